What follows belongs to an exercise in optimizing a design on an open flow for small area, a short achievable clock period and few clock cycles per item; a production flow would make more cautious choices. RTL that was checked went through simulation tests only; none was proved equivalent to the original. Runs are listed by start time; runs that overlapped did not see each other's results, and the first one shown may already differ from the original design. Some runs may be left out. An edit can pass the tests and still lose a function that they never use. Only the layout flow was run in runs 2 to 4, 6, 10, 17 to 20, 22 to 24, 26 to 28, 30 to 32, 37 and 43; the RTL was not checked for function there.

**run.sh**
```bash
#!/bin/bash
# synth_recipe.tcl (not shown) runs the flow's synth.tcl, then flattens the netlist and writes it again
# the make line also repeats each setting of config.mk as NAME=value (left out here)
make -C /OpenROAD-flow-scripts/flow DESIGN_CONFIG=/design/flow/config.mk WORK_HOME=/design/flow/orfs CLKGATE_MAP_FILE= SYNTH_SCRIPT=/design/flow/synth_recipe.tcl finish
```
**constraint.sdc**
```tcl
create_clock -name core_clock -period 14.0 [get_ports {Clock}]
set_input_delay 2.8000 -clock core_clock [delete_from_list [all_inputs] [get_ports {Clock}]]
set_output_delay 2.8000 -clock core_clock [all_outputs]
set_load 0.01 [all_outputs]
```
**design.v**
```verilog
typedef enum logic [3:0] {
	S_TOP_IDLE,
	S_TOP_ENABLE_UART_RX,
	S_TOP_WAIT_UART_RX,
	S_burst_read,
	S_M3_TOP_converting,
	S_M2_TOP_converting,
	S_M1_TOP_converting,
	S_VGA
} TOP_state_type;
typedef enum logic [1:0] {
	S_RXC_IDLE,
	S_RXC_SYNC,
	S_RXC_ASSEMBLE_DATA,
	S_RXC_STOP_BIT
} RX_Controller_state_type;
typedef enum logic [2:0] {
	S_US_IDLE,
	S_US_STRIP_FILE_HEADER_1,
	S_US_STRIP_FILE_HEADER_2,
	S_US_START_FIRST_BYTE_RECEIVE,
	S_US_WRITE_FIRST_BYTE,
	S_US_START_SECOND_BYTE_RECEIVE,
	S_US_WRITE_SECOND_BYTE
} UART_SRAM_state_type;
typedef enum logic [3:0] {
	S_VS_WAIT_NEW_PIXEL_ROW,
	S_VS_NEW_PIXEL_ROW_DELAY_1,
	S_VS_NEW_PIXEL_ROW_DELAY_2,
	S_VS_NEW_PIXEL_ROW_DELAY_3,
	S_VS_NEW_PIXEL_ROW_DELAY_4,
	S_VS_NEW_PIXEL_ROW_DELAY_5,
	S_VS_FETCH_PIXEL_DATA_0,
	S_VS_FETCH_PIXEL_DATA_1,
	S_VS_FETCH_PIXEL_DATA_2,
	S_VS_FETCH_PIXEL_DATA_3
} VGA_SRAM_state_type;
typedef enum logic [5:0] {
	S_M1_convert_IDLE,
	S_M1_convert_Leadin_0,
	S_M1_convert_Leadin_1,
	S_M1_convert_Leadin_2,
	S_M1_convert_Leadin_3,
	S_M1_convert_Leadin_4,
	S_M1_convert_Leadin_5,
	S_M1_convert_Leadin_6,
	S_M1_convert_Leadin_7,
	S_M1_convert_Leadin_8,
	S_M1_convert_Leadin_9,
	S_M1_convert_Leadin_10,
	S_M1_convert_CommonCase_0,
	S_M1_convert_CommonCase_1,
	S_M1_convert_CommonCase_2,
	S_M1_convert_CommonCase_3,
	S_M1_convert_CommonCase_4,
	S_M1_convert_CommonCase_5,
	S_M1_convert_CommonCase_6,
	S_M1_convert_CommonCase_7,
	S_M1_convert_CommonCase_8,
	S_M1_convert_CommonCase_9,
	S_M1_convert_CommonCase_10
} S_M1_convert_state_type;
typedef enum logic [3:0] {
	S_M2_Leadin_CQ,
	S_M2_Leadin_CT,
	S_M2_load_T1,
	S_M2_CommonCase_1,
	S_M2_load_S_prime1,
	S_M2_CommonCase_2,
	S_M2_Leadout_CS,
	S_M2_Leadout_WS,
	S_M2_convert_IDLE
} S_M2_state_type;
typedef enum logic [3:0] {
	S_M3_Leadin,
	S_M3_read_2_leadin,
	S_M3_00_R3W1,
	S_M3_00_R3W1_delay,
	S_M3_10_10_ZeroRun,
	S_M3_wait_Qb_update,
	S_M3_11_fillZero,
	S_M3_wait,
	S_M3_read,
	S_M3_convert_IDLE
} S_M3_state_type;
`timescale 1ns/100ps
`default_nettype none
module Milestone1_convert (
	input  logic          Clock,
    input  logic           Resetn,  
	input logic           Enable,
	input logic   [15:0]  SRAM_read_data,
	input logic           redo,
	output logic          SRAM_we_n,
	output logic  [17:0]  SRAM_address,
	output logic  [15:0]  SRAM_write_data,
	output logic          Finish
);
S_M1_convert_state_type S_M1_convert_state;
enum logic [2:0] {
	mode_normal_R,
	mode_normal_GB,
	mode_R_R_extra,
	mode_R_Y_extra,
	mode_extra_GB
} RGB_mode;
logic [17:0] SRAM_address_Y;
logic [17:0] SRAM_address_U;
logic [17:0] SRAM_address_V;
logic [17:0] SRAM_address_RGB;
logic[15:0] VGA_sram_data_Y;
logic[7:0] red_buffer,red_buffer_extra;
logic[7:0] blue_buffer;
logic signed [31:0] U_upsampled[3:0];
logic signed [31:0] V_upsampled[3:0];
logic signed [31:0] Y_upsampled[3:0];
logic [31:0] Y_temp,Y_temp_extra;
logic [7:0] Y_shift_reg[3:0];
logic [7:0] U_shift_reg[7:0];
logic [7:0] V_shift_reg[7:0];
logic multiplier_mode;
logic UV_mode;
logic quick_v_mode;
logic [17:0]end_of_row;
logic [8:0] row_nbr;
logic [17:0] pixel_nbr;
logic [7:0] R,R_extra;
logic [7:0] G;
logic [7:0] B;
logic [31:0] result;
logic [31:0] result_intermediate;
logic signed [63:0] M1_long,M2_long,M3_long;
logic signed [31:0] M1,M2,M3;
logic signed [31:0] oprand1,oprand2,oprand3,oprand4,oprand5,oprand6;
logic signed [31:0] Y_to_use,Y_extra_to_use;
logic signed [31:0] R_intermediate,R_extra_intermediate,G_intermediate,B_intermediate;
logic signed [31:0] R_signed,R_extra_signed,B_signed,G_signed;
assign
	M1_long = oprand1*oprand2,
	M2_long = oprand3*oprand4,
	M3_long = oprand5*oprand6,
	M1 = M1_long[31:0],
	M2 = M2_long[31:0],
	M3 = M3_long[31:0];
always_comb begin
	oprand1 = 32'd0;
	oprand2 = 32'd0;
	oprand3 = 32'd0;
	oprand4 = 32'd0;
	oprand5 = 32'd0;
	oprand6 = 32'd0;
	if (multiplier_mode == 1'b0) begin 
		case (RGB_mode)
		mode_normal_R: begin
			oprand1 = 32'd76284;
			oprand2 = Y_upsampled[0]-32'd16; 
			oprand3 = 32'd104595;
			oprand4 = V_upsampled[0]-32'd128;
			oprand5 = 32'd1; 
			oprand6 = 32'd1; 
		end
		mode_normal_GB: begin
			oprand1 = -32'd25624;
			oprand2 = U_upsampled[0]-32'd128;
			oprand3 = -32'd53281;
			oprand4 = V_upsampled[0]-32'd128;
			oprand5 = 32'd132251;
			oprand6 = U_upsampled[0]-32'd128;
		end
		mode_R_R_extra: begin
			oprand1 = 32'd76284;
			oprand2 = Y_upsampled[0]-32'd16; 
			oprand3 = 32'd104595;
			oprand4 = V_upsampled[0]-32'd128;
			oprand5 = 32'd104595; 
			oprand6 = V_upsampled[1]-32'd128; 
		end
		mode_R_Y_extra: begin
			oprand1 = 32'd76284;
			oprand2 = Y_upsampled[0]-32'd16; 
			oprand3 = 32'd104595;
			oprand4 = V_upsampled[0]-32'd128;
			oprand5 = 32'd76284; 
			oprand6 = Y_upsampled[2]-32'd16; 
		end
		mode_extra_GB: begin
			oprand1 = -32'd25624;
			oprand2 = U_upsampled[0]-32'd128;
			oprand3 = -32'd53281;
			oprand4 = V_upsampled[0]-32'd128;
			oprand5 = 32'd132251;
			oprand6 = U_upsampled[0]-32'd128;
		end
		endcase
	end else begin
		if (UV_mode == 1'b0) begin
			oprand1 = 32'd21;
			oprand2 = {24'd0,{U_shift_reg[0]}}+{24'd0,{U_shift_reg[5]}};
			oprand3 = -32'd52;
			oprand4 = {24'd0,{U_shift_reg[1]}}+{24'd0,{U_shift_reg[4]}};
			oprand5 = 32'd159;
			oprand6 = {24'd0,{U_shift_reg[2]}}+{24'd0,{U_shift_reg[3]}};
		end else begin
			oprand1 = 32'd21;
			oprand2 = {24'd0,{V_shift_reg[0]}}+{24'd0,{V_shift_reg[5]}};
			oprand3 = -32'd52;
			oprand4 = {24'd0,{V_shift_reg[1]}}+{24'd0,{V_shift_reg[4]}};
			oprand5 = 32'd159;
			oprand6 = {24'd0,{V_shift_reg[2]}}+{24'd0,{V_shift_reg[3]}};
		end
	end
	R_intermediate = 32'd0;
	R_extra_intermediate = 32'd0;
	G_intermediate = 32'd0;
	B_intermediate = 32'd0;
	result = 32'd0;
	result_intermediate = 32'd0;
	R = 8'd0;
	R_extra = 8'd0;
	G =  8'd0;
	B =  8'd0;
	R_signed = 32'd0;
	R_extra_signed = 32'd0;
	G_signed = 32'd0;
	B_signed = 32'd0;
	Y_to_use = 32'd0;
	Y_extra_to_use = 32'd0;
	if (multiplier_mode == 1'b0) begin
		case (RGB_mode)
		mode_normal_R: begin
			R_signed = M1 + M2;
			R_intermediate = {{16{R_signed[31]}},{R_signed[31:16]}};
			Y_to_use = M1; 
			R = ($signed(R_intermediate) < $signed('d0)) ? 8'd0 : (($signed(R_intermediate) > $signed('d255)) ? 8'd255 : R_intermediate[7:0]);
		end
		mode_normal_GB: begin
			G_signed = (Y_temp + M1 + M2);
			G_intermediate = {{16{G_signed[31]}},{G_signed[31:16]}};
			G = ($signed(G_intermediate) < $signed('d0)) ? 8'd0 : (($signed(G_intermediate) > $signed('d255)) ? 8'd255 : G_intermediate[7:0]);
			B_signed = (Y_temp + M3);
			B_intermediate = {{16{B_signed[31]}},{B_signed[31:16]}};
			B = ($signed(B_intermediate) < $signed('d0)) ? 8'd0 : (($signed(B_intermediate) > $signed('d255)) ? 8'd255 : B_intermediate[7:0]);
		end
		mode_R_R_extra: begin
			R_signed = M1 + M2;
			R_intermediate = {{16{R_signed[31]}},{R_signed[31:16]}};
			Y_to_use = M1; 
			R = ($signed(R_intermediate) < $signed('d0)) ? 8'd0 : (($signed(R_intermediate) > $signed('d255)) ? 8'd255 : R_intermediate[7:0]);
			R_extra_signed = Y_temp_extra + M3; 
			R_extra_intermediate = {{16{R_extra_signed[31]}},{R_extra_signed[31:16]}};
			R_extra = ($signed(R_extra_intermediate) < $signed('d0)) ? 8'd0 : (($signed(R_extra_intermediate) > $signed('d255)) ? 8'd255 : R_extra_intermediate[7:0]);
		end
		mode_R_Y_extra: begin
			R_signed = M1 + M2;
			R_intermediate = {{16{R_signed[31]}},{R_signed[31:16]}};
			Y_to_use = M1; 
			Y_extra_to_use = M3; 
			R = ($signed(R_intermediate) < $signed('d0)) ? 8'd0 : (($signed(R_intermediate) > $signed('d255)) ? 8'd255 : R_intermediate[7:0]);
		end
		mode_extra_GB: begin
			G_signed = (Y_temp_extra + M1 + M2);
			G_intermediate = {{16{G_signed[31]}},{G_signed[31:16]}};
			G = ($signed(G_intermediate) < $signed('d0)) ? 8'd0 : (($signed(G_intermediate) > $signed('d255)) ? 8'd255 : G_intermediate[7:0]);
			B_signed = (Y_temp_extra + M3);
			B_intermediate = {{16{B_signed[31]}},{B_signed[31:16]}};
			B = ($signed(B_intermediate) < $signed('d0)) ? 8'd0 : (($signed(B_intermediate) > $signed('d255)) ? 8'd255 : B_intermediate[7:0]);
		end
		endcase
	end else begin
		result_intermediate = M1+M2+M3+32'd128;
		result = {{8{result_intermediate[31]}},{result_intermediate[31:8]}};
	end
end	
always_ff @ (posedge Clock or negedge Resetn) begin
	if (Resetn == 1'b0) begin
		S_M1_convert_state <= S_M1_convert_IDLE;
		SRAM_we_n <= 1'b1;
		SRAM_address <= 18'd0;
		SRAM_address_Y <= 18'd0;
		SRAM_address_U <= 18'd38400;
		SRAM_address_V <= 18'd57600;
		SRAM_address_RGB <= 18'd146944;
		Y_upsampled[0] <= 32'd0;
		Y_upsampled[1] <= 32'd0;
		Y_upsampled[2] <= 32'd0;
		Y_upsampled[3] <= 32'd0;
		U_upsampled[0] <= 32'd0;
		U_upsampled[1] <= 32'd0;
		U_upsampled[2] <= 32'd0;
		U_upsampled[3] <= 32'd0;
		V_upsampled[0] <= 32'd0;
		V_upsampled[1] <= 32'd0;
		V_upsampled[2] <= 32'd0;
		V_upsampled[3] <= 32'd0;
		Y_shift_reg[0] <= 8'd0;
		Y_shift_reg[1] <= 8'd0;
		Y_shift_reg[2] <= 8'd0;
		Y_shift_reg[3] <= 8'd0;
		U_shift_reg[0] <= 8'd0;
		U_shift_reg[1] <= 8'd0;
		U_shift_reg[2] <= 8'd0;
		U_shift_reg[3] <= 8'd0;
		U_shift_reg[4] <= 8'd0;
		U_shift_reg[5] <= 8'd0;
		U_shift_reg[6] <= 8'd0;
		U_shift_reg[7] <= 8'd0;
		V_shift_reg[0] <= 8'd0;
		V_shift_reg[1] <= 8'd0;
		V_shift_reg[2] <= 8'd0;
		V_shift_reg[3] <= 8'd0;
		V_shift_reg[4] <= 8'd0;
		V_shift_reg[5] <= 8'd0;
		V_shift_reg[6] <= 8'd0;
		V_shift_reg[7] <= 8'd0;
		multiplier_mode <= 1'b0;
		RGB_mode <= mode_normal_R;
		UV_mode <= 1'b0;
		Finish <= 1'b0;
		red_buffer <= 8'd0;
		red_buffer_extra <= 8'd0;
		blue_buffer <= 8'd0;
		end_of_row <= 18'd318; 
		SRAM_write_data <= 16'd0;
		row_nbr <= 9'd0;
		pixel_nbr <= 18'd0;
	end else begin
		case (S_M1_convert_state)
		S_M1_convert_IDLE: begin
			SRAM_we_n <= 1'b1;
			if (Finish == 1'b1) begin
				SRAM_we_n <= 1'b1; 
				if (redo == 1'b1) begin
					Finish <= 1'b0;
					SRAM_we_n <= 1'b1;
					SRAM_address <= 18'd0;
					SRAM_address_Y <= 18'd0;
					SRAM_address_U <= 18'd38400;
					SRAM_address_V <= 18'd57600;
					SRAM_address_RGB <= 18'd146944;
					multiplier_mode <= 1'b0;
					RGB_mode <= mode_normal_R;
					UV_mode <= 1'b0;
					red_buffer <= 8'd0;
					red_buffer_extra <= 8'd0;
					blue_buffer <= 8'd0;
					end_of_row <= 18'd318; 
					SRAM_write_data <= 16'd0;
					row_nbr <= 9'd0;
					pixel_nbr <= 18'd0;
				end
			end else begin
				if (Enable == 1'b1) begin
					S_M1_convert_state <= S_M1_convert_Leadin_0;
				end
			end
		end
		S_M1_convert_Leadin_0: begin
			SRAM_address <= SRAM_address_Y;
			SRAM_address_Y <= 18'd1 + SRAM_address_Y;
			SRAM_we_n <= 1'b1; 
			S_M1_convert_state <= S_M1_convert_Leadin_1;
		end
		S_M1_convert_Leadin_1: begin
			SRAM_address <= SRAM_address_U;
			SRAM_address_U <= 18'd1 + SRAM_address_U;
			SRAM_we_n <= 1'b1; 
			S_M1_convert_state <= S_M1_convert_Leadin_2;
		end
		S_M1_convert_Leadin_2: begin
			SRAM_address <= SRAM_address_V;
			SRAM_address_V <= 18'd1 + SRAM_address_V;
			SRAM_we_n <= 1'b1; 
			S_M1_convert_state <= S_M1_convert_Leadin_3;
		end
		S_M1_convert_Leadin_3: begin
			SRAM_address <= SRAM_address_U;
			SRAM_address_U <= 18'd1 + SRAM_address_U;
			SRAM_we_n <= 1'b1; 
			Y_shift_reg[0] <= SRAM_read_data[15:8];
			Y_shift_reg[1] <= SRAM_read_data[7:0];
			S_M1_convert_state <= S_M1_convert_Leadin_4;
		end
		S_M1_convert_Leadin_4: begin
			SRAM_address <= SRAM_address_V;
			SRAM_address_V <= 18'd1 + SRAM_address_V;
			SRAM_we_n <= 1'b1; 
			U_shift_reg[3] <= SRAM_read_data[7:0]; 
			U_shift_reg[2] <= SRAM_read_data[15:8];
			U_shift_reg[1] <= SRAM_read_data[15:8];
			U_shift_reg[0] <= SRAM_read_data[15:8];
			S_M1_convert_state <= S_M1_convert_Leadin_5;
		end
		S_M1_convert_Leadin_5: begin
			SRAM_address <= SRAM_address_Y;
			SRAM_address_Y <= 18'd1 + SRAM_address_Y;
			SRAM_we_n <= 1'b1; 
			V_shift_reg[3] <= SRAM_read_data[7:0]; 
			V_shift_reg[2] <= SRAM_read_data[15:8];
			V_shift_reg[1] <= SRAM_read_data[15:8];
			V_shift_reg[0] <= SRAM_read_data[15:8];
			S_M1_convert_state <= S_M1_convert_Leadin_6;
		end
		S_M1_convert_Leadin_6: begin
			SRAM_address <= SRAM_address_U;
			SRAM_address_U <= 18'd1 + SRAM_address_U;
			SRAM_we_n <= 1'b1; 
			U_shift_reg[4] <= SRAM_read_data[15:8]; 
			U_shift_reg[5] <= SRAM_read_data[7:0];
			S_M1_convert_state <= S_M1_convert_Leadin_7;
		end
		S_M1_convert_Leadin_7: begin
			SRAM_address <= SRAM_address_V;
			SRAM_address_V <= 18'd1 + SRAM_address_V;
			SRAM_we_n <= 1'b1; 
			V_shift_reg[5] <= SRAM_read_data[7:0];
			V_shift_reg[4] <= SRAM_read_data[15:8]; 
			S_M1_convert_state <= S_M1_convert_Leadin_8;
		end
		S_M1_convert_Leadin_8: begin
			Y_shift_reg[2] <= SRAM_read_data[15:8];
			Y_shift_reg[3] <= SRAM_read_data[7:0];
			S_M1_convert_state <= S_M1_convert_Leadin_9;
		end
		S_M1_convert_Leadin_9: begin
			U_shift_reg[6] <= SRAM_read_data[15:8];
			U_shift_reg[7] <= SRAM_read_data[7:0];
			S_M1_convert_state <= S_M1_convert_Leadin_10;
		end
		S_M1_convert_Leadin_10: begin
			Y_upsampled[0] <= {24'd0,Y_shift_reg[0]};
			Y_upsampled[1] <= {24'd0,Y_shift_reg[1]};
			Y_upsampled[2] <= {24'd0,Y_shift_reg[2]};
			Y_upsampled[3] <= {24'd0,Y_shift_reg[3]};
			V_shift_reg[6] <= SRAM_read_data[15:8];
			V_shift_reg[7] <= SRAM_read_data[7:0];
			S_M1_convert_state <= S_M1_convert_CommonCase_0;
			multiplier_mode <= 1'b1;
			UV_mode <= 1'b0;
		end
		S_M1_convert_CommonCase_0: begin
			SRAM_address <= SRAM_address_U;
			SRAM_address_U <= 18'd1 + SRAM_address_U;
			SRAM_we_n <= 1'b1; 
			U_shift_reg[0] <= U_shift_reg[1];
			U_shift_reg[1] <= U_shift_reg[2];
			U_shift_reg[2] <= U_shift_reg[3];
			U_shift_reg[3] <= U_shift_reg[4];
			U_shift_reg[4] <= U_shift_reg[5];
			U_shift_reg[5] <= U_shift_reg[6];
			U_shift_reg[6] <= U_shift_reg[7];
			U_upsampled[1] <= result;
			U_upsampled[0] <= U_shift_reg[2];
			S_M1_convert_state <= S_M1_convert_CommonCase_1;
			UV_mode <= 1'b1;
		end
		S_M1_convert_CommonCase_1: begin
			SRAM_address <= SRAM_address_V;
			SRAM_address_V <= 18'd1 + SRAM_address_V;
			SRAM_we_n <= 1'b1; 
			V_shift_reg[0] <= V_shift_reg[1];
			V_shift_reg[1] <= V_shift_reg[2];
			V_shift_reg[2] <= V_shift_reg[3];
			V_shift_reg[3] <= V_shift_reg[4];
			V_shift_reg[4] <= V_shift_reg[5];
			V_shift_reg[5] <= V_shift_reg[6];
			V_shift_reg[6] <= V_shift_reg[7];
			V_upsampled[1] <= result;
			V_upsampled[0] <= V_shift_reg[2];
			S_M1_convert_state <= S_M1_convert_CommonCase_2;
			UV_mode <= 1'b0;
		end
		S_M1_convert_CommonCase_2: begin
			SRAM_address <= SRAM_address_Y;
			SRAM_address_Y <= 18'd1 + SRAM_address_Y;
			SRAM_we_n <= 1'b1; 
			U_shift_reg[0] <= U_shift_reg[1];
			U_shift_reg[1] <= U_shift_reg[2];
			U_shift_reg[2] <= U_shift_reg[3];
			U_shift_reg[3] <= U_shift_reg[4];
			U_shift_reg[4] <= U_shift_reg[5];
			U_shift_reg[5] <= U_shift_reg[6];
			U_upsampled[3] <= result;
			U_upsampled[2] <= U_shift_reg[2];
			S_M1_convert_state <= S_M1_convert_CommonCase_3;
			UV_mode <= 1'b1;
		end
		S_M1_convert_CommonCase_3: begin
			SRAM_address <= SRAM_address_Y;
			SRAM_address_Y <= 18'd1 + SRAM_address_Y;
			SRAM_we_n <= 1'b1; 
			U_shift_reg[6] <= SRAM_read_data[15:8];
			U_shift_reg[7] <= SRAM_read_data[7:0];
			V_shift_reg[0] <= V_shift_reg[1];
			V_shift_reg[1] <= V_shift_reg[2];
			V_shift_reg[2] <= V_shift_reg[3];
			V_shift_reg[3] <= V_shift_reg[4];
			V_shift_reg[4] <= V_shift_reg[5];
			V_shift_reg[5] <= V_shift_reg[6];
			V_upsampled[3] <= result;
			V_upsampled[2] <= V_shift_reg[2];
			S_M1_convert_state <= S_M1_convert_CommonCase_4;
			multiplier_mode <= 1'b0;
			RGB_mode <= mode_R_Y_extra;
		end
		S_M1_convert_CommonCase_4: begin	
			V_shift_reg[6] <= SRAM_read_data[15:8];
			V_shift_reg[7] <= SRAM_read_data[7:0];
			red_buffer <= R;
			Y_temp <= Y_to_use;
			Y_temp_extra <= Y_extra_to_use;
			S_M1_convert_state <= S_M1_convert_CommonCase_5;
			RGB_mode <= mode_normal_GB;
		end
		S_M1_convert_CommonCase_5: begin
			SRAM_address <= SRAM_address_RGB;
			SRAM_address_RGB <= 18'd1 + SRAM_address_RGB;
			SRAM_we_n <= 1'b0; 
			SRAM_write_data <= {red_buffer,G};
			blue_buffer <= B;
			Y_shift_reg[0] <= SRAM_read_data[15:8];
			Y_shift_reg[1] <= SRAM_read_data[7:0];
			Y_upsampled[0] <= Y_upsampled[1];
			Y_upsampled[1] <= Y_upsampled[2];
			Y_upsampled[2] <= Y_upsampled[3];
			U_upsampled[0] <= U_upsampled[1];
			U_upsampled[1] <= U_upsampled[2];
			U_upsampled[2] <= U_upsampled[3];
			V_upsampled[0] <= V_upsampled[1];
			V_upsampled[1] <= V_upsampled[2];
			V_upsampled[2] <= V_upsampled[3];
			S_M1_convert_state <= S_M1_convert_CommonCase_6;
			RGB_mode <= mode_R_R_extra;
		end
		S_M1_convert_CommonCase_6: begin
			SRAM_address <= SRAM_address_RGB;
			SRAM_address_RGB <= 18'd1 + SRAM_address_RGB;
			SRAM_we_n <= 1'b0; 
			SRAM_write_data <= {blue_buffer,R};
			Y_shift_reg[2] <= SRAM_read_data[15:8];
			Y_shift_reg[3] <= SRAM_read_data[7:0];
			pixel_nbr <= pixel_nbr + 18'd1;
			Y_temp <= Y_to_use;
			red_buffer_extra <= R_extra;
			S_M1_convert_state <= S_M1_convert_CommonCase_7;
			RGB_mode <= mode_normal_GB;
		end
		S_M1_convert_CommonCase_7: begin
			SRAM_address <= SRAM_address_RGB;
			SRAM_address_RGB <= 18'd1 + SRAM_address_RGB;
			SRAM_we_n <= 1'b0; 
			SRAM_write_data <= {G,B};
			pixel_nbr <= pixel_nbr + 18'd1;
			Y_upsampled[0] <= Y_upsampled[1];
			Y_upsampled[1] <= Y_upsampled[2];
			U_upsampled[0] <= U_upsampled[1];
			U_upsampled[1] <= U_upsampled[2];
			V_upsampled[0] <= V_upsampled[1];
			V_upsampled[1] <= V_upsampled[2];
			S_M1_convert_state <= S_M1_convert_CommonCase_8;
			RGB_mode <= mode_extra_GB;
		end
		S_M1_convert_CommonCase_8: begin
			SRAM_address <= SRAM_address_RGB;
			SRAM_address_RGB <= 18'd1 + SRAM_address_RGB;
			SRAM_we_n <= 1'b0; 
			SRAM_write_data <= {red_buffer_extra,G};
			blue_buffer <= B;
			Y_upsampled[0] <= Y_upsampled[1];
			U_upsampled[0] <= U_upsampled[1];
			V_upsampled[0] <= V_upsampled[1];
			S_M1_convert_state <= S_M1_convert_CommonCase_9;
			RGB_mode <= mode_normal_R;
		end
		S_M1_convert_CommonCase_9: begin
			SRAM_address <= SRAM_address_RGB;
			SRAM_address_RGB <= 18'd1 + SRAM_address_RGB;
			SRAM_we_n <= 1'b0; 
			SRAM_write_data <= {blue_buffer,R};
			Y_temp <= Y_to_use;
			pixel_nbr <= pixel_nbr + 18'd1;
			S_M1_convert_state <= S_M1_convert_CommonCase_10;
			RGB_mode <= mode_normal_GB;
		end
		S_M1_convert_CommonCase_10: begin
			if (pixel_nbr < end_of_row) begin
				if (pixel_nbr < end_of_row - 18'd8) begin
					SRAM_address <= SRAM_address_RGB;
					SRAM_address_RGB <= 18'd1 + SRAM_address_RGB;
					SRAM_we_n <= 1'b0; 
					SRAM_write_data <= {G,B};
					pixel_nbr <= pixel_nbr + 18'd1;
					Y_upsampled[0] <= {24'd0,Y_shift_reg[0]};
					Y_upsampled[1] <= {24'd0,Y_shift_reg[1]};
					Y_upsampled[2] <= {24'd0,Y_shift_reg[2]};
					Y_upsampled[3] <= {24'd0,Y_shift_reg[3]};
					S_M1_convert_state <= S_M1_convert_CommonCase_0;
					multiplier_mode <= 1'b1;
					UV_mode <= 1'b0;	
				end else begin
					SRAM_address <= SRAM_address_RGB;
					SRAM_address_RGB <= 18'd1 + SRAM_address_RGB;
					SRAM_we_n <= 1'b0; 
					SRAM_write_data <= {G,B};
					pixel_nbr <= pixel_nbr + 18'd1;
					Y_upsampled[0] <= {24'd0,Y_shift_reg[0]};
					Y_upsampled[1] <= {24'd0,Y_shift_reg[1]};
					Y_upsampled[2] <= {24'd0,Y_shift_reg[2]};
					Y_upsampled[3] <= {24'd0,Y_shift_reg[3]};
					U_shift_reg[6] <= U_shift_reg[5];
					U_shift_reg[7] <= U_shift_reg[5];
					V_shift_reg[6] <= V_shift_reg[5];
					V_shift_reg[7] <= V_shift_reg[5];
					S_M1_convert_state <= S_M1_convert_CommonCase_0;
					multiplier_mode <= 1'b1;
					UV_mode <= 1'b0;
				end
			end else begin
				SRAM_address_Y <= SRAM_address_Y - 18'd2;
				SRAM_address_U <= SRAM_address_U - 18'd3;
				SRAM_address_V <= SRAM_address_V - 18'd3;
				row_nbr <= row_nbr + 9'd1;
				SRAM_address <= SRAM_address_RGB;
				SRAM_address_RGB <= 18'd1 + SRAM_address_RGB;
				SRAM_we_n <= 1'b0; 
				SRAM_write_data <= {G,B};
				pixel_nbr <= pixel_nbr + 18'd1;
				if (SRAM_address_Y < 17'd38399) begin
					S_M1_convert_state <= S_M1_convert_Leadin_0;
					end_of_row <= end_of_row + 18'd320;
				end else begin
					SRAM_address <= SRAM_address_RGB;
					SRAM_we_n <= 1'b0; 
					SRAM_write_data <= {G,B};
					Finish <= 1'b1;
					S_M1_convert_state <= S_M1_convert_IDLE;
				end
			end
		end
		default: S_M1_convert_state <= S_M1_convert_IDLE;
		endcase
	end
end
endmodule
```
**config.mk**
```make
export PLATFORM = sky130hd
export DESIGN_NAME = Milestone1_convert
export DESIGN_NICKNAME = Milestone1_convert
export VERILOG_FILES = /design/flow/design.v
export SDC_FILE = /design/flow/constraint.sdc
export NUM_CORES = 4
export LEC_CHECK = 0
export CAP_MARGIN = 20
export CORE_MARGIN = 2
export CORE_UTILIZATION = 40
export SLEW_MARGIN = 20
```
==> results of run 1 <==
-- what timing repair did --
action | in CTS | in global routing
resized for setup | 0 | 2
buffers inserted | 0 | 0
endpoints found under the setup margin | 0 | 16
-- synth_stat cells, drive strengths merged, types with 26 or more instances --
library cell,number
inv,1598
fa,1023
nand2,833
ha,798
nor2,580
dfrtp,540
a21oi,402
o21ai,346
xnor2,255
clkbuf,220
nand3,137
nor3,112
xor2,103
a21o,102
a31oi,95
a22oi,88
mux2i,82
and2,67
edfxtp,64
mux2,59
o21a,56
nand2b,54
o22ai,50
or3,46
nor2b,45
and3,41
a22o,40
nand4,35
o21bai,35
buf,33
a211oi,32
nor4,30
a21boi,26
-- path summary, 6_finish.rpt --
path | start | end | slack, ns | depth (start not counted)
min in group asynchronous | Resetn | V_shift_reg[6][1] | 1.97 | 1
worst max register to register | U_shift_reg[1][1] | SRAM_write_data[3] | 0.56 | 50
worst min-delay path | U_upsampled[1][18] | U_upsampled[0][18] | 0.45 | 2
max in group asynchronous | Resetn | SRAM_address[11] | 9.70 | 4
worst max-delay path | U_shift_reg[1][1] | SRAM_write_data[3] | 0.56 | 50
worst min register to register | U_upsampled[1][18] | U_upsampled[0][18] | 0.45 | 2
-- logic make-up (layout without fill, tap and decap cells) --
| group | count (synthesis) | after routing |
|---|---|---|
| AOI/OAI and AO/OA | 1478 | 1478 |
| xor gates and xnor gates | 365 | 365 |
| adders and majority gates | 1822 | 1822 |
| buffers and inverters | 1853 | 1995 |
| DFF | 621 | 621 |
| muxes | 141 | 141 |
| other | 2 | 39 |
| and+or+nand+nor | 2069 | 2069 |
-- tightest hold or removal path: stages, from the launching register on --
cell and delay [ns]:
dfrtp_1 0.35, nand2_1 0.06, nand2_1 0.05
-- metal layers --
metal	part of all wire, %	global-route usage, %
met1	43	37.5
met2	45	42.3
met3	7.5	4.58
met4	4.5	10.7
met5	0.035	0
-- per-stage QoR --
stage / instances / hold WS, ns / utilization, %
after floorplan: 8382 / 0.439 / -
after global placement: 10900 / 0.457 / 42.7
after detailed placement: 10900 / 0.459 / 42.7
after CTS: 11000 / 0.438 / 44.0
after global routing: 11000 / 0.478 / 44.1
final: 11000 / 0.446 / 44.1
-- cell type report --
| type | count | area [µm²] |
|---|---|---|
| inverters | 1600 | 6010 |
| flip-flops and latches | 621 | 15900 |
| well taps | 2511 | 3140 |
| diodes | 6 | 15.0 |
| clock buffers | 113 | 2170 |
| multi-input cells | 5908 | 54200 |
| fillers | 18500 | 106000 |
| clock inverters | 27 | 427 |
| repair buffers | 255 | 2080 |
==> flow_summary_export.csv, run 1 <==
group,metric,value,unit
run_status,status,"finished clean",
synth,ys_seq_area_share,20.7,%
synth,syn_area_per_cell,9.19,µm²
floorplan,dieArea,0.195,mm²
critical_path,cp_max_fo,7,
drt,antenna_violating_nets_post_route,0,
clock_network,cts_root_buffer,"clkbuf_16",
finish,drive_above_1_share,5.65,%
finish,final_cell_mix,"inv_1 (1596), fa_1 (1023), nand2_1 (830), ha_1 (798), nor2_1 (572)",
synth,synth_simple_gate_area_share,12.0,%
clock_network,clockBufferDepth,3,
clock_network,clkLatencyLatePin,0.73,ns
finish,areaGrowthSynthToFinish,9.32,%
synth,synth_flop_cell,"dfrtp_1",
synth,ys_ff_latch,621,
place,gp_congestion,1.02,
sta,tns,0,ns
drt,wl_per_cell,24.2,µm
sta,max_freq,0.0744,GHz
critical_path,crit_required,14.60,ns
sta,slew_violations,0,
place,io_buffers,55,
clock_network,ctsHtreeMaxLevel,3,
floorplan,die_h,442,µm
worst_hold_path,hp-class,"reg -> reg",
sta,hold_viol_final,0,
critical_path,cp_slowest_cell,"o21ai_0",
critical_path,slowest_delay,0.66,ns
critical_path,critPathBufInv,7,
critical_path,path_class,"reg -> reg",
grt,grt_pass1_wl,398000,µm
floorplan,initial_core_util,40.3,%
place,dp_hpwl,219000,µm
finish,final_nets,10300,
synth,yosysTopAreaCellShare,26.7,%
finish,final_common_cell,"inv_1",
clock_network,clock-sinks,621,
synth,synth_top_area_cell,"fa_1",
critical_path,cp-end-kind,"register",
clock_network,ctsHoldBuffers,0,
floorplan,die_x,442,µm
floorplan,core,0.190,mm²
synth,synth_cell_types,93,
grt,grt_max_degree,133,
floorplan,io_pins,56,
sta,tightest_slew,1.24,ns
drt,drc,0,
grt,grtUsageTotal,27.1,%
synth,synth_edf_count,64,
floorplan,placementRows,160,
synth,synth-compound-area-share,12.3,%
drt,vias,60600,
place,dp_slack,0.575,ns
grt,grt_pass1_vias,61800,
synth,synthAdderAreaFrac,39.7,%
synth,synthXorXnorAreaFrac,4.31,%
sta,setup_ws,0.564,ns
grt,grt_antenna_before_repair,16,
sta,setup_viol,0,
synth,synth_area_leaders,"fa_1 (27%), dfrtp_1 (18%), ha_1 (13%)",
place,post_dp_cell_area,0.0813,mm²
sta,finalCritPeriodShare,96.0,%
finish,reg_top3,"U_upsampled: 96 flops, V_upsampled: 96 flops",
clock_network,path_clk_slew,0.06,ns
critical_path,cp_top_family,"adder cells",
synth,synth_warnings,7,
drt,totalWireLength,267000,µm
clock_network,cts-buffers-inserted,76,
synth,synth_top_family_by_area,"adder cells",
drt,first_pass_iters,9,
sta,finalClockSkew,0.0791,ns
sta,min_period,13.44,ns
drt,vias_per_cell,5.49,
synth,synthCells,8351,
finish,fin_area,0.0839,mm²
synth,muxShareOfSynthArea,1.93,%
sta,rsz0062_at_grt,"no",
synth,netlist_area,0.0768,mm²
grt,grt_overflow,0,
sta,relSlewSlack,16.9,%
synth,async_flop_share,89.7,%
run,drv_cap,0,
drt,drtIter0Drc,5706,
critical_path,startpoint_type,"register",
critical_path,cp.arrival,14.04,ns
clock_network,cts_tree,"done",
Testbench counts, summed over its fixed seeds: cycles 1,710,736, frames 8.
Power of run 1 is left out: the tool's default activity adds up to more than one toggle a clock period on the data nets, which glitch-free logic cannot reach.
--- run 2: outline of the changes from run 1 ---
design.v: 643 -> 1105 lines; modules unchanged: 0
  Milestone1_convert: edited, 556 -> 206 lines, not shown
  firu: new, 276 lines, not shown
  pixu: new, 536 lines, shown in part
==> module pixu as of run 2, first 40 of 536 lines <==
module pixu(input wire [7:0] y, input wire [8:0] wu, input wire [8:0] wv, output wire [7:0] r8, output wire [7:0] g8, output wire [7:0] b8);
wire cr_1 = y[5] ^ y[3];
wire cr_2 = y[5] & y[3];
wire cr_3 = y[6] ^ y[4] ^ y[2];
wire cr_4 = (y[6] & y[4]) | (y[6] & y[2]) | (y[4] & y[2]);
wire cr_5 = y[7] ^ y[5] ^ y[3];
wire cr_6 = (y[7] & y[5]) | (y[7] & y[3]) | (y[5] & y[3]);
wire cr_7 = y[0] ^ ~wv[5];
wire cr_8 = y[0] & ~wv[5];
wire cr_9 = y[6] ^ y[4] ^ y[1];
wire cr_10 = (y[6] & y[4]) | (y[6] & y[1]) | (y[4] & y[1]);
wire cr_11 = ~wv[6] ^ wv[4];
wire cr_12 = ~wv[6] & wv[4];
wire cr_13 = y[7] ^ y[5] ^ y[2];
wire cr_14 = (y[7] & y[5]) | (y[7] & y[2]) | (y[5] & y[2]);
wire cr_15 = ~wv[7] ^ wv[5] ^ ~wv[3];
wire cr_16 = (~wv[7] & wv[5]) | (~wv[7] & ~wv[3]) | (wv[5] & ~wv[3]);
wire cr_17 = y[6] ^ y[3] ^ ~wv[8];
wire cr_18 = (y[6] & y[3]) | (y[6] & ~wv[8]) | (y[3] & ~wv[8]);
wire cr_19 = ~y[4] ^ ~wv[6];
wire cr_20 = ~y[4] & ~wv[6];
wire cr_21 = ~y[5] ^ ~wv[7] ^ wv[5];
wire cr_22 = (~y[5] & ~wv[7]) | (~y[5] & wv[5]) | (~wv[7] & wv[5]);
wire cr_23 = ~y[6] ^ ~wv[8] ^ wv[6];
wire cr_24 = (~y[6] & ~wv[8]) | (~y[6] & wv[6]) | (~wv[8] & wv[6]);
wire cr_25 = wv[4] ^ wv[1];
wire cr_26 = wv[4] & wv[1];
wire cr_27 = ~y[7] ^ y[0] ^ wv[7];
wire cr_28 = (~y[7] & y[0]) | (~y[7] & wv[7]) | (y[0] & wv[7]);
wire cr_29 = wv[5] ^ wv[2] ^ 1'b1;
wire cr_30 = (wv[5] & wv[2]) | (wv[5] & 1'b1) | (wv[2] & 1'b1);
wire cr_31 = y[1] ^ wv[8] ^ wv[6];
wire cr_32 = (y[1] & wv[8]) | (y[1] & wv[6]) | (wv[8] & wv[6]);
wire cr_33 = wv[3] ^ 1'b1;
wire cr_34 = wv[3] & 1'b1;
wire cr_35 = y[2] ^ y[0] ^ wv[7];
wire cr_36 = (y[2] & y[0]) | (y[2] & wv[7]) | (y[0] & wv[7]);
wire cr_37 = wv[4] ^ ~wv[0] ^ 1'b1;
wire cr_38 = (wv[4] & ~wv[0]) | (wv[4] & 1'b1) | (~wv[0] & 1'b1);
wire cr_39 = y[3] ^ y[1] ^ wv[8];
==> run 2 against run 1 <==
- clock skew fell by 0.040 ns
- synthesized area fell by 69%
- critical endpoint is now SRAM_write_data[0]
- utilization rose by 0.73 points
- via count fell by 73%
==> flow_summary_export.csv, run 2 <==
group,metric,value,unit
grt,grt_max_degree,58,
grt,met2_usage,34.8,%
synth,ys_ff_latch,274,
finish,final_cell_mix,"inv_1 (479), fa_1 (278), ha_1 (211), edfxtp_1 (186), nor2_1 (118)",
place,io_buffers,55,
finish,ff_latch_area,0.00736,mm²
finish,drive_above_1_share,6.34,%
grt,grt_pass1_vias,17200,
drt,vias,16600,
drt,drtIter0Drc,1134,
grt,grtUsageTotal,20.9,%
synth,synthCells,2262,
drt,antenna_violating_nets_post_route,0,
drt,wl_met1,27000,µm
clock_network,cts_root_buffer,"clkbuf_16",
synth,synth_edf_count,186,
sta,relSlewSlack,30.1,%
clock_network,cts-buffers-inserted,29,
synth,yosysMostFrequentCell,"inv_1",
sta,rsz0062_at_grt,"no",
grt,grt_antenna_before_repair,2,
sta,setup_viol,0,
synth,synth_cell_types,87,
clock_network,ctsHtreeMaxLevel,1,
drt,routed.top_layer,"met5",
clock_network,path_clk_slew,0.08,ns
finish,multiInputGateArea,0.0145,mm²
drt,drc,0,
sta,max_freq,0.116,GHz
sta,slew_violations,0,
synth,synth_flop_cell,"edfxtp_1",
drt,wl_met2,30000,µm
critical_path,cp_max_fo,40,
floorplan,initial_core_util,40.4,%
finish,stdcell_count,3124,
grt,grt_pass1_wl,98400,µm
floorplan,placementRows,89,
finish,fill_cells,5481,
critical_path,crit_required,14.42,ns
clock_network,ctsHoldBuffers,0,
worst_hold_path,whs_path_depth,0,
sta,finalClockSkew,0.0391,ns
place,numPlacedInstances,3070,
clock_network,cts_tree,"done",
synth,synth_top_area_cell,"edfxtp_1",
critical_path,ff2ff_path_depth,23,
floorplan,die_h,248,µm
synth,synth_area_leaders,"edfxtp_1 (23%), fa_1 (23%), ha_1 (11%)",
critical_path,startpoint_type,"register",
place,gp_congestion,0.932,
drt,totalWireLength,63100,µm
floorplan,die_x,248,µm
floorplan,io_pins,56,
worst_hold_path,hp-class,"reg -> reg",
grt,use_met3,4.52,%
critical_path,path_class,"reg -> reg",
grt,grt.busiest_layer,"met2",
clock_network,clkLatencyLatePin,0.60,ns
synth,yosysTopAreaCellShare,23.4,%
synth,ys_top_cells_by_count,"inv_1 (479), fa_1 (278), ha_1 (212)",
sta,tns,0,ns
drt,vias_per_cell,5.30,
finish,reg_top3,"su: 48 flops, sv: 48 flops",
floorplan,dieArea,0.0616,mm²
sta,tightest_slew,1.02,ns
synth,syn_area_per_cell,10.6,µm²
synth,netlist_area,0.0239,mm²
clock_network,cts.repair.resized,0,
drt,wl_per_cell,20.2,µm
grt,met1_usage,27.7,%
clock_network,clock-sinks,274,
critical_path,cp.arrival,9.01,ns
synth,async_flop_share,1.09,%
clock_network,post_cts_buffers,0,
finish,final_common_cell,"inv_1",
clock_network,clockBufferDepth,3,
floorplan,core,0.0590,mm²
place,dp_hpwl,50600,µm
sta,hold_viol_final,0,
finish,areaGrowthSynthToFinish,10.8,%
drt,dr_wl_met3,4380,µm
run,drv_cap,0,
critical_path,cp-end-kind,"register",
synth,synth_warnings,3,
synth,ys_seq_area_share,30.8,%
drt,first_pass_iters,5,
sta,min_period,8.58,ns
run_status,status,"finished clean",
sta,finalCritPeriodShare,61.3,%
grt,grt_overflow,0,
finish,final_nets,2838,
run 2: cell types whose count changed after synthesis, moves of 85 or more:
| cell | before | now |
|---|---|---|
| nand3_1 | 137 | 48 |
| a31oi_1 | 95 | 7 |
| clkbuf_1 | 219 | 31 |
| nor2_1 | 580 | 118 |
| a21oi_1 | 399 | 82 |
| xnor2_1 | 253 | 55 |
| edfxtp_1 | 64 | 186 |
| dfrtp_1 | 540 | 2 |
| ha_1 | 798 | 212 |
| nand2_1 | 832 | 116 |
| inv_1 | 1597 | 479 |
| dfxtp_1 | 0 | 85 |
| fa_1 | 1023 | 278 |
| o21ai_0 | 334 | 77 |
run 2: cells by family (layout without fill, tap and decap cells):
family / after synthesis / in the layout / share of synthesized area (%)
AOI/OAI and AO/OA: 329 / 329 / 9.17
DFF: 274 / 274 / 30.8
muxes: 97 / 97 / 4.29
buffers and inverters: 532 / 620 / 8.54
xor gates and xnor gates: 95 / 95 / 3.49
adders and majority gates: 490 / 490 / 34.4
other: 0 / 1 / 0
and+or+nand+nor: 445 / 445 / 9.24
run 2: metrics by stage:
step / hold WS (ns) / utilization (%) / area, µm² / worst slack [ns]
floorplan: 0.310 / - / 23900 / 5.54
global placement: 0.310 / 43.0 / 25400 / 5.83
detailed placement: 0.313 / 43.0 / 25400 / 5.53
CTS: 0.328 / 44.8 / 26400 / 5.59
global route: 0.346 / 44.8 / 26400 / 4.96
finish: 0.326 / 44.8 / 26400 / 5.42
run 2: critical path: stages, from the launching register on:
cell and delay, ns:
dfxtp_1 0.35, inv_1 0.10, ha_1 0.31, nand2_1 0.29, inv_2 0.30, buf_4 0.54
mux2i_1 0.92, inv_1 0.52, fa_1 0.56, fa_1 0.51, fa_1 0.53, inv_1 0.06
fa_1 0.51, inv_1 0.04, ha_1 0.41, nand3_1 0.11, nor3_1 0.28, nand3_1 0.15
nor3_1 0.36, nor3_1 0.18, or2_2 0.36, o31ai_1 0.48, inv_1 0.24, o221ai_1 0.25
run 2: worst paths after layout:
path                            slack [ns]                  to     start
worst min-delay path                  0.33            tag_c[0]  tag_b[0]
min in group asynchronous             2.41              Finish    Resetn
worst min register to register        0.33            tag_c[0]  tag_b[0]
worst max-delay path                  5.42  SRAM_write_data[0]     ph[0]
worst max register to register        5.42  SRAM_write_data[0]     ph[0]
max in group asynchronous            11.37           SRAM_we_n    Resetn
run 2: area by class of cell:
cell class | count | share of cell area (%)
clock buffer | 32 | 2.79
inverter | 481 | 6.83
sequential | 274 | 27.8
multi-input combinational | 1456 | 54.8
timing repair buffer | 86 | 2.96
tap | 773 | 3.66
antenna | 1 | 0.00946
clock inverter | 21 | 1.14
Power of run 2 is not shown: the default activity estimate is doubtful for this run.
## Run 3: large edit since run 2, in outline
design.v: 1105 -> 907 lines; modules unchanged: 0
  Milestone1_convert: edited, 206 -> 267 lines, not shown
  fir_sum: new, 144 lines, not shown
  pix_sum: new, 409 lines, shown in part
  removed: firu, pixu
==> module pix_sum as of run 3, first 37 of 409 lines <==
module pix_sum(input wire [22:0] yt, input wire [8:0] pu, input wire [8:0] npu, input wire [8:0] pv, input wire [8:0] npv,
  output wire [10:0] ra, output wire [10:0] rb, output wire rc,
  output wire [10:0] ga, output wire [10:0] gb, output wire gc,
  output wire [10:0] ba, output wire [10:0] bb, output wire bc);
wire sr_1 = yt[5] ^ npv[7] ^ pv[5];
wire sr_2 = (yt[5] & npv[7]) | (yt[5] & pv[5]) | (npv[7] & pv[5]);
wire sr_3 = yt[6] ^ pv[8] ^ pv[6];
wire sr_4 = (yt[6] & pv[8]) | (yt[6] & pv[6]) | (pv[8] & pv[6]);
wire sr_5 = yt[7] ^ npv[7] ^ pv[5];
wire sr_6 = (yt[7] & npv[7]) | (yt[7] & pv[5]) | (npv[7] & pv[5]);
wire sr_7 = yt[8] ^ pv[8] ^ pv[6];
wire sr_8 = (yt[8] & pv[8]) | (yt[8] & pv[6]) | (pv[8] & pv[6]);
wire sr_9 = yt[9] ^ pv[7];
wire sr_10 = yt[9] & pv[7];
wire sr_11 = yt[10] ^ npv[8];
wire sr_12 = yt[10] & npv[8];
wire sr_13 = yt[11] ^ pv[6] ^ npv[2];
wire sr_14 = (yt[11] & pv[6]) | (yt[11] & npv[2]) | (pv[6] & npv[2]);
wire sr_15 = yt[12] ^ npv[7];
wire sr_16 = yt[12] & npv[7];
wire sr_17 = yt[13] ^ pv[8] ^ npv[4];
wire sr_18 = (yt[13] & pv[8]) | (yt[13] & npv[4]) | (pv[8] & npv[4]);
wire sr_19 = pv[2] ^ npv[0];
wire sr_20 = pv[2] & npv[0];
wire sr_21 = yt[14] ^ pv[5] ^ pv[3];
wire sr_22 = (yt[14] & pv[5]) | (yt[14] & pv[3]) | (pv[5] & pv[3]);
wire sr_23 = yt[15] ^ npv[6] ^ pv[4];
wire sr_24 = (yt[15] & npv[6]) | (yt[15] & pv[4]) | (npv[6] & pv[4]);
wire sr_25 = npv[2] ^ pv[0];
wire sr_26 = npv[2] & pv[0];
wire sr_27 = yt[16] ^ pv[7] ^ pv[5];
wire sr_28 = (yt[16] & pv[7]) | (yt[16] & pv[5]) | (pv[7] & pv[5]);
wire sr_29 = npv[3] ^ pv[1];
wire sr_30 = npv[3] & pv[1];
wire sr_31 = yt[17] ^ npv[8] ^ pv[6];
wire sr_32 = (yt[17] & npv[8]) | (yt[17] & pv[6]) | (npv[8] & pv[6]);
wire sr_33 = npv[4] ^ pv[2] ^ npv[7];
==> run 3 against run 2 <==
- design area grew 14%
- synthesized area increased by 13%
- sequential cell count is 166 higher
- utilization rose by 0.20 points
- global-route usage down 3.2 points
- cell count rose by 9.7%
- largest cell class unchanged
- clock skew shrank 0.015 ns
- count of clock-buffer cells in the layout is 32 higher
==> flow_summary_export.csv, run 3 <==
group,metric,value,unit
run_status,status,"finished clean",
floorplan,io_pins,56,
critical_path,cp-end-kind,"register",
clock_network,cts.repair.resized,0,
grt,grt_overflow,0,
grt,grt_pass1_wl,97400,µm
clock_network,cts-buffers-inserted,49,
finish,drive_above_1_share,6.97,%
place,dp_hpwl,47700,µm
drt,vias_per_cell,5.01,
synth,yosysTopAreaCellShare,20.6,%
place,post_dp_cell_area,0.0286,mm²
synth,synth_flop_cell,"dfxtp_1",
drt,wl_met2,30100,µm
drt,totalWireLength,61200,µm
floorplan,core,0.0672,mm²
critical_path,cp.arrival,8.32,ns
clock_network,clockBufferDepth,3,
critical_path,worstReg2RegStart,"ph[0]",
critical_path,cp_top_family,"simple AND/OR/NAND/NOR gates",
place,io_buffers,55,
synth,netlist_area,0.0271,mm²
finish,fin_area,0.0302,mm²
synth,synth_edf_count,186,
sta,tightest_slew,1.05,ns
floorplan,initial_core_util,40.3,%
sta,finalCritPeriodShare,56.3,%
finish,reg_top3,"su: 48 flops, sv: 48 flops, p_yt: 23 flops",
drt,routed.top_layer,"met4",
critical_path,cp_max_fo,25,
grt,grt_pass1_vias,17900,
clock_network,ctsHoldBuffers,0,
place,gp_congestion,0.923,
synth,synth-compound-area-share,9.51,%
clock_network,clock-sinks,440,
synth,synthAdderAreaFrac,29.1,%
floorplan,die_x,264,µm
synth,syn_area_per_cell,11.0,µm²
clock_network,path_clk_slew,0.06,ns
synth,synth_top_area_cell,"edfxtp_1",
clock_network,ctsHtreeMaxLevel,2,
synth,synth_simple_gate_area_share,8.20,%
sta,relSlewSlack,29.7,%
synth,synth_top_family_by_area,"adder cells",
clock_network,clkLatencyLatePin,0.58,ns
drt,drtIter0Drc,1020,
worst_hold_path,whs_path_depth,0,
finish,multiInputGateArea,0.0144,mm²
floorplan,dieArea,0.0698,mm²
critical_path,critPathBufInv,3,
synth,muxShareOfSynthArea,2.91,%
grt,grtUsageTotal,17.8,%
worst_hold_path,hp-class,"reg -> reg",
synth,ys_ff_latch,440,
synth,async_flop_share,0.682,%
sta,setup_viol,0,
critical_path,crit_required,14.44,ns
synth,synthXorXnorAreaFrac,3.49,%
drt,drc,0,
drt,vias,17200,
finish,final_cell_mix,"inv_1 (464), fa_1 (255), dfxtp_1 (251), ha_1 (221), edfxtp_1 (186)",
sta,min_period,7.88,ns
finish,areaGrowthSynthToFinish,11.6,%
synth,synth_cell_types,88,
synth,synth_warnings,3,
sta,hold_viol_final,0,
critical_path,ff2ff_path_depth,25,
finish,fill_cells,6134,
critical_path,slowest_delay,0.82,ns
synth,synthCells,2452,
drt,dr_wl_met3,2850,µm
synth,synth_area_leaders,"edfxtp_1 (21%), fa_1 (19%), dfxtp_1 (19%)",
sta,finalClockSkew,0.0245,ns
run,drv_cap,0,
critical_path,startpoint_type,"register",
finish,diodes,0,
drt,antenna_violating_nets_post_route,0,
clock_network,cts_tree,"done",
finish,ff_latch_area,0.0107,mm²
drt,wl_per_cell,17.9,µm
sta,slew_violations,0,
clock_network,post_cts_buffers,0,
floorplan,placementRows,95,
finish,final_nets,3013,
critical_path,reg2reg_slack,6.12,ns
sta,tns,0,ns
floorplan,die_h,264,µm
sta,max_freq,0.127,GHz
critical_path,path_class,"reg -> reg",
worst_hold_path,hold_path_end,"tag_b[1]",
finish,final_common_cell,"inv_1",
synth,ys_seq_area_share,39.4,%
worst_hold_path,hold_path_startpoint,"tag_a[1]",
sta,rsz0062_at_grt,"no",
grt,grt_max_degree,60,
drt,first_pass_iters,5,
clock_network,cts_root_buffer,"clkbuf_16",
grt,grt_antenna_before_repair,0,
critical_path,cp_slowest_cell,"or3_1",
drt,wl_met1,26600,µm
synth,yosysMostFrequentCell,"inv_1",
critical_path,r2r_end,"p_yt[22]",
synth,ys_top_cells_by_count,"inv_1 (465), fa_1 (255), dfxtp_1 (251)",
run 3: cells by family (layout without fill, tap and decap cells):
logic type,Yosys count,count (layout)
AND/OR/NAND/NOR,450,450
buffers and inverters,520,622
flip-flops,440,440
adder cells (fa/ha/maj),476,476
AO/OA/AOI/OAI,385,385
XOR/XNOR,108,108
multiplexers,73,73
run 3: metrics by stage:
stage	std cells	worst slack, ns	hold WS (ns)	util, %
finish	3427	6.12	0.329	45.0
detailed placement	3339	6.13	0.312	42.6
global route	3427	5.52	0.331	45.0
CTS	3427	6.06	0.327	45.0
floorplan	2452	7.25	0.310	-
global placement	3339	6.41	0.313	42.6
run 3: per-layer routing:
layer | track usage [%] | vias up
met2 | 30.6 | 346
met4 | 5.02 | 0
met3 | 2.86 | 104
met1 | 23.1 | 8459
met5 | 0 | -
li1 | - | 8274
run 3: layout make-up:
type                       count  area share, %
inverter                     467           5.80
multi-input combinational   1492           47.7
clock inverter                24          0.886
tap                          873           3.61
clock buffer                  64           4.54
sequential                   440           35.4
timing repair buffer          67           2.12
run 3: worst max-delay path by stage:
stage	from	to	slack, ns	cells past startpoint
floorplan	ph[0]	p_yt[22]	7.25	25
detailed placement	ph[0]	p_yt[22]	6.13	25
finish	ph[0]	p_yt[22]	6.12	25
CTS	ph[0]	p_yt[22]	6.06	25
global route	ph[0]	p_yt[22]	5.52	25
global placement	ph[0]	p_yt[22]	6.41	25
run 3: worst reg2reg max path: cells and delay by family, from the launching register on:
kind | cells | cell delay [ns]
xor+xnor | 2 | 0.57
flops | 1 | 0.71
simple gates | 7 | 2.03
compound gates | 8 | 1.89
buf+inv | 3 | 0.65
fa+ha+maj | 5 | 1.86
Power of run 3 is not shown: default switching activity piles up to over one toggle a cycle in this logic, so the estimate is an artifact.
==> run 4: changes to the inputs <==
==> flow/run.sh (new file) <==
#!/bin/bash
# Standard ORFS layout (standard.sh), with timing repair aimed at a setup
# margin below the design's clock period.  The SDC and clock are unchanged.
set -euo pipefail
bash standard.sh SETUP_SLACK_MARGIN=9.5 finish > orfs_make.log 2>&1
==> standard.sh (new file) <==
#!/bin/bash
# synth_recipe.tcl (not shown) runs the flow's synth.tcl, then flattens the netlist and writes it again
# the make line also repeats each setting of config.mk as NAME=value (left out here)
make -C /OpenROAD-flow-scripts/flow DESIGN_CONFIG=/design/flow/config.mk WORK_HOME=/design/flow/orfs CLKGATE_MAP_FILE= SYNTH_SCRIPT=/design/flow/synth_recipe.tcl "${@:-finish}"
removed: run.sh
==> run 4 against run 3 <==
- via count grew 2.0%
- worst setup slack better by 2.0 ns
- utilization increased by 1.3 points
- register-to-register slack improved by 2.0 ns
- sequential cell count did not move
- highest routed layer unchanged
==> flow_summary_export.csv, run 4 <==
group,metric,value,unit
place,dp_hpwl,47600,µm
synth,ys_top_cells_by_count,"inv_1 (465), fa_1 (255), dfxtp_1 (251)",
synth,synth_top_area_cell,"edfxtp_1",
floorplan,placementRows,95,
finish,ff_latch_area,0.0107,mm²
sta,finalClockSkew,0.0336,ns
synth,ys_ff_latch,440,
sta,setup_viol,0,
synth,synthCells,2452,
grt,grt_overflow,0,
worst_hold_path,hold_path_startpoint,"tag_a[1]",
finish,areaGrowthSynthToFinish,14.9,%
synth,async_flop_share,0.682,%
place,io_buffers,55,
sta,tns,0,ns
synth,netlist_area,0.0271,mm²
critical_path,cp.arrival,6.32,ns
critical_path,startpoint_type,"register",
finish,multiInputGateArea,0.0149,mm²
drt,drtIter0Drc,945,
grt,grtUsageTotal,18.1,%
sta,min_period,5.87,ns
drt,vias,17500,
synth,synth_cell_types,88,
drt,wl_per_cell,18.0,µm
clock_network,ctsHtreeMaxLevel,2,
clock_network,cts_tree,"done",
clock_network,clockBufferDepth,3,
grt,grt_pass1_wl,99600,µm
floorplan,dieArea,0.0698,mm²
sta,finalCritPeriodShare,41.9,%
finish,drive_above_1_share,12.1,%
critical_path,crit_path_start,"ph[1]",
run,drv_cap,0,
sta,rsz0062_at_grt,"yes",
sta,tightest_slew,1.04,ns
clock_network,cts_root_buffer,"clkbuf_16",
synth,yosysMostFrequentCell,"inv_1",
sta,hold_viol_final,0,
floorplan,io_pins,56,
floorplan,initial_core_util,40.3,%
critical_path,cp-end-kind,"register",
worst_hold_path,hp-class,"reg -> reg",
floorplan,die_x,264,µm
finish,final_cell_mix,"inv_1 (453), fa_1 (254), dfxtp_1 (241), ha_1 (215), edfxtp_1 (186)",
drt,drc,0,
critical_path,crit_required,14.45,ns
finish,diodes,0,
floorplan,core,0.0672,mm²
sta,relSlewSlack,30.5,%
synth,synth_warnings,3,
clock_network,clock-sinks,440,
synth,synth_edf_count,186,
clock_network,cts-buffers-inserted,48,
sta,max_freq,0.170,GHz
clock_network,clkLatencyLatePin,0.60,ns
synth,ys_seq_area_share,39.4,%
grt,grt_pass1_vias,18100,
critical_path,cp_max_fo,6,
drt,totalWireLength,62900,µm
clock_network,path_clk_slew,0.06,ns
grt,grt_antenna_before_repair,0,
drt,vias_per_cell,5.03,
critical_path,worstReg2RegStart,"ph[1]",
floorplan,die_h,264,µm
synth,syn_area_per_cell,11.0,µm²
finish,final_common_cell,"inv_1",
place,gp_congestion,0.933,
finish,final_nets,3068,
finish,fill_cells,6004,
finish,reg_top3,"su: 48 flops, sv: 48 flops, p_yt: 23 flops",
sta,slew_violations,0,
synth,synth_flop_cell,"dfxtp_1",
synth,yosysTopAreaCellShare,20.6,%
grt,grt_max_degree,61,
synth,synth_area_leaders,"edfxtp_1 (21%), fa_1 (19%), dfxtp_1 (19%)",
run_status,status,"finished clean",
critical_path,path_class,"reg -> reg",
drt,first_pass_iters,6,
drt,antenna_violating_nets_post_route,0,
run 4: through the flow:
stage          hold WS (ns)  std cells  utilization (%)  cell area (µm²)  worst slack [ns]
4_1_cts               0.328       3463             46.0            30900              8.17
2_1_floorplan         0.310       2452                -            27300              7.97
3_3_place_gp          0.314       3338             42.8            28800              6.63
5_1_grt               0.339       3484             46.4            31100              7.93
3_5_place_dp          0.315       3338             42.8            28800              6.36
6_report              0.326       3484             46.4            31100              8.13
run 4: logic make-up after synthesis:
| logic type | count (synthesis) | share of synthesized area [%] |
|---|---|---|
| buffers and inverters | 520 | 7.38 |
| xor gates and xnor gates | 108 | 3.49 |
| DFF | 440 | 39.4 |
| and+or+nand+nor | 450 | 8.20 |
| AOI/OAI and AO/OA | 385 | 9.51 |
| muxes | 73 | 2.91 |
| adders and majority gates | 476 | 29.1 |
run 4: timing repair:
action | CTS | global route
hold buffers | 0 | 0
cloned | 2 | 1
gates resized for setup | 61 | 24
endpoints found under the setup margin | 54 | 47
buffers inserted | 34 | 20
pin swaps | 33 | 14
run 4: worst paths after layout:
path / endpoint / slack (ns) / cells after the start
worst max-delay path: p_yt[22] / 8.13 / 22
worst min-delay path: tag_b[1] / 0.33 / 0
worst max register to register: p_yt[22] / 8.13 / 22
worst min register to register: tag_b[1] / 0.33 / 0
max in group asynchronous: SRAM_we_n / 11.25 / 1
min in group asynchronous: Finish / 2.47 / 1
run 4: final cells by class:
| class | count | area share, % |
|---|---|---|
| Timing Repair inverter | 1 | 0.0281 |
| Multi-Input combinational cell | 1494 | 47.8 |
| Timing Repair Buffer | 120 | 3.45 |
| Tap cell | 873 | 3.51 |
| Clock buffer | 71 | 4.59 |
| Clock inverter | 18 | 0.527 |
| Inverter | 467 | 5.70 |
| Sequential cell | 440 | 34.4 |
run 4: worst max-delay path: stages (launching register included):
cell and delay, ns:
dfxtp_4 0.34, or2b_4 0.26, or3_4 0.47, mux2i_4 0.24, ha_4 0.29, inv_4 0.04
ha_4 0.27, inv_4 0.04, fa_1 0.56, fa_1 0.45, fa_1 0.54, inv_2 0.05
ha_4 0.21, o21ai_2 0.13, nand2_1 0.06, a21o_1 0.17, and3_4 0.15, o31a_1 0.30
o311a_1 0.32, o21a_1 0.21, o21a_1 0.21, o41ai_4 0.27, o21ai_1 0.13
run 4: layer usage:
metal | global-route usage (%) | wire length, µm | vias up
met1 | 24.3 | 27800 | 8655
met2 | 30.8 | 30900 | 383
met3 | 2.76 | 2780 | 87
li1 | - | - | 8397
met4 | 4.56 | 1390 | 0
met5 | 0 | 0 | -
Power of run 4 is left out for the same reason.
--- run 5: outline of the changes from run 4 ---
design.v: 907 -> 1065 lines; modules unchanged: 0
  Milestone1_convert: edited, 267 -> 294 lines, not shown
  yt_part: new, 56 lines, not shown
  pix_sum: edited, 409 -> 481 lines, not shown
  fir_sum: edited, 144 -> 147 lines
==> module fir_sum, changes in run 5 <==
@@ -1,2 +1,3 @@
-module fir_sum(input wire [8:0] p1, input wire [8:0] np2, input wire [8:0] p3, input wire [8:0] np3, output wire [8:0] w);
+module fir_sum(input wire [8:0] p1, input wire [8:0] np2, input wire [8:0] p3, input wire [8:0] np3,
+  output wire [8:0] ha, output wire [8:0] hb, output wire c);
 wire fi_1 = p1[8] ^ p1[6];
@@ -141,4 +142,6 @@
 wire fi_140 = p3[8] & fi_110;
-wire [16:0] fs = {fi_140, fi_139, fi_137, fi_135, fi_133, fi_131, fi_129, fi_127, fi_125, fi_123, fi_121, fi_119, fi_117, fi_115, fi_113, np3[0], p1[0]} + {1'b0, fi_138, fi_136, fi_134, fi_132, fi_130, fi_128, fi_126, fi_124, fi_122, fi_120, fi_118, fi_116, fi_114, fi_112, fi_111, p3[0]};
-assign w = fs[16:8];
+wire [8:0] fi_lo = {1'b0, {fi_123, fi_121, fi_119, fi_117, fi_115, fi_113, np3[0], p1[0]}} + {1'b0, {fi_122, fi_120, fi_118, fi_116, fi_114, fi_112, fi_111, p3[0]}};
+assign ha = {fi_140, fi_139, fi_137, fi_135, fi_133, fi_131, fi_129, fi_127, fi_125};
+assign hb = {1'b0, fi_138, fi_136, fi_134, fi_132, fi_130, fi_128, fi_126, fi_124};
+assign c = fi_lo[8];
 endmodule
==> run 5 against run 4 <==
- clock skew rose by 0.027 ns
- non-clock buffer count fell by 58
- utilization fell by 1.2 points
- count of clock-buffer cells in the layout rose by 1
- design area rose by 0.99%
- worst setup slack improved by 1.5 ns
- via count fell by 0.90%
- synthesized cell count fell by 0.16%
- register-to-register slack improved by 2.1 ns
- critical path depth fell by 21
- routed wire length rose by 1.5%
- highest routed layer unchanged
==> flow_summary_export.csv, run 5 <==
group,metric,value,unit
grt,grt_pass1_wl,101000,µm
floorplan,die_h,269,µm
place,gp_congestion,0.911,
sta,relSlewSlack,25.9,%
synth,synth_edf_count,170,
clock_network,cts-buffers-inserted,52,
worst_hold_path,hold_path_end,"tag_b[0]",
drt,vias,17400,
synth,ys_top_cells_by_count,"inv_1 (464), dfxtp_1 (312), fa_1 (280)",
critical_path,r2r_end,"q_gc",
synth,async_flop_share,0.619,%
floorplan,core,0.0697,mm²
drt,antenna_violating_nets_post_route,0,
clock_network,cts_tree,"done",
finish,drive_above_1_share,7.32,%
floorplan,initial_core_util,40.2,%
sta,slew_violations,0,
synth,synthCells,2448,
drt,totalWireLength,63800,µm
finish,fill_cells,6464,
sta,tns,0,ns
sta,rsz0062_at_grt,"no",
finish,reg_top3,"su: 48 flops, sv: 48 flops",
critical_path,ff2ff_path_depth,10,
critical_path,cp_max_fo,2,
worst_hold_path,hp-class,"reg -> reg",
finish,final_cell_mix,"inv_1 (464), dfxtp_1 (311), fa_1 (280), ha_1 (210), edfxtp_1 (170)",
worst_hold_path,hold_path_startpoint,"tag_a[0]",
clock_network,clock-sinks,485,
drt,drtIter0Drc,1056,
place,dp_hpwl,49900,µm
synth,ys_ff_latch,485,
run,drv_cap,0,
synth,synth_top_area_cell,"dfxtp_1",
synth,yosysTopAreaCellShare,22.3,%
synth,yosysMostFrequentCell,"inv_1",
sta,setup_viol,0,
grt,grt_antenna_before_repair,0,
critical_path,crit_required,11.20,ns
synth,synth_area_leaders,"dfxtp_1 (22%), fa_1 (20%), edfxtp_1 (18%)",
critical_path,cp_slowest_cell,"clkdlybuf4s50_1",
critical_path,cp.arrival,1.53,ns
floorplan,placementRows,97,
floorplan,dieArea,0.0722,mm²
clock_network,path_clk_slew,0.06,ns
synth,synth_cell_types,84,
critical_path,cp-end-kind,"primary output",
worst_hold_path,whs_path_depth,0,
sta,min_period,4.33,ns
clock_network,ctsHtreeMaxLevel,2,
drt,vias_per_cell,4.97,
drt,first_pass_iters,5,
sta,tightest_slew,1.10,ns
finish,areaGrowthSynthToFinish,12.2,%
floorplan,die_x,269,µm
grt,grt_max_degree,60,
critical_path,worstPathCellList,"clkdlybuf4s50_1",
synth,synth_flop_cell,"dfxtp_1",
critical_path,worstReg2RegStart,"p_nu[4]",
clock_network,clockBufferDepth,3,
critical_path,cp_top_family,"buffers and inverters",
finish,final_common_cell,"inv_1",
grt,grtUsageTotal,18.1,%
synth,synth_warnings,3,
grt,grt_pass1_vias,18100,
clock_network,post_cts_buffers,0,
sta,finalCritPeriodShare,30.9,%
critical_path,startpoint_type,"register",
synth,netlist_area,0.0280,mm²
critical_path,path_class,"reg -> out",
synth,syn_area_per_cell,11.4,µm²
drt,drc,0,
floorplan,io_pins,56,
clock_network,clkLatencyLatePin,0.64,ns
sta,max_freq,0.231,GHz
finish,final_nets,3023,
sta,finalClockSkew,0.0609,ns
finish,diodes,0,
run_status,status,"finished clean",
synth,ys_seq_area_share,40.8,%
sta,hold_viol_final,0,
drt,wl_per_cell,18.2,µm
grt,grt_overflow,0,
critical_path,critPathBufInv,1,
clock_network,cts_root_buffer,"clkbuf_16",
critical_path,slowest_delay,0.56,ns
critical_path,reg2reg_slack,10.26,ns
place,io_buffers,55,
==> run 5: cell count changes after synthesis, sizes merged, moves of 17 or more <==
cell	before	now
a211oi	25	8
a21o	51	27
dfxtp	251	312
fa	255	280
nand2	117	96
nand3	47	27
==> run 5: worst max path at each step <==
stage | startpoint | endpoint | slack [ns] | cells after the start
after detailed placement | SRAM_read_data[8] | sv[5][0] | 10.12 | 3
after global routing | SRAM_address[17] | SRAM_address[17] | 9.62 | 1
final | SRAM_address[17] | SRAM_address[17] | 9.67 | 1
after global placement | SRAM_read_data[12] | sv[5][4] | 10.16 | 3
after floorplan | p_u[8] | q_bc | 10.63 | 11
after CTS | SRAM_address[17] | SRAM_address[17] | 9.63 | 1
==> run 5: final cells by class <==
type                            count  area (µm²)  area share [%]
Clock buffer                       72        1560            4.95
Clock inverter                     25         309           0.983
Inverter                          466        1750            5.56
Multi-Input combinational cell   1446       14600            46.5
Sequential cell                   485       11400            36.4
Tap cell                          940        1180            3.74
Timing Repair Buffer               62         602            1.91
==> run 5: routing by layer <==
| layer | vias up | share of wire, % | global-route usage, % |
|---|---|---|---|
| li1 | 8263 | - | - |
| met1 | 8634 | 46 | 24.7 |
| met2 | 367 | 47 | 29.8 |
| met3 | 100 | 4.5 | 2.62 |
| met4 | 0 | 2.8 | 5.93 |
| met5 | - | 0 | 0 |
==> run 5: cell families (layout without fill, tap and decap cells) <==
| kind of cell | after synthesis | in the layout | synth area share, % |
|---|---|---|---|
| AND/OR/NAND/NOR | 392 | 392 | 6.97 |
| multiplexers | 93 | 93 | 3.59 |
| flip-flops | 485 | 485 | 40.8 |
| AO/OA/AOI/OAI | 367 | 367 | 8.86 |
| adder cells (fa/ha/maj) | 490 | 490 | 29.4 |
| buffers and inverters | 517 | 625 | 7.05 |
| XOR/XNOR | 104 | 104 | 3.35 |
==> run 5: repair_timing <==
item                       CTS  global route
setup endpoints to repair    1             0
hold buffers                 0             0
gates resized for setup      1             0
==> run 5: metrics by stage <==
stage | setup WS, ns | instances | hold WS [ns] | cell area, µm² | util (%)
floorplan | 10.63 | 2448 | 0.310 | 28000 | -
global placement | 10.16 | 3399 | 0.315 | 29600 | 42.5
detailed placement | 10.12 | 3399 | 0.321 | 29600 | 42.5
CTS | 9.63 | 3496 | 0.330 | 31400 | 45.1
global route | 9.62 | 3496 | 0.336 | 31400 | 45.1
finish | 9.67 | 3496 | 0.328 | 31400 | 45.1
Testbench counts for the RTL of run 5, summed over its fixed seeds: cycles 1,545,808, frames 8.
Power of run 5 is left out for the same reason.
## Run 6: large edit since run 5, in outline
design.v: 1065 -> 987 lines; modules unchanged: 0
  Milestone1_convert: edited, 294 -> 286 lines, not shown
  yt_part: edited, 56 -> 55 lines
  pix_sum: edited, 481 -> 413 lines, not shown
  fir_sum: edited, 147 -> 146 lines, not shown
==> module yt_part, changes in run 6 <==
@@ -1,2 +1,2 @@
-module yt_part(input wire [7:0] y, output wire [13:0] lo, output wire c, output wire [10:0] ha, output wire [10:0] hb);
+module yt_part(input wire [7:0] y, output wire [13:0] lo, output wire c, output wire [10:0] hi);
 wire [7:0] ny = ~y;
@@ -53,4 +53,3 @@
 assign c = yp_lo[14];
-assign ha = {ny[7], ny[7], ny[7], yp_47, yp_45, yp_43, yp_41, yp_39, yp_37, yp_35, yp_33};
-assign hb = {1'b0, 1'b0, yp_48, yp_46, yp_44, yp_42, yp_40, yp_38, yp_36, yp_34, yp_32};
+assign hi = {ny[7], ny[7], ny[7], yp_47, yp_45, yp_43, yp_41, yp_39, yp_37, yp_35, yp_33} + {1'b0, 1'b0, yp_48, yp_46, yp_44, yp_42, yp_40, yp_38, yp_36, yp_34, yp_32};
 endmodule
removed: flow/run.sh
removed: standard.sh
==> run.sh (new file) <==
#!/bin/bash
# synth_recipe.tcl (not shown) runs the flow's synth.tcl, then flattens the netlist and writes it again
# the make line also repeats each setting of config.mk as NAME=value (left out here)
make -C /OpenROAD-flow-scripts/flow DESIGN_CONFIG=/design/flow/config.mk WORK_HOME=/design/flow/orfs CLKGATE_MAP_FILE= SYNTH_SCRIPT=/design/flow/synth_recipe.tcl finish
==> run 6 against run 5 <==
- still clean
- via count is 4.2% lower
- register-to-register slack lost 2.0 ns
- clock skew is 0.026 ns lower
==> flow_summary_export.csv, run 6 <==
group,metric,value,unit
run_status,status,"finished clean",
clock_network,post_cts_buffers,0,
synth,yosysMostFrequentCell,"inv_1",
drt,wl_per_cell,17.1,µm
critical_path,cp_max_fo,9,
sta,finalClockSkew,0.0344,ns
drt,first_pass_iters,5,
drt,vias,16600,
floorplan,die_h,261,µm
critical_path,r2r_end,"q_g[10]",
clock_network,clockBufferDepth,3,
sta,min_period,5.70,ns
clock_network,cts_root_buffer,"clkbuf_16",
sta,slew_violations,0,
drt,vias_per_cell,5.02,
place,dp_hpwl,44200,µm
synth,synthCells,2363,
synth,synth_cell_types,90,
sta,tightest_slew,0.963,ns
critical_path,reg2reg_slack,8.30,ns
synth,ys_seq_area_share,37.7,%
finish,reg_top3,"su: 48 flops, sv: 48 flops",
critical_path,ff2ff_path_depth,16,
clock_network,cts-buffers-inserted,45,
clock_network,cts.repair.resized,0,
floorplan,die_x,261,µm
sta,max_freq,0.175,GHz
place,gp_congestion,0.884,
synth,ys_top_cells_by_count,"inv_1 (390), fa_1 (253), dfxtp_1 (237)",
finish,stdcell_count,3315,
run,drv_cap,0,
finish,multiInputGateArea,0.0147,mm²
place,io_buffers,55,
synth,ys_ff_latch,410,
critical_path,worstReg2RegStart,"p_u[6]",
synth,yosysTopAreaCellShare,19.4,%
finish,areaGrowthSynthToFinish,10.8,%
synth,netlist_area,0.0263,mm²
finish,final_common_cell,"inv_1",
finish,drive_above_1_share,7.55,%
sta,relSlewSlack,35.8,%
clock_network,clkLatencyLatePin,0.59,ns
floorplan,initial_core_util,40.2,%
sta,setup_viol,0,
drt,totalWireLength,56600,µm
clock_network,path_clk_slew,0.06,ns
critical_path,crit_required,14.48,ns
worst_hold_path,hp-class,"reg -> reg",
finish,diodes,0,
drt,antenna_violating_nets_post_route,0,
sta,tns,0,ns
finish,ff_latch_area,0.00993,mm²
sta,hold_viol_final,0,
finish,fill_cells,5969,
floorplan,io_pins,56,
place,numPlacedInstances,3234,
synth,synth_flop_cell,"dfxtp_1",
grt,grtUsageTotal,17.3,%
critical_path,cp-end-kind,"register",
sta,finalCritPeriodShare,40.7,%
clock_network,cts_tree,"done",
synth,syn_area_per_cell,11.1,µm²
synth,synth_top_area_cell,"edfxtp_1",
critical_path,crit_path_start,"p_u[6]",
critical_path,path_class,"reg -> reg",
drt,drtIter0Drc,867,
clock_network,ctsHtreeMaxLevel,2,
finish,final_nets,2893,
sta,rsz0062_at_grt,"no",
grt,grt_overflow,0,
clock_network,clock-sinks,410,
synth,synth_edf_count,170,
synth,synth_warnings,3,
grt,grt_pass1_vias,17600,
critical_path,crit_path_end,"q_g[10]",
grt,grt_antenna_before_repair,0,
floorplan,placementRows,94,
critical_path,startpoint_type,"register",
floorplan,core,0.0655,mm²
synth,synth_area_leaders,"edfxtp_1 (19%), fa_1 (19%), dfxtp_1 (18%)",
drt,drc,0,
clock_network,ctsHoldBuffers,0,
synth,async_flop_share,0.732,%
grt,grt_pass1_wl,93200,µm
finish,final_cell_mix,"inv_1 (390), fa_1 (253), dfxtp_1 (236), ha_1 (203), edfxtp_1 (170)",
floorplan,dieArea,0.0679,mm²
critical_path,cp.arrival,6.18,ns
grt,grt_max_degree,99,
[run 6: changes by cell type in the layout (fill, tap and decap cells not counted), sizes merged, moves of 9 or more]
cell,delta
and2,+35
xnor2,+31
and3,+13
mux2,+9
nand2,+11
fa,-27
nor2,-23
a21oi,+10
mux2i,-14
a21boi,+9
inv,-76
nand3,+15
dfxtp,-75
[run 6: worst min-delay path by stage]
| stage | from | to | slack [ns] | cells past startpoint |
|---|---|---|---|---|
| floorplan | tag_a[0] | tag_b[0] | 0.31 | 0 |
| global placement | tag_a[0] | tag_b[0] | 0.32 | 0 |
| detailed placement | tag_b[0] | tag_c[0] | 0.32 | 0 |
| CTS | tag_b[1] | tag_c[1] | 0.33 | 0 |
| global route | tag_b[0] | tag_c[0] | 0.34 | 0 |
| finish | tag_b[0] | tag_c[0] | 0.33 | 0 |
[run 6: worst max-delay path, cell delays in order (launching register included)]
cell	delay, ns
dfxtp_1	0.69
inv_1	0.43
fa_1	0.60
inv_1	0.08
fa_1	0.55
fa_1	0.45
fa_1	0.51
inv_1	0.04
ha_1	0.21
fa_1	0.40
a21o_1	0.17
a21oi_1	0.22
o21bai_1	0.11
a2111oi_0	0.64
o31ai_1	0.15
a21oi_1	0.19
xnor2_1	0.15
[run 6: layout make-up]
class / instances / share of cell area [%]
Clock buffer: 67 / 4.42
Timing Repair Buffer: 62 / 2.07
Inverter: 391 / 5.03
Tap cell: 864 / 3.70
Multi-Input combinational cell: 1507 / 50.2
Clock inverter: 14 / 0.570
Sequential cell: 410 / 34.0
[run 6: stage by stage]
stage	hold slack [ns]	utilization (%)	worst slack (ns)	cell area [µm²]
2_1_floorplan	0.310	-	8.97	26300
3_3_place_gp	0.315	42.3	8.44	27700
3_5_place_dp	0.315	42.3	8.29	27700
4_1_cts	0.327	44.6	8.27	29200
5_1_grt	0.335	44.6	7.85	29200
6_report	0.326	44.6	8.30	29200
[run 6: logic make-up after synthesis]
kind of cell	Yosys count	share of synthesized area, %
adders and majority gates	456	28.9
DFF	410	37.7
and+or+nand+nor	453	9.00
buffers and inverters	446	6.68
AOI/OAI and AO/OA	372	9.51
muxes	88	3.67
xor gates and xnor gates	138	4.59
[run 6: layer usage]
layer | routed length (µm) | global-route usage [%]
met4 | 1380 | 4.84
met5 | 0 | 0
met1 | 25400 | 22.7
met2 | 27800 | 30.0
met3 | 1980 | 2.40
Power of run 6 is left out for the same reason.
==> run 7: changes to the inputs <==
==> design.v: back to that of run 5 <==
==> run 7 against run 6 <==
- critical path depth decreased by 15
- first-iteration DRC count up 22%
- clock skew rose by 0.026 ns
- critical path type is now reg -> out
- die area up 6.3%
- critical endpoint is now SRAM_we_n
==> flow_summary_export.csv, run 7 <==
group,metric,value,unit
clock_network,cts-buffers-inserted,52,
finish,areaGrowthSynthToFinish,12.2,%
floorplan,die_h,269,µm
synth,yosysMostFrequentCell,"inv_1",
critical_path,r2r_end,"q_gc",
clock_network,clock-sinks,485,
drt,vias_per_cell,4.97,
synth,synth_warnings,3,
critical_path,slowest_delay,0.54,ns
finish,final_common_cell,"inv_1",
place,io_buffers,55,
worst_hold_path,hold_path_end,"tag_b[0]",
critical_path,path_class,"reg -> out",
sta,finalCritPeriodShare,32.0,%
critical_path,crit_required,11.20,ns
critical_path,worstPathCellList,"clkdlybuf4s50_1",
grt,grt_max_degree,60,
critical_path,startpoint_type,"register",
floorplan,core,0.0697,mm²
critical_path,critPathBufInv,1,
drt,vias,17400,
floorplan,io_pins,56,
drt,first_pass_iters,5,
place,dp_hpwl,49900,µm
worst_hold_path,hp-class,"reg -> reg",
run_status,status,"finished clean",
place,gp_congestion,0.911,
drt,antenna_violating_nets_post_route,0,
grt,grt_pass1_vias,18100,
clock_network,clkLatencyLatePin,0.64,ns
finish,final_cell_mix,"inv_1 (464), dfxtp_1 (311), fa_1 (280), ha_1 (210), edfxtp_1 (170)",
worst_hold_path,hold_path_startpoint,"tag_a[0]",
place,dp_slack,10.12,ns
clock_network,post_cts_buffers,0,
sta,hold_viol_final,0,
clock_network,cts_tree,"done",
grt,grt_antenna_before_repair,0,
synth,yosysTopAreaCellShare,22.3,%
clock_network,clockBufferDepth,3,
floorplan,initial_core_util,40.2,%
sta,setup_ws,9.52,ns
run,drv_cap,0,
critical_path,cp_max_fo,1,
sta,tns,0,ns
synth,synth_top_area_cell,"dfxtp_1",
synth,synth_area_leaders,"dfxtp_1 (22%), fa_1 (20%), edfxtp_1 (18%)",
sta,rsz0062_at_grt,"no",
finish,reg_top3,"su: 48 flops, sv: 48 flops",
critical_path,cp.arrival,1.68,ns
synth,synthCells,2448,
critical_path,ff2ff_path_depth,10,
clock_network,path_clk_slew,0.06,ns
synth,ys_seq_area_share,40.8,%
floorplan,dieArea,0.0722,mm²
critical_path,cp-end-kind,"primary output",
sta,relSlewSlack,25.9,%
grt,grt_pass1_wl,101000,µm
clock_network,cts.repair.resized,0,
synth,ys_ff_latch,485,
drt,wl_per_cell,18.2,µm
sta,setup_viol,0,
worst_hold_path,whs_path_depth,0,
critical_path,cp_slowest_cell,"clkdlybuf4s50_1",
finish,fill_cells,6463,
sta,max_freq,0.223,GHz
synth,synth_cell_types,84,
clock_network,ctsHtreeMaxLevel,2,
drt,drtIter0Drc,1056,
finish,final_nets,3023,
grt,grtUsageTotal,18.1,%
synth,synth_flop_cell,"dfxtp_1",
synth,syn_area_per_cell,11.4,µm²
clock_network,ctsHoldBuffers,0,
sta,min_period,4.48,ns
finish,diodes,0,
synth,netlist_area,0.0280,mm²
critical_path,worstReg2RegStart,"p_nu[4]",
critical_path,cp_top_family,"buffers and inverters",
synth,synth_edf_count,170,
sta,tightest_slew,1.10,ns
floorplan,die_x,269,µm
drt,drc,0,
clock_network,cts_root_buffer,"clkbuf_16",
sta,finalClockSkew,0.0608,ns
synth,ys_top_cells_by_count,"inv_1 (464), dfxtp_1 (312), fa_1 (280)",
critical_path,reg2reg_slack,10.26,ns
floorplan,placementRows,97,
finish,drive_above_1_share,7.32,%
synth,async_flop_share,0.619,%
grt,grt_overflow,0,
drt,totalWireLength,63800,µm
sta,slew_violations,0,
## run 7: cell types whose count changed in the layout (fill, tap and decap cells not counted), moves of 11 or more
cell and change:
and2_1 -33, fa_1 +27, inv_1 +74, nand3_1 -14, nand2_1 -11, nor2_1 +22, xnor2_1 -31, mux2i_1 +14
clkbuf_16 +11, dfxtp_1 +75
## run 7: worst max path at each step
| stage | start | to | slack (ns) | cells after the start |
|---|---|---|---|---|
| 3_5_place_dp | SRAM_read_data[8] | sv[5][0] | 10.12 | 3 |
| 6_report | SRAM_we_n | SRAM_we_n | 9.52 | 1 |
| 5_1_grt | SRAM_we_n | SRAM_we_n | 9.46 | 1 |
| 2_1_floorplan | p_u[8] | q_bc | 10.63 | 11 |
| 4_1_cts | SRAM_we_n | SRAM_we_n | 9.49 | 1 |
| 3_3_place_gp | SRAM_read_data[12] | sv[5][4] | 10.16 | 3 |
## run 7: routing by layer
| layer | GRT usage, % | vias to the layer above | wire (µm) |
|---|---|---|---|
| met5 | 0 | - | 0 |
| li1 | - | 8263 | - |
| met4 | 5.93 | 0 | 1760 |
| met3 | 2.62 | 100 | 2890 |
| met1 | 24.7 | 8632 | 29200 |
| met2 | 29.8 | 369 | 30000 |
## run 7: kinds of logic (layout without fill, tap and decap cells)
group | after synthesis | count (layout) | synth area share, %
fa+ha+maj | 490 | 490 | 29.4
compound gates | 367 | 367 | 8.86
simple gates | 392 | 392 | 6.97
xor+xnor | 104 | 104 | 3.35
buf+inv | 517 | 625 | 7.05
mux | 93 | 93 | 3.59
flops | 485 | 485 | 40.8
## run 7: layout make-up
type,instances,area [µm²],share of cell area (%)
multi-input cells,1446,14600,46.5
clock buffers,72,1560,4.95
repair buffers,62,603,1.92
well taps,940,1180,3.74
inverters,466,1750,5.56
clock inverters,25,309,0.983
flip-flops and latches,485,11400,36.3
## run 7: per-stage QoR
step / instances / area [µm²] / hold slack [ns] / util, %
2_1_floorplan: 2448 / 28000 / 0.310 / -
3_3_place_gp: 3399 / 29600 / 0.315 / 42.5
3_5_place_dp: 3399 / 29600 / 0.321 / 42.5
4_1_cts: 3496 / 31400 / 0.330 / 45.1
5_1_grt: 3496 / 31400 / 0.336 / 45.1
6_report: 3496 / 31400 / 0.328 / 45.1
Testbench counts for the RTL of run 7, summed over its fixed seeds: cycles 1,545,808, frames 8.
Power of run 7 is left out for the same reason.
==> run 8: too many edits to list; what changed since run 7 <==
design.v: 1065 -> 1004 lines; modules unchanged: 0
  Milestone1_convert: edited, 294 -> 291 lines, not shown
  yt_part: edited, 56 -> 55 lines, not shown
  pix_sum: edited, 481 -> 417 lines, shown in part
  fir_sum: edited, 147 -> 146 lines, not shown
  csa_fa: new, 4 lines
  csa_ha: new, 4 lines
==> module pix_sum as of run 8, first 38 of 417 lines <==
module pix_sum(input wire [13:0] ytl, input wire ytc, input wire [10:0] yth,
  input wire [8:0] pu, input wire [8:0] npu, input wire [8:0] pv, input wire [8:0] npv,
  output wire [10:0] ra, output wire [10:0] rb, output wire rc,
  output wire [10:0] ga, output wire [10:0] gb, output wire gc,
  output wire [10:0] ba, output wire [10:0] bb, output wire bc);
wire [0:0] ytc_v = ytc;
wire sr_1, sr_2;
csa_fa sr_1_f (.a(ytl[5]), .b(npv[7]), .c(pv[5]), .s(sr_1), .co(sr_2));
wire sr_3, sr_4;
csa_fa sr_3_f (.a(ytl[6]), .b(pv[8]), .c(pv[6]), .s(sr_3), .co(sr_4));
wire sr_5, sr_6;
csa_fa sr_5_f (.a(ytl[7]), .b(npv[7]), .c(pv[5]), .s(sr_5), .co(sr_6));
wire sr_7, sr_8;
csa_fa sr_7_f (.a(ytl[8]), .b(pv[8]), .c(pv[6]), .s(sr_7), .co(sr_8));
wire sr_9, sr_10;
csa_ha sr_9_h (.a(ytl[9]), .b(pv[7]), .s(sr_9), .co(sr_10));
wire sr_11, sr_12;
csa_ha sr_11_h (.a(ytl[10]), .b(npv[8]), .s(sr_11), .co(sr_12));
wire sr_13, sr_14;
csa_fa sr_13_f (.a(ytl[11]), .b(pv[6]), .c(npv[2]), .s(sr_13), .co(sr_14));
wire sr_15, sr_16;
csa_ha sr_15_h (.a(ytl[12]), .b(npv[7]), .s(sr_15), .co(sr_16));
wire sr_17, sr_18;
csa_fa sr_17_f (.a(ytl[13]), .b(pv[8]), .c(npv[4]), .s(sr_17), .co(sr_18));
wire sr_19, sr_20;
csa_ha sr_19_h (.a(pv[2]), .b(npv[0]), .s(sr_19), .co(sr_20));
wire sr_21, sr_22;
csa_fa sr_21_f (.a(yth[0]), .b(ytc_v[0]), .c(pv[5]), .s(sr_21), .co(sr_22));
wire sr_23, sr_24;
csa_ha sr_23_h (.a(pv[3]), .b(npv[1]), .s(sr_23), .co(sr_24));
wire sr_25, sr_26;
csa_fa sr_25_f (.a(yth[1]), .b(npv[6]), .c(pv[4]), .s(sr_25), .co(sr_26));
wire sr_27, sr_28;
csa_fa sr_27_f (.a(npv[2]), .b(pv[0]), .c(npv[5]), .s(sr_27), .co(sr_28));
wire sr_29, sr_30;
csa_fa sr_29_f (.a(yth[2]), .b(pv[7]), .c(pv[5]), .s(sr_29), .co(sr_30));
wire sr_31, sr_32;
csa_ha sr_31_h (.a(npv[3]), .b(pv[1]), .s(sr_31), .co(sr_32));
==> module csa_fa as of run 8 <==
module csa_fa(input wire a, input wire b, input wire c, output wire s, output wire co);
assign s = a ^ b ^ c;
assign co = (a & b) | (a & c) | (b & c);
endmodule
==> module csa_ha as of run 8 <==
module csa_ha(input wire a, input wire b, output wire s, output wire co);
assign s = a ^ b;
assign co = a & b;
endmodule
--- a/config.mk
+++ b/config.mk
@@ -11 +11,2 @@
 export SLEW_MARGIN = 20
+export SYNTH_HIERARCHICAL = 1
==> run 8 against run 7 <==
- count of clock-buffer cells in the layout increased by 1
- fmax rose by 1.3%
- die area down 4.5%
- via count is 5.3% lower
- non-clock buffer count unchanged
- critical path depth unchanged
- sequential share of layout area up 1.0 points
- utilization fell by 0.76 points
- hold slack gained 0.0022 ns
==> flow_summary_export.csv, run 8 <==
group,metric,value,unit
grt,grtUsageTotal,17.3,%
finish,multiInputGateArea,0.0146,mm²
drt,vias_per_cell,5.29,
floorplan,core,0.0660,mm²
grt,grt_antenna_before_repair,0,
clock_network,clkLatencyLatePin,0.59,ns
floorplan,die_x,263,µm
drt,first_pass_iters,5,
finish,final_cell_mix,"dfxtp_1 (287), fa_1 (256), ha_1 (221), edfxtp_1 (170), inv_1 (111)",
clock_network,cts-buffers-inserted,49,
floorplan,placementRows,94,
finish,finalCoreUtilization,44.4,%
drt,drc,0,
drt,wl_per_cell,19.1,µm
clock_network,clock-sinks,461,
clock_network,ctsHtreeMaxLevel,2,
clock_network,cts_root_buffer,"clkbuf_16",
sta,tns,0,ns
finish,fill_cells,5921,
floorplan,dieArea,0.0689,mm²
finish,ff_latch_area,0.0109,mm²
synth,synth_cell_types,88,
finish,reg_top3,"su: 48 flops, sv: 48 flops",
finish,final_nets,2702,
critical_path,path_class,"reg -> out",
clock_network,post_cts_buffers,0,
clock_network,cts.repair.resized,0,
grt,grt_max_degree,49,
synth,yosysTopAreaCellShare,21.6,%
critical_path,cp-end-kind,"primary output",
clock_network,ctsHoldBuffers,0,
finish,areaGrowthSynthToFinish,9.46,%
synth,async_flop_share,0.651,%
place,dp_hpwl,45300,µm
sta,relSlewSlack,29.0,%
clock_network,cts_tree,"done",
synth,synth_flop_cell,"dfxtp_1",
synth,synth_edf_count,170,
grt,grt_overflow,0,
synth,netlist_area,0.0267,mm²
synth,synth_warnings,9,
drt,drtIter0Drc,1034,
synth,ys_ff_latch,461,
critical_path,worstPathCellList,"clkdlybuf4s50_1",
run,drv_cap,0,
grt,grt_pass1_vias,17000,
synth,synthCells,2214,
place,numPlacedInstances,3018,
critical_path,startpoint_type,"register",
sta,hold_viol_final,0,
synth,syn_area_per_cell,12.1,µm²
sta,slew_violations,0,
synth,synth_area_leaders,"dfxtp_1 (22%), fa_1 (19%), edfxtp_1 (19%)",
floorplan,initial_core_util,40.5,%
sta,tightest_slew,1.06,ns
sta,setup_viol,0,
critical_path,slowest_delay,0.53,ns
sta,finalCritPeriodShare,31.6,%
critical_path,cp_slowest_cell,"clkdlybuf4s50_1",
drt,antenna_violating_nets_post_route,0,
critical_path,cp.arrival,1.62,ns
sta,min_period,4.42,ns
sta,rsz0062_at_grt,"no",
finish,stdcell_count,3106,
synth,yosysMostFrequentCell,"dfxtp_1",
run_status,status,"finished clean",
critical_path,cp_top_family,"buffers and inverters",
critical_path,crit_required,11.20,ns
clock_network,clockBufferDepth,3,
floorplan,die_h,263,µm
critical_path,critPathBufInv,1,
synth,ys_top_cells_by_count,"dfxtp_1 (288), fa_1 (256), ha_1 (221)",
place,gp_congestion,0.876,
synth,ys_seq_area_share,40.9,%
worst_hold_path,hp-class,"reg -> reg",
grt,grt_pass1_wl,94200,µm
clock_network,path_clk_slew,0.06,ns
sta,max_freq,0.226,GHz
floorplan,io_pins,56,
finish,drive_above_1_share,7.81,%
synth,synth_top_area_cell,"dfxtp_1",
drt,totalWireLength,59300,µm
finish,diodes,0,
sta,finalClockSkew,0.0229,ns
finish,final_common_cell,"dfxtp_1",
critical_path,cp_max_fo,1,
place,io_buffers,55,
drt,vias,16400,
## run 8: changes by cell type after synthesis, moves of 12 or more
cell / previous run / this run
nand4_1: 12 / 25
dfxtp_1: 312 / 288
a22oi_1: 24 / 11
xnor2_1: 58 / 79
a31oi_1: 9 / 21
a21oi_1: 83 / 99
nand3_1: 27 / 50
inv_1: 464 / 111
buf_4: 0 / 69
and2_1: 9 / 22
o21ai_1: 4 / 36
fa_1: 280 / 256
## run 8: metal layers
metal | share of wire (%) | routed length (µm) | track usage [%] | vias up
met3 | 4.7 | 2800 | 2.78 | 109
met2 | 47 | 27800 | 28.0 | 393
met1 | 44 | 26300 | 23.2 | 8202
met5 | 0 | 0 | 0 | -
li1 | - | - | - | 7741
met4 | 3.9 | 2310 | 7.25 | 0
## run 8: through the flow
| stage | hold WS, ns | instance area (µm²) | setup WS, ns |
|---|---|---|---|
| floorplan | 0.310 | 26700 | 10.08 |
| global placement | 0.320 | 27700 | 9.86 |
| detailed placement | 0.319 | 27700 | 9.83 |
| CTS | 0.337 | 29300 | 9.53 |
| global route | 0.345 | 29300 | 9.51 |
| finish | 0.330 | 29300 | 9.58 |
## run 8: kinds of logic after synthesis
group	after synthesis	share of synthesized area, %
AO/OA/AOI/OAI	393	9.49
XOR/XNOR	119	4.00
adder cells (fa/ha/maj)	477	29.5
buffers and inverters	237	4.37
flip-flops	461	40.9
multiplexers	82	3.32
AND/OR/NAND/NOR	445	8.38
## run 8: worst paths after layout
check	from	to	slack (ns)	depth (start not counted)
worst max-delay path	SRAM_we_n	SRAM_we_n	9.58	1
worst min-delay path	tag_b[1]	tag_c[1]	0.33	0
worst max register to register	f_p1[6]	g_h[8]	9.82	11
worst min register to register	tag_b[1]	tag_c[1]	0.33	0
max in group asynchronous	Resetn	SRAM_we_n	11.39	1
min in group asynchronous	Resetn	Finish	2.39	1
## run 8: area by class of cell
type                            instances  area share [%]
Tap cell                              864            3.69
Timing Repair Buffer                   62            2.06
Inverter                              115            1.47
Multi-Input combinational cell       1516            50.0
Clock inverter                         15           0.363
Clock buffer                           73            5.04
Sequential cell                       461            37.4
## run 8: Yosys stat by module (local to each module, per instance)
module	flops+latches	cells inside	times used
pix_sum	0	174	1
fir_sum	0	53	1
Milestone1_convert	461	1591	1
csa_fa	0	1	245
csa_ha	0	1	48
yt_part	0	103	1
Testbench counts for the RTL of run 8, summed over its fixed seeds: cycles 1,545,808, frames 8.
Power of run 8 is left out for the same reason.
==> run 9: changes to the inputs <==
==> flow/run.sh (new file) <==
#!/bin/bash
# Standard ORFS layout (standard.sh) with two changes in how it is made:
#  - the port buffers are buf_4 cells instead of the buffer ORFS picks
#  - timing repair aims at a setup margin below the design's clock period
# The SDC, clock period and I/O constraints are the standard flow's, unchanged.
set -euo pipefail
bash standard.sh SETUP_SLACK_MARGIN=10.0 "BUFFER_PORTS_ARGS=-buffer_cell sky130_fd_sc_hd__buf_4" finish > orfs_make.log 2>&1
==> standard.sh (new file) <==
#!/bin/bash
# synth_recipe.tcl (not shown) runs the flow's synth.tcl, then flattens the netlist and writes it again
# the make line also repeats each setting of config.mk as NAME=value (left out here)
make -C /OpenROAD-flow-scripts/flow DESIGN_CONFIG=/design/flow/config.mk WORK_HOME=/design/flow/orfs CLKGATE_MAP_FILE= SYNTH_SCRIPT=/design/flow/synth_recipe.tcl "${@:-finish}"
removed: run.sh
==> run 9 against run 8 <==
- register-to-register slack better by 0.27 ns
- die area stayed put
- critical path type unchanged
- still clean
- first-iteration DRC count is 5.6% lower
- count of clock-buffer cells in the layout is 12 lower
- hold slack worse by 0.0034 ns
- worst setup slack better by 0.43 ns
- highest routed layer unchanged
- global-route usage is 0.26 points lower
- critical endpoint unchanged
==> flow_summary_export.csv, run 9 <==
group,metric,value,unit
run_status,status,"finished clean",
critical_path,slowest_delay,0.52,ns
clock_network,ctsHtreeMaxLevel,2,
drt,drtIter0Drc,976,
critical_path,worstPathCellList,"buf_6",
critical_path,r2r_end,"g_h[8]",
grt,grt_pass1_wl,93000,µm
grt,grt_antenna_before_repair,1,
synth,ys_seq_area_share,40.9,%
grt,grtUsageTotal,17.1,%
synth,synthCells,2214,
worst_hold_path,whs_path_depth,0,
synth,yosysTopAreaCellShare,21.6,%
critical_path,path_class,"reg -> out",
sta,finalClockSkew,0.0289,ns
worst_hold_path,hold_path_end,"tag_c[1]",
floorplan,io_pins,56,
sta,hold_ws,0.327,ns
synth,synth_area_leaders,"dfxtp_1 (22%), fa_1 (19%), edfxtp_1 (19%)",
critical_path,crit_required,11.20,ns
synth,netlist_area,0.0267,mm²
sta,min_period,3.99,ns
drt,wl_per_cell,19.0,µm
worst_hold_path,hp-class,"reg -> reg",
grt,grt_max_degree,49,
clock_network,cts-buffers-inserted,48,
synth,yosysMostFrequentCell,"dfxtp_1",
synth,ys_top_cells_by_count,"dfxtp_1 (288), fa_1 (256), ha_1 (221)",
grt,grt_overflow,0,
finish,final_common_cell,"dfxtp_1",
synth,synth_top_area_cell,"dfxtp_1",
synth,async_flop_share,0.651,%
synth,ys_ff_latch,461,
clock_network,clkLatencyLatePin,0.59,ns
critical_path,cp-end-kind,"primary output",
grt,grt_pass1_vias,16900,
floorplan,dieArea,0.0689,mm²
sta,rsz0062_at_grt,"yes",
critical_path,cp_max_fo,1,
critical_path,cp_slowest_cell,"dfstp_2",
critical_path,startpoint_type,"register",
place,gp_congestion,0.843,
drt,first_pass_iters,7,
sta,relSlewSlack,31.8,%
critical_path,cp_top_family,"flip-flops",
place,io_buffers,55,
synth,synth_flop_cell,"dfxtp_1",
run,drv_cap,0,
finish,fill_cells,5972,
drt,vias_per_cell,5.27,
finish,final_nets,2701,
synth,syn_area_per_cell,12.1,µm²
sta,tightest_slew,1.02,ns
synth,synth_cell_types,88,
sta,max_freq,0.250,GHz
sta,finalCritPeriodShare,28.5,%
critical_path,cp.arrival,1.19,ns
clock_network,path_clk_slew,0.06,ns
place,dp_hpwl,45300,µm
drt,drc,0,
worst_hold_path,hold_path_startpoint,"tag_b[1]",
finish,areaGrowthSynthToFinish,9.10,%
sta,slew_violations,0,
synth,synth_edf_count,170,
floorplan,core,0.0660,mm²
finish,drive_above_1_share,10.5,%
critical_path,ff2ff_path_depth,11,
floorplan,die_h,263,µm
critical_path,worst-path-stages,1,
clock_network,cts_root_buffer,"clkbuf_16",
drt,antenna_violating_nets_post_route,0,
critical_path,reg2reg_slack,10.09,ns
finish,reg_top3,"su: 48 flops, sv: 48 flops",
drt,totalWireLength,58900,µm
clock_network,cts_tree,"done",
floorplan,die_x,263,µm
clock_network,ctsHoldBuffers,0,
drt,vias,16400,
finish,diodes,0,
finish,final_cell_mix,"dfxtp_1 (284), fa_1 (255), ha_1 (220), edfxtp_1 (170), inv_1 (110)",
synth,synth_warnings,9,
clock_network,clock-sinks,461,
sta,tns,0,ns
critical_path,worstReg2RegStart,"f_p1[8]",
floorplan,initial_core_util,40.5,%
floorplan,placementRows,94,
clock_network,clockBufferDepth,3,
sta,setup_viol,0,
sta,hold_viol_final,0,
critical_path,critPathBufInv,1,
run 9: Yosys stat by module (local to each module, per instance):
module,cells,copies in the design
Milestone1_convert,1591,1
pix_sum,174,1
yt_part,103,1
fir_sum,53,1
csa_fa,1,245
csa_ha,1,48
run 9: layout make-up:
| class | count | area [µm²] | share of cell area, % |
|---|---|---|---|
| inverter | 115 | 432 | 1.48 |
| tap | 864 | 1080 | 3.70 |
| timing repair buffer | 62 | 469 | 1.61 |
| sequential | 461 | 11000 | 37.5 |
| multi-input combinational | 1516 | 14600 | 50.2 |
| clock buffer | 61 | 1330 | 4.56 |
| clock inverter | 29 | 269 | 0.922 |
run 9: layer usage:
| metal | wire length [µm] | part of all wire, % | GRT usage [%] |
|---|---|---|---|
| met4 | 1650 | 2.8 | 5.56 |
| met1 | 26300 | 45 | 22.8 |
| met2 | 28100 | 48 | 28.3 |
| met5 | 0 | 0 | 0 |
| met3 | 2830 | 4.8 | 2.84 |
run 9: kinds of logic (layout without fill, tap and decap cells):
kind of cell / after synthesis / after routing / synth area share [%]
adder cells (fa/ha/maj): 477 / 477 / 29.5
AND/OR/NAND/NOR: 445 / 445 / 8.38
flip-flops: 461 / 461 / 40.9
AO/OA/AOI/OAI: 393 / 393 / 9.49
XOR/XNOR: 119 / 119 / 4.00
multiplexers: 82 / 82 / 3.32
buffers and inverters: 237 / 267 / 4.37
run 9: what timing repair did:
item,in CTS,in global routing
pin swaps,0,5
resized for setup,5,2
setup endpoints to repair,3,3
buffers inserted,0,1
run 9: stage by stage:
stage | worst slack (ns) | instances | util (%) | area, µm²
after global routing | 9.96 | 3108 | 44.2 | 29200
after global placement | 9.85 | 3017 | 41.8 | 27600
after detailed placement | 9.84 | 3017 | 41.8 | 27600
after CTS | 9.97 | 3107 | 44.2 | 29200
final | 10.01 | 3108 | 44.2 | 29200
after floorplan | 10.08 | 2214 | - | 26700
run 9: worst max-delay path by stage:
stage	endpoint	slack, ns	startpoint
3_5_place_dp	g_h[8]	9.84	f_p1[6]
4_1_cts	SRAM_we_n	9.97	SRAM_we_n
2_1_floorplan	g_h[8]	10.08	f_p1[6]
6_report	SRAM_we_n	10.01	SRAM_we_n
3_3_place_gp	g_h[8]	9.85	f_p1[6]
5_1_grt	SRAM_we_n	9.96	SRAM_we_n
Power of run 9 is left out for the same reason.
==> run 10: changes to the inputs <==
--- a/design.v
+++ b/design.v
@@ -188,2 +188,5 @@
 assign wr = (kind_b != K_NONE);
+always_ff @(posedge Clock) begin
+	SRAM_we_n <= ~(run && wr);
+end
 always_ff @(posedge Clock or negedge Resetn) begin
@@ -192,7 +195,4 @@
 		Finish    <= 1'b0;
-		SRAM_we_n <= 1'b1;
 	end else begin
-		SRAM_we_n <= 1'b1;
 		if (run) begin
-			SRAM_we_n <= ~wr;
 			if (nph == 4'd7 && y_addr == 16'd38400) begin
@@ -306,3 +306,3 @@
 assign t_cd = {1'b0, tc} + {1'b0, td};
-logic [8:0]  f_p1, f_np2, f_p3;
+logic [8:0]  f_p1, f_np2, f_p3, f_np3;
 always_ff @(posedge Clock) begin
@@ -311,2 +311,3 @@
 	f_p3  <= t_cd;
+	f_np3 <= ~t_cd;
 end
@@ -314,3 +315,3 @@
 logic       fm_c, g_c;
-fir_sum u_fir (.p1(f_p1), .np2(f_np2), .p3(f_p3), .np3(~f_p3), .hi(fm_h), .c(fm_c));
+fir_sum u_fir (.p1(f_p1), .np2(f_np2), .p3(f_p3), .np3(f_np3), .hi(fm_h), .c(fm_c));
 always_ff @(posedge Clock) begin
==> run 10 against run 9 <==
- still clean on timing, DRC and antenna
- clock skew decreased by 0.0062 ns
- hold slack got worse by 0.0077 ns
- first-iteration DRC count decreased by 7.8%
- synthesized area about the same
- critical path depth unchanged
- cell count decreased by 0.64%
- synthesized cell count decreased by 1.2%
- routed wire length decreased by 1.7%
- register-to-register slack improved by 0.02 ns
- via count decreased by 1.5%
- global-route usage decreased by 0.070 points
- non-clock buffer count increased by 1
- highest routed layer is now met5
==> flow_summary_export.csv, run 10 <==
group,metric,value,unit
sta,rsz0062_at_grt,"no",
critical_path,reg2reg_slack,10.11,ns
critical_path,cp.arrival,1.11,ns
critical_path,cp_slowest_cell,"dfrtp_1",
place,io_buffers,55,
grt,grt_pass1_vias,16800,
floorplan,core,0.0660,mm²
sta,finalCritPeriodShare,27.9,%
clock_network,path_clk_slew,0.06,ns
sta,min_period,3.91,ns
place,dp_hpwl,44100,µm
synth,async_flop_share,0.426,%
drt,first_pass_iters,5,
sta,hold_viol_final,0,
critical_path,crit_required,11.20,ns
critical_path,slowest_delay,0.38,ns
sta,relSlewSlack,30.4,%
critical_path,cp-end-kind,"primary output",
finish,final_nets,2683,
critical_path,cp_top_family,"flip-flops",
grt,grtUsageTotal,17.0,%
clock_network,clkLatencyLatePin,0.59,ns
worst_hold_path,whs_path_depth,0,
grt,grt_overflow,0,
place,dp_slack,9.75,ns
synth,synth_top_area_cell,"dfxtp_1",
finish,areaGrowthSynthToFinish,9.49,%
clock_network,ctsHoldBuffers,0,
synth,synth_area_leaders,"dfxtp_1 (22%), fa_1 (19%), edfxtp_1 (19%)",
grt,grt_max_degree,55,
synth,synth_cell_types,90,
finish,reg_top3,"su: 48 flops, sv: 48 flops",
drt,drtIter0Drc,900,
drt,drc,0,
clock_network,clockBufferDepth,3,
synth,ys_seq_area_share,41.6,%
drt,antenna_violating_nets_post_route,0,
floorplan,die_h,262,µm
grt,grt_pass1_wl,92700,µm
synth,synthCells,2188,
synth,netlist_area,0.0267,mm²
synth,yosysTopAreaCellShare,22.3,%
finish,final_cell_mix,"dfxtp_1 (295), fa_1 (255), ha_1 (219), edfxtp_1 (170), nor2_1 (120)",
run,drv_cap,0,
clock_network,clock-sinks,470,
clock_network,cts_root_buffer,"clkbuf_16",
sta,tightest_slew,1.04,ns
run_status,status,"finished clean",
synth,ys_ff_latch,470,
synth,synth_edf_count,170,
synth,synth_flop_cell,"dfxtp_1",
sta,setup_viol,0,
critical_path,worstPathCellList,"buf_4",
finish,multiInputGateArea,0.0145,mm²
grt,grt_antenna_before_repair,3,
synth,yosysMostFrequentCell,"dfxtp_1",
critical_path,critPathBufInv,1,
floorplan,io_pins,56,
finish,stdcell_count,3088,
clock_network,cts-buffers-inserted,50,
critical_path,worstReg2RegStart,"f_p1[6]",
critical_path,startpoint_type,"register",
sta,setup_ws,10.09,ns
floorplan,initial_core_util,40.5,%
finish,drive_above_1_share,10.9,%
clock_network,cts_tree,"done",
floorplan,die_x,262,µm
drt,wl_per_cell,18.8,µm
critical_path,r2r_end,"g_h[6]",
place,gp_congestion,0.867,
drt,vias,16100,
clock_network,ctsHtreeMaxLevel,2,
critical_path,ff2ff_path_depth,11,
sta,slew_violations,0,
sta,max_freq,0.256,GHz
floorplan,placementRows,94,
critical_path,cp_max_fo,2,
worst_hold_path,hp-class,"reg -> reg",
synth,synth_warnings,9,
floorplan,dieArea,0.0689,mm²
synth,syn_area_per_cell,12.2,µm²
worst_hold_path,hold_path_end,"tag_c[1]",
drt,totalWireLength,57900,µm
sta,finalClockSkew,0.0227,ns
finish,diodes,0,
finish,final_common_cell,"dfxtp_1",
place,numPlacedInstances,2997,
finish,ff_latch_area,0.0111,mm²
sta,tns,0,ns
synth,ys_top_cells_by_count,"dfxtp_1 (298), fa_1 (256), ha_1 (221)",
drt,vias_per_cell,5.22,
critical_path,path_class,"reg -> out",
finish,fill_cells,5978,
worst_hold_path,hold_path_startpoint,"tag_b[1]",
==> run 10: changes by cell type after synthesis, sizes merged, moves of 9 or more <==
cell / change
o21ai: -21
nor3: -14
nor2: +16
dfxtp: +10
xor2: +9
inv: -9
a21oi: +9
==> run 10: area by class of cell <==
cell class                      instances  share of cell area (%)
Sequential cell                       470                    38.0
Clock buffer                           69                    4.80
Tap cell                              864                    3.69
Clock inverter                         21                   0.812
Timing Repair Buffer                   63                    1.62
Inverter                              106                    1.36
Multi-Input combinational cell       1495                    49.7
==> run 10: timing repair <==
| item | 4_1_cts | 5_1_grt |
|---|---|---|
| buffers inserted | 1 | 0 |
| resized for setup | 3 | 6 |
| setup endpoints to repair | 3 | 3 |
| gates cloned | 0 | 0 |
| pin swaps | 4 | 5 |
==> run 10: cell families (layout without fill, tap and decap cells) <==
| group | Yosys count | after routing | share of synthesized area [%] |
|---|---|---|---|
| flip-flops | 470 | 470 | 41.6 |
| buffers and inverters | 223 | 259 | 4.17 |
| AND/OR/NAND/NOR | 424 | 424 | 7.92 |
| adder cells (fa/ha/maj) | 477 | 477 | 29.5 |
| AO/OA/AOI/OAI | 383 | 383 | 9.16 |
| XOR/XNOR | 125 | 125 | 4.10 |
| multiplexers | 86 | 86 | 3.52 |
==> run 10: worst max-delay path by stage <==
| stage | from | slack (ns) | endpoint | cells past startpoint |
|---|---|---|---|---|
| 2_1_floorplan | f_p1[6] | 10.08 | g_h[8] | 11 |
| 3_3_place_gp | f_p1[6] | 9.85 | g_h[8] | 11 |
| 3_5_place_dp | f_p1[6] | 9.75 | g_h[6] | 11 |
| 4_1_cts | f_p1[8] | 10.04 | g_h[6] | 11 |
| 5_1_grt | f_p1[6] | 10.01 | g_h[8] | 11 |
| 6_report | Finish | 10.09 | Finish | 1 |
==> run 10: through the flow <==
stage	cell area, µm²	hold slack, ns	utilization [%]
floorplan	26700	0.310	-
global placement	27600	0.318	41.8
detailed placement	27600	0.313	41.8
CTS	29200	0.322	44.3
global route	29300	0.315	44.3
finish	29300	0.319	44.3
==> run 10: layer usage <==
metal	GRT usage [%]	up-vias	share of wire, %
met1	23.3	8088	46
met2	27.6	320	47
li1	-	7610	-
met4	4.88	6	2.6
met3	3.18	101	4.8
met5	0	-	0.074
==> run 10: Yosys stat by module (local to each module, per instance) <==
module	cells inside	flip-flops and latches	cell area, µm²
Milestone1_convert	1565	470	18600
csa_fa	1	0	20.0
csa_ha	1	0	12.5
fir_sum	53	0	469
pix_sum	174	0	1360
yt_part	103	0	811
Power of run 10 is left out for the same reason.
--- run 11: outline of the changes from run 10 ---
design.v: 1005 -> 930 lines; modules unchanged: 4
  Milestone1_convert: edited, 292 -> 293 lines
  pix_sum: edited, 417 -> 341 lines, not shown
==> module Milestone1_convert, changes in run 11 <==
@@ -249,3 +249,4 @@
 logic [10:0] p_yth;
-logic [8:0]  p_u, p_nu, p_v, p_nv;
+logic [8:0]  p_u, p_v;
+logic [10:0] p_u3, p_v3;
 always_ff @(posedge Clock) begin
@@ -255,5 +256,5 @@
 	p_u   <= su9;
-	p_nu  <= ~su9;
+	p_u3  <= {2'd0, su9} + {1'b0, su9, 1'b0};
 	p_v   <= sv9;
-	p_nv  <= ~sv9;
+	p_v3  <= {2'd0, sv9} + {1'b0, sv9, 1'b0};
 end
@@ -264,3 +265,3 @@
 pix_sum u_pix (.ytl(p_ytl), .ytc(p_ytc), .yth(p_yth),
-	.pu(p_u), .npu(p_nu), .pv(p_v), .npv(p_nv),
+	.pu(p_u), .pu3(p_u3), .pv(p_v), .pv3(p_v3),
 	.ra(m_ra), .rb(m_rb), .rc(m_rc), .ga(m_ga), .gb(m_gb), .gc(m_gc),
@@ -276,5 +277,5 @@
 logic [10:0] s_r, s_g, s_b;
-assign s_r = q_ra + q_rb + {10'd0, q_rc} + 11'd1024;
-assign s_g = q_ga + q_gb + {10'd0, q_gc} + 11'd1024;
-assign s_b = q_ba + q_bb + {10'd0, q_bc} + 11'd1024;
+assign s_r = q_ra + q_rb + {10'd0, q_rc};
+assign s_g = q_ga + q_gb + {10'd0, q_gc};
+assign s_b = q_ba + q_bb + {10'd0, q_bc};
 logic [7:0] r8, g8, b8;
==> run 11 against run 10 <==
- die area shrank 0.97%
- synthesized area decreased by 0.98%
- sequential share of layout area rose by 0.32 points
- clock skew down 0.0054 ns
- global-route usage rose by 0.37 points
- register-to-register slack improved by 0.06 ns
- routed wire length up 0.71%
- design area down 0.49%
- first-iteration DRC count increased by 3.6%
- critical path depth is the same
==> flow_summary_export.csv, run 11 <==
group,metric,value,unit
run_status,status,"finished clean",
critical_path,cp_slowest_cell,"dfrtp_1",
place,numPlacedInstances,3028,
clock_network,path_clk_slew,0.06,ns
finish,multiInputGateArea,0.0140,mm²
synth,netlist_area,0.0265,mm²
synth,muxShareOfSynthArea,3.45,%
synth,synth_warnings,9,
synth,synthAdderAreaFrac,26.3,%
finish,fill_cells,6124,
synth,async_flop_share,0.424,%
critical_path,cp.arrival,1.13,ns
drt,drtIter0Drc,932,
sta,hold_viol_final,0,
synth,synthXorXnorAreaFrac,4.63,%
sta,slew_violations,0,
finish,final_common_cell,"dfxtp_1",
sta,finalCritPeriodShare,28.1,%
finish,final_cell_mix,"dfxtp_1 (297), ha_1 (219), fa_1 (208), edfxtp_1 (170), inv_1 (145)",
drt,vias,16200,
clock_network,clockBufferDepth,3,
sta,finalClockSkew,0.0174,ns
clock_network,clock-sinks,472,
place,io_buffers,55,
floorplan,die_h,261,µm
critical_path,slowest_delay,0.39,ns
worst_hold_path,hold_path_startpoint,"tag_a[1]",
synth,synth_flop_cell,"dfxtp_1",
floorplan,dieArea,0.0682,mm²
grt,grt_pass1_vias,16900,
synth,synth_top_family_by_area,"adder cells",
drt,drc,0,
synth,synth-compound-area-share,10.1,%
worst_hold_path,hp-class,"reg -> reg",
sta,relSlewSlack,32.8,%
drt,wl_per_cell,18.6,µm
grt,grt_max_degree,107,
finish,ff_latch_area,0.0112,mm²
finish,drive_above_1_share,11.7,%
synth,synth_area_leaders,"dfxtp_1 (23%), edfxtp_1 (19%), fa_1 (16%)",
clock_network,clkLatencyLatePin,0.60,ns
place,dp_hpwl,45000,µm
drt,vias_per_cell,5.16,
critical_path,crit_path_start,"Finish",
critical_path,cp_max_fo,3,
sta,max_freq,0.254,GHz
critical_path,critPathBufInv,1,
finish,diodes,0,
floorplan,io_pins,56,
sta,tns,0,ns
synth,ys_top_cells_by_count,"dfxtp_1 (300), ha_1 (221), fa_1 (209)",
clock_network,cts_root_buffer,"clkbuf_16",
critical_path,crit_required,11.20,ns
clock_network,cts_tree,"done",
sta,tightest_slew,1.01,ns
floorplan,placementRows,94,
synth,synth_simple_gate_area_share,8.47,%
place,gp_congestion,0.871,
drt,antenna_violating_nets_post_route,0,
synth,synthCells,2218,
synth,ys_seq_area_share,42.2,%
sta,setup_viol,0,
grt,grt_antenna_before_repair,1,
sta,rsz0062_at_grt,"no",
finish,reg_top3,"su: 48 flops, sv: 48 flops",
finish,final_nets,2670,
synth,ys_ff_latch,472,
critical_path,path_class,"reg -> out",
critical_path,worstPathCellList,"buf_4",
synth,synth_edf_count,170,
finish,stdcell_count,3128,
critical_path,startpoint_type,"register",
clock_network,ctsHoldBuffers,0,
floorplan,core,0.0656,mm²
place,post_dp_cell_area,0.0273,mm²
grt,grt_overflow,0,
synth,yosysTopAreaCellShare,22.7,%
run,drv_cap,0,
synth,syn_area_per_cell,11.9,µm²
grt,grt_pass1_wl,92800,µm
drt,first_pass_iters,5,
critical_path,worstReg2RegStart,"f_p1[8]",
floorplan,initial_core_util,40.3,%
drt,totalWireLength,58300,µm
finish,areaGrowthSynthToFinish,10.0,%
sta,hold_ws,0.327,ns
synth,yosysMostFrequentCell,"dfxtp_1",
synth,synth_top_area_cell,"dfxtp_1",
synth,synth_cell_types,86,
critical_path,cp_top_family,"flip-flops",
clock_network,cts-buffers-inserted,52,
finish,fin_area,0.0291,mm²
clock_network,ctsHtreeMaxLevel,2,
floorplan,die_x,261,µm
sta,min_period,3.93,ns
critical_path,cp-end-kind,"primary output",
grt,grtUsageTotal,17.4,%
## run 11: worst paths after layout
check	endpoint	slack, ns	depth (start not counted)
max in group asynchronous	run	11.93	1
max	Finish	10.07	1
min in group asynchronous	run	1.98	1
min	tag_b[1]	0.33	0
min reg2reg	tag_b[1]	0.33	0
max reg2reg	g_h[8]	10.17	11
## run 11: cells by family after synthesis
group                    count (synthesis)
adder cells (fa/ha/maj)                430
AO/OA/AOI/OAI                          406
flip-flops                             472
AND/OR/NAND/NOR                        422
multiplexers                            83
buffers and inverters                  265
XOR/XNOR                               140
## run 11: final cells by class
type	instances	share of cell area, %
clock buffers	74	5.14
clock inverters	24	0.954
inverters	145	1.87
repair buffers	68	1.75
well taps	864	3.71
flip-flops and latches	472	38.4
multi-input cells	1481	48.2
## run 11: metrics by stage
step	util (%)	worst slack (ns)
6_report	44.4	10.07
5_1_grt	44.4	10.01
4_1_cts	44.3	10.03
3_5_place_dp	41.6	9.84
3_3_place_gp	41.6	9.84
2_1_floorplan	-	10.08
## run 11: metal layers
metal  vias to the layer above  share of wire (%)  global-route usage (%)
met1                      8072                 47                    24.1
met4                         0                2.0                    4.17
met2                       264                 47                    28.6
met5                         -                  0                       0
met3                        81                3.7                    2.66
li1                       7739                  -                       -
## run 11: per-module statistics from Yosys, one instance, submodules excluded
module | cells inside | copies in the design | flops+latches
fir_sum | 53 | 1 | 0
yt_part | 103 | 1 | 0
pix_sum | 202 | 1 | 0
Milestone1_convert | 1607 | 1 | 472
csa_ha | 1 | 57 | 0
csa_fa | 1 | 196 | 0
## run 11: what timing repair did
item / in CTS / in global routing
pin swaps: 1 / 7
gates cloned: 0 / 0
resized for setup: 4 / 3
setup endpoints to repair: 2 / 2
setup buffers: 0 / 2
Testbench counts for the RTL of run 11, summed over its fixed seeds: cycles 1,545,808, frames 8.
Power of run 11 is left out for the same reason.
==> run 12: changes to the inputs <==
--- a/config.mk
+++ b/config.mk
@@ -10,2 +10,3 @@
 export CORE_UTILIZATION = 40
+export CTS_BUF_LIST = sky130_fd_sc_hd__clkbuf_8
 export SLEW_MARGIN = 20
==> run 12 against run 11 <==
- count of clock-buffer cells in the layout increased by 24
- register-to-register slack got worse by 0.07 ns
- cell count increased by 1.8%
- highest routed layer unchanged
- sequential cell count did not move
- clock skew grew 0.0073 ns
- design area barely moved
- synthesized cell count is the same
- synthesized area did not move
==> flow_summary_export.csv, run 12 <==
group,metric,value,unit
run_status,status,"finished clean",
synth,synthAdderAreaFrac,26.3,%
synth,synth-compound-area-share,10.1,%
grt,met1_usage,24.1,%
sta,setup_ws,10.03,ns
clock_network,clock-sinks,472,
critical_path,startpoint_type,"register",
finish,areaGrowthSynthToFinish,10.1,%
synth,netlist_area,0.0265,mm²
grt,grt_antenna_before_repair,1,
synth,synthCells,2218,
drt,vias,16300,
grt,grt.busiest_layer,"met2",
floorplan,dieArea,0.0682,mm²
clock_network,clockBufferDepth,3,
grt,grt_pass1_vias,17200,
critical_path,cp_max_fo,2,
grt,grt_pass1_wl,93400,µm
drt,antenna_violating_nets_post_route,0,
grt,grtUsageTotal,17.6,%
clock_network,ctsHtreeMaxLevel,3,
critical_path,reg2reg_slack,10.10,ns
run,drv_cap,0,
synth,synth_edf_count,170,
drt,wl_per_cell,18.4,µm
clock_network,clkLatencyLatePin,0.67,ns
critical_path,critPathBufInv,1,
floorplan,die_x,261,µm
sta,relSlewSlack,32.6,%
sta,hold_ws,0.323,ns
critical_path,cp_top_family,"flip-flops",
sta,tightest_slew,1.01,ns
finish,drive_above_1_share,13.4,%
synth,yosysMostFrequentCell,"dfxtp_1",
place,dp_slack,9.84,ns
synth,syn_area_per_cell,11.9,µm²
clock_network,ctsHoldBuffers,0,
synth,synth_top_area_cell,"dfxtp_1",
critical_path,slowest_delay,0.39,ns
place,gp_congestion,0.871,
floorplan,die_h,261,µm
place,dp_hpwl,45000,µm
drt,vias_per_cell,5.11,
finish,fill_cells,6148,
sta,setup_viol,0,
sta,tns,0,ns
synth,synth_simple_gate_area_share,8.47,%
grt,use_met3,3.01,%
grt,grt_max_degree,107,
synth,ys_top_cells_by_count,"dfxtp_1 (300), ha_1 (221), fa_1 (209)",
synth,ys_seq_area_share,42.2,%
sta,max_freq,0.252,GHz
synth,synth_area_leaders,"dfxtp_1 (23%), edfxtp_1 (19%), fa_1 (16%)",
synth,synth_warnings,9,
critical_path,cp-end-kind,"primary output",
finish,final_common_cell,"dfxtp_1",
critical_path,path_class,"reg -> out",
finish,finalCoreUtilization,44.4,%
place,io_buffers,55,
critical_path,cp_slowest_cell,"dfrtp_1",
synth,async_flop_share,0.424,%
synth,ys_ff_latch,472,
finish,reg_top3,"su: 48 flops, sv: 48 flops",
drt,drtIter0Drc,801,
sta,hold_viol_final,0,
synth,synth_flop_cell,"dfxtp_1",
drt,totalWireLength,58700,µm
synth,muxShareOfSynthArea,3.45,%
sta,slew_violations,0,
clock_network,path_clk_slew,0.06,ns
floorplan,core,0.0656,mm²
floorplan,initial_core_util,40.3,%
floorplan,io_pins,56,
sta,min_period,3.97,ns
synth,synth_cell_types,86,
clock_network,cts_root_buffer,"clkbuf_8",
finish,diodes,0,
synth,synth_top_family_by_area,"adder cells",
sta,rsz0062_at_grt,"yes",
sta,finalCritPeriodShare,28.4,%
finish,final_nets,2701,
synth,synthXorXnorAreaFrac,4.63,%
drt,first_pass_iters,5,
drt,drc,0,
grt,grt_overflow,0,
synth,yosysTopAreaCellShare,22.7,%
finish,final_cell_mix,"dfxtp_1 (293), ha_1 (219), fa_1 (208), edfxtp_1 (170), inv_1 (162)",
critical_path,cp.arrival,1.17,ns
sta,finalClockSkew,0.0247,ns
clock_network,cts-buffers-inserted,82,
critical_path,worstPathCellList,"buf_6",
grt,met2_usage,28.5,%
worst_hold_path,hp-class,"reg -> reg",
floorplan,placementRows,94,
clock_network,cts_tree,"done",
critical_path,crit_required,11.20,ns
## run 12: logic make-up after synthesis
family,Yosys count
DFF,472
xor gates and xnor gates,140
AOI/OAI and AO/OA,406
and+or+nand+nor,422
muxes,83
buffers and inverters,265
adders and majority gates,430
## run 12: per-stage QoR
stage	cell area, µm²	std cells
after CTS	29100	3181
after floorplan	26500	2218
after global placement	27300	3028
after global routing	29100	3183
final	29100	3183
after detailed placement	27300	3028
## run 12: worst paths after layout
kind	startpoint	to	cells after the start
min in group asynchronous	Resetn	run	1
worst min register to register	tag_b[1]	tag_c[1]	0
worst max register to register	f_p1[6]	g_h[8]	11
max in group asynchronous	Resetn	run	1
worst max-delay path	Finish	Finish	1
worst min-delay path	tag_b[1]	tag_c[1]	0
## run 12: repair_timing
| action | 4_1_cts | 5_1_grt |
|---|---|---|
| gates resized for setup | 8 | 6 |
| setup endpoints to repair | 7 | 3 |
| pin swaps | 1 | 14 |
| buffers inserted | 1 | 2 |
## run 12: cell type report
cell class | instances | area [µm²] | area share [%]
Multi-Input combinational cell | 1481 | 14000 | 48.2
Tap cell | 864 | 1080 | 3.71
Timing Repair Buffer | 69 | 522 | 1.79
Sequential cell | 472 | 11200 | 38.3
Clock buffer | 98 | 1350 | 4.63
Clock inverter | 54 | 427 | 1.46
Inverter | 145 | 544 | 1.87
## run 12: per-module statistics from Yosys (local to each module, per instance)
module	cells inside	flops+latches	copies in the design
Milestone1_convert	1607	472	1
yt_part	103	0	1
csa_ha	1	0	57
fir_sum	53	0	1
pix_sum	202	0	1
csa_fa	1	0	196
## run 12: per-layer routing
layer	up-vias	routed length, µm	part of all wire, %
met1	8054	27400	47
met3	82	2530	4.3
met5	-	0	0
met4	0	1240	2.1
met2	329	27600	47
li1	7814	-	-
Power of run 12 is left out for the same reason.
==> run 13: changes to the inputs <==
--- a/config.mk
+++ b/config.mk
@@ -10,3 +10,3 @@
 export CORE_UTILIZATION = 40
-export CTS_BUF_LIST = sky130_fd_sc_hd__clkbuf_8
+export CTS_BUF_LIST = sky130_fd_sc_hd__clkbuf_4 sky130_fd_sc_hd__clkbuf_8
 export SLEW_MARGIN = 20
==> run 13 against run 12 <==
- synthesized cell count unchanged
- via count up 0.14%
- design area up 0.22%
- cell count unchanged
- critical path type unchanged
- worst setup slack worse by 0.00080 ns
- clock skew down 0.0025 ns
- fmax about the same
- largest cell class unchanged
- sequential share of layout area down 0.084 points
- critical path depth unchanged
- hold slack about the same
- register-to-register slack about the same
- critical endpoint unchanged
- count of clock-buffer cells in the layout up 17
==> flow_summary_export.csv, run 13 <==
group,metric,value,unit
sta,tns,0,ns
finish,stdcell_count,3183,
place,gp_congestion,0.871,
synth,synth_cell_types,86,
clock_network,cts_tree,"done",
grt,grt_pass1_wl,93400,µm
finish,finalCoreUtilization,44.5,%
finish,final_nets,2701,
floorplan,io_pins,56,
clock_network,clkLatencyLatePin,0.66,ns
clock_network,clock-sinks,472,
clock_network,path_clk_slew,0.06,ns
clock_network,cts-buffers-inserted,82,
sta,hold_viol_final,0,
synth,ys_seq_area_share,42.2,%
finish,areaGrowthSynthToFinish,10.4,%
sta,max_freq,0.252,GHz
sta,slew_violations,0,
drt,drtIter0Drc,801,
place,numPlacedInstances,3028,
sta,setup_viol,0,
clock_network,ctsHoldBuffers,0,
synth,synth_area_leaders,"dfxtp_1 (23%), edfxtp_1 (19%), fa_1 (16%)",
grt,grt_antenna_before_repair,1,
place,io_buffers,55,
critical_path,critPathBufInv,1,
finish,drive_above_1_share,14.1,%
synth,synth_top_area_cell,"dfxtp_1",
synth,synth_warnings,9,
critical_path,startpoint_type,"register",
drt,antenna_violating_nets_post_route,0,
critical_path,cp_top_family,"flip-flops",
critical_path,worstPathCellList,"buf_6",
drt,vias_per_cell,5.12,
synth,netlist_area,0.0265,mm²
sta,rsz0062_at_grt,"yes",
run,drv_cap,0,
critical_path,cp_max_fo,2,
finish,ff_latch_area,0.0112,mm²
clock_network,ctsHtreeMaxLevel,3,
sta,finalCritPeriodShare,28.4,%
sta,min_period,3.97,ns
synth,syn_area_per_cell,11.9,µm²
critical_path,cp_slowest_cell,"dfrtp_1",
floorplan,placementRows,94,
finish,diodes,0,
critical_path,path_class,"reg -> out",
grt,grt_max_degree,107,
sta,hold_ws,0.324,ns
floorplan,initial_core_util,40.3,%
synth,yosysTopAreaCellShare,22.7,%
finish,final_cell_mix,"dfxtp_1 (293), ha_1 (219), fa_1 (208), edfxtp_1 (170), inv_1 (145)",
finish,reg_top3,"su: 48 flops, sv: 48 flops",
floorplan,die_x,261,µm
drt,drc,0,
floorplan,core,0.0656,mm²
critical_path,crit_required,11.20,ns
run_status,status,"finished clean",
grt,grt_pass1_vias,17200,
sta,relSlewSlack,32.3,%
clock_network,cts_root_buffer,"clkbuf_8",
drt,vias,16300,
worst_hold_path,hp-class,"reg -> reg",
synth,yosysMostFrequentCell,"dfxtp_1",
synth,ys_top_cells_by_count,"dfxtp_1 (300), ha_1 (221), fa_1 (209)",
drt,wl_per_cell,18.5,µm
grt,grt_overflow,0,
critical_path,cp-end-kind,"primary output",
finish,final_common_cell,"dfxtp_1",
synth,synth_flop_cell,"dfxtp_1",
critical_path,slowest_delay,0.39,ns
finish,multiInputGateArea,0.0140,mm²
synth,ys_ff_latch,472,
finish,fill_cells,6136,
sta,tightest_slew,1.02,ns
place,dp_hpwl,45000,µm
synth,async_flop_share,0.424,%
critical_path,cp.arrival,1.17,ns
floorplan,die_h,261,µm
synth,synthCells,2218,
drt,totalWireLength,58800,µm
grt,grtUsageTotal,17.6,%
clock_network,clockBufferDepth,3,
sta,finalClockSkew,0.0222,ns
synth,synth_edf_count,170,
drt,first_pass_iters,5,
floorplan,dieArea,0.0682,mm²
## run 13: stage by stage
step | instance area, µm² | worst slack [ns]
6_report | 29200 | 10.03
5_1_grt | 29200 | 9.96
4_1_cts | 29200 | 9.96
3_5_place_dp | 27300 | 9.84
3_3_place_gp | 27300 | 9.84
2_1_floorplan | 26500 | 10.08
## run 13: kinds of logic after synthesis
family	Yosys count	share of synthesized area, %
DFF	472	42.2
adders and majority gates	430	26.3
and+or+nand+nor	422	8.47
AOI/OAI and AO/OA	406	10.1
buffers and inverters	265	4.89
xor gates and xnor gates	140	4.63
muxes	83	3.45
## run 13: modules after synthesis, one instance, submodules excluded
| module | cells | copies in the design |
|---|---|---|
| csa_ha | 1 | 57 |
| Milestone1_convert | 1607 | 1 |
| csa_fa | 1 | 196 |
| pix_sum | 202 | 1 |
| fir_sum | 53 | 1 |
| yt_part | 103 | 1 |
## run 13: layout make-up
| cell class | count | share of cell area (%) |
|---|---|---|
| multi-input combinational | 1481 | 48.1 |
| sequential | 472 | 38.3 |
| clock buffer | 115 | 5.06 |
| tap | 864 | 3.70 |
| inverter | 145 | 1.86 |
| timing repair buffer | 69 | 1.79 |
| clock inverter | 37 | 1.24 |
## run 13: path summary, 6_finish.rpt
path,startpoint,endpoint,cells after the start,slack [ns]
max,Finish,Finish,1,10.03
min,tag_b[1],tag_c[1],0,0.32
max reg2reg,f_p1[6],g_h[8],11,10.10
min reg2reg,tag_b[1],tag_c[1],0,0.32
max in group asynchronous,Resetn,run,1,11.99
min in group asynchronous,Resetn,run,1,1.91
## run 13: per-layer routing
| layer | routed length, µm | GRT usage (%) |
|---|---|---|
| met5 | 0 | 0 |
| met4 | 1230 | 5.52 |
| met3 | 2430 | 3.01 |
| met2 | 27500 | 28.5 |
| met1 | 27600 | 24.1 |
## run 13: what timing repair did
action	in CTS	in global routing
pin swaps	1	14
gates cloned	0	0
endpoints found under the setup margin	7	3
setup buffers	1	2
gates resized for setup	8	6
endpoints found under the hold margin	0	0
Power of run 13 is left out for the same reason.
==> run 14: changes to the inputs <==
--- a/config.mk
+++ b/config.mk
@@ -10,3 +10,4 @@
 export CORE_UTILIZATION = 40
-export CTS_BUF_LIST = sky130_fd_sc_hd__clkbuf_4 sky130_fd_sc_hd__clkbuf_8
+export CTS_CLUSTER_DIAMETER = 60
+export CTS_CLUSTER_SIZE = 24
 export SLEW_MARGIN = 20
==> run 14 against run 13 <==
- critical path type unchanged
- still clean
- synthesized cell count is the same
- critical path depth stayed put
- sequential cell count unchanged
- worst setup slack better by 0.064 ns
- design area shrank 1.4%
==> flow_summary_export.csv, run 14 <==
group,metric,value,unit
synth,synth_edf_count,170,
floorplan,die_h,261,µm
sta,finalClockSkew,0.0326,ns
synth,synth_cell_types,86,
synth,ys_top_cells_by_count,"dfxtp_1 (300), ha_1 (221), fa_1 (209)",
synth,synthCells,2218,
sta,hold_ws,0.321,ns
critical_path,slowest_delay,0.40,ns
finish,drive_above_1_share,11.3,%
finish,diodes,0,
finish,areaGrowthSynthToFinish,8.81,%
sta,max_freq,0.256,GHz
finish,final_common_cell,"dfxtp_1",
sta,relSlewSlack,33.3,%
critical_path,path_class,"reg -> out",
floorplan,core,0.0656,mm²
floorplan,initial_core_util,40.3,%
finish,final_nets,2658,
place,gp_congestion,0.871,
drt,first_pass_iters,5,
synth,netlist_area,0.0265,mm²
clock_network,ctsHtreeMaxLevel,2,
grt,grt_overflow,0,
synth,ys_seq_area_share,42.2,%
sta,rsz0062_at_grt,"no",
worst_hold_path,hp-class,"reg -> reg",
critical_path,crit_required,11.20,ns
critical_path,cp_max_fo,3,
sta,min_period,3.91,ns
drt,drc,0,
drt,totalWireLength,58000,µm
synth,synth_top_area_cell,"dfxtp_1",
clock_network,cts_tree,"done",
finish,reg_top3,"su: 48 flops, sv: 48 flops",
critical_path,cp_top_family,"flip-flops",
sta,finalCritPeriodShare,27.9,%
floorplan,dieArea,0.0682,mm²
drt,vias,16100,
sta,setup_viol,0,
place,io_buffers,55,
synth,synth_flop_cell,"dfxtp_1",
clock_network,cts_root_buffer,"clkbuf_16",
synth,yosysTopAreaCellShare,22.7,%
drt,wl_per_cell,18.7,µm
drt,vias_per_cell,5.18,
synth,async_flop_share,0.424,%
clock_network,clock-sinks,472,
clock_network,cts-buffers-inserted,41,
place,dp_hpwl,45000,µm
finish,fill_cells,6159,
sta,hold_viol_final,0,
grt,grt_pass1_wl,92300,µm
drt,antenna_violating_nets_post_route,0,
floorplan,placementRows,94,
critical_path,cp-end-kind,"primary output",
critical_path,cp.arrival,1.11,ns
clock_network,path_clk_slew,0.08,ns
synth,ys_ff_latch,472,
critical_path,reg2reg_slack,10.16,ns
grt,grt_antenna_before_repair,1,
synth,synth_warnings,9,
clock_network,ctsHoldBuffers,0,
drt,drtIter0Drc,878,
synth,syn_area_per_cell,11.9,µm²
finish,fin_area,0.0288,mm²
critical_path,critPathBufInv,1,
run_status,status,"finished clean",
finish,final_cell_mix,"dfxtp_1 (297), ha_1 (219), fa_1 (208), edfxtp_1 (170), inv_1 (145)",
critical_path,worstPathCellList,"buf_4",
floorplan,die_x,261,µm
sta,tightest_slew,1.00,ns
critical_path,startpoint_type,"register",
critical_path,cp_slowest_cell,"dfrtp_1",
synth,yosysMostFrequentCell,"dfxtp_1",
run,drv_cap,0,
floorplan,io_pins,56,
grt,grt_pass1_vias,16800,
grt,grt_max_degree,107,
place,post_dp_cell_area,0.0273,mm²
synth,synth_area_leaders,"dfxtp_1 (23%), edfxtp_1 (19%), fa_1 (16%)",
sta,tns,0,ns
grt,grtUsageTotal,17.3,%
clock_network,clkLatencyLatePin,0.59,ns
sta,slew_violations,0,
clock_network,clockBufferDepth,3,
finish,finalCoreUtilization,43.9,%
## run 14: routing by layer
| metal | part of all wire, % | global-route usage [%] |
|---|---|---|
| met2 | 47 | 28.8 |
| met1 | 47 | 24.1 |
| met3 | 4.1 | 2.54 |
| met5 | 0 | 0 |
| met4 | 1.8 | 3.80 |
## run 14: repair_timing
item,CTS,global route
endpoints found under the setup margin,2,2
pin swaps,1,7
gates resized for setup,4,2
buffers inserted,0,1
## run 14: modules after synthesis (local to each module, per instance)
module,cells inside,cell area (µm²),copies in the design
Milestone1_convert,1607,19000,1
csa_fa,1,20.0,196
csa_ha,1,12.5,57
fir_sum,53,469,1
pix_sum,202,1500,1
yt_part,103,811,1
## run 14: stage by stage
step / setup slack (ns) / cells
detailed placement: 9.84 / 3028
global route: 10.02 / 3105
CTS: 10.04 / 3104
finish: 10.09 / 3105
global placement: 9.84 / 3028
floorplan: 10.08 / 2218
## run 14: kinds of logic (layout without fill, tap and decap cells)
group	Yosys count	after routing	synth area share, %
flip-flops	472	472	42.2
AO/OA/AOI/OAI	406	406	10.1
adder cells (fa/ha/maj)	430	430	26.3
multiplexers	83	83	3.45
buffers and inverters	265	288	4.89
XOR/XNOR	140	140	4.63
AND/OR/NAND/NOR	422	422	8.47
## run 14: worst paths after layout
check,startpoint,cells past startpoint,end
worst max register to register,f_p1[6],11,g_h[8]
worst max-delay path,Finish,1,Finish
worst min register to register,tag_b[0],0,tag_c[0]
max in group asynchronous,Resetn,1,run
min in group asynchronous,Resetn,1,run
worst min-delay path,tag_b[0],0,tag_c[0]
## run 14: layout make-up
type | instances | area, µm² | area share (%)
inverter | 145 | 544 | 1.89
timing repair buffer | 67 | 503 | 1.75
tap | 864 | 1080 | 3.75
clock buffer | 47 | 1110 | 3.86
clock inverter | 29 | 349 | 1.21
multi-input combinational | 1481 | 14000 | 48.8
sequential | 472 | 11200 | 38.8
Power of run 14 is left out for the same reason.
==> run 15: changes to the inputs <==
--- a/config.mk
+++ b/config.mk
@@ -9,5 +9,3 @@
 export CORE_MARGIN = 2
-export CORE_UTILIZATION = 40
-export CTS_CLUSTER_DIAMETER = 60
-export CTS_CLUSTER_SIZE = 24
+export CORE_UTILIZATION = 60
 export SLEW_MARGIN = 20
==> run 15 against run 14 <==
- die area shrank 33%
- largest cell class unchanged
- synthesized cell count unchanged
- cell count is 8.3% lower
- clock skew down 0.016 ns
- sequential cell count did not move
- synthesized area did not move
- global-route usage up 8.1 points
==> flow_summary_export.csv, run 15 <==
group,metric,value,unit
grt,grt_overflow,0,
finish,diodes,0,
synth,synth-compound-area-share,10.1,%
critical_path,cp.arrival,1.14,ns
drt,first_pass_iters,5,
synth,synthCells,2218,
synth,synth_top_area_cell,"dfxtp_1",
drt,vias_per_cell,5.67,
synth,ys_seq_area_share,42.2,%
drt,antenna_violating_nets_post_route,0,
finish,final_nets,2670,
finish,areaGrowthSynthToFinish,8.50,%
finish,final_cell_mix,"dfxtp_1 (297), ha_1 (219), fa_1 (208), edfxtp_1 (170), inv_1 (145)",
critical_path,cp_top_family,"flip-flops",
floorplan,initial_core_util,61.2,%
synth,ys_ff_latch,472,
floorplan,die_h,214,µm
clock_network,clock-sinks,472,
sta,setup_viol,0,
worst_hold_path,whs_path_depth,0,
synth,synth_flop_cell,"dfxtp_1",
finish,reg_top3,"su: 48 flops, sv: 48 flops",
synth,netlist_area,0.0265,mm²
floorplan,core,0.0433,mm²
critical_path,worstReg2RegStart,"f_p1[6]",
sta,hold_viol_final,0,
synth,muxShareOfSynthArea,3.45,%
drt,drtIter0Drc,1127,
sta,finalClockSkew,0.0170,ns
critical_path,crit_required,11.20,ns
finish,drive_above_1_share,11.8,%
drt,vias,16100,
synth,ys_top_cells_by_count,"dfxtp_1 (300), ha_1 (221), fa_1 (209)",
floorplan,placementRows,76,
sta,max_freq,0.254,GHz
sta,rsz0062_at_grt,"yes",
synth,synth_edf_count,170,
critical_path,startpoint_type,"register",
finish,final_common_cell,"dfxtp_1",
floorplan,dieArea,0.0458,mm²
critical_path,slowest_delay,0.39,ns
run_status,status,"finished clean",
place,gp_congestion,0.871,
synth,async_flop_share,0.424,%
grt,grt_pass1_wl,90700,µm
grt,grt_antenna_before_repair,0,
drt,wl_per_cell,20.0,µm
synth,yosysTopAreaCellShare,22.7,%
drt,totalWireLength,57000,µm
critical_path,cp-end-kind,"primary output",
clock_network,cts-buffers-inserted,51,
synth,synth_simple_gate_area_share,8.47,%
sta,tns,0,ns
worst_hold_path,hold_path_startpoint,"tag_b[1]",
synth,yosysMostFrequentCell,"dfxtp_1",
critical_path,critPathBufInv,1,
synth,syn_area_per_cell,11.9,µm²
synth,synthAdderAreaFrac,26.3,%
place,io_buffers,55,
synth,synth_top_family_by_area,"adder cells",
clock_network,clockBufferDepth,3,
synth,synthXorXnorAreaFrac,4.63,%
critical_path,r2r_end,"g_h[6]",
clock_network,clkLatencyLatePin,0.60,ns
grt,grtUsageTotal,25.4,%
drt,drc,0,
critical_path,reg2reg_slack,10.13,ns
critical_path,ff2ff_path_depth,11,
place,dp_hpwl,43600,µm
clock_network,ctsHtreeMaxLevel,2,
sta,relSlewSlack,34.7,%
synth,synth_warnings,9,
worst_hold_path,hold_path_end,"tag_c[1]",
clock_network,ctsHoldBuffers,0,
grt,grt_pass1_vias,16500,
run,drv_cap,0,
clock_network,cts_root_buffer,"clkbuf_16",
grt,grt_max_degree,64,
synth,synth_cell_types,86,
worst_hold_path,hp-class,"reg -> reg",
synth,synth_area_leaders,"dfxtp_1 (23%), edfxtp_1 (19%), fa_1 (16%)",
floorplan,die_x,214,µm
critical_path,cp_slowest_cell,"dfrtp_1",
sta,slew_violations,0,
critical_path,cp_max_fo,3,
critical_path,path_class,"reg -> out",
floorplan,io_pins,56,
finish,fill_cells,3276,
critical_path,worstPathCellList,"buf_4",
sta,min_period,3.94,ns
clock_network,cts_tree,"done",
sta,tightest_slew,0.979,ns
clock_network,path_clk_slew,0.06,ns
sta,finalCritPeriodShare,28.2,%
==> run 15: cells by family after synthesis <==
family | count (synthesis)
simple gates | 422
flops | 472
fa+ha+maj | 430
xor+xnor | 140
mux | 83
compound gates | 406
buf+inv | 265
==> run 15: layout make-up <==
cell class,instances,area (µm²),area share (%)
clock inverters,23,218,0.758
well taps,585,732,2.55
multi-input cells,1481,14000,48.9
repair buffers,69,518,1.80
inverters,145,544,1.90
clock buffers,72,1490,5.19
flip-flops and latches,472,11200,38.9
==> run 15: timing repair <==
item | CTS | global route
pin swaps | 0 | 11
setup endpoints to repair | 2 | 2
buffers inserted | 0 | 3
resized for setup | 4 | 4
==> run 15: worst max path at each step <==
stage,from,to,cells past startpoint
finish,Finish,Finish,1
global route,f_p1[6],g_h[8],11
CTS,Finish,Finish,1
detailed placement,f_p1[6],g_h[8],11
global placement,f_p1[6],g_h[8],11
floorplan,f_p1[6],g_h[8],11
==> run 15: layer usage <==
layer | up-vias | track usage (%) | wire, µm
met1 | 7942 | 37.0 | 27200
li1 | 7726 | - | -
met3 | 92 | 3.69 | 2680
met5 | - | 0 | 0
met2 | 385 | 39.9 | 25700
met4 | 0 | 7.44 | 1380
==> run 15: metrics by stage <==
step / instance area, µm² / instances / hold WS (ns) / util, % / setup slack [ns]
after floorplan: 26500 / 2218 / 0.310 / - / 10.08
after global placement: 26900 / 2749 / 0.314 / 62.3 / 9.89
after detailed placement: 26900 / 2749 / 0.326 / 62.3 / 9.87
after CTS: 28700 / 2844 / 0.342 / 66.2 / 10.01
after global routing: 28700 / 2847 / 0.347 / 66.4 / 9.99
final: 28700 / 2847 / 0.333 / 66.4 / 10.06
==> run 15: per-module statistics from Yosys, one instance, submodules excluded <==
module,times used,flip-flops and latches,cells
fir_sum,1,0,53
yt_part,1,0,103
csa_fa,196,0,1
pix_sum,1,0,202
csa_ha,57,0,1
Milestone1_convert,1,472,1607
Power of run 15 is left out for the same reason.
==> run 16: changes to the inputs <==
--- a/flow/run.sh
+++ b/flow/run.sh
@@ -6,2 +6,2 @@
 set -euo pipefail
-bash standard.sh SETUP_SLACK_MARGIN=10.0 "BUFFER_PORTS_ARGS=-buffer_cell sky130_fd_sc_hd__buf_4" finish > orfs_make.log 2>&1
+bash standard.sh SETUP_SLACK_MARGIN=9.6 "BUFFER_PORTS_ARGS=-buffer_cell sky130_fd_sc_hd__buf_4" finish > orfs_make.log 2>&1
--- a/config.mk
+++ b/config.mk
@@ -9,3 +9,5 @@
 export CORE_MARGIN = 2
-export CORE_UTILIZATION = 60
+export CORE_UTILIZATION = 40
+export CTS_CLUSTER_DIAMETER = 60
+export CTS_CLUSTER_SIZE = 24
 export SLEW_MARGIN = 20
==> run 16 against run 15 <==
- still clean
- fmax down 5.3%
- worst setup slack worse by 0.22 ns
- synthesized area unchanged
- sequential cell count unchanged
- global-route usage down 8.1 points
- hold slack worse by 0.0092 ns
- sequential share of layout area down 0.087 points
- critical path depth up 10
- cell count up 9.0%
- die area up 49%
- critical endpoint is now g_h[8]
- largest cell class unchanged
==> flow_summary_export.csv, run 16 <==
group,metric,value,unit
run_status,status,"finished clean",
sta,hold_viol_final,0,
synth,async_flop_share,0.424,%
clock_network,cts.repair.resized,0,
clock_network,post_cts_buffers,0,
floorplan,io_pins,56,
finish,reg_top3,"su: 48 flops, sv: 48 flops",
critical_path,critPathBufInv,0,
sta,tns,0,ns
synth,synth_top_area_cell,"dfxtp_1",
drt,totalWireLength,58200,µm
synth,ys_top_cells_by_count,"dfxtp_1 (300), ha_1 (221), fa_1 (209)",
critical_path,cp_common_cell,"fa_1",
run,drv_cap,0,
drt,vias,16100,
critical_path,cp_max_fo,3,
finish,final_cell_mix,"dfxtp_1 (299), ha_1 (221), fa_1 (209), edfxtp_1 (170), inv_1 (145)",
finish,multiInputGateArea,0.0140,mm²
sta,finalCritPeriodShare,29.8,%
clock_network,cts-buffers-inserted,41,
critical_path,cp_slowest_cell,"fa_1",
grt,grt_overflow,0,
grt,grt_antenna_before_repair,1,
drt,drtIter0Drc,870,
floorplan,dieArea,0.0682,mm²
finish,drive_above_1_share,11.0,%
critical_path,startpoint_type,"register",
clock_network,cts_tree,"done",
worst_hold_path,whs_path_depth,0,
place,io_buffers,55,
floorplan,die_h,261,µm
drt,drc,0,
synth,synth_area_leaders,"dfxtp_1 (23%), edfxtp_1 (19%), fa_1 (16%)",
drt,vias_per_cell,5.19,
critical_path,cp.arrival,4.66,ns
place,post_dp_cell_area,0.0273,mm²
drt,wl_per_cell,18.7,µm
synth,ys_seq_area_share,42.2,%
clock_network,clockBufferDepth,3,
floorplan,initial_core_util,40.3,%
critical_path,worstPathCellList,"ha_1 > fa_1 > fa_1 > fa_1 > fa_1 > ha_1 > fa_1 > a211oi_2 > o21ai_1 > a31oi_1 > xnor2_1",
sta,slew_violations,0,
critical_path,path_class,"reg -> reg",
synth,synth_cell_types,86,
finish,fill_cells,6163,
place,dp_hpwl,45000,µm
critical_path,reg2reg_slack,9.83,ns
sta,min_period,4.17,ns
synth,ys_ff_latch,472,
floorplan,placementRows,94,
finish,final_common_cell,"dfxtp_1",
critical_path,ff2ff_path_depth,11,
worst_hold_path,hp-class,"reg -> reg",
floorplan,core,0.0656,mm²
drt,first_pass_iters,5,
sta,relSlewSlack,33.4,%
synth,synth_edf_count,170,
synth,synth_warnings,9,
clock_network,cts_root_buffer,"clkbuf_16",
critical_path,worst-path-stages,11,
finish,areaGrowthSynthToFinish,8.67,%
critical_path,cp_top_family,"adder cells",
clock_network,clkLatencyLatePin,0.59,ns
synth,netlist_area,0.0265,mm²
synth,yosysTopAreaCellShare,22.7,%
clock_network,ctsHtreeMaxLevel,2,
critical_path,slowest_delay,0.58,ns
sta,finalClockSkew,0.0341,ns
grt,grt_max_degree,107,
sta,rsz0062_at_grt,"no",
drt,antenna_violating_nets_post_route,0,
finish,final_nets,2657,
sta,max_freq,0.240,GHz
synth,yosysMostFrequentCell,"dfxtp_1",
synth,synth_flop_cell,"dfxtp_1",
sta,tightest_slew,0.999,ns
grt,grtUsageTotal,17.3,%
critical_path,cp-end-kind,"register",
finish,diodes,0,
finish,fin_area,0.0288,mm²
place,gp_congestion,0.871,
sta,setup_viol,0,
critical_path,crit_required,14.49,ns
clock_network,ctsHoldBuffers,0,
clock_network,clock-sinks,472,
sta,hold_ws,0.324,ns
synth,syn_area_per_cell,11.9,µm²
finish,ff_latch_area,0.0112,mm²
grt,grt_pass1_wl,92300,µm
synth,synthCells,2218,
floorplan,die_x,261,µm
clock_network,path_clk_slew,0.08,ns
grt,grt_pass1_vias,16800,
-- run 16: cell counts after synthesis --
Identical to the previous run, type by type.
-- run 16: final cells by class --
| class | count | area share, % |
|---|---|---|
| clock buffers | 47 | 3.86 |
| clock inverters | 29 | 1.21 |
| inverters | 145 | 1.89 |
| multi-input cells | 1481 | 48.7 |
| flip-flops and latches | 472 | 38.8 |
| well taps | 864 | 3.76 |
| repair buffers | 66 | 1.72 |
-- run 16: through the flow --
stage / std cells / worst slack [ns] / utilization, %
global placement: 3028 / 9.84 / 41.6
floorplan: 2218 / 10.08 / -
CTS: 3104 / 9.82 / 43.8
global route: 3104 / 9.67 / 43.8
finish: 3104 / 9.83 / 43.8
detailed placement: 3028 / 9.84 / 41.6
-- run 16: layer usage --
metal	routed length (µm)	track usage, %	vias up
met2	27500	28.8	292
met5	0	0	-
met3	2360	2.54	79
met1	27200	24.0	8047
li1	-	-	7702
met4	1060	3.80	0
-- run 16: modules after synthesis, one instance, submodules excluded --
module,area [µm²],times used,cells,flip-flops and latches
csa_ha,12.5,57,1,0
fir_sum,469,1,53,0
yt_part,811,1,103,0
csa_fa,20.0,196,1,0
pix_sum,1500,1,202,0
Milestone1_convert,19000,1,1607,472
-- run 16: final timing paths --
path                            end     start
min                        tag_c[0]  tag_b[0]
max in group asynchronous       run    Resetn
min reg2reg                tag_c[0]  tag_b[0]
max reg2reg                  g_h[8]   f_p1[6]
min in group asynchronous       run    Resetn
max                          g_h[8]   f_p1[6]
-- run 16: worst reg2reg max path, delay by kind of cell (launching register included) --
family          cells  cell delay (ns)
compound gates      3             0.59
flops               1             0.44
xor+xnor            1             0.14
fa+ha+maj           7             2.92
-- run 16: cells by family after synthesis --
group / after synthesis / share of synthesized area (%)
AOI/OAI and AO/OA: 406 / 10.1
and+or+nand+nor: 422 / 8.47
muxes: 83 / 3.45
buffers and inverters: 265 / 4.89
adders and majority gates: 430 / 26.3
DFF: 472 / 42.2
xor gates and xnor gates: 140 / 4.63
Power of run 16 is left out for the same reason.
==> run 17: changes to the inputs <==
--- a/design.v
+++ b/design.v
@@ -106,3 +106,3 @@
 logic [15:0] y_addr;        
-logic [17:0] u_addr;        
+logic [15:0] u_addr;        
 logic [17:0] rgb_addr;      
@@ -208,4 +208,11 @@
 end
-logic [17:0] v_addr;
-assign v_addr = {u_addr[17:8] + 10'd75, u_addr[7:0]};    
+logic [17:0] v_addr, a_sel, a_inc;
+assign v_addr = {1'b0, u_addr[15:8] + 9'd75, u_addr[7:0]};    
+always_comb begin
+	a_sel = rgb_addr;
+	if (rd_y) a_sel = {2'd0, y_addr};
+	if (rd_u) a_sel = {2'd0, u_addr};
+	if (rd_v) a_sel = v_addr;
+end
+assign a_inc = a_sel + 18'd1;
 always_ff @(posedge Clock) begin
@@ -219,3 +226,3 @@
 		y_addr   <= 16'd0;
-		u_addr   <= 18'd38400;
+		u_addr   <= 16'd38400;
 		rgb_addr <= 18'd146944;
@@ -247,20 +254,9 @@
 		tag_a <= T_NONE;
-		if (rd_y) begin
-			SRAM_address <= {2'd0, y_addr};
-			y_addr <= y_addr + 16'd1;
-			tag_a  <= T_Y;
-		end
-		if (rd_u) begin
-			SRAM_address <= u_addr;
-			u_addr <= u_addr + 18'd1;
-			tag_a  <= T_U;
-		end
-		if (rd_v) begin
-			SRAM_address <= v_addr;
-			tag_a  <= T_V;
-		end
-		if (wr) begin
-			SRAM_address <= rgb_addr;
-			rgb_addr <= rgb_addr + 18'd1;
-		end
+		if (rd_y) tag_a <= T_Y;
+		if (rd_u) tag_a <= T_U;
+		if (rd_v) tag_a <= T_V;
+		SRAM_address <= a_sel;
+		if (rd_y) y_addr   <= a_inc[15:0];
+		if (rd_u) u_addr   <= a_inc[15:0];
+		if (wr)   rgb_addr <= a_inc;
 	end
--- a/flow/run.sh
+++ b/flow/run.sh
@@ -6,2 +6,2 @@
 set -euo pipefail
-bash standard.sh SETUP_SLACK_MARGIN=9.6 "BUFFER_PORTS_ARGS=-buffer_cell sky130_fd_sc_hd__buf_4" finish > orfs_make.log 2>&1
+bash standard.sh SETUP_SLACK_MARGIN=10.0 "BUFFER_PORTS_ARGS=-buffer_cell sky130_fd_sc_hd__buf_4" finish > orfs_make.log 2>&1
==> run 17 against run 16 <==
- worst setup slack gained 0.26 ns
- critical path depth shrank 10
- fmax grew 6.7%
- first-iteration DRC count grew 19%
==> flow_summary_export.csv, run 17 <==
group,metric,value,unit
drt,wl_met1,26600,µm
synth,synth_top_area_cell,"dfxtp_1",
grt,grt_max_degree,52,
critical_path,cp_max_fo,2,
floorplan,die_h,261,µm
sta,finalCritPeriodShare,27.9,%
drt,drc,0,
synth,synthAdderAreaFrac,26.2,%
sta,slew_violations,0,
drt,antenna_violating_nets_post_route,0,
floorplan,initial_core_util,40.2,%
sta,max_freq,0.256,GHz
floorplan,dieArea,0.0680,mm²
sta,rsz0062_at_grt,"yes",
synth,muxShareOfSynthArea,3.54,%
finish,diodes,0,
clock_network,cts_root_buffer,"clkbuf_16",
clock_network,clock-sinks,470,
critical_path,crit_required,11.20,ns
synth,synthXorXnorAreaFrac,3.52,%
drt,routed.top_layer,"met4",
critical_path,cp_slowest_cell,"dfrtp_1",
synth,synth-compound-area-share,11.2,%
sta,tns,0,ns
clock_network,clockBufferDepth,3,
place,io_buffers,55,
drt,wl_met2,28400,µm
finish,drive_above_1_share,12.1,%
clock_network,ctsHtreeMaxLevel,2,
floorplan,die_x,261,µm
sta,setup_viol,0,
run,drv_cap,0,
synth,synth_simple_gate_area_share,8.50,%
drt,vias_per_cell,5.23,
synth,synth_warnings,9,
critical_path,critPathBufInv,1,
drt,first_pass_iters,5,
synth,yosysMostFrequentCell,"dfxtp_1",
synth,netlist_area,0.0264,mm²
finish,final_nets,2673,
grt,grt_antenna_before_repair,0,
clock_network,cts-buffers-inserted,38,
critical_path,slowest_delay,0.39,ns
synth,ys_ff_latch,470,
worst_hold_path,hp-class,"reg -> reg",
finish,final_cell_mix,"dfxtp_1 (294), ha_1 (211), fa_1 (208), edfxtp_1 (170), inv_1 (146)",
grt,grtUsageTotal,17.8,%
clock_network,clkLatencyLatePin,0.59,ns
run_status,status,"finished clean",
synth,ys_seq_area_share,42.2,%
critical_path,cp_top_family,"flip-flops",
synth,async_flop_share,0.426,%
drt,wl_per_cell,19.1,µm
synth,ys_top_cells_by_count,"dfxtp_1 (298), ha_1 (217), fa_1 (209)",
grt,grt_overflow,0,
synth,synth_top_family_by_area,"adder cells",
floorplan,placementRows,94,
finish,reg_top3,"su: 48 flops, sv: 48 flops",
place,post_dp_cell_area,0.0272,mm²
critical_path,worstPathCellList,"buf_4",
sta,tightest_slew,1.01,ns
critical_path,cp-end-kind,"primary output",
synth,yosysTopAreaCellShare,22.6,%
drt,vias,16300,
sta,hold_viol_final,0,
synth,synth_area_leaders,"dfxtp_1 (23%), edfxtp_1 (19%), fa_1 (16%)",
drt,dr_wl_met3,2910,µm
grt,grt_pass1_vias,17200,
synth,synth_cell_types,101,
synth,synth_edf_count,170,
synth,syn_area_per_cell,11.8,µm²
critical_path,startpoint_type,"register",
finish,fin_area,0.0288,mm²
critical_path,path_class,"reg -> out",
synth,synthCells,2239,
sta,finalClockSkew,0.0380,ns
drt,drtIter0Drc,1033,
drt,totalWireLength,59600,µm
clock_network,ctsHoldBuffers,0,
finish,final_common_cell,"dfxtp_1",
floorplan,core,0.0655,mm²
place,dp_hpwl,46000,µm
synth,synth_flop_cell,"dfxtp_1",
sta,min_period,3.90,ns
place,gp_congestion,0.876,
sta,relSlewSlack,32.7,%
clock_network,cts_tree,"done",
clock_network,path_clk_slew,0.08,ns
floorplan,io_pins,56,
critical_path,cp.arrival,1.10,ns
finish,areaGrowthSynthToFinish,9.21,%
grt,grt_pass1_wl,94700,µm
run 17: cell count changes after synthesis, sizes merged, moves of 7 or more:
cell	delta
and3	-12
xnor2	-18
xor2	-16
buf	+8
and2	-34
a21oi	+12
nor2	+69
o21a	-8
o21bai	+7
a211oi	+15
nand2	+14
a31o	-7
a2bb2oi	-7
a31oi	+8
run 17: timing repair:
action	4_1_cts	5_1_grt
resized for setup	11	19
cloned	0	0
endpoints found under the setup margin	24	14
pin swaps	2	13
setup buffers	3	4
run 17: kinds of logic (layout without fill, tap and decap cells):
family / Yosys count / after routing
flops: 470 / 470
simple gates: 448 / 448
compound gates: 434 / 434
fa+ha+maj: 426 / 426
buf+inv: 270 / 288
xor+xnor: 106 / 106
mux: 85 / 85
run 17: worst paths after layout:
| kind | start | endpoint | slack (ns) | cells past startpoint |
|---|---|---|---|---|
| setup / recovery | Finish | Finish | 10.10 | 1 |
| hold / removal | tag_b[0] | tag_c[0] | 0.33 | 0 |
| setup reg to reg | f_p1[6] | g_h[8] | 10.14 | 11 |
| hold reg to reg | tag_b[0] | tag_c[0] | 0.33 | 0 |
| max in group asynchronous | Resetn | Finish | 11.92 | 1 |
| min in group asynchronous | Resetn | Finish | 1.99 | 1 |
run 17: routing by layer:
layer / track usage (%) / vias up
met5: 0 / -
met4: 5.52 / 0
met3: 3.49 / 104
met2: 30.0 / 365
met1: 23.0 / 8047
li1: - / 7799
run 17: Yosys stat by module, one instance, submodules excluded:
| module | flip-flops and latches | copies in the design |
|---|---|---|
| Milestone1_convert | 470 | 1 |
| pix_sum | 0 | 1 |
| yt_part | 0 | 1 |
| fir_sum | 0 | 1 |
| csa_fa | 0 | 196 |
| csa_ha | 0 | 57 |
run 17: area by class of cell:
class	instances	area (µm²)
clock inverter	30	417
multi-input combinational	1499	14100
clock buffer	40	980
fill	5945	36700
tap	864	1080
inverter	146	548
timing repair buffer	72	557
sequential	470	11100
run 17: per-stage QoR:
stage	util, %	setup WS (ns)	cells	hold WS, ns
after floorplan	-	10.08	2239	0.310
after global placement	41.5	9.62	3044	0.313
after detailed placement	41.5	9.57	3044	0.314
after CTS	43.7	10.02	3117	0.335
after global routing	43.9	9.98	3121	0.340
final	43.9	10.10	3121	0.331
Power of run 17 is left out for the same reason.
==> run 18: changes to the inputs <==
--- a/flow/run.sh
+++ b/flow/run.sh
@@ -6,2 +6,2 @@
 set -euo pipefail
-bash standard.sh SETUP_SLACK_MARGIN=10.0 "BUFFER_PORTS_ARGS=-buffer_cell sky130_fd_sc_hd__buf_4" finish > orfs_make.log 2>&1
+bash standard.sh SETUP_SLACK_MARGIN=10.3 "BUFFER_PORTS_ARGS=-buffer_cell sky130_fd_sc_hd__buf_4" finish > orfs_make.log 2>&1
--- a/config.mk
+++ b/config.mk
@@ -10,4 +10,4 @@
 export CORE_UTILIZATION = 40
-export CTS_CLUSTER_DIAMETER = 60
-export CTS_CLUSTER_SIZE = 24
+export CTS_CLUSTER_DIAMETER = 70
+export CTS_CLUSTER_SIZE = 36
 export SLEW_MARGIN = 20
==> run 18 against run 17 <==
- die area is the same
- register-to-register slack better by 0.04 ns
- count of clock-buffer cells in the layout decreased by 7
- non-clock buffer count increased by 27
- hold slack better by 0.0075 ns
- critical endpoint unchanged
==> flow_summary_export.csv, run 18 <==
group,metric,value,unit
clock_network,clkLatencyLatePin,0.63,ns
critical_path,crit_required,11.20,ns
sta,relSlewSlack,32.7,%
critical_path,startpoint_type,"register",
place,dp_hpwl,46100,µm
clock_network,ctsHtreeMaxLevel,1,
finish,diodes,0,
worst_hold_path,hp-class,"reg -> reg",
run,drv_cap,0,
drt,wl_per_cell,19.2,µm
sta,finalClockSkew,0.0406,ns
drt,drtIter0Drc,1012,
finish,fill_cells,5959,
clock_network,clockBufferDepth,3,
place,io_buffers,55,
synth,syn_area_per_cell,11.8,µm²
place,gp_congestion,0.883,
sta,rsz0062_at_grt,"yes",
finish,areaGrowthSynthToFinish,10.4,%
grt,grt_max_degree,50,
floorplan,dieArea,0.0680,mm²
synth,ys_seq_area_share,42.2,%
critical_path,slowest_delay,0.40,ns
synth,ys_ff_latch,470,
synth,ys_top_cells_by_count,"dfxtp_1 (298), ha_1 (217), fa_1 (209)",
drt,drc,0,
drt,totalWireLength,60100,µm
synth,synthCells,2239,
critical_path,critPathBufInv,1,
synth,synth_edf_count,170,
sta,setup_viol,0,
floorplan,die_h,261,µm
critical_path,cp.arrival,1.12,ns
drt,first_pass_iters,5,
critical_path,path_class,"reg -> out",
clock_network,cts_root_buffer,"clkbuf_16",
clock_network,cts_tree,"done",
floorplan,placementRows,94,
floorplan,core,0.0655,mm²
synth,async_flop_share,0.426,%
synth,yosysMostFrequentCell,"dfxtp_1",
sta,tightest_slew,1.01,ns
synth,synth_top_area_cell,"dfxtp_1",
synth,yosysTopAreaCellShare,22.6,%
critical_path,cp-end-kind,"primary output",
sta,max_freq,0.255,GHz
critical_path,cp_max_fo,2,
drt,antenna_violating_nets_post_route,0,
synth,synth_area_leaders,"dfxtp_1 (23%), edfxtp_1 (19%), fa_1 (16%)",
finish,final_cell_mix,"dfxtp_1 (255), ha_1 (210), fa_1 (208), edfxtp_1 (170), inv_1 (145)",
synth,synth_flop_cell,"dfxtp_1",
floorplan,io_pins,56,
sta,tns,0,ns
sta,finalCritPeriodShare,28.0,%
grt,grtUsageTotal,17.8,%
synth,synth_cell_types,101,
synth,netlist_area,0.0264,mm²
critical_path,worstPathCellList,"buf_6",
finish,final_common_cell,"dfxtp_1",
finish,final_nets,2693,
grt,grt_overflow,0,
critical_path,cp_top_family,"flip-flops",
grt,grt_antenna_before_repair,0,
drt,vias_per_cell,5.26,
clock_network,cts-buffers-inserted,30,
floorplan,initial_core_util,40.2,%
floorplan,die_x,261,µm
run_status,status,"finished clean",
sta,hold_viol_final,0,
grt,grt_pass1_wl,95100,µm
finish,drive_above_1_share,14.5,%
clock_network,path_clk_slew,0.11,ns
sta,min_period,3.92,ns
critical_path,cp_slowest_cell,"dfrtp_1",
drt,vias,16500,
synth,synth_warnings,9,
clock_network,clock-sinks,470,
grt,grt_pass1_vias,17200,
sta,slew_violations,0,
finish,reg_top3,"su: 48 flops, sv: 48 flops",
## run 18: cell count changes in the layout (fill, tap and decap cells not counted), sizes merged
| cell | previous run | this run |
|---|---|---|
| inv | 165 | 155 |
| a211oi | 28 | 29 |
| buf | 72 | 99 |
| clkinv | 8 | 13 |
| clkinvlp | 2 | 1 |
| clkbuf | 40 | 33 |
| bufinv | 1 | 0 |
## run 18: cells by family after synthesis
kind of cell             share of synthesized area [%]
flip-flops                                        42.2
AND/OR/NAND/NOR                                   8.50
AO/OA/AOI/OAI                                     11.2
multiplexers                                      3.54
adder cells (fa/ha/maj)                           26.2
buffers and inverters                             4.91
XOR/XNOR                                          3.52
## run 18: area by class of cell
type / count / area [µm²] / share of cell area, %
Timing Repair Buffer: 99 / 905 / 3.11
Multi-Input combinational cell: 1500 / 14100 / 48.6
Tap cell: 864 / 1080 / 3.71
Sequential cell: 470 / 11200 / 38.4
Inverter: 146 / 552 / 1.90
Clock buffer: 33 / 805 / 2.76
Clock inverter: 23 / 447 / 1.53
## run 18: timing repair
item | 4_1_cts | 5_1_grt
setup buffers | 14 | 17
endpoints found under the setup margin | 84 | 85
pin swaps | 5 | 11
gates cloned | 0 | 1
gates resized for setup | 82 | 33
hold buffers | 0 | 0
## run 18: final timing paths
path                       depth (start not counted)  slack (ns)        to  startpoint
setup / recovery                                   1       10.08    Finish      Finish
hold / removal                                     0        0.34  tag_c[0]    tag_b[0]
setup reg to reg                                  11       10.18    g_h[8]     f_p1[6]
hold reg to reg                                    0        0.34  tag_c[0]    tag_b[0]
max in group asynchronous                          1       11.95    Finish      Resetn
min in group asynchronous                          1        1.97       run      Resetn
## run 18: metal layers
| layer | vias up | part of all wire (%) | global-route usage [%] |
|---|---|---|---|
| met2 | 324 | 50 | 31.2 |
| met4 | 0 | 1.7 | 3.38 |
| met5 | - | 0 | 0 |
| met3 | 64 | 3.9 | 2.27 |
| met1 | 8255 | 45 | 23.6 |
| li1 | 7834 | - | - |
## run 18: Yosys stat by module (local to each module, per instance)
module              cells  flops+latches  cell area [µm²]
yt_part               104              0              816
csa_ha                  1              0             12.5
Milestone1_convert   1627            470            18900
pix_sum               202              0             1500
csa_fa                  1              0             20.0
fir_sum                53              0              469
## run 18: metrics by stage
step                      setup WS, ns  instances  utilization (%)  cell area (µm²)  hold slack [ns]
final                            10.08       3135             44.4            29100            0.338
after global routing             10.02       3135             44.4            29100            0.346
after CTS                        10.04       3117             44.0            28800            0.342
after detailed placement          9.65       3047             41.6            27200            0.314
after global placement            9.79       3047             41.6            27200            0.312
after floorplan                  10.29       2239                -            26400            0.310
Power of run 18 is left out for the same reason.
==> run 19: changes to the inputs <==
--- a/flow/run.sh
+++ b/flow/run.sh
@@ -6,2 +6,2 @@
 set -euo pipefail
-bash standard.sh SETUP_SLACK_MARGIN=10.3 "BUFFER_PORTS_ARGS=-buffer_cell sky130_fd_sc_hd__buf_4" finish > orfs_make.log 2>&1
+bash standard.sh SETUP_SLACK_MARGIN=10.0 "BUFFER_PORTS_ARGS=-buffer_cell sky130_fd_sc_hd__buf_4" finish > orfs_make.log 2>&1
--- a/config.mk
+++ b/config.mk
@@ -11,3 +11,3 @@
 export CTS_CLUSTER_DIAMETER = 70
-export CTS_CLUSTER_SIZE = 36
+export CTS_CLUSTER_SIZE = 44
 export SLEW_MARGIN = 20
==> run 19 against run 18 <==
- still clean
- sequential share of layout area grew 0.69 points
- count of clock-buffer cells in the layout shrank 4
- via count shrank 1.6%
- utilization shrank 0.98 points
- cell count shrank 1.0%
- die area is the same
- hold slack lost 0.0041 ns
- routed wire length shrank 1.4%
- synthesized cell count is the same
- critical path depth is the same
- clock skew shrank 0.021 ns
- highest routed layer unchanged
==> flow_summary_export.csv, run 19 <==
group,metric,value,unit
finish,reg_top3,"su: 48 flops, sv: 48 flops",
drt,vias_per_cell,5.23,
clock_network,cts_tree,"done",
drt,totalWireLength,59300,µm
synth,synth_cell_types,101,
synth,muxShareOfSynthArea,3.54,%
grt,grt_pass1_wl,94100,µm
drt,routed.top_layer,"met4",
drt,wl_per_cell,19.1,µm
drt,wl_met1,26700,µm
critical_path,reg2reg_slack,10.11,ns
sta,finalClockSkew,0.0198,ns
critical_path,cp_max_fo,2,
synth,synth_simple_gate_area_share,8.50,%
place,dp_hpwl,46000,µm
synth,ys_seq_area_share,42.2,%
floorplan,initial_core_util,40.2,%
critical_path,cp_top_family,"flip-flops",
synth,ys_ff_latch,470,
worst_hold_path,hp-class,"reg -> reg",
grt,grt_max_degree,52,
critical_path,worstPathCellList,"buf_4",
synth,synth_top_area_cell,"dfxtp_1",
drt,antenna_violating_nets_post_route,0,
synth,synth_top_family_by_area,"adder cells",
finish,final_nets,2663,
synth,synthXorXnorAreaFrac,3.52,%
sta,tightest_slew,0.994,ns
floorplan,dieArea,0.0680,mm²
floorplan,die_h,261,µm
finish,drive_above_1_share,11.4,%
sta,hold_ws,0.334,ns
critical_path,crit_required,11.20,ns
synth,yosysMostFrequentCell,"dfxtp_1",
sta,relSlewSlack,33.7,%
run_status,status,"finished clean",
critical_path,path_class,"reg -> out",
synth,synthAdderAreaFrac,26.2,%
synth,synth_warnings,9,
synth,yosysTopAreaCellShare,22.6,%
sta,setup_ws,10.07,ns
drt,wl_met2,28400,µm
worst_hold_path,whs_path_depth,0,
critical_path,ff2ff_path_depth,11,
floorplan,die_x,261,µm
synth,synth_edf_count,170,
clock_network,cts_root_buffer,"clkbuf_16",
sta,tns,0,ns
finish,ff_latch_area,0.0111,mm²
floorplan,placementRows,94,
critical_path,critPathBufInv,1,
sta,hold_viol_final,0,
finish,fill_cells,5990,
floorplan,core,0.0655,mm²
critical_path,cp.arrival,1.13,ns
sta,rsz0062_at_grt,"yes",
synth,syn_area_per_cell,11.8,µm²
clock_network,path_clk_slew,0.10,ns
place,dp_slack,9.57,ns
grt,grt_pass1_vias,17000,
run,drv_cap,0,
critical_path,startpoint_type,"register",
synth,synth_flop_cell,"dfxtp_1",
sta,min_period,3.93,ns
synth,synthCells,2239,
critical_path,cp-end-kind,"primary output",
worst_hold_path,hold_path_startpoint,"tag_b[0]",
clock_network,clock-sinks,470,
synth,netlist_area,0.0264,mm²
grt,grt_antenna_before_repair,0,
finish,diodes,0,
critical_path,worstReg2RegStart,"f_p1[6]",
drt,drtIter0Drc,1129,
sta,setup_viol,0,
place,io_buffers,55,
finish,final_cell_mix,"dfxtp_1 (294), ha_1 (211), fa_1 (208), edfxtp_1 (170), inv_1 (146)",
sta,finalCritPeriodShare,28.1,%
synth,async_flop_share,0.426,%
clock_network,cts-buffers-inserted,28,
sta,slew_violations,0,
critical_path,r2r_end,"g_h[6]",
floorplan,io_pins,56,
finish,areaGrowthSynthToFinish,8.01,%
critical_path,cp_slowest_cell,"dfrtp_1",
synth,synth_area_leaders,"dfxtp_1 (23%), edfxtp_1 (19%), fa_1 (16%)",
worst_hold_path,hold_path_end,"tag_c[0]",
drt,vias,16200,
grt,grt_overflow,0,
clock_network,ctsHtreeMaxLevel,1,
grt,grtUsageTotal,17.6,%
finish,final_common_cell,"dfxtp_1",
finish,multiInputGateArea,0.0141,mm²
drt,first_pass_iters,5,
place,gp_congestion,0.876,
critical_path,slowest_delay,0.39,ns
synth,ys_top_cells_by_count,"dfxtp_1 (298), ha_1 (217), fa_1 (209)",
drt,dr_wl_met3,2700,µm
drt,drc,0,
clock_network,clkLatencyLatePin,0.61,ns
synth,synth-compound-area-share,11.2,%
sta,max_freq,0.254,GHz
clock_network,clockBufferDepth,3,
-- run 19: cell counts after synthesis --
Identical to the previous run, type by type.
-- run 19: logic make-up (layout without fill, tap and decap cells) --
logic type	count (synthesis)	count (layout)
AO/OA/AOI/OAI	434	434
XOR/XNOR	106	106
adder cells (fa/ha/maj)	426	426
buffers and inverters	270	270
flip-flops	470	470
multiplexers	85	85
AND/OR/NAND/NOR	448	448
-- run 19: final cells by class --
cell class | instances | share of cell area (%)
Tap cell | 864 | 3.80
Inverter | 146 | 1.92
Multi-Input combinational cell | 1499 | 49.4
Clock buffer | 29 | 2.55
Timing Repair Buffer | 72 | 1.96
Sequential cell | 470 | 39.1
Clock inverter | 23 | 1.24
-- run 19: timing repair --
| item | CTS | global route |
|---|---|---|
| buffers inserted | 3 | 4 |
| setup endpoints to repair | 21 | 16 |
| cloned | 0 | 0 |
| hold buffers | 0 | 0 |
| pin swaps | 2 | 12 |
| gates resized for setup | 10 | 20 |
-- run 19: worst register-to-register path, stage by stage, from the launching register on --
cell and delay [ns]:
dfxtp_4 0.36, ha_4 0.23, fa_1 0.56, fa_1 0.44
fa_1 0.51, fa_1 0.46, ha_4 0.19, fa_2 0.39
a211oi_2 0.27, o21bai_1 0.12, a21oi_2 0.16, xnor2_1 0.13
-- run 19: metal layers --
layer  global-route usage, %  vias to the layer above
met3                    2.95                       83
met1                    23.1                     8054
met5                       0                        -
met2                    29.9                      310
met4                    4.78                        0
li1                        -                     7768
-- run 19: worst max-delay path by stage --
stage | from | cells after the start | slack, ns | to
finish | Finish | 1 | 10.07 | Finish
floorplan | f_p1[6] | 11 | 10.08 | g_h[8]
global placement | nk[0] | 11 | 9.62 | rgb_addr[14]
global route | f_p1[6] | 11 | 9.95 | g_h[8]
detailed placement | nk[0] | 11 | 9.57 | rgb_addr[14]
CTS | nph[1] | 14 | 10.0 | u_addr[14]
-- run 19: per-module statistics from Yosys (local to each module, per instance) --
module,cell area (µm²),copies in the design
Milestone1_convert,18900,1
pix_sum,1500,1
yt_part,816,1
fir_sum,469,1
csa_fa,20.0,196
csa_ha,12.5,57
-- run 19: through the flow --
stage          instance area, µm²  std cells  util, %
3_5_place_dp                27200       3044     41.5
6_report                    28500       3103     43.5
4_1_cts                     28300       3099     43.3
5_1_grt                     28500       3103     43.5
2_1_floorplan               26400       2239        -
3_3_place_gp                27200       3044     41.5
Power of run 19 is left out for the same reason.
==> run 20: changes to the inputs <==
==> flow/run.sh (replaced) <==
#!/bin/bash
# Standard ORFS layout (standard.sh) with these changes in how it is made:
#  - the port buffers are buf_4 cells instead of the buffer ORFS picks
#  - clock tree: larger sink clusters, no dummy loads
#  - timing repair aims at a setup margin below the design's clock period
# The SDC, clock period and I/O constraints are the standard flow's, unchanged.
set -euo pipefail
bash standard.sh SETUP_SLACK_MARGIN=10.0 \
  "BUFFER_PORTS_ARGS=-buffer_cell sky130_fd_sc_hd__buf_4" \
  "CTS_ARGS=-sink_clustering_enable -repair_clock_nets -sink_clustering_size 36 -sink_clustering_max_diameter 70 -dont_use_dummy_load" \
  finish > orfs_make.log 2>&1
--- a/config.mk
+++ b/config.mk
@@ -10,4 +10,2 @@
 export CORE_UTILIZATION = 40
-export CTS_CLUSTER_DIAMETER = 70
-export CTS_CLUSTER_SIZE = 44
 export SLEW_MARGIN = 20
==> run 20 against run 19 <==
- die area unchanged
- routed wire length is 0.15% lower
- cell count down 0.77%
- sequential share of layout area grew 0.53 points
- still clean on timing, DRC and antenna
- largest cell class unchanged
- design area down 1.3%
- sequential cell count unchanged
==> flow_summary_export.csv, run 20 <==
group,metric,value,unit
sta,slew_violations,0,
finish,fill_cells,6026,
grt,grt_max_degree,52,
worst_hold_path,hold_path_startpoint,"tag_b[0]",
sta,rsz0062_at_grt,"yes",
critical_path,r2r_end,"g_h[6]",
critical_path,startpoint_type,"register",
grt,grt_pass1_wl,93900,µm
drt,wl_per_cell,19.2,µm
drt,vias,16200,
floorplan,dieArea,0.0680,mm²
synth,synth_area_leaders,"dfxtp_1 (23%), edfxtp_1 (19%), fa_1 (16%)",
synth,yosysTopAreaCellShare,22.6,%
critical_path,ff2ff_path_depth,11,
run_status,status,"finished clean",
sta,finalCritPeriodShare,28.0,%
clock_network,cts_root_buffer,"clkbuf_16",
synth,netlist_area,0.0264,mm²
worst_hold_path,whs_path_depth,0,
synth,ys_top_cells_by_count,"dfxtp_1 (298), ha_1 (217), fa_1 (209)",
critical_path,path_class,"reg -> out",
drt,drc,0,
sta,setup_viol,0,
synth,synth_edf_count,170,
critical_path,cp-end-kind,"primary output",
clock_network,cts-buffers-inserted,28,
sta,finalClockSkew,0.0466,ns
finish,reg_top3,"su: 48 flops, sv: 48 flops",
critical_path,cp_top_family,"flip-flops",
finish,diodes,0,
synth,ys_ff_latch,470,
grt,grtUsageTotal,17.5,%
critical_path,worstReg2RegStart,"f_p1[6]",
finish,final_cell_mix,"dfxtp_1 (294), ha_1 (211), fa_1 (208), edfxtp_1 (170), inv_1 (146)",
critical_path,cp.arrival,1.12,ns
critical_path,crit_required,11.20,ns
critical_path,reg2reg_slack,10.10,ns
finish,fin_area,0.0281,mm²
synth,muxShareOfSynthArea,3.54,%
sta,min_period,3.92,ns
synth,synth_cell_types,101,
synth,syn_area_per_cell,11.8,µm²
floorplan,die_x,261,µm
drt,first_pass_iters,5,
clock_network,clockBufferDepth,3,
grt,grt_antenna_before_repair,0,
worst_hold_path,hp-class,"reg -> reg",
synth,synthAdderAreaFrac,26.2,%
finish,areaGrowthSynthToFinish,6.57,%
synth,synth-compound-area-share,11.2,%
synth,synth_top_area_cell,"dfxtp_1",
synth,synth_top_family_by_area,"adder cells",
place,gp_congestion,0.876,
grt,grt_overflow,0,
drt,totalWireLength,59200,µm
drt,antenna_violating_nets_post_route,0,
sta,max_freq,0.255,GHz
grt,grt_pass1_vias,17000,
finish,final_nets,2663,
floorplan,die_h,261,µm
place,dp_slack,9.57,ns
clock_network,clock-sinks,470,
clock_network,ctsHtreeMaxLevel,1,
sta,relSlewSlack,33.8,%
synth,yosysMostFrequentCell,"dfxtp_1",
critical_path,cp_max_fo,2,
synth,synth_warnings,9,
place,post_dp_cell_area,0.0272,mm²
clock_network,cts_tree,"done",
floorplan,core,0.0655,mm²
finish,drive_above_1_share,10.5,%
synth,ys_seq_area_share,42.2,%
place,dp_hpwl,46000,µm
synth,synthCells,2239,
critical_path,slowest_delay,0.39,ns
finish,finalCoreUtilization,42.9,%
place,io_buffers,55,
worst_hold_path,hold_path_end,"tag_c[0]",
synth,synthXorXnorAreaFrac,3.52,%
sta,hold_viol_final,0,
clock_network,ctsHoldBuffers,0,
sta,setup_ws,10.08,ns
clock_network,path_clk_slew,0.08,ns
drt,vias_per_cell,5.27,
floorplan,placementRows,94,
critical_path,cp_slowest_cell,"dfrtp_1",
floorplan,initial_core_util,40.2,%
clock_network,clkLatencyLatePin,0.60,ns
run,drv_cap,0,
synth,synth_simple_gate_area_share,8.50,%
synth,async_flop_share,0.426,%
critical_path,worstPathCellList,"buf_4",
sta,tns,0,ns
finish,final_common_cell,"dfxtp_1",
critical_path,critPathBufInv,1,
drt,drtIter0Drc,998,
synth,synth_flop_cell,"dfxtp_1",
sta,tightest_slew,0.992,ns
floorplan,io_pins,56,
run 20: cell counts after synthesis:
No cell type changed its count.
run 20: per-module statistics from Yosys (local to each module, per instance):
module	cells	area, µm²	flip-flops and latches
Milestone1_convert	1627	18900	470
pix_sum	202	1500	0
yt_part	104	816	0
fir_sum	53	469	0
csa_fa	1	20.0	0
csa_ha	1	12.5	0
run 20: worst reg2reg max path, stage by stage (launching register included):
cell,delay [ns]
dfxtp_4,0.36
ha_4,0.23
fa_1,0.56
fa_1,0.44
fa_1,0.51
fa_1,0.46
ha_4,0.20
fa_2,0.39
a211oi_2,0.27
o21bai_1,0.12
a21oi_2,0.16
xnor2_1,0.13
run 20: layout make-up:
cell class | instances | area, µm² | share of cell area (%)
multi-input combinational | 1499 | 14100 | 50.1
timing repair buffer | 72 | 557 | 1.98
tap | 864 | 1080 | 3.85
inverter | 146 | 548 | 1.95
sequential | 470 | 11100 | 39.6
clock buffer | 28 | 701 | 2.49
run 20: stage by stage:
stage | std cells | hold slack, ns
3_5_place_dp | 3044 | 0.314
2_1_floorplan | 2239 | 0.310
6_report | 3079 | 0.331
3_3_place_gp | 3044 | 0.313
5_1_grt | 3079 | 0.340
4_1_cts | 3075 | 0.335
run 20: per-layer routing:
metal / track usage, % / wire (µm)
met5: 0 / 0
met4: 5.14 / 1670
met3: 2.91 / 2900
met2: 29.8 / 28200
met1: 23.0 / 26500
run 20: worst max-delay path by stage:
stage | start | endpoint | slack, ns | cells past startpoint
floorplan | f_p1[6] | g_h[8] | 10.08 | 11
global placement | nk[0] | rgb_addr[14] | 9.62 | 11
detailed placement | nk[0] | rgb_addr[14] | 9.57 | 11
CTS | nph[2] | u_addr[14] | 10.03 | 12
global route | f_p1[6] | g_h[8] | 9.94 | 11
finish | Finish | Finish | 10.08 | 1
run 20: repair_timing:
action / in CTS / in global routing
pin swaps: 3 / 11
endpoints found under the hold margin: 0 / 0
setup buffers: 3 / 4
resized for setup: 12 / 18
gates cloned: 0 / 0
setup endpoints to repair: 22 / 14
run 20: cell families after synthesis:
family          count (synthesis)
xor+xnor                      106
flops                         470
mux                            85
simple gates                  448
fa+ha+maj                     426
buf+inv                       270
compound gates                434
Power of run 20 is left out for the same reason.
==> run 21: changes to the inputs <==
--- a/design.v
+++ b/design.v
@@ -106,3 +106,3 @@
 logic [15:0] y_addr;        
-logic [15:0] u_addr;        
+logic [17:0] u_addr;        
 logic [17:0] rgb_addr;      
@@ -208,11 +208,4 @@
 end
-logic [17:0] v_addr, a_sel, a_inc;
-assign v_addr = {1'b0, u_addr[15:8] + 9'd75, u_addr[7:0]};    
-always_comb begin
-	a_sel = rgb_addr;
-	if (rd_y) a_sel = {2'd0, y_addr};
-	if (rd_u) a_sel = {2'd0, u_addr};
-	if (rd_v) a_sel = v_addr;
-end
-assign a_inc = a_sel + 18'd1;
+logic [17:0] v_addr;
+assign v_addr = {u_addr[17:8] + 10'd75, u_addr[7:0]};    
 always_ff @(posedge Clock) begin
@@ -226,3 +219,3 @@
 		y_addr   <= 16'd0;
-		u_addr   <= 16'd38400;
+		u_addr   <= 18'd38400;
 		rgb_addr <= 18'd146944;
@@ -254,9 +247,20 @@
 		tag_a <= T_NONE;
-		if (rd_y) tag_a <= T_Y;
-		if (rd_u) tag_a <= T_U;
-		if (rd_v) tag_a <= T_V;
-		SRAM_address <= a_sel;
-		if (rd_y) y_addr   <= a_inc[15:0];
-		if (rd_u) u_addr   <= a_inc[15:0];
-		if (wr)   rgb_addr <= a_inc;
+		if (rd_y) begin
+			SRAM_address <= {2'd0, y_addr};
+			y_addr <= y_addr + 16'd1;
+			tag_a  <= T_Y;
+		end
+		if (rd_u) begin
+			SRAM_address <= u_addr;
+			u_addr <= u_addr + 18'd1;
+			tag_a  <= T_U;
+		end
+		if (rd_v) begin
+			SRAM_address <= v_addr;
+			tag_a  <= T_V;
+		end
+		if (wr) begin
+			SRAM_address <= rgb_addr;
+			rgb_addr <= rgb_addr + 18'd1;
+		end
 	end
==> flow/run.sh (replaced) <==
#!/bin/bash
# Standard ORFS layout (standard.sh) with two changes in how it is made:
#  - the port buffers are buf_4 cells instead of the buffer ORFS picks
#  - timing repair aims at a setup margin below the design's clock period
# The SDC, clock period and I/O constraints are the standard flow's, unchanged.
set -euo pipefail
bash standard.sh SETUP_SLACK_MARGIN=10.0 "BUFFER_PORTS_ARGS=-buffer_cell sky130_fd_sc_hd__buf_4" finish > orfs_make.log 2>&1
--- a/config.mk
+++ b/config.mk
@@ -10,2 +10,4 @@
 export CORE_UTILIZATION = 40
+export CTS_CLUSTER_DIAMETER = 70
+export CTS_CLUSTER_SIZE = 36
 export SLEW_MARGIN = 20
==> run 21 against run 20 <==
- still clean
- utilization is 0.74 points higher
- count of clock-buffer cells in the layout is 12 higher
- clock skew is 0.016 ns lower
- cell count is 0.39% higher
- routed wire length is 2.5% lower
- register-to-register slack better by 0.07 ns
- critical path depth stayed put
- design area is 1.9% higher
- fmax hardly changed
- non-clock buffer count is 5 lower
- die area is 0.38% higher
==> flow_summary_export.csv, run 21 <==
group,metric,value,unit
clock_network,clock-sinks,472,
clock_network,ctsHoldBuffers,0,
finish,finalCoreUtilization,43.6,%
run_status,status,"finished clean",
sta,hold_viol_final,0,
floorplan,initial_core_util,40.3,%
sta,hold_ws,0.334,ns
synth,ys_seq_area_share,42.2,%
critical_path,reg2reg_slack,10.17,ns
sta,relSlewSlack,32.4,%
synth,ys_ff_latch,472,
synth,ys_top_cells_by_count,"dfxtp_1 (300), ha_1 (221), fa_1 (209)",
finish,reg_top3,"su: 48 flops, sv: 48 flops",
synth,yosysMostFrequentCell,"dfxtp_1",
worst_hold_path,hold_path_end,"tag_c[1]",
drt,totalWireLength,57800,µm
critical_path,r2r_end,"g_h[8]",
grt,grt_antenna_before_repair,1,
run,drv_cap,0,
finish,final_nets,2651,
floorplan,dieArea,0.0682,mm²
clock_network,path_clk_slew,0.09,ns
place,dp_hpwl,45000,µm
drt,first_pass_iters,5,
critical_path,cp_max_fo,3,
finish,drive_above_1_share,10.7,%
sta,max_freq,0.255,GHz
synth,synth_top_area_cell,"dfxtp_1",
floorplan,core,0.0656,mm²
clock_network,clkLatencyLatePin,0.57,ns
critical_path,worstReg2RegStart,"f_p1[6]",
critical_path,cp.arrival,1.12,ns
clock_network,ctsHtreeMaxLevel,2,
synth,synthCells,2218,
floorplan,die_x,261,µm
synth,synth_cell_types,86,
sta,setup_viol,0,
floorplan,io_pins,56,
critical_path,slowest_delay,0.41,ns
finish,final_common_cell,"dfxtp_1",
grt,grtUsageTotal,17.2,%
critical_path,cp_slowest_cell,"dfrtp_1",
floorplan,die_h,261,µm
clock_network,cts_root_buffer,"clkbuf_16",
grt,grt_max_degree,107,
worst_hold_path,whs_path_depth,0,
sta,min_period,3.92,ns
sta,tns,0,ns
drt,wl_per_cell,18.7,µm
sta,rsz0062_at_grt,"no",
critical_path,worstPathCellList,"buf_4",
critical_path,ff2ff_path_depth,11,
synth,async_flop_share,0.424,%
synth,syn_area_per_cell,11.9,µm²
synth,synth_area_leaders,"dfxtp_1 (23%), edfxtp_1 (19%), fa_1 (16%)",
synth,synth_warnings,9,
finish,areaGrowthSynthToFinish,8.19,%
critical_path,startpoint_type,"register",
place,gp_congestion,0.871,
critical_path,critPathBufInv,1,
drt,vias_per_cell,5.18,
synth,synth_flop_cell,"dfxtp_1",
place,io_buffers,55,
drt,vias,16000,
worst_hold_path,hp-class,"reg -> reg",
synth,yosysTopAreaCellShare,22.7,%
worst_hold_path,hold_path_startpoint,"tag_b[1]",
clock_network,clockBufferDepth,3,
drt,drtIter0Drc,830,
grt,grt_pass1_wl,91900,µm
floorplan,placementRows,94,
critical_path,path_class,"reg -> out",
drt,drc,0,
critical_path,cp-end-kind,"primary output",
grt,grt_pass1_vias,16700,
synth,netlist_area,0.0265,mm²
finish,diodes,0,
sta,slew_violations,0,
synth,synth_edf_count,170,
critical_path,cp_top_family,"flip-flops",
grt,grt_overflow,0,
clock_network,cts_tree,"done",
sta,finalCritPeriodShare,28.0,%
critical_path,crit_required,11.20,ns
sta,tightest_slew,1.01,ns
clock_network,cts-buffers-inserted,34,
sta,finalClockSkew,0.0303,ns
finish,final_cell_mix,"dfxtp_1 (297), ha_1 (219), fa_1 (208), edfxtp_1 (170), inv_1 (145)",
drt,antenna_violating_nets_post_route,0,
[run 21: stage by stage]
stage / worst slack, ns / instance area, µm² / cells
floorplan: 10.08 / 26500 / 2218
global placement: 9.84 / 27300 / 3028
detailed placement: 9.84 / 27300 / 3028
CTS: 10.04 / 28600 / 3090
global route: 10.02 / 28600 / 3091
finish: 10.08 / 28600 / 3091
[run 21: logic make-up after synthesis]
kind of cell               Yosys count  share of synthesized area [%]
muxes                               83                           3.45
DFF                                472                           42.2
adders and majority gates          430                           26.3
and+or+nand+nor                    422                           8.47
xor gates and xnor gates           140                           4.63
AOI/OAI and AO/OA                  406                           10.1
buffers and inverters              265                           4.89
[run 21: final cells by class]
| class | instances | area, µm² |
|---|---|---|
| multi-input cells | 1481 | 14000 |
| repair buffers | 67 | 503 |
| fillers | 6169 | 37000 |
| clock buffers | 40 | 958 |
| clock inverters | 22 | 335 |
| well taps | 864 | 1080 |
| inverters | 145 | 544 |
| flip-flops and latches | 472 | 11200 |
[run 21: metal layers]
layer | wire length (µm) | track usage [%]
met5 | 0 | 0
met4 | 1080 | 3.65
met3 | 1940 | 2.47
met2 | 27200 | 28.6
met1 | 27500 | 24.0
[run 21: worst register-to-register path, stage by stage, from the launching register on]
cell,delay (ns)
dfxtp_2,0.41
ha_4,0.22
fa_1,0.49
fa_1,0.43
fa_1,0.51
fa_1,0.45
ha_4,0.19
fa_2,0.39
a211oi_2,0.27
o21ai_1,0.10
a31oi_1,0.17
xnor2_1,0.14
[run 21: worst max path at each step]
| stage | slack, ns | start | cells past startpoint | end |
|---|---|---|---|---|
| CTS | 10.04 | f_p1[8] | 11 | g_h[8] |
| finish | 10.08 | Finish | 1 | Finish |
| floorplan | 10.08 | f_p1[6] | 11 | g_h[8] |
| global placement | 9.84 | f_p1[6] | 11 | g_h[8] |
| global route | 10.02 | Finish | 1 | Finish |
| detailed placement | 9.84 | f_p1[6] | 11 | g_h[8] |
[run 21: per-module statistics from Yosys, one instance, submodules excluded]
| module | area, µm² | copies in the design |
|---|---|---|
| Milestone1_convert | 19000 | 1 |
| csa_fa | 20.0 | 196 |
| csa_ha | 12.5 | 57 |
| fir_sum | 469 | 1 |
| pix_sum | 1500 | 1 |
| yt_part | 811 | 1 |
[run 21: what timing repair did]
action                     4_1_cts  5_1_grt
pin swaps                        1        7
setup buffers                    0        1
resized for setup                4        3
setup endpoints to repair        2        2
Testbench counts for the RTL of run 21, summed over its fixed seeds: cycles 1,545,808, frames 8.
Power of run 21 is left out for the same reason.
==> run 22: changes to the inputs <==
--- a/design.v
+++ b/design.v
@@ -106,3 +106,3 @@
 logic [15:0] y_addr;        
-logic [17:0] u_addr;        
+logic [15:0] u_addr;        
 logic [17:0] rgb_addr;      
@@ -208,4 +208,11 @@
 end
-logic [17:0] v_addr;
-assign v_addr = {u_addr[17:8] + 10'd75, u_addr[7:0]};    
+logic [17:0] v_addr, a_sel, a_inc;
+assign v_addr = {1'b0, u_addr[15:8] + 9'd75, u_addr[7:0]};    
+always_comb begin
+	a_sel = rgb_addr;
+	if (rd_y) a_sel = {2'd0, y_addr};
+	if (rd_u) a_sel = {2'd0, u_addr};
+	if (rd_v) a_sel = v_addr;
+end
+assign a_inc = a_sel + 18'd1;
 always_ff @(posedge Clock) begin
@@ -219,3 +226,3 @@
 		y_addr   <= 16'd0;
-		u_addr   <= 18'd38400;
+		u_addr   <= 16'd38400;
 		rgb_addr <= 18'd146944;
@@ -247,20 +254,9 @@
 		tag_a <= T_NONE;
-		if (rd_y) begin
-			SRAM_address <= {2'd0, y_addr};
-			y_addr <= y_addr + 16'd1;
-			tag_a  <= T_Y;
-		end
-		if (rd_u) begin
-			SRAM_address <= u_addr;
-			u_addr <= u_addr + 18'd1;
-			tag_a  <= T_U;
-		end
-		if (rd_v) begin
-			SRAM_address <= v_addr;
-			tag_a  <= T_V;
-		end
-		if (wr) begin
-			SRAM_address <= rgb_addr;
-			rgb_addr <= rgb_addr + 18'd1;
-		end
+		if (rd_y) tag_a <= T_Y;
+		if (rd_u) tag_a <= T_U;
+		if (rd_v) tag_a <= T_V;
+		SRAM_address <= a_sel;
+		if (rd_y) y_addr   <= a_inc[15:0];
+		if (rd_u) u_addr   <= a_inc[15:0];
+		if (wr)   rgb_addr <= a_inc;
 	end
==> flow/run.sh (replaced) <==
#!/bin/bash
# Standard ORFS layout (standard.sh) with these changes in how it is made:
#  - the port buffers are buf_4 cells instead of the buffer ORFS picks
#  - clock tree: larger sink clusters, no dummy loads
#  - timing repair aims at a setup margin below the design's clock period
# The SDC, clock period and I/O constraints are the standard flow's, unchanged.
set -euo pipefail
bash standard.sh SETUP_SLACK_MARGIN=10.0 \
  "BUFFER_PORTS_ARGS=-buffer_cell sky130_fd_sc_hd__buf_4" \
  "CTS_ARGS=-sink_clustering_enable -repair_clock_nets -sink_clustering_size 36 -sink_clustering_max_diameter 70 -dont_use_dummy_load -wire_unit 40" \
  finish > orfs_make.log 2>&1
--- a/config.mk
+++ b/config.mk
@@ -10,4 +10,2 @@
 export CORE_UTILIZATION = 40
-export CTS_CLUSTER_DIAMETER = 70
-export CTS_CLUSTER_SIZE = 36
 export SLEW_MARGIN = 20
==> run 22 against run 21 <==
- still clean on timing, DRC and antenna
- synthesized cell count is 0.95% higher
- register-to-register slack worse by 0.07 ns
- die area is 0.37% lower
- highest routed layer unchanged
==> flow_summary_export.csv, run 22 <==
group,metric,value,unit
drt,routed.top_layer,"met4",
synth,ys_seq_area_share,42.2,%
drt,wl_per_cell,19.2,µm
grt,grt_antenna_before_repair,0,
finish,areaGrowthSynthToFinish,6.57,%
drt,wl_met1,26500,µm
synth,synth_top_area_cell,"dfxtp_1",
sta,setup_ws,10.08,ns
synth,synth_cell_types,101,
finish,diodes,0,
drt,drtIter0Drc,998,
floorplan,die_x,261,µm
drt,first_pass_iters,5,
sta,finalClockSkew,0.0466,ns
synth,netlist_area,0.0264,mm²
critical_path,startpoint_type,"register",
clock_network,cts_root_buffer,"clkbuf_16",
finish,final_nets,2663,
finish,final_common_cell,"dfxtp_1",
drt,antenna_violating_nets_post_route,0,
clock_network,clkLatencyLatePin,0.60,ns
critical_path,cp.arrival,1.12,ns
synth,ys_top_cells_by_count,"dfxtp_1 (298), ha_1 (217), fa_1 (209)",
synth,async_flop_share,0.426,%
grt,grt_pass1_vias,17000,
sta,hold_viol_final,0,
sta,finalCritPeriodShare,28.0,%
run_status,status,"finished clean",
synth,ys_ff_latch,470,
finish,fin_area,0.0281,mm²
place,dp_slack,9.57,ns
critical_path,crit_required,11.20,ns
critical_path,worstPathCellList,"buf_4",
sta,max_freq,0.255,GHz
place,dp_hpwl,46000,µm
clock_network,path_clk_slew,0.08,ns
critical_path,path_class,"reg -> out",
grt,grt_max_degree,52,
synth,synth_flop_cell,"dfxtp_1",
floorplan,initial_core_util,40.2,%
floorplan,placementRows,94,
place,gp_congestion,0.876,
drt,drc,0,
sta,tightest_slew,0.992,ns
grt,grt_overflow,0,
sta,min_period,3.92,ns
clock_network,clock-sinks,470,
sta,relSlewSlack,33.8,%
grt,grtUsageTotal,17.5,%
sta,setup_viol,0,
clock_network,cts-buffers-inserted,28,
synth,synthCells,2239,
drt,dr_wl_met3,2900,µm
sta,slew_violations,0,
sta,tns,0,ns
drt,vias_per_cell,5.27,
synth,synth_warnings,9,
critical_path,cp-end-kind,"primary output",
clock_network,clockBufferDepth,3,
clock_network,ctsHtreeMaxLevel,1,
floorplan,core,0.0655,mm²
critical_path,cp_max_fo,2,
run,drv_cap,0,
floorplan,io_pins,56,
finish,final_cell_mix,"dfxtp_1 (294), ha_1 (211), fa_1 (208), edfxtp_1 (170), inv_1 (146)",
grt,grt_pass1_wl,93900,µm
synth,yosysMostFrequentCell,"dfxtp_1",
finish,reg_top3,"su: 48 flops, sv: 48 flops",
sta,rsz0062_at_grt,"yes",
finish,drive_above_1_share,10.5,%
floorplan,die_h,261,µm
clock_network,ctsHoldBuffers,0,
synth,syn_area_per_cell,11.8,µm²
critical_path,cp_top_family,"flip-flops",
clock_network,cts_tree,"done",
drt,wl_met2,28200,µm
place,io_buffers,55,
place,post_dp_cell_area,0.0272,mm²
critical_path,reg2reg_slack,10.10,ns
critical_path,critPathBufInv,1,
critical_path,slowest_delay,0.39,ns
synth,synth_edf_count,170,
floorplan,dieArea,0.0680,mm²
worst_hold_path,hp-class,"reg -> reg",
synth,yosysTopAreaCellShare,22.6,%
drt,totalWireLength,59200,µm
synth,synth_area_leaders,"dfxtp_1 (23%), edfxtp_1 (19%), fa_1 (16%)",
critical_path,cp_slowest_cell,"dfrtp_1",
drt,vias,16200,
[run 22: cell count changes in the layout (fill, tap and decap cells not counted), sizes merged, moves of 8 or more]
cell | before | now
o21a | 12 | 4
a21oi | 102 | 114
clkbuf | 40 | 28
a211oi | 13 | 28
inv | 159 | 146
and2 | 56 | 22
nand2 | 108 | 122
a31oi | 14 | 22
xnor2 | 96 | 78
and3 | 27 | 15
nor2 | 56 | 125
xor2 | 44 | 28
[run 22: Yosys stat by module, one instance, submodules excluded]
module / cells inside / times used / area, µm²
Milestone1_convert: 1627 / 1 / 18900
yt_part: 104 / 1 / 816
fir_sum: 53 / 1 / 469
csa_ha: 1 / 57 / 12.5
csa_fa: 1 / 196 / 20.0
pix_sum: 202 / 1 / 1500
[run 22: per-layer routing]
| layer | vias to the layer above | track usage (%) |
|---|---|---|
| met2 | 358 | 29.8 |
| met5 | - | 0 |
| met4 | 0 | 5.14 |
| met1 | 8020 | 23.0 |
| met3 | 98 | 2.91 |
| li1 | 7738 | - |
[run 22: worst paths after layout]
kind / startpoint / to / cells past startpoint
worst min-delay path: tag_b[0] / tag_c[0] / 0
min in group asynchronous: Resetn / Finish / 1
worst max-delay path: Finish / Finish / 1
worst min register to register: tag_b[0] / tag_c[0] / 0
max in group asynchronous: Resetn / Finish / 1
worst max register to register: f_p1[6] / g_h[6] / 11
[run 22: timing repair]
| item | CTS | global route |
|---|---|---|
| setup endpoints to repair | 22 | 14 |
| gates resized for setup | 12 | 18 |
| buffers inserted | 3 | 4 |
| hold endpoints to repair | 0 | 0 |
| pin swaps | 3 | 11 |
[run 22: kinds of logic after synthesis]
family | after synthesis | synth area share (%)
AND/OR/NAND/NOR | 448 | 8.50
adder cells (fa/ha/maj) | 426 | 26.2
multiplexers | 85 | 3.54
buffers and inverters | 270 | 4.91
flip-flops | 470 | 42.2
AO/OA/AOI/OAI | 434 | 11.2
XOR/XNOR | 106 | 3.52
[run 22: through the flow]
step	cells	utilization [%]	hold WS [ns]
floorplan	2239	-	0.310
global placement	3044	41.5	0.313
detailed placement	3044	41.5	0.314
CTS	3075	42.7	0.335
global route	3079	42.9	0.340
finish	3079	42.9	0.331
[run 22: cell type report]
| cell class | instances | area (µm²) |
|---|---|---|
| Timing Repair Buffer | 72 | 557 |
| Tap cell | 864 | 1080 |
| Inverter | 146 | 548 |
| Multi-Input combinational cell | 1499 | 14100 |
| Clock buffer | 28 | 701 |
| Fill cell | 6026 | 37400 |
| Sequential cell | 470 | 11100 |
Power of run 22 is left out for the same reason.
==> run 23: changes to the inputs <==
--- a/flow/run.sh
+++ b/flow/run.sh
@@ -9,3 +9,3 @@
   "BUFFER_PORTS_ARGS=-buffer_cell sky130_fd_sc_hd__buf_4" \
-  "CTS_ARGS=-sink_clustering_enable -repair_clock_nets -sink_clustering_size 36 -sink_clustering_max_diameter 70 -dont_use_dummy_load -wire_unit 40" \
+  "CTS_ARGS=-sink_clustering_enable -repair_clock_nets -sink_clustering_size 36 -sink_clustering_max_diameter 70 -dont_use_dummy_load" \
   finish > orfs_make.log 2>&1
--- a/config.mk
+++ b/config.mk
@@ -10,2 +10,3 @@
 export CORE_UTILIZATION = 40
+export GPL_TIMING_DRIVEN = 1
 export SLEW_MARGIN = 20
==> run 23 against run 22 <==
- still clean on timing, DRC and antenna
- first-iteration DRC count unchanged
- hold slack unchanged
- routed wire length unchanged
- non-clock buffer count unchanged
- cell count unchanged
- via count unchanged
- clock skew unchanged
- synthesized area unchanged
- sequential cell count unchanged
- synthesized cell count unchanged
- worst setup slack unchanged
- highest routed layer unchanged
==> flow_summary_export.csv, run 23 <==
group,metric,value,unit
synth,synth_top_area_cell,"dfxtp_1",
run_status,status,"finished clean",
floorplan,die_h,261,µm
drt,antenna_violating_nets_post_route,0,
critical_path,startpoint_type,"register",
synth,ys_ff_latch,470,
synth,synth_cell_types,101,
sta,slew_violations,0,
critical_path,cp.arrival,1.12,ns
drt,drtIter0Drc,998,
clock_network,cts_tree,"done",
floorplan,initial_core_util,40.2,%
finish,diodes,0,
critical_path,worstReg2RegStart,"f_p1[6]",
worst_hold_path,hold_path_startpoint,"tag_b[0]",
finish,ff_latch_area,0.0111,mm²
synth,ys_top_cells_by_count,"dfxtp_1 (298), ha_1 (217), fa_1 (209)",
grt,grt_pass1_wl,93900,µm
drt,wl_per_cell,19.2,µm
sta,relSlewSlack,33.8,%
run,drv_cap,0,
critical_path,reg2reg_slack,10.10,ns
floorplan,dieArea,0.0680,mm²
synth,yosysMostFrequentCell,"dfxtp_1",
critical_path,worstPathCellList,"buf_4",
worst_hold_path,hp-class,"reg -> reg",
grt,grt_antenna_before_repair,0,
synth,netlist_area,0.0264,mm²
floorplan,io_pins,56,
grt,grt_max_degree,52,
grt,grt_overflow,0,
critical_path,r2r_end,"g_h[6]",
finish,multiInputGateArea,0.0141,mm²
sta,tightest_slew,0.992,ns
synth,async_flop_share,0.426,%
clock_network,clkLatencyLatePin,0.60,ns
synth,synth_warnings,9,
critical_path,cp-end-kind,"primary output",
clock_network,clock-sinks,470,
finish,areaGrowthSynthToFinish,6.57,%
critical_path,slowest_delay,0.39,ns
worst_hold_path,whs_path_depth,0,
worst_hold_path,hold_path_end,"tag_c[0]",
sta,tns,0,ns
synth,syn_area_per_cell,11.8,µm²
synth,synth_edf_count,170,
critical_path,critPathBufInv,1,
finish,final_cell_mix,"dfxtp_1 (294), ha_1 (211), fa_1 (208), edfxtp_1 (170), inv_1 (146)",
synth,synth_area_leaders,"dfxtp_1 (23%), edfxtp_1 (19%), fa_1 (16%)",
synth,synthCells,2239,
clock_network,cts-buffers-inserted,28,
drt,drc,0,
finish,fill_cells,6026,
sta,setup_ws,10.08,ns
finish,final_common_cell,"dfxtp_1",
drt,vias_per_cell,5.27,
drt,vias,16200,
finish,reg_top3,"su: 48 flops, sv: 48 flops",
floorplan,die_x,261,µm
grt,grtUsageTotal,17.5,%
drt,totalWireLength,59200,µm
critical_path,cp_top_family,"flip-flops",
finish,drive_above_1_share,10.5,%
floorplan,core,0.0655,mm²
sta,hold_viol_final,0,
synth,yosysTopAreaCellShare,22.6,%
clock_network,ctsHtreeMaxLevel,1,
critical_path,ff2ff_path_depth,11,
floorplan,placementRows,94,
drt,first_pass_iters,5,
synth,synth_flop_cell,"dfxtp_1",
place,io_buffers,55,
sta,finalClockSkew,0.0466,ns
critical_path,cp_max_fo,2,
place,dp_hpwl,46000,µm
place,dp_slack,9.57,ns
critical_path,path_class,"reg -> out",
sta,setup_viol,0,
sta,max_freq,0.255,GHz
sta,rsz0062_at_grt,"yes",
clock_network,cts_root_buffer,"clkbuf_16",
clock_network,clockBufferDepth,3,
place,gp_congestion,0.876,
critical_path,cp_slowest_cell,"dfrtp_1",
finish,final_nets,2663,
sta,finalCritPeriodShare,28.0,%
synth,ys_seq_area_share,42.2,%
critical_path,crit_required,11.20,ns
grt,grt_pass1_vias,17000,
clock_network,path_clk_slew,0.08,ns
sta,min_period,3.92,ns
run 23: worst max path at each step:
| stage | startpoint | end | cells past startpoint |
|---|---|---|---|
| after CTS | nph[2] | u_addr[14] | 12 |
| after global routing | f_p1[6] | g_h[8] | 11 |
| after detailed placement | nk[0] | rgb_addr[14] | 11 |
| after global placement | nk[0] | rgb_addr[14] | 11 |
| final | Finish | Finish | 1 |
| after floorplan | f_p1[6] | g_h[8] | 11 |
run 23: per-module statistics from Yosys, one instance, submodules excluded:
| module | copies in the design | cells inside | area [µm²] |
|---|---|---|---|
| Milestone1_convert | 1 | 1627 | 18900 |
| csa_ha | 57 | 1 | 12.5 |
| pix_sum | 1 | 202 | 1500 |
| yt_part | 1 | 104 | 816 |
| fir_sum | 1 | 53 | 469 |
| csa_fa | 196 | 1 | 20.0 |
run 23: area by class of cell:
class	count	share of cell area, %
repair buffers	72	1.98
multi-input cells	1499	50.1
well taps	864	3.85
flip-flops and latches	470	39.6
inverters	146	1.95
clock buffers	28	2.49
run 23: stage by stage:
stage,cells,hold WS (ns),util (%),area [µm²]
after global routing,3079,0.340,42.9,28100
final,3079,0.331,42.9,28100
after CTS,3075,0.335,42.7,28000
after floorplan,2239,0.310,-,26400
after detailed placement,3044,0.314,41.5,27200
after global placement,3044,0.313,41.5,27200
run 23: timing repair:
action	CTS	global route
buffers inserted	3	4
pin swaps	3	11
hold buffers	0	0
endpoints found under the setup margin	22	14
resized for setup	12	18
run 23: per-layer routing:
| metal | wire length (µm) | vias up | GRT usage (%) |
|---|---|---|---|
| li1 | - | 7738 | - |
| met1 | 26500 | 8020 | 23.0 |
| met2 | 28200 | 358 | 29.8 |
| met3 | 2900 | 98 | 2.91 |
| met4 | 1670 | 0 | 5.14 |
| met5 | 0 | - | 0 |
run 23: cells by family (layout without fill, tap and decap cells):
group,count (synthesis),count (layout),share of synthesized area (%)
muxes,85,85,3.54
AOI/OAI and AO/OA,434,434,11.2
adders and majority gates,426,426,26.2
DFF,470,470,42.2
and+or+nand+nor,448,448,8.50
buffers and inverters,270,246,4.91
xor gates and xnor gates,106,106,3.52
Power of run 23 is left out for the same reason.
==> run 24: changes to the inputs <==
==> run.sh (new file) <==
#!/bin/bash
# synth_recipe.tcl (not shown) runs the flow's synth.tcl, then flattens the netlist and writes it again
# the make line also repeats each setting of config.mk as NAME=value (left out here)
make -C /OpenROAD-flow-scripts/flow DESIGN_CONFIG=/design/flow/config.mk WORK_HOME=/design/flow/orfs CLKGATE_MAP_FILE= SYNTH_SCRIPT=/design/flow/synth_recipe.tcl finish
--- a/config.mk
+++ b/config.mk
@@ -10,3 +10,5 @@
 export CORE_UTILIZATION = 40
-export GPL_TIMING_DRIVEN = 1
+export CTS_CLUSTER_DIAMETER = 70
+export CTS_CLUSTER_SIZE = 36
+export SETUP_SLACK_MARGIN = 5
 export SLEW_MARGIN = 20
removed: flow/run.sh
removed: standard.sh
==> run 24 against run 23 <==
- cell count rose by 0.52%
- count of clock-buffer cells in the layout unchanged
- routed wire length shrank 0.64%
- first-iteration DRC count increased by 14%
- worst setup slack got worse by 0.71 ns
- synthesized area is the same
- largest cell class unchanged
- highest routed layer unchanged
==> flow_summary_export.csv, run 24 <==
group,metric,value,unit
floorplan,initial_core_util,40.2,%
sta,tightest_slew,1.12,ns
floorplan,io_pins,56,
critical_path,path_class,"reg -> reg",
sta,tns,0,ns
grt,grt_pass1_vias,16900,
synth,async_flop_share,0.426,%
sta,setup_viol,0,
synth,synth_top_area_cell,"dfxtp_1",
drt,totalWireLength,58800,µm
grt,grt_overflow,0,
sta,min_period,4.63,ns
worst_hold_path,whs_path_depth,0,
floorplan,die_x,261,µm
finish,reg_top3,"su: 48 flops, sv: 48 flops",
place,gp_congestion,0.899,
clock_network,clock-sinks,470,
floorplan,core,0.0655,mm²
grt,grtUsageTotal,17.5,%
floorplan,dieArea,0.0680,mm²
synth,netlist_area,0.0264,mm²
synth,ys_seq_area_share,42.2,%
clock_network,clkLatencyLatePin,0.60,ns
clock_network,cts-buffers-inserted,27,
place,io_buffers,55,
place,dp_hpwl,46100,µm
synth,synth_edf_count,170,
synth,ys_top_cells_by_count,"dfxtp_1 (298), ha_1 (217), fa_1 (209)",
sta,slew_violations,0,
synth,yosysTopAreaCellShare,22.6,%
critical_path,cp-end-kind,"register",
synth,synth_area_leaders,"dfxtp_1 (23%), edfxtp_1 (19%), fa_1 (16%)",
run,drv_cap,0,
critical_path,worstReg2RegStart,"nk[0]",
clock_network,post_cts_buffers,0,
clock_network,ctsHoldBuffers,0,
critical_path,r2r_end,"rgb_addr[14]",
finish,diodes,0,
finish,drive_above_1_share,7.89,%
sta,hold_viol_final,0,
drt,vias,16300,
drt,wl_per_cell,19.0,µm
drt,drtIter0Drc,1139,
floorplan,placementRows,94,
sta,finalCritPeriodShare,33.1,%
critical_path,cp_max_fo,13,
critical_path,crit_required,14.50,ns
sta,max_freq,0.216,GHz
critical_path,startpoint_type,"register",
clock_network,cts.repair.resized,0,
grt,grt_pass1_wl,93900,µm
grt,grt_antenna_before_repair,0,
finish,final_common_cell,"dfxtp_1",
finish,areaGrowthSynthToFinish,7.76,%
clock_network,path_clk_slew,0.11,ns
synth,synth_cell_types,101,
drt,vias_per_cell,5.27,
sta,hold_ws,0.339,ns
synth,ys_ff_latch,470,
synth,yosysMostFrequentCell,"dfxtp_1",
drt,drc,0,
synth,syn_area_per_cell,11.8,µm²
critical_path,reg2reg_slack,9.37,ns
drt,first_pass_iters,7,
critical_path,cp.arrival,5.13,ns
worst_hold_path,hold_path_startpoint,"tag_a[0]",
finish,final_cell_mix,"dfxtp_1 (297), ha_1 (217), fa_1 (209), edfxtp_1 (170), inv_1 (146)",
worst_hold_path,hp-class,"reg -> reg",
sta,rsz0062_at_grt,"no",
critical_path,ff2ff_path_depth,11,
clock_network,cts_root_buffer,"clkbuf_16",
sta,finalClockSkew,0.0256,ns
finish,final_nets,2656,
worst_hold_path,hold_path_end,"tag_b[0]",
clock_network,cts_tree,"done",
clock_network,ctsHtreeMaxLevel,1,
floorplan,die_h,261,µm
sta,relSlewSlack,25.4,%
clock_network,clockBufferDepth,3,
drt,antenna_violating_nets_post_route,0,
grt,grt_max_degree,50,
synth,synthCells,2239,
run_status,status,"finished clean",
synth,synth_warnings,9,
synth,synth_flop_cell,"dfxtp_1",
## run 24: cell counts after synthesis
Identical to the previous run, type by type.
## run 24: how the worst max path moves through the flow
stage	from	endpoint	slack, ns	depth (start not counted)
6_report	nk[0]	rgb_addr[14]	9.37	11
2_1_floorplan	f_p1[6]	g_h[8]	10.08	11
5_1_grt	nk[0]	rgb_addr[14]	9.21	11
4_1_cts	nk[0]	rgb_addr[14]	9.49	11
3_5_place_dp	nk[0]	rgb_addr[14]	9.50	11
3_3_place_gp	nk[0]	rgb_addr[14]	9.62	11
## run 24: per-layer routing
metal  vias to the layer above  global-route usage [%]  part of all wire [%]
met4                         0                    4.30                   2.5
li1                       7759                       -                     -
met2                       350                    30.0                    48
met3                        86                    1.81                   3.7
met5                         -                       0                     0
met1                      8103                    23.6                    46
## run 24: per-stage QoR
step | instances | util [%] | worst slack (ns) | instance area (µm²)
after global routing | 3095 | 43.4 | 9.21 | 28400
after global placement | 3045 | 41.7 | 9.62 | 27300
after detailed placement | 3045 | 41.7 | 9.50 | 27300
final | 3095 | 43.4 | 9.37 | 28400
after floorplan | 2239 | - | 10.08 | 26400
after CTS | 3095 | 43.4 | 9.49 | 28400
## run 24: final cells by class
type | count | area [µm²]
Fill cell | 5956 | 37100
Multi-Input combinational cell | 1499 | 14000
Sequential cell | 470 | 11100
Tap cell | 864 | 1080
Clock buffer | 28 | 701
Timing Repair Buffer | 66 | 633
Inverter | 146 | 548
Clock inverter | 22 | 364
## run 24: kinds of logic after synthesis
family                     after synthesis  share of synthesized area (%)
AOI/OAI and AO/OA                      434                           11.2
xor gates and xnor gates               106                           3.52
adders and majority gates              426                           26.2
buffers and inverters                  270                           4.91
DFF                                    470                           42.2
muxes                                   85                           3.54
and+or+nand+nor                        448                           8.50
## run 24: Yosys stat by module, one instance, submodules excluded
module | cell area (µm²) | copies in the design
Milestone1_convert | 18900 | 1
csa_fa | 20.0 | 196
csa_ha | 12.5 | 57
fir_sum | 469 | 1
pix_sum | 1500 | 1
yt_part | 816 | 1
## run 24: critical path: stages (launching register included)
cell and delay (ns):
dfxtp_1 0.48, inv_1 0.13, ha_1 0.22, or2_2 0.28, a21o_1 0.18, a21oi_1 0.85
nand3_1 0.69, o32a_4 0.43, a211oi_4 0.56, nand4b_4 0.19, nor3b_1 0.18, a311o_1 0.32
Power of run 24 is left out for the same reason.
==> run 25: changes to the inputs <==
--- a/design.v
+++ b/design.v
@@ -106,3 +106,3 @@
 logic [15:0] y_addr;        
-logic [15:0] u_addr;        
+logic [17:0] u_addr;        
 logic [17:0] rgb_addr;      
@@ -208,11 +208,4 @@
 end
-logic [17:0] v_addr, a_sel, a_inc;
-assign v_addr = {1'b0, u_addr[15:8] + 9'd75, u_addr[7:0]};    
-always_comb begin
-	a_sel = rgb_addr;
-	if (rd_y) a_sel = {2'd0, y_addr};
-	if (rd_u) a_sel = {2'd0, u_addr};
-	if (rd_v) a_sel = v_addr;
-end
-assign a_inc = a_sel + 18'd1;
+logic [17:0] v_addr;
+assign v_addr = {u_addr[17:8] + 10'd75, u_addr[7:0]};    
 always_ff @(posedge Clock) begin
@@ -226,3 +219,3 @@
 		y_addr   <= 16'd0;
-		u_addr   <= 16'd38400;
+		u_addr   <= 18'd38400;
 		rgb_addr <= 18'd146944;
@@ -254,9 +247,20 @@
 		tag_a <= T_NONE;
-		if (rd_y) tag_a <= T_Y;
-		if (rd_u) tag_a <= T_U;
-		if (rd_v) tag_a <= T_V;
-		SRAM_address <= a_sel;
-		if (rd_y) y_addr   <= a_inc[15:0];
-		if (rd_u) u_addr   <= a_inc[15:0];
-		if (wr)   rgb_addr <= a_inc;
+		if (rd_y) begin
+			SRAM_address <= {2'd0, y_addr};
+			y_addr <= y_addr + 16'd1;
+			tag_a  <= T_Y;
+		end
+		if (rd_u) begin
+			SRAM_address <= u_addr;
+			u_addr <= u_addr + 18'd1;
+			tag_a  <= T_U;
+		end
+		if (rd_v) begin
+			SRAM_address <= v_addr;
+			tag_a  <= T_V;
+		end
+		if (wr) begin
+			SRAM_address <= rgb_addr;
+			rgb_addr <= rgb_addr + 18'd1;
+		end
 	end
==> flow/run.sh (new file) <==
#!/bin/bash
# Standard ORFS layout (standard.sh) with these changes in how it is made:
#  - the port buffers are buf_4 cells instead of the buffer ORFS picks
#  - clock tree: larger sink clusters, no dummy loads
#  - timing repair aims at a setup margin below the design's clock period
# The SDC, clock period and I/O constraints are the standard flow's, unchanged.
set -euo pipefail
bash standard.sh SETUP_SLACK_MARGIN=10.0 \
  "BUFFER_PORTS_ARGS=-buffer_cell sky130_fd_sc_hd__buf_4" \
  "CTS_ARGS=-sink_clustering_enable -repair_clock_nets -sink_clustering_size 36 -sink_clustering_max_diameter 70 -dont_use_dummy_load" \
  finish > orfs_make.log 2>&1
==> standard.sh (new file) <==
#!/bin/bash
# synth_recipe.tcl (not shown) runs the flow's synth.tcl, then flattens the netlist and writes it again
# the make line also repeats each setting of config.mk as NAME=value (left out here)
make -C /OpenROAD-flow-scripts/flow DESIGN_CONFIG=/design/flow/config.mk WORK_HOME=/design/flow/orfs CLKGATE_MAP_FILE= SYNTH_SCRIPT=/design/flow/synth_recipe.tcl "${@:-finish}"
--- a/config.mk
+++ b/config.mk
@@ -10,5 +10,2 @@
 export CORE_UTILIZATION = 40
-export CTS_CLUSTER_DIAMETER = 70
-export CTS_CLUSTER_SIZE = 36
-export SETUP_SLACK_MARGIN = 5
 export SLEW_MARGIN = 20
removed: run.sh
==> run 25 against run 24 <==
- sequential share of layout area rose by 0.46 points
- utilization fell by 0.39 points
- via count fell by 2.1%
- cell count fell by 1.0%
- design area fell by 0.73%
- largest cell class unchanged
- clock skew rose by 0.030 ns
- critical path depth fell by 10
- die area rose by 0.38%
- hold slack got worse by 0.0048 ns
- fmax rose by 18%
- first-iteration DRC count fell by 26%
==> flow_summary_export.csv, run 25 <==
group,metric,value,unit
clock_network,clkLatencyLatePin,0.56,ns
drt,totalWireLength,57600,µm
critical_path,crit_required,11.20,ns
synth,synth_edf_count,170,
synth,synth_area_leaders,"dfxtp_1 (23%), edfxtp_1 (19%), fa_1 (16%)",
floorplan,core,0.0656,mm²
floorplan,dieArea,0.0682,mm²
sta,slew_violations,0,
critical_path,worstReg2RegStart,"f_p1[6]",
place,gp_congestion,0.871,
critical_path,ff2ff_path_depth,11,
sta,finalClockSkew,0.0560,ns
critical_path,crit_path_start,"Finish",
sta,tightest_slew,1.01,ns
grt,met1_usage,23.9,%
floorplan,placementRows,94,
sta,tns,0,ns
worst_hold_path,hp-class,"reg -> reg",
clock_network,ctsHtreeMaxLevel,2,
clock_network,path_clk_slew,0.09,ns
synth,ys_ff_latch,472,
floorplan,initial_core_util,40.3,%
synth,netlist_area,0.0265,mm²
finish,drive_above_1_share,9.77,%
grt,grt_overflow,0,
sta,rsz0062_at_grt,"yes",
sta,max_freq,0.255,GHz
place,dp_hpwl,45000,µm
synth,synth_cell_types,86,
synth,synth_flop_cell,"dfxtp_1",
drt,first_pass_iters,5,
sta,min_period,3.92,ns
run,drv_cap,0,
clock_network,clock-sinks,472,
finish,diodes,0,
drt,vias,15900,
critical_path,slowest_delay,0.41,ns
critical_path,cp_slowest_cell,"dfrtp_1",
critical_path,reg2reg_slack,10.12,ns
sta,finalCritPeriodShare,28.0,%
finish,final_cell_mix,"dfxtp_1 (297), ha_1 (219), fa_1 (208), edfxtp_1 (170), inv_1 (145)",
clock_network,clockBufferDepth,3,
critical_path,cp_top_family,"flip-flops",
place,io_buffers,55,
sta,setup_viol,0,
critical_path,r2r_end,"g_h[8]",
drt,vias_per_cell,5.21,
run_status,status,"finished clean",
sta,hold_viol_final,0,
clock_network,cts-buffers-inserted,34,
finish,final_common_cell,"dfxtp_1",
critical_path,critPathBufInv,1,
critical_path,cp-end-kind,"primary output",
grt,grt_max_degree,107,
clock_network,cts_root_buffer,"clkbuf_16",
finish,reg_top3,"su: 48 flops, sv: 48 flops",
synth,yosysMostFrequentCell,"dfxtp_1",
synth,async_flop_share,0.424,%
synth,ys_top_cells_by_count,"dfxtp_1 (300), ha_1 (221), fa_1 (209)",
drt,drc,0,
grt,grt.busiest_layer,"met2",
critical_path,crit_path_end,"Finish",
clock_network,cts_tree,"done",
finish,areaGrowthSynthToFinish,6.57,%
drt,drtIter0Drc,842,
grt,grt_antenna_before_repair,1,
critical_path,startpoint_type,"register",
synth,synth_top_area_cell,"dfxtp_1",
grt,grt_pass1_vias,16600,
drt,wl_per_cell,18.8,µm
finish,fill_cells,6200,
critical_path,cp.arrival,1.12,ns
floorplan,io_pins,56,
floorplan,die_x,261,µm
sta,relSlewSlack,32.7,%
grt,grt_pass1_wl,91600,µm
critical_path,worstPathCellList,"buf_4",
synth,ys_seq_area_share,42.2,%
synth,syn_area_per_cell,11.9,µm²
critical_path,cp_max_fo,3,
synth,yosysTopAreaCellShare,22.7,%
grt,use_met3,2.56,%
finish,final_nets,2652,
critical_path,path_class,"reg -> out",
critical_path,worst-path-stages,1,
synth,synth_warnings,9,
grt,grtUsageTotal,17.2,%
synth,synthCells,2218,
grt,met2_usage,28.5,%
floorplan,die_h,261,µm
drt,antenna_violating_nets_post_route,0,
==> run 25: changes by cell type after synthesis, sizes merged, moves of 7 or more <==
cell / before / now
nor2: 125 / 56
and2: 22 / 56
xnor2: 78 / 96
xor2: 28 / 44
a211oi: 28 / 13
nand2: 122 / 108
a21oi: 114 / 102
and3: 15 / 27
a31oi: 22 / 14
buf: 92 / 84
o21a: 4 / 12
a2bb2oi: 0 / 7
a31o: 3 / 10
o21bai: 32 / 25
==> run 25: per-module statistics from Yosys, one instance, submodules excluded <==
| module | area [µm²] | flip-flops and latches |
|---|---|---|
| yt_part | 811 | 0 |
| csa_ha | 12.5 | 0 |
| csa_fa | 20.0 | 0 |
| Milestone1_convert | 19000 | 472 |
| fir_sum | 469 | 0 |
| pix_sum | 1500 | 0 |
==> run 25: logic make-up after synthesis <==
logic type | Yosys count | share of synthesized area (%)
buffers and inverters | 265 | 4.89
xor gates and xnor gates | 140 | 4.63
and+or+nand+nor | 422 | 8.47
DFF | 472 | 42.2
AOI/OAI and AO/OA | 406 | 10.1
adders and majority gates | 430 | 26.3
muxes | 83 | 3.45
==> run 25: cell type report <==
cell class	instances	area [µm²]	share of cell area [%]
timing repair buffer	68	510	1.81
multi-input combinational	1481	14000	49.8
sequential	472	11200	39.6
tap	864	1080	3.83
inverter	145	544	1.93
clock buffer	34	851	3.02
==> run 25: layer usage <==
layer	part of all wire, %	wire (µm)
met1	47	27100
met2	47	27200
met3	4.0	2290
met4	1.6	950
met5	0	0
==> run 25: how the worst min path moves through the flow <==
stage | slack [ns] | depth (start not counted) | to | startpoint
detailed placement | 0.32 | 0 | tag_b[0] | tag_a[0]
finish | 0.33 | 0 | tag_c[1] | tag_b[1]
CTS | 0.34 | 0 | tag_c[1] | tag_b[1]
global route | 0.35 | 0 | tag_c[1] | tag_b[1]
global placement | 0.32 | 0 | tag_c[0] | tag_b[0]
floorplan | 0.31 | 0 | tag_b[0] | tag_a[0]
==> run 25: repair_timing <==
| action | in CTS | in global routing |
|---|---|---|
| buffers inserted | 0 | 2 |
| gates resized for setup | 4 | 5 |
| hold buffers | 0 | 0 |
| endpoints found under the setup margin | 2 | 2 |
| pin swaps | 1 | 14 |
==> run 25: through the flow <==
step,cells,hold WS (ns),area [µm²],util (%),setup slack (ns)
final,3064,0.334,28200,43.0,10.08
after floorplan,2218,0.310,26500,-,10.08
after global routing,3064,0.347,28200,43.0,9.98
after CTS,3062,0.337,28200,42.9,10.04
after global placement,3028,0.319,27300,41.6,9.84
after detailed placement,3028,0.319,27300,41.6,9.84
Testbench counts for the RTL of run 25, summed over its fixed seeds: cycles 1,545,808, frames 8.
Power of run 25 is left out for the same reason.
==> run 26: changes to the inputs <==
--- a/design.v
+++ b/design.v
@@ -106,3 +106,3 @@
 logic [15:0] y_addr;        
-logic [17:0] u_addr;        
+logic [15:0] u_addr;        
 logic [17:0] rgb_addr;      
@@ -208,4 +208,11 @@
 end
-logic [17:0] v_addr;
-assign v_addr = {u_addr[17:8] + 10'd75, u_addr[7:0]};    
+logic [17:0] v_addr, a_sel, a_inc;
+assign v_addr = {1'b0, u_addr[15:8] + 9'd75, u_addr[7:0]};    
+always_comb begin
+	a_sel = rgb_addr;
+	if (rd_y) a_sel = {2'd0, y_addr};
+	if (rd_u) a_sel = {2'd0, u_addr};
+	if (rd_v) a_sel = v_addr;
+end
+assign a_inc = a_sel + 18'd1;
 always_ff @(posedge Clock) begin
@@ -219,3 +226,3 @@
 		y_addr   <= 16'd0;
-		u_addr   <= 18'd38400;
+		u_addr   <= 16'd38400;
 		rgb_addr <= 18'd146944;
@@ -247,20 +254,9 @@
 		tag_a <= T_NONE;
-		if (rd_y) begin
-			SRAM_address <= {2'd0, y_addr};
-			y_addr <= y_addr + 16'd1;
-			tag_a  <= T_Y;
-		end
-		if (rd_u) begin
-			SRAM_address <= u_addr;
-			u_addr <= u_addr + 18'd1;
-			tag_a  <= T_U;
-		end
-		if (rd_v) begin
-			SRAM_address <= v_addr;
-			tag_a  <= T_V;
-		end
-		if (wr) begin
-			SRAM_address <= rgb_addr;
-			rgb_addr <= rgb_addr + 18'd1;
-		end
+		if (rd_y) tag_a <= T_Y;
+		if (rd_u) tag_a <= T_U;
+		if (rd_v) tag_a <= T_V;
+		SRAM_address <= a_sel;
+		if (rd_y) y_addr   <= a_inc[15:0];
+		if (rd_u) u_addr   <= a_inc[15:0];
+		if (wr)   rgb_addr <= a_inc;
 	end
@@ -347,14 +343,11 @@
 end
-logic [10:0] q_ra, q_rb, q_ga, q_gb, q_ba, q_bb;
-logic        q_rc, q_gc, q_bc;
-logic [10:0] m_ra, m_rb, m_ga, m_gb, m_ba, m_bb;
-logic        m_rc, m_gc, m_bc;
+logic [10:0] q_r, q_g, q_b, m_r, m_g, m_b;
+logic        q_rc, q_gc, q_bc, m_rc, m_gc, m_bc;
 pix_sum u_pix (.ytl(p_ytl), .ytc(p_ytc), .yth(p_yth),
 	.pu(p_u), .pu3(p_u3), .pv(p_v), .pv3(p_v3),
-	.ra(m_ra), .rb(m_rb), .rc(m_rc), .ga(m_ga), .gb(m_gb), .gc(m_gc),
-	.ba(m_ba), .bb(m_bb), .bc(m_bc));
+	.rh(m_r), .rc(m_rc), .gh(m_g), .gc(m_gc), .bh(m_b), .bc(m_bc));
 always_ff @(posedge Clock) begin
-	q_ra <= m_ra; q_rb <= m_rb; q_rc <= m_rc;
-	q_ga <= m_ga; q_gb <= m_gb; q_gc <= m_gc;
-	q_ba <= m_ba; q_bb <= m_bb; q_bc <= m_bc;
+	q_r <= m_r; q_rc <= m_rc;
+	q_g <= m_g; q_gc <= m_gc;
+	q_b <= m_b; q_bc <= m_bc;
 end
@@ -364,5 +357,5 @@
 logic [10:0] s_r, s_g, s_b;
-assign s_r = q_ra + q_rb + {10'd0, q_rc};
-assign s_g = q_ga + q_gb + {10'd0, q_gc};
-assign s_b = q_ba + q_bb + {10'd0, q_bc};
+assign s_r = q_r + {10'd0, q_rc};
+assign s_g = q_g + {10'd0, q_gc};
+assign s_b = q_b + {10'd0, q_bc};
 logic [7:0] r8, g8, b8;
@@ -437,5 +430,4 @@
   input wire [8:0] pu, input wire [10:0] pu3, input wire [8:0] pv, input wire [10:0] pv3,
-  output wire [10:0] ra, output wire [10:0] rb, output wire rc,
-  output wire [10:0] ga, output wire [10:0] gb, output wire gc,
-  output wire [10:0] ba, output wire [10:0] bb, output wire bc);
+  output wire [10:0] rh, output wire rc, output wire [10:0] gh, output wire gc,
+  output wire [10:0] bh, output wire bc);
 wire [0:0] ytc_v = ytc;
@@ -538,4 +530,3 @@
 wire [16:0] r_lo = {1'b0, {sr_69, sr_67, sr_65, sr_63, sr_61, sr_59, sr_57, sr_55, sr_53, sr_51, sr_49, pv[0], ytl[1], ytl[0], pv3[1], pv3[0]}} + {1'b0, {sr_68, sr_66, sr_64, sr_62, sr_60, sr_58, sr_56, sr_54, sr_52, sr_50, sr_48, sr_47, pv3[3], pv3[2], 1'b0, 1'b0}};
-assign ra = {sr_91, sr_89, sr_87, sr_85, sr_83, sr_81, sr_79, sr_77, sr_75, sr_73, sr_71};
-assign rb = {sr_90, sr_88, sr_86, sr_84, sr_82, sr_80, sr_78, sr_76, sr_74, sr_72, sr_70};
+assign rh = {sr_91, sr_89, sr_87, sr_85, sr_83, sr_81, sr_79, sr_77, sr_75, sr_73, sr_71} + {sr_90, sr_88, sr_86, sr_84, sr_82, sr_80, sr_78, sr_76, sr_74, sr_72, sr_70};
 assign rc = r_lo[16];
@@ -684,4 +675,3 @@
 wire [16:0] g_lo = {1'b0, {sg_121, sg_119, sg_117, sg_115, sg_113, sg_111, sg_109, sg_107, sg_105, sg_103, sg_101, sg_99, npv[3], ytl[0], npv[1], pv[0]}} + {1'b0, {sg_120, sg_118, sg_116, sg_114, sg_112, sg_110, sg_108, sg_106, sg_104, sg_102, sg_100, sg_98, sg_97, npv[2], npv[0], 1'b0}};
-assign ga = {~yth[10], sg_141, sg_139, sg_137, sg_135, sg_133, sg_131, sg_129, sg_127, sg_125, sg_123};
-assign gb = {sg_142, sg_140, sg_138, sg_136, sg_134, sg_132, sg_130, sg_128, sg_126, sg_124, sg_122};
+assign gh = {~yth[10], sg_141, sg_139, sg_137, sg_135, sg_133, sg_131, sg_129, sg_127, sg_125, sg_123} + {sg_142, sg_140, sg_138, sg_136, sg_134, sg_132, sg_130, sg_128, sg_126, sg_124, sg_122};
 assign gc = g_lo[16];
@@ -772,4 +762,3 @@
 wire [16:0] b_lo = {1'b0, {sb_63, sb_61, sb_59, sb_57, sb_55, sb_53, sb_51, sb_49, sb_47, sb_45, sb_43, sb_41, pu3[0], ytl[0], pu3[1], pu3[0]}} + {1'b0, {sb_62, sb_60, sb_58, sb_56, sb_54, sb_52, sb_50, sb_48, sb_46, sb_44, sb_42, sb_40, sb_39, pu3[2], 1'b0, 1'b0}};
-assign ba = {~yth[10], sb_83, sb_81, sb_79, sb_77, sb_75, sb_73, sb_71, sb_69, sb_67, sb_65};
-assign bb = {sb_84, sb_82, sb_80, sb_78, sb_76, sb_74, sb_72, sb_70, sb_68, sb_66, sb_64};
+assign bh = {~yth[10], sb_83, sb_81, sb_79, sb_77, sb_75, sb_73, sb_71, sb_69, sb_67, sb_65} + {sb_84, sb_82, sb_80, sb_78, sb_76, sb_74, sb_72, sb_70, sb_68, sb_66, sb_64};
 assign bc = b_lo[16];
==> run 26 against run 25 <==
- cell count up 0.42%
- count of clock-buffer cells in the layout down 5
- worst setup slack worse by 0.027 ns
- via count up 1.9%
- utilization up 1.2 points
- critical path depth unchanged
- sequential cell count down 35
- fmax down 0.69%
==> flow_summary_export.csv, run 26 <==
group,metric,value,unit
run_status,status,"finished clean",
drt,vias,16200,
drt,first_pass_iters,5,
grt,grt_pass1_vias,17000,
floorplan,die_h,257,µm
clock_network,clkLatencyLatePin,0.62,ns
finish,reg_top3,"su: 48 flops, sv: 48 flops",
drt,wl_per_cell,19.9,µm
synth,ys_ff_latch,437,
synth,synth_area_leaders,"dfxtp_1 (21%), edfxtp_1 (20%), fa_1 (16%)",
sta,rsz0062_at_grt,"yes",
drt,vias_per_cell,5.28,
grt,grt_pass1_wl,96600,µm
floorplan,initial_core_util,40.5,%
finish,areaGrowthSynthToFinish,9.21,%
finish,final_cell_mix,"dfxtp_1 (257), ha_1 (220), fa_1 (205), edfxtp_1 (170), inv_1 (146)",
clock_network,clock-sinks,437,
synth,ys_seq_area_share,40.9,%
synth,ys_top_cells_by_count,"dfxtp_1 (265), ha_1 (226), fa_1 (206)",
sta,tightest_slew,1.18,ns
finish,drive_above_1_share,11.3,%
drt,totalWireLength,61300,µm
critical_path,cp_max_fo,2,
place,io_buffers,55,
finish,fill_cells,5873,
grt,grt_max_degree,53,
synth,async_flop_share,0.458,%
clock_network,path_clk_slew,0.09,ns
clock_network,clockBufferDepth,3,
finish,final_common_cell,"dfxtp_1",
sta,tns,0,ns
worst_hold_path,hp-class,"reg -> reg",
sta,setup_viol,0,
sta,finalClockSkew,0.113,ns
synth,synth_cell_types,94,
clock_network,cts_tree,"done",
drt,drc,0,
place,dp_hpwl,48200,µm
sta,slew_violations,0,
critical_path,critPathBufInv,1,
finish,fin_area,0.0279,mm²
drt,antenna_violating_nets_post_route,0,
critical_path,cp_top_family,"flip-flops",
floorplan,core,0.0632,mm²
critical_path,startpoint_type,"register",
critical_path,worstReg2RegStart,"f_p1[6]",
synth,yosysTopAreaCellShare,20.7,%
critical_path,cp.arrival,1.15,ns
run,drv_cap,0,
critical_path,crit_required,11.20,ns
critical_path,crit_path_start,"Finish",
sta,max_freq,0.253,GHz
synth,synth_flop_cell,"dfxtp_1",
sta,hold_ws,0.333,ns
synth,syn_area_per_cell,11.7,µm²
critical_path,slowest_delay,0.40,ns
floorplan,placementRows,92,
sta,finalCritPeriodShare,28.2,%
drt,drtIter0Drc,967,
critical_path,worstPathCellList,"buf_6",
critical_path,cp-end-kind,"primary output",
grt,grt_overflow,0,
clock_network,cts_root_buffer,"clkbuf_16",
sta,min_period,3.95,ns
critical_path,cp_slowest_cell,"dfrtp_1",
synth,synth_top_area_cell,"dfxtp_1",
grt,grtUsageTotal,18.6,%
clock_network,cts-buffers-inserted,29,
floorplan,io_pins,56,
synth,synth_warnings,9,
clock_network,ctsHoldBuffers,0,
synth,synthCells,2183,
finish,finalCoreUtilization,44.2,%
floorplan,dieArea,0.0660,mm²
worst_hold_path,hold_path_startpoint,"tag_b[0]",
synth,netlist_area,0.0256,mm²
sta,relSlewSlack,21.5,%
place,post_dp_cell_area,0.0269,mm²
finish,diodes,0,
sta,hold_viol_final,0,
floorplan,die_x,257,µm
critical_path,path_class,"reg -> out",
clock_network,ctsHtreeMaxLevel,1,
synth,synth_edf_count,170,
finish,final_nets,2685,
grt,grt_antenna_before_repair,0,
place,gp_congestion,0.916,
synth,yosysMostFrequentCell,"dfxtp_1",
==> run 26: layout make-up <==
type	count	area [µm²]	area share [%]
multi-input combinational	1537	14500	51.8
timing repair buffer	80	642	2.30
sequential	437	10500	37.5
inverter	148	556	1.99
tap	846	1060	3.79
clock buffer	29	726	2.60
==> run 26: cell families after synthesis <==
kind of cell	after synthesis	share of synthesized area (%)
flip-flops	437	40.9
AND/OR/NAND/NOR	456	9.20
adder cells (fa/ha/maj)	432	27.2
XOR/XNOR	144	4.93
multiplexers	88	3.81
AO/OA/AOI/OAI	417	10.8
buffers and inverters	209	3.17
==> run 26: routing by layer <==
metal / track usage, % / part of all wire [%] / vias up
li1: - / - / 7770
met1: 23.3 / 42 / 8098
met5: 0 / 0 / -
met3: 2.24 / 3.3 / 87
met4: 5.91 / 3.5 / 0
met2: 33.5 / 51 / 290
==> run 26: repair_timing <==
action,CTS,global route
gates cloned,0,1
pin swaps,4,16
setup endpoints to repair,17,32
buffers inserted,0,12
gates resized for setup,21,24
==> run 26: worst paths after layout <==
path / end / slack (ns) / cells past startpoint
setup / recovery: Finish / 10.05 / 1
hold / removal: tag_c[0] / 0.33 / 0
setup reg to reg: g_h[8] / 10.07 / 11
hold reg to reg: tag_c[0] / 0.33 / 0
max in group asynchronous: Finish / 11.97 / 1
min in group asynchronous: run / 1.95 / 1
==> run 26: per-stage QoR <==
stage          setup slack [ns]  instances
2_1_floorplan             10.05       2183
3_5_place_dp               9.44       3035
3_3_place_gp               9.60       3035
5_1_grt                    9.90       3077
4_1_cts                    9.99       3064
6_report                  10.05       3077
==> run 26: modules after synthesis, one instance, submodules excluded <==
| module | copies in the design | cells | flip-flops and latches |
|---|---|---|---|
| Milestone1_convert | 1 | 1468 | 437 |
| csa_fa | 196 | 1 | 0 |
| csa_ha | 57 | 1 | 0 |
| fir_sum | 1 | 53 | 0 |
| pix_sum | 1 | 304 | 0 |
| yt_part | 1 | 105 | 0 |
Power of run 26 is left out for the same reason.
==> run 27: changes to the inputs <==
--- a/flow/run.sh
+++ b/flow/run.sh
@@ -7,3 +7,3 @@
 set -euo pipefail
-bash standard.sh SETUP_SLACK_MARGIN=10.0 \
+bash standard.sh SETUP_SLACK_MARGIN=10.15 \
   "BUFFER_PORTS_ARGS=-buffer_cell sky130_fd_sc_hd__buf_4" \
==> run 27 against run 26 <==
- hold slack worse by 0.0077 ns
- via count is 0.81% higher
- routed wire length decreased by 1.1%
- cell count increased by 0.29%
- first-iteration DRC count is 12% higher
- worst setup slack improved by 0.039 ns
- synthesized area stayed put
- utilization rose by 0.45 points
- die area unchanged
- clock skew fell by 0.040 ns
==> flow_summary_export.csv, run 27 <==
group,metric,value,unit
floorplan,die_x,257,µm
sta,setup_viol,0,
critical_path,slowest_delay,0.40,ns
drt,vias,16400,
worst_hold_path,hp-class,"reg -> reg",
grt,grt_pass1_vias,17100,
clock_network,ctsHtreeMaxLevel,1,
finish,reg_top3,"su: 48 flops, sv: 48 flops",
floorplan,io_pins,56,
grt,grt_pass1_wl,95600,µm
floorplan,core,0.0632,mm²
finish,final_common_cell,"ha_1",
place,gp_congestion,0.910,
place,io_buffers,55,
drt,wl_per_cell,19.6,µm
synth,yosysTopAreaCellShare,20.7,%
critical_path,path_class,"reg -> out",
critical_path,cp_top_family,"flip-flops",
critical_path,cp-end-kind,"primary output",
grt,grt.busiest_layer,"met2",
floorplan,placementRows,92,
grt,grt_max_degree,53,
sta,slew_violations,0,
synth,synth_warnings,9,
finish,finalCoreUtilization,44.6,%
sta,tns,0,ns
drt,drc,0,
finish,areaGrowthSynthToFinish,10.3,%
synth,synth_area_leaders,"dfxtp_1 (21%), edfxtp_1 (20%), fa_1 (16%)",
synth,ys_ff_latch,437,
grt,grt_overflow,0,
clock_network,clockBufferDepth,3,
drt,antenna_violating_nets_post_route,0,
critical_path,worstPathCellList,"buf_6",
sta,rsz0062_at_grt,"yes",
run_status,status,"finished clean",
grt,grtUsageTotal,18.3,%
synth,syn_area_per_cell,11.7,µm²
run,drv_cap,0,
critical_path,cp_max_fo,2,
floorplan,dieArea,0.0660,mm²
sta,relSlewSlack,33.2,%
synth,synthCells,2183,
finish,drive_above_1_share,13.9,%
clock_network,cts_tree,"done",
floorplan,initial_core_util,40.5,%
drt,drtIter0Drc,1082,
synth,yosysMostFrequentCell,"dfxtp_1",
drt,first_pass_iters,5,
sta,max_freq,0.256,GHz
sta,hold_viol_final,0,
sta,finalCritPeriodShare,27.9,%
drt,totalWireLength,60600,µm
place,dp_hpwl,47000,µm
sta,min_period,3.91,ns
synth,synth_flop_cell,"dfxtp_1",
sta,finalClockSkew,0.0728,ns
grt,met2_usage,32.9,%
critical_path,startpoint_type,"register",
finish,final_cell_mix,"ha_1 (218), dfxtp_1 (214), fa_1 (205), edfxtp_1 (170), inv_1 (148)",
synth,netlist_area,0.0256,mm²
synth,synth_top_area_cell,"dfxtp_1",
critical_path,critPathBufInv,1,
clock_network,cts-buffers-inserted,29,
drt,vias_per_cell,5.31,
grt,met1_usage,23.1,%
synth,ys_top_cells_by_count,"dfxtp_1 (265), ha_1 (226), fa_1 (206)",
clock_network,path_clk_slew,0.08,ns
clock_network,ctsHoldBuffers,0,
synth,synth_edf_count,170,
clock_network,cts_root_buffer,"clkbuf_16",
synth,async_flop_share,0.458,%
synth,synth_cell_types,94,
grt,use_met3,2.15,%
critical_path,cp_slowest_cell,"dfrtp_1",
synth,ys_seq_area_share,40.9,%
critical_path,cp.arrival,1.11,ns
grt,grt_antenna_before_repair,1,
clock_network,clkLatencyLatePin,0.62,ns
floorplan,die_h,257,µm
finish,final_nets,2693,
clock_network,clock-sinks,437,
sta,tightest_slew,1.00,ns
critical_path,crit_required,11.20,ns
[run 27: cell count changes in the layout (fill, tap and decap cells not counted), sizes merged]
| cell | previous run | this run |
|---|---|---|
| buf | 79 | 86 |
| nor2 | 105 | 106 |
| diode | 0 | 1 |
[run 27: kinds of logic (layout without fill, tap and decap cells)]
family	Yosys count	count (layout)	share of synthesized area (%)
AND/OR/NAND/NOR	456	457	9.20
AO/OA/AOI/OAI	417	417	10.8
buffers and inverters	209	264	3.17
adder cells (fa/ha/maj)	432	432	27.2
other	0	1	0
XOR/XNOR	144	144	4.93
flip-flops	437	437	40.9
multiplexers	88	88	3.81
[run 27: what timing repair did]
item	CTS	global route
endpoints found under the setup margin	55	58
resized for setup	71	58
setup buffers	4	14
gates cloned	1	2
pin swaps	16	25
[run 27: worst paths after layout]
check | slack (ns) | cells past startpoint | to | start
setup / recovery | 10.09 | 1 | Finish | Finish
hold / removal | 0.33 | 0 | tag_b[0] | tag_a[0]
setup reg to reg | 10.11 | 11 | g_h[8] | f_p1[8]
hold reg to reg | 0.33 | 0 | tag_b[0] | tag_a[0]
max in group asynchronous | 11.93 | 1 | run | Resetn
min in group asynchronous | 1.98 | 1 | Finish | Resetn
[run 27: layout make-up]
cell class,count,area (µm²)
Timing Repair Buffer,87,816
Clock buffer,29,726
Antenna cell,1,2.50
Fill cell,5714,35000
Inverter,148,556
Multi-Input combinational cell,1538,14500
Tap cell,846,1060
Sequential cell,437,10500
[run 27: routing by layer]
layer	part of all wire (%)	wire, µm
met3	3.8	2320
met2	51	30800
met1	43	25700
met5	0	0
met4	2.8	1690
[run 27: per-module statistics from Yosys (local to each module, per instance)]
module	copies in the design	cells inside	flip-flops and latches	cell area [µm²]
Milestone1_convert	1	1468	437	17400
csa_fa	196	1	0	20.0
csa_ha	57	1	0	12.5
fir_sum	1	53	0	469
pix_sum	1	304	0	2300
yt_part	1	105	0	810
[run 27: stage by stage]
step	hold WS, ns	instances	area [µm²]	setup slack, ns
final	0.325	3086	28200	10.09
after global routing	0.351	3085	28200	9.97
after CTS	0.325	3069	27900	10.05
after detailed placement	0.312	3035	26900	9.34
after global placement	0.316	3035	26900	9.44
after floorplan	0.310	2183	25600	10.16
Power of run 27 is left out for the same reason.
==> run 28: changes to the inputs <==
--- a/flow/run.sh
+++ b/flow/run.sh
@@ -7,3 +7,3 @@
 set -euo pipefail
-bash standard.sh SETUP_SLACK_MARGIN=10.15 \
+bash standard.sh SETUP_SLACK_MARGIN=10.0 \
   "BUFFER_PORTS_ARGS=-buffer_cell sky130_fd_sc_hd__buf_4" \
--- a/config.mk
+++ b/config.mk
@@ -9,3 +9,3 @@
 export CORE_MARGIN = 2
-export CORE_UTILIZATION = 40
+export CORE_UTILIZATION = 60
 export SLEW_MARGIN = 20
==> run 28 against run 27 <==
- still clean
- register-to-register slack got worse by 0.04 ns
- first-iteration DRC count fell by 8.6%
- via count shrank 0.74%
- worst setup slack lost 0.045 ns
- sequential cell count unchanged
- critical path depth did not move
- design area down 2.9%
- utilization rose by 21 points
- non-clock buffer count decreased by 14
- largest cell class unchanged
==> flow_summary_export.csv, run 28 <==
group,metric,value,unit
drt,vias,16300,
sta,min_period,3.95,ns
floorplan,core,0.0420,mm²
floorplan,die_x,210,µm
floorplan,io_pins,56,
critical_path,cp_top_family,"flip-flops",
critical_path,crit_required,11.20,ns
sta,rsz0062_at_grt,"yes",
grt,grtUsageTotal,26.1,%
place,numPlacedInstances,2726,
run,drv_cap,0,
finish,finalCoreUtilization,65.1,%
clock_network,ctsHtreeMaxLevel,1,
drt,first_pass_iters,5,
finish,diodes,0,
run_status,status,"finished clean",
worst_hold_path,hp-class,"reg -> reg",
grt,grt_pass1_vias,16800,
critical_path,reg2reg_slack,10.07,ns
synth,synth_flop_cell,"dfxtp_1",
synth,netlist_area,0.0256,mm²
critical_path,worstReg2RegStart,"f_p1[6]",
clock_network,clockBufferDepth,3,
synth,synth_cell_types,94,
critical_path,cp_slowest_cell,"dfrtp_1",
drt,drtIter0Drc,989,
drt,vias_per_cell,5.89,
critical_path,cp-end-kind,"primary output",
grt,met1_usage,38.6,%
drt,totalWireLength,56000,µm
sta,finalClockSkew,0.0910,ns
finish,final_nets,2676,
sta,tns,0,ns
finish,final_cell_mix,"dfxtp_1 (256), ha_1 (220), fa_1 (205), edfxtp_1 (170), inv_1 (148)",
critical_path,r2r_end,"g_h[8]",
grt,grt_overflow,0,
drt,antenna_violating_nets_post_route,0,
synth,synth_area_leaders,"dfxtp_1 (21%), edfxtp_1 (20%), fa_1 (16%)",
sta,hold_viol_final,0,
grt,use_met3,3.35,%
finish,areaGrowthSynthToFinish,7.08,%
critical_path,cp_max_fo,2,
critical_path,startpoint_type,"register",
sta,relSlewSlack,34.6,%
finish,final_common_cell,"dfxtp_1",
critical_path,cp.arrival,1.15,ns
synth,synth_edf_count,170,
clock_network,cts-buffers-inserted,27,
sta,finalCritPeriodShare,28.2,%
synth,ys_ff_latch,437,
sta,slew_violations,0,
finish,drive_above_1_share,11.0,%
clock_network,cts_root_buffer,"clkbuf_16",
critical_path,ff2ff_path_depth,11,
place,gp_congestion,0.924,
synth,ys_top_cells_by_count,"dfxtp_1 (265), ha_1 (226), fa_1 (206)",
worst_hold_path,hold_path_startpoint,"tag_b[1]",
critical_path,path_class,"reg -> out",
grt,grt_max_degree,53,
finish,fill_cells,3267,
synth,syn_area_per_cell,11.7,µm²
place,dp_hpwl,43700,µm
synth,ys_seq_area_share,40.9,%
clock_network,cts_tree,"done",
grt,grt_antenna_before_repair,0,
worst_hold_path,whs_path_depth,0,
place,io_buffers,55,
sta,tightest_slew,0.981,ns
synth,yosysTopAreaCellShare,20.7,%
floorplan,placementRows,75,
synth,synth_top_area_cell,"dfxtp_1",
synth,synth_warnings,9,
clock_network,clock-sinks,437,
clock_network,clkLatencyLatePin,0.61,ns
drt,drc,0,
synth,synthCells,2183,
grt,grt_pass1_wl,90300,µm
synth,yosysMostFrequentCell,"dfxtp_1",
floorplan,die_h,210,µm
grt,met2_usage,41.3,%
floorplan,dieArea,0.0443,mm²
sta,setup_viol,0,
drt,wl_per_cell,20.3,µm
worst_hold_path,hold_path_end,"tag_c[1]",
finish,stdcell_count,2761,
grt,grt.busiest_layer,"met2",
clock_network,path_clk_slew,0.11,ns
critical_path,slowest_delay,0.45,ns
finish,reg_top3,"su: 48 flops, sv: 48 flops",
floorplan,initial_core_util,60.8,%
critical_path,critPathBufInv,1,
critical_path,worstPathCellList,"buf_4",
sta,max_freq,0.253,GHz
synth,async_flop_share,0.458,%
-- run 28: cell counts after synthesis --
Identical to the previous run, type by type.
-- run 28: how the worst max path moves through the flow --
stage	slack, ns	cells after the start	endpoint	start
2_1_floorplan	10.05	20	rgb_addr[12]	nk[0]
3_3_place_gp	9.83	16	rgb_addr[12]	nph[2]
3_5_place_dp	9.62	16	rgb_addr[12]	nph[2]
4_1_cts	9.99	17	rgb_addr[12]	nph[0]
5_1_grt	9.89	11	g_h[8]	f_p1[6]
6_report	10.05	1	Finish	Finish
-- run 28: Yosys stat by module, one instance, submodules excluded --
module              times used  flip-flops and latches
fir_sum                      1                       0
csa_ha                      57                       0
csa_fa                     196                       0
pix_sum                      1                       0
Milestone1_convert           1                     437
yt_part                      1                       0
-- run 28: logic make-up after synthesis --
group | Yosys count | synth area share (%)
adders and majority gates | 432 | 27.2
AOI/OAI and AO/OA | 417 | 10.8
muxes | 88 | 3.81
and+or+nand+nor | 456 | 9.20
buffers and inverters | 209 | 3.17
DFF | 437 | 40.9
xor gates and xnor gates | 144 | 4.93
-- run 28: area by class of cell --
class	instances	area [µm²]	share of cell area, %
Clock buffer	27	676	2.47
Timing Repair Buffer	73	559	2.04
Multi-Input combinational cell	1537	14400	52.8
Inverter	148	556	2.03
Tap cell	539	674	2.46
Sequential cell	437	10500	38.3
-- run 28: repair_timing --
item | in CTS | in global routing
endpoints found under the hold margin | 0 | 0
setup endpoints to repair | 18 | 28
pin swaps | 2 | 15
hold buffers | 0 | 0
resized for setup | 15 | 23
cloned | 0 | 0
setup buffers | 2 | 6
-- run 28: layer usage --
| layer | part of all wire [%] | up-vias | wire length, µm |
|---|---|---|---|
| met5 | 0 | - | 0 |
| met4 | 2.2 | 0 | 1240 |
| li1 | - | 7782 | - |
| met3 | 4.8 | 85 | 2680 |
| met2 | 45 | 376 | 25300 |
| met1 | 48 | 8012 | 26800 |
-- run 28: metrics by stage --
stage | hold slack, ns | area [µm²] | setup WS, ns
3_5_place_dp | 0.318 | 26500 | 9.62
5_1_grt | 0.353 | 27400 | 9.89
4_1_cts | 0.351 | 27200 | 9.99
3_3_place_gp | 0.314 | 26500 | 9.83
2_1_floorplan | 0.310 | 25600 | 10.05
6_report | 0.345 | 27400 | 10.05
Power of run 28 is left out for the same reason.
## Run 29: large edit since run 28, in outline
design.v: 919 -> 959 lines; modules unchanged: 4
  Milestone1_convert: edited, 286 -> 289 lines, not shown
  pix_sum: edited, 337 -> 374 lines, shown in part
==> module pix_sum as of run 29, first 40 of 374 lines <==
module pix_sum(input wire [13:0] ytl, input wire ytc, input wire [10:0] yth,
  input wire [8:0] pu, input wire [10:0] pu3, input wire [8:0] pv, input wire [10:0] pv3, input wire isb,
  output wire [10:0] xa, output wire [10:0] xb, output wire xc,
  output wire [10:0] ga, output wire [10:0] gb, output wire gc);
wire [0:0] ytc_v = ytc;
wire [8:0] npu = ~pu;
wire [10:0] npu3 = ~pu3;
wire [8:0] npv = ~pv;
wire [10:0] npv3 = ~pv3;
wire [0:0] isb_v = isb;
wire [0:0] nisb_v = ~isb;
wire sg_1, sg_2;
csa_ha sg_1_h (.a(yth[0]), .b(ytc_v[0]), .s(sg_1), .co(sg_2));
wire sg_3, sg_4;
csa_ha sg_3_h (.a(yth[1]), .b(npu[7]), .s(sg_3), .co(sg_4));
wire sg_5, sg_6;
csa_ha sg_5_h (.a(ytl[4]), .b(pu3[3]), .s(sg_5), .co(sg_6));
wire sg_7, sg_8;
csa_fa sg_7_f (.a(ytl[5]), .b(npu3[4]), .c(npv[7]), .s(sg_7), .co(sg_8));
wire sg_9, sg_10;
csa_ha sg_9_h (.a(ytl[6]), .b(pu3[5]), .s(sg_9), .co(sg_10));
wire sg_11, sg_12;
csa_ha sg_11_h (.a(ytl[7]), .b(pu3[6]), .s(sg_11), .co(sg_12));
wire sg_13, sg_14;
csa_fa sg_13_f (.a(ytl[8]), .b(npu3[7]), .c(npu[0]), .s(sg_13), .co(sg_14));
wire sg_15, sg_16;
csa_ha sg_15_h (.a(ytl[9]), .b(pu3[8]), .s(sg_15), .co(sg_16));
wire sg_17, sg_18;
csa_fa sg_17_f (.a(ytl[10]), .b(npu3[9]), .c(npu[2]), .s(sg_17), .co(sg_18));
wire sg_19, sg_20;
csa_ha sg_19_h (.a(npv[7]), .b(npv[0]), .s(sg_19), .co(sg_20));
wire sg_21, sg_22;
csa_fa sg_21_f (.a(ytl[11]), .b(npu3[10]), .c(npu[3]), .s(sg_21), .co(sg_22));
wire sg_23, sg_24;
csa_fa sg_23_f (.a(npu3[0]), .b(npv[8]), .c(npv[1]), .s(sg_23), .co(sg_24));
wire sg_25, sg_26;
csa_fa sg_25_f (.a(ytl[12]), .b(npu[4]), .c(npu3[1]), .s(sg_25), .co(sg_26));
wire sg_27, sg_28;
csa_ha sg_27_h (.a(npv[2]), .b(npv3[0]), .s(sg_27), .co(sg_28));
wire sg_29, sg_30;
--- a/config.mk
+++ b/config.mk
@@ -9,3 +9,3 @@
 export CORE_MARGIN = 2
-export CORE_UTILIZATION = 60
+export CORE_UTILIZATION = 40
 export SLEW_MARGIN = 20
==> run 29 against run 28 <==
- non-clock buffer count decreased by 3
- count of clock-buffer cells in the layout increased by 4
- synthesized cell count increased by 0.23%
- die area increased by 46%
- clock skew decreased by 0.031 ns
- hold slack got worse by 0.016 ns
- critical endpoint is now g_h[4]
==> flow_summary_export.csv, run 29 <==
group,metric,value,unit
run_status,status,"finished clean",
place,dp_hpwl,45400,µm
drt,antenna_violating_nets_post_route,0,
place,io_buffers,55,
worst_hold_path,whs_path_depth,0,
floorplan,die_x,254,µm
synth,yosysMostFrequentCell,"dfxtp_1",
synth,yosysTopAreaCellShare,22.7,%
synth,ys_seq_area_share,44.3,%
grt,grt_pass1_wl,90400,µm
sta,setup_viol,0,
grt,grt_pass1_vias,16100,
run,drv_cap,0,
synth,synth_cell_types,83,
critical_path,crit_path_start,"f_p1[6]",
synth,ys_ff_latch,463,
synth,syn_area_per_cell,11.4,µm²
synth,ys_top_cells_by_count,"dfxtp_1 (283), nand2_1 (187), ha_1 (185)",
floorplan,core,0.0617,mm²
clock_network,clkLatencyLatePin,0.62,ns
synth,synth_edf_count,178,
floorplan,initial_core_util,40.5,%
critical_path,startpoint_type,"register",
sta,relSlewSlack,28.2,%
sta,hold_ws,0.329,ns
critical_path,worst-path-stages,11,
finish,final_nets,2573,
grt,grt_max_degree,58,
critical_path,cp_common_cell,"fa_1",
clock_network,clock-sinks,463,
drt,totalWireLength,57700,µm
clock_network,cts-buffers-inserted,31,
clock_network,ctsHtreeMaxLevel,1,
critical_path,cp-end-kind,"register",
critical_path,cp_slowest_cell,"fa_1",
critical_path,ff2ff_path_depth,11,
clock_network,cts_tree,"done",
synth,netlist_area,0.0250,mm²
sta,hold_viol_final,0,
sta,slew_violations,0,
grt,grt_overflow,0,
synth,synth_area_leaders,"dfxtp_1 (23%), edfxtp_1 (21%), fa_1 (14%)",
finish,fin_area,0.0268,mm²
critical_path,worstReg2RegStart,"f_p1[6]",
sta,tns,0,ns
synth,synth_flop_cell,"dfxtp_1",
sta,finalClockSkew,0.0600,ns
critical_path,slowest_delay,0.57,ns
critical_path,cp_max_fo,3,
grt,grtUsageTotal,18.1,%
finish,drive_above_1_share,9.34,%
synth,synth_top_area_cell,"dfxtp_1",
finish,diodes,0,
finish,areaGrowthSynthToFinish,7.32,%
place,dp_slack,9.85,ns
floorplan,dieArea,0.0645,mm²
grt,grt_antenna_before_repair,0,
critical_path,crit_required,14.49,ns
critical_path,worstPathCellList,"ha_4 > fa_1 > fa_1 > fa_1 > fa_1 > ha_4 > fa_2 > buf_4 > a21o_2 > a21oi_1 > xnor2_1",
drt,vias,15800,
floorplan,die_h,254,µm
finish,final_cell_mix,"dfxtp_1 (280), nand2_1 (187), ha_1 (183), fa_1 (180), edfxtp_1 (178)",
clock_network,path_clk_slew,0.09,ns
critical_path,cp.arrival,4.43,ns
floorplan,placementRows,91,
critical_path,cp_top_family,"adder cells",
synth,async_flop_share,0.432,%
synth,synth_warnings,9,
sta,max_freq,0.254,GHz
critical_path,path_class,"reg -> reg",
sta,setup_ws,10.07,ns
sta,tightest_slew,1.05,ns
critical_path,critPathBufInv,1,
drt,first_pass_iters,6,
place,post_dp_cell_area,0.0259,mm²
sta,rsz0062_at_grt,"yes",
clock_network,cts_root_buffer,"clkbuf_16",
clock_network,ctsHoldBuffers,0,
clock_network,clockBufferDepth,3,
worst_hold_path,hold_path_startpoint,"tag_b[1]",
sta,finalCritPeriodShare,28.1,%
finish,reg_top3,"su: 48 flops, sv: 48 flops",
drt,vias_per_cell,5.22,
worst_hold_path,hp-class,"reg -> reg",
sta,min_period,3.93,ns
drt,drtIter0Drc,1242,
drt,wl_per_cell,19.1,µm
finish,final_common_cell,"dfxtp_1",
place,gp_congestion,0.903,
drt,drc,0,
floorplan,io_pins,56,
synth,synthCells,2188,
==> run 29: through the flow <==
step                      instances  util, %
final                          3022     43.5
after global routing           3022     43.5
after CTS                      3016     43.3
after detailed placement       2984     42.0
after global placement         2984     42.0
after floorplan                2188        -
==> run 29: what timing repair did <==
item                                   CTS  global route
setup endpoints to repair                4             3
endpoints found under the hold margin    0             0
setup buffers                            0             6
pin swaps                                1            14
cloned                                   1             0
gates resized for setup                  4             8
==> run 29: worst reg2reg max path, delay by kind of cell, from the launching register on <==
kind,cells,cell delay [ns]
fa+ha+maj,7,2.80
compound gates,2,0.39
buf+inv,1,0.16
xor+xnor,1,0.13
flops,1,0.36
==> run 29: path summary, 6_finish.rpt <==
path	endpoint	slack, ns
max	g_h[4]	10.07
min	tag_c[1]	0.33
max reg2reg	g_h[4]	10.07
min reg2reg	tag_c[1]	0.33
max in group asynchronous	run	11.92
min in group asynchronous	Finish	1.98
==> run 29: modules after synthesis (local to each module, per instance) <==
module	times used	cell area (µm²)	cells inside
Milestone1_convert	1	18300	1568
csa_fa	170	20.0	1
csa_ha	47	12.5	1
fir_sum	1	469	53
pix_sum	1	1430	247
yt_part	1	811	103
==> run 29: layout make-up <==
class | instances | area (µm²)
Timing Repair Buffer | 70 | 526
Multi-Input combinational cell | 1483 | 12900
Clock buffer | 31 | 776
Fill cell | 5818 | 34900
Timing Repair inverter | 1 | 5.00
Sequential cell | 463 | 11100
Tap cell | 837 | 1050
Inverter | 137 | 518
==> run 29: kinds of logic after synthesis <==
logic type	count (synthesis)	share of synthesized area (%)
XOR/XNOR	128	4.49
AO/OA/AOI/OAI	346	8.79
AND/OR/NAND/NOR	565	10.9
buffers and inverters	242	4.38
adder cells (fa/ha/maj)	366	23.8
multiplexers	78	3.46
flip-flops	463	44.3
==> run 29: metal layers <==
layer / track usage (%) / wire length, µm / vias up
li1: - / - / 7522
met1: 24.8 / 26500 / 7834
met2: 30.1 / 27200 / 358
met3: 2.50 / 2750 / 63
met4: 4.29 / 1200 / 0
met5: 0 / 0 / -
Testbench counts for the RTL of run 29, summed over its fixed seeds: cycles 1,547,720, frames 8.
Power of run 29 is left out for the same reason.
==> run 30: changes to the inputs <==
--- a/design.v
+++ b/design.v
@@ -310,7 +310,8 @@
 end
-logic [8:0] fm_h, g_h;
+logic [8:0] fm_a, fm_b, g_a, g_b;
 logic       fm_c, g_c;
-fir_sum u_fir (.p1(f_p1), .np2(f_np2), .p3(f_p3), .np3(f_np3), .hi(fm_h), .c(fm_c));
+fir_sum u_fir (.p1(f_p1), .np2(f_np2), .p3(f_p3), .np3(f_np3), .ha(fm_a), .hb(fm_b), .c(fm_c));
 always_ff @(posedge Clock) begin
-	g_h <= fm_h;
+	g_a <= fm_a;
+	g_b <= fm_b;
 	g_c <= fm_c;
@@ -318,3 +319,3 @@
 logic [8:0] fw;
-assign fw = g_h + {8'd0, g_c};
+assign fw = g_a + g_b + {8'd0, g_c};
 always_ff @(posedge Clock) begin
@@ -806,3 +807,3 @@
 module fir_sum(input wire [8:0] p1, input wire [8:0] np2, input wire [8:0] p3, input wire [8:0] np3,
-  output wire [8:0] hi, output wire c);
+  output wire [8:0] ha, output wire [8:0] hb, output wire c);
 wire fi_1, fi_2;
@@ -948,3 +949,4 @@
 wire [8:0] fi_lo = {1'b0, {fi_123, fi_121, fi_119, fi_117, fi_115, fi_113, np3[0], p1[0]}} + {1'b0, {fi_122, fi_120, fi_118, fi_116, fi_114, fi_112, fi_111, p3[0]}};
-assign hi = {fi_140, fi_139, fi_137, fi_135, fi_133, fi_131, fi_129, fi_127, fi_125} + {1'b0, fi_138, fi_136, fi_134, fi_132, fi_130, fi_128, fi_126, fi_124};
+assign ha = {fi_140, fi_139, fi_137, fi_135, fi_133, fi_131, fi_129, fi_127, fi_125};
+assign hb = {1'b0, fi_138, fi_136, fi_134, fi_132, fi_130, fi_128, fi_126, fi_124};
 assign c = fi_lo[8];
==> run 30 against run 29 <==
- still clean
- cell count decreased by 1.5%
- non-clock buffer count decreased by 2
- global-route usage is 0.42 points lower
- sequential share of layout area is 0.59 points higher
- synthesized area up 0.37%
- largest cell class unchanged
- highest routed layer unchanged
==> flow_summary_export.csv, run 30 <==
group,metric,value,unit
run_status,status,"finished clean",
critical_path,critPathBufInv,1,
synth,yosysMostFrequentCell,"dfxtp_1",
finish,stdcell_count,2978,
synth,syn_area_per_cell,11.6,µm²
finish,areaGrowthSynthToFinish,7.04,%
sta,rsz0062_at_grt,"no",
worst_hold_path,whs_path_depth,0,
floorplan,initial_core_util,40.6,%
sta,setup_viol,0,
floorplan,die_x,254,µm
clock_network,ctsHoldBuffers,0,
synth,netlist_area,0.0251,mm²
critical_path,r2r_end,"q_xc",
finish,final_common_cell,"dfxtp_1",
clock_network,clock-sinks,472,
clock_network,cts-buffers-inserted,35,
critical_path,reg2reg_slack,10.31,ns
synth,ys_seq_area_share,44.8,%
place,io_buffers,55,
drt,antenna_violating_nets_post_route,0,
critical_path,crit_path_start,"SRAM_address[6]",
sta,max_freq,0.255,GHz
critical_path,cp.arrival,1.13,ns
drt,vias_per_cell,5.15,
critical_path,worstReg2RegStart,"p_isb",
drt,drtIter0Drc,1032,
place,numPlacedInstances,2938,
critical_path,ff2ff_path_depth,13,
finish,reg_top3,"su: 48 flops, sv: 48 flops",
floorplan,placementRows,91,
drt,first_pass_iters,5,
sta,tightest_slew,0.995,ns
critical_path,slowest_delay,0.38,ns
clock_network,ctsHtreeMaxLevel,2,
synth,ys_top_cells_by_count,"dfxtp_1 (292), ha_1 (183), fa_1 (182)",
synth,synth_cell_types,84,
floorplan,dieArea,0.0647,mm²
place,dp_slack,9.86,ns
critical_path,worstPathCellList,"buf_4",
critical_path,path_class,"reg -> out",
sta,finalClockSkew,0.139,ns
grt,grt_pass1_vias,15700,
worst_hold_path,hold_path_startpoint,"tag_b[1]",
grt,grt_max_degree,62,
sta,min_period,3.93,ns
sta,slew_violations,0,
critical_path,crit_required,11.20,ns
floorplan,die_h,254,µm
critical_path,cp_slowest_cell,"dfxtp_1",
drt,wl_per_cell,18.8,µm
synth,synth_warnings,9,
synth,yosysTopAreaCellShare,23.3,%
sta,setup_ws,10.07,ns
finish,fin_area,0.0269,mm²
place,gp_congestion,0.914,
grt,grtUsageTotal,17.6,%
finish,final_cell_mix,"dfxtp_1 (291), ha_1 (183), fa_1 (182), edfxtp_1 (178), nand2_1 (173)",
clock_network,cts_root_buffer,"clkbuf_16",
finish,final_nets,2527,
sta,tns,0,ns
finish,drive_above_1_share,9.16,%
synth,synth_flop_cell,"dfxtp_1",
grt,grt_pass1_wl,87900,µm
grt,grt_overflow,0,
critical_path,cp-end-kind,"primary output",
synth,async_flop_share,0.424,%
place,post_dp_cell_area,0.0259,mm²
worst_hold_path,hp-class,"reg -> reg",
synth,synth_edf_count,178,
drt,totalWireLength,55900,µm
drt,drc,0,
grt,grt_antenna_before_repair,1,
critical_path,cp_top_family,"flip-flops",
synth,synth_top_area_cell,"dfxtp_1",
synth,synthCells,2154,
clock_network,path_clk_slew,0.11,ns
clock_network,clkLatencyLatePin,0.61,ns
sta,finalCritPeriodShare,28.0,%
place,dp_hpwl,44200,µm
floorplan,io_pins,56,
run,drv_cap,0,
clock_network,cts_tree,"done",
sta,relSlewSlack,33.7,%
drt,vias,15300,
floorplan,core,0.0618,mm²
sta,hold_viol_final,0,
synth,synth_area_leaders,"dfxtp_1 (23%), edfxtp_1 (21%), fa_1 (15%)",
worst_hold_path,hold_path_end,"tag_c[1]",
synth,ys_ff_latch,472,
critical_path,startpoint_type,"register",
clock_network,clockBufferDepth,3,
critical_path,cp_max_fo,2,
## run 30: what timing repair did
| item | 4_1_cts | 5_1_grt |
|---|---|---|
| cloned | 1 | 0 |
| setup buffers | 0 | 3 |
| gates resized for setup | 1 | 1 |
| setup endpoints to repair | 1 | 1 |
## run 30: logic make-up after synthesis
group,synth area share (%)
flip-flops,44.8
adder cells (fa/ha/maj),23.7
other,0.0149
XOR/XNOR,4.15
buffers and inverters,4.76
AND/OR/NAND/NOR,9.85
AO/OA/AOI/OAI,9.15
multiplexers,3.61
## run 30: how the worst max path moves through the flow
stage / end / slack (ns) / depth (start not counted)
after floorplan: q_xc / 10.57 / 12
after global placement: q_xc / 9.80 / 13
after detailed placement: q_xc / 9.86 / 13
after CTS: SRAM_address[6] / 10.03 / 1
after global routing: SRAM_address[7] / 10.03 / 1
final: SRAM_address[6] / 10.07 / 1
## run 30: final cells by class
class	instances	area (µm²)
timing repair buffer	68	510
antenna	1	2.50
sequential	472	11200
timing repair inverter	1	5.00
multi-input combinational	1429	12700
clock buffer	35	876
inverter	135	510
fill	5690	35000
tap	837	1050
## run 30: Yosys stat by module, one instance, submodules excluded
module,cells,times used
yt_part,103,1
pix_sum,247,1
csa_ha,1,47
fir_sum,35,1
csa_fa,1,170
Milestone1_convert,1552,1
## run 30: routing by layer
metal	wire length, µm	vias up	GRT usage (%)
met5	0	-	0
met4	1540	0	5.48
met3	2090	74	2.15
met2	26700	289	29.5
met1	25600	7601	24.0
li1	-	7382	-
## run 30: worst reg2reg max path, stage by stage, from the launching register on
cell	delay [ns]
dfxtp_1	0.30
buf_4	0.32
clkinvlp_4	0.15
buf_4	0.18
o21ai_1	0.24
inv_1	0.09
fa_1	0.53
fa_1	0.44
fa_1	0.48
ha_1	0.21
a211oi_1	0.23
nor2_1	0.08
o31ai_1	0.20
nand3_1	0.09
## run 30: stage by stage
| stage | hold slack, ns | util (%) |
|---|---|---|
| 3_5_place_dp | 0.312 | 42.0 |
| 5_1_grt | 0.332 | 43.4 |
| 3_3_place_gp | 0.314 | 42.0 |
| 4_1_cts | 0.326 | 43.4 |
| 2_1_floorplan | 0.310 | - |
| 6_report | 0.330 | 43.4 |
Power of run 30 is left out for the same reason.
==> run 31: changes to the inputs <==
--- a/design.v
+++ b/design.v
@@ -119,3 +119,3 @@
 logic [8:0]  up_reg, vp_reg;        
-logic [7:0]  b0_save, g1_save;
+logic [7:0]  b0_save;
 function automatic logic [11:0] succ(input logic [3:0] p, input logic [7:0] kk);
@@ -303,3 +303,3 @@
 assign t_cd = {1'b0, tc} + {1'b0, td};
-logic [8:0]  f_p1, f_np2, f_p3, f_np3;
+logic [8:0]  f_p1, f_np2, f_p3;
 always_ff @(posedge Clock) begin
@@ -308,3 +308,2 @@
 	f_p3  <= t_cd;
-	f_np3 <= ~t_cd;
 end
@@ -312,3 +311,3 @@
 logic       fm_c, g_c;
-fir_sum u_fir (.p1(f_p1), .np2(f_np2), .p3(f_p3), .np3(f_np3), .ha(fm_a), .hb(fm_b), .c(fm_c));
+fir_sum u_fir (.p1(f_p1), .np2(f_np2), .p3(f_p3), .np3(~f_p3), .ha(fm_a), .hb(fm_b), .c(fm_c));
 always_ff @(posedge Clock) begin
@@ -371,6 +370,5 @@
 	K_RG1:   SRAM_write_data <= {b0_save, x8};
-	default: SRAM_write_data <= {g1_save, x8};
+	default: SRAM_write_data <= {g8, x8};
 	endcase
 	if (kind_b == K_B0)  b0_save <= x8;
-	if (kind_b == K_RG1) g1_save <= g8;
 end
==> run 31 against run 30 <==
- still clean
- first-iteration DRC count is 6.0% lower
- routed wire length down 0.94%
- fmax is 0.35% lower
- via count shrank 2.2%
- synthesized area shrank 1.5%
- non-clock buffer count shrank 5
- cell count fell by 1.7%
- worst setup slack worse by 0.014 ns
- critical endpoint is now SRAM_address[17]
- largest cell class unchanged
==> flow_summary_export.csv, run 31 <==
group,metric,value,unit
clock_network,clockBufferDepth,3,
floorplan,core,0.0614,mm²
place,post_dp_cell_area,0.0255,mm²
finish,areaGrowthSynthToFinish,5.97,%
clock_network,clkLatencyLatePin,0.58,ns
drt,wl_per_cell,18.9,µm
worst_hold_path,whs_path_depth,0,
sta,setup_viol,0,
synth,synth_cell_types,78,
synth,ys_top_cells_by_count,"dfxtp_1 (283), nand2_1 (209), ha_1 (183)",
drt,first_pass_iters,6,
sta,min_period,3.94,ns
grt,grt_pass1_wl,87300,µm
drt,drc,0,
drt,drtIter0Drc,970,
finish,diodes,0,
place,dp_hpwl,44000,µm
clock_network,ctsHtreeMaxLevel,1,
floorplan,placementRows,91,
drt,totalWireLength,55300,µm
place,gp_congestion,0.902,
grt,grt_antenna_before_repair,0,
synth,yosysTopAreaCellShare,22.9,%
finish,final_common_cell,"dfxtp_1",
floorplan,die_h,253,µm
run,drv_cap,0,
finish,fin_area,0.0262,mm²
place,dp_slack,9.66,ns
clock_network,path_clk_slew,0.10,ns
clock_network,cts-buffers-inserted,27,
critical_path,ff2ff_path_depth,13,
finish,reg_top3,"su: 48 flops, sv: 48 flops",
sta,relSlewSlack,35.0,%
synth,syn_area_per_cell,11.4,µm²
floorplan,dieArea,0.0638,mm²
critical_path,cp_max_fo,2,
sta,hold_viol_final,0,
critical_path,worst-path-stages,1,
finish,drive_above_1_share,8.42,%
grt,grt_overflow,0,
worst_hold_path,hp-class,"reg -> reg",
grt,grtUsageTotal,17.5,%
drt,antenna_violating_nets_post_route,0,
critical_path,cp_top_family,"flip-flops",
synth,synthCells,2162,
synth,synth_flop_cell,"dfxtp_1",
critical_path,critPathBufInv,1,
finish,fill_cells,5709,
critical_path,cp_slowest_cell,"dfxtp_1",
synth,async_flop_share,0.440,%
drt,vias,15000,
sta,max_freq,0.254,GHz
synth,yosysMostFrequentCell,"dfxtp_1",
grt,grt_max_degree,62,
critical_path,worstPathCellList,"buf_4",
finish,final_nets,2525,
synth,ys_ff_latch,455,
clock_network,post_cts_buffers,0,
critical_path,cp-end-kind,"primary output",
sta,finalCritPeriodShare,28.1,%
clock_network,clock-sinks,455,
floorplan,die_x,253,µm
sta,setup_ws,10.06,ns
clock_network,cts_tree,"done",
clock_network,cts_root_buffer,"clkbuf_16",
sta,rsz0062_at_grt,"no",
run_status,status,"finished clean",
critical_path,crit_required,11.20,ns
critical_path,startpoint_type,"register",
critical_path,slowest_delay,0.41,ns
sta,finalClockSkew,0.0605,ns
synth,synth_edf_count,170,
sta,slew_violations,0,
sta,tightest_slew,0.974,ns
sta,tns,0,ns
critical_path,path_class,"reg -> out",
grt,grt_pass1_vias,16000,
finish,final_cell_mix,"dfxtp_1 (281), nand2_1 (209), ha_1 (183), fa_1 (182), edfxtp_1 (170)",
synth,netlist_area,0.0247,mm²
drt,vias_per_cell,5.13,
floorplan,initial_core_util,40.3,%
floorplan,io_pins,56,
synth,synth_warnings,9,
place,io_buffers,55,
synth,synth_top_area_cell,"dfxtp_1",
critical_path,cp.arrival,1.14,ns
synth,ys_seq_area_share,43.8,%
synth,synth_area_leaders,"dfxtp_1 (23%), edfxtp_1 (21%), fa_1 (15%)",
-- run 31: changes by cell type in the layout (fill, tap and decap cells not counted), moves of 9 or more --
cell     before  now
nand2_1     173  209
inv_1       133  151
o21ai_0      72   89
xnor2_1      58   71
xor2_1       61   49
a22oi_1      29   19
dfxtp_1     291  281
nand4_1      22   12
mux2i_1      14   23
-- run 31: final cells by class --
type | instances | area [µm²] | area share (%)
well taps | 790 | 988 | 3.78
flip-flops and latches | 455 | 10800 | 41.3
repair buffers | 63 | 473 | 1.81
multi-input cells | 1442 | 12700 | 48.3
clock buffers | 27 | 676 | 2.58
inverters | 151 | 567 | 2.16
-- run 31: path summary, 6_finish.rpt --
| kind | slack, ns | end | startpoint |
|---|---|---|---|
| worst max-delay path | 10.06 | SRAM_address[17] | SRAM_address[17] |
| worst min-delay path | 0.34 | tag_b[0] | tag_a[0] |
| worst max register to register | 10.35 | q_xc | p_isb |
| worst min register to register | 0.34 | tag_b[0] | tag_a[0] |
| max in group asynchronous | 11.92 | run | Resetn |
| min in group asynchronous | 1.98 | run | Resetn |
-- run 31: Yosys stat by module (local to each module, per instance) --
| module | copies in the design | cells inside |
|---|---|---|
| Milestone1_convert | 1 | 1560 |
| csa_fa | 170 | 1 |
| csa_ha | 47 | 1 |
| fir_sum | 1 | 35 |
| pix_sum | 1 | 247 |
| yt_part | 1 | 103 |
-- run 31: worst reg2reg max path, stage by stage (launching register included) --
cell and delay [ns]:
dfxtp_4 0.45, inv_1 0.09, buf_4 0.31, nand2_1 0.15, o21ai_1 0.21, inv_1 0.11, fa_1 0.54, fa_1 0.44
fa_1 0.47, ha_1 0.20, a211oi_1 0.21, nor2_1 0.08, o31ai_1 0.20, nand3_1 0.09
-- run 31: per-stage QoR --
step	utilization [%]	hold WS (ns)	std cells
global route	42.7	0.348	2928
finish	42.7	0.339	2928
floorplan	-	0.310	2162
detailed placement	41.6	0.318	2901
global placement	41.6	0.317	2901
CTS	42.7	0.342	2928
-- run 31: logic make-up after synthesis --
| kind of cell | share of synthesized area [%] |
|---|---|
| buffers and inverters | 5.02 |
| XOR/XNOR | 4.25 |
| multiplexers | 3.89 |
| adder cells (fa/ha/maj) | 24.0 |
| AND/OR/NAND/NOR | 9.68 |
| flip-flops | 43.8 |
| other | 0.0152 |
| AO/OA/AOI/OAI | 9.33 |
-- run 31: repair_timing --
action,CTS,global route
hold endpoints to repair,0,0
setup endpoints to repair,1,1
gates resized for setup,1,2
hold buffers,0,0
-- run 31: per-layer routing --
layer  wire length (µm)  up-vias  global-route usage (%)  share of wire (%)
met2              27100      254                    30.6                 49
met5                  0        -                       0                  0
li1                   -     7325                       -                  -
met4               1350        0                    4.62                2.4
met3               2000       71                    2.02                3.6
met1              24900     7360                    23.0                 45
Power of run 31 is left out for the same reason.
==> run 32: changes to the inputs <==
--- a/flow/run.sh
+++ b/flow/run.sh
@@ -9,3 +9,3 @@
   "BUFFER_PORTS_ARGS=-buffer_cell sky130_fd_sc_hd__buf_4" \
-  "CTS_ARGS=-sink_clustering_enable -repair_clock_nets -sink_clustering_size 36 -sink_clustering_max_diameter 70 -dont_use_dummy_load" \
+  "CTS_ARGS=-sink_clustering_enable -repair_clock_nets -root_buf sky130_fd_sc_hd__clkbuf_16 -buf_list sky130_fd_sc_hd__clkbuf_8 -sink_clustering_size 18 -sink_clustering_max_diameter 50 -dont_use_dummy_load" \
   finish > orfs_make.log 2>&1
==> run 32 against run 31 <==
- first-iteration DRC count decreased by 22%
- highest routed layer unchanged
- design area fell by 0.21%
- utilization decreased by 0.090 points
- clock skew shrank 0.011 ns
- worst setup slack better by 0.043 ns
- largest cell class unchanged
==> flow_summary_export.csv, run 32 <==
group,metric,value,unit
floorplan,dieArea,0.0638,mm²
sta,setup_viol,0,
critical_path,cp.arrival,1.10,ns
sta,slew_violations,0,
drt,vias_per_cell,5.13,
clock_network,cts_root_buffer,"clkbuf_16",
critical_path,startpoint_type,"register",
place,post_dp_cell_area,0.0255,mm²
critical_path,r2r_end,"q_xc",
sta,min_period,3.90,ns
sta,relSlewSlack,32.1,%
grt,grt_overflow,0,
synth,ys_top_cells_by_count,"dfxtp_1 (283), nand2_1 (209), ha_1 (183)",
critical_path,worst-path-stages,1,
drt,vias,15100,
critical_path,cp_max_fo,2,
drt,totalWireLength,55700,µm
synth,async_flop_share,0.440,%
place,gp_congestion,0.902,
synth,synthCells,2162,
grt,grtUsageTotal,17.7,%
sta,tns,0,ns
floorplan,initial_core_util,40.3,%
floorplan,placementRows,91,
critical_path,worstPathCellList,"buf_4",
clock_network,path_clk_slew,0.10,ns
finish,fill_cells,5717,
synth,synth_warnings,9,
run,drv_cap,0,
finish,diodes,0,
sta,finalCritPeriodShare,27.8,%
synth,syn_area_per_cell,11.4,µm²
finish,fin_area,0.0261,mm²
synth,synth_edf_count,170,
synth,netlist_area,0.0247,mm²
critical_path,worstReg2RegStart,"p_isb",
grt,grt_antenna_before_repair,0,
synth,synth_cell_types,78,
clock_network,clkLatencyLatePin,0.53,ns
sta,hold_ws,0.300,ns
critical_path,ff2ff_path_depth,13,
drt,drc,0,
synth,yosysTopAreaCellShare,22.9,%
floorplan,core,0.0614,mm²
critical_path,crit_path_end,"SRAM_address[8]",
floorplan,die_h,253,µm
finish,final_common_cell,"dfxtp_1",
place,io_buffers,55,
finish,finalCoreUtilization,42.6,%
sta,tightest_slew,1.02,ns
drt,antenna_violating_nets_post_route,0,
clock_network,clockBufferDepth,3,
critical_path,crit_required,11.20,ns
finish,multiInputGateArea,0.0127,mm²
synth,yosysMostFrequentCell,"dfxtp_1",
critical_path,path_class,"reg -> out",
sta,hold_viol_final,0,
sta,rsz0062_at_grt,"no",
finish,reg_top3,"su: 48 flops, sv: 48 flops",
drt,wl_per_cell,18.9,µm
finish,final_nets,2539,
critical_path,slowest_delay,0.40,ns
clock_network,cts-buffers-inserted,41,
synth,ys_ff_latch,455,
critical_path,cp_slowest_cell,"dfxtp_1",
floorplan,io_pins,56,
run_status,status,"finished clean",
clock_network,ctsHtreeMaxLevel,2,
finish,drive_above_1_share,9.01,%
worst_hold_path,whs_path_depth,0,
sta,finalClockSkew,0.0497,ns
clock_network,clock-sinks,455,
synth,ys_seq_area_share,43.8,%
grt,grt_pass1_vias,16000,
place,dp_hpwl,44000,µm
sta,max_freq,0.257,GHz
finish,final_cell_mix,"dfxtp_1 (281), nand2_1 (209), ha_1 (183), fa_1 (182), edfxtp_1 (170)",
critical_path,cp-end-kind,"primary output",
grt,grt_max_degree,62,
critical_path,critPathBufInv,1,
critical_path,cp_top_family,"flip-flops",
synth,synth_area_leaders,"dfxtp_1 (23%), edfxtp_1 (21%), fa_1 (15%)",
drt,drtIter0Drc,756,
synth,synth_flop_cell,"dfxtp_1",
critical_path,crit_path_start,"SRAM_address[8]",
finish,areaGrowthSynthToFinish,5.75,%
drt,first_pass_iters,5,
critical_path,reg2reg_slack,10.33,ns
finish,ff_latch_area,0.0108,mm²
clock_network,cts_tree,"done",
floorplan,die_x,253,µm
worst_hold_path,hp-class,"reg -> reg",
synth,synth_top_area_cell,"dfxtp_1",
grt,grt_pass1_wl,87700,µm
==> run 32: metal layers <==
layer  vias up  GRT usage, %  routed length, µm
met1      7391          23.0              25100
li1       7348             -                  -
met5         -             0                  0
met2       265          30.4              26900
met3        86          2.86               2190
met4         0          5.38               1510
==> run 32: cell families after synthesis <==
group	count (synthesis)	synth area share, %
flip-flops	455	43.8
AO/OA/AOI/OAI	354	9.33
XOR/XNOR	120	4.25
multiplexers	88	3.89
AND/OR/NAND/NOR	514	9.68
adder cells (fa/ha/maj)	365	24.0
other	1	0.0152
buffers and inverters	265	5.02
==> run 32: what timing repair did <==
action,in CTS,in global routing
buffers inserted,0,0
endpoints found under the setup margin,1,1
gates resized for setup,1,2
hold buffers,0,0
==> run 32: worst min-delay path by stage <==
stage,endpoint,startpoint,slack [ns]
finish,p_isb,c_isb,0.30
floorplan,p_isb,c_isb,0.31
CTS,p_isb,c_isb,0.30
global route,p_isb,c_isb,0.32
detailed placement,tag_c[0],tag_b[0],0.32
global placement,tag_c[0],tag_b[0],0.32
==> run 32: layout make-up <==
class                           count  share of cell area, %
Multi-Input combinational cell   1442                   48.4
Clock buffer                       41                   2.38
Sequential cell                   455                   41.4
Timing Repair Buffer               63                   1.81
Inverter                          151                   2.17
Tap cell                          790                   3.78
==> run 32: metrics by stage <==
step | instances | worst slack [ns]
6_report | 2942 | 10.10
5_1_grt | 2942 | 10.05
4_1_cts | 2942 | 10.02
3_5_place_dp | 2901 | 9.66
3_3_place_gp | 2901 | 9.61
2_1_floorplan | 2162 | 10.57
==> run 32: modules after synthesis, one instance, submodules excluded <==
module              cells inside  flip-flops and latches  times used
Milestone1_convert          1560                     455           1
csa_ha                         1                       0          47
csa_fa                         1                       0         170
yt_part                      103                       0           1
fir_sum                       35                       0           1
pix_sum                      247                       0           1
Power of run 32 is left out for the same reason.
==> run 33: changes to the inputs <==
--- a/design.v
+++ b/design.v
@@ -110,3 +110,3 @@
 logic [2:0]  kind_a, kind_b;         
-logic        c_even, c_isb, c_firv, c_ldv, c_ldu, c_ph2;
+logic        c_even, c_ph1, c_isb, c_firv, c_ldv, c_ldu, c_ph2;
 logic [2:0]  c_kind;
@@ -115,3 +115,4 @@
 logic [7:0]  y_sel;                 
-logic [15:0] hu, hv;
+logic [7:0]  hu;                    
+logic [15:0] hv;
 logic [7:0]  su [0:5];
@@ -144,15 +145,12 @@
 	end
-	4'd2: begin
-		if (kk == 8'd0)        iu = I_PORT;
-		else if (kk <= 8'd155) iu = kk[0] ? I_LO : I_HI;
-		else if (kk == 8'd159) iu = I_HI;
+	4'd1: begin
+		if (kk <= 8'd155)      iu = kk[0] ? I_LO : I_PORT;
+		else if (kk == 8'd159) iu = I_PORT;
 		else                   iu = I_REP;
-		if (kk == 8'd159)      iv = I_REP;
 	end
+	4'd2: if (kk == 8'd159) begin iu = I_REP; iv = I_REP; end
 	4'd3: if (kk == 8'd159) begin iu = I_REP; iv = I_REP; end
-	4'd4: if (kk == 8'd159) begin iu = I_REP; iv = I_LO; end
-	4'd5: iu = I_LO;
-	4'd6: iv = I_HI;
-	4'd7: begin iu = I_HI; iv = I_LO; end
-	4'd8: iu = I_LO;
+	4'd4: if (kk == 8'd159) begin iu = I_LO; iv = I_LO; end
+	4'd6: begin iu = I_PORT; iv = I_HI; end
+	4'd7: begin iu = I_LO; iv = I_LO; end
 	default: ;
@@ -179,7 +177,7 @@
 		end else if (nk == 8'd155) rd_v = 1'b1;
-		else if (nk == 8'd156 || nk == 8'd159) rd_u = 1'b1;
+		else if (nk == 8'd158 || nk == 8'd159) rd_u = 1'b1;
 	end
-	4'd8: rd_y = 1'b1;
-	4'd9: rd_v = 1'b1;
-	4'd0: rd_u = (nk == 8'd0);
+	4'd8:  rd_y = 1'b1;
+	4'd9:  rd_v = 1'b1;
+	4'd10: rd_u = 1'b1;
 	default: ;
@@ -226,3 +224,3 @@
 		kind_b   <= K_NONE;
-		c_even <= 1'b0; c_isb <= 1'b0; c_kind <= K_NONE; c_firv <= 1'b0;
+		c_even <= 1'b0; c_ph1 <= 1'b0; c_isb <= 1'b0; c_kind <= K_NONE; c_firv <= 1'b0;
 		c_ldv  <= 1'b0; c_ldu <= 1'b0; c_ph2  <= 1'b0;
@@ -234,2 +232,3 @@
 		c_even <= (nph == 4'd1) || (nph == 4'd2);
+		c_ph1  <= (nph == 4'd1);
 		c_isb  <= (nph == 4'd1) || (nph == 4'd4);
@@ -266,3 +265,3 @@
 	if (tag_c == T_Y) y_lo <= SRAM_read_data[7:0];
-	if (tag_c == T_U) hu   <= SRAM_read_data;
+	if (tag_c == T_U) hu   <= SRAM_read_data[7:0];
 	if (tag_c == T_V) hv   <= SRAM_read_data;
@@ -284,3 +283,3 @@
 		su[3] <= su[4]; su[4] <= su[5];
-		su[5] <= ins_val(c_ins_u, hu, su[5], SRAM_read_data[15:8]);
+		su[5] <= ins_val(c_ins_u, {8'd0, hu}, su[5], SRAM_read_data[15:8]);
 	end
@@ -324,3 +323,5 @@
 logic [8:0]  su9, sv9;
-assign su9 = c_even ? {su[2][7], ~su[2][7], su[2][6:0]} : up_reg;
+logic [7:0]  su_e;                  
+assign su_e = c_ph1 ? su[2] : su[1];
+assign su9 = c_even ? {su_e[7], ~su_e[7], su_e[6:0]} : up_reg;
 assign sv9 = c_even ? {sv[1][7], ~sv[1][7], sv[1][6:0]} : vp_reg;
--- a/flow/run.sh
+++ b/flow/run.sh
@@ -9,3 +9,3 @@
   "BUFFER_PORTS_ARGS=-buffer_cell sky130_fd_sc_hd__buf_4" \
-  "CTS_ARGS=-sink_clustering_enable -repair_clock_nets -root_buf sky130_fd_sc_hd__clkbuf_16 -buf_list sky130_fd_sc_hd__clkbuf_8 -sink_clustering_size 18 -sink_clustering_max_diameter 50 -dont_use_dummy_load" \
+  "CTS_ARGS=-sink_clustering_enable -repair_clock_nets -sink_clustering_size 36 -sink_clustering_max_diameter 70 -dont_use_dummy_load" \
   finish > orfs_make.log 2>&1
==> run 33 against run 32 <==
- still clean on timing, DRC and antenna
- register-to-register slack worse by 0.02 ns
- non-clock buffer count rose by 3
- first-iteration DRC count increased by 54%
- count of clock-buffer cells in the layout shrank 12
- critical path depth unchanged
- synthesized area fell by 0.94%
- sequential share of layout area shrank 0.71 points
- critical path type unchanged
- highest routed layer is now met5
==> flow_summary_export.csv, run 33 <==
group,metric,value,unit
run_status,status,"finished clean",
clock_network,cts_tree,"done",
grt,grt_pass1_vias,15600,
sta,hold_viol_final,0,
synth,ys_ff_latch,447,
clock_network,clock-sinks,447,
finish,final_nets,2516,
clock_network,cts_root_buffer,"clkbuf_16",
synth,async_flop_share,0.447,%
sta,min_period,3.90,ns
finish,multiInputGateArea,0.0127,mm²
synth,synth_flop_cell,"dfxtp_1",
synth,yosysTopAreaCellShare,23.1,%
grt,grt_overflow,0,
critical_path,cp_max_fo,3,
place,gp_congestion,0.922,
grt,grtUsageTotal,17.1,%
critical_path,slowest_delay,0.39,ns
drt,totalWireLength,54000,µm
clock_network,post_cts_buffers,0,
critical_path,ff2ff_path_depth,13,
drt,antenna_violating_nets_post_route,0,
floorplan,placementRows,90,
synth,synth_area_leaders,"dfxtp_1 (23%), edfxtp_1 (20%), fa_1 (15%)",
finish,areaGrowthSynthToFinish,6.19,%
finish,final_cell_mix,"dfxtp_1 (281), nand2_1 (193), ha_1 (183), fa_1 (182), edfxtp_1 (162)",
sta,max_freq,0.256,GHz
finish,fill_cells,5561,
critical_path,path_class,"reg -> out",
drt,first_pass_iters,5,
sta,slew_violations,0,
synth,syn_area_per_cell,11.4,µm²
critical_path,worstReg2RegStart,"p_isb",
clock_network,cts-buffers-inserted,29,
critical_path,worstPathCellList,"buf_4",
floorplan,die_h,251,µm
critical_path,cp_slowest_cell,"dfrtp_1",
worst_hold_path,hp-class,"reg -> reg",
synth,yosysMostFrequentCell,"dfxtp_1",
worst_hold_path,hold_path_end,"tag_c[1]",
synth,synth_cell_types,77,
sta,rsz0062_at_grt,"no",
floorplan,dieArea,0.0632,mm²
critical_path,crit_required,11.20,ns
critical_path,r2r_end,"q_xc",
worst_hold_path,hold_path_startpoint,"tag_b[1]",
synth,netlist_area,0.0245,mm²
floorplan,initial_core_util,40.5,%
synth,synth_top_area_cell,"dfxtp_1",
floorplan,core,0.0605,mm²
sta,finalClockSkew,0.0497,ns
sta,tns,0,ns
floorplan,io_pins,56,
sta,finalCritPeriodShare,27.9,%
sta,tightest_slew,1.02,ns
clock_network,ctsHtreeMaxLevel,1,
clock_network,clockBufferDepth,3,
synth,synth_edf_count,162,
grt,grt_antenna_before_repair,1,
clock_network,clkLatencyLatePin,0.59,ns
drt,drtIter0Drc,1164,
drt,vias_per_cell,5.19,
clock_network,path_clk_slew,0.07,ns
run,drv_cap,0,
grt,grt_max_degree,49,
finish,ff_latch_area,0.0106,mm²
critical_path,startpoint_type,"register",
worst_hold_path,whs_path_depth,0,
finish,diodes,0,
critical_path,reg2reg_slack,10.31,ns
drt,wl_per_cell,18.5,µm
critical_path,cp-end-kind,"primary output",
floorplan,die_x,251,µm
finish,reg_top3,"su: 48 flops, sv: 48 flops",
place,io_buffers,55,
synth,synthCells,2151,
clock_network,ctsHoldBuffers,0,
critical_path,cp_top_family,"flip-flops",
drt,vias,15100,
finish,drive_above_1_share,8.22,%
synth,ys_top_cells_by_count,"dfxtp_1 (283), nand2_1 (193), ha_1 (183)",
place,dp_hpwl,42900,µm
critical_path,cp.arrival,1.10,ns
finish,final_common_cell,"dfxtp_1",
critical_path,critPathBufInv,1,
synth,synth_warnings,9,
sta,setup_viol,0,
grt,grt_pass1_wl,85000,µm
drt,drc,0,
synth,ys_seq_area_share,43.2,%
sta,relSlewSlack,32.0,%
==> run 33: cell types whose count changed after synthesis, sizes merged, moves of 9 or more <==
cell    delta
nand2     -16
nor2      -18
xor2      -11
xnor2      +9
and2      +25
inv       -13
o211ai    +10
==> run 33: final cells by class <==
cell class | instances | share of cell area [%]
multi-input cells | 1449 | 48.8
flip-flops and latches | 447 | 40.7
well taps | 782 | 3.76
clock buffers | 29 | 2.79
inverters | 138 | 1.99
repair buffers | 66 | 1.92
==> run 33: repair_timing <==
item	CTS	global route
endpoints found under the hold margin	0	0
resized for setup	2	1
endpoints found under the setup margin	1	1
cloned	0	0
pin swaps	0	0
==> run 33: cells by family after synthesis <==
kind of cell / synth area share (%)
fa+ha+maj: 24.2
mux: 3.40
other cells: 0.0153
simple gates: 10.3
xor+xnor: 4.22
compound gates: 9.59
flops: 43.2
buf+inv: 5.00
==> run 33: worst max-delay path by stage <==
stage | to | from | slack, ns | cells after the start
CTS | Finish | Finish | 10.05 | 1
global route | Finish | Finish | 10.03 | 1
finish | Finish | Finish | 10.10 | 1
detailed placement | q_xc | p_isb | 9.60 | 12
global placement | q_xc | p_isb | 9.63 | 12
floorplan | q_xc | p_isb | 10.57 | 12
==> run 33: metrics by stage <==
| stage | utilization (%) | instances | worst slack [ns] | area (µm²) | hold WS (ns) |
|---|---|---|---|---|---|
| 5_1_grt | 43.0 | 2911 | 10.03 | 26000 | 0.332 |
| 2_1_floorplan | - | 2151 | 10.57 | 24500 | 0.310 |
| 3_5_place_dp | 41.8 | 2882 | 9.60 | 25300 | 0.312 |
| 6_report | 43.0 | 2911 | 10.10 | 26000 | 0.320 |
| 3_3_place_gp | 41.8 | 2881 | 9.63 | 25200 | 0.313 |
| 4_1_cts | 43.0 | 2911 | 10.05 | 26000 | 0.328 |
==> run 33: per-module statistics from Yosys, one instance, submodules excluded <==
| module | flops+latches | cells | cell area, µm² |
|---|---|---|---|
| Milestone1_convert | 447 | 1549 | 18000 |
| csa_fa | 0 | 1 | 20.0 |
| csa_ha | 0 | 1 | 12.5 |
| fir_sum | 0 | 35 | 280 |
| pix_sum | 0 | 247 | 1430 |
| yt_part | 0 | 103 | 811 |
==> run 33: layer usage <==
layer	track usage (%)	vias up	share of wire (%)
li1	-	7292	-
met1	23.3	7495	46
met2	29.1	272	49
met3	1.84	58	3.4
met4	4.23	2	2.0
met5	0	-	0.017
Testbench counts for the RTL of run 33, summed over its fixed seeds: cycles 1,547,720, frames 8.
Power of run 33 is not shown: the default activity estimate is doubtful for this run.
==> run 34: changes to the inputs <==
--- a/flow/run.sh
+++ b/flow/run.sh
@@ -9,3 +9,3 @@
   "BUFFER_PORTS_ARGS=-buffer_cell sky130_fd_sc_hd__buf_4" \
-  "CTS_ARGS=-sink_clustering_enable -repair_clock_nets -sink_clustering_size 36 -sink_clustering_max_diameter 70 -dont_use_dummy_load" \
+  "CTS_ARGS=-sink_clustering_enable -repair_clock_nets -root_buf sky130_fd_sc_hd__clkbuf_16 -buf_list sky130_fd_sc_hd__clkbuf_8 -sink_clustering_size 18 -sink_clustering_max_diameter 50 -dont_use_dummy_load" \
   finish > orfs_make.log 2>&1
==> run 34 against run 33 <==
- register-to-register slack got worse by 0.02 ns
- synthesized cell count did not move
- sequential share of layout area rose by 0.078 points
- first-iteration DRC count shrank 8.3%
- critical path type unchanged
- cell count grew 0.55%
- clock skew grew 0.013 ns
- hold slack lost 0.022 ns
- global-route usage increased by 0.26 points
- count of clock-buffer cells in the layout is 16 higher
- via count is 0.58% higher
==> flow_summary_export.csv, run 34 <==
group,metric,value,unit
clock_network,ctsHoldBuffers,0,
clock_network,clockBufferDepth,3,
finish,stdcell_count,2927,
critical_path,crit_required,11.20,ns
clock_network,cts_tree,"done",
grt,grt_antenna_before_repair,1,
synth,yosysMostFrequentCell,"dfxtp_1",
sta,finalClockSkew,0.0630,ns
drt,antenna_violating_nets_post_route,0,
synth,ys_ff_latch,447,
drt,totalWireLength,54400,µm
sta,setup_viol,0,
critical_path,slowest_delay,0.40,ns
critical_path,critPathBufInv,1,
floorplan,initial_core_util,40.5,%
worst_hold_path,hp-class,"reg -> reg",
run_status,status,"finished clean",
synth,yosysTopAreaCellShare,23.1,%
sta,max_freq,0.256,GHz
sta,slew_violations,0,
finish,final_nets,2532,
finish,areaGrowthSynthToFinish,5.99,%
drt,drc,0,
grt,grt_max_degree,49,
synth,synthCells,2151,
floorplan,io_pins,56,
grt,grt_pass1_wl,85600,µm
synth,async_flop_share,0.447,%
sta,hold_ws,0.299,ns
finish,drive_above_1_share,8.90,%
critical_path,startpoint_type,"register",
sta,hold_viol_final,0,
critical_path,cp_top_family,"flip-flops",
synth,netlist_area,0.0245,mm²
clock_network,clkLatencyLatePin,0.57,ns
floorplan,die_x,251,µm
clock_network,cts_root_buffer,"clkbuf_16",
run,drv_cap,0,
sta,min_period,3.90,ns
clock_network,clock-sinks,447,
synth,synth_edf_count,162,
grt,grt_overflow,0,
critical_path,cp_slowest_cell,"dfrtp_1",
sta,relSlewSlack,31.6,%
floorplan,core,0.0605,mm²
clock_network,ctsHtreeMaxLevel,2,
drt,first_pass_iters,5,
synth,synth_cell_types,77,
critical_path,path_class,"reg -> out",
place,dp_hpwl,42900,µm
synth,synth_top_area_cell,"dfxtp_1",
finish,diodes,0,
grt,grt_pass1_vias,15800,
finish,finalCoreUtilization,42.9,%
sta,finalCritPeriodShare,27.8,%
synth,synth_flop_cell,"dfxtp_1",
place,io_buffers,55,
floorplan,placementRows,90,
clock_network,post_cts_buffers,0,
clock_network,path_clk_slew,0.08,ns
critical_path,cp-end-kind,"primary output",
drt,wl_per_cell,18.6,µm
drt,vias_per_cell,5.20,
critical_path,cp.arrival,1.10,ns
floorplan,die_h,251,µm
sta,tns,0,ns
grt,grtUsageTotal,17.4,%
finish,final_cell_mix,"dfxtp_1 (281), nand2_1 (193), ha_1 (183), fa_1 (182), edfxtp_1 (162)",
floorplan,dieArea,0.0632,mm²
clock_network,cts-buffers-inserted,45,
synth,syn_area_per_cell,11.4,µm²
place,gp_congestion,0.922,
drt,vias,15200,
place,numPlacedInstances,2882,
finish,final_common_cell,"dfxtp_1",
sta,tightest_slew,1.03,ns
critical_path,cp_max_fo,3,
synth,synth_area_leaders,"dfxtp_1 (23%), edfxtp_1 (20%), fa_1 (15%)",
synth,synth_warnings,9,
critical_path,worstPathCellList,"buf_4",
finish,reg_top3,"su: 48 flops, sv: 48 flops",
synth,ys_top_cells_by_count,"dfxtp_1 (283), nand2_1 (193), ha_1 (183)",
synth,ys_seq_area_share,43.2,%
sta,rsz0062_at_grt,"no",
drt,drtIter0Drc,1067,
[run 34: cell counts after synthesis]
Identical to the previous run, type by type.
[run 34: what timing repair did]
item / in CTS / in global routing
resized for setup: 2 / 1
setup endpoints to repair: 1 / 1
hold endpoints to repair: 0 / 0
cloned: 0 / 0
[run 34: per-module statistics from Yosys (local to each module, per instance)]
module	cells	area [µm²]
Milestone1_convert	1549	18000
pix_sum	247	1430
yt_part	103	811
fir_sum	35	280
csa_fa	1	20.0
csa_ha	1	12.5
[run 34: final timing paths]
kind / from / to / slack (ns) / cells past startpoint
max: Finish / Finish / 10.10 / 1
min: tag_b[1] / tag_c[1] / 0.30 / 0
max reg2reg: p_isb / q_xc / 10.29 / 13
min reg2reg: tag_b[1] / tag_c[1] / 0.30 / 0
max in group asynchronous: Resetn / run / 11.90 / 1
min in group asynchronous: Resetn / run / 2.01 / 1
[run 34: metal layers]
metal	GRT usage (%)	vias to the layer above	routed length (µm)
li1	-	7312	-
met4	5.36	2	1530
met3	2.48	86	1990
met1	23.3	7503	24800
met5	0	-	11
met2	29.1	303	26100
[run 34: kinds of logic (layout without fill, tap and decap cells)]
kind of cell,after synthesis,after routing,synth area share (%)
mux,76,76,3.40
fa+ha+maj,365,365,24.2
other cells,1,1,0.0153
flops,447,447,43.2
compound gates,368,368,9.59
buf+inv,255,249,5.00
simple gates,521,521,10.3
xor+xnor,118,118,4.22
[run 34: layout make-up]
type / count / area (µm²)
fill: 5583 / 34500
multi-input combinational: 1449 / 12700
sequential: 447 / 10600
tap: 782 / 978
clock buffer: 45 / 676
inverter: 138 / 518
timing repair buffer: 66 / 499
[run 34: worst register-to-register path, delay by kind of cell (launching register included)]
kind / cells / cell delay, ns
and+or+nand+nor: 3 / 0.32
AOI/OAI and AO/OA: 3 / 0.56
adders and majority gates: 4 / 1.73
buffers and inverters: 3 / 0.50
DFF: 1 / 0.47
[run 34: metrics by stage]
step | setup WS [ns] | area (µm²)
finish | 10.10 | 25900
detailed placement | 9.60 | 25300
CTS | 10.06 | 25900
floorplan | 10.57 | 24500
global placement | 9.63 | 25200
global route | 10.05 | 25900
Power of run 34 is not shown: the default activity estimate is doubtful for this run.
==> run 35: changes to the inputs <==
--- a/flow/run.sh
+++ b/flow/run.sh
@@ -3,5 +3,8 @@
 #  - the port buffers are buf_4 cells instead of the buffer ORFS picks
-#  - clock tree: larger sink clusters, no dummy loads
+#  - clock tree: clkbuf_16 root, clkbuf_8 leaf buffers over small sink
+#    clusters, no dummy loads
 #  - timing repair aims at a setup margin below the design's clock period
-# The SDC, clock period and I/O constraints are the standard flow's, unchanged.
+# The SDC, clock period and I/O constraints are the standard flow's, unchanged.  ORFS
+# writes each step's log under orfs/logs; make's own output goes to
+# orfs_make.log here.
 set -euo pipefail
==> run 35 against run 34 <==
- global-route usage stayed put
- routed wire length stayed put
- first-iteration DRC count is the same
- design area did not move
- register-to-register slack hardly changed
- utilization is the same
- sequential cell count unchanged
- clock skew is the same
- via count is the same
==> flow_summary_export.csv, run 35 <==
group,metric,value,unit
critical_path,slowest_delay,0.40,ns
synth,async_flop_share,0.447,%
finish,finalCoreUtilization,42.9,%
sta,finalClockSkew,0.0630,ns
drt,drtIter0Drc,1067,
worst_hold_path,hold_path_startpoint,"tag_b[1]",
worst_hold_path,whs_path_depth,0,
sta,hold_ws,0.299,ns
synth,ys_ff_latch,447,
sta,max_freq,0.256,GHz
synth,yosysMostFrequentCell,"dfxtp_1",
clock_network,ctsHtreeMaxLevel,2,
finish,final_nets,2532,
synth,synthCells,2151,
sta,min_period,3.90,ns
drt,vias,15200,
clock_network,cts_tree,"done",
clock_network,path_clk_slew,0.08,ns
clock_network,cts-buffers-inserted,45,
grt,grt_pass1_vias,15800,
sta,relSlewSlack,31.6,%
critical_path,path_class,"reg -> out",
sta,rsz0062_at_grt,"no",
floorplan,core,0.0605,mm²
finish,final_cell_mix,"dfxtp_1 (281), nand2_1 (193), ha_1 (183), fa_1 (182), edfxtp_1 (162)",
grt,grtUsageTotal,17.4,%
floorplan,die_h,251,µm
clock_network,clkLatencyLatePin,0.57,ns
critical_path,cp_max_fo,3,
critical_path,cp_slowest_cell,"dfrtp_1",
sta,tns,0,ns
run,drv_cap,0,
place,gp_congestion,0.922,
drt,vias_per_cell,5.20,
drt,wl_per_cell,18.6,µm
sta,slew_violations,0,
critical_path,worstReg2RegStart,"p_isb",
place,dp_hpwl,42900,µm
critical_path,ff2ff_path_depth,13,
finish,diodes,0,
sta,tightest_slew,1.03,ns
grt,grt_overflow,0,
synth,netlist_area,0.0245,mm²
drt,totalWireLength,54400,µm
critical_path,crit_required,11.20,ns
critical_path,critPathBufInv,1,
finish,reg_top3,"su: 48 flops, sv: 48 flops",
floorplan,placementRows,90,
critical_path,cp_top_family,"flip-flops",
sta,finalCritPeriodShare,27.8,%
synth,synth_top_area_cell,"dfxtp_1",
finish,areaGrowthSynthToFinish,5.99,%
clock_network,clockBufferDepth,3,
synth,synth_edf_count,162,
finish,drive_above_1_share,8.90,%
worst_hold_path,hp-class,"reg -> reg",
grt,grt_max_degree,49,
synth,ys_top_cells_by_count,"dfxtp_1 (283), nand2_1 (193), ha_1 (183)",
clock_network,post_cts_buffers,0,
synth,synth_cell_types,77,
clock_network,clock-sinks,447,
synth,ys_seq_area_share,43.2,%
critical_path,cp.arrival,1.10,ns
grt,grt_pass1_wl,85600,µm
floorplan,dieArea,0.0632,mm²
floorplan,initial_core_util,40.5,%
synth,syn_area_per_cell,11.4,µm²
synth,synth_warnings,9,
drt,drc,0,
worst_hold_path,hold_path_end,"tag_c[1]",
critical_path,cp-end-kind,"primary output",
grt,grt_antenna_before_repair,1,
run_status,status,"finished clean",
critical_path,reg2reg_slack,10.29,ns
drt,antenna_violating_nets_post_route,0,
critical_path,startpoint_type,"register",
synth,yosysTopAreaCellShare,23.1,%
drt,first_pass_iters,5,
critical_path,worstPathCellList,"buf_4",
place,io_buffers,55,
finish,final_common_cell,"dfxtp_1",
synth,synth_area_leaders,"dfxtp_1 (23%), edfxtp_1 (20%), fa_1 (15%)",
sta,hold_viol_final,0,
critical_path,r2r_end,"q_xc",
floorplan,io_pins,56,
synth,synth_flop_cell,"dfxtp_1",
sta,setup_viol,0,
floorplan,die_x,251,µm
clock_network,cts_root_buffer,"clkbuf_16",
==> run 35: cell counts after synthesis <==
Identical to the previous run, type by type.
==> run 35: worst max-delay path by stage <==
stage,start,to,slack (ns),cells past startpoint
after floorplan,p_isb,q_xc,10.57,12
after global placement,p_isb,q_xc,9.63,12
after detailed placement,p_isb,q_xc,9.60,12
after CTS,Finish,Finish,10.06,1
after global routing,Finish,Finish,10.05,1
final,Finish,Finish,10.10,1
==> run 35: modules after synthesis, one instance, submodules excluded <==
module | area, µm² | flops+latches | copies in the design | cells
pix_sum | 1430 | 0 | 1 | 247
Milestone1_convert | 18000 | 447 | 1 | 1549
csa_fa | 20.0 | 0 | 170 | 1
yt_part | 811 | 0 | 1 | 103
csa_ha | 12.5 | 0 | 47 | 1
fir_sum | 280 | 0 | 1 | 35
==> run 35: kinds of logic (layout without fill, tap and decap cells) <==
kind of cell    Yosys count  in the layout  share of synthesized area, %
simple gates            521            521                          10.3
compound gates          368            368                          9.59
xor+xnor                118            118                          4.22
buf+inv                 255            249                          5.00
other cells               1              1                        0.0153
fa+ha+maj               365            365                          24.2
mux                      76             76                          3.40
flops                   447            447                          43.2
==> run 35: final cells by class <==
cell class	count	area, µm²
Inverter	138	518
Timing Repair Buffer	66	499
Sequential cell	447	10600
Fill cell	5583	34500
Multi-Input combinational cell	1449	12700
Clock buffer	45	676
Tap cell	782	978
==> run 35: repair_timing <==
item | CTS | global route
resized for setup | 2 | 1
hold buffers | 0 | 0
setup endpoints to repair | 1 | 1
hold endpoints to repair | 0 | 0
==> run 35: per-stage QoR <==
stage | area [µm²] | setup slack [ns] | instances
floorplan | 24500 | 10.57 | 2151
global placement | 25200 | 9.63 | 2881
detailed placement | 25300 | 9.60 | 2882
CTS | 25900 | 10.06 | 2927
global route | 25900 | 10.05 | 2927
finish | 25900 | 10.10 | 2927
==> run 35: layer usage <==
layer	GRT usage [%]	wire, µm	vias to the layer above
met5	0	11	-
met4	5.36	1530	2
met3	2.48	1990	86
met2	29.1	26100	303
met1	23.3	24800	7503
li1	-	-	7312
Power of run 35 is not shown: the default activity estimate is doubtful for this run.
==> run 36: changes to the inputs <==
==> run.sh (new file) <==
#!/bin/bash
# synth_recipe.tcl (not shown) runs the flow's synth.tcl, then flattens the netlist and writes it again
# the make line also repeats each setting of config.mk as NAME=value (left out here)
make -C /OpenROAD-flow-scripts/flow DESIGN_CONFIG=/design/flow/config.mk WORK_HOME=/design/flow/orfs CLKGATE_MAP_FILE= SYNTH_SCRIPT=/design/flow/synth_recipe.tcl finish
--- a/config.mk
+++ b/config.mk
@@ -10,2 +10,4 @@
 export CORE_UTILIZATION = 40
+export CTS_CLUSTER_DIAMETER = 70
+export CTS_CLUSTER_SIZE = 36
 export SLEW_MARGIN = 20
removed: flow/run.sh
removed: standard.sh
==> run 36 against run 35 <==
- clock skew down 0.027 ns
- highest routed layer is now met4
- first-iteration DRC count up 6.8%
- critical path depth unchanged
- via count down 0.18%
- still clean on timing, DRC and antenna
- sequential cell count unchanged
- design area up 1.9%
- worst setup slack worse by 0.44 ns
==> flow_summary_export.csv, run 36 <==
group,metric,value,unit
run_status,status,"finished clean",
clock_network,clock-sinks,447,
sta,rsz0062_at_grt,"no",
critical_path,cp_slowest_cell,"clkdlybuf4s50_1",
drt,vias,15200,
synth,netlist_area,0.0245,mm²
sta,finalCritPeriodShare,31.0,%
floorplan,dieArea,0.0632,mm²
floorplan,die_x,251,µm
sta,tightest_slew,1.02,ns
synth,synth_edf_count,162,
sta,relSlewSlack,31.9,%
clock_network,cts-buffers-inserted,27,
synth,synth_flop_cell,"dfxtp_1",
sta,max_freq,0.230,GHz
synth,synth_area_leaders,"dfxtp_1 (23%), edfxtp_1 (20%), fa_1 (15%)",
synth,ys_seq_area_share,43.2,%
critical_path,cp-end-kind,"primary output",
critical_path,cp.arrival,1.54,ns
synth,async_flop_share,0.447,%
drt,wl_per_cell,18.5,µm
floorplan,die_h,251,µm
place,post_dp_cell_area,0.0254,mm²
drt,first_pass_iters,6,
synth,synth_cell_types,77,
synth,synthCells,2151,
drt,totalWireLength,54200,µm
finish,fill_cells,5518,
finish,final_common_cell,"dfxtp_1",
sta,setup_viol,0,
clock_network,post_cts_buffers,0,
finish,reg_top3,"su: 48 flops, sv: 48 flops",
worst_hold_path,whs_path_depth,0,
run,drv_cap,0,
drt,drc,0,
finish,drive_above_1_share,6.60,%
critical_path,reg2reg_slack,9.77,ns
finish,fin_area,0.0264,mm²
critical_path,path_class,"reg -> out",
critical_path,critPathBufInv,1,
worst_hold_path,hp-class,"reg -> reg",
finish,finalCoreUtilization,43.7,%
worst_hold_path,hold_path_end,"tag_c[1]",
grt,grtUsageTotal,17.2,%
synth,ys_top_cells_by_count,"dfxtp_1 (283), nand2_1 (193), ha_1 (183)",
synth,yosysTopAreaCellShare,23.1,%
clock_network,cts.repair.resized,0,
worst_hold_path,hold_path_startpoint,"tag_b[1]",
clock_network,ctsHtreeMaxLevel,1,
drt,drtIter0Drc,1140,
grt,grt_overflow,0,
finish,areaGrowthSynthToFinish,7.99,%
synth,ys_ff_latch,447,
grt,grt_pass1_wl,85900,µm
finish,final_nets,2516,
critical_path,slowest_delay,0.56,ns
grt,grt_max_degree,54,
floorplan,io_pins,56,
clock_network,cts_tree,"done",
synth,yosysMostFrequentCell,"dfxtp_1",
floorplan,placementRows,90,
critical_path,crit_required,11.20,ns
synth,syn_area_per_cell,11.4,µm²
drt,antenna_violating_nets_post_route,0,
sta,tns,0,ns
sta,slew_violations,0,
critical_path,worstReg2RegStart,"p_isb",
synth,synth_warnings,9,
drt,vias_per_cell,5.17,
critical_path,cp_top_family,"buffers and inverters",
sta,finalClockSkew,0.0358,ns
clock_network,cts_root_buffer,"clkbuf_16",
sta,min_period,4.34,ns
critical_path,startpoint_type,"register",
critical_path,cp_max_fo,2,
place,gp_congestion,0.923,
critical_path,r2r_end,"q_xc",
place,dp_hpwl,43100,µm
grt,grt_pass1_vias,15600,
clock_network,clkLatencyLatePin,0.61,ns
clock_network,ctsHoldBuffers,0,
critical_path,worstPathCellList,"clkdlybuf4s50_1",
sta,hold_viol_final,0,
floorplan,core,0.0605,mm²
synth,synth_top_area_cell,"dfxtp_1",
critical_path,ff2ff_path_depth,13,
clock_network,path_clk_slew,0.11,ns
finish,final_cell_mix,"dfxtp_1 (282), nand2_1 (193), ha_1 (183), fa_1 (182), edfxtp_1 (162)",
grt,grt_antenna_before_repair,0,
floorplan,initial_core_util,40.5,%
clock_network,clockBufferDepth,3,
place,io_buffers,55,
run 36: layout make-up:
cell class	count	area, µm²	area share (%)
multi-input combinational	1449	12700	48.0
sequential	447	10600	40.0
tap	782	978	3.70
clock buffer	28	679	2.57
timing repair buffer	68	648	2.45
inverter	138	518	1.96
clock inverter	22	337	1.27
antenna	1	2.50	0.00947
run 36: kinds of logic (layout without fill, tap and decap cells):
family / count (synthesis) / after routing / synth area share [%]
AND/OR/NAND/NOR: 521 / 521 / 10.3
flip-flops: 447 / 447 / 43.2
AO/OA/AOI/OAI: 368 / 368 / 9.59
adder cells (fa/ha/maj): 365 / 365 / 24.2
buffers and inverters: 255 / 256 / 5.00
XOR/XNOR: 118 / 118 / 4.22
multiplexers: 76 / 76 / 3.40
other: 1 / 2 / 0.0153
run 36: worst max-delay path by stage:
stage	start	to	slack [ns]	cells after the start
floorplan	p_isb	q_xc	10.57	12
CTS	SRAM_address[15]	SRAM_address[15]	9.62	1
detailed placement	p_isb	q_xc	9.79	13
finish	SRAM_address[15]	SRAM_address[15]	9.66	1
global placement	p_isb	q_xc	9.78	13
global route	p_isb	q_xc	9.38	13
run 36: metal layers:
metal	wire length [µm]	vias up	track usage [%]	share of wire, %
met3	1860	53	1.62	3.4
met1	25100	7562	23.6	46
met4	843	0	3.38	1.6
li1	-	7328	-	-
met5	0	-	0	0
met2	26400	236	29.7	49
run 36: per-module statistics from Yosys (local to each module, per instance):
module | cells | flops+latches | cell area (µm²)
yt_part | 103 | 0 | 811
csa_fa | 1 | 0 | 20.0
fir_sum | 35 | 0 | 280
csa_ha | 1 | 0 | 12.5
Milestone1_convert | 1549 | 447 | 18000
pix_sum | 247 | 0 | 1430
run 36: metrics by stage:
stage | hold WS, ns | setup WS, ns | std cells
6_report | 0.315 | 9.66 | 2935
5_1_grt | 0.327 | 9.38 | 2934
4_1_cts | 0.325 | 9.62 | 2934
3_5_place_dp | 0.316 | 9.79 | 2884
3_3_place_gp | 0.314 | 9.78 | 2884
2_1_floorplan | 0.310 | 10.57 | 2151
Power of run 36 is not shown: the default activity estimate is doubtful for this run.
==> run 37: changes to the inputs <==
--- a/design.v
+++ b/design.v
@@ -192,15 +192,16 @@
 	if (!Resetn) begin
-		run       <= 1'b0;
-		Finish    <= 1'b0;
-	end else begin
-		if (run) begin
-			if (nph == 4'd7 && y_addr == 16'd38400) begin
-				run    <= 1'b0;
-				Finish <= 1'b1;
-			end
-		end else if (Finish) begin
-			if (redo) Finish <= 1'b0;
-		end else if (Enable) begin
-			run <= 1'b1;
-		end
+		run <= 1'b0;
+	end else if (run) begin
+		if (nph == 4'd7 && y_addr == 16'd38400) run <= 1'b0;
+	end else if (!Finish && Enable) begin
+		run <= 1'b1;
+	end
+end
+always_ff @(posedge Clock) begin
+	if (!Resetn) begin
+		Finish <= 1'b0;
+	end else if (run) begin
+		if (nph == 4'd7 && y_addr == 16'd38400) Finish <= 1'b1;
+	end else if (Finish && redo) begin
+		Finish <= 1'b0;
 	end
==> flow/run.sh (new file) <==
#!/bin/bash
# Standard ORFS layout (standard.sh) with these changes in how it is made:
#  - the port buffers are buf_4 cells instead of the buffer ORFS picks
#  - clock tree: clkbuf_16 root, clkbuf_8 leaf buffers over small sink
#    clusters, no dummy loads
#  - timing repair aims at a setup margin below the design's clock period
# The SDC, clock period and I/O constraints are the standard flow's, unchanged.  ORFS
# writes each step's log under orfs/logs; make's own output goes to
# orfs_make.log here.
set -euo pipefail
bash standard.sh SETUP_SLACK_MARGIN=10.0 \
  "BUFFER_PORTS_ARGS=-buffer_cell sky130_fd_sc_hd__buf_4" \
  "CTS_ARGS=-sink_clustering_enable -repair_clock_nets -root_buf sky130_fd_sc_hd__clkbuf_16 -buf_list sky130_fd_sc_hd__clkbuf_8 -sink_clustering_size 18 -sink_clustering_max_diameter 50 -dont_use_dummy_load" \
  finish > orfs_make.log 2>&1
==> standard.sh (new file) <==
#!/bin/bash
# synth_recipe.tcl (not shown) runs the flow's synth.tcl, then flattens the netlist and writes it again
# the make line also repeats each setting of config.mk as NAME=value (left out here)
make -C /OpenROAD-flow-scripts/flow DESIGN_CONFIG=/design/flow/config.mk WORK_HOME=/design/flow/orfs CLKGATE_MAP_FILE= SYNTH_SCRIPT=/design/flow/synth_recipe.tcl "${@:-finish}"
--- a/config.mk
+++ b/config.mk
@@ -10,4 +10,2 @@
 export CORE_UTILIZATION = 40
-export CTS_CLUSTER_DIAMETER = 70
-export CTS_CLUSTER_SIZE = 36
 export SLEW_MARGIN = 20
removed: run.sh
==> run 37 against run 36 <==
- still clean on timing, DRC and antenna
- synthesized area grew 0.27%
- count of clock-buffer cells in the layout grew 19
- non-clock buffer count shrank 4
- clock skew grew 0.018 ns
- critical path type unchanged
- critical endpoint is now SRAM_address[3]
==> flow_summary_export.csv, run 37 <==
group,metric,value,unit
worst_hold_path,hold_path_startpoint,"tag_a[1]",
drt,wl_per_cell,18.4,µm
clock_network,clkLatencyLatePin,0.55,ns
sta,finalClockSkew,0.0543,ns
critical_path,cp_top_family,"flip-flops",
clock_network,cts_tree,"done",
worst_hold_path,hold_path_end,"tag_b[1]",
run_status,status,"finished clean",
clock_network,cts-buffers-inserted,47,
synth,ys_ff_latch,447,
sta,tns,0,ns
critical_path,worstPathCellList,"buf_4",
synth,synth_area_leaders,"dfxtp_1 (23%), edfxtp_1 (20%), fa_1 (15%)",
finish,fill_cells,5619,
synth,async_flop_share,0.224,%
grt,grt_pass1_vias,15600,
critical_path,cp_max_fo,2,
synth,synth_top_area_cell,"dfxtp_1",
clock_network,clock-sinks,447,
clock_network,ctsHtreeMaxLevel,2,
sta,rsz0062_at_grt,"no",
synth,ys_top_cells_by_count,"dfxtp_1 (284), nand2_1 (189), ha_1 (183)",
drt,totalWireLength,54000,µm
floorplan,io_pins,56,
finish,ff_latch_area,0.0106,mm²
sta,max_freq,0.258,GHz
finish,areaGrowthSynthToFinish,5.91,%
finish,drive_above_1_share,9.26,%
drt,vias,15200,
sta,min_period,3.87,ns
critical_path,path_class,"reg -> out",
synth,netlist_area,0.0245,mm²
finish,multiInputGateArea,0.0127,mm²
critical_path,slowest_delay,0.38,ns
finish,final_common_cell,"dfxtp_1",
clock_network,path_clk_slew,0.10,ns
synth,ys_seq_area_share,43.1,%
drt,antenna_violating_nets_post_route,0,
finish,final_cell_mix,"dfxtp_1 (283), nand2_1 (189), ha_1 (183), fa_1 (182), edfxtp_1 (162)",
floorplan,die_x,252,µm
finish,diodes,0,
synth,synth_edf_count,162,
floorplan,die_h,252,µm
critical_path,critPathBufInv,1,
clock_network,post_cts_buffers,0,
synth,synth_warnings,9,
drt,vias_per_cell,5.17,
synth,synthCells,2171,
clock_network,cts_root_buffer,"clkbuf_16",
worst_hold_path,whs_path_depth,0,
clock_network,ctsHoldBuffers,0,
place,gp_congestion,0.896,
worst_hold_path,hp-class,"reg -> reg",
critical_path,ff2ff_path_depth,11,
sta,setup_viol,0,
floorplan,dieArea,0.0634,mm²
sta,slew_violations,0,
synth,yosysTopAreaCellShare,23.2,%
sta,finalCritPeriodShare,27.6,%
grt,grtUsageTotal,17.1,%
finish,final_nets,2546,
grt,grt_antenna_before_repair,0,
synth,synth_flop_cell,"dfxtp_1",
floorplan,initial_core_util,40.6,%
drt,drtIter0Drc,926,
synth,yosysMostFrequentCell,"dfxtp_1",
grt,grt_pass1_wl,84900,µm
run,drv_cap,0,
grt,grt_max_degree,52,
place,io_buffers,55,
critical_path,crit_required,11.20,ns
critical_path,cp-end-kind,"primary output",
sta,relSlewSlack,29.8,%
critical_path,cp.arrival,1.07,ns
critical_path,reg2reg_slack,10.21,ns
critical_path,r2r_end,"q_xc",
finish,reg_top3,"su: 48 flops, sv: 48 flops",
clock_network,clockBufferDepth,3,
floorplan,core,0.0605,mm²
grt,grt_overflow,0,
critical_path,startpoint_type,"register",
sta,tightest_slew,1.05,ns
drt,first_pass_iters,7,
drt,drc,0,
floorplan,placementRows,90,
critical_path,cp_slowest_cell,"dfxtp_1",
critical_path,worstReg2RegStart,"p_isb",
synth,synth_cell_types,78,
place,dp_hpwl,42300,µm
sta,hold_viol_final,0,
synth,syn_area_per_cell,11.3,µm²
## run 37: area by class of cell
class	instances	share of cell area, %
clock buffer	47	2.71
sequential	447	40.7
timing repair buffer	64	1.85
tap	782	3.76
inverter	142	2.07
multi-input combinational	1458	48.9
timing repair inverter	1	0.0193
## run 37: worst reg2reg max path, cell delays in order (launching register included)
cell and delay, ns:
dfxtp_1 0.49, clkinvlp_4 0.36, nand2_1 0.23, nand2_1 0.09
fa_1 0.60, fa_1 0.46, fa_1 0.46, ha_1 0.30
a211oi_1 0.24, nor2_1 0.08, o31ai_1 0.21, nand3_1 0.09
## run 37: per-layer routing
metal / up-vias / GRT usage, % / share of wire (%)
li1: 7374 / - / -
met1: 7501 / 22.9 / 45
met2: 268 / 28.7 / 48
met3: 73 / 2.73 / 4.1
met4: 0 / 4.83 / 2.4
met5: - / 0 / 0
## run 37: cell families after synthesis
family | synth area share [%]
fa+ha+maj | 24.2
other cells | 0.0153
mux | 3.68
flops | 43.1
simple gates | 10.3
buf+inv | 5.20
compound gates | 9.27
xor+xnor | 4.25
## run 37: what timing repair did
item / in CTS / in global routing
endpoints found under the setup margin: 1 / 1
gates cloned: 0 / 1
gates resized for setup: 2 / 1
## run 37: modules after synthesis (local to each module, per instance)
module | cell area [µm²] | copies in the design
Milestone1_convert | 18000 | 1
pix_sum | 1430 | 1
yt_part | 811 | 1
fir_sum | 280 | 1
csa_fa | 20.0 | 170
csa_ha | 12.5 | 47
## run 37: worst max path at each step
stage	startpoint	endpoint	slack (ns)	depth (start not counted)
after floorplan	p_isb	q_xc	10.57	12
after global placement	p_isb	q_xc	9.90	12
after detailed placement	p_isb	q_xc	9.94	12
after CTS	p_isb	q_xc	10.04	11
after global routing	p_isb	q_xc	10.06	11
final	SRAM_address[3]	SRAM_address[3]	10.13	1
## run 37: through the flow
step | hold WS [ns] | utilization (%) | cells | worst slack, ns | instance area [µm²]
after global routing | 0.333 | 43.0 | 2941 | 10.06 | 26000
after global placement | 0.319 | 41.8 | 2893 | 9.90 | 25300
after floorplan | 0.310 | - | 2171 | 10.57 | 24500
after detailed placement | 0.319 | 41.8 | 2893 | 9.94 | 25300
final | 0.331 | 43.0 | 2941 | 10.13 | 26000
after CTS | 0.335 | 43.0 | 2940 | 10.04 | 26000
Power of run 37 is left out: the tool's default activity adds up to more than one toggle a clock period on the data nets, which glitch-free logic cannot reach.
==> run 38: changes to the inputs <==
--- a/design.v
+++ b/design.v
@@ -192,16 +192,15 @@
 	if (!Resetn) begin
-		run <= 1'b0;
-	end else if (run) begin
-		if (nph == 4'd7 && y_addr == 16'd38400) run <= 1'b0;
-	end else if (!Finish && Enable) begin
-		run <= 1'b1;
-	end
-end
-always_ff @(posedge Clock) begin
-	if (!Resetn) begin
-		Finish <= 1'b0;
-	end else if (run) begin
-		if (nph == 4'd7 && y_addr == 16'd38400) Finish <= 1'b1;
-	end else if (Finish && redo) begin
-		Finish <= 1'b0;
+		run       <= 1'b0;
+		Finish    <= 1'b0;
+	end else begin
+		if (run) begin
+			if (nph == 4'd7 && y_addr == 16'd38400) begin
+				run    <= 1'b0;
+				Finish <= 1'b1;
+			end
+		end else if (Finish) begin
+			if (redo) Finish <= 1'b0;
+		end else if (Enable) begin
+			run <= 1'b1;
+		end
 	end
==> run.sh (new file) <==
#!/bin/bash
# synth_recipe.tcl (not shown) runs the flow's synth.tcl, then flattens the netlist and writes it again
# the make line also repeats each setting of config.mk as NAME=value (left out here)
make -C /OpenROAD-flow-scripts/flow DESIGN_CONFIG=/design/flow/config.mk WORK_HOME=/design/flow/orfs CLKGATE_MAP_FILE= SYNTH_SCRIPT=/design/flow/synth_recipe.tcl finish
removed: flow/run.sh
removed: standard.sh
==> run 38 against run 37 <==
- first-iteration DRC count is 14% higher
- fmax fell by 10%
- synthesized cell count shrank 0.92%
- hold slack got worse by 0.0061 ns
- sequential cell count stayed put
- sequential share of layout area decreased by 1.3 points
- design area is 3.4% higher
- critical path depth did not move
- utilization increased by 1.5 points
- worst setup slack worse by 0.43 ns
- highest routed layer unchanged
==> flow_summary_export.csv, run 38 <==
group,metric,value,unit
run_status,status,"finished clean",
sta,finalClockSkew,0.0192,ns
clock_network,clockBufferDepth,3,
floorplan,core,0.0605,mm²
synth,synth_area_leaders,"dfxtp_1 (23%), edfxtp_1 (20%), fa_1 (15%)",
critical_path,ff2ff_path_depth,13,
sta,relSlewSlack,32.5,%
synth,ys_top_cells_by_count,"dfxtp_1 (283), nand2_1 (193), ha_1 (183)",
critical_path,worstReg2RegStart,"p_isb",
critical_path,cp_max_fo,2,
clock_network,cts-buffers-inserted,47,
grt,grt_antenna_before_repair,0,
synth,synth_warnings,9,
place,gp_congestion,0.923,
grt,grt_max_degree,54,
sta,tightest_slew,1.01,ns
run,drv_cap,0,
critical_path,cp_slowest_cell,"clkdlybuf4s50_1",
finish,diodes,0,
drt,totalWireLength,55000,µm
floorplan,io_pins,56,
sta,slew_violations,0,
synth,ys_ff_latch,447,
critical_path,crit_path_start,"SRAM_address[15]",
critical_path,worst-path-stages,1,
worst_hold_path,hp-class,"reg -> reg",
worst_hold_path,hold_path_startpoint,"tag_b[1]",
floorplan,placementRows,90,
critical_path,cp.arrival,1.50,ns
synth,synth_edf_count,162,
drt,drc,0,
drt,first_pass_iters,5,
critical_path,cp_top_family,"buffers and inverters",
synth,synth_cell_types,77,
clock_network,cts.repair.resized,0,
clock_network,cts_tree,"done",
finish,drive_above_1_share,7.35,%
clock_network,cts_root_buffer,"clkbuf_16",
worst_hold_path,whs_path_depth,0,
finish,final_cell_mix,"dfxtp_1 (282), nand2_1 (193), ha_1 (183), fa_1 (182), edfxtp_1 (162)",
finish,ff_latch_area,0.0106,mm²
drt,wl_per_cell,18.5,µm
finish,final_common_cell,"dfxtp_1",
synth,async_flop_share,0.447,%
clock_network,clock-sinks,447,
grt,grt_pass1_vias,15800,
synth,synth_top_area_cell,"dfxtp_1",
synth,ys_seq_area_share,43.2,%
synth,netlist_area,0.0245,mm²
finish,multiInputGateArea,0.0127,mm²
finish,fill_cells,5490,
floorplan,die_x,251,µm
clock_network,clkLatencyLatePin,0.59,ns
sta,max_freq,0.232,GHz
synth,yosysTopAreaCellShare,23.1,%
synth,synth_flop_cell,"dfxtp_1",
synth,syn_area_per_cell,11.4,µm²
clock_network,post_cts_buffers,0,
clock_network,path_clk_slew,0.06,ns
drt,antenna_violating_nets_post_route,0,
critical_path,crit_required,11.20,ns
sta,min_period,4.30,ns
sta,hold_viol_final,0,
finish,areaGrowthSynthToFinish,9.79,%
finish,reg_top3,"su: 48 flops, sv: 48 flops",
floorplan,initial_core_util,40.5,%
critical_path,cp-end-kind,"primary output",
grt,grt_pass1_wl,87000,µm
finish,final_nets,2536,
sta,setup_viol,0,
critical_path,reg2reg_slack,9.78,ns
synth,yosysMostFrequentCell,"dfxtp_1",
floorplan,die_h,251,µm
drt,vias_per_cell,5.16,
place,io_buffers,55,
clock_network,ctsHtreeMaxLevel,2,
drt,drtIter0Drc,1059,
critical_path,worstPathCellList,"clkdlybuf4s50_1",
critical_path,startpoint_type,"register",
sta,finalCritPeriodShare,30.7,%
sta,rsz0062_at_grt,"no",
floorplan,dieArea,0.0632,mm²
drt,vias,15300,
critical_path,slowest_delay,0.56,ns
grt,grt_overflow,0,
critical_path,path_class,"reg -> out",
critical_path,critPathBufInv,1,
grt,grtUsageTotal,17.6,%
clock_network,ctsHoldBuffers,0,
synth,synthCells,2151,
place,dp_hpwl,43100,µm
sta,tns,0,ns
[run 38: cell types whose count changed after synthesis, sizes merged, moves of 10 or more]
| cell | change |
|---|---|
| nor2 | -41 |
| and2 | +25 |
| o21ai | +19 |
| xor2 | -12 |
| xnor2 | +11 |
| a21oi | -10 |
| o22ai | -10 |
[run 38: layout make-up]
cell class,count,share of cell area (%)
repair buffers,68,2.41
multi-input cells,1449,47.2
clock inverters,19,0.498
well taps,782,3.64
clock buffers,68,4.94
flip-flops and latches,447,39.4
inverters,138,1.93
[run 38: routing by layer]
layer  track usage [%]  wire [µm]
met2              29.7      26500
met1              23.7      25000
met3              2.52       2190
met4              4.69       1290
met5                 0          0
[run 38: final timing paths]
path                                     to
max                        SRAM_address[15]
min                                tag_c[1]
max reg2reg                            q_xc
min reg2reg                        tag_c[1]
max in group asynchronous               run
min in group asynchronous            Finish
[run 38: kinds of logic after synthesis]
group	Yosys count	synth area share (%)
compound gates	368	9.59
other cells	1	0.0153
mux	76	3.40
flops	447	43.2
xor+xnor	118	4.22
simple gates	521	10.3
fa+ha+maj	365	24.2
buf+inv	255	5.00
[run 38: modules after synthesis, one instance, submodules excluded]
module / copies in the design / area, µm² / flops+latches / cells inside
csa_ha: 47 / 12.5 / 0 / 1
yt_part: 1 / 811 / 0 / 103
Milestone1_convert: 1 / 18000 / 447 / 1549
fir_sum: 1 / 280 / 0 / 35
pix_sum: 1 / 1430 / 0 / 247
csa_fa: 170 / 20.0 / 0 / 1
[run 38: stage by stage]
step	instances	setup WS (ns)	utilization, %	hold slack, ns	cell area [µm²]
after floorplan	2151	10.57	-	0.310	24500
after global placement	2884	9.78	42.0	0.314	25400
after detailed placement	2884	9.79	42.0	0.316	25400
after CTS	2971	9.65	44.4	0.329	26900
after global routing	2971	9.38	44.4	0.334	26900
final	2971	9.70	44.4	0.325	26900
Testbench counts for the RTL of run 38, summed over its fixed seeds: cycles 1,547,720, frames 8.
Power of run 38 is not shown: the default activity estimate is doubtful for this run.
==> run 39: changes to the inputs <==
--- a/design.v
+++ b/design.v
@@ -106,3 +106,3 @@
 logic [15:0] y_addr;        
-logic [17:0] u_addr;        
+logic [15:0] u_addr;        
 logic [17:0] rgb_addr;      
@@ -192,19 +192,27 @@
 	if (!Resetn) begin
-		run       <= 1'b0;
-		Finish    <= 1'b0;
-	end else begin
-		if (run) begin
-			if (nph == 4'd7 && y_addr == 16'd38400) begin
-				run    <= 1'b0;
-				Finish <= 1'b1;
-			end
-		end else if (Finish) begin
-			if (redo) Finish <= 1'b0;
-		end else if (Enable) begin
-			run <= 1'b1;
-		end
+		run <= 1'b0;
+	end else if (run) begin
+		if (nph == 4'd7 && y_addr == 16'd38400) run <= 1'b0;
+	end else if (!Finish && Enable) begin
+		run <= 1'b1;
 	end
 end
-logic [17:0] v_addr;
-assign v_addr = {u_addr[17:8] + 10'd75, u_addr[7:0]};    
+always_ff @(posedge Clock) begin
+	if (!Resetn) begin
+		Finish <= 1'b0;
+	end else if (run) begin
+		if (nph == 4'd7 && y_addr == 16'd38400) Finish <= 1'b1;
+	end else if (Finish && redo) begin
+		Finish <= 1'b0;
+	end
+end
+logic [17:0] v_addr, a_sel, a_inc;
+assign v_addr = {1'b0, u_addr[15:8] + 9'd75, u_addr[7:0]};    
+always_comb begin
+	a_sel = rgb_addr;
+	if (rd_y) a_sel = {2'd0, y_addr};
+	if (rd_u) a_sel = {2'd0, u_addr};
+	if (rd_v) a_sel = v_addr;
+end
+assign a_inc = a_sel + 18'd1;
 always_ff @(posedge Clock) begin
@@ -218,3 +226,3 @@
 		y_addr   <= 16'd0;
-		u_addr   <= 18'd38400;
+		u_addr   <= 16'd38400;
 		rgb_addr <= 18'd146944;
@@ -243,20 +251,9 @@
 		tag_a <= T_NONE;
-		if (rd_y) begin
-			SRAM_address <= {2'd0, y_addr};
-			y_addr <= y_addr + 16'd1;
-			tag_a  <= T_Y;
-		end
-		if (rd_u) begin
-			SRAM_address <= u_addr;
-			u_addr <= u_addr + 18'd1;
-			tag_a  <= T_U;
-		end
-		if (rd_v) begin
-			SRAM_address <= v_addr;
-			tag_a  <= T_V;
-		end
-		if (wr) begin
-			SRAM_address <= rgb_addr;
-			rgb_addr <= rgb_addr + 18'd1;
-		end
+		if (rd_y) tag_a <= T_Y;
+		if (rd_u) tag_a <= T_U;
+		if (rd_v) tag_a <= T_V;
+		SRAM_address <= a_sel;
+		if (rd_y) y_addr   <= a_inc[15:0];
+		if (rd_u) u_addr   <= a_inc[15:0];
+		if (wr)   rgb_addr <= a_inc;
 	end
==> flow/run.sh (new file) <==
#!/bin/bash
# Standard ORFS layout (standard.sh) with these changes in how it is made:
#  - the port buffers are buf_4 cells instead of the buffer ORFS picks
#  - clock tree: clkbuf_16 root, clkbuf_8 leaf buffers over small sink
#    clusters, no dummy loads
#  - timing repair aims at a setup margin below the design's clock period
# The SDC, clock period and I/O constraints are the standard flow's, unchanged.  ORFS
# writes each step's log under orfs/logs; make's own output goes to
# orfs_make.log here.
set -euo pipefail
bash standard.sh SETUP_SLACK_MARGIN=10.0 \
  "BUFFER_PORTS_ARGS=-buffer_cell sky130_fd_sc_hd__buf_4" \
  "CTS_ARGS=-sink_clustering_enable -repair_clock_nets -root_buf sky130_fd_sc_hd__clkbuf_16 -buf_list sky130_fd_sc_hd__clkbuf_8 -sink_clustering_size 18 -sink_clustering_max_diameter 50 -dont_use_dummy_load" \
  finish > orfs_make.log 2>&1
==> standard.sh (new file) <==
#!/bin/bash
# synth_recipe.tcl (not shown) runs the flow's synth.tcl, then flattens the netlist and writes it again
# the make line also repeats each setting of config.mk as NAME=value (left out here)
make -C /OpenROAD-flow-scripts/flow DESIGN_CONFIG=/design/flow/config.mk WORK_HOME=/design/flow/orfs CLKGATE_MAP_FILE= SYNTH_SCRIPT=/design/flow/synth_recipe.tcl "${@:-finish}"
removed: run.sh
==> run 39 against run 38 <==
- critical path depth unchanged
- cell count decreased by 1.5%
- synthesized cell count decreased by 0.74%
- hold slack worse by 0.015 ns
- routed wire length is 2.1% lower
- global-route usage is 0.34 points lower
==> flow_summary_export.csv, run 39 <==
group,metric,value,unit
critical_path,worstPathCellList,"buf_4",
clock_network,clock-sinks,445,
critical_path,reg2reg_slack,10.25,ns
critical_path,ff2ff_path_depth,11,
critical_path,critPathBufInv,1,
critical_path,cp_slowest_cell,"dfxtp_1",
sta,setup_viol,0,
finish,diodes,0,
worst_hold_path,hold_path_startpoint,"tag_b[1]",
finish,final_nets,2527,
floorplan,io_pins,56,
drt,totalWireLength,53800,µm
clock_network,path_clk_slew,0.08,ns
grt,grt_pass1_wl,85500,µm
clock_network,cts_root_buffer,"clkbuf_16",
sta,finalCritPeriodShare,27.1,%
floorplan,die_h,251,µm
synth,yosysTopAreaCellShare,23.1,%
drt,vias_per_cell,5.14,
grt,grt_overflow,0,
sta,tns,0,ns
clock_network,clockBufferDepth,3,
finish,final_common_cell,"dfxtp_1",
drt,first_pass_iters,5,
place,io_buffers,55,
finish,drive_above_1_share,11.0,%
drt,wl_per_cell,18.4,µm
finish,fill_cells,5588,
synth,synth_warnings,9,
clock_network,clkLatencyLatePin,0.57,ns
sta,finalClockSkew,0.0593,ns
worst_hold_path,hp-class,"reg -> reg",
critical_path,worst-path-stages,1,
sta,slew_violations,0,
floorplan,initial_core_util,40.5,%
drt,antenna_violating_nets_post_route,0,
worst_hold_path,hold_path_end,"tag_c[1]",
critical_path,worstReg2RegStart,"nk[0]",
finish,reg_top3,"su: 48 flops, sv: 48 flops",
finish,areaGrowthSynthToFinish,6.76,%
critical_path,startpoint_type,"register",
place,dp_hpwl,41800,µm
critical_path,cp.arrival,1.00,ns
drt,vias,15000,
grt,grt_max_degree,54,
synth,synth_cell_types,89,
synth,netlist_area,0.0245,mm²
drt,drtIter0Drc,978,
critical_path,path_class,"reg -> out",
synth,async_flop_share,0.225,%
critical_path,cp_max_fo,1,
grt,grt_pass1_vias,15600,
critical_path,cp_top_family,"flip-flops",
floorplan,placementRows,90,
run_status,status,"finished clean",
clock_network,cts_tree,"done",
critical_path,crit_required,11.20,ns
synth,synth_area_leaders,"dfxtp_1 (23%), edfxtp_1 (20%), fa_1 (15%)",
synth,yosysMostFrequentCell,"dfxtp_1",
sta,rsz0062_at_grt,"no",
sta,min_period,3.80,ns
floorplan,dieArea,0.0632,mm²
synth,synth_edf_count,162,
synth,syn_area_per_cell,11.5,µm²
worst_hold_path,whs_path_depth,0,
drt,drc,0,
floorplan,core,0.0605,mm²
critical_path,crit_path_end,"SRAM_address[4]",
sta,max_freq,0.263,GHz
critical_path,cp-end-kind,"primary output",
synth,synth_top_area_cell,"dfxtp_1",
synth,ys_top_cells_by_count,"dfxtp_1 (282), fa_1 (182), ha_1 (180), nand2_1 (180), edfxtp_1 (162)",
run,drv_cap,0,
synth,synthCells,2135,
sta,hold_viol_final,0,
finish,final_cell_mix,"dfxtp_1 (279), fa_1 (182), nand2_1 (180), ha_1 (179), edfxtp_1 (162)",
synth,ys_ff_latch,445,
critical_path,slowest_delay,0.31,ns
critical_path,crit_path_start,"SRAM_address[4]",
synth,ys_seq_area_share,43.0,%
critical_path,r2r_end,"rgb_addr[16]",
place,gp_congestion,0.886,
sta,tightest_slew,1.01,ns
sta,relSlewSlack,33.0,%
clock_network,ctsHtreeMaxLevel,2,
synth,synth_flop_cell,"dfxtp_1",
grt,grt_antenna_before_repair,0,
clock_network,cts-buffers-inserted,49,
floorplan,die_x,251,µm
grt,grtUsageTotal,17.2,%
==> run 39: changes by cell type after synthesis, moves of 10 or more <==
cell	before	now
and2_1	41	22
a211oi_1	6	18
o21ai_0	97	50
mux2i_1	18	42
inv_1	138	155
nor2_1	102	139
xnor2_1	80	58
and3_1	20	10
nand2_1	193	180
o21bai_1	13	23
==> run 39: timing repair <==
item,4_1_cts,5_1_grt
hold buffers,0,0
resized for setup,12,8
setup endpoints to repair,14,14
gates cloned,2,0
pin swaps,1,4
buffers inserted,1,11
==> run 39: worst reg2reg max path: stages, from the launching register on <==
cell	delay, ns
dfxtp_2	0.43
inv_1	0.15
ha_1	0.23
nor2_1	0.23
o2111ai_1	0.17
a21oi_1	0.47
o21a_2	0.59
mux2_2	0.42
a21oi_2	0.39
nor4_2	0.13
and3_1	0.20
a211o_1	0.21
==> run 39: layout make-up <==
type                            instances  area (µm²)  area share, %
Multi-Input combinational cell       1415       12700           48.6
Sequential cell                       445       10500           40.3
Tap cell                              782         978           3.74
Clock buffer                           49         731           2.80
Timing Repair Buffer                   78         593           2.27
Inverter                              155         586           2.24
Timing Repair inverter                  1        5.00         0.0191
==> run 39: stage by stage <==
step	instances	hold WS [ns]	utilization (%)	instance area, µm²	setup slack (ns)
after global placement	2862	0.314	41.7	25200	9.18
after floorplan	2135	0.310	-	24500	10.04
after global routing	2925	0.332	43.2	26100	10.00
after detailed placement	2862	0.314	41.7	25200	9.09
final	2925	0.309	43.2	26100	10.20
after CTS	2914	0.312	43.0	26000	10.02
==> run 39: cells by family (layout without fill, tap and decap cells) <==
group	count (synthesis)	in the layout	share of synthesized area, %
AO/OA/AOI/OAI	345	346	9.50
adder cells (fa/ha/maj)	362	362	24.1
flip-flops	445	445	43.0
other	1	1	0.0153
XOR/XNOR	97	97	3.47
multiplexers	105	105	4.71
buffers and inverters	276	283	5.36
AND/OR/NAND/NOR	504	504	9.84
==> run 39: Yosys stat by module (local to each module, per instance) <==
module | times used | cell area (µm²) | cells inside | flops+latches
Milestone1_convert | 1 | 18000 | 1531 | 445
csa_fa | 170 | 20.0 | 1 | 0
csa_ha | 47 | 12.5 | 1 | 0
fir_sum | 1 | 280 | 35 | 0
pix_sum | 1 | 1430 | 247 | 0
yt_part | 1 | 817 | 105 | 0
==> run 39: metal layers <==
layer	global-route usage, %	routed length (µm)	vias to the layer above
li1	-	-	7287
met1	22.8	24400	7430
met2	29.3	26100	238
met3	2.16	1820	93
met4	5.83	1460	0
met5	0	0	-
Testbench counts for the RTL of run 39, summed over its fixed seeds: cycles 1,547,720, frames 8.
Power of run 39 is left out: the tool's default activity adds up to more than one toggle a clock period on the data nets, which glitch-free logic cannot reach.
==> run 40: changes to the inputs <==
--- a/flow/run.sh
+++ b/flow/run.sh
@@ -3,3 +3,3 @@
 #  - the port buffers are buf_4 cells instead of the buffer ORFS picks
-#  - clock tree: clkbuf_16 root, clkbuf_8 leaf buffers over small sink
+#  - clock tree: clkbuf_16 root, clkbuf_4 and clkbuf_8 buffers over small sink
 #    clusters, no dummy loads
@@ -12,3 +12,3 @@
   "BUFFER_PORTS_ARGS=-buffer_cell sky130_fd_sc_hd__buf_4" \
-  "CTS_ARGS=-sink_clustering_enable -repair_clock_nets -root_buf sky130_fd_sc_hd__clkbuf_16 -buf_list sky130_fd_sc_hd__clkbuf_8 -sink_clustering_size 18 -sink_clustering_max_diameter 50 -dont_use_dummy_load" \
+  "CTS_ARGS=-sink_clustering_enable -repair_clock_nets -root_buf sky130_fd_sc_hd__clkbuf_16 -buf_list {sky130_fd_sc_hd__clkbuf_4 sky130_fd_sc_hd__clkbuf_8} -sink_clustering_size 12 -sink_clustering_max_diameter 40 -dont_use_dummy_load" \
   finish > orfs_make.log 2>&1
==> run 40 against run 39 <==
- die area did not move
- design area rose by 1.1%
- critical path depth did not move
- worst setup slack got worse by 0.017 ns
- count of clock-buffer cells in the layout rose by 21
- utilization rose by 0.48 points
- synthesized area did not move
- routed wire length rose by 0.48%
- cell count rose by 0.62%
- sequential share of layout area fell by 0.44 points
- global-route usage rose by 0.15 points
- fmax fell by 0.45%
- critical path type unchanged
- highest routed layer unchanged
==> flow_summary_export.csv, run 40 <==
group,metric,value,unit
drt,vias_per_cell,5.17,
critical_path,reg2reg_slack,10.27,ns
critical_path,cp.arrival,1.02,ns
critical_path,crit_required,11.20,ns
drt,drc,0,
place,dp_slack,9.09,ns
sta,tns,0,ns
critical_path,ff2ff_path_depth,15,
synth,synth_simple_gate_area_share,9.84,%
critical_path,path_class,"reg -> out",
critical_path,slowest_delay,0.33,ns
floorplan,io_pins,56,
clock_network,cts_root_buffer,"clkbuf_16",
drt,first_pass_iters,5,
critical_path,cp_max_fo,1,
critical_path,worstReg2RegStart,"nph[0]",
run_status,status,"finished clean",
synth,netlist_area,0.0245,mm²
finish,stdcell_count,2943,
drt,vias,15200,
clock_network,cts_tree,"done",
floorplan,dieArea,0.0632,mm²
finish,final_common_cell,"dfxtp_1",
sta,rsz0062_at_grt,"no",
grt,met2_usage,29.3,%
synth,syn_area_per_cell,11.5,µm²
synth,ys_ff_latch,445,
drt,antenna_violating_nets_post_route,0,
critical_path,worst-path-stages,1,
critical_path,worstPathCellList,"buf_4",
synth,synthCells,2135,
grt,grt_overflow,0,
floorplan,core,0.0605,mm²
grt,grtUsageTotal,17.4,%
critical_path,startpoint_type,"register",
finish,diodes,0,
grt,use_met3,2.81,%
clock_network,ctsHtreeMaxLevel,3,
synth,muxShareOfSynthArea,4.71,%
sta,finalClockSkew,0.0659,ns
finish,final_nets,2545,
sta,max_freq,0.262,GHz
drt,wl_per_cell,18.4,µm
synth,yosysTopAreaCellShare,23.1,%
synth,synth_top_area_cell,"dfxtp_1",
critical_path,crit_path_start,"SRAM_write_data[5]",
synth,synth_area_leaders,"dfxtp_1 (23%), edfxtp_1 (20%), fa_1 (15%)",
synth,synth_warnings,9,
synth,ys_top_cells_by_count,"dfxtp_1 (282), fa_1 (182), ha_1 (180), nand2_1 (180), edfxtp_1 (162)",
critical_path,critPathBufInv,1,
floorplan,placementRows,90,
critical_path,cp_slowest_cell,"dfxtp_1",
grt,met1_usage,22.6,%
critical_path,cp-end-kind,"primary output",
grt,grt_antenna_before_repair,0,
place,numPlacedInstances,2862,
critical_path,r2r_end,"y_addr[14]",
drt,drtIter0Drc,919,
synth,yosysMostFrequentCell,"dfxtp_1",
floorplan,die_h,251,µm
place,io_buffers,55,
sta,setup_viol,0,
worst_hold_path,hold_path_startpoint,"tag_b[0]",
floorplan,die_x,251,µm
clock_network,clock-sinks,445,
synth,ys_seq_area_share,43.0,%
finish,reg_top3,"su: 48 flops, sv: 48 flops",
worst_hold_path,whs_path_depth,0,
sta,finalCritPeriodShare,27.3,%
grt,grt_pass1_vias,15800,
place,gp_congestion,0.886,
finish,drive_above_1_share,11.6,%
synth,synth_edf_count,162,
clock_network,path_clk_slew,0.05,ns
sta,tightest_slew,1.00,ns
clock_network,clkLatencyLatePin,0.57,ns
drt,totalWireLength,54100,µm
run,drv_cap,0,
synth,synth-compound-area-share,9.50,%
sta,min_period,3.82,ns
floorplan,initial_core_util,40.5,%
finish,areaGrowthSynthToFinish,7.95,%
grt,grt_pass1_wl,85800,µm
sta,slew_violations,0,
grt,grt_max_degree,54,
sta,relSlewSlack,33.1,%
synth,synth_cell_types,89,
critical_path,cp_top_family,"flip-flops",
synth,synth_flop_cell,"dfxtp_1",
sta,setup_ws,10.18,ns
finish,final_cell_mix,"dfxtp_1 (279), fa_1 (182), nand2_1 (180), ha_1 (179), edfxtp_1 (162)",
place,dp_hpwl,41800,µm
synth,async_flop_share,0.225,%
grt,grt.busiest_layer,"met2",
synth,synthAdderAreaFrac,24.1,%
critical_path,crit_path_end,"SRAM_write_data[5]",
synth,synthXorXnorAreaFrac,3.47,%
clock_network,cts-buffers-inserted,70,
sta,hold_viol_final,0,
clock_network,clockBufferDepth,3,
synth,synth_top_family_by_area,"adder cells",
worst_hold_path,hp-class,"reg -> reg",
-- run 40: repair_timing --
action	CTS	global route
pin swaps	1	1
setup endpoints to repair	14	24
setup buffers	1	8
gates cloned	2	0
gates resized for setup	11	4
hold buffers	0	0
-- run 40: worst min-delay path by stage --
stage	slack, ns	endpoint
global placement	0.31	tag_c[1]
finish	0.32	tag_c[0]
floorplan	0.31	p_isb
detailed placement	0.31	tag_c[1]
global route	0.31	tag_c[0]
CTS	0.31	tag_c[0]
-- run 40: layout make-up --
type | instances | area (µm²)
inverters | 155 | 586
clock buffers | 70 | 1060
well taps | 782 | 978
fillers | 5572 | 34000
repair buffers | 75 | 567
multi-input cells | 1415 | 12700
flip-flops and latches | 445 | 10500
repair inverters | 1 | 5.00
-- run 40: kinds of logic after synthesis --
logic type / count (synthesis)
compound gates: 345
flops: 445
simple gates: 504
xor+xnor: 97
mux: 105
other cells: 1
buf+inv: 276
fa+ha+maj: 362
-- run 40: per-module statistics from Yosys, one instance, submodules excluded --
module              cells inside  copies in the design  area (µm²)
csa_ha                         1                    47        12.5
Milestone1_convert          1531                     1       18000
fir_sum                       35                     1         280
yt_part                      105                     1         817
csa_fa                         1                   170        20.0
pix_sum                      247                     1        1430
-- run 40: layer usage --
metal	vias up	share of wire, %
met2	329	48
met4	0	2.5
met3	95	4.3
li1	7328	-
met5	-	0
met1	7454	45
-- run 40: per-stage QoR --
stage          utilization [%]  area [µm²]  hold slack [ns]
2_1_floorplan                -       24500            0.310
6_report                  43.7       26400            0.315
3_5_place_dp              41.7       25200            0.314
4_1_cts                   43.6       26400            0.311
5_1_grt                   43.7       26400            0.311
3_3_place_gp              41.7       25200            0.314
Power of run 40 is left out for the same reason.
==> run 41: changes to the inputs <==
==> flow/run.sh (replaced) <==
#!/bin/bash
# Standard ORFS layout (standard.sh) with these changes in how it is made:
#  - the port buffers are buf_2 cells instead of the buffer ORFS picks
#  - clock tree: clkbuf_16 root, clkbuf_8 leaf buffers over small sink
#    clusters, no dummy loads
#  - timing repair aims at a setup margin below the design's clock period
# The SDC, clock period and I/O constraints are the standard flow's, unchanged.  ORFS
# writes each step's log under orfs/logs; make's own output goes to
# orfs_make.log here.
set -euo pipefail
bash standard.sh SETUP_SLACK_MARGIN=10.0 \
  "BUFFER_PORTS_ARGS=-buffer_cell sky130_fd_sc_hd__buf_2" \
  "CTS_ARGS=-sink_clustering_enable -repair_clock_nets -root_buf sky130_fd_sc_hd__clkbuf_16 -buf_list sky130_fd_sc_hd__clkbuf_8 -sink_clustering_size 18 -sink_clustering_max_diameter 50 -dont_use_dummy_load" \
  finish > orfs_make.log 2>&1
==> run 41 against run 40 <==
- still clean on timing, DRC and antenna
- via count shrank 0.95%
- synthesized cell count is the same
- fmax is essentially flat
==> flow_summary_export.csv, run 41 <==
group,metric,value,unit
floorplan,dieArea,0.0632,mm²
synth,yosysTopAreaCellShare,23.1,%
drt,drc,0,
grt,grt_pass1_wl,85000,µm
grt,grt_max_degree,54,
grt,met1_usage,22.6,%
synth,synth_flop_cell,"dfxtp_1",
finish,final_common_cell,"dfxtp_1",
grt,grt.busiest_layer,"met2",
synth,ys_seq_area_share,43.0,%
synth,async_flop_share,0.225,%
critical_path,cp-end-kind,"primary output",
clock_network,clock-sinks,445,
grt,grt_pass1_vias,15600,
critical_path,crit_path_start,"SRAM_write_data[15]",
drt,drtIter0Drc,849,
sta,tightest_slew,0.996,ns
clock_network,cts-buffers-inserted,46,
finish,drive_above_1_share,10.6,%
synth,ys_top_cells_by_count,"dfxtp_1 (282), fa_1 (182), ha_1 (180), nand2_1 (180), edfxtp_1 (162)",
worst_hold_path,hp-class,"reg -> reg",
synth,netlist_area,0.0245,mm²
sta,rsz0062_at_grt,"no",
synth,synth_warnings,9,
critical_path,worstPathCellList,"buf_2",
critical_path,ff2ff_path_depth,17,
sta,setup_viol,0,
sta,slew_violations,0,
finish,final_nets,2517,
place,gp_congestion,0.922,
critical_path,cp.arrival,1.02,ns
synth,synth_edf_count,162,
clock_network,cts_tree,"done",
critical_path,cp_slowest_cell,"dfxtp_1",
drt,vias,15100,
critical_path,worst-path-stages,1,
clock_network,clockBufferDepth,3,
run_status,status,"finished clean",
critical_path,cp_top_family,"flip-flops",
sta,tns,0,ns
worst_hold_path,whs_path_depth,0,
sta,min_period,3.82,ns
finish,areaGrowthSynthToFinish,5.91,%
sta,relSlewSlack,33.6,%
sta,hold_viol_final,0,
grt,met2_usage,29.0,%
critical_path,path_class,"reg -> out",
floorplan,io_pins,56,
grt,grtUsageTotal,17.1,%
clock_network,cts_root_buffer,"clkbuf_16",
place,numPlacedInstances,2863,
critical_path,crit_required,11.20,ns
synth,synth_top_area_cell,"dfxtp_1",
drt,first_pass_iters,5,
floorplan,core,0.0605,mm²
sta,finalClockSkew,0.0806,ns
drt,vias_per_cell,5.16,
synth,synth_area_leaders,"dfxtp_1 (23%), edfxtp_1 (20%), fa_1 (15%)",
place,io_buffers,55,
critical_path,worstReg2RegStart,"nph[0]",
synth,yosysMostFrequentCell,"dfxtp_1",
drt,wl_per_cell,18.4,µm
sta,max_freq,0.262,GHz
floorplan,placementRows,90,
place,dp_hpwl,41700,µm
critical_path,slowest_delay,0.33,ns
run,drv_cap,0,
finish,final_cell_mix,"dfxtp_1 (279), fa_1 (182), nand2_1 (180), ha_1 (178), edfxtp_1 (162)",
critical_path,cp_max_fo,1,
sta,finalCritPeriodShare,27.3,%
clock_network,ctsHtreeMaxLevel,2,
worst_hold_path,hold_path_startpoint,"tag_b[1]",
synth,synthCells,2135,
grt,grt_overflow,0,
finish,reg_top3,"su: 48 flops, sv: 48 flops",
drt,totalWireLength,53600,µm
drt,antenna_violating_nets_post_route,0,
clock_network,path_clk_slew,0.10,ns
critical_path,critPathBufInv,1,
synth,synth_cell_types,89,
synth,syn_area_per_cell,11.5,µm²
grt,grt_antenna_before_repair,2,
clock_network,clkLatencyLatePin,0.55,ns
floorplan,initial_core_util,40.5,%
floorplan,die_h,251,µm
floorplan,die_x,251,µm
synth,ys_ff_latch,445,
finish,stdcell_count,2916,
critical_path,startpoint_type,"register",
grt,use_met3,2.72,%
## run 41: changes by cell type in the layout (fill, tap and decap cells not counted), moves of 4 or more
cell	before	now
buf_4	74	15
buf_2	0	55
clkbuf_8	61	41
clkbuf_16	9	5
## run 41: path summary, 6_finish.rpt
kind / slack [ns] / end
worst min register to register: 0.32 / tag_c[1]
worst min-delay path: 0.32 / tag_c[1]
min in group asynchronous: 2.03 / run
worst max-delay path: 10.18 / SRAM_write_data[15]
worst max register to register: 10.21 / u_addr[14]
max in group asynchronous: 11.88 / run
## run 41: area by class of cell
type,instances,area (µm²)
Timing Repair Buffer,72,414
Tap cell,782,978
Timing Repair inverter,1,5.00
Inverter,155,586
Antenna cell,1,2.50
Fill cell,5596,34500
Multi-Input combinational cell,1414,12700
Sequential cell,445,10500
Clock buffer,46,689
## run 41: metrics by stage
step                      cell area [µm²]  hold slack (ns)  util, %  worst slack, ns
after floorplan                     24500            0.310        -            10.04
after global placement              25100            0.314     41.5             9.11
after detailed placement            25100            0.315     41.5             9.12
after CTS                           25900            0.325     42.8            10.01
after global routing                25900            0.326     42.9             9.98
final                               25900            0.322     42.9            10.18
## run 41: cells by family (layout without fill, tap and decap cells)
family | Yosys count | count (layout) | share of synthesized area [%]
buffers and inverters | 276 | 274 | 5.36
adders and majority gates | 362 | 362 | 24.1
DFF | 445 | 445 | 43.0
xor gates and xnor gates | 97 | 97 | 3.47
and+or+nand+nor | 504 | 504 | 9.84
muxes | 105 | 105 | 4.71
other | 1 | 2 | 0.0153
AOI/OAI and AO/OA | 345 | 345 | 9.50
## run 41: routing by layer
| metal | up-vias | wire length (µm) |
|---|---|---|
| met2 | 229 | 25800 |
| li1 | 7268 | - |
| met4 | 0 | 1580 |
| met5 | - | 0 |
| met3 | 89 | 1900 |
| met1 | 7475 | 24300 |
## run 41: what timing repair did
| action | CTS | global route |
|---|---|---|
| hold buffers | 0 | 0 |
| setup endpoints to repair | 14 | 12 |
| buffers inserted | 2 | 3 |
| cloned | 1 | 0 |
| pin swaps | 1 | 1 |
| gates resized for setup | 12 | 13 |
## run 41: modules after synthesis, one instance, submodules excluded
module / cells / area [µm²] / flops+latches
Milestone1_convert: 1531 / 18000 / 445
pix_sum: 247 / 1430 / 0
yt_part: 105 / 817 / 0
fir_sum: 35 / 280 / 0
csa_fa: 1 / 20.0 / 0
csa_ha: 1 / 12.5 / 0
Power of run 41 is left out for the same reason.
==> run 42: changes to the inputs <==
--- a/config.mk
+++ b/config.mk
@@ -9,3 +9,3 @@
 export CORE_MARGIN = 2
-export CORE_UTILIZATION = 40
+export CORE_UTILIZATION = 55
 export SLEW_MARGIN = 20
==> run 42 against run 41 <==
- critical path depth is the same
- critical endpoint is now SRAM_address[14]
- global-route usage grew 6.8 points
- synthesized cell count is the same
- still clean
- synthesized area is the same
- non-clock buffer count shrank 1
- first-iteration DRC count grew 23%
- sequential share of layout area grew 0.43 points
- hold slack gained 0.015 ns
- via count shrank 0.14%
- fmax shrank 0.26%
- die area shrank 27%
- cell count shrank 6.7%
==> flow_summary_export.csv, run 42 <==
group,metric,value,unit
run_status,status,"finished clean",
finish,final_common_cell,"dfxtp_1",
sta,finalCritPeriodShare,27.3,%
critical_path,startpoint_type,"register",
synth,ys_seq_area_share,43.0,%
grt,grt_pass1_wl,85600,µm
clock_network,path_clk_slew,0.08,ns
synth,syn_area_per_cell,11.5,µm²
floorplan,io_pins,56,
drt,first_pass_iters,5,
floorplan,die_h,215,µm
drt,drtIter0Drc,1048,
clock_network,cts_tree,"done",
finish,fin_area,0.0257,mm²
drt,drc,0,
finish,diodes,0,
critical_path,worstPathCellList,"buf_2",
critical_path,crit_required,11.20,ns
synth,yosysTopAreaCellShare,23.1,%
place,gp_congestion,0.929,
place,dp_hpwl,42500,µm
critical_path,path_class,"reg -> out",
sta,finalClockSkew,0.0749,ns
critical_path,cp_slowest_cell,"dfxtp_1",
floorplan,initial_core_util,55.5,%
place,post_dp_cell_area,0.0249,mm²
floorplan,core,0.0441,mm²
drt,vias_per_cell,5.53,
grt,grtUsageTotal,24.0,%
floorplan,placementRows,77,
synth,yosysMostFrequentCell,"dfxtp_1",
critical_path,critPathBufInv,1,
drt,antenna_violating_nets_post_route,0,
worst_hold_path,hp-class,"reg -> reg",
sta,setup_viol,0,
synth,synth_flop_cell,"dfxtp_1",
sta,hold_viol_final,0,
synth,ys_ff_latch,445,
clock_network,clock-sinks,445,
finish,final_nets,2514,
clock_network,ctsHtreeMaxLevel,2,
place,dp_slack,9.50,ns
drt,vias,15000,
synth,netlist_area,0.0245,mm²
clock_network,clockBufferDepth,3,
sta,max_freq,0.261,GHz
critical_path,cp_max_fo,1,
floorplan,dieArea,0.0462,mm²
clock_network,clkLatencyLatePin,0.56,ns
finish,areaGrowthSynthToFinish,4.76,%
drt,totalWireLength,54600,µm
synth,synth_warnings,9,
floorplan,die_x,215,µm
sta,tightest_slew,1.04,ns
synth,synth_area_leaders,"dfxtp_1 (23%), edfxtp_1 (20%), fa_1 (15%)",
clock_network,cts_root_buffer,"clkbuf_16",
critical_path,cp_top_family,"flip-flops",
synth,synth_edf_count,162,
critical_path,cp-end-kind,"primary output",
synth,synth_top_area_cell,"dfxtp_1",
synth,synth_cell_types,89,
sta,rsz0062_at_grt,"no",
sta,min_period,3.82,ns
synth,async_flop_share,0.225,%
clock_network,ctsHoldBuffers,0,
place,io_buffers,55,
sta,slew_violations,0,
grt,grt_overflow,0,
sta,relSlewSlack,30.1,%
sta,setup_ws,10.18,ns
clock_network,cts-buffers-inserted,42,
critical_path,cp.arrival,1.02,ns
critical_path,slowest_delay,0.35,ns
sta,tns,0,ns
drt,wl_per_cell,20.0,µm
synth,synthCells,2135,
grt,grt_max_degree,54,
grt,grt_pass1_vias,15200,
synth,ys_top_cells_by_count,"dfxtp_1 (282), fa_1 (182), ha_1 (180), nand2_1 (180), edfxtp_1 (162)",
grt,grt_antenna_before_repair,0,
run,drv_cap,0,
finish,drive_above_1_share,10.5,%
finish,final_cell_mix,"dfxtp_1 (280), fa_1 (182), nand2_1 (180), ha_1 (179), edfxtp_1 (162)",
critical_path,reg2reg_slack,10.25,ns
finish,reg_top3,"su: 48 flops, sv: 48 flops",
## run 42: cell counts after synthesis
Identical to the previous run, type by type.
## run 42: final cells by class
type                       instances  area [µm²]
timing repair inverter             1        5.00
inverter                         155         586
tap                              592         741
sequential                       445       10500
fill                            3808       18500
multi-input combinational       1416       12700
clock buffer                      42         634
timing repair buffer              71         408
## run 42: per-module statistics from Yosys, one instance, submodules excluded
module | cells inside | copies in the design | area (µm²) | flip-flops and latches
Milestone1_convert | 1531 | 1 | 18000 | 445
pix_sum | 247 | 1 | 1430 | 0
yt_part | 105 | 1 | 817 | 0
fir_sum | 35 | 1 | 280 | 0
csa_fa | 1 | 170 | 20.0 | 0
csa_ha | 1 | 47 | 12.5 | 0
## run 42: path summary, 6_finish.rpt
kind	start	end	cells after the start
max	SRAM_address[14]	SRAM_address[14]	1
min	tag_a[0]	tag_b[0]	0
max reg2reg	p_isb	q_xc	11
min reg2reg	tag_a[0]	tag_b[0]	0
max in group asynchronous	Resetn	run	1
min in group asynchronous	Resetn	run	1
## run 42: cells by family (layout without fill, tap and decap cells)
group | after synthesis | count (layout) | synth area share, %
AND/OR/NAND/NOR | 504 | 504 | 9.84
flip-flops | 445 | 445 | 43.0
adder cells (fa/ha/maj) | 362 | 362 | 24.1
AO/OA/AOI/OAI | 345 | 347 | 9.50
buffers and inverters | 276 | 269 | 5.36
multiplexers | 105 | 105 | 4.71
XOR/XNOR | 97 | 97 | 3.47
other | 1 | 1 | 0.0153
## run 42: repair_timing
item                                   CTS  global route
endpoints found under the hold margin    0             0
setup buffers                            1             5
setup endpoints to repair               14            22
pin swaps                                1             2
cloned                                   2             1
resized for setup                       11            13
## run 42: worst reg2reg max path: cells and delay by family (launching register included)
kind | cells | cell delay, ns
adder cells (fa/ha/maj) | 3 | 1.12
AO/OA/AOI/OAI | 3 | 0.51
flip-flops | 1 | 0.31
AND/OR/NAND/NOR | 3 | 0.63
buffers and inverters | 2 | 1.04
## run 42: per-stage QoR
| step | hold slack [ns] | cells | util (%) |
|---|---|---|---|
| 2_1_floorplan | 0.310 | 2135 | - |
| 3_3_place_gp | 0.319 | 2671 | 56.3 |
| 3_5_place_dp | 0.322 | 2671 | 56.3 |
| 4_1_cts | 0.346 | 2716 | 57.9 |
| 5_1_grt | 0.353 | 2722 | 58.1 |
| 6_report | 0.337 | 2722 | 58.1 |
## run 42: routing by layer
metal / track usage [%] / up-vias / share of wire [%]
li1: - / 7265 / -
met5: 0 / - / 0
met2: 38.3 / 302 / 46
met4: 6.57 / 0 / 2.2
met1: 34.2 / 7402 / 47
met3: 3.75 / 71 / 4.7
Power of run 42 is left out for the same reason.
==> run 43: changes to the inputs <==
--- a/design.v
+++ b/design.v
@@ -98,3 +98,2 @@
 );
-localparam logic [1:0] T_NONE = 2'd0, T_Y = 2'd1, T_U = 2'd2, T_V = 2'd3;
 localparam logic [2:0] K_NONE = 3'd0, K_B0 = 3'd1, K_RG0 = 3'd2, K_RG1 = 3'd3, K_B1 = 3'd4;
@@ -108,6 +107,5 @@
 logic [17:0] rgb_addr;      
-logic [1:0]  tag_a, tag_b, tag_c;    
-logic [2:0]  kind_a, kind_b;         
 logic        c_even, c_ph1, c_isb, c_firv, c_ldv, c_ldu, c_ph2;
-logic [2:0]  c_kind;
+logic [2:0]  c_kind;                
+logic        c_ldy, c_ldhu, c_ldhv;   
 logic [2:0]  c_ins_u, c_ins_v;
@@ -186,3 +184,14 @@
 logic wr;    
-assign wr = (kind_b == K_RG0) || (kind_b == K_RG1) || (kind_b == K_B1);
+assign wr = (c_kind == K_RG0) || (c_kind == K_RG1) || (c_kind == K_B1);
+function automatic logic [2:0] kind_of(input logic [3:0] p, input logic [7:0] kk);
+	case (p)
+	4'd3:    kind_of = K_B0;
+	4'd4:    kind_of = K_RG0;
+	4'd0:    kind_of = (kk == 8'd0) ? K_NONE : K_RG1;
+	4'd1:    kind_of = (kk == 8'd0) ? K_NONE : K_B1;
+	4'd5:    kind_of = K_RG1;
+	4'd6:    kind_of = K_B1;
+	default: kind_of = K_NONE;
+	endcase
+endfunction
 always_ff @(posedge Clock) begin
@@ -218,5 +227,2 @@
 always_ff @(posedge Clock) begin
-	tag_b  <= tag_a;
-	tag_c  <= tag_b;
-	kind_b <= kind_a;
 	if (!run) begin
@@ -229,5 +235,3 @@
 		SRAM_address <= 18'd57600;
-		tag_a    <= (Enable && !Finish) ? T_V : T_NONE;
-		kind_a   <= K_NONE;
-		kind_b   <= K_NONE;
+		c_ldy <= 1'b0; c_ldhu <= 1'b0; c_ldhv <= 1'b0;
 		c_even <= 1'b0; c_ph1 <= 1'b0; c_isb <= 1'b0; c_kind <= K_NONE; c_firv <= 1'b0;
@@ -242,4 +246,7 @@
 		c_isb  <= (nph == 4'd1) || (nph == 4'd4);
-		c_kind <= (nph == 4'd1) ? K_B0 : (nph == 4'd2) ? K_RG0 :
-		          (nph == 4'd3) ? K_RG1 : (nph == 4'd4) ? K_B1 : K_NONE;
+		c_kind <= nlead ? K_NONE : kind_of(nph, nk);
+		c_ldy  <= (nph == 4'd0 && nk != 8'd0) || (nph == 4'd10);
+		c_ldhu <= (nph == 4'd1 && ((!nk[0] && nk <= 8'd154) || nk == 8'd159)) || (nph == 4'd6);
+		c_ldhv <= (nph == 4'd1 && ((nk[0] && nk <= 8'd153) || nk == 8'd156)) || (nph == 4'd5) ||
+		          (nph == 4'd0 && nk == 8'd0);
 		c_firv <= (nph == 4'd4) || (nph == 4'd10);
@@ -249,7 +256,2 @@
 		{c_ins_u, c_ins_v} <= ins_of(nph, nk);
-		kind_a <= nlead ? K_NONE : c_kind;
-		tag_a <= T_NONE;
-		if (rd_y) tag_a <= T_Y;
-		if (rd_u) tag_a <= T_U;
-		if (rd_v) tag_a <= T_V;
 		SRAM_address <= a_sel;
@@ -261,7 +263,7 @@
 always_ff @(posedge Clock) begin
-	if (tag_c == T_Y) y_lo <= SRAM_read_data[7:0];
-	if (tag_c == T_U) hu   <= SRAM_read_data[7:0];
-	if (tag_c == T_V) hv   <= SRAM_read_data;
-	if (tag_c == T_Y)  y_sel <= SRAM_read_data[15:8];
-	else if (c_ph2)    y_sel <= y_lo;
+	if (c_ldy)  y_lo <= SRAM_read_data[7:0];
+	if (c_ldhu) hu   <= SRAM_read_data[7:0];
+	if (c_ldhv) hv   <= SRAM_read_data;
+	if (c_ldy)       y_sel <= SRAM_read_data[15:8];
+	else if (c_ph2)  y_sel <= y_lo;
 end
@@ -365,3 +367,3 @@
 always_ff @(posedge Clock) begin
-	case (kind_b)
+	case (c_kind)
 	K_RG0:   SRAM_write_data <= {x8, g8};
@@ -370,3 +372,3 @@
 	endcase
-	if (kind_b == K_B0)  b0_save <= x8;
+	if (c_kind == K_B0)  b0_save <= x8;
 end
--- a/config.mk
+++ b/config.mk
@@ -9,3 +9,3 @@
 export CORE_MARGIN = 2
-export CORE_UTILIZATION = 55
+export CORE_UTILIZATION = 40
 export SLEW_MARGIN = 20
==> run 43 against run 42 <==
- utilization decreased by 15 points
- sequential cell count down 9
- still clean
- critical path depth stayed put
- critical path type unchanged
- routed wire length grew 3.2%
- critical endpoint is now Finish
- fmax is 1.0% lower
- design area is 0.98% higher
==> flow_summary_export.csv, run 43 <==
group,metric,value,unit
drt,wl_per_cell,19.1,µm
finish,stdcell_count,2946,
clock_network,cts-buffers-inserted,52,
critical_path,r2r_end,"rgb_addr[17]",
synth,synth_flop_cell,"dfxtp_1",
finish,multiInputGateArea,0.0127,mm²
grt,grt_max_degree,49,
grt,grt_pass1_wl,87500,µm
sta,finalCritPeriodShare,27.6,%
sta,setup_viol,0,
clock_network,cts_root_buffer,"clkbuf_16",
critical_path,worstReg2RegStart,"nk[1]",
worst_hold_path,hp-class,"reg -> reg",
synth,synthCells,2153,
sta,max_freq,0.259,GHz
synth,ys_top_cells_by_count,"dfxtp_1 (273), nand2_1 (190), fa_1 (182)",
floorplan,die_h,250,µm
synth,synth_cell_types,89,
synth,synth_top_area_cell,"dfxtp_1",
critical_path,reg2reg_slack,10.17,ns
finish,areaGrowthSynthToFinish,6.65,%
synth,async_flop_share,0.229,%
grt,grt_pass1_vias,15700,
critical_path,ff2ff_path_depth,11,
drt,totalWireLength,56300,µm
synth,synthXorXnorAreaFrac,3.43,%
critical_path,cp_max_fo,3,
sta,relSlewSlack,33.5,%
drt,first_pass_iters,5,
finish,final_common_cell,"dfxtp_1",
critical_path,worstPathCellList,"buf_2",
sta,min_period,3.86,ns
place,gp_congestion,0.899,
synth,netlist_area,0.0243,mm²
clock_network,clockBufferDepth,3,
sta,finalClockSkew,0.0880,ns
critical_path,cp-end-kind,"primary output",
floorplan,die_x,250,µm
finish,diodes,0,
finish,final_nets,2548,
synth,ys_ff_latch,436,
grt,grtUsageTotal,17.9,%
sta,hold_ws,0.384,ns
synth,synthAdderAreaFrac,24.3,%
finish,reg_top3,"su: 48 flops, sv: 48 flops",
floorplan,dieArea,0.0627,mm²
critical_path,path_class,"reg -> out",
synth,synth-compound-area-share,10.7,%
place,post_dp_cell_area,0.0249,mm²
critical_path,cp.arrival,1.06,ns
grt,grt_antenna_before_repair,0,
synth,synth_warnings,9,
critical_path,critPathBufInv,1,
drt,antenna_violating_nets_post_route,0,
synth,synth_top_family_by_area,"adder cells",
sta,rsz0062_at_grt,"no",
run,drv_cap,0,
worst_hold_path,whs_path_depth,0,
run_status,status,"finished clean",
floorplan,placementRows,90,
synth,synth_area_leaders,"dfxtp_1 (23%), edfxtp_1 (20%), fa_1 (15%)",
drt,vias_per_cell,5.22,
floorplan,core,0.0602,mm²
drt,drc,0,
finish,final_cell_mix,"dfxtp_1 (269), nand2_1 (190), fa_1 (182), ha_1 (177), edfxtp_1 (162)",
synth,yosysTopAreaCellShare,22.5,%
grt,grt_overflow,0,
place,dp_hpwl,44000,µm
floorplan,io_pins,56,
sta,tns,0,ns
clock_network,ctsHtreeMaxLevel,2,
floorplan,initial_core_util,40.3,%
drt,vias,15400,
worst_hold_path,hold_path_end,"p_isb",
critical_path,cp_slowest_cell,"dfxtp_1",
synth,ys_seq_area_share,42.6,%
place,io_buffers,55,
synth,muxShareOfSynthArea,3.93,%
synth,synth_simple_gate_area_share,9.61,%
place,numPlacedInstances,2881,
clock_network,clock-sinks,436,
finish,ff_latch_area,0.0104,mm²
sta,tightest_slew,0.998,ns
finish,drive_above_1_share,10.6,%
finish,fin_area,0.0259,mm²
sta,slew_violations,0,
synth,synth_edf_count,162,
critical_path,cp_top_family,"flip-flops",
worst_hold_path,hold_path_startpoint,"c_isb",
synth,syn_area_per_cell,11.3,µm²
clock_network,cts_tree,"done",
finish,fill_cells,5630,
critical_path,startpoint_type,"register",
clock_network,path_clk_slew,0.09,ns
synth,yosysMostFrequentCell,"dfxtp_1",
critical_path,slowest_delay,0.35,ns
critical_path,crit_required,11.20,ns
sta,hold_viol_final,0,
clock_network,clkLatencyLatePin,0.58,ns
drt,drtIter0Drc,951,
==> run 43: cell types whose count changed in the layout (fill, tap and decap cells not counted), sizes merged, moves of 6 or more <==
cell    change
a211oi      +7
a31oi      +11
and2        -6
buf         +8
clkbuf     +10
dfxtp       -9
mux2i      -15
nand2       +9
o211ai      +7
o221ai      -6
==> run 43: worst max path at each step <==
stage / startpoint / to / slack (ns) / cells past startpoint
after floorplan: nk[0] / u_addr[14] / 10.02 / 16
after global placement: nph[2] / y_addr[14] / 9.55 / 15
after detailed placement: nph[2] / u_addr[14] / 9.45 / 15
after CTS: nk[1] / rgb_addr[12] / 10.03 / 15
after global routing: nk[1] / rgb_addr[12] / 9.96 / 15
final: Finish / Finish / 10.14 / 1
==> run 43: timing repair <==
item / CTS / global route
hold buffers: 0 / 0
buffers inserted: 2 / 9
gates cloned: 1 / 1
resized for setup: 11 / 11
setup endpoints to repair: 17 / 18
pin swaps: 1 / 4
==> run 43: logic make-up (layout without fill, tap and decap cells) <==
| kind of cell | count (synthesis) | after routing |
|---|---|---|
| and+or+nand+nor | 506 | 506 |
| buffers and inverters | 278 | 289 |
| other | 1 | 1 |
| muxes | 88 | 88 |
| adders and majority gates | 362 | 362 |
| xor gates and xnor gates | 95 | 95 |
| DFF | 436 | 436 |
| AOI/OAI and AO/OA | 387 | 387 |
==> run 43: per-stage QoR <==
step,util [%],worst slack [ns]
after global placement,41.4,9.55
after detailed placement,41.4,9.45
after floorplan,-,10.02
after global routing,43.0,9.96
after CTS,42.8,10.03
final,43.0,10.14
==> run 43: Yosys stat by module, one instance, submodules excluded <==
module              cells inside  flip-flops and latches  cell area, µm²  times used
csa_fa                         1                       0            20.0         170
yt_part                      105                       0             816           1
Milestone1_convert          1549                     436           17800           1
csa_ha                         1                       0            12.5          47
pix_sum                      247                       0            1430           1
fir_sum                       35                       0             280           1
==> run 43: layout make-up <==
| class | count | area share (%) |
|---|---|---|
| flip-flops and latches | 436 | 40.0 |
| repair inverters | 1 | 0.0290 |
| multi-input cells | 1439 | 49.1 |
| inverters | 157 | 2.29 |
| well taps | 782 | 3.78 |
| repair buffers | 79 | 1.84 |
| clock buffers | 52 | 2.98 |
==> run 43: worst reg2reg max path: stages (launching register included) <==
cell      delay, ns
dfxtp_2        0.37
ha_2           0.26
or3b_1         0.43
o41a_1         0.39
o22ai_4        0.27
buf_4          0.17
nor2_2         0.12
o22ai_1        0.52
o211ai_2       0.34
nor3_1         0.45
and3_1         0.23
o211ai_1       0.08
==> run 43: layer usage <==
layer | track usage, % | routed length [µm] | vias up
li1 | - | - | 7409
met1 | 24.2 | 26000 | 7546
met2 | 29.0 | 26100 | 331
met3 | 3.27 | 2620 | 97
met4 | 5.92 | 1620 | 0
met5 | 0 | 0 | -
Power of run 43 is left out for the same reason.
==> run 44: changes to the inputs <==
==> design.v: back to that of run 39 <==
--- a/config.mk
+++ b/config.mk
@@ -10,2 +10,3 @@
 export CORE_UTILIZATION = 40
+export PLACE_DENSITY = 0.75
 export SLEW_MARGIN = 20
==> run 44 against run 43 <==
- still clean on timing, DRC and antenna
- design area is 0.10% higher
- global-route usage down 0.79 points
- via count decreased by 0.66%
- synthesized cell count fell by 0.84%
- clock skew fell by 0.0011 ns
- cell count shrank 0.88%
- hold slack worse by 0.048 ns
- fmax rose by 0.41%
- utilization down 0.12 points
- routed wire length down 4.8%
- first-iteration DRC count decreased by 1.1%
- non-clock buffer count down 2
==> flow_summary_export.csv, run 44 <==
group,metric,value,unit
critical_path,worstReg2RegStart,"p_isb",
worst_hold_path,hp-class,"reg -> reg",
floorplan,dieArea,0.0632,mm²
run_status,status,"finished clean",
grt,grt_antenna_before_repair,0,
synth,synth_flop_cell,"dfxtp_1",
sta,max_freq,0.260,GHz
sta,setup_viol,0,
synth,netlist_area,0.0245,mm²
drt,drc,0,
critical_path,path_class,"reg -> out",
sta,finalClockSkew,0.0869,ns
clock_network,clkLatencyLatePin,0.56,ns
synth,synth_cell_types,89,
place,io_buffers,55,
grt,grt_pass1_vias,15800,
critical_path,ff2ff_path_depth,14,
sta,finalCritPeriodShare,27.5,%
critical_path,cp-end-kind,"primary output",
synth,synth_area_leaders,"dfxtp_1 (23%), edfxtp_1 (20%), fa_1 (15%)",
floorplan,die_h,251,µm
critical_path,critPathBufInv,1,
floorplan,placementRows,90,
finish,final_common_cell,"dfxtp_1",
grt,grt_overflow,0,
clock_network,cts_tree,"done",
drt,antenna_violating_nets_post_route,0,
synth,ys_top_cells_by_count,"dfxtp_1 (282), fa_1 (182), ha_1 (180), nand2_1 (180), edfxtp_1 (162)",
synth,synth_warnings,9,
clock_network,cts_root_buffer,"clkbuf_16",
sta,hold_viol_final,0,
clock_network,ctsHoldBuffers,0,
clock_network,clockBufferDepth,3,
finish,reg_top3,"su: 48 flops, sv: 48 flops",
synth,synthCells,2135,
place,dp_hpwl,41200,µm
drt,vias,15300,
synth,async_flop_share,0.225,%
sta,tightest_slew,0.909,ns
sta,hold_ws,0.336,ns
worst_hold_path,whs_path_depth,0,
clock_network,clock-sinks,445,
drt,first_pass_iters,7,
drt,totalWireLength,53600,µm
floorplan,core,0.0605,mm²
sta,min_period,3.85,ns
clock_network,ctsHtreeMaxLevel,2,
critical_path,r2r_end,"q_xc",
synth,yosysTopAreaCellShare,23.1,%
synth,ys_ff_latch,445,
floorplan,die_x,251,µm
critical_path,crit_required,11.20,ns
critical_path,slowest_delay,0.35,ns
synth,ys_seq_area_share,43.0,%
finish,final_cell_mix,"dfxtp_1 (281), fa_1 (182), nand2_1 (180), ha_1 (178), edfxtp_1 (162)",
sta,tns,0,ns
sta,rsz0062_at_grt,"no",
synth,yosysMostFrequentCell,"dfxtp_1",
synth,synth_edf_count,162,
critical_path,reg2reg_slack,10.29,ns
critical_path,worstPathCellList,"buf_2",
grt,grt_max_degree,54,
synth,syn_area_per_cell,11.5,µm²
critical_path,startpoint_type,"register",
finish,areaGrowthSynthToFinish,5.89,%
critical_path,cp.arrival,1.05,ns
run,drv_cap,0,
synth,synth_top_area_cell,"dfxtp_1",
place,gp_congestion,0.903,
sta,relSlewSlack,38.9,%
drt,drtIter0Drc,941,
worst_hold_path,hold_path_startpoint,"tag_a[0]",
finish,drive_above_1_share,10.8,%
worst_hold_path,hold_path_end,"tag_b[0]",
drt,wl_per_cell,18.4,µm
sta,slew_violations,0,
floorplan,initial_core_util,40.5,%
clock_network,cts-buffers-inserted,45,
floorplan,io_pins,56,
finish,final_nets,2522,
critical_path,cp_slowest_cell,"dfxtp_1",
finish,diodes,0,
drt,vias_per_cell,5.23,
critical_path,cp_top_family,"flip-flops",
grt,grtUsageTotal,17.1,%
clock_network,path_clk_slew,0.10,ns
grt,grt_pass1_wl,85400,µm
critical_path,cp_max_fo,1,
## run 44: cell types whose count changed in the layout (fill, tap and decap cells not counted), moves of 7 or more
cell / before / now
a211oi_1: 26 / 18
and2_1: 15 / 22
o21ai_0: 57 / 47
o211ai_1: 19 / 9
mux2i_1: 29 / 41
dfxtp_1: 269 / 281
a31oi_1: 15 / 5
o221ai_1: 1 / 8
nand2_1: 190 / 180
o21ai_1: 6 / 13
clkbuf_8: 47 / 40
## run 44: per-layer routing
| layer | up-vias | wire length [µm] | GRT usage, % | share of wire [%] |
|---|---|---|---|---|
| met3 | 99 | 2480 | 2.25 | 4.6 |
| met1 | 7523 | 23600 | 22.6 | 44 |
| met4 | 0 | 1450 | 5.68 | 2.7 |
| met5 | - | 0 | 0 | 0 |
| li1 | 7279 | - | - | - |
| met2 | 381 | 26000 | 29.1 | 49 |
## run 44: cell type report
cell class                      instances  area, µm²
Fill cell                            5525      34500
Multi-Input combinational cell       1415      12700
Sequential cell                       445      10500
Tap cell                              782        978
Clock buffer                           45        676
Inverter                              155        586
Timing Repair Buffer                   77        444
Timing Repair inverter                  1       5.00
## run 44: kinds of logic (layout without fill, tap and decap cells)
group	Yosys count	in the layout	share of synthesized area [%]
other	1	1	0.0153
AO/OA/AOI/OAI	345	346	9.50
flip-flops	445	445	43.0
XOR/XNOR	97	97	3.47
buffers and inverters	276	278	5.36
adder cells (fa/ha/maj)	362	362	24.1
AND/OR/NAND/NOR	504	504	9.84
multiplexers	105	105	4.71
## run 44: modules after synthesis, one instance, submodules excluded
module / times used / flip-flops and latches / area (µm²) / cells inside
Milestone1_convert: 1 / 445 / 18000 / 1531
csa_ha: 47 / 0 / 12.5 / 1
fir_sum: 1 / 0 / 280 / 35
yt_part: 1 / 0 / 817 / 105
csa_fa: 170 / 0 / 20.0 / 1
pix_sum: 1 / 0 / 1430 / 247
## run 44: metrics by stage
step                      std cells  setup slack [ns]  util, %  instance area, µm²
after floorplan                2135             10.04        -               24500
after global placement         2862              9.22     41.5               25100
after detailed placement       2862              9.03     41.5               25100
after CTS                      2914             10.00     42.8               25900
after global routing           2920             10.02     42.9               25900
final                          2920             10.15     42.9               25900
## run 44: worst max-delay path by stage
stage,startpoint,endpoint,slack [ns],depth (start not counted)
2_1_floorplan,nph[0],rgb_addr[16],10.04,17
3_3_place_gp,nk[0],rgb_addr[16],9.22,14
3_5_place_dp,nk[0],u_addr[14],9.03,14
4_1_cts,p_isb,q_xc,10.00,12
5_1_grt,nk[0],rgb_addr[16],10.02,15
6_report,SRAM_address[0],SRAM_address[0],10.15,1
## run 44: repair_timing
| item | in CTS | in global routing |
|---|---|---|
| gates cloned | 2 | 0 |
| pin swaps | 2 | 2 |
| resized for setup | 7 | 9 |
| buffers inserted | 5 | 6 |
| endpoints found under the setup margin | 24 | 23 |
Testbench counts for the RTL of run 44, summed over its fixed seeds: cycles 1,547,720, frames 8.
Power of run 44 is left out for the same reason.
==> run 45: changes to the inputs <==
--- a/design.v
+++ b/design.v
@@ -98,3 +98,2 @@
 );
-localparam logic [1:0] T_NONE = 2'd0, T_Y = 2'd1, T_U = 2'd2, T_V = 2'd3;
 localparam logic [2:0] K_NONE = 3'd0, K_B0 = 3'd1, K_RG0 = 3'd2, K_RG1 = 3'd3, K_B1 = 3'd4;
@@ -108,6 +107,5 @@
 logic [17:0] rgb_addr;      
-logic [1:0]  tag_a, tag_b, tag_c;    
-logic [2:0]  kind_a, kind_b;         
 logic        c_even, c_ph1, c_isb, c_firv, c_ldv, c_ldu, c_ph2;
-logic [2:0]  c_kind;
+logic [2:0]  c_kind;                
+logic        c_ldy, c_ldhu, c_ldhv;   
 logic [2:0]  c_ins_u, c_ins_v;
@@ -186,3 +184,14 @@
 logic wr;    
-assign wr = (kind_b == K_RG0) || (kind_b == K_RG1) || (kind_b == K_B1);
+assign wr = (c_kind == K_RG0) || (c_kind == K_RG1) || (c_kind == K_B1);
+function automatic logic [2:0] kind_of(input logic [3:0] p, input logic [7:0] kk);
+	case (p)
+	4'd3:    kind_of = K_B0;
+	4'd4:    kind_of = K_RG0;
+	4'd0:    kind_of = (kk == 8'd0) ? K_NONE : K_RG1;
+	4'd1:    kind_of = (kk == 8'd0) ? K_NONE : K_B1;
+	4'd5:    kind_of = K_RG1;
+	4'd6:    kind_of = K_B1;
+	default: kind_of = K_NONE;
+	endcase
+endfunction
 always_ff @(posedge Clock) begin
@@ -208,3 +217,3 @@
 end
-logic [17:0] v_addr, a_sel, a_inc;
+logic [17:0] v_addr, a_sel;
 assign v_addr = {1'b0, u_addr[15:8] + 9'd75, u_addr[7:0]};    
@@ -216,7 +225,3 @@
 end
-assign a_inc = a_sel + 18'd1;
 always_ff @(posedge Clock) begin
-	tag_b  <= tag_a;
-	tag_c  <= tag_b;
-	kind_b <= kind_a;
 	if (!run) begin
@@ -229,5 +234,3 @@
 		SRAM_address <= 18'd57600;
-		tag_a    <= (Enable && !Finish) ? T_V : T_NONE;
-		kind_a   <= K_NONE;
-		kind_b   <= K_NONE;
+		c_ldy <= 1'b0; c_ldhu <= 1'b0; c_ldhv <= 1'b0;
 		c_even <= 1'b0; c_ph1 <= 1'b0; c_isb <= 1'b0; c_kind <= K_NONE; c_firv <= 1'b0;
@@ -242,4 +245,7 @@
 		c_isb  <= (nph == 4'd1) || (nph == 4'd4);
-		c_kind <= (nph == 4'd1) ? K_B0 : (nph == 4'd2) ? K_RG0 :
-		          (nph == 4'd3) ? K_RG1 : (nph == 4'd4) ? K_B1 : K_NONE;
+		c_kind <= nlead ? K_NONE : kind_of(nph, nk);
+		c_ldy  <= (nph == 4'd0 && nk != 8'd0) || (nph == 4'd10);
+		c_ldhu <= (nph == 4'd1 && ((!nk[0] && nk <= 8'd154) || nk == 8'd159)) || (nph == 4'd6);
+		c_ldhv <= (nph == 4'd1 && ((nk[0] && nk <= 8'd153) || nk == 8'd156)) || (nph == 4'd5) ||
+		          (nph == 4'd0 && nk == 8'd0);
 		c_firv <= (nph == 4'd4) || (nph == 4'd10);
@@ -249,11 +255,6 @@
 		{c_ins_u, c_ins_v} <= ins_of(nph, nk);
-		kind_a <= nlead ? K_NONE : c_kind;
-		tag_a <= T_NONE;
-		if (rd_y) tag_a <= T_Y;
-		if (rd_u) tag_a <= T_U;
-		if (rd_v) tag_a <= T_V;
 		SRAM_address <= a_sel;
-		if (rd_y) y_addr   <= a_inc[15:0];
-		if (rd_u) u_addr   <= a_inc[15:0];
-		if (wr)   rgb_addr <= a_inc;
+		if (rd_y) y_addr   <= y_addr + 16'd1;
+		if (rd_u) u_addr   <= u_addr + 16'd1;
+		if (wr)   rgb_addr <= rgb_addr + 18'd1;
 	end
@@ -261,7 +262,7 @@
 always_ff @(posedge Clock) begin
-	if (tag_c == T_Y) y_lo <= SRAM_read_data[7:0];
-	if (tag_c == T_U) hu   <= SRAM_read_data[7:0];
-	if (tag_c == T_V) hv   <= SRAM_read_data;
-	if (tag_c == T_Y)  y_sel <= SRAM_read_data[15:8];
-	else if (c_ph2)    y_sel <= y_lo;
+	if (c_ldy)  y_lo <= SRAM_read_data[7:0];
+	if (c_ldhu) hu   <= SRAM_read_data[7:0];
+	if (c_ldhv) hv   <= SRAM_read_data;
+	if (c_ldy)       y_sel <= SRAM_read_data[15:8];
+	else if (c_ph2)  y_sel <= y_lo;
 end
@@ -365,3 +366,3 @@
 always_ff @(posedge Clock) begin
-	case (kind_b)
+	case (c_kind)
 	K_RG0:   SRAM_write_data <= {x8, g8};
@@ -370,3 +371,3 @@
 	endcase
-	if (kind_b == K_B0)  b0_save <= x8;
+	if (c_kind == K_B0)  b0_save <= x8;
 end
==> run 45 against run 44 <==
- clock skew rose by 0.025 ns
- worst setup slack improved by 0.045 ns
- non-clock buffer count fell by 10
- synthesized cell count fell by 2.2%
- routed wire length fell by 0.35%
- design area fell by 1.9%
- register-to-register slack got worse by 0.02 ns
- die area fell by 1.6%
- utilization barely moved
- cell count fell by 2.0%
- via count fell by 2.6%
- count of clock-buffer cells in the layout did not move
- critical path type unchanged
==> flow_summary_export.csv, run 45 <==
group,metric,value,unit
finish,drive_above_1_share,9.24,%
critical_path,r2r_end,"q_xc",
finish,multiInputGateArea,0.0125,mm²
sta,setup_viol,0,
finish,diodes,0,
grt,grt_pass1_wl,84100,µm
synth,synth_warnings,9,
drt,totalWireLength,53400,µm
synth,synth_edf_count,162,
clock_network,cts_root_buffer,"clkbuf_16",
clock_network,ctsHtreeMaxLevel,2,
critical_path,slowest_delay,0.34,ns
floorplan,core,0.0592,mm²
floorplan,die_h,249,µm
finish,reg_top3,"su: 48 flops, sv: 48 flops",
synth,synth_flop_cell,"dfxtp_1",
clock_network,cts-buffers-inserted,45,
worst_hold_path,whs_path_depth,0,
drt,drc,0,
worst_hold_path,hp-class,"reg -> reg",
floorplan,placementRows,89,
synth,ys_ff_latch,436,
critical_path,cp_slowest_cell,"dfxtp_1",
grt,grt_overflow,0,
critical_path,ff2ff_path_depth,13,
sta,tightest_slew,1.01,ns
critical_path,crit_required,11.20,ns
clock_network,clockBufferDepth,3,
drt,vias_per_cell,5.21,
critical_path,reg2reg_slack,10.27,ns
synth,synthCells,2088,
critical_path,worstPathCellList,"buf_2",
place,dp_hpwl,42300,µm
floorplan,io_pins,56,
critical_path,startpoint_type,"register",
finish,fill_cells,5497,
synth,synth_top_area_cell,"dfxtp_1",
sta,max_freq,0.263,GHz
finish,areaGrowthSynthToFinish,5.52,%
clock_network,cts_tree,"done",
sta,rsz0062_at_grt,"no",
grt,grtUsageTotal,17.1,%
finish,final_nets,2476,
critical_path,worstReg2RegStart,"p_isb",
sta,min_period,3.80,ns
synth,yosysTopAreaCellShare,22.7,%
synth,ys_seq_area_share,43.0,%
grt,grt_pass1_vias,15500,
synth,syn_area_per_cell,11.5,µm²
critical_path,cp_max_fo,3,
grt,grt_max_degree,84,
drt,drtIter0Drc,971,
clock_network,path_clk_slew,0.10,ns
place,gp_congestion,0.946,
synth,async_flop_share,0.229,%
floorplan,dieArea,0.0622,mm²
place,io_buffers,55,
grt,grt_antenna_before_repair,0,
sta,finalClockSkew,0.112,ns
sta,relSlewSlack,32.8,%
drt,antenna_violating_nets_post_route,0,
floorplan,die_x,249,µm
run,drv_cap,0,
drt,wl_per_cell,18.7,µm
worst_hold_path,hold_path_end,"p_isb",
worst_hold_path,hold_path_startpoint,"c_isb",
drt,first_pass_iters,5,
sta,slew_violations,0,
floorplan,initial_core_util,40.7,%
critical_path,cp_top_family,"flip-flops",
critical_path,cp.arrival,1.00,ns
synth,synth_cell_types,82,
drt,vias,14900,
finish,final_common_cell,"dfxtp_1",
critical_path,cp-end-kind,"primary output",
finish,final_cell_mix,"dfxtp_1 (272), nand2_1 (184), ha_1 (184), fa_1 (182), edfxtp_1 (162)",
clock_network,clock-sinks,436,
run_status,status,"finished clean",
sta,hold_viol_final,0,
critical_path,worst-path-stages,1,
synth,netlist_area,0.0241,mm²
critical_path,critPathBufInv,1,
synth,synth_area_leaders,"dfxtp_1 (23%), edfxtp_1 (20%), fa_1 (15%)",
clock_network,clkLatencyLatePin,0.59,ns
synth,yosysMostFrequentCell,"dfxtp_1",
synth,ys_top_cells_by_count,"dfxtp_1 (273), ha_1 (184), nand2_1 (184)",
finish,ff_latch_area,0.0104,mm²
sta,tns,0,ns
critical_path,path_class,"reg -> out",
sta,finalCritPeriodShare,27.2,%
run 45: worst max path at each step:
stage | startpoint | end | slack, ns
after floorplan | p_isb | q_xc | 10.57
after global placement | p_isb | q_xc | 9.95
after detailed placement | p_isb | q_xc | 10.00
after CTS | p_isb | q_xc | 10.04
after global routing | p_isb | q_xc | 10.07
final | Finish | Finish | 10.20
run 45: what timing repair did:
action	CTS	global route
endpoints found under the hold margin	0	0
gates resized for setup	1	2
cloned	0	0
endpoints found under the setup margin	1	1
hold buffers	0	0
buffers inserted	0	3
run 45: through the flow:
stage	hold WS (ns)	area, µm²	setup WS (ns)	cells	utilization [%]
finish	0.356	25400	10.20	2861	42.9
global route	0.367	25400	10.07	2861	42.9
CTS	0.360	25400	10.04	2858	42.9
detailed placement	0.324	24700	10.00	2813	41.7
global placement	0.323	24700	9.95	2813	41.7
floorplan	0.310	24100	10.57	2088	-
run 45: kinds of logic (layout without fill, tap and decap cells):
logic type                 Yosys count  count (layout)  share of synthesized area, %
and+or+nand+nor                    495             495                          9.97
adders and majority gates          366             366                          24.7
xor gates and xnor gates           121             121                          4.40
buffers and inverters              255             255                          5.09
DFF                                436             436                          43.0
muxes                               91              91                          4.08
AOI/OAI and AO/OA                  323             323                          8.80
other                                1               1                        0.0156
run 45: modules after synthesis, one instance, submodules excluded:
module / flip-flops and latches / copies in the design / area, µm² / cells inside
Milestone1_convert: 436 / 1 / 17600 / 1486
csa_fa: 0 / 170 / 20.0 / 1
csa_ha: 0 / 47 / 12.5 / 1
fir_sum: 0 / 1 / 280 / 35
pix_sum: 0 / 1 / 1430 / 247
yt_part: 0 / 1 / 811 / 103
run 45: per-layer routing:
metal  part of all wire [%]  GRT usage [%]
met1                     45           22.2
met5                      0              0
met2                     49           29.5
met4                    2.7           5.70
met3                    3.5           2.28
run 45: cell type report:
cell class | count | area share [%]
well taps | 773 | 3.80
inverters | 143 | 2.13
clock buffers | 45 | 2.66
flip-flops and latches | 436 | 40.7
multi-input cells | 1397 | 49.2
repair buffers | 67 | 1.45
Testbench counts for the RTL of run 45, summed over its fixed seeds: cycles 1,547,720, frames 8.
Power of run 45 is left out for the same reason.
==> run 46: changes to the inputs <==
==> run.sh (new file) <==
#!/bin/bash
# synth_recipe.tcl (not shown) runs the flow's synth.tcl, then flattens the netlist and writes it again
# the make line also repeats each setting of config.mk as NAME=value (left out here)
make -C /OpenROAD-flow-scripts/flow DESIGN_CONFIG=/design/flow/config.mk WORK_HOME=/design/flow/orfs CLKGATE_MAP_FILE= SYNTH_SCRIPT=/design/flow/synth_recipe.tcl finish
--- a/config.mk
+++ b/config.mk
@@ -10,3 +10,2 @@
 export CORE_UTILIZATION = 40
-export PLACE_DENSITY = 0.75
 export SLEW_MARGIN = 20
removed: flow/run.sh
removed: standard.sh
==> run 46 against run 45 <==
- largest cell class unchanged
- via count down 0.53%
- still clean on timing, DRC and antenna
- count of clock-buffer cells in the layout up 22
- global-route usage up 0.34 points
- synthesized cell count unchanged
- synthesized area unchanged
- register-to-register slack worse by 0.62 ns
==> flow_summary_export.csv, run 46 <==
group,metric,value,unit
sta,hold_viol_final,0,
floorplan,die_h,249,µm
drt,totalWireLength,54000,µm
drt,first_pass_iters,5,
clock_network,ctsHoldBuffers,0,
floorplan,io_pins,56,
critical_path,cp.arrival,4.80,ns
critical_path,crit_required,14.45,ns
grt,grt_pass1_wl,85100,µm
floorplan,die_x,249,µm
clock_network,clkLatencyLatePin,0.58,ns
drt,vias,14800,
finish,final_cell_mix,"dfxtp_1 (271), nand2_1 (184), ha_1 (184), fa_1 (182), edfxtp_1 (162)",
place,io_buffers,55,
run,drv_cap,0,
clock_network,ctsHtreeMaxLevel,2,
clock_network,cts-buffers-inserted,47,
clock_network,clock-sinks,436,
synth,synth_edf_count,162,
sta,finalClockSkew,0.0210,ns
synth,ys_top_cells_by_count,"dfxtp_1 (273), ha_1 (184), nand2_1 (184)",
synth,netlist_area,0.0241,mm²
critical_path,startpoint_type,"register",
critical_path,slowest_delay,0.70,ns
critical_path,cp_max_fo,27,
synth,synth_area_leaders,"dfxtp_1 (23%), edfxtp_1 (20%), fa_1 (15%)",
finish,final_nets,2472,
grt,grt_pass1_vias,15300,
place,gp_congestion,0.887,
sta,rsz0062_at_grt,"no",
finish,final_common_cell,"dfxtp_1",
drt,routed.top_layer,"met4",
synth,syn_area_per_cell,11.5,µm²
sta,max_freq,0.230,GHz
sta,setup_viol,0,
synth,ys_ff_latch,436,
grt,grtUsageTotal,17.4,%
synth,ys_seq_area_share,43.0,%
sta,slew_violations,0,
place,numPlacedInstances,2810,
critical_path,path_class,"reg -> reg",
finish,reg_top3,"su: 48 flops, sv: 48 flops",
place,post_dp_cell_area,0.0250,mm²
finish,fin_area,0.0266,mm²
drt,wl_met1,25500,µm
drt,vias_per_cell,5.11,
critical_path,cp_top_family,"adder cells",
grt,grt_max_degree,89,
clock_network,cts.repair.resized,0,
floorplan,placementRows,89,
clock_network,post_cts_buffers,0,
sta,min_period,4.35,ns
clock_network,cts_root_buffer,"clkbuf_16",
drt,antenna_violating_nets_post_route,0,
drt,wl_met2,25000,µm
finish,areaGrowthSynthToFinish,10.4,%
drt,drtIter0Drc,790,
worst_hold_path,hp-class,"reg -> reg",
synth,async_flop_share,0.229,%
sta,tns,0,ns
synth,yosysTopAreaCellShare,22.7,%
finish,drive_above_1_share,7.72,%
grt,grt_overflow,0,
clock_network,clockBufferDepth,3,
place,dp_hpwl,42200,µm
critical_path,cp_common_cell,"fa_1",
critical_path,critPathBufInv,2,
finish,stdcell_count,2899,
synth,synth_top_area_cell,"dfxtp_1",
critical_path,worstPathCellList,"inv_1 > o21ai_0 > inv_1 > fa_1 > fa_1 > fa_1 > ha_1 > o21ai_0 > nor2_1 > o31ai_1 > nand3_1",
sta,tightest_slew,1.03,ns
clock_network,cts_tree,"done",
drt,wl_per_cell,18.6,µm
floorplan,initial_core_util,40.7,%
critical_path,cp-end-kind,"register",
grt,grt_antenna_before_repair,0,
sta,finalCritPeriodShare,31.1,%
synth,yosysMostFrequentCell,"dfxtp_1",
run_status,status,"finished clean",
floorplan,core,0.0592,mm²
sta,relSlewSlack,31.6,%
synth,synthCells,2088,
clock_network,path_clk_slew,0.06,ns
floorplan,dieArea,0.0622,mm²
drt,drc,0,
critical_path,cp_slowest_cell,"dfxtp_2",
synth,synth_flop_cell,"dfxtp_1",
drt,dr_wl_met3,2200,µm
synth,synth_warnings,9,
synth,synth_cell_types,82,
run 46: worst register-to-register path, delay by kind of cell (launching register included):
family / cells / cell delay, ns
adder cells (fa/ha/maj): 4 / 1.74
AO/OA/AOI/OAI: 3 / 0.86
buffers and inverters: 2 / 0.76
flip-flops: 1 / 0.70
AND/OR/NAND/NOR: 2 / 0.16
run 46: per-module statistics from Yosys, one instance, submodules excluded:
module	flip-flops and latches	times used	cell area, µm²	cells
pix_sum	0	1	1430	247
yt_part	0	1	811	103
fir_sum	0	1	280	35
Milestone1_convert	436	1	17600	1486
csa_ha	0	47	12.5	1
csa_fa	0	170	20.0	1
run 46: metal layers:
layer	track usage, %	vias up
li1	-	7127
met1	23.9	7315
met2	28.3	290
met3	3.07	81
met4	5.06	0
met5	0	-
run 46: cell type report:
class                      count  area (µm²)
antenna                        1        2.50
inverter                     143         537
timing repair buffer          61         596
clock buffer                  67        1360
tap                          773         967
clock inverter                21         260
multi-input combinational   1397       12500
fill                        5490       32600
sequential                   436       10400
run 46: through the flow:
stage / utilization [%] / hold WS, ns / setup WS (ns)
after CTS: 44.9 / 0.368 / 9.03
after global routing: 44.9 / 0.359 / 9.20
after floorplan: - / 0.310 / 10.57
after detailed placement: 42.2 / 0.348 / 9.08
final: 44.9 / 0.357 / 9.65
after global placement: 42.2 / 0.359 / 9.06
run 46: cells by family after synthesis:
| kind of cell | after synthesis | synth area share (%) |
|---|---|---|
| other | 1 | 0.0156 |
| multiplexers | 91 | 4.08 |
| flip-flops | 436 | 43.0 |
| XOR/XNOR | 121 | 4.40 |
| AND/OR/NAND/NOR | 495 | 9.97 |
| buffers and inverters | 255 | 5.09 |
| AO/OA/AOI/OAI | 323 | 8.80 |
| adder cells (fa/ha/maj) | 366 | 24.7 |
run 46: path summary, 6_finish.rpt:
| kind | startpoint | to | slack [ns] | depth (start not counted) |
|---|---|---|---|---|
| worst min register to register | c_isb | p_isb | 0.36 | 0 |
| worst min-delay path | c_isb | p_isb | 0.36 | 0 |
| min in group asynchronous | Resetn | run | 2.37 | 1 |
| worst max-delay path | p_isb | q_xc | 9.65 | 11 |
| max in group asynchronous | Resetn | run | 11.51 | 1 |
| worst max register to register | p_isb | q_xc | 9.65 | 11 |
Power of run 46 is left out for the same reason.

-- afterwards: timing with drivers on the ports --
Ports are ideal in the flow. The routed layouts listed here were re-timed in OpenROAD.
Step 1, drivers: a clkbuf_16 drives Clock and a buf_2 each remaining input, both assumed.
Step 2 adds t to the input delays and takes it off the output delays; t is the mean of the earliest and latest rising clock arrival at the registers after step 1. Input paths then give back, and output paths get back, about the clock's delay inside the block.
Slacks: ideal ports / drivers / drivers and shift; pairs: ideal ports / drivers.
| run | t (ns) | setup WS [ns] | worst setup path at the end |
|---|---|---|---|
| run 1 | 0.772 | 0.564 / 0.564 / 0.564 | register to register |
| run 2 | 0.627 | 5.415 / 5.415 / 5.415 | register to register |
| run 3 | 0.629 | 6.120 / 6.120 / 6.120 | register to register |
| run 4 | 0.637 | 8.130 / 8.130 / 8.130 | register to register |
| run 5 | 0.677 | 9.668 / 9.599 / 10.123 | input to register |
| run 6 | 0.633 | 8.300 / 8.300 / 8.300 | register to register |
| run 7 | 0.677 | 9.521 / 9.451 / 10.123 | input to register |
| run 8 | 0.643 | 9.577 / 9.516 / 9.820 | register to register |
| run 9 | 0.641 | 10.007 / 9.948 / 10.090 | register to register |
| run 10 | 0.643 | 10.091 / 10.032 / 10.113 | register to register |
| run 11 | 0.651 | 10.066 / 10.010 / 10.171 | register to register |
| run 12 | 0.707 | 10.027 / 9.974 / 10.103 | register to register |
| run 13 | 0.710 | 10.026 / 9.972 / 10.103 | register to register |
| run 14 | 0.629 | 10.090 / 10.031 / 10.159 | register to register |
| run 15 | 0.655 | 10.057 / 9.995 / 10.132 | register to register |
| run 16 | 0.629 | 9.835 / 9.835 / 9.835 | register to register |
| run 17 | 0.630 | 10.097 / 10.038 / 10.140 | register to register |
| run 18 | 0.664 | 10.076 / 10.020 / 10.181 | register to register |
| run 19 | 0.653 | 10.066 / 10.011 / 10.112 | register to register |
| run 20 | 0.636 | 10.083 / 10.027 / 10.096 | register to register |
| run 21 | 0.613 | 10.084 / 10.026 / 10.168 | register to register |
| run 22 | 0.636 | 10.083 / 10.027 / 10.096 | register to register |
| run 23 | 0.636 | 10.083 / 10.027 / 10.096 | register to register |
| run 24 | 0.648 | 9.372 / 9.372 / 9.372 | register to register |
| run 25 | 0.593 | 10.080 / 10.021 / 10.123 | register to register |
| run 26 | 0.641 | 10.053 / 9.992 / 10.075 | register to register |
| run 27 | 0.637 | 10.092 / 10.034 / 10.107 | register to register |
| run 28 | 0.621 | 10.047 / 9.991 / 10.073 | register to register |
| run 29 | 0.653 | 10.065 / 10.032 / 10.065 | register to register |
| run 30 | 0.595 | 10.074 / 10.022 / 10.306 | register to register |
| run 31 | 0.609 | 10.061 / 10.005 / 10.348 | register to register |
| run 32 | 0.578 | 10.104 / 10.047 / 10.331 | register to register |
| run 33 | 0.638 | 10.097 / 10.035 / 10.307 | register to register |
| run 34 | 0.595 | 10.101 / 10.041 / 10.294 | register to register |
| run 35 | 0.595 | 10.101 / 10.041 / 10.294 | register to register |
| run 36 | 0.651 | 9.657 / 9.600 / 9.767 | register to register |
| run 37 | 0.587 | 10.130 / 10.069 / 10.213 | register to register |
| run 38 | 0.630 | 9.695 / 9.639 / 9.785 | register to register |
| run 39 | 0.585 | 10.201 / 10.139 / 10.249 | register to register |
| run 40 | 0.599 | 10.184 / 10.122 / 10.273 | register to register |
| run 41 | 0.576 | 10.185 / 10.126 / 10.213 | register to register |
| run 42 | 0.580 | 10.175 / 10.118 / 10.247 | register to register |
| run 43 | 0.595 | 10.136 / 10.077 / 10.167 | register to register |
| run 44 | 0.584 | 10.152 / 10.091 / 10.290 | register to register |
| run 45 | 0.584 | 10.196 / 10.142 / 10.267 | register to register |
| run 46 | 0.627 | 9.651 / 9.651 / 9.651 | register to register |
After both steps every run listed still meets setup and hold.
